This is an optimization exercise on Yosys and OpenROAD, whose aim is small area, a short achievable clock period and few clock cycles, not a production implementation.
Where RTL was checked, it was by simulation tests only, not by an equivalence proof against the original.
Order is by start time. A run may have started before the one above it ended, and the first run may already hold edits.
Not every run is shown, and edits may drop behaviour that the tests do not exercise.
Function not checked in runs 2 to 12, 17 to 24, 26 to 29, 33 to 35 and 44: the RTL went through the layout flow alone.
In runs 6, 8, 9 and 11 to 53 the design's own scripts or RTL, not TritonCTS, make the clock network.
The clock input has no modelled driver; a real chip could not lean on it and would need a root buffer or a full tree.
Power is estimated from default activity; no workload was simulated.

--- flow/config.mk ---
export PLATFORM = sky130hd
export DESIGN_NAME = conversion
export DESIGN_NICKNAME = conversion
export VERILOG_FILES = /design/flow/design.v
export SDC_FILE = /design/flow/constraint.sdc
export NUM_CORES = 4
export LEC_CHECK = 0
export CAP_MARGIN = 20
export CORE_MARGIN = 2
export CORE_UTILIZATION = 40
export SLEW_MARGIN = 20
--- flow/constraint.sdc ---
create_clock -name core_clock -period 4.5 [get_ports {clk}]
set_input_delay 0.9000 -clock core_clock [delete_from_list [all_inputs] [get_ports {clk}]]
set_output_delay 0.9000 -clock core_clock [all_outputs]
set_load 0.01 [all_outputs]
--- flow/design.v ---
`timescale 1ns / 1ps
module conversion(
	ready,postfix,
	clk,reset,load,infix
);
input clk, reset, load;
input [7:0] infix;
output ready;
output [7:0] postfix;
localparam QN = 29;           
reg       iv, c_dig, c_opn, c_cls, c_hi, c_lo;
reg [3:0] nib;
wire [3:0] in_n = infix[3:0];
always @(posedge clk) begin
	iv    <= load & ~reset;
	c_dig <= load & ~reset & infix[4];
	c_opn <= load & ~reset & ~infix[4] & ~in_n[2] & ~in_n[1] & ~in_n[0];
	c_cls <= load & ~reset & ~infix[4] & ~in_n[2] & ~in_n[1] &  in_n[0];
	c_hi  <= load & ~reset & ~infix[4] &  in_n[1] & ~(in_n[0] ^ in_n[2]);
	c_lo  <= load & ~reset & ~infix[4] &  (in_n[2] ^ in_n[1]) & in_n[0];
	nib   <= in_n;
end
reg        lv, lo, hv, ho;
reg [4:0]  wp;                
reg [2:0]  sp;                
reg        snd, rdy, hd;
reg [3:0]  h;
reg [3:0]  q [1:QN+1];
wire [3:0] hi_n = {1'b1, ho, 1'b1, ho};
wire [3:0] lo_n = {1'b1, lo, ~lo, 1'b1};
wire       pa   = c_cls | c_lo;                      
wire       n1   = c_dig | (hv & (c_hi | pa)) | (lv & pa);
wire       n2   = pa & hv & lv;
wire [3:0] wd0  = c_dig ? nib : (hv ? hi_n : lo_n);
wire [3:0] wd1  = lo_n;
wire [3:0] curv = {lv, lo, hv, ho};
wire [3:0] bus_e = c_opn ? curv : (wp[0] ? wd1 : wd0);
wire [3:0] bus_o = c_opn ? curv : (wp[0] ? wd0 : wd1);
wire [3:0] top  = q[5'd30 - {2'b00, sp}];
wire       more = (wp > 5'd1);
always @(*) q[QN+1] = bus_o;
genvar i;
generate for (i = 1; i <= QN; i = i + 1) begin : g_q
	wire we = (n1 & (wp == i)) | (n2 & (wp == i - 1)) |
	          (c_opn & ({2'b00, sp} == QN - i));
	always @(posedge clk)
		if (snd)      q[i] <= q[i+1];
		else if (we)  q[i] <= (i % 2 == 0) ? bus_e : bus_o;
end endgenerate
always @(posedge clk) begin
	if (reset) begin
		wp  <= 5'd0;
		sp  <= 3'd0;
		lv  <= 1'b0;
		hv  <= 1'b0;
		snd <= 1'b0;
		rdy <= 1'b0;
	end
	else if (snd) begin
		if (more) begin
			h  <= q[1];
			hd <= ~(q[1][3] & (q[1][2] | q[1][1]));
			wp <= wp - 5'd1;
		end
		else if (hv) begin
			h  <= hi_n;
			hd <= 1'b0;
			hv <= 1'b0;
		end
		else if (lv) begin
			h  <= lo_n;
			hd <= 1'b0;
			lv <= 1'b0;
		end
		else begin
			snd <= 1'b0;
			rdy <= 1'b0;
			wp  <= 5'd0;
		end
	end
	else begin
		if (c_dig && wp == 5'd0) begin
			h  <= nib;
			hd <= 1'b1;
		end
		wp <= wp + {3'b000, n2, n1 & ~n2};
		if (c_opn) begin
			sp <= sp + 3'd1;
			lv <= 1'b0;
			hv <= 1'b0;
		end
		else if (c_cls) begin
			sp <= sp - 3'd1;
			{lv, lo, hv, ho} <= top;
		end
		else if (c_hi) begin
			hv <= 1'b1;
			ho <= nib[2];
		end
		else if (c_lo) begin
			lv <= 1'b1;
			lo <= nib[2];
			hv <= 1'b0;
		end
		if (iv && !load) begin
			snd <= 1'b1;
			rdy <= 1'b1;
		end
	end
end
assign ready   = rdy;
assign postfix = {3'b001, hd, h};
endmodule
--- flow/run.sh ---
#!/bin/bash
# synth_recipe.tcl (not shown) runs the flow's synth.tcl, then flattens the netlist and writes it again
# the make line also repeats each setting of config.mk as NAME=value (left out here)
make -C /OpenROAD-flow-scripts/flow DESIGN_CONFIG=/design/flow/config.mk WORK_HOME=/design/flow/orfs CLKGATE_MAP_FILE= SYNTH_SCRIPT=/design/flow/synth_recipe.tcl finish
==> results of run 1 <==
## Yosys cell counts (all sizes together), types with 3 or more instances
| cell | number | area (µm²) |
|---|---|---|
| a222oi | 4 | 40.04 |
| nor3 | 9 | 61.31 |
| nand2b | 8 | 50.05 |
| nor2b | 14 | 87.58 |
| dfxtp | 22 | 440.4 |
| mux2i | 6 | 60.06 |
| nand2 | 92 | 345.3 |
| a22o | 3 | 26.28 |
| a21o | 73 | 548.0 |
| nand3 | 11 | 60.06 |
| a221oi | 5 | 43.79 |
| a31oi | 17 | 106.4 |
| a221o | 9 | 90.09 |
| edfxtp | 123 | 3694 |
| a211oi | 7 | 65.06 |
| and2 | 4 | 25.02 |
| ha | 16 | 200.2 |
| o221ai | 9 | 78.83 |
| o21ai | 33 | 172.7 |
| nor2 | 24 | 95.09 |
| buf | 31 | 195.2 |
| o31ai | 4 | 30.03 |
| or3 | 4 | 30.03 |
| inv | 30 | 112.6 |
| a21boi | 4 | 30.02 |
| nand3b | 3 | 22.52 |
| nor4 | 3 | 18.77 |
| a21oi | 43 | 219.0 |
| clkbuf | 28 | 105.1 |
| and3 | 5 | 31.28 |
| o211ai | 4 | 30.03 |
## final cells by class
class	count	area (µm²)	share of cell area [%]
clock buffers	18	429.2	5.233
clock inverters	14	162.7	1.984
inverters	31	116.4	1.419
multi-input cells	452	2923	35.64
flip-flops and latches	145	4138	50.46
well taps	229	286.5	3.494
repair buffers	15	145.1	1.770
## power groups by stage
stage,clock (mW),sequential [mW],combinational [mW]
after floorplan,0,1.59,0.257
after global placement,0,1.61,0.319
after detailed placement,0,1.62,0.325
after CTS,1.45,1.59,0.329
after global routing,1.51,1.59,0.359
final,1.44,1.59,0.326
## layer usage
layer	up-vias	part of all wire (%)
li1	2493	-
met3	26	6.6
met2	216	46
met1	2655	46
met4	0	2.2
met5	-	0
## worst max-delay path, delay by kind of cell, from the launching register on
family          cells  cell delay, ns
compound gates      3            0.94
buf+inv             1            0.14
fa+ha+maj           1            0.53
flops               1            0.51
simple gates        2            0.65
## registers in the layout (all words and copies together) (netlist names)
register and count:
iv 1, hd 1, c_lo 1, wp 5, c_hi 1, lv 1
h 4, c_cls 1, c_dig 1, hv 1, lo 1, ho 1
q 116, nib 4, c_opn 1, snd 1, rdy 1, sp 3
## cells by family after synthesis
| logic type | Yosys count | share of synthesized area (%) |
|---|---|---|
| compound gates | 236 | 22.48 |
| simple gates | 186 | 12.13 |
| flops | 145 | 55.42 |
| buf+inv | 90 | 5.585 |
| fa+ha+maj | 17 | 2.952 |
| mux | 8 | 1.107 |
| other cells | 2 | 0.1007 |
| xor+xnor | 2 | 0.2349 |
## path summary, 6_finish.rpt
check | startpoint | end | slack (ns)
hold / removal | rdy | rdy | 0.48
setup / recovery | sp[0] | ho | 1.59
hold reg to reg | rdy | rdy | 0.48
setup reg to reg | sp[0] | ho | 1.59
## stage by stage
| stage | std cells | worst slack, ns | util, % |
|---|---|---|---|
| 2_1_floorplan | 687 | 2.403 | - |
| 3_3_place_gp | 872 | 1.570 | 41.93 |
| 3_5_place_dp | 872 | 1.572 | 41.93 |
| 4_1_cts | 904 | 1.579 | 45.19 |
| 5_1_grt | 904 | 1.433 | 45.19 |
| 6_report | 904 | 1.590 | 45.19 |
==> impl_results.md, run 1 <==
- WHS: 0.4788 ns
- Worst Hold Path Cells: 2
- DR DRC count: 0
- Fmax: 0.3437 GHz
- Final Max Slew Viols: 0
- EDFF count, synth: 123
- Setup Buffers After CTS: 0
- Critical Path AT: 3.21 ns
- Final setup fails: 0
- Fin. Hold Viols: 0
- First-pass GRT wire length: 29870 µm
- Cts-stage hold buffer count: 0
- Design area: 8200 µm²
- CTS tree: built
- Reg clk slew, reported paths: 0.06 ns
- Power, Total: 3.352 mW
- Switching share of power: 24.60%
- # resized after CTS: 0
- Setup Crit Path Kind: flip-flop to flip-flop
- Mean area per synthesized cell: 10.87 µm²
- Vias per cell: 5.962
- I/O pins: 20
- NetSw: 0.8246 mW
- Vias in the first global route: 5252
- Post-DP HPWL: 12280 µm
- Drt pass-1 iters: 6
- Crit end category: flip-flop
- Row count: 49
- PD cells: 408.7 nW/µm²
- RSZ-0062 raised after global routing: no
- Final worst path period need: 2.910 ns
- Wirelength, routed: 18870 µm
- Sink Count: 145
- Yosys reg bits: 145
- Final worst path period share: 64.66%
- Avg WL per Cell: 20.87 µm
- Most common cell after layout, fill and taps aside: edfxtp_1
- CTS root buf: clkbuf_16
- Fin nets: 690
- Fraction of layout instances using a drive strength above 1: 7.407%
- Synthesis-to-finish area growth: 9.929%
- Antenna violations before repair: 0
- Max transition margin: 29.79%
- GRT Util Overall: 19.66%
- Crit path launch type: flip-flop
- Initial DRC count: 597
- Number of synthesis warnings: 6
- CP max stage delay: 0.57 ns
- Comb pwr share: 9.7%
- Clock latency on the worst-skew pair: 0.43 ns
- I/O Buffers: 13
- Worst path slowest cell: o32ai_1
- Num CTS Buffers: 17
- Setup TNS: 0 ns
- Setup Skew: 0.009840 ns
- Most frequent cells in the layout: edfxtp_1, nand2_1, a21o_1
- Slew of the pin with the lowest slew margin: 1.042 ns
- Clk pwr share: 42.9%
- Met3 usage: 4.205%
- M2 GR Usage: 30.47%
- Cell Int Power: 2.527 mW
- DIE HEIGHT: 140.6 µm
- Routability cong.: 0.8962
- Worst EP required: 4.80 ns
- Fill cell count: 1695
- Max IR drop VDD: 258.5 µV
- Die Area: 19760 µm²
- Clock Tree Buf Depth: 2
- Remaining antenna violation count: 0
- Cell variety after synth: 77
- Die W: 140.6 µm
- Prevailing post-synth register cell: edfxtp_1
- Syn Inst Count: 686
- Cells along the critical path: inv_1, ha_1, or3_4, nand3_1, a31oi_1, o32ai_1, o221a_1
- Maximum fanout along the worst path: 19
- Synth async-reset ratio: 0%
- LEAKAGE: 3.011 nW
- Post-synthesis sequential area ratio: 55.42%
- Area post-placement: 7609 µm²
- Share of total power in sequential cells: 47.4%
- Cell area after synthesis: 7460 µm²
- Core region area: 18150 µm²
- H-tree levels: 4
- Status: finished clean
- Initial Utilization: 41.11%
- HP Class: flip-flop to flip-flop
- Via count: 5390
- Most used routing layer in global routing: met2
- Grt total ovfl: 0
- Met1 Track Usage GR: 27.56%
- N_diodes: 0
- Largest net degree at the start of global routing: 100
- Max cap viols: 0
- Worst r2r path cells: 7
Testbench counts, summed over its fixed seeds: cycles 5,210.
==> run 2: changes to the inputs <==
--- a/flow/design.v
+++ b/flow/design.v
@@ -37,11 +37,22 @@
 wire [3:0] bus_e = c_opn ? curv : (wp[0] ? wd1 : wd0);
 wire [3:0] bus_o = c_opn ? curv : (wp[0] ? wd0 : wd1);
-wire [3:0] top  = q[5'd30 - {2'b00, sp}];
+reg  [3:0] top;
+always @(*)
+	case (sp)
+	3'd1: top = q[29];
+	3'd2: top = q[28];
+	3'd3: top = q[27];
+	3'd4: top = q[26];
+	3'd5: top = q[25];
+	default: top = q[24];
+	endcase
+wire [31:0] dw = 32'd1 << wp;       
+wire [7:0]  ds = 8'd1 << sp;        
 wire       more = (wp > 5'd1);
 always @(*) q[QN+1] = bus_o;
 genvar i;
 generate for (i = 1; i <= QN; i = i + 1) begin : g_q
-	wire we = (n1 & (wp == i)) | (n2 & (wp == i - 1)) |
-	          (c_opn & ({2'b00, sp} == QN - i));
+	wire we = (n1 & dw[i]) | (n2 & dw[i-1]) |
+	          ((QN - i < 8) ? (c_opn & ds[(QN - i) % 8]) : 1'b0);
 	always @(posedge clk)
 		if (snd)      q[i] <= q[i+1];
--- a/flow/config.mk
+++ b/flow/config.mk
@@ -6,6 +6,8 @@
 export NUM_CORES = 4
 export LEC_CHECK = 0
+export ABC_CLOCK_PERIOD_IN_PS = 1500
 export CAP_MARGIN = 20
 export CORE_MARGIN = 2
 export CORE_UTILIZATION = 40
+export SETUP_SLACK_MARGIN = 3.0
 export SLEW_MARGIN = 20
==> run 2 against run 1 <==
  * Still clean
  * Synthesized area shrank 5.8%
  * Sequential share of layout area shrank 6.9 points
  * Utilization grew 11 points
  * Routed wire length grew 12%
  * Worst hold slack gained 0.044 ns
  * Die area shrank 5.6%
  * Count of clock-buffer cells in the layout is the same
  * Sequential power is essentially flat
  * Largest power group unchanged
  * Highest routed layer unchanged
==> impl_results.md, run 2 <==
- Worst R2R Setup Slack: 2.43 ns
- First-pass GRT wire length: 29900 µm
- Mean area per synthesized cell: 11.11 µm²
- FF-to-FF End: wp[4]
- Worst EP required: 4.81 ns
- Cell area after synthesis: 7030 µm²
- Vias per cell: 5.851
- CTS tree: built
- Post-synthesis sequential area ratio: 58.80%
- PD cells: 354.4 nW/µm²
- H-tree levels: 4
- Crit. path cell count: 10
- Setup ws final: 2.428 ns
- Worst r2r path cells: 10
- Worst path slowest cell: o32a_1
- Fin. Hold Viols: 0
- Number of flip-flops in the largest register: 116
- Wirelength, routed: 21090 µm
- Vias in the first global route: 5454
- Reg clk slew, reported paths: 0.06 ns
- Post-synthesis mux area share: 0.4449%
- HP Class: flip-flop to flip-flop
- Max IR drop VDD: 292.4 µV
- Crit path launch type: flip-flop
- Status: finished clean
- Cell variety after synth: 62
- Synthesis-to-finish area growth: 36.89%
- CTS root buf: clkbuf_16
- Max cap viols: 0
- Clock latency on the worst-skew pair: 0.44 ns
- Clock Tree Buf Depth: 2
- Largest net degree at the start of global routing: 102
- Most used routing layer in global routing: met2
- GRT Util Overall: 21.71%
- Final Core Density: 55.84%
- Syn Inst Count: 633
- I/O pins: 20
- Simple-gate share of the synthesized area: 12.24%
- Most common cell on crit path: nor2_4
- Main combinational cell family by area after synthesis: compound AO/OA/AOI/OAI gates
- Via count: 5623
- Hold wc startpoint: q[20][3]
- LEAKAGE: 3.652 nW
- Die Area: 18650 µm²
- Final setup fails: 0
- M2 GR Usage: 34.72%
- Yosys reg bits: 145
- Reg2reg start: c_cls
- Power, Total: 3.411 mW
- Post-Synth XOR/XNOR Area: 0.4983%
- Largest area contributor in the netlist: edfxtp_1
- Met1 Track Usage GR: 26.95%
- Worst Hold Path Cells: 1
- Sink Count: 145
- Routability cong.: 0.8438
- Grt total ovfl: 0
- Synth Area in Adders: 2.776%
- DIE HEIGHT: 136.6 µm
- Post-DP HPWL: 10380 µm
- Drt pass-1 iters: 5
- Post-synth top area share: 52.54%
- Register area: 4192 µm²
- N_diodes: 0
- Setup Skew: 0.01199 ns
- Die W: 136.6 µm
- Synth top area cells: edfxtp_1, a21o_1, dfxtp_1, nand2_1, a21oi_1
- Slew of the pin with the lowest slew margin: 0.5639 ns
- EDFF count, synth: 123
- Crit end category: flip-flop
- Core region area: 17240 µm²
- Hold path endpoint: q[19][3]
- Final worst path period share: 46.05%
- Avg WL per Cell: 21.94 µm
- Setup Crit Path Kind: flip-flop to flip-flop
- Fin nets: 749
- Met3 usage: 6.296%
- CP max stage delay: 0.40 ns
- Setup TNS: 0 ns
- Final Max Slew Viols: 0
- Remaining antenna violation count: 0
- Largest Register: q
- Fraction of layout instances using a drive strength above 1: 38.99%
- Synth async-reset ratio: 0%
- Fmax: 0.4826 GHz
- Most frequent cells in the layout: edfxtp_1, a21o_1, nand2_1, buf_4, nand2_2
- Final worst path period need: 2.072 ns
- Compound-Gate Fraction of Synth Area: 20.23%
- Number of synthesis warnings: 2
- Max transition margin: 62.41%
- I/O Buffers: 13
- Num CTS Buffers: 17
- Commonest cells post-synth: edfxtp_1, nand2_1, a21o_1, a21oi_1, nor2_1
- Maximum fanout along the worst path: 6
- Most common cell in the netlist: edfxtp_1
- Dpl ws: 1.853 ns
- Antenna violations before repair: 0
- Initial DRC count: 519
- Prevailing post-synth register cell: edfxtp_1
- Fill cell count: 1339
- Most common cell after layout, fill and taps aside: edfxtp_1
- RSZ-0062 raised after global routing: yes
- Largest regs: q x116, wp x5
- Initial Utilization: 40.79%
- Row count: 48
- CP delay by family, top: compound AO/OA/AOI/OAI gates
- Cells along the critical path: o32a_1, nor2_4, nor2_4, ha_4, inv_2, fa_2, nor2_4, a21o_1, a222oi_1, o32ai_1
- CP Buf/Inv Count: 1
- DR DRC count: 0
- Critical Path AT: 2.38 ns
- Multi-input logic area: 3339 µm²
==> run 2: changes by cell type after synthesis, sizes merged, moves of 6 or more <==
cell	delta
a31oi	-6
nor2	+8
o21ai	-13
nand2	+8
nor2b	-7
inv	-6
a21oi	-7
==> run 2: timing repair <==
action	in CTS	in global routing
resized for setup	161	86
setup endpoints to repair	269	253
pin swaps	30	31
buffers inserted	56	41
gates cloned	2	6
hold buffers	0	0
==> run 2: kinds of logic after synthesis <==
| group | Yosys count |
|---|---|
| flops | 145 |
| xor+xnor | 4 |
| buf+inv | 78 |
| compound gates | 199 |
| simple gates | 187 |
| mux | 3 |
| other cells | 2 |
| fa+ha+maj | 15 |
==> run 2: worst max-delay path by stage <==
| stage | slack, ns | endpoint | start |
|---|---|---|---|
| 4_1_cts | 2.48 | wp[4] | c_lo |
| 2_1_floorplan | 2.38 | wp[4] | c_cls |
| 3_5_place_dp | 1.85 | h[2] | reset |
| 6_report | 2.43 | wp[4] | c_cls |
| 5_1_grt | 2.34 | wp[4] | c_cls |
| 3_3_place_gp | 1.87 | h[0] | reset |
==> run 2: power by group <==
group	internal (mW)	switching [mW]	leakage (nW)
sequential	1.53	0.0390	1.29
clock	0.754	0.560	0.256
combinational	0.230	0.293	2.11
==> run 2: worst reg2reg max path: cells and delay by family (launching register included) <==
family | cells | cell delay (ns)
DFF | 1 | 0.37
and+or+nand+nor | 3 | 0.23
AOI/OAI and AO/OA | 4 | 0.90
adders and majority gates | 2 | 0.40
buffers and inverters | 1 | 0.05
==> run 2: final cells by class <==
class,count,share of cell area (%)
flip-flops and latches,145,43.55
well taps,225,2.925
repair buffers,121,12.03
clock buffers,18,4.459
inverters,24,1.118
multi-input cells,414,34.70
clock inverters,14,1.222
==> run 2: per-stage QoR <==
stage | instance area, µm² | instances | hold slack, ns
6_report | 9624 | 961 | 0.5231
5_1_grt | 9624 | 961 | 0.5377
4_1_cts | 8935 | 914 | 0.5176
3_5_place_dp | 7363 | 824 | 0.4858
3_3_place_gp | 7363 | 824 | 0.4700
2_1_floorplan | 7224 | 634 | 0.4736
==> run 2: routing by layer <==
metal / up-vias / share of wire (%)
met2: 252 / 48
met4: 0 / 3.8
met3: 63 / 7.1
li1: 2507 / -
met1: 2801 / 41
met5: - / 0
==> run 3: changes to the inputs <==
--- a/flow/config.mk
+++ b/flow/config.mk
@@ -6,8 +6,6 @@
 export NUM_CORES = 4
 export LEC_CHECK = 0
-export ABC_CLOCK_PERIOD_IN_PS = 1500
 export CAP_MARGIN = 20
 export CORE_MARGIN = 2
 export CORE_UTILIZATION = 40
-export SETUP_SLACK_MARGIN = 3.0
 export SLEW_MARGIN = 20
==> run 3 against run 2 <==
  * Sequential cell count did not move
  * Utilization fell by 10 points
  * Synthesized area did not move
  * Synthesized cell count did not move
  * Die area did not move
  * Sequential power barely moved
  * Worst setup slack got worse by 0.81 ns
  * Design area fell by 18%
  * Register-to-register slack got worse by 0.81 ns
  * Largest power group unchanged
  * First-iteration DRC count fell by 5.4%
  * Worst hold slack got worse by 0.0050 ns
==> impl_results.md, run 3 <==
- Status: finished clean
- Most common cell in the netlist: edfxtp_1
- Synth async-reset ratio: 0%
- Critical Path AT: 2.93 ns
- Yosys reg bits: 145
- Clock latency on the worst-skew pair: 0.43 ns
- Largest net degree at the start of global routing: 95
- DIE HEIGHT: 136.6 µm
- Maximum fanout along the worst path: 11
- Number of synthesis warnings: 2
- Die W: 136.6 µm
- Crit end category: flip-flop
- Fmax: 0.3474 GHz
- Sink Count: 145
- Number of flip-flops in the largest register: 116
- Syn Inst Count: 633
- Grt total ovfl: 0
- Wirelength, routed: 16010 µm
- Fraction of layout instances using a drive strength above 1: 7.006%
- Max IR drop VDD: 252.3 µV
- M1 WL: 7129 µm
- Dpl ws: 1.334 ns
- Worst path slowest cell: a21boi_0
- CTS tree: built
- Final setup fails: 0
- Setup ws final: 1.622 ns
- Most frequent cells in the layout: edfxtp_1, nand2_1, a21o_1
- H-tree levels: 4
- Commonest cells post-synth: edfxtp_1, nand2_1, a21o_1, a21oi_1, nor2_1
- Slew of the pin with the lowest slew margin: 1.087 ns
- N_diodes: 0
- Drt pass-1 iters: 5
- DR DRC count: 0
- Multi-input logic area: 2584 µm²
- Cts-stage hold buffer count: 0
- Vias in the first global route: 4733
- GRT Util Overall: 18.19%
- I/O Buffers: 13
- Setup Skew: 0.005779 ns
- Cell area after synthesis: 7030 µm²
- Setup Buffers After CTS: 0
- Register area: 4138 µm²
- Final worst path period need: 2.878 ns
- Core region area: 17240 µm²
- Avg WL per Cell: 18.76 µm
- Antenna violations before repair: 0
- Vias per cell: 5.698
- Routability cong.: 0.8504
- Max transition margin: 27.54%
- Area post-placement: 7238 µm²
- LEAKAGE: 2.880 nW
- Die Area: 18650 µm²
- Post-synthesis sequential area ratio: 58.80%
- DR top layer: met4
- Initial Utilization: 40.79%
- # resized after CTS: 0
- Fin. Hold Viols: 0
- Routed length on met3: 793 µm
- Fin nets: 641
- Most common cell after layout, fill and taps aside: edfxtp_1
- Largest regs: q x116, wp x5
- Largest area contributor in the netlist: edfxtp_1
- PD cells: 429.2 nW/µm²
- Fill cell count: 1570
- Num CTS Buffers: 17
- Final worst path period share: 63.96%
- Worst EP required: 4.56 ns
- Reg clk slew, reported paths: 0.06 ns
- Remaining antenna violation count: 0
- Mean area per synthesized cell: 11.11 µm²
- Synth top area cells: edfxtp_1, a21o_1, dfxtp_1, nand2_1, a21oi_1
- Clock Tree Buf Depth: 2
- EDFF count, synth: 123
- Largest Register: q
- Crit path launch type: flip-flop
- WL met2: 7759 µm
- Final Max Slew Viols: 0
- Setup TNS: 0 ns
- First-pass GRT wire length: 25450 µm
- Post-DP HPWL: 10230 µm
- Cells along the critical path: inv_1, ha_1, o21a_1, a31oi_1, a21boi_0
- RSZ-0062 raised after global routing: no
- Post-synth top area share: 52.54%
- Row count: 48
- CP max stage delay: 0.73 ns
- Prevailing post-synth register cell: edfxtp_1
- Max cap viols: 0
- Cell variety after synth: 62
- Synthesis-to-finish area growth: 11.89%
- HP Class: flip-flop to flip-flop
- Setup Crit Path Kind: flip-flop to flip-flop
- Via count: 4860
- Initial DRC count: 491
- CTS root buf: clkbuf_16
- I/O pins: 20
- Design area: 7866 µm²
run 3: cells by family after synthesis:
logic type / count (synthesis) / share of synthesized area (%)
muxes: 3 / 0.4449
other: 2 / 0.1068
and+or+nand+nor: 187 / 12.24
buffers and inverters: 78 / 4.894
DFF: 145 / 58.80
xor gates and xnor gates: 4 / 0.4984
adders and majority gates: 15 / 2.776
AOI/OAI and AO/OA: 199 / 20.24
run 3: worst paths after layout:
path	start	end	slack (ns)	depth (start not counted)
worst max register to register	wp[1]	h[0]	1.62	5
worst max-delay path	wp[1]	h[0]	1.62	5
worst min register to register	rdy	rdy	0.52	1
worst min-delay path	rdy	rdy	0.52	1
run 3: final cells by class:
| cell class | count | area share (%) |
|---|---|---|
| Clock buffer | 19 | 5.503 |
| Clock inverter | 13 | 2.386 |
| Inverter | 24 | 1.145 |
| Multi-Input combinational cell | 411 | 32.85 |
| Sequential cell | 145 | 52.60 |
| Tap cell | 225 | 3.579 |
| Timing Repair Buffer | 16 | 1.941 |
run 3: worst max-delay path, delay by kind of cell (launching register included):
kind	cells	cell delay, ns
compound gates	3	1.53
flops	1	0.43
fa+ha+maj	1	0.40
buf+inv	1	0.16
run 3: per-stage QoR:
stage	power, mW	utilization [%]	hold WS (ns)	cells
2_1_floorplan	1.821	-	0.4868	634
3_3_place_gp	1.907	41.92	0.4676	821
3_5_place_dp	1.920	41.99	0.5066	821
4_1_cts	3.397	45.59	0.5239	853
5_1_grt	3.494	45.64	0.5297	853
6_report	3.376	45.64	0.5181	853
run 3: metal layers:
| layer | vias to the layer above | GRT usage [%] |
|---|---|---|
| met1 | 2416 | 23.88 |
| met2 | 141 | 29.36 |
| met3 | 26 | 3.963 |
| li1 | 2277 | - |
| met4 | 0 | 7.350 |
| met5 | - | 0 |
run 3: power breakdown:
part / leakage (nW) / total [mW] / switching (mW) / internal [mW]
logic: 1.31 / 0.307 / 0.196 / 0.111
clock network: 0.293 / 1.48 / 0.554 / 0.927
registers: 1.27 / 1.59 / 0.0486 / 1.54
total: 2.88 / 3.38 / 0.798 / 2.58
==> run 4: changes to the inputs <==
--- a/flow/design.v
+++ b/flow/design.v
@@ -9,5 +9,5 @@
 output [7:0] postfix;
 localparam QN = 29;           
-reg       iv, c_dig, c_opn, c_cls, c_hi, c_lo;
+reg       iv, c_dig, c_opn, c_cls, c_hi, c_lo, c_pa;
 reg [3:0] nib;
 wire [3:0] in_n = infix[3:0];
@@ -19,4 +19,5 @@
 	c_hi  <= load & ~reset & ~infix[4] &  in_n[1] & ~(in_n[0] ^ in_n[2]);
 	c_lo  <= load & ~reset & ~infix[4] &  (in_n[2] ^ in_n[1]) & in_n[0];
+	c_pa  <= load & ~reset & ~infix[4] &  ~(in_n[2] & in_n[1]) & in_n[0];
 	nib   <= in_n;
 end
@@ -29,5 +30,5 @@
 wire [3:0] hi_n = {1'b1, ho, 1'b1, ho};
 wire [3:0] lo_n = {1'b1, lo, ~lo, 1'b1};
-wire       pa   = c_cls | c_lo;                      
+wire       pa   = c_pa;                              
 wire       n1   = c_dig | (hv & (c_hi | pa)) | (lv & pa);
 wire       n2   = pa & hv & lv;
@@ -50,4 +51,15 @@
 wire [7:0]  ds = 8'd1 << sp;        
 wire       more = (wp > 5'd1);
+wire [4:0] wp_p1 = wp + 5'd1;
+wire [4:0] wp_p2 = wp + 5'd2;
+wire [4:0] wp_m1 = wp - 5'd1;
+wire       done  = snd & ~more & ~hv & ~lv;
+always @(posedge clk)
+	if (reset | done)       wp <= 5'd0;
+	else if (snd) begin
+		if (more)           wp <= wp_m1;
+	end
+	else if (n2)            wp <= wp_p2;
+	else if (n1)            wp <= wp_p1;
 always @(*) q[QN+1] = bus_o;
 genvar i;
@@ -61,5 +73,4 @@
 always @(posedge clk) begin
 	if (reset) begin
-		wp  <= 5'd0;
 		sp  <= 3'd0;
 		lv  <= 1'b0;
@@ -72,5 +83,4 @@
 			h  <= q[1];
 			hd <= ~(q[1][3] & (q[1][2] | q[1][1]));
-			wp <= wp - 5'd1;
 		end
 		else if (hv) begin
@@ -87,5 +97,4 @@
 			snd <= 1'b0;
 			rdy <= 1'b0;
-			wp  <= 5'd0;
 		end
 	end
@@ -95,5 +104,4 @@
 			hd <= 1'b1;
 		end
-		wp <= wp + {3'b000, n2, n1 & ~n2};
 		if (c_opn) begin
 			sp <= sp + 3'd1;
--- a/flow/config.mk
+++ b/flow/config.mk
@@ -6,6 +6,8 @@
 export NUM_CORES = 4
 export LEC_CHECK = 0
+export ABC_CLOCK_PERIOD_IN_PS = 1900
 export CAP_MARGIN = 20
 export CORE_MARGIN = 2
 export CORE_UTILIZATION = 40
+export SETUP_SLACK_MARGIN = 2.6
 export SLEW_MARGIN = 20
==> run 4 against run 3 <==
  * Critical path depth rose by 2
  * Final cell count rose by 1.6%
  * Worst setup slack improved by 1.0 ns
  * Count of clock-buffer cells in the layout fell by 2
  * Design area rose by 6.2%
  * Critical path type unchanged
  * Critical endpoint is now wp[2]
==> impl_results.md, run 4 <==
- Status: finished clean
- Remaining antenna violation count: 0
- Synth async-reset ratio: 0%
- Row count: 48
- Most frequent cells in the layout: edfxtp_1, nand2_1, a21o_1
- Max transition margin: 33.56%
- Hold wc startpoint: sp[0]
- Power, Total: 3.431 mW
- Avg WL per Cell: 19.51 µm
- N_diodes: 0
- Number of flip-flops in the largest register: 116
- Syn Inst Count: 616
- PD cells: 410.9 nW/µm²
- LEAKAGE: 3.149 nW
- Final Max Slew Viols: 0
- Vias in the first global route: 4715
- Cell variety after synth: 51
- Drt pass-1 iters: 5
- Routability cong.: 0.8840
- Fmax: 0.5408 GHz
- Crit end category: flip-flop
- Dpl ws: 1.762 ns
- Via count: 4901
- Mean area per synthesized cell: 11.24 µm²
- CTS root buf: clkbuf_16
- Antenna violations before repair: 0
- DIE HEIGHT: 135.6 µm
- Die W: 135.6 µm
- Post-synth top area share: 53.35%
- Core region area: 17120 µm²
- Post-synthesis sequential area ratio: 60.00%
- Commonest cells post-synth: edfxtp_1, nand2_1, a21o_1, a21oi_1, clkbuf_1
- GRT Util Overall: 19.10%
- Fin. Hold Viols: 0
- Crit path launch type: flip-flop
- Worst EP required: 4.81 ns
- Largest regs: q x116, wp x5
- Critical Path AT: 2.16 ns
- Clock Tree Buf Depth: 2
- Worst r2r path cells: 7
- Max IR drop VDD: 242.7 µV
- Fin nets: 657
- Post-DP HPWL: 10180 µm
- Cts-stage hold buffer count: 0
- Clock latency on the worst-skew pair: 0.43 ns
- Vias per cell: 5.653
- Setup crit end: wp[2]
- Sink Count: 146
- Grt total ovfl: 0
- H-tree levels: 4
- Num CTS Buffers: 17
- Setup Crit Path Kind: flip-flop to flip-flop
- Synth top area cells: edfxtp_1, a21o_1, dfxtp_1, nand2_1, ha_1
- Largest net degree at the start of global routing: 112
- Setup TNS: 0 ns
- Cell area after synthesis: 6923 µm²
- Final worst path period share: 41.09%
- Layout Cells excl Fill: 867
- HP Class: flip-flop to flip-flop
- Setup Skew: 0.008259 ns
- Most common cell in the netlist: edfxtp_1
- I/O pins: 20
- Die Area: 18380 µm²
- Final worst path period need: 1.849 ns
- Initial DRC count: 383
- Worst R2R Setup Slack: 2.65 ns
- Crit path from: wp[2]
- Slew of the pin with the lowest slew margin: 0.9934 ns
- Final setup fails: 0
- EDFF count, synth: 123
- Initial Utilization: 40.45%
- Yosys reg bits: 146
- FF-to-FF End: wp[2]
- Largest area contributor in the netlist: edfxtp_1
- Fraction of layout instances using a drive strength above 1: 21.50%
- I/O Buffers: 13
- Wirelength, routed: 16920 µm
- Placed cell count: 805
- Reg clk slew, reported paths: 0.06 ns
- Prevailing post-synth register cell: edfxtp_1
- Maximum fanout along the worst path: 11
- Largest Register: q
- Most common cell after layout, fill and taps aside: edfxtp_1
- WHS: 0.5172 ns
- Setup ws final: 2.651 ns
- Reg2reg start: wp[2]
- Number of synthesis warnings: 2
- DR DRC count: 0
- First-pass GRT wire length: 26220 µm
- Max cap viols: 0
- Synthesis-to-finish area growth: 20.64%
- RSZ-0062 raised after global routing: yes
- CTS tree: built
-- run 4: changes by cell type in the layout (fill, tap and decap cells not counted), sizes merged, moves of 7 or more --
cell           delta
o221ai           -10
buf              +33
clkdlybuf4s50     -7
nand2            -15
-- run 4: per-stage QoR --
| stage | area [µm²] | utilization (%) |
|---|---|---|
| finish | 8352 | 48.79 |
| detailed placement | 7216 | 42.16 |
| floorplan | 6984 | - |
| global placement | 7213 | 42.14 |
| global route | 8352 | 48.79 |
| CTS | 8225 | 48.06 |
-- run 4: logic make-up after synthesis --
group	Yosys count	share of synthesized area, %
compound gates	196	19.97
flops	146	60.00
simple gates	166	10.74
xor+xnor	3	0.3796
other cells	2	0.1085
fa+ha+maj	18	3.217
buf+inv	78	4.537
mux	7	1.048
-- run 4: repair_timing --
action	in CTS	in global routing
cloned	1	0
gates resized for setup	88	22
buffers inserted	21	8
pin swaps	8	6
endpoints found under the hold margin	0	0
setup endpoints to repair	255	160
-- run 4: cell type report --
type                    count  area (µm²)
repair buffers             43       376.6
flip-flops and latches    146        4193
fillers                  1537        8765
well taps                 225       281.5
repair inverters            1       7.507
inverters                  27       108.9
clock inverters            15       214.0
multi-input cells         393        2745
clock buffers              17       425.4
-- run 4: worst min path at each step --
stage	cells past startpoint	endpoint
after detailed placement	1	q[19][3]
after global routing	1	q[22][3]
after CTS	2	q[22][0]
after global placement	2	q[14][0]
final	2	sp[0]
after floorplan	2	sp[1]
-- run 4: metal layers --
| metal | track usage, % | vias up | share of wire, % |
|---|---|---|---|
| met5 | 0 | - | 0 |
| met4 | 6.887 | 0 | 2.1 |
| met3 | 4.078 | 25 | 5.3 |
| met2 | 31.12 | 160 | 49 |
| met1 | 25.24 | 2437 | 44 |
| li1 | - | 2279 | - |
-- run 4: worst max-delay path, stage by stage, from the launching register on --
cell and delay, ns:
dfxtp_4 0.37, clkinvlp_4 0.11, buf_4 0.21, ha_1 0.30
nor3_1 0.22, a31o_2 0.15, o22ai_1 0.09, a2111oi_2 0.30
-- run 4: report_power, final --
part	switching, mW	internal [mW]
clock network	0.547	0.978
registers	0.0304	1.54
logic	0.205	0.136
==> run 5: changes to the inputs <==
--- a/flow/config.mk
+++ b/flow/config.mk
@@ -10,4 +10,6 @@
 export CORE_MARGIN = 2
 export CORE_UTILIZATION = 40
+export CTS_CLUSTER_DIAMETER = 200
+export CTS_CLUSTER_SIZE = 40
 export SETUP_SLACK_MARGIN = 2.6
 export SLEW_MARGIN = 20
==> run 5 against run 4 <==
  * Still clean on timing, DRC and antenna
  * Synthesized area did not move
  * Sequential power hardly changed
  * Via count stayed put
  * Sequential cell count stayed put
  * Die area stayed put
  * Maximum frequency stayed put
  * Sequential share of layout area unchanged
  * Routed wire length unchanged
  * Synthesized cell count unchanged
  * Worst hold slack stayed put
  * Combinational power is essentially flat
  * Largest cell class unchanged
  * Highest routed layer unchanged
==> impl_results.md, run 5 <==
- Status: finished clean
- Most frequent cells in the layout: edfxtp_1, nand2_1, a21o_1
- Grt total ovfl: 0
- Initial DRC count: 383
- Post-synthesis sequential area ratio: 60.00%
- Avg WL per Cell: 19.51 µm
- Drt pass-1 iters: 5
- Die Area: 18380 µm²
- Syn Inst Count: 616
- Vias in the first global route: 4715
- Largest area contributor in the netlist: edfxtp_1
- Die W: 135.6 µm
- Worst EP required: 4.81 ns
- CTS root buf: clkbuf_16
- Via count: 4901
- Cts-stage hold buffer count: 0
- Core region area: 17120 µm²
- Largest regs: q x116, wp x5
- Post-synth top area share: 53.35%
- EDFF count, synth: 123
- HP Class: flip-flop to flip-flop
- Max IR drop VDD: 242.7 µV
- Fraction of layout instances using a drive strength above 1: 21.50%
- Initial Utilization: 40.45%
- Largest Register: q
- Crit path launch type: flip-flop
- Clock latency on the worst-skew pair: 0.43 ns
- Fmax: 0.5408 GHz
- Most common cell after layout, fill and taps aside: edfxtp_1
- Synth async-reset ratio: 0%
- CTS tree: built
- RSZ-0062 raised after global routing: yes
- Max cap viols: 0
- Crit end category: flip-flop
- Number of flip-flops in the largest register: 116
- DR DRC count: 0
- Vias per cell: 5.653
- Final Max Slew Viols: 0
- Fin nets: 657
- I/O pins: 20
- Number of synthesis warnings: 2
- Cell variety after synth: 51
- Mean area per synthesized cell: 11.24 µm²
- LEAKAGE: 3.149 nW
- Max transition margin: 33.56%
- Reg clk slew, reported paths: 0.06 ns
- Maximum fanout along the worst path: 11
- Commonest cells post-synth: edfxtp_1, nand2_1, a21o_1, a21oi_1, clkbuf_1
- Routability cong.: 0.8840
- Most common cell in the netlist: edfxtp_1
- Prevailing post-synth register cell: edfxtp_1
- Num CTS Buffers: 17
- H-tree levels: 4
- Register area: 4193 µm²
- Setup TNS: 0 ns
- Fin. Hold Viols: 0
- DIE HEIGHT: 135.6 µm
- Setup Crit Path Kind: flip-flop to flip-flop
- Synth top area cells: edfxtp_1, a21o_1, dfxtp_1, nand2_1, ha_1
- PD cells: 410.9 nW/µm²
- Multi-input logic area: 2745 µm²
- N_diodes: 0
- Sink Count: 146
- Yosys reg bits: 146
- Worst Hold Path Cells: 2
- Synthesis-to-finish area growth: 20.64%
- First-pass GRT wire length: 26220 µm
- I/O Buffers: 13
- Critical Path AT: 2.16 ns
- Cell area after synthesis: 6923 µm²
- Fill cell count: 1537
- Clock Tree Buf Depth: 2
- Antenna violations before repair: 0
- Largest net degree at the start of global routing: 112
- Worst r2r path cells: 7
- Wirelength, routed: 16920 µm
- Final worst path period share: 41.09%
- Final worst path period need: 1.849 ns
- Post-DP HPWL: 10180 µm
- Final Core Density: 48.79%
- GRT Util Overall: 19.10%
- Final setup fails: 0
- Remaining antenna violation count: 0
- Setup Skew: 0.008259 ns
- Slew of the pin with the lowest slew margin: 0.9934 ns
- Row count: 48
[run 5: cell counts after synthesis]
Identical to the previous run, type by type.
[run 5: path summary, 6_finish.rpt]
check        start  slack [ns]    end
max          wp[2]        2.65  wp[2]
min          sp[0]        0.52  sp[0]
max reg2reg  wp[2]        2.65  wp[2]
min reg2reg  sp[0]        0.52  sp[0]
[run 5: timing repair]
item                                    4_1_cts  5_1_grt
gates resized for setup                      88       22
pin swaps                                     8        6
buffers inserted                             21        8
endpoints found under the setup margin      255      160
gates cloned                                  1        0
[run 5: through the flow]
step	area [µm²]	total power, mW	cells	hold WS, ns	setup WS [ns]
after detailed placement	7216	1.877	805	0.5076	1.762
after CTS	8225	3.450	859	0.5208	2.604
after global placement	7213	1.869	805	0.5000	1.801
final	8352	3.431	867	0.5172	2.651
after global routing	8352	3.547	867	0.5318	2.557
after floorplan	6984	1.787	617	0.4806	2.481
[run 5: final cells by class]
class / count / share of cell area, %
Clock buffer: 17 / 5.094
Inverter: 27 / 1.303
Timing Repair Buffer: 43 / 4.509
Multi-Input combinational cell: 393 / 32.87
Clock inverter: 15 / 2.562
Timing Repair inverter: 1 / 0.08989
Tap cell: 225 / 3.371
Sequential cell: 146 / 50.20
[run 5: power breakdown]
| part | internal (mW) | total (mW) | switching (mW) |
|---|---|---|---|
| clock | 0.978 | 1.53 | 0.547 |
| combinational | 0.136 | 0.341 | 0.205 |
| sequential | 1.54 | 1.57 | 0.0304 |
| total | 2.65 | 3.43 | 0.782 |
[run 5: routing by layer]
metal  GRT usage [%]  wire, µm  vias to the layer above
met1           25.24      7458                     2437
li1                -         -                     2279
met5               0         0                        -
met2           31.12      8218                      160
met4           6.887       350                        0
met3           4.078       890                       25
[run 5: cell families after synthesis]
family	after synthesis	synth area share (%)
xor+xnor	3	0.3796
mux	7	1.048
fa+ha+maj	18	3.217
other cells	2	0.1085
compound gates	196	19.97
simple gates	166	10.74
buf+inv	78	4.537
flops	146	60.00
[run 5: worst max-delay path: stages, from the launching register on]
cell        delay, ns
dfxtp_4          0.37
clkinvlp_4       0.11
buf_4            0.21
ha_1             0.30
nor3_1           0.22
a31o_2           0.15
o22ai_1          0.09
a2111oi_2        0.30
==> run 6: changes to the inputs <==
==> flow/flow/run.sh (new file) <==
#!/bin/bash
# Standard ORFS flow, except that the clock tree is built by flow/cts.tcl.
set -euo pipefail
R=orfs/results/$FLOW_PLATFORM/conversion/base
bash standard.sh place > flow_place.log 2>&1
RES=$R SETUP_MARGIN=2.9 NROOT=4 NLEAF=2 ROOTBUF=sky130_fd_sc_hd__clkbuf_8 LEAFBUF=sky130_fd_sc_hd__clkbuf_16 \
	openroad -exit -no_init -threads $NUM_CORES flow/cts.tcl > flow_cts.log 2>&1
bash standard.sh finish > flow_finish.log 2>&1
==> flow/flow/cts.tcl (new file) <==
# Clock tree step in place of ORFS's TritonCTS: a shallow balanced tree built
# by tree.tcl (NROOT buffers on the clock port, NLEAF leaf buffers under
# each), then the same timing repair and legalisation as ORFS's cts step.
set R $::env(RES)
set margin $::env(SETUP_MARGIN)
read_liberty $::env(FLOW_HOME)/platforms/sky130hd/lib/sky130_fd_sc_hd__tt_025C_1v80.lib
read_db $R/3_place.odb
read_sdc $R/3_place.sdc
source $::env(FLOW_HOME)/platforms/sky130hd/setRC.tcl
set_dont_use [get_lib_cells {sky130_fd_sc_hd__probe_p_8 sky130_fd_sc_hd__probec_p_8 sky130_fd_sc_hd__lpflow_*}]
source [file join [file dirname [info script]] tree.tcl]
build_tree $::env(NROOT) $::env(NLEAF) $::env(ROOTBUF) $::env(LEAFBUF)
detailed_placement
estimate_parasitics -placement
set_propagated_clock [all_clocks]
report_clock_latency
repair_timing -setup_margin $margin -verbose
detailed_placement
check_placement -verbose
estimate_parasitics -placement
report_clock_latency
report_worst_slack -max
report_worst_slack -min
write_db $R/4_1_cts.odb
write_sdc -no_timestamp $R/4_cts.sdc
==> flow/flow/tree.tcl (new file) <==
# One- or two-level clock tree, built by hand: the clock port drives NROOT
# buffers; each drives NLEAF leaf buffers (or, with NLEAF 0, the flip-flops
# directly). Flip-flops are split into equal groups by recursive bisection
# of their locations, alternating x and y, so the leaves see equal loads.
proc bisect { items k axis } {
  if {$k <= 1} { return [list $items] }
  set items [lsort -integer -index $axis $items]
  set n [llength $items]
  set k1 [expr {$k / 2}]
  set n1 [expr {($n * $k1 + $k / 2) / $k}]
  set other [expr {$axis == 1 ? 2 : 1}]
  return [concat [bisect [lrange $items 0 [expr {$n1 - 1}]] $k1 $other] \
                 [bisect [lrange $items $n1 end] [expr {$k - $k1}] $other]]
}

proc centre { items } {
  set sx 0; set sy 0
  foreach s $items { incr sx [lindex $s 1]; incr sy [lindex $s 2] }
  set n [llength $items]
  return [list [expr {$sx / $n}] [expr {$sy / $n}]]
}

proc add_buf { name master innet xy } {
  set block [ord::get_db_block]
  set inst [odb::dbInst_create $block $master $name]
  set net [odb::dbNet_create $block "${name}_net"]
  $net setSigType CLOCK
  [$inst findITerm A] connect $innet
  [$inst findITerm X] connect $net
  $inst setLocation [expr {[lindex $xy 0] - [$master getWidth] / 2}] \
                    [expr {[lindex $xy 1] - [$master getHeight] / 2}]
  $inst setPlacementStatus PLACED
  return $net
}

proc build_tree { nroot nleaf root_master leaf_master } {
  set block [ord::get_db_block]
  set db [ord::get_db]
  set rm [$db findMaster $root_master]
  set lm [$db findMaster $leaf_master]
  set clk [$block findNet clk]
  set sinks {}
  foreach it [$clk getITerms] {
    set box [[$it getInst] getBBox]
    lappend sinks [list $it [expr {([$box xMin] + [$box xMax]) / 2}] [expr {([$box yMin] + [$box yMax]) / 2}]]
  }
  set roots [bisect $sinks $nroot 1]
  set r 0
  foreach rg $roots {
    set rnet [add_buf "clkroot_$r" $rm $clk [centre $rg]]
    if {$nleaf == 0} {
      foreach s $rg { set it [lindex $s 0]; $it disconnect; $it connect $rnet }
      puts "root $r: [llength $rg] sinks"
    } else {
      set l 0
      foreach lg [bisect $rg $nleaf 2] {
        set lnet [add_buf "clkleaf_${r}_$l" $lm $rnet [centre $lg]]
        foreach s $lg { set it [lindex $s 0]; $it disconnect; $it connect $lnet }
        puts "leaf $r $l: [llength $lg] sinks"
        incr l
      }
    }
    incr r
  }
}
==> flow/standard.sh (new file) <==
#!/bin/bash
# synth_recipe.tcl (not shown) runs the flow's synth.tcl, then flattens the netlist and writes it again
# the make line also repeats each setting of config.mk as NAME=value (left out here)
make -C /OpenROAD-flow-scripts/flow DESIGN_CONFIG=/design/flow/config.mk WORK_HOME=/design/flow/orfs CLKGATE_MAP_FILE= SYNTH_SCRIPT=/design/flow/synth_recipe.tcl "${@:-finish}"
==> flow/config.mk (replaced) <==
export PLATFORM = sky130hd
export DESIGN_NAME = conversion
export DESIGN_NICKNAME = conversion
export VERILOG_FILES = /design/flow/design.v
export SDC_FILE = /design/flow/constraint.sdc
export NUM_CORES = 4
export LEC_CHECK = 0
export ABC_CLOCK_PERIOD_IN_PS = 1200
export CAP_MARGIN = 20
export CORE_MARGIN = 2
export CORE_UTILIZATION = 40
export SETUP_SLACK_MARGIN = 2.9
export SLEW_MARGIN = 20
removed: flow/run.sh
==> run 6 against run 5 <==
  * Synthesized cell count is the same
  * Clock skew rose by 0.0030 ns
  * Design area up 9.4%
  * Clock power is 48% lower
  * Via count is 9.5% higher
  * Global-route usage is 0.56 points higher
  * First-iteration DRC count up 36%
  * Die area unchanged
  * Critical endpoint unchanged
==> impl_results.md, run 6 <==
- Die W: 135.6 µm
- I/O Buffers: 13
- Layout Cells excl Fill: 916
- First-pass GRT wire length: 28380 µm
- Post-synth top area share: 53.35%
- Initial Utilization: 40.45%
- Final Core Density: 53.40%
- Max cap viols: 0
- Area post-placement: 7440 µm²
- Maximum fanout along the worst path: 4
- Prevailing post-synth register cell: edfxtp_1
- Final worst path period share: 40.07%
- RSZ-0062 raised after global routing: yes
- Mean area per synthesized cell: 11.24 µm²
- Synth top area cells: edfxtp_1, a21o_1, dfxtp_1, nand2_1, ha_1
- Setup Crit Path Kind: flip-flop to flip-flop
- Most common cell after layout, fill and taps aside: edfxtp_1
- Crit path launch type: flip-flop
- Yosys reg bits: 146
- Avg WL per Cell: 21.31 µm
- GRT Util Overall: 19.66%
- Max transition margin: 66.58%
- Largest net degree at the start of global routing: 70
- Critical Path AT: 1.95 ns
- Wirelength, routed: 19520 µm
- Clock latency on the worst-skew pair: 0.29 ns
- DR DRC count: 0
- Largest area contributor in the netlist: edfxtp_1
- Worst EP required: 4.65 ns
- Design area: 9140 µm²
- Final Max Slew Viols: 0
- Via count: 5367
- DIE HEIGHT: 135.6 µm
- Vias per cell: 5.859
- PD cells: 307.5 nW/µm²
- Reg2reg start: wp[0]
- Final setup fails: 0
- I/O pins: 20
- Crit path from: wp[0]
- FF-to-FF End: wp[2]
- Setup crit end: wp[2]
- Power, Total: 2.811 mW
- Crit end category: flip-flop
- Die Area: 18380 µm²
- Slew of the pin with the lowest slew margin: 0.5012 ns
- Grt total ovfl: 0
- Vias in the first global route: 5075
- LEAKAGE: 3.473 nW
- Setup TNS: 0 ns
- Syn Inst Count: 616
- Drt pass-1 iters: 4
- Max IR drop VDD: 250.4 µV
- Initial DRC count: 520
- Synth async-reset ratio: 0%
- Final worst path period need: 1.803 ns
- EDFF count, synth: 123
- Most frequent cells in the layout: edfxtp_1, nand2_1, a21o_1
- Status: finished clean
- Most common cell in the netlist: edfxtp_1
- Fmax: 0.5546 GHz
- Setup Skew: 0.01128 ns
- Core region area: 17120 µm²
- Post-synthesis sequential area ratio: 60.00%
- Worst r2r path cells: 7
- WHS: 0.5244 ns
- Worst R2R Setup Slack: 2.70 ns
- Cell area after synthesis: 6923 µm²
- Fin. Hold Viols: 0
- Placed cell count: 809
- Fraction of layout instances using a drive strength above 1: 36.47%
- Dpl ws: 1.802 ns
- Routability cong.: 0.8603
- Largest Register: q
- Post-DP HPWL: 10590 µm
- Antenna violations before repair: 0
- Largest regs: q x116, wp x5
- Synthesis-to-finish area growth: 32.03%
- HP Class: flip-flop to flip-flop
- N_diodes: 0
- Number of synthesis warnings: 2
- Fin nets: 721
- Cell variety after synth: 51
- Setup ws final: 2.697 ns
- Row count: 48
- Commonest cells post-synth: edfxtp_1, nand2_1, a21o_1, a21oi_1, clkbuf_1
- Number of flip-flops in the largest register: 116
- Remaining antenna violation count: 0
- Reg clk slew, reported paths: 0.08 ns
==> run 6: cell counts after synthesis <==
No cell type changed its count.
==> run 6: critical path: stages, from the launching register on <==
cell and delay [ns]:
dfxtp_4 0.38, buf_4 0.15, ha_4 0.17, ha_4 0.21
nor3_2 0.12, a31o_2 0.16, o22ai_1 0.09, a2111oi_1 0.38
==> run 6: cell families after synthesis <==
| family | count (synthesis) | synth area share [%] |
|---|---|---|
| other | 2 | 0.1085 |
| and+or+nand+nor | 166 | 10.74 |
| buffers and inverters | 78 | 4.537 |
| DFF | 146 | 60.00 |
| AOI/OAI and AO/OA | 196 | 19.97 |
| muxes | 7 | 1.048 |
| adders and majority gates | 18 | 3.217 |
| xor gates and xnor gates | 3 | 0.3796 |
==> run 6: report_power, final <==
group	total (mW)	switching (mW)	internal (mW)
Sequential	1.56	0.0307	1.53
Combinational	0.452	0.255	0.198
Clock	0.798	0.400	0.399
==> run 6: worst min-delay path by stage <==
stage | from | endpoint | cells past startpoint
floorplan | sp[1] | sp[1] | 2
global placement | q[23][0] | q[22][0] | 2
detailed placement | q[4][0] | q[3][0] | 2
global route | q[10][3] | q[9][3] | 1
finish | q[18][3] | q[17][3] | 1
==> run 6: layer usage <==
metal	global-route usage [%]	part of all wire [%]	vias up
li1	-	-	2405
met2	32.77	48	258
met3	2.132	7.5	45
met1	27.49	42	2659
met5	0	0	-
met4	5.150	2.7	0
==> run 6: layout make-up <==
type,count,area (µm²)
plain buffers,12,255.2
fillers,1407,7976
inverters,27,147.6
multi-input cells,396,3266
flip-flops and latches,146,4212
well taps,225,281.5
repair buffers,109,970.9
repair inverters,1,7.507
==> run 7: changes to the inputs <==
==> flow/design.v (replaced) <==
`timescale 1ns / 1ps
module conversion(
	ready,postfix,
	clk,reset,load,infix
);
input clk, reset, load;
input [7:0] infix;
output ready;
output [7:0] postfix;
localparam QN = 29;           
reg       c_dig, c_opn, c_cls, c_hi, c_pa;
reg [3:0] nib;
wire [3:0] in_n = infix[3:0];
wire       ld   = load & ~reset;
always @(posedge clk) begin
	c_dig <= ld &  infix[4];
	c_opn <= ld & ~infix[4] & ~in_n[2] & ~in_n[1] & ~in_n[0];           
	c_cls <= ld & ~infix[4] & ~in_n[2] & ~in_n[1] &  in_n[0];           
	c_hi  <= ld & ~infix[4] &  in_n[1] & ~(in_n[0] ^ in_n[2]);          
	c_pa  <= ld & ~infix[4] & ~(in_n[2] & in_n[1]) & in_n[0];           
	nib   <= in_n;
end
wire iv   = c_dig | c_opn | c_hi | c_pa;
wire c_lo = c_pa & ~c_cls;
reg        lv, lo, hv, ho;
reg [3:0]  hp;                
reg        p;
reg [2:0]  sp;                
reg        snd, rdy, hd;
reg [3:0]  h;
reg [3:0]  q [1:QN+1];
wire [3:0] hi_n = {1'b1, ho, 1'b1, ho};
wire [3:0] lo_n = {1'b1, lo, ~lo, 1'b1};
wire       n1   = c_dig | (hv & (c_hi | c_pa)) | (lv & c_pa);    
wire       n2   = c_pa & hv & lv;                                
wire       wa   = ~p & n1;                   
wire       wb   =  p & n2;                   
wire       wc   = (p & n1) | (~p & n2);      
wire [3:0] wd0  = c_dig ? nib : (hv ? hi_n : lo_n);
wire [3:0] wd1  = lo_n;
wire [3:0] curv = {lv, lo, hv, ho};
wire [3:0] bus_e = c_opn ? curv : (p ? wd1 : wd0);
wire [3:0] bus_o = c_opn ? curv : (p ? wd0 : wd1);
reg  [3:0] top;
always @(*)
	case (sp)
	3'd1: top = q[29];
	3'd2: top = q[28];
	3'd3: top = q[27];
	3'd4: top = q[26];
	3'd5: top = q[25];
	default: top = q[24];
	endcase
reg [15:0] dh;                
reg [7:0]  ds;                
integer k;
always @(*) begin
	for (k = 0; k < 16; k = k + 1) dh[k] = (hp == k);
	for (k = 0; k < 8; k = k + 1)  ds[k] = (sp == k);
end
wire       more = (hp != 4'd0);             
wire       done = snd & ~more & ~hv & ~lv;
wire       inc  = n2 | (n1 & p);
wire [3:0] hp_p1 = hp + 4'd1;
wire [3:0] hp_m1 = hp - 4'd1;
always @(posedge clk)
	if (reset | done) begin
		hp <= 4'd0;
		p  <= 1'b0;
	end
	else if (snd) begin
		if (more) begin
			p <= ~p;
			if (!p) hp <= hp_m1;
		end
	end
	else begin
		p <= p ^ (n1 & ~n2);
		if (inc) hp <= hp_p1;
	end
always @(*) q[QN+1] = bus_o;
genvar i;
generate for (i = 1; i <= QN; i = i + 1) begin : g_q
	wire we;
	if (i % 2 == 0)
		assign we = (wa & dh[i/2]) | (wb & dh[i/2-1]) |
		            ((QN - i < 8) ? (c_opn & ds[(QN - i) % 8]) : 1'b0);
	else
		assign we = (wc & dh[i/2]) |
		            ((QN - i < 8) ? (c_opn & ds[(QN - i) % 8]) : 1'b0);
	always @(posedge clk)
		if (snd)      q[i] <= q[i+1];
		else if (we)  q[i] <= (i % 2 == 0) ? bus_e : bus_o;
end endgenerate
always @(posedge clk) begin
	if (reset) begin
		sp  <= 3'd0;
		lv  <= 1'b0;
		hv  <= 1'b0;
		snd <= 1'b0;
		rdy <= 1'b0;
	end
	else if (snd) begin
		if (more) begin
			h  <= q[1];
			hd <= ~(q[1][3] & (q[1][2] | q[1][1]));
		end
		else if (hv) begin
			h  <= hi_n;
			hd <= 1'b0;
			hv <= 1'b0;
		end
		else if (lv) begin
			h  <= lo_n;
			hd <= 1'b0;
			lv <= 1'b0;
		end
		else begin
			snd <= 1'b0;
			rdy <= 1'b0;
		end
	end
	else begin
		if (c_dig && hp == 4'd0 && !p) begin
			h  <= nib;
			hd <= 1'b1;
		end
		if (c_opn) begin
			sp <= sp + 3'd1;
			lv <= 1'b0;
			hv <= 1'b0;
		end
		else if (c_cls) begin
			sp <= sp - 3'd1;
			{lv, lo, hv, ho} <= top;
		end
		else if (c_hi) begin
			hv <= 1'b1;
			ho <= nib[2];
		end
		else if (c_lo) begin
			lv <= 1'b1;
			lo <= nib[2];
			hv <= 1'b0;
		end
		if (iv && !load) begin
			snd <= 1'b1;
			rdy <= 1'b1;
		end
	end
end
assign ready   = rdy;
assign postfix = {3'b001, hd, h};
endmodule
==> flow/run.sh (new file) <==
#!/bin/bash
# synth_recipe.tcl (not shown) runs the flow's synth.tcl, then flattens the netlist and writes it again
# the make line also repeats each setting of config.mk as NAME=value (left out here)
make -C /OpenROAD-flow-scripts/flow DESIGN_CONFIG=/design/flow/config.mk WORK_HOME=/design/flow/orfs CLKGATE_MAP_FILE= SYNTH_SCRIPT=/design/flow/synth_recipe.tcl finish
--- a/flow/config.mk
+++ b/flow/config.mk
@@ -6,8 +6,8 @@
 export NUM_CORES = 4
 export LEC_CHECK = 0
-export ABC_CLOCK_PERIOD_IN_PS = 1200
+export ABC_CLOCK_PERIOD_IN_PS = 1900
 export CAP_MARGIN = 20
 export CORE_MARGIN = 2
 export CORE_UTILIZATION = 40
-export SETUP_SLACK_MARGIN = 2.9
+export SETUP_SLACK_MARGIN = 2.6
 export SLEW_MARGIN = 20
removed: flow/flow/run.sh
removed: flow/flow/cts.tcl
removed: flow/flow/tree.tcl
removed: flow/standard.sh
==> run 7 against run 6 <==
  * Worst hold slack got worse by 0.036 ns
  * Sequential share of layout area is 5.1 points higher
  * Synthesized cell count is 4.1% lower
  * First-iteration DRC count decreased by 29%
  * Die area down 0.91%
  * Clock skew is 0.0068 ns lower
  * Critical path type unchanged
  * Largest cell class unchanged
==> impl_results.md, run 7 <==
- Status: finished clean
- Die W: 134.9 µm
- CTS root buf: clkbuf_16
- Multi-input logic area: 2570 µm²
- Final worst path period share: 41.62%
- Largest area contributor in the netlist: edfxtp_1
- Clock Tree Buf Depth: 2
- Vias per cell: 5.683
- Post-synth top area share: 53.86%
- Yosys reg bits: 144
- PD cells: 422.5 nW/µm²
- Prevailing post-synth register cell: edfxtp_1
- Cts-stage hold buffer count: 0
- Design area: 8077 µm²
- Fin. Hold Viols: 0
- First-pass GRT wire length: 24980 µm
- Most common cell after layout, fill and taps aside: edfxtp_1
- Synth async-reset ratio: 0%
- Commonest cells post-synth: edfxtp_1, nand2_1, a21o_1, a21oi_1, o21ai_0
- Core region area: 16640 µm²
- Post-DP HPWL: 9977 µm
- Largest net degree at the start of global routing: 77
- Fmax: 0.5340 GHz
- Number of flip-flops in the largest register: 116
- Mean area per synthesized cell: 11.60 µm²
- Fill cell count: 1436
- Final worst path period need: 1.873 ns
- CTS tree: built
- Setup Skew: 0.004522 ns
- Vias in the first global route: 4494
- Setup TNS: 0 ns
- Grt total ovfl: 0
- Antenna violations before repair: 0
- Final Max Slew Viols: 0
- I/O Buffers: 13
- Initial DRC count: 370
- Max IR drop VDD: 302.6 µV
- CP max stage delay: 0.64 ns
- Synthesis-to-finish area growth: 17.77%
- Initial Utilization: 41.21%
- LEAKAGE: 3.054 nW
- RSZ-0062 raised after global routing: yes
- Sink Count: 144
- DR top layer: met4
- Crit path launch type: flip-flop
- Cells along the critical path: clkinvlp_2, o21ai_2
- M1 WL: 7142 µm
- Row count: 47
- Die Area: 18210 µm²
- H-tree levels: 4
- GRT Util Overall: 18.43%
- Avg WL per Cell: 19.30 µm
- Area post-placement: 7044 µm²
- Final Core Density: 48.53%
- Routed length on met3: 978 µm
- M2 GR Usage: 27.83%
- Register area: 4135 µm²
- Cell variety after synth: 64
- Remaining antenna violation count: 0
- Max transition margin: 54.76%
- Fin nets: 628
- Wirelength, routed: 16170 µm
- Drt pass-1 iters: 5
- Maximum fanout along the worst path: 14
- Clock latency on the worst-skew pair: 0.42 ns
- Crit end category: flip-flop
- Num CTS Buffers: 17
- Met1 Track Usage GR: 25.58%
- Max cap viols: 0
- Most used routing layer in global routing: met2
- Post-synthesis sequential area ratio: 59.99%
- Cell area after synthesis: 6858 µm²
- DR DRC count: 0
- WL met2: 7624 µm
- N_diodes: 0
- I/O pins: 20
- Fraction of layout instances using a drive strength above 1: 20.71%
- EDFF count, synth: 123
- Routability cong.: 0.8509
- Via count: 4762
- Syn Inst Count: 591
- Reg clk slew, reported paths: 0.06 ns
- Most frequent cells in the layout: edfxtp_1, nand2_1, a21o_1
- Slew of the pin with the lowest slew margin: 0.6749 ns
- Final setup fails: 0
- Met3 usage: 4.092%
- Largest Register: q
- Setup Crit Path Kind: flip-flop to flip-flop
- Critical Path AT: 1.97 ns
- Most common cell in the netlist: edfxtp_1
- Worst path slowest cell: clkinvlp_2
- DIE HEIGHT: 134.9 µm
- Number of synthesis warnings: 2
- Worst EP required: 4.60 ns
- Synth top area cells: edfxtp_1, a21o_1, dfxtp_1, nand2_1, a21oi_1
- HP Class: flip-flop to flip-flop
-- run 7: cell types whose count changed in the layout (fill, tap and decap cells not counted), moves of 8 or more --
cell	delta
o21ai_4	-8
nor2b_4	-9
ha_4	-10
a21oi_2	-13
o21ai_2	+8
dfxtp_4	-12
nand3_1	+8
buf_6	-19
buf_4	-55
clkbuf_16	+8
a21oi_1	+13
a221o_1	-8
-- run 7: final timing paths --
path	endpoint	cells after the start	start	slack, ns
worst min register to register	rdy	1	rdy	0.49
worst min-delay path	rdy	1	rdy	0.49
worst max-delay path	q[21][3]	2	snd	2.63
worst max register to register	q[21][3]	2	snd	2.63
-- run 7: through the flow --
| stage | hold slack (ns) | instances | setup slack (ns) | power (mW) |
|---|---|---|---|---|
| after floorplan | 0.4868 | 592 | 2.664 | 1.795 |
| after global placement | 0.4673 | 785 | 1.837 | 1.863 |
| after detailed placement | 0.4735 | 785 | 1.809 | 1.873 |
| after CTS | 0.4919 | 824 | 2.567 | 3.410 |
| after global routing | 0.5105 | 838 | 2.520 | 3.530 |
| final | 0.4888 | 838 | 2.627 | 3.413 |
-- run 7: cell type report --
class / instances / area share (%)
clock buffers: 17 / 5.267
clock inverters: 15 / 2.696
inverters: 30 / 1.487
multi-input cells: 375 / 31.82
flip-flops and latches: 144 / 51.20
well taps: 220 / 3.408
repair buffers: 36 / 4.059
repair inverters: 1 / 0.06197
-- run 7: power breakdown --
part / total [mW] / switching, mW / internal (mW)
clock network: 1.52 / 0.545 / 0.979
registers: 1.57 / 0.0322 / 1.53
logic: 0.322 / 0.196 / 0.127
-- run 7: logic make-up (layout without fill, tap and decap cells) --
| group | Yosys count | after routing | share of synthesized area, % |
|---|---|---|---|
| other cells | 2 | 3 | 0.1095 |
| mux | 3 | 3 | 0.5290 |
| compound gates | 195 | 195 | 20.16 |
| buf+inv | 73 | 99 | 5.364 |
| flops | 144 | 144 | 59.99 |
| simple gates | 158 | 158 | 11.11 |
| fa+ha+maj | 13 | 13 | 2.354 |
| xor+xnor | 3 | 3 | 0.3832 |
-- run 7: repair_timing --
| item | in CTS | in global routing |
|---|---|---|
| setup endpoints to repair | 262 | 186 |
| hold endpoints to repair | 0 | 0 |
| gates resized for setup | 71 | 29 |
| setup buffers | 7 | 13 |
| pin swaps | 2 | 8 |
| gates cloned | 0 | 1 |
-- run 7: critical path: cells and delay by family, from the launching register on --
kind            cells  cell delay, ns
buf+inv             1            0.64
flops               1            0.52
compound gates      1            0.38
==> run 8: changes to the inputs <==
==> flow/flow/run.sh (new file) <==
#!/bin/bash
# Standard ORFS flow, except that the clock tree is built by flow/cts.tcl.
set -euo pipefail
R=orfs/results/$FLOW_PLATFORM/conversion/base
bash standard.sh place > flow_place.log 2>&1
RES=$R SETUP_MARGIN=2.85 NROOT=4 NLEAF=2 ROOTBUF=sky130_fd_sc_hd__clkbuf_8 LEAFBUF=sky130_fd_sc_hd__clkbuf_16 \
	openroad -exit -no_init -threads $NUM_CORES flow/cts.tcl > flow_cts.log 2>&1
bash standard.sh finish > flow_finish.log 2>&1
==> flow/flow/cts.tcl (new file) <==
# Clock tree step in place of ORFS's TritonCTS: a shallow balanced tree built
# by tree.tcl (NROOT buffers on the clock port, NLEAF leaf buffers under
# each), then the same timing repair and legalisation as ORFS's cts step.
set R $::env(RES)
set margin $::env(SETUP_MARGIN)
read_liberty $::env(FLOW_HOME)/platforms/sky130hd/lib/sky130_fd_sc_hd__tt_025C_1v80.lib
read_db $R/3_place.odb
read_sdc $R/3_place.sdc
source $::env(FLOW_HOME)/platforms/sky130hd/setRC.tcl
set_dont_use [get_lib_cells {sky130_fd_sc_hd__probe_p_8 sky130_fd_sc_hd__probec_p_8 sky130_fd_sc_hd__lpflow_*}]
source [file join [file dirname [info script]] tree.tcl]
build_tree $::env(NROOT) $::env(NLEAF) $::env(ROOTBUF) $::env(LEAFBUF)
detailed_placement
estimate_parasitics -placement
set_propagated_clock [all_clocks]
report_clock_latency
repair_timing -setup_margin $margin -verbose
detailed_placement
check_placement -verbose
estimate_parasitics -placement
report_clock_latency
report_worst_slack -max
report_worst_slack -min
write_db $R/4_1_cts.odb
write_sdc -no_timestamp $R/4_cts.sdc
==> flow/flow/tree.tcl (new file) <==
# One- or two-level clock tree, built by hand: the clock port drives NROOT
# buffers; each drives NLEAF leaf buffers (or, with NLEAF 0, the flip-flops
# directly). Flip-flops are split into equal groups by recursive bisection
# of their locations, alternating x and y, so the leaves see equal loads.
proc bisect { items k axis } {
  if {$k <= 1} { return [list $items] }
  set items [lsort -integer -index $axis $items]
  set n [llength $items]
  set k1 [expr {$k / 2}]
  set n1 [expr {($n * $k1 + $k / 2) / $k}]
  set other [expr {$axis == 1 ? 2 : 1}]
  return [concat [bisect [lrange $items 0 [expr {$n1 - 1}]] $k1 $other] \
                 [bisect [lrange $items $n1 end] [expr {$k - $k1}] $other]]
}

proc centre { items } {
  set sx 0; set sy 0
  foreach s $items { incr sx [lindex $s 1]; incr sy [lindex $s 2] }
  set n [llength $items]
  return [list [expr {$sx / $n}] [expr {$sy / $n}]]
}

proc add_buf { name master innet xy } {
  set block [ord::get_db_block]
  set inst [odb::dbInst_create $block $master $name]
  set net [odb::dbNet_create $block "${name}_net"]
  $net setSigType CLOCK
  [$inst findITerm A] connect $innet
  [$inst findITerm X] connect $net
  $inst setLocation [expr {[lindex $xy 0] - [$master getWidth] / 2}] \
                    [expr {[lindex $xy 1] - [$master getHeight] / 2}]
  $inst setPlacementStatus PLACED
  return $net
}

proc build_tree { nroot nleaf root_master leaf_master } {
  set block [ord::get_db_block]
  set db [ord::get_db]
  set rm [$db findMaster $root_master]
  set lm [$db findMaster $leaf_master]
  set clk [$block findNet clk]
  set sinks {}
  foreach it [$clk getITerms] {
    set box [[$it getInst] getBBox]
    lappend sinks [list $it [expr {([$box xMin] + [$box xMax]) / 2}] [expr {([$box yMin] + [$box yMax]) / 2}]]
  }
  set roots [bisect $sinks $nroot 1]
  set r 0
  foreach rg $roots {
    set rnet [add_buf "clkroot_$r" $rm $clk [centre $rg]]
    if {$nleaf == 0} {
      foreach s $rg { set it [lindex $s 0]; $it disconnect; $it connect $rnet }
      puts "root $r: [llength $rg] sinks"
    } else {
      set l 0
      foreach lg [bisect $rg $nleaf 2] {
        set lnet [add_buf "clkleaf_${r}_$l" $lm $rnet [centre $lg]]
        foreach s $lg { set it [lindex $s 0]; $it disconnect; $it connect $lnet }
        puts "leaf $r $l: [llength $lg] sinks"
        incr l
      }
    }
    incr r
  }
}
==> flow/standard.sh (new file) <==
#!/bin/bash
# synth_recipe.tcl (not shown) runs the flow's synth.tcl, then flattens the netlist and writes it again
# the make line also repeats each setting of config.mk as NAME=value (left out here)
make -C /OpenROAD-flow-scripts/flow DESIGN_CONFIG=/design/flow/config.mk WORK_HOME=/design/flow/orfs CLKGATE_MAP_FILE= SYNTH_SCRIPT=/design/flow/synth_recipe.tcl "${@:-finish}"
--- a/flow/config.mk
+++ b/flow/config.mk
@@ -10,4 +10,4 @@
 export CORE_MARGIN = 2
 export CORE_UTILIZATION = 40
-export SETUP_SLACK_MARGIN = 2.6
+export SETUP_SLACK_MARGIN = 2.85
 export SLEW_MARGIN = 20
removed: flow/run.sh
==> run 8 against run 7 <==
  * First-iteration DRC count up 52%
  * Still clean on timing, DRC and antenna
  * Final cell count up 5.1%
  * Critical path type unchanged
  * Critical path depth up 2
  * Routed wire length up 17%
  * Sequential share of layout area down 4.6 points
==> impl_results.md, run 8 <==
- Synth top area cells: edfxtp_1, a21o_1, dfxtp_1, nand2_1, a21oi_1
- Final Max Slew Viols: 0
- Clock latency on the worst-skew pair: 0.29 ns
- Most common cell after layout, fill and taps aside: edfxtp_1
- Core region area: 16640 µm²
- Final Core Density: 53.70%
- Crit end category: flip-flop
- Power, Total: 2.788 mW
- Reg2reg start: p
- Largest net degree at the start of global routing: 71
- Row count: 47
- I/O pins: 20
- Wirelength, routed: 18920 µm
- Post-DP HPWL: 10070 µm
- Post-synthesis sequential area ratio: 59.99%
- Initial DRC count: 564
- DR DRC count: 0
- Area post-placement: 7074 µm²
- WHS: 0.4859 ns
- Number of flip-flops in the largest register: 116
- Worst path slowest cell: dfxtp_4
- HP Class: flip-flop to flip-flop
- Cell area after synthesis: 6858 µm²
- Fin nets: 686
- Setup Skew: 0.01349 ns
- Fin. Hold Viols: 0
- FF-to-FF End: q[22][2]
- Crit path launch type: flip-flop
- CP Buf/Inv Count: 1
- Max cap viols: 0
- GRT Util Overall: 18.93%
- Setup TNS: 0 ns
- Critical Path AT: 1.79 ns
- Post-synth top area share: 53.86%
- LEAKAGE: 3.343 nW
- Largest Register: q
- Crit path from: p
- Max IR drop VDD: 161.7 µV
- Die Area: 18210 µm²
- Setup crit end: q[22][2]
- Commonest cells post-synth: edfxtp_1, nand2_1, a21o_1, a21oi_1, o21ai_0
- Placed cell count: 785
- Maximum fanout along the worst path: 6
- Setup Crit Path Kind: flip-flop to flip-flop
- Largest area contributor in the netlist: edfxtp_1
- Remaining antenna violation count: 0
- Die W: 134.9 µm
- Avg WL per Cell: 21.47 µm
- Vias in the first global route: 4843
- Initial Utilization: 41.21%
- Vias per cell: 5.921
- Synth async-reset ratio: 0%
- Most common cell in the netlist: edfxtp_1
- Syn Inst Count: 591
- First-pass GRT wire length: 27140 µm
- Setup ws final: 2.684 ns
- EDFF count, synth: 123
- Worst R2R Setup Slack: 2.68 ns
- PD cells: 312.0 nW/µm²
- Prevailing post-synth register cell: edfxtp_1
- Synthesis-to-finish area growth: 30.30%
- Grt total ovfl: 0
- Most frequent cells in the layout: edfxtp_1, a21o_1, nand2_1
- Final worst path period share: 40.35%
- Status: finished clean
- CP max stage delay: 0.41 ns
- Dpl ws: 1.937 ns
- Yosys reg bits: 144
- CP delay by family, top: compound AO/OA/AOI/OAI gates
- Via count: 5216
- Cells along the critical path: clkinvlp_4, nor3_4, a32o_2, a221o_1
- RSZ-0062 raised after global routing: yes
- Final setup fails: 0
- Layout Cells excl Fill: 881
- Antenna violations before repair: 0
- Mean area per synthesized cell: 11.60 µm²
- Max transition margin: 63.40%
- N_diodes: 0
- Worst EP required: 4.47 ns
- Crit. path cell count: 4
- Design area: 8936 µm²
- Fmax: 0.5508 GHz
- Worst r2r path cells: 4
- Fill cell count: 1330
- Routability cong.: 0.8553
- I/O Buffers: 13
- Reg clk slew, reported paths: 0.08 ns
- DIE HEIGHT: 134.9 µm
- Number of synthesis warnings: 2
- Fraction of layout instances using a drive strength above 1: 37.97%
- Cell variety after synth: 64
- Slew of the pin with the lowest slew margin: 0.5454 ns
- Drt pass-1 iters: 5
- Final worst path period need: 1.816 ns
==> run 8: cell counts after synthesis <==
No cell type changed its count.
==> run 8: logic make-up after synthesis <==
group / count (synthesis) / synth area share [%]
adder cells (fa/ha/maj): 13 / 2.354
multiplexers: 3 / 0.5290
flip-flops: 144 / 59.99
XOR/XNOR: 3 / 0.3832
buffers and inverters: 73 / 5.364
other: 2 / 0.1095
AND/OR/NAND/NOR: 158 / 11.11
AO/OA/AOI/OAI: 195 / 20.16
==> run 8: how the worst min path moves through the flow <==
stage	from	cells past startpoint	end
after floorplan	sp[1]	2	sp[1]
after global placement	rdy	1	rdy
after detailed placement	rdy	1	rdy
after global routing	rdy	1	rdy
final	rdy	1	rdy
==> run 8: power breakdown <==
| group | internal [mW] | switching, mW |
|---|---|---|
| Sequential | 1.53 | 0.0317 |
| Combinational | 0.187 | 0.251 |
| Clock | 0.398 | 0.393 |
| Total | 2.11 | 0.675 |
==> run 8: layout make-up <==
cell class                 instances  area (µm²)  share of cell area (%)
inverter                          30       127.6                   1.428
sequential                       144        4161                   46.57
multi-input combinational        378        3231                   36.15
timing repair buffer              96       878.3                   9.829
buffer                            12       255.2                   2.856
tap                              220       275.3                   3.080
timing repair inverter             1       7.507                 0.08401
==> run 8: worst reg2reg max path, stage by stage, from the launching register on <==
cell and delay [ns]:
dfxtp_4 0.41, clkinvlp_4 0.20, nor3_4 0.33, a32o_2 0.26, a221o_1 0.30
==> run 8: routing by layer <==
metal	track usage [%]	wire (µm)	vias to the layer above
met5	0	0	-
met4	5.382	800	0
met3	0.9009	1387	64
met2	30.96	8991	255
met1	27.61	7738	2601
li1	-	-	2296
==> run 9: changes to the inputs <==
--- a/flow/design.v
+++ b/flow/design.v
@@ -34,7 +34,4 @@
 wire       n1   = c_dig | (hv & (c_hi | c_pa)) | (lv & c_pa);    
 wire       n2   = c_pa & hv & lv;                                
-wire       wa   = ~p & n1;                   
-wire       wb   =  p & n2;                   
-wire       wc   = (p & n1) | (~p & n2);      
 wire [3:0] wd0  = c_dig ? nib : (hv ? hi_n : lo_n);
 wire [3:0] wd1  = lo_n;
@@ -84,8 +81,8 @@
 	wire we;
 	if (i % 2 == 0)
-		assign we = (wa & dh[i/2]) | (wb & dh[i/2-1]) |
+		assign we = (~p & dh[i/2]) | (p & dh[i/2-1]) |
 		            ((QN - i < 8) ? (c_opn & ds[(QN - i) % 8]) : 1'b0);
 	else
-		assign we = (wc & dh[i/2]) |
+		assign we = dh[i/2] |
 		            ((QN - i < 8) ? (c_opn & ds[(QN - i) % 8]) : 1'b0);
 	always @(posedge clk)
@@ -122,7 +119,7 @@
 	end
 	else begin
-		if (c_dig && hp == 4'd0 && !p) begin
-			h  <= nib;
-			hd <= 1'b1;
+		if (hp == 4'd0 && !p) begin    
+			h  <= bus_e;
+			hd <= c_dig;
 		end
 		if (c_opn) begin
==> run 9 against run 8 <==
  * Maximum frequency rose by 5.5%
  * Largest power group unchanged
  * Clock skew rose by 0.0072 ns
  * First-iteration DRC count fell by 15%
  * Combinational power fell by 28%
  * Global-route usage fell by 0.74 points
  * Clock power rose by 2%
  * Register-to-register slack improved by 0.11 ns
  * Final cell count fell by 4.2%
==> impl_results.md, run 9 <==
- Status: finished clean
- M1 WL: 7241 µm
- Critical Path AT: 0.82 ns
- CP Buf/Inv Count: 1
- Max IR drop VDD: 184.1 µV
- Post-synthesis sequential area ratio: 60.74%
- Clock latency on the worst-skew pair: 0.30 ns
- Fin nets: 649
- Fill cell count: 1488
- CP delay by family, top: flip-flops
- Cells along the critical path: clkbuf_2
- Die Area: 17990 µm²
- FF-to-FF End: h[0]
- Fin. Hold Viols: 0
- Final worst path period share: 38.26%
- Row count: 47
- Final Max Slew Viols: 0
- CP max stage delay: 0.38 ns
- Worst EP required: 3.60 ns
- DIE HEIGHT: 134.1 µm
- Fmax: 0.5809 GHz
- Initial Utilization: 40.84%
- Maximum fanout along the worst path: 1
- Mean area per synthesized cell: 11.40 µm²
- Largest Register: q
- Post-DP HPWL: 9600 µm
- DR DRC count: 0
- EDFF count, synth: 123
- Die W: 134.1 µm
- Number of flip-flops in the largest register: 116
- PD cells: 327.9 nW/µm²
- Via count: 4807
- Power, Total: 2.663 mW
- Most frequent cells in the layout: edfxtp_1, nand2_1, a21o_1
- First-pass GRT wire length: 26100 µm
- Most common cell after layout, fill and taps aside: edfxtp_1
- Syn Inst Count: 594
- Hold path endpoint: rdy
- Worst R2R Setup Slack: 2.79 ns
- Synthesis-to-finish area growth: 19.93%
- Prevailing post-synth register cell: edfxtp_1
- N_diodes: 0
- Cell variety after synth: 60
- I/O Buffers: 13
- LEAKAGE: 3.062 nW
- Worst r2r path cells: 6
- Final setup fails: 0
- Routed length on met3: 906 µm
- Avg WL per Cell: 19.89 µm
- Wirelength, routed: 16790 µm
- Worst Hold Path Cells: 1
- Vias in the first global route: 4690
- Setup TNS: 0 ns
- Most common cell in the netlist: edfxtp_1
- Reg2reg start: hp[1]
- Remaining antenna violation count: 0
- WL met2: 8261 µm
- Grt total ovfl: 0
- Post-synth top area share: 54.54%
- Synth top area cells: edfxtp_1, a21o_1, dfxtp_1, nand2_1, a21oi_1
- GRT Util Overall: 18.19%
- Commonest cells post-synth: edfxtp_1, nand2_1, a21o_1, a21oi_1, inv_1
- Largest net degree at the start of global routing: 40
- Worst path slowest cell: edfxtp_1
- RSZ-0062 raised after global routing: yes
- Setup Skew: 0.02065 ns
- Reg clk slew, reported paths: 0.08 ns
- Yosys reg bits: 144
- Number of synthesis warnings: 2
- Drt pass-1 iters: 6
- Core region area: 16580 µm²
- Setup Crit Path Kind: flip-flop to output pin
- DR top layer: met4
- I/O pins: 20
- Vias per cell: 5.695
- Cell area after synthesis: 6773 µm²
- Crit end category: output pin
- Routability cong.: 0.8647
- HP Class: flip-flop to flip-flop
- Synth async-reset ratio: 0%
- Largest area contributor in the netlist: edfxtp_1
- Max cap viols: 0
- Antenna violations before repair: 0
- Fraction of layout instances using a drive strength above 1: 24.84%
- Crit path launch type: flip-flop
- Initial DRC count: 480
- Final worst path period need: 1.722 ns
- Hold wc startpoint: rdy
[run 9: through the flow]
stage | instance area (µm²) | utilization (%) | setup WS (ns) | instances | hold slack (ns)
detailed placement | 6989 | 42.15 | 1.866 | 785 | 0.4757
floorplan | 6800 | - | 2.766 | 595 | 0.4866
global route | 8123 | 48.98 | 2.734 | 844 | 0.5128
finish | 8123 | 48.98 | 2.778 | 844 | 0.5063
global placement | 6983 | 42.11 | 1.933 | 785 | 0.4664
[run 9: power by group]
part	internal, mW	switching (mW)
Clock	0.399	0.406
Sequential	1.52	0.0246
Combinational	0.127	0.186
Total	2.05	0.617
[run 9: worst max path at each step]
stage / startpoint / endpoint / slack, ns / cells after the start
floorplan: hp[1] / h[0] / 2.77 / 7
global placement: snd / hp[3] / 1.93 / 5
detailed placement: snd / hp[3] / 1.87 / 5
global route: hp[0] / h[0] / 2.73 / 6
finish: h[3] / postfix[3] / 2.78 / 1
[run 9: cell type report]
type / count / area, µm² / area share (%)
Buffer: 12 / 255.2 / 3.142
Inverter: 28 / 113.9 / 1.402
Multi-Input combinational cell: 377 / 2700 / 33.24
Sequential cell: 144 / 4158 / 51.19
Tap cell: 220 / 275.3 / 3.389
Timing Repair Buffer: 63 / 620.6 / 7.640
[run 9: kinds of logic after synthesis]
family,share of synthesized area (%)
AOI/OAI and AO/OA,17.92
DFF,60.74
and+or+nand+nor,12.21
xor gates and xnor gates,0.5174
muxes,0.9606
buffers and inverters,5.321
other,0.1109
adders and majority gates,2.217
[run 9: layer usage]
metal  GRT usage (%)  up-vias
met2           30.46      156
li1                -     2202
met1           25.81     2419
met4           4.094        0
met5               0        -
met3           1.776       30
==> run 10: changes to the inputs <==
==> flow/run.sh (new file) <==
#!/bin/bash
# synth_recipe.tcl (not shown) runs the flow's synth.tcl, then flattens the netlist and writes it again
# the make line also repeats each setting of config.mk as NAME=value (left out here)
make -C /OpenROAD-flow-scripts/flow DESIGN_CONFIG=/design/flow/config.mk WORK_HOME=/design/flow/orfs CLKGATE_MAP_FILE= SYNTH_SCRIPT=/design/flow/synth_recipe.tcl finish
--- a/flow/config.mk
+++ b/flow/config.mk
@@ -10,4 +10,4 @@
 export CORE_MARGIN = 2
 export CORE_UTILIZATION = 40
-export SETUP_SLACK_MARGIN = 2.85
+export SETUP_SLACK_MARGIN = 2.6
 export SLEW_MARGIN = 20
removed: flow/flow/run.sh
removed: flow/flow/cts.tcl
removed: flow/flow/tree.tcl
removed: flow/standard.sh
==> run 10 against run 9 <==
  * Still clean on timing, DRC and antenna
  * Sequential share of layout area up 2.4 points
  * Critical path depth is the same
  * Via count shrank 5.4%
  * Die area did not move
  * Routed wire length down 7.1%
  * First-iteration DRC count shrank 18%
  * Worst hold slack got worse by 0.013 ns
  * Clock power rose by 59%
  * Worst setup slack got worse by 0.12 ns
  * Register-to-register slack lost 0.13 ns
  * Combinational power down 18%
  * Critical path type unchanged
  * Critical endpoint is now postfix[1]
==> impl_results.md, run 10 <==
- Status: finished clean
- Cell variety after synth: 60
- Most common cell in the netlist: edfxtp_1
- Reg2reg start: p
- Final setup fails: 0
- Vias per cell: 5.497
- CP max stage delay: 0.36 ns
- Crit end category: output pin
- Cells along the critical path: buf_2
- PD cells: 401.4 nW/µm²
- Design area: 7717 µm²
- Worst path slowest cell: edfxtp_1
- Wirelength, routed: 15600 µm
- DR DRC count: 0
- DIE HEIGHT: 134.1 µm
- Final worst path period share: 40.93%
- Via count: 4546
- Cell area after synthesis: 6773 µm²
- Prevailing post-synth register cell: edfxtp_1
- Maximum fanout along the worst path: 1
- Post-DP HPWL: 9561 µm
- CP Buf/Inv Count: 1
- Mean area per synthesized cell: 11.40 µm²
- Crit path launch type: flip-flop
- Worst r2r path cells: 5
- Max transition margin: 63.21%
- Yosys reg bits: 144
- Clock latency on the worst-skew pair: 0.43 ns
- Max IR drop VDD: 309.9 µV
- Post-synthesis mux area share: 0.9607%
- Vias in the first global route: 4526
- Simple-gate share of the synthesized area: 12.21%
- Synth Area in Adders: 2.217%
- H-tree levels: 4
- Post-synthesis sequential area ratio: 60.74%
- Commonest cells post-synth: edfxtp_1, nand2_1, a21o_1, a21oi_1, inv_1
- Initial DRC count: 395
- Most common cell after layout, fill and taps aside: edfxtp_1
- CTS root buf: clkbuf_16
- Slew of the pin with the lowest slew margin: 0.5366 ns
- Setup TNS: 0 ns
- Setup Crit Path Kind: flip-flop to output pin
- Syn Inst Count: 594
- Sink Count: 144
- Worst R2R Setup Slack: 2.66 ns
- Synth async-reset ratio: 0%
- CTS tree: built
- Routability cong.: 0.8642
- Drt pass-1 iters: 5
- Placed cell count: 785
- Crit. path cell count: 1
- Fmax: 0.5429 GHz
- Cts-stage hold buffer count: 0
- EDFF count, synth: 123
- Main combinational cell family by area after synthesis: compound AO/OA/AOI/OAI gates
- I/O pins: 20
- Dpl ws: 1.621 ns
- Setup Skew: 0.01459 ns
- Die Area: 17990 µm²
- Fin nets: 618
- Fin. Hold Viols: 0
- Worst Hold Path Cells: 1
- Worst EP required: 3.60 ns
- Compound-Gate Fraction of Synth Area: 17.92%
- CP delay by family, top: flip-flops
- Largest Register: q
- Final worst path period need: 1.842 ns
- Avg WL per Cell: 18.86 µm
- Num CTS Buffers: 17
- Post-Synth XOR/XNOR Area: 0.5173%
- Hold wc startpoint: rdy
- First-pass GRT wire length: 25010 µm
- Initial Utilization: 40.84%
- Number of synthesis warnings: 2
- GRT Util Overall: 18.45%
- Post-synth top area share: 54.54%
- RSZ-0062 raised after global routing: yes
- LEAKAGE: 2.886 nW
- Crit path from: h[1]
- N_diodes: 0
- Die W: 134.1 µm
- Clock Tree Buf Depth: 2
- I/O Buffers: 13
- Largest net degree at the start of global routing: 61
- Setup ws final: 2.658 ns
- Max cap viols: 0
- Fraction of layout instances using a drive strength above 1: 15.32%
- Most frequent cells in the layout: edfxtp_1, nand2_1, a21o_1
- Area post-placement: 6960 µm²
- Antenna violations before repair: 0
- Synthesis-to-finish area growth: 13.95%
- Core region area: 16580 µm²
- HP Class: flip-flop to flip-flop
- Final Max Slew Viols: 0
- Layout Cells excl Fill: 827
- Grt total ovfl: 0
- Remaining antenna violation count: 0
- Critical Path AT: 0.94 ns
- Synth top area cells: edfxtp_1, a21o_1, dfxtp_1, nand2_1, a21oi_1
- Number of flip-flops in the largest register: 116
- Reg clk slew, reported paths: 0.06 ns
- Row count: 47
- Largest area contributor in the netlist: edfxtp_1
-- run 10: layout make-up --
cell class	count	area, µm²
well taps	220	275.3
inverters	28	108.9
clock inverters	11	92.59
repair buffers	27	232.7
clock buffers	20	436.7
flip-flops and latches	144	4138
multi-input cells	376	2426
fillers	1567	8866
repair inverters	1	7.507
-- run 10: logic make-up (layout without fill, tap and decap cells) --
logic type | Yosys count | in the layout
muxes | 6 | 6
DFF | 144 | 144
xor gates and xnor gates | 4 | 4
and+or+nand+nor | 173 | 173
buffers and inverters | 75 | 87
other | 2 | 3
adders and majority gates | 12 | 12
AOI/OAI and AO/OA | 178 | 178
-- run 10: final timing paths --
check               end
max          postfix[1]
max reg2reg    q[16][1]
min                 rdy
min reg2reg         rdy
-- run 10: through the flow --
step | util [%] | hold WS (ns) | power [mW]
after global placement | 41.97 | 0.4691 | 1.819
after CTS | 45.96 | 0.4975 | 3.118
after floorplan | - | 0.4949 | 1.750
after detailed placement | 41.97 | 0.4772 | 1.828
after global routing | 46.54 | 0.5198 | 3.204
final | 46.54 | 0.4931 | 3.098
-- run 10: repair_timing --
action                                  CTS  global route
setup buffers                             5             5
endpoints found under the setup margin  250            95
endpoints found under the hold margin     0             0
gates cloned                              1             0
gates resized for setup                  63            18
pin swaps                                 2             1
-- run 10: layer usage --
layer	routed length (µm)	global-route usage (%)	part of all wire, %
met1	7221	24.80	46
met2	7321	29.12	47
met5	0	0	0
met3	780	4.913	5.0
met4	274	6.257	1.8
-- run 10: power by group --
| part | switching (mW) | internal, mW |
|---|---|---|
| logic | 0.162 | 0.0945 |
| clock network | 0.532 | 0.751 |
| registers | 0.0315 | 1.53 |
| total | 0.725 | 2.37 |
==> run 11: changes to the inputs <==
==> flow/flow/run.sh (new file) <==
#!/bin/bash
# Standard ORFS flow, except that the clock tree is built by flow/cts.tcl.
set -euo pipefail
R=orfs/results/$FLOW_PLATFORM/conversion/base
bash standard.sh place > flow_place.log 2>&1
RES=$R SETUP_MARGIN=2.9 NROOT=4 NLEAF=3 ROOTBUF=sky130_fd_sc_hd__buf_12 LEAFBUF=sky130_fd_sc_hd__buf_6 \
	openroad -exit -no_init -threads $NUM_CORES flow/cts.tcl > flow_cts.log 2>&1
bash standard.sh finish > flow_finish.log 2>&1
==> flow/flow/cts.tcl (new file) <==
# Clock tree step in place of ORFS's TritonCTS: a shallow balanced tree built
# by tree.tcl (NROOT buffers on the clock port, NLEAF leaf buffers under
# each), then the same timing repair and legalisation as ORFS's cts step.
set R $::env(RES)
set margin $::env(SETUP_MARGIN)
read_liberty $::env(FLOW_HOME)/platforms/sky130hd/lib/sky130_fd_sc_hd__tt_025C_1v80.lib
read_db $R/3_place.odb
read_sdc $R/3_place.sdc
source $::env(FLOW_HOME)/platforms/sky130hd/setRC.tcl
set_dont_use [get_lib_cells {sky130_fd_sc_hd__probe_p_8 sky130_fd_sc_hd__probec_p_8 sky130_fd_sc_hd__lpflow_*}]
source [file join [file dirname [info script]] tree.tcl]
build_tree $::env(NROOT) $::env(NLEAF) $::env(ROOTBUF) $::env(LEAFBUF)
detailed_placement
estimate_parasitics -placement
set_propagated_clock [all_clocks]
report_clock_latency
repair_timing -setup_margin $margin -verbose
detailed_placement
check_placement -verbose
estimate_parasitics -placement
report_clock_latency
report_worst_slack -max
report_worst_slack -min
write_db $R/4_1_cts.odb
write_sdc -no_timestamp $R/4_cts.sdc
==> flow/flow/tree.tcl (new file) <==
# One- or two-level clock tree, built by hand: the clock port drives NROOT
# buffers; each drives NLEAF leaf buffers (or, with NLEAF 0, the flip-flops
# directly). Flip-flops are split into equal groups by recursive bisection
# of their locations, alternating x and y, so the leaves see equal loads.
proc bisect { items k axis } {
  if {$k <= 1} { return [list $items] }
  set items [lsort -integer -index $axis $items]
  set n [llength $items]
  set k1 [expr {$k / 2}]
  set n1 [expr {($n * $k1 + $k / 2) / $k}]
  set other [expr {$axis == 1 ? 2 : 1}]
  return [concat [bisect [lrange $items 0 [expr {$n1 - 1}]] $k1 $other] \
                 [bisect [lrange $items $n1 end] [expr {$k - $k1}] $other]]
}

proc centre { items } {
  set sx 0; set sy 0
  foreach s $items { incr sx [lindex $s 1]; incr sy [lindex $s 2] }
  set n [llength $items]
  return [list [expr {$sx / $n}] [expr {$sy / $n}]]
}

proc add_buf { name master innet xy } {
  set block [ord::get_db_block]
  set inst [odb::dbInst_create $block $master $name]
  set net [odb::dbNet_create $block "${name}_net"]
  $net setSigType CLOCK
  [$inst findITerm A] connect $innet
  [$inst findITerm X] connect $net
  $inst setLocation [expr {[lindex $xy 0] - [$master getWidth] / 2}] \
                    [expr {[lindex $xy 1] - [$master getHeight] / 2}]
  $inst setPlacementStatus PLACED
  return $net
}

proc build_tree { nroot nleaf root_master leaf_master } {
  set block [ord::get_db_block]
  set db [ord::get_db]
  set rm [$db findMaster $root_master]
  set lm [$db findMaster $leaf_master]
  set clk [$block findNet clk]
  set sinks {}
  foreach it [$clk getITerms] {
    set box [[$it getInst] getBBox]
    lappend sinks [list $it [expr {([$box xMin] + [$box xMax]) / 2}] [expr {([$box yMin] + [$box yMax]) / 2}]]
  }
  set roots [bisect $sinks $nroot 1]
  set r 0
  foreach rg $roots {
    set rnet [add_buf "clkroot_$r" $rm $clk [centre $rg]]
    if {$nleaf == 0} {
      foreach s $rg { set it [lindex $s 0]; $it disconnect; $it connect $rnet }
      puts "root $r: [llength $rg] sinks"
    } else {
      set l 0
      foreach lg [bisect $rg $nleaf 2] {
        set lnet [add_buf "clkleaf_${r}_$l" $lm $rnet [centre $lg]]
        foreach s $lg { set it [lindex $s 0]; $it disconnect; $it connect $lnet }
        puts "leaf $r $l: [llength $lg] sinks"
        incr l
      }
    }
    incr r
  }
}
==> flow/standard.sh (new file) <==
#!/bin/bash
# synth_recipe.tcl (not shown) runs the flow's synth.tcl, then flattens the netlist and writes it again
# the make line also repeats each setting of config.mk as NAME=value (left out here)
make -C /OpenROAD-flow-scripts/flow DESIGN_CONFIG=/design/flow/config.mk WORK_HOME=/design/flow/orfs CLKGATE_MAP_FILE= SYNTH_SCRIPT=/design/flow/synth_recipe.tcl "${@:-finish}"
--- a/flow/config.mk
+++ b/flow/config.mk
@@ -10,4 +10,4 @@
 export CORE_MARGIN = 2
 export CORE_UTILIZATION = 40
-export SETUP_SLACK_MARGIN = 2.6
+export SETUP_SLACK_MARGIN = 2.9
 export SLEW_MARGIN = 20
removed: flow/run.sh
==> run 11 against run 10 <==
  * Combinational power rose by 31%
  * Still clean on timing, DRC and antenna
  * Critical path type is now flip-flop to flip-flop
  * Design area rose by 8.6%
  * Final cell count rose by 4.5%
==> impl_results.md, run 11 <==
- Status: finished clean
- Crit path launch type: flip-flop
- Mean area per synthesized cell: 11.40 µm²
- Drt pass-1 iters: 5
- Reg clk slew, reported paths: 0.09 ns
- Post-DP HPWL: 9677 µm
- Fin. Hold Viols: 0
- Largest Register: q
- Core region area: 16580 µm²
- Synthesis-to-finish area growth: 23.70%
- Fmax: 0.5879 GHz
- Largest net degree at the start of global routing: 67
- Dpl ws: 2.046 ns
- Crit path from: hp[0]
- Commonest cells post-synth: edfxtp_1, nand2_1, a21o_1, a21oi_1, inv_1
- Area post-placement: 7014 µm²
- Die W: 134.1 µm
- Hold wc startpoint: rdy
- Avg WL per Cell: 20.48 µm
- Number of flip-flops in the largest register: 116
- Setup Crit Path Kind: flip-flop to flip-flop
- Synth top area cells: edfxtp_1, a21o_1, dfxtp_1, nand2_1, a21oi_1
- EDFF count, synth: 123
- Initial DRC count: 458
- Slew of the pin with the lowest slew margin: 0.5208 ns
- PD cells: 313.5 nW/µm²
- DR DRC count: 0
- Most common cell in the netlist: edfxtp_1
- Max cap viols: 0
- Final setup fails: 0
- Final Max Slew Viols: 0
- DIE HEIGHT: 134.1 µm
- Post-synth top area share: 54.54%
- Final worst path period share: 37.80%
- Yosys reg bits: 144
- Reg2reg start: hp[0]
- Clock latency on the worst-skew pair: 0.24 ns
- Cell variety after synth: 60
- HP Class: flip-flop to flip-flop
- Number of synthesis warnings: 2
- Via count: 4954
- N_diodes: 0
- Maximum fanout along the worst path: 4
- Design area: 8378 µm²
- Grt total ovfl: 0
- Most frequent cells in the layout: edfxtp_1, nand2_1, a21o_1
- Die Area: 17990 µm²
- Wirelength, routed: 17690 µm
- Largest area contributor in the netlist: edfxtp_1
- Setup Skew: 0.02733 ns
- Final worst path period need: 1.701 ns
- Setup ws final: 2.799 ns
- Final Core Density: 50.52%
- Synth async-reset ratio: 0%
- RSZ-0062 raised after global routing: yes
- Remaining antenna violation count: 0
- Prevailing post-synth register cell: edfxtp_1
- Worst r2r path cells: 6
- Setup TNS: 0 ns
- Max transition margin: 65.23%
- Routability cong.: 0.8512
- Fraction of layout instances using a drive strength above 1: 31.37%
- I/O pins: 20
- LEAKAGE: 3.158 nW
- Vias per cell: 5.734
- Max IR drop VDD: 149.3 µV
- First-pass GRT wire length: 26160 µm
- Antenna violations before repair: 0
- Fin nets: 669
- Power, Total: 2.626 mW
- Row count: 47
- Vias in the first global route: 4683
- Setup crit end: h[0]
- FF-to-FF End: h[0]
- Crit end category: flip-flop
- Post-synthesis sequential area ratio: 60.74%
- Syn Inst Count: 594
- Worst R2R Setup Slack: 2.80 ns
- Initial Utilization: 40.84%
- Cell area after synthesis: 6773 µm²
- Critical Path AT: 1.68 ns
- I/O Buffers: 13
- GRT Util Overall: 18.42%
- Most common cell after layout, fill and taps aside: edfxtp_1
- Worst EP required: 4.48 ns
-- run 11: cell counts after synthesis --
Identical to the previous run, type by type.
-- run 11: worst min-delay path by stage --
stage               cells past startpoint  slack, ns     to
finish                                  1       0.49    rdy
global route                            1       0.52    rdy
detailed placement                      1       0.47    rdy
global placement                        1       0.47    rdy
floorplan                               2       0.49  hp[0]
-- run 11: logic make-up after synthesis --
family / count (synthesis) / share of synthesized area (%)
compound gates: 178 / 17.92
simple gates: 173 / 12.21
flops: 144 / 60.74
buf+inv: 75 / 5.321
fa+ha+maj: 12 / 2.217
mux: 6 / 0.9606
xor+xnor: 4 / 0.5174
other cells: 2 / 0.1109
-- run 11: final cells by class --
| class | instances | area [µm²] |
|---|---|---|
| Buffer | 16 | 215.2 |
| Sequential cell | 144 | 4160 |
| Inverter | 28 | 117.6 |
| Timing Repair inverter | 1 | 7.507 |
| Timing Repair Buffer | 75 | 695.7 |
| Multi-Input combinational cell | 380 | 2907 |
| Tap cell | 220 | 275.3 |
| Fill cell | 1470 | 8205 |
-- run 11: per-stage QoR --
step / hold slack (ns) / std cells
floorplan: 0.4865 / 595
global placement: 0.4658 / 786
detailed placement: 0.4674 / 786
global route: 0.5234 / 864
finish: 0.4933 / 864
-- run 11: power breakdown --
group          internal (mW)  leakage (nW)  total (mW)  switching, mW
Clock                  0.348         0.110       0.743          0.396
Sequential              1.52          1.26        1.55         0.0254
Combinational          0.135          1.78       0.335          0.199
-- run 11: metal layers --
layer  share of wire, %  wire length (µm)  track usage, %  up-vias
met4                2.3               410           3.743        0
met1                 44              7733           25.80     2522
li1                   -                 -               -     2241
met3                5.9              1052           2.230       31
met5                  0                 0               0        -
met2                 48              8494           31.14      160
-- run 11: worst max-delay path: stages (launching register included) --
cell     delay, ns
dfxtp_4       0.36
inv_4         0.07
ha_4          0.15
or3b_4        0.40
or3_4         0.35
o21ai_2       0.07
o21ai_2       0.05
==> run 12: changes to the inputs <==
==> flow/flow/run.sh (replaced) <==
#!/bin/bash
# Standard ORFS flow, except that the clock tree is built by flow/cts.tcl.
set -euo pipefail
R=orfs/results/$FLOW_PLATFORM/conversion/base
bash standard.sh place > flow_place.log 2>&1
RES=$R SETUP_MARGIN=2.75 NROOT=4 NLEAF=3 ROOTBUF=sky130_fd_sc_hd__buf_12 LEAFBUF=sky130_fd_sc_hd__buf_6 \
	openroad -exit -no_init -threads $NUM_CORES flow/cts.tcl > flow_cts.log 2>&1
bash standard.sh finish > flow_finish.log 2>&1
--- a/flow/config.mk
+++ b/flow/config.mk
@@ -10,4 +10,4 @@
 export CORE_MARGIN = 2
 export CORE_UTILIZATION = 40
-export SETUP_SLACK_MARGIN = 2.9
+export SETUP_SLACK_MARGIN = 2.75
 export SLEW_MARGIN = 20
==> run 12 against run 11 <==
  * Register-to-register slack got worse by 0.05 ns
  * Total power fell by 1.9%
  * Clock skew fell by 0.012 ns
  * Design area fell by 6.7%
  * Sequential power barely moved
  * Synthesized cell count did not move
  * Still clean on timing, DRC and antenna
  * Global-route usage fell by 1.4 points
  * Combinational power fell by 13%
  * Maximum frequency fell by 2.8%
  * Utilization fell by 3.4 points
  * First-iteration DRC count fell by 18%
  * Final cell count fell by 3.9%
==> impl_results.md, run 12 <==
- EDFF count, synth: 123
- Clk pwr share: 28.4%
- Wirelength, routed: 15640 µm
- Worst Hold Path Cells: 1
- Most frequent cells in the layout: edfxtp_1, nand2_1, a21o_1
- Cells along the critical path: inv_4, ha_4, or3b_4, or3_4, o21ai_2, o21ai_2
- Core region area: 16580 µm²
- N_diodes: 0
- I/O pins: 20
- Vias per cell: 5.545
- Antenna violations before repair: 0
- HP Class: flip-flop to flip-flop
- Row count: 47
- Die Area: 17990 µm²
- First-pass GRT wire length: 24590 µm
- Synth top area cells: edfxtp_1, a21o_1, dfxtp_1, nand2_1, a21oi_1
- Final setup fails: 0
- Largest Register: q
- Max transition margin: 65.43%
- CP max stage delay: 0.42 ns
- Reg clk slew, reported paths: 0.09 ns
- Switching share of power: 22.75%
- LEAKAGE: 2.970 nW
- Synthesis-to-finish area growth: 15.46%
- Vias in the first global route: 4483
- Crit path launch type: flip-flop
- Yosys reg bits: 144
- Post-synthesis sequential area ratio: 60.74%
- Final worst path period share: 38.89%
- PD cells: 329.4 nW/µm²
- Setup TNS: 0 ns
- Post-DP HPWL: 9353 µm
- Hold path endpoint: rdy
- Fraction of layout instances using a drive strength above 1: 19.67%
- Design area: 7820 µm²
- Worst r2r path cells: 6
- Fin nets: 635
- Largest area contributor in the netlist: edfxtp_1
- Worst R2R Setup Slack: 2.75 ns
- Initial DRC count: 375
- Mean area per synthesized cell: 11.40 µm²
- Cell Int Power: 1.990 mW
- Grt total ovfl: 0
- Cell area after synthesis: 6773 µm²
- Comb pwr share: 11.4%
- Area post-placement: 6978 µm²
- Remaining antenna violation count: 0
- Reg2reg start: hp[1]
- Clock latency on the worst-skew pair: 0.22 ns
- Most common cell in the netlist: edfxtp_1
- Avg WL per Cell: 18.84 µm
- Maximum fanout along the worst path: 6
- Max cap viols: 0
- Largest net degree at the start of global routing: 64
- Die W: 134.1 µm
- FF-to-FF End: h[0]
- Share of total power in sequential cells: 60.2%
- Post-synth top area share: 54.54%
- Register area: 4149 µm²
- Hold wc startpoint: rdy
- Max IR drop VDD: 205.9 µV
- RSZ-0062 raised after global routing: yes
- Number of flip-flops in the largest register: 116
- Fmax: 0.5714 GHz
- Fin. Hold Viols: 0
- Status: finished clean
- NetSw: 0.5860 mW
- Number of synthesis warnings: 2
- GRT Util Overall: 17.06%
- DR DRC count: 0
- Worst EP required: 4.47 ns
- Via count: 4602
- Most common cell after layout, fill and taps aside: edfxtp_1
- I/O Buffers: 13
- Fill cell count: 1531
- Cell variety after synth: 60
- Syn Inst Count: 594
- Commonest cells post-synth: edfxtp_1, nand2_1, a21o_1, a21oi_1, inv_1
- Crit end category: flip-flop
- Critical Path AT: 1.72 ns
- Final Max Slew Viols: 0
- Routability cong.: 0.8520
- Drt pass-1 iters: 5
- Worst path slowest cell: or3b_4
- Final worst path period need: 1.750 ns
- Setup Crit Path Kind: flip-flop to flip-flop
- DIE HEIGHT: 134.1 µm
- Setup Skew: 0.01514 ns
- Prevailing post-synth register cell: edfxtp_1
- Initial Utilization: 40.84%
- Slew of the pin with the lowest slew margin: 0.5178 ns
- Synth async-reset ratio: 0%
- Most common cell on crit path: o21ai_2
- Multi-input logic area: 2589 µm²
==> run 12: changes by cell type in the layout (fill, tap and decap cells not counted), moves of 5 or more <==
cell	delta
buf_6	-8
a21oi_2	-15
o21ai_0	+7
a21oi_1	+17
clkbuf_2	-5
buf_4	-23
==> run 12: kinds of logic (layout without fill, tap and decap cells) <==
| kind of cell | count (synthesis) | count (layout) | share of synthesized area (%) |
|---|---|---|---|
| other cells | 2 | 3 | 0.1109 |
| fa+ha+maj | 12 | 12 | 2.217 |
| mux | 6 | 6 | 0.9606 |
| xor+xnor | 4 | 4 | 0.5174 |
| simple gates | 173 | 173 | 12.21 |
| flops | 144 | 144 | 60.74 |
| buf+inv | 75 | 90 | 5.321 |
| compound gates | 178 | 178 | 17.92 |
==> run 12: layout make-up <==
class / instances / area share [%]
well taps: 220 / 3.520
flip-flops and latches: 144 / 53.06
inverters: 28 / 1.456
plain buffers: 16 / 2.752
multi-input cells: 376 / 33.10
repair inverters: 1 / 0.09600
repair buffers: 45 / 6.016
==> run 12: worst max path at each step <==
| stage | from | to | cells past startpoint |
|---|---|---|---|
| floorplan | hp[1] | h[0] | 7 |
| global placement | snd | q[1][3] | 3 |
| detailed placement | snd | q[1][3] | 3 |
| global route | hp[1] | h[0] | 6 |
| finish | hp[1] | h[0] | 6 |
==> run 12: stage by stage <==
step	total power, mW	worst slack (ns)	std cells	hold WS (ns)	util (%)
after floorplan	1.751	2.766	595	0.4866	-
after global placement	1.817	1.754	785	0.4651	42.08
after detailed placement	1.827	1.724	785	0.4674	42.08
after global routing	2.675	2.709	830	0.5330	47.16
final	2.576	2.750	830	0.4922	47.16
==> run 12: power by group through the flow <==
stage	Sequential (mW)	Combinational, mW	Clock [mW]
after floorplan	1.57	0.179	0
after global routing	1.55	0.322	0.798
final	1.55	0.293	0.732
after detailed placement	1.59	0.232	0
after global placement	1.59	0.225	0
==> run 12: critical path: cells and delay by family, from the launching register on <==
kind | cells | cell delay [ns]
compound gates | 2 | 0.13
fa+ha+maj | 1 | 0.16
buf+inv | 1 | 0.07
flops | 1 | 0.38
simple gates | 2 | 0.77
==> run 12: layer usage <==
layer	share of wire (%)	vias up	wire length [µm]	GRT usage, %
met2	48	139	7568	28.66
met5	0	-	0	0
met4	1.9	0	300	3.392
met1	45	2276	7069	24.43
li1	-	2163	-	-
met3	4.5	24	700	1.474
==> run 13: changes to the inputs <==
--- a/flow/design.v
+++ b/flow/design.v
@@ -24,7 +24,7 @@
 wire c_lo = c_pa & ~c_cls;
 reg        lv, lo, hv, ho;
-reg [3:0]  hp;                
-reg        p;
-reg [2:0]  sp;                
+reg [3:0]  hl, hh;            
+reg        p;                 
+reg [6:0]  so;                
 reg        snd, rdy, hd;
 reg [3:0]  h;
@@ -39,29 +39,20 @@
 wire [3:0] bus_e = c_opn ? curv : (p ? wd1 : wd0);
 wire [3:0] bus_o = c_opn ? curv : (p ? wd0 : wd1);
-reg  [3:0] top;
+wire [3:0] top = ({4{so[1]}} & q[29]) | ({4{so[2]}} & q[28]) |
+                 ({4{so[3]}} & q[27]) | ({4{so[4]}} & q[26]) |
+                 ({4{so[5]}} & q[25]) | ({4{so[6]}} & q[24]);
+reg [15:0] dh;                
+integer k;
 always @(*)
-	case (sp)
-	3'd1: top = q[29];
-	3'd2: top = q[28];
-	3'd3: top = q[27];
-	3'd4: top = q[26];
-	3'd5: top = q[25];
-	default: top = q[24];
-	endcase
-reg [15:0] dh;                
-reg [7:0]  ds;                
-integer k;
-always @(*) begin
-	for (k = 0; k < 16; k = k + 1) dh[k] = (hp == k);
-	for (k = 0; k < 8; k = k + 1)  ds[k] = (sp == k);
-end
-wire       more = (hp != 4'd0);             
+	for (k = 0; k < 16; k = k + 1) dh[k] = hl[k % 4] & hh[k / 4];
+wire [7:0] ds = {1'b0, so};
+wire       h0   = hl[0] & hh[0];
+wire       more = ~h0;                      
 wire       done = snd & ~more & ~hv & ~lv;
 wire       inc  = n2 | (n1 & p);
-wire [3:0] hp_p1 = hp + 4'd1;
-wire [3:0] hp_m1 = hp - 4'd1;
 always @(posedge clk)
 	if (reset | done) begin
-		hp <= 4'd0;
+		hl <= 4'b0001;
+		hh <= 4'b0001;
 		p  <= 1'b0;
 	end
@@ -69,10 +60,16 @@
 		if (more) begin
 			p <= ~p;
-			if (!p) hp <= hp_m1;
+			if (!p) begin                    
+				hl <= {hl[0], hl[3:1]};
+				if (hl[0]) hh <= {hh[0], hh[3:1]};
+			end
 		end
 	end
 	else begin
 		p <= p ^ (n1 & ~n2);
-		if (inc) hp <= hp_p1;
+		if (inc) begin                       
+			hl <= {hl[2:0], hl[3]};
+			if (hl[3]) hh <= {hh[2:0], hh[3]};
+		end
 	end
 always @(*) q[QN+1] = bus_o;
@@ -92,5 +89,5 @@
 always @(posedge clk) begin
 	if (reset) begin
-		sp  <= 3'd0;
+		so  <= 7'd1;
 		lv  <= 1'b0;
 		hv  <= 1'b0;
@@ -119,15 +116,15 @@
 	end
 	else begin
-		if (hp == 4'd0 && !p) begin    
+		if (h0 && !p) begin            
 			h  <= bus_e;
 			hd <= c_dig;
 		end
 		if (c_opn) begin
-			sp <= sp + 3'd1;
+			so <= {so[5:0], 1'b0};
 			lv <= 1'b0;
 			hv <= 1'b0;
 		end
 		else if (c_cls) begin
-			sp <= sp - 3'd1;
+			so <= {1'b0, so[6:1]};
 			{lv, lo, hv, ho} <= top;
 		end
--- a/flow/config.mk
+++ b/flow/config.mk
@@ -6,5 +6,5 @@
 export NUM_CORES = 4
 export LEC_CHECK = 0
-export ABC_CLOCK_PERIOD_IN_PS = 1900
+export ABC_CLOCK_PERIOD_IN_PS = 1500
 export CAP_MARGIN = 20
 export CORE_MARGIN = 2
==> run 13 against run 12 <==
  * Largest power group unchanged
  * Synthesized cell count is 0.17% lower
  * Register-to-register slack gained 0.02 ns
  * Still clean
  * Sequential cell count rose by 8
  * Via count grew 0.26%
  * Routed wire length is 2.0% higher
  * Critical endpoint is now hh[0]
  * Worst hold slack worse by 0.028 ns
==> impl_results.md, run 13 <==
- Status: finished clean
- Worst EP required: 4.61 ns
- CP delay by family, top: buffers and inverters
- Worst path slowest cell: a211oi_1
- Via count: 4614
- Number of synthesis warnings: 2
- Die Area: 18060 µm²
- PD cells: 349.5 nW/µm²
- Max cap viols: 0
- Largest Register: q
- Synth async-reset ratio: 0%
- Fin. Hold Viols: 0
- Syn Inst Count: 593
- Drt pass-1 iters: 5
- Routability cong.: 0.8074
- Final Max Slew Viols: 0
- HP Class: flip-flop to flip-flop
- GRT Util Overall: 17.69%
- Most frequent cells in the layout: edfxtp_1, nand2_1, a21o_1
- Fin nets: 607
- CP Buf/Inv Count: 3
- Setup Crit Path Kind: input pin to flip-flop
- DR DRC count: 0
- Hold wc startpoint: so[0]
- Max IR drop VDD: 193.5 µV
- Post-synthesis mux area share: 2.152%
- Vias per cell: 5.668
- Clock latency on the worst-skew pair: 0.23 ns
- Number of flip-flops in the largest register: 116
- Cell area after synthesis: 6802 µm²
- Synthesis-to-finish area growth: 12.03%
- Die W: 134.4 µm
- Most common cell after layout, fill and taps aside: edfxtp_1
- Layout Cells excl Fill: 814
- Fmax: 0.5737 GHz
- I/O pins: 20
- Main combinational cell family by area after synthesis: compound AO/OA/AOI/OAI gates
- Final worst path period need: 1.743 ns
- Synth Area in Adders: 0%
- First-pass GRT wire length: 25340 µm
- Met1 Track Usage GR: 24.72%
- Avg WL per Cell: 19.61 µm
- Setup TNS: 0 ns
- Cells along the critical path: clkbuf_2, inv_2, o41ai_4, buf_4, a211oi_1, mux2i_1
- FF-to-FF End: q[23][1]
- Slew of the pin with the lowest slew margin: 0.5851 ns
- Post-Synth XOR/XNOR Area: 0.2575%
- Critical Path AT: 1.85 ns
- Reg clk slew, reported paths: 0.08 ns
- Met3 usage: 3.250%
- Most used routing layer in global routing: met2
- Crit end category: flip-flop
- Post-DP HPWL: 9539 µm
- Maximum fanout along the worst path: 11
- Core region area: 16580 µm²
- Final worst path period share: 38.74%
- Wirelength, routed: 15960 µm
- CP max stage delay: 0.21 ns
- Commonest cells post-synth: edfxtp_1, nand2_1, a21o_1, dfxtp_1, clkbuf_1
- Post-synth top area share: 54.30%
- I/O Buffers: 13
- Grt total ovfl: 0
- Hold path endpoint: so[0]
- Fill cell count: 1531
- Reg2reg start: p
- Mean area per synthesized cell: 11.47 µm²
- Simple-gate share of the synthesized area: 11.96%
- RSZ-0062 raised after global routing: yes
- Initial DRC count: 462
- Yosys reg bits: 152
- Worst Hold Path Cells: 2
- Worst R2R Setup Slack: 2.77 ns
- Max transition margin: 60.58%
- Post-synthesis sequential area ratio: 62.84%
- Row count: 47
- Remaining antenna violation count: 0
- Setup Skew: 0.01840 ns
- Largest net degree at the start of global routing: 88
- Fraction of layout instances using a drive strength above 1: 14.14%
- LEAKAGE: 2.924 nW
- Final setup fails: 0
- Prevailing post-synth register cell: edfxtp_1
- Synth top area cells: edfxtp_1, dfxtp_1, a21o_1, nand2_1, a21oi_1
- Placed cell count: 776
- EDFF count, synth: 123
- Compound-Gate Fraction of Synth Area: 17.66%
- DIE HEIGHT: 134.4 µm
- Most common cell in the netlist: edfxtp_1
- Largest area contributor in the netlist: edfxtp_1
- Largest regs: q x116, so x7
- Initial Utilization: 41.01%
- Cell variety after synth: 57
- Worst r2r path cells: 6
- N_diodes: 0
- Vias in the first global route: 4509
- M2 GR Usage: 28.43%
- Antenna violations before repair: 0
- Crit path launch type: input pin
## run 13: cell count changes in the layout (fill, tap and decap cells not counted), sizes merged, moves of 5 or more
cell	change
a31oi	-6
o21ai	-16
dfxtp	+8
nand2b	-5
a21oi	-11
inv	-6
ha	-12
nand2	+24
nand3	-9
buf	-7
## run 13: layer usage
metal | vias to the layer above | routed length [µm]
li1 | 2134 | -
met1 | 2267 | 7038
met2 | 179 | 7525
met3 | 34 | 1002
met4 | 0 | 394
met5 | - | 0
## run 13: cell type report
| class | instances | area, µm² | area share [%] |
|---|---|---|---|
| Inverter | 21 | 83.83 | 1.100 |
| Timing Repair Buffer | 39 | 436.7 | 5.731 |
| Buffer | 16 | 215.2 | 2.824 |
| Multi-Input combinational cell | 366 | 2316 | 30.39 |
| Sequential cell | 152 | 4293 | 56.34 |
| Tap cell | 220 | 275.3 | 3.612 |
## run 13: cell families (layout without fill, tap and decap cells)
kind of cell              after synthesis  after routing
AOI/OAI and AO/OA                     163            163
xor gates and xnor gates                2              2
buffers and inverters                  76             76
DFF                                   152            152
muxes                                  14             14
other                                   2              3
and+or+nand+nor                       184            184
## run 13: tightest hold or removal path: stages (launching register included)
cell	delay [ns]
dfxtp_1	0.33
nand2_1	0.06
nand2_1	0.04
## run 13: how the worst max path moves through the flow
stage	from	slack, ns	end	cells past startpoint
2_1_floorplan	snd	2.80	h[0]	6
3_3_place_gp	reset	1.85	h[2]	4
3_5_place_dp	reset	1.84	h[2]	4
5_1_grt	reset	2.67	hh[0]	6
6_report	reset	2.76	hh[0]	6
## run 13: through the flow
step | area, µm² | power [mW] | hold WS [ns] | setup WS, ns | util [%]
final | 7620 | 2.663 | 0.4637 | 2.757 | 45.95
after global placement | 7007 | 1.883 | 0.4539 | 1.848 | 42.25
after global routing | 7620 | 2.768 | 0.5059 | 2.669 | 45.95
after floorplan | 6817 | 1.813 | 0.4307 | 2.803 | -
after detailed placement | 7007 | 1.891 | 0.4574 | 1.838 | 42.25
## run 13: report_power, final
part	switching (mW)	total, mW	internal, mW
clock	0.410	0.759	0.348
sequential	0.0298	1.63	1.60
combinational	0.166	0.278	0.113
Testbench counts for the RTL of run 13, summed over its fixed seeds: cycles 5,210.
==> run 14: changes to the inputs <==
--- a/flow/config.mk
+++ b/flow/config.mk
@@ -6,5 +6,5 @@
 export NUM_CORES = 4
 export LEC_CHECK = 0
-export ABC_CLOCK_PERIOD_IN_PS = 1500
+export ABC_CLOCK_PERIOD_IN_PS = 1900
 export CAP_MARGIN = 20
 export CORE_MARGIN = 2
==> run 14 against run 13 <==
  * Maximum frequency stayed put
  * Register-to-register slack barely moved
  * Critical path depth stayed put
  * Sequential cell count unchanged
  * Combinational power about the same
  * Design area unchanged
  * Sequential share of layout area is the same
==> impl_results.md, run 14 <==
- Post-synth top area share: 54.30%
- Row count: 47
- Vias per cell: 5.668
- Via count: 4614
- First-pass GRT wire length: 25340 µm
- Setup Crit Path Kind: input pin to flip-flop
- Synth top area cells: edfxtp_1, dfxtp_1, a21o_1, nand2_1, a21oi_1
- Prevailing post-synth register cell: edfxtp_1
- Largest net degree at the start of global routing: 88
- Wirelength, routed: 15960 µm
- Cell variety after synth: 57
- Avg WL per Cell: 19.61 µm
- Setup TNS: 0 ns
- Dpl ws: 1.838 ns
- Die W: 134.4 µm
- Die Area: 18060 µm²
- Synthesis-to-finish area growth: 12.03%
- Max transition margin: 60.58%
- Critical Path AT: 1.85 ns
- Max cap viols: 0
- Synth async-reset ratio: 0%
- RSZ-0062 raised after global routing: yes
- Crit end category: flip-flop
- Number of synthesis warnings: 2
- Design area: 7620 µm²
- Initial Utilization: 41.01%
- Fmax: 0.5737 GHz
- Fin. Hold Viols: 0
- Worst EP required: 4.61 ns
- Number of flip-flops in the largest register: 116
- Slew of the pin with the lowest slew margin: 0.5851 ns
- Reg clk slew, reported paths: 0.08 ns
- Post-synthesis sequential area ratio: 62.84%
- GRT Util Overall: 17.69%
- Core region area: 16580 µm²
- Post-DP HPWL: 9539 µm
- Yosys reg bits: 152
- Final worst path period need: 1.743 ns
- Most common cell after layout, fill and taps aside: edfxtp_1
- PD cells: 349.5 nW/µm²
- Crit path launch type: input pin
- Final Max Slew Viols: 0
- Power, Total: 2.663 mW
- Most frequent cells in the layout: edfxtp_1, nand2_1, a21o_1
- DIE HEIGHT: 134.4 µm
- Maximum fanout along the worst path: 11
- Largest Register: q
- Largest regs: q x116, so x7
- N_diodes: 0
- Drt pass-1 iters: 5
- Max IR drop VDD: 193.5 µV
- Mean area per synthesized cell: 11.47 µm²
- Largest area contributor in the netlist: edfxtp_1
- Vias in the first global route: 4509
- Cell area after synthesis: 6802 µm²
- Fin nets: 607
- Fraction of layout instances using a drive strength above 1: 14.14%
- DR DRC count: 0
- Most common cell in the netlist: edfxtp_1
- Grt total ovfl: 0
- Area post-placement: 7007 µm²
- Antenna violations before repair: 0
- Final worst path period share: 38.74%
- Final setup fails: 0
- Initial DRC count: 462
- I/O pins: 20
- Commonest cells post-synth: edfxtp_1, nand2_1, a21o_1, dfxtp_1, clkbuf_1
- LEAKAGE: 2.924 nW
- Setup Skew: 0.01840 ns
- I/O Buffers: 13
- Clock latency on the worst-skew pair: 0.23 ns
- Status: finished clean
- Routability cong.: 0.8074
- Syn Inst Count: 593
- Setup ws final: 2.757 ns
- Remaining antenna violation count: 0
- HP Class: flip-flop to flip-flop
- WHS: 0.4637 ns
- EDFF count, synth: 123
## run 14: final timing paths
check                            from  endpoint  slack (ns)  depth (start not counted)
worst min register to register  so[0]     so[0]        0.46                          2
worst max register to register      p  q[23][1]        2.77                          6
worst max-delay path            reset     hh[0]        2.76                          6
worst min-delay path            so[0]     so[0]        0.46                          2
## run 14: power breakdown
group          internal, mW  switching [mW]  leakage (nW)  total, mW
clock network         0.348           0.410         0.110      0.759
registers              1.60          0.0298          1.35       1.63
logic                 0.113           0.166          1.47      0.278
total                  2.06           0.606          2.92       2.66
## run 14: cell type report
class | instances | area, µm²
sequential | 152 | 4293
multi-input combinational | 366 | 2316
tap | 220 | 275.3
buffer | 16 | 215.2
inverter | 21 | 83.83
fill | 1531 | 8964
timing repair buffer | 39 | 436.7
## run 14: kinds of logic after synthesis
logic type,after synthesis,share of synthesized area [%]
AND/OR/NAND/NOR,184,11.96
AO/OA/AOI/OAI,163,17.66
flip-flops,152,62.84
buffers and inverters,76,5.022
multiplexers,14,2.152
XOR/XNOR,2,0.2576
other,2,0.1104
## run 14: critical path: stages
cell and delay [ns]:
clkbuf_2 0.20, inv_2 0.16, o41ai_4 0.11, buf_4 0.18, a211oi_1 0.21, mux2i_1 0.09
## run 14: per-stage QoR
step                util (%)  std cells
floorplan                  -        594
global placement       42.25        776
detailed placement     42.25        776
finish                 45.95        814
global route           45.95        814
## run 14: per-layer routing
layer  global-route usage [%]  routed length [µm]  share of wire (%)
met3                    3.250                1002                6.3
met1                    24.72                7038                 44
met5                        0                   0                  0
met4                    4.912                 394                2.5
met2                    28.43                7525                 47
==> run 15: changes to the inputs <==
--- a/flow/flow/run.sh
+++ b/flow/flow/run.sh
@@ -2,4 +2,6 @@
 # Standard ORFS flow, except that the clock tree is built by flow/cts.tcl.
 set -euo pipefail
+# port buffers: plain buf_2 instead of the delay cell buffer_ports picks
+export BUFFER_PORTS_ARGS="-buffer_cell sky130_fd_sc_hd__buf_2"
 R=orfs/results/$FLOW_PLATFORM/conversion/base
 bash standard.sh place > flow_place.log 2>&1
--- a/flow/config.mk
+++ b/flow/config.mk
@@ -6,5 +6,4 @@
 export NUM_CORES = 4
 export LEC_CHECK = 0
-export ABC_CLOCK_PERIOD_IN_PS = 1900
 export CAP_MARGIN = 20
 export CORE_MARGIN = 2
==> run 15 against run 14 <==
  * Worst hold slack improved by 0.013 ns
  * Critical path depth fell by 1
  * Largest power group unchanged
  * Combinational power fell by 1%
  * Still clean
  * Clock power fell by 1%
  * Die area did not move
  * Critical endpoint is now q[8][2]
  * Final cell count rose by 0.37%
==> impl_results.md, run 15 <==
- Antenna violations before repair: 1
- Row count: 47
- Final worst path period need: 1.769 ns
- Comb pwr share: 10.4%
- Critical Path AT: 1.85 ns
- DR DRC count: 0
- Wirelength, routed: 16020 µm
- Crit path launch type: flip-flop
- Hold path endpoint: so[0]
- Fin. Hold Viols: 0
- I/O pins: 20
- Synthesis-to-finish area growth: 11.41%
- Setup Skew: 0.01567 ns
- Prevailing post-synth register cell: edfxtp_1
- GRT Util Overall: 17.40%
- Crit end category: flip-flop
- Mean area per synthesized cell: 11.47 µm²
- Commonest cells post-synth: edfxtp_1, nand2_1, a21o_1, dfxtp_1, clkbuf_1
- LEAKAGE: 2.893 nW
- I/O Buffers: 13
- Fraction of layout instances using a drive strength above 1: 15.58%
- Most common cell after layout, fill and taps aside: edfxtp_1
- N_diodes: 0
- Die W: 134.4 µm
- Worst R2R Setup Slack: 2.73 ns
- Dpl ws: 1.744 ns
- Routability cong.: 0.8276
- Max cap viols: 0
- Cell variety after synth: 57
- Hold wc startpoint: so[0]
- Maximum fanout along the worst path: 15
- Post-synthesis sequential area ratio: 62.84%
- Max transition margin: 66.81%
- Fin nets: 610
- Via count: 4645
- Synth async-reset ratio: 0%
- Largest regs: q x116, so x7
- Cell Int Power: 2.054 mW
- Cell area after synthesis: 6802 µm²
- Setup ws final: 2.731 ns
- Final Max Slew Viols: 0
- Setup TNS: 0 ns
- First-pass GRT wire length: 25060 µm
- Max IR drop VDD: 178.9 µV
- Share of total power in sequential cells: 61.3%
- HP Class: flip-flop to flip-flop
- Initial DRC count: 441
- Fill cell count: 1542
- PD cells: 349.8 nW/µm²
- Worst EP required: 4.59 ns
- Die Area: 18060 µm²
- Yosys reg bits: 152
- Remaining antenna violation count: 0
- Core region area: 16580 µm²
- RSZ-0062 raised after global routing: yes
- Vias in the first global route: 4568
- Avg WL per Cell: 19.61 µm
- Reg2reg start: lo
- Final setup fails: 0
- Number of synthesis warnings: 2
- Grt total ovfl: 0
- Fmax: 0.5654 GHz
- Largest net degree at the start of global routing: 51
- EDFF count, synth: 123
- Vias per cell: 5.685
- Post-DP HPWL: 9484 µm
- Number of flip-flops in the largest register: 116
- Crit path from: lo
- WHS: 0.4763 ns
- Synth top area cells: edfxtp_1, dfxtp_1, a21o_1, nand2_1, a21oi_1
- Most common cell in the netlist: edfxtp_1
- Largest Register: q
- Reg clk slew, reported paths: 0.09 ns
- Worst Hold Path Cells: 2
- Drt pass-1 iters: 6
- Clock latency on the worst-skew pair: 0.23 ns
- Syn Inst Count: 593
- Clk pwr share: 28.3%
- Setup Crit Path Kind: flip-flop to flip-flop
- Post-synth top area share: 54.30%
- Most frequent cells in the layout: edfxtp_1, nand2_1, a21o_1
- DIE HEIGHT: 134.4 µm
- Slew of the pin with the lowest slew margin: 0.4956 ns
- Switching share of power: 22.49%
- FF-to-FF End: q[8][2]
- Largest area contributor in the netlist: edfxtp_1
- Final Core Density: 45.69%
- Final worst path period share: 39.30%
- Status: finished clean
- NetSw: 0.5961 mW
- Initial Utilization: 41.01%
- Worst r2r path cells: 5
run 15: cell types whose count changed in the layout (fill, tap and decap cells not counted), moves of 2 or more:
cell / delta
buf_6: +2
clkdlybuf4s50_1: -6
buf_2: +12
buf_16: +2
a21oi_1: +2
nor3_4: -2
nor3_2: +2
dlymetal6s2s_1: -6
nor2_2: -2
run 15: cell families after synthesis:
group | synth area share (%)
XOR/XNOR | 0.2576
AO/OA/AOI/OAI | 17.66
other | 0.1104
flip-flops | 62.84
multiplexers | 2.152
AND/OR/NAND/NOR | 11.96
buffers and inverters | 5.022
run 15: metal layers:
layer | wire length [µm] | GRT usage [%] | part of all wire (%)
met5 | 0 | 0 | 0
met1 | 7006 | 24.19 | 44
met3 | 864 | 1.738 | 5.4
met4 | 506 | 5.673 | 3.2
met2 | 7645 | 28.77 | 48
run 15: how the worst max path moves through the flow:
stage	endpoint	depth (start not counted)
after floorplan	h[0]	6
final	q[8][2]	5
after global routing	q[16][2]	5
after detailed placement	h[0]	4
after global placement	h[0]	4
run 15: cell type report:
| class | instances | area, µm² | share of cell area [%] |
|---|---|---|---|
| buffer | 16 | 215.2 | 2.840 |
| inverter | 21 | 87.58 | 1.156 |
| multi-input combinational | 367 | 2281 | 30.10 |
| sequential | 152 | 4293 | 56.65 |
| tap | 220 | 275.3 | 3.633 |
| timing repair buffer | 41 | 425.4 | 5.614 |
run 15: through the flow:
| step | instance area, µm² | power, mW | instances |
|---|---|---|---|
| global placement | 6942 | 1.875 | 775 |
| detailed placement | 6942 | 1.884 | 775 |
| global route | 7577 | 2.760 | 817 |
| floorplan | 6817 | 1.813 | 594 |
| finish | 7577 | 2.650 | 817 |
run 15: worst max-delay path, cell delays in order (launching register included):
cell and delay, ns:
edfxtp_1 0.52, mux2i_2 0.15, a2111o_1 0.48, a21oi_4 0.18
buf_12 0.19, a21o_1 0.11
run 15: power groups by stage:
stage | sequential, mW | clock, mW | combinational (mW)
floorplan | 1.64 | 0 | 0.171
global placement | 1.66 | 0 | 0.213
detailed placement | 1.66 | 0 | 0.221
global route | 1.63 | 0.831 | 0.300
finish | 1.63 | 0.750 | 0.274
==> run 16: changes to the inputs <==
--- a/flow/flow/run.sh
+++ b/flow/flow/run.sh
@@ -6,5 +6,5 @@
 R=orfs/results/$FLOW_PLATFORM/conversion/base
 bash standard.sh place > flow_place.log 2>&1
-RES=$R SETUP_MARGIN=2.75 NROOT=4 NLEAF=3 ROOTBUF=sky130_fd_sc_hd__buf_12 LEAFBUF=sky130_fd_sc_hd__buf_6 \
+RES=$R SETUP_MARGIN=2.85 NROOT=4 NLEAF=3 ROOTBUF=sky130_fd_sc_hd__buf_12 LEAFBUF=sky130_fd_sc_hd__buf_6 \
 	openroad -exit -no_init -threads $NUM_CORES flow/cts.tcl > flow_cts.log 2>&1
 bash standard.sh finish > flow_finish.log 2>&1
--- a/flow/config.mk
+++ b/flow/config.mk
@@ -9,4 +9,4 @@
 export CORE_MARGIN = 2
 export CORE_UTILIZATION = 40
-export SETUP_SLACK_MARGIN = 2.75
+export SETUP_SLACK_MARGIN = 2.85
 export SLEW_MARGIN = 20
==> run 16 against run 15 <==
  * Still clean on timing, DRC and antenna
  * Register-to-register slack improved by 0.10 ns
  * Sequential power about the same
  * Maximum frequency increased by 6.0%
  * Combinational power increased by 9.1%
  * Critical endpoint is now hh[0]
  * Largest cell class unchanged
==> impl_results.md, run 16 <==
- Post-DP HPWL: 9428 µm
- Maximum fanout along the worst path: 6
- RSZ-0062 raised after global routing: yes
- DIE HEIGHT: 134.4 µm
- Final setup fails: 0
- Hold path endpoint: so[0]
- Largest Register: q
- I/O Buffers: 13
- Worst path slowest cell: or4_4
- Final worst path period need: 1.669 ns
- Fraction of layout instances using a drive strength above 1: 19.87%
- Wirelength, routed: 16750 µm
- Initial DRC count: 414
- FF-to-FF End: hh[0]
- Core region area: 16580 µm²
- Final Max Slew Viols: 0
- EDFF count, synth: 123
- Fin nets: 622
- Drt pass-1 iters: 6
- HP Class: flip-flop to flip-flop
- Largest area contributor in the netlist: edfxtp_1
- Antenna violations before repair: 0
- Mean area per synthesized cell: 11.47 µm²
- Most frequent cells in the layout: edfxtp_1, nand2_1, a21o_1
- CP max stage delay: 0.55 ns
- Post-synthesis sequential area ratio: 62.84%
- GRT Util Overall: 18.28%
- Hold wc startpoint: so[0]
- Synthesis-to-finish area growth: 14.68%
- Setup TNS: 0 ns
- LEAKAGE: 2.980 nW
- Number of flip-flops in the largest register: 116
- Synth async-reset ratio: 0%
- Yosys reg bits: 152
- Crit path launch type: flip-flop
- Final worst path period share: 37.08%
- Fmax: 0.5992 GHz
- Grt total ovfl: 0
- Reg2reg start: p
- Worst r2r path cells: 5
- Setup Crit Path Kind: flip-flop to flip-flop
- First-pass GRT wire length: 26100 µm
- Cells along the critical path: buf_12, inv_8, or4_4, a22o_4, mux2i_1
- Vias in the first global route: 4671
- Syn Inst Count: 593
- Synth top area cells: edfxtp_1, dfxtp_1, a21o_1, nand2_1, a21oi_1
- Row count: 47
- Number of synthesis warnings: 2
- Power, Total: 2.685 mW
- Reg clk slew, reported paths: 0.10 ns
- Die Area: 18060 µm²
- Initial Utilization: 41.01%
- Cell variety after synth: 57
- DR DRC count: 0
- Clock latency on the worst-skew pair: 0.23 ns
- Worst EP required: 4.61 ns
- Setup Skew: 0.02095 ns
- I/O pins: 20
- Routability cong.: 0.8233
- Prevailing post-synth register cell: edfxtp_1
- Remaining antenna violation count: 0
- Post-synth top area share: 54.30%
- Fin. Hold Viols: 0
- Commonest cells post-synth: edfxtp_1, nand2_1, a21o_1, dfxtp_1, clkbuf_1
- Vias per cell: 5.729
- Status: finished clean
- Most common cell after layout, fill and taps aside: edfxtp_1
- Most common cell in the netlist: edfxtp_1
- Die W: 134.4 µm
- Worst R2R Setup Slack: 2.83 ns
- PD cells: 344.2 nW/µm²
- Crit end category: flip-flop
- Max cap viols: 0
- Largest net degree at the start of global routing: 54
- Cell area after synthesis: 6802 µm²
- Critical Path AT: 1.78 ns
- Worst Hold Path Cells: 2
- Final Core Density: 47.03%
- N_diodes: 0
- Largest regs: q x116, so x7
- Fill cell count: 1535
- Via count: 4749
- Max IR drop VDD: 193.0 µV
- Avg WL per Cell: 20.21 µm
## run 16: cell types whose count changed in the layout (fill, tap and decap cells not counted), sizes merged
cell,delta
clkbuf,+2
buf,+10
## run 16: worst max-delay path by stage
stage / from / end / slack (ns) / cells after the start
6_report: p / hh[0] / 2.83 / 5
3_3_place_gp: c_opn / q[1][3] / 1.98 / 4
3_5_place_dp: c_opn / q[5][3] / 1.93 / 4
5_1_grt: p / hh[2] / 2.80 / 5
2_1_floorplan: c_dig / h[1] / 2.84 / 6
## run 16: power breakdown
| part | switching, mW | internal, mW | total (mW) |
|---|---|---|---|
| Sequential | 0.0273 | 1.60 | 1.62 |
| Combinational | 0.176 | 0.123 | 0.299 |
| Clock | 0.415 | 0.348 | 0.763 |
## run 16: final cells by class
class                      instances  area, µm²  share of cell area [%]
buffer                            16      215.2                   2.759
inverter                          21      95.09                   1.219
multi-input combinational        367       2369                   30.37
sequential                       152       4305                   55.20
tap                              220      275.3                   3.529
timing repair buffer              53      540.5                   6.930
## run 16: metrics by stage
step | setup WS (ns) | instances | area (µm²) | hold slack [ns]
finish | 2.831 | 829 | 7800 | 0.4755
detailed placement | 1.930 | 775 | 6960 | 0.4604
floorplan | 2.841 | 594 | 6844 | 0.4307
global placement | 1.983 | 775 | 6960 | 0.4534
global route | 2.803 | 829 | 7800 | 0.4918
## run 16: kinds of logic (layout without fill, tap and decap cells)
logic type             Yosys count  in the layout  synth area share, %
flip-flops                     152            152                62.84
AND/OR/NAND/NOR                184            185                11.96
XOR/XNOR                         2              2               0.2576
other                            2              3               0.1104
multiplexers                    14             14                2.152
AO/OA/AOI/OAI                  163            163                17.66
buffers and inverters           76             90                5.022
## run 16: metal layers
layer	vias up	part of all wire [%]	track usage [%]
li1	2170	-	-
met2	182	48	30.53
met1	2365	43	25.55
met4	0	2.9	5.029
met3	32	6.0	1.852
met5	-	0	0
## run 16: worst max-delay path: cells and delay by family (launching register included)
| kind | cells | cell delay, ns |
|---|---|---|
| multiplexers | 1 | 0.12 |
| AO/OA/AOI/OAI | 1 | 0.31 |
| buffers and inverters | 2 | 0.15 |
| flip-flops | 1 | 0.41 |
| AND/OR/NAND/NOR | 1 | 0.55 |
==> run 17: changes to the inputs <==
--- a/flow/design.v
+++ b/flow/design.v
@@ -9,5 +9,5 @@
 output [7:0] postfix;
 localparam QN = 29;           
-reg       c_dig, c_opn, c_cls, c_hi, c_pa;
+reg       c_dig, c_opn, c_cls, c_hi, c_pa, c_hp;
 reg [3:0] nib;
 wire [3:0] in_n = infix[3:0];
@@ -19,4 +19,5 @@
 	c_hi  <= ld & ~infix[4] &  in_n[1] & ~(in_n[0] ^ in_n[2]);          
 	c_pa  <= ld & ~infix[4] & ~(in_n[2] & in_n[1]) & in_n[0];           
+	c_hp  <= ld & ~infix[4] & (in_n[1] | in_n[0]);                      
 	nib   <= in_n;
 end
@@ -32,5 +33,5 @@
 wire [3:0] hi_n = {1'b1, ho, 1'b1, ho};
 wire [3:0] lo_n = {1'b1, lo, ~lo, 1'b1};
-wire       n1   = c_dig | (hv & (c_hi | c_pa)) | (lv & c_pa);    
+wire       n1   = c_dig | (hv & c_hp) | (lv & c_pa);             
 wire       n2   = c_pa & hv & lv;                                
 wire [3:0] wd0  = c_dig ? nib : (hv ? hi_n : lo_n);
@@ -52,5 +53,5 @@
 wire       inc  = n2 | (n1 & p);
 always @(posedge clk)
-	if (reset | done) begin
+	if (reset) begin
 		hl <= 4'b0001;
 		hh <= 4'b0001;
@@ -58,10 +59,9 @@
 	end
 	else if (snd) begin
-		if (more) begin
+		if (more | done)
 			p <= ~p;
-			if (!p) begin                    
-				hl <= {hl[0], hl[3:1]};
-				if (hl[0]) hh <= {hh[0], hh[3:1]};
-			end
+		if (more & ~p) begin                 
+			hl <= {hl[0], hl[3:1]};
+			if (hl[0]) hh <= {hh[0], hh[3:1]};
 		end
 	end
==> run 17 against run 16 <==
  * Maximum frequency rose by 1.3%
  * Largest power group unchanged
  * Critical endpoint is now postfix[4]
  * Critical path type is now flip-flop to output pin
  * Clock skew fell by 0.0053 ns
  * Sequential cell count rose by 1
  * Register-to-register slack improved by 0.02 ns
==> impl_results.md, run 17 <==
- Status: finished clean
- Number of flip-flops in the largest register: 116
- Cell area after synthesis: 6857 µm²
- HP Class: flip-flop to flip-flop
- Setup Skew: 0.01567 ns
- Commonest cells post-synth: edfxtp_1, nand2_1, a21o_1, dfxtp_1
- Antenna violations before repair: 0
- LEAKAGE: 2.860 nW
- Cell variety after synth: 61
- M1 WL: 7173 µm
- Routed length on met3: 1229 µm
- Drt pass-1 iters: 5
- Setup Crit Path Kind: flip-flop to output pin
- I/O pins: 20
- Fin nets: 633
- Setup crit end: postfix[4]
- Worst R2R Setup Slack: 2.85 ns
- Max cap viols: 0
- Reg clk slew, reported paths: 0.09 ns
- Number of synthesis warnings: 2
- Largest Register: q
- CP delay by family, top: flip-flops
- Largest net degree at the start of global routing: 45
- Most common cell after layout, fill and taps aside: edfxtp_1
- Fmax: 0.6070 GHz
- Final setup fails: 0
- Syn Inst Count: 599
- Remaining antenna violation count: 0
- Share of total power in sequential cells: 59.6%
- Largest area contributor in the netlist: edfxtp_1
- Fraction of layout instances using a drive strength above 1: 20.00%
- NetSw: 0.6610 mW
- Core region area: 16640 µm²
- Maximum fanout along the worst path: 1
- Die W: 134.9 µm
- Via count: 4889
- RSZ-0062 raised after global routing: yes
- Mean area per synthesized cell: 11.45 µm²
- Initial Utilization: 41.20%
- Post-synth top area share: 53.87%
- WL met2: 8176 µm
- Synthesis-to-finish area growth: 14.91%
- First-pass GRT wire length: 26930 µm
- Worst r2r path cells: 4
- Most frequent cells in the layout: edfxtp_1, nand2_1, a21o_1
- Grt total ovfl: 0
- GRT Util Overall: 18.47%
- Post-synthesis sequential area ratio: 62.63%
- Clock latency on the worst-skew pair: 0.23 ns
- Avg WL per Cell: 20.24 µm
- Crit path from: hd
- Slew of the pin with the lowest slew margin: 0.6112 ns
- Initial DRC count: 491
- Synth async-reset ratio: 0%
- Final worst path period share: 36.61%
- Crit end category: output pin
- Final worst path period need: 1.647 ns
- Largest regs: q x116, so x7
- Row count: 47
- Final Core Density: 47.34%
- DR DRC count: 0
- Final Max Slew Viols: 0
- Synth top area cells: edfxtp_1, dfxtp_1, a21o_1, nand2_1, a21oi_1
- Setup TNS: 0 ns
- Reg2reg start: ho
- Max transition margin: 58.72%
- Vias in the first global route: 4957
- N_diodes: 0
- Switching share of power: 23.86%
- Post-DP HPWL: 9352 µm
- Clk pwr share: 27.4%
- Wirelength, routed: 17000 µm
- Prevailing post-synth register cell: edfxtp_1
- Die Area: 18200 µm²
- Fill cell count: 1480
- Most common cell in the netlist: edfxtp_1
- Crit path launch type: flip-flop
- Cell Int Power: 2.109 mW
- Crit. path cell count: 1
- Max IR drop VDD: 179.9 µV
- CP Buf/Inv Count: 1
- Critical Path AT: 0.75 ns
- CP max stage delay: 0.38 ns
- Comb pwr share: 13.0%
- I/O Buffers: 13
- Fin. Hold Viols: 0
- Vias per cell: 5.820
- Yosys reg bits: 153
- EDFF count, synth: 123
- Cells along the critical path: buf_2
- FF-to-FF End: q[13][2]
- DIE HEIGHT: 134.9 µm
- Routability cong.: 0.7866
- Worst path slowest cell: edfxtp_1
- PD cells: 351.6 nW/µm²
- Worst EP required: 3.60 ns
- DR top layer: met4
-- run 17: how the worst min path moves through the flow --
stage,endpoint,cells after the start,startpoint
final,rdy,2,rdy
after global routing,rdy,2,rdy
after detailed placement,rdy,2,rdy
after global placement,rdy,2,rdy
after floorplan,so[0],2,so[0]
-- run 17: per-stage QoR --
stage               worst slack (ns)  hold slack, ns  power [mW]  instance area, µm²  std cells
finish                         2.853          0.4715       2.770                7879        840
global route                   2.780          0.4977       2.879                7879        840
detailed placement             1.483          0.4584       1.959                6973        780
global placement               1.585          0.4456       1.949                6973        780
floorplan                      2.845          0.4307       1.882                6905        600
-- run 17: kinds of logic (layout without fill, tap and decap cells) --
kind of cell	Yosys count	count (layout)	synth area share (%)
simple gates	171	171	11.22
mux	9	9	1.332
other cells	2	3	0.1095
flops	153	153	62.63
compound gates	182	183	19.23
buf+inv	81	100	5.347
xor+xnor	1	1	0.1278
-- run 17: layout make-up --
cell class | count | area, µm² | share of cell area [%]
inverters | 25 | 97.59 | 1.239
repair inverters | 1 | 7.507 | 0.09528
repair buffers | 58 | 593.1 | 7.527
flip-flops and latches | 153 | 4318 | 54.80
multi-input cells | 367 | 2372 | 30.11
plain buffers | 16 | 215.2 | 2.731
well taps | 220 | 275.3 | 3.494
-- run 17: per-layer routing --
layer,vias to the layer above,global-route usage (%)
li1,2215,-
met1,2448,24.74
met2,188,30.74
met3,38,3.566
met4,0,5.146
met5,-,0
-- run 17: power groups by stage --
stage | logic, mW | registers [mW] | clock network [mW]
floorplan | 0.222 | 1.66 | 0
global placement | 0.259 | 1.69 | 0
detailed placement | 0.268 | 1.69 | 0
global route | 0.390 | 1.66 | 0.833
finish | 0.361 | 1.65 | 0.758
==> run 18: changes to the inputs <==
--- a/flow/flow/run.sh
+++ b/flow/flow/run.sh
@@ -6,5 +6,5 @@
 R=orfs/results/$FLOW_PLATFORM/conversion/base
 bash standard.sh place > flow_place.log 2>&1
-RES=$R SETUP_MARGIN=2.85 NROOT=4 NLEAF=3 ROOTBUF=sky130_fd_sc_hd__buf_12 LEAFBUF=sky130_fd_sc_hd__buf_6 \
+RES=$R SETUP_MARGIN=2.95 NROOT=4 NLEAF=3 ROOTBUF=sky130_fd_sc_hd__buf_12 LEAFBUF=sky130_fd_sc_hd__buf_6 \
 	openroad -exit -no_init -threads $NUM_CORES flow/cts.tcl > flow_cts.log 2>&1
 bash standard.sh finish > flow_finish.log 2>&1
--- a/flow/config.mk
+++ b/flow/config.mk
@@ -9,4 +9,4 @@
 export CORE_MARGIN = 2
 export CORE_UTILIZATION = 40
-export SETUP_SLACK_MARGIN = 2.85
+export SETUP_SLACK_MARGIN = 2.95
 export SLEW_MARGIN = 20
==> run 18 against run 17 <==
  * Sequential cell count unchanged
  * Maximum frequency fell by 1.8%
  * Die area unchanged
  * Via count up 1.6%
  * Register-to-register slack got worse by 0.03 ns
  * Worst hold slack gained 0.034 ns
  * Final cell count rose by 1.5%
  * Global-route usage is 0.59 points lower
  * Synthesized area unchanged
  * Utilization increased by 2.4 points
  * First-iteration DRC count rose by 10%
  * Critical path type is now flip-flop to flip-flop
==> impl_results.md, run 18 <==
- HP Class: flip-flop to flip-flop
- PD cells: 340.1 nW/µm²
- LEAKAGE: 3.000 nW
- Avg WL per Cell: 20.69 µm
- Largest area contributor in the netlist: edfxtp_1
- Wirelength, routed: 17650 µm
- Status: finished clean
- Post-synthesis mux area share: 1.332%
- RSZ-0062 raised after global routing: yes
- EDFF count, synth: 123
- Most frequent cells in the layout: edfxtp_1, nand2_1, a21o_1
- Fill cell count: 1451
- Routability cong.: 0.7908
- Setup Crit Path Kind: flip-flop to flip-flop
- Setup crit end: q[6][2]
- Worst R2R Setup Slack: 2.82 ns
- Slew of the pin with the lowest slew margin: 0.5446 ns
- Setup Skew: 0.01835 ns
- Critical Path AT: 1.65 ns
- Fin nets: 646
- Most common cell after layout, fill and taps aside: edfxtp_1
- Max transition margin: 62.98%
- Prevailing post-synth register cell: edfxtp_1
- CP delay by family, top: flip-flops
- Maximum fanout along the worst path: 7
- Die Area: 18200 µm²
- Cell variety after synth: 61
- Via count: 4967
- Initial DRC count: 542
- Fin. Hold Viols: 0
- GRT Util Overall: 17.89%
- Crit. path cell count: 5
- Initial Utilization: 41.20%
- DIE HEIGHT: 134.9 µm
- Worst r2r path cells: 5
- Number of flip-flops in the largest register: 116
- Placed cell count: 781
- Final setup fails: 0
- Largest net degree at the start of global routing: 66
- Worst path slowest cell: edfxtp_1
- Main combinational cell family by area after synthesis: compound AO/OA/AOI/OAI gates
- I/O Buffers: 13
- Final worst path period share: 37.28%
- Commonest cells post-synth: edfxtp_1, nand2_1, a21o_1, dfxtp_1
- Cell area after synthesis: 6857 µm²
- Die W: 134.9 µm
- Most common cell in the netlist: edfxtp_1
- DR DRC count: 0
- Post-synth top area share: 53.87%
- CP max stage delay: 0.49 ns
- Power, Total: 2.815 mW
- Mean area per synthesized cell: 11.45 µm²
- Post-DP HPWL: 9240 µm
- Largest Register: q
- I/O pins: 20
- Simple-gate share of the synthesized area: 11.22%
- Synth top area cells: edfxtp_1, dfxtp_1, a21o_1, nand2_1, a21oi_1
- Largest regs: q x116, so x7
- Fraction of layout instances using a drive strength above 1: 27.01%
- Grt total ovfl: 0
- Number of synthesis warnings: 2
- Synth async-reset ratio: 0%
- Clock latency on the worst-skew pair: 0.23 ns
- Crit path from: ho
- Vias in the first global route: 4764
- FF-to-FF End: q[6][2]
- Synthesis-to-finish area growth: 20.71%
- Post-synthesis sequential area ratio: 62.63%
- N_diodes: 0
- Vias per cell: 5.823
- Antenna violations before repair: 0
- Reg clk slew, reported paths: 0.09 ns
- Syn Inst Count: 599
- Core region area: 16640 µm²
- Final Max Slew Viols: 0
- Fmax: 0.5962 GHz
- Setup TNS: 0 ns
- Crit path launch type: flip-flop
- Layout Cells excl Fill: 853
- Max IR drop VDD: 195.2 µV
- Row count: 47
- First-pass GRT wire length: 25880 µm
- CP Buf/Inv Count: 1
- Max cap viols: 0
- Post-Synth XOR/XNOR Area: 0.1277%
- Remaining antenna violation count: 0
- Crit end category: flip-flop
- Cells along the critical path: mux2i_2, a2111o_1, a21oi_4, buf_12, a21o_1
- Synth Area in Adders: 0%
- Final worst path period need: 1.677 ns
- Yosys reg bits: 153
- Drt pass-1 iters: 5
- Compound-Gate Fraction of Synth Area: 19.23%
- Reg2reg start: ho
- Worst EP required: 4.47 ns
run 18: report_power, final:
group / switching (mW) / internal, mW / total [mW]
sequential: 0.0359 / 1.61 / 1.65
combinational: 0.234 / 0.177 / 0.411
clock: 0.408 / 0.348 / 0.756
run 18: logic make-up after synthesis:
logic type,count (synthesis)
buffers and inverters,81
XOR/XNOR,1
AO/OA/AOI/OAI,182
multiplexers,9
flip-flops,153
other,2
AND/OR/NAND/NOR,171
run 18: final cells by class:
type | instances | area, µm² | share of cell area (%)
sequential | 153 | 4324 | 52.24
tap | 220 | 275.3 | 3.326
timing repair inverter | 2 | 15.01 | 0.1814
inverter | 25 | 101.3 | 1.224
timing repair buffer | 70 | 783.3 | 9.463
multi-input combinational | 367 | 2562 | 30.96
buffer | 16 | 215.2 | 2.600
run 18: worst min-delay path by stage:
stage / slack [ns] / end / from / cells past startpoint
after global placement: 0.45 / rdy / rdy / 2
after global routing: 0.54 / so[0] / so[0] / 2
after detailed placement: 0.46 / rdy / rdy / 2
after floorplan: 0.43 / so[0] / so[0] / 2
final: 0.51 / so[0] / so[0] / 2
run 18: metal layers:
layer	wire, µm	global-route usage [%]	vias to the layer above
met1	7299	24.36	2470
li1	-	-	2234
met5	0	0	-
met3	1102	2.365	54
met2	8607	29.92	209
met4	636	5.439	0
run 18: worst register-to-register path, cell delays in order, from the launching register on:
cell      delay [ns]
edfxtp_1        0.49
mux2i_2         0.29
a2111o_1        0.24
a21oi_4         0.09
buf_12          0.15
a21o_1          0.16
run 18: per-stage QoR:
| step | instance area (µm²) | setup WS [ns] | hold slack [ns] | util [%] |
|---|---|---|---|---|
| final | 8277 | 2.823 | 0.5050 | 49.73 |
| after global placement | 6984 | 1.609 | 0.4456 | 41.97 |
| after global routing | 8277 | 2.784 | 0.5377 | 49.73 |
| after floorplan | 6922 | 2.845 | 0.4307 | - |
| after detailed placement | 6984 | 1.555 | 0.4556 | 41.97 |
==> run 19: changes to the inputs <==
--- a/flow/flow/run.sh
+++ b/flow/flow/run.sh
@@ -6,5 +6,5 @@
 R=orfs/results/$FLOW_PLATFORM/conversion/base
 bash standard.sh place > flow_place.log 2>&1
-RES=$R SETUP_MARGIN=2.95 NROOT=4 NLEAF=3 ROOTBUF=sky130_fd_sc_hd__buf_12 LEAFBUF=sky130_fd_sc_hd__buf_6 \
+RES=$R SETUP_MARGIN=2.85 NROOT=4 NLEAF=3 ROOTBUF=sky130_fd_sc_hd__buf_12 LEAFBUF=sky130_fd_sc_hd__buf_6 \
 	openroad -exit -no_init -threads $NUM_CORES flow/cts.tcl > flow_cts.log 2>&1
 bash standard.sh finish > flow_finish.log 2>&1
--- a/flow/config.mk
+++ b/flow/config.mk
@@ -8,5 +8,5 @@
 export CAP_MARGIN = 20
 export CORE_MARGIN = 2
-export CORE_UTILIZATION = 40
-export SETUP_SLACK_MARGIN = 2.95
+export CORE_UTILIZATION = 55
+export SETUP_SLACK_MARGIN = 2.85
 export SLEW_MARGIN = 20
==> run 19 against run 18 <==
  * Synthesized area unchanged
  * Routed wire length decreased by 1.2%
  * Register-to-register slack got worse by 0.03 ns
  * Largest cell class unchanged
  * Largest power group unchanged
==> impl_results.md, run 19 <==
- Largest area contributor in the netlist: edfxtp_1
- Post-synthesis sequential area ratio: 62.63%
- Power, Total: 2.787 mW
- Vias in the first global route: 4594
- Critical Path AT: 1.69 ns
- Slew of the pin with the lowest slew margin: 0.6429 ns
- Antenna violations before repair: 0
- Fraction of layout instances using a drive strength above 1: 19.16%
- Largest net degree at the start of global routing: 75
- Vias per cell: 6.162
- Setup ws final: 2.789 ns
- Area post-placement: 6908 µm²
- I/O pins: 20
- Prevailing post-synth register cell: edfxtp_1
- Design area: 7794 µm²
- Fin. Hold Viols: 0
- Largest Register: q
- Post-synth top area share: 53.87%
- WHS: 0.4674 ns
- Hold wc startpoint: rdy
- Routability cong.: 0.7870
- DIE HEIGHT: 115.7 µm
- Grt total ovfl: 0
- Initial DRC count: 416
- Final worst path period share: 38.02%
- Reg2reg start: p
- Number of synthesis warnings: 2
- First-pass GRT wire length: 26220 µm
- Fin nets: 629
- Crit path launch type: flip-flop
- Row count: 40
- Status: finished clean
- Commonest cells post-synth: edfxtp_1, nand2_1, a21o_1, dfxtp_1
- Die W: 115.7 µm
- Synthesis-to-finish area growth: 13.67%
- RSZ-0062 raised after global routing: yes
- EDFF count, synth: 123
- Die Area: 13380 µm²
- Setup Skew: 0.02274 ns
- Max transition margin: 56.69%
- Core region area: 12110 µm²
- Most frequent cells in the layout: edfxtp_1, nand2_1, a21o_1
- Max cap viols: 0
- Cell variety after synth: 61
- Placed cell count: 729
- Final Max Slew Viols: 0
- Final Core Density: 64.35%
- N_diodes: 0
- Syn Inst Count: 599
- Most common cell after layout, fill and taps aside: edfxtp_1
- Mean area per synthesized cell: 11.45 µm²
- Wirelength, routed: 17430 µm
- Maximum fanout along the worst path: 7
- Via count: 4831
- PD cells: 357.6 nW/µm²
- Clock latency on the worst-skew pair: 0.23 ns
- Largest regs: q x116, so x7
- Remaining antenna violation count: 0
- Worst EP required: 4.48 ns
- Post-DP HPWL: 9238 µm
- Yosys reg bits: 153
- Dpl ws: 1.769 ns
- Drt pass-1 iters: 5
- Max IR drop VDD: 251.2 µV
- Avg WL per Cell: 22.24 µm
- Cell area after synthesis: 6857 µm²
- Crit end category: flip-flop
- Fmax: 0.5845 GHz
- Synth async-reset ratio: 0%
- Number of flip-flops in the largest register: 116
- HP Class: flip-flop to flip-flop
- Layout Cells excl Fill: 784
- Reg clk slew, reported paths: 0.10 ns
- DR DRC count: 0
- Final worst path period need: 1.711 ns
- Crit path from: p
- GRT Util Overall: 25.68%
- Most common cell in the netlist: edfxtp_1
- Synth top area cells: edfxtp_1, dfxtp_1, a21o_1, nand2_1, a21oi_1
- I/O Buffers: 13
- Setup TNS: 0 ns
- Initial Utilization: 56.61%
- LEAKAGE: 2.838 nW
- Setup Crit Path Kind: flip-flop to flip-flop
- Final setup fails: 0
-- run 19: logic make-up (layout without fill, tap and decap cells) --
group                  after synthesis  in the layout  share of synthesized area (%)
AO/OA/AOI/OAI                      182            184                          19.23
AND/OR/NAND/NOR                    171            171                          11.22
flip-flops                         153            153                          62.63
buffers and inverters               81             95                          5.347
multiplexers                         9              9                          1.332
other                                2              3                         0.1095
XOR/XNOR                             1              1                         0.1278
-- run 19: per-layer routing --
layer	vias up	routed length (µm)	track usage, %
met5	-	0	0
met2	202	8400	42.22
li1	2220	-	-
met4	0	536	7.619
met3	41	1121	2.301
met1	2368	7375	36.82
-- run 19: critical path: stages, from the launching register on --
cell and delay, ns:
dfxtp_4 0.40, or3b_4 0.40, a21oi_4 0.16, nor3_4 0.07, buf_12 0.14, buf_12 0.13, a21o_1 0.15
-- run 19: final timing paths --
kind               to  slack, ns  cells after the start
max          q[20][1]       2.79                      6
min               rdy       0.47                      2
max reg2reg  q[20][1]       2.79                      6
min reg2reg       rdy       0.47                      2
-- run 19: layout make-up --
cell class / count / area (µm²)
multi-input cells: 368 / 2421
inverters: 25 / 100.1
fillers: 993 / 4318
plain buffers: 16 / 215.2
flip-flops and latches: 153 / 4318
repair buffers: 53 / 521.8
well taps: 168 / 210.2
repair inverters: 1 / 7.507
-- run 19: report_power, final --
part | switching [mW] | leakage (nW) | internal (mW)
Sequential | 0.0389 | 1.32 | 1.61
Combinational | 0.223 | 1.41 | 0.152
Clock | 0.413 | 0.110 | 0.348
==> run 20: changes to the inputs <==
--- a/flow/config.mk
+++ b/flow/config.mk
@@ -8,5 +8,5 @@
 export CAP_MARGIN = 20
 export CORE_MARGIN = 2
-export CORE_UTILIZATION = 55
+export CORE_UTILIZATION = 65
 export SETUP_SLACK_MARGIN = 2.85
 export SLEW_MARGIN = 20
==> run 20 against run 19 <==
  * Still clean on timing, DRC and antenna
  * Clock skew about the same
  * Maximum frequency decreased by 0.12%
  * Die area decreased by 15%
  * Global-route usage increased by 1.6 points
  * Worst setup slack got worse by 0.0021 ns
  * Critical path depth decreased by 1
  * Register-to-register slack about the same
  * Utilization increased by 11 points
  * Sequential share of layout area increased by 0.66 points
  * Critical endpoint is now q[18][2]
  * Largest power group unchanged
==> impl_results.md, run 20 <==
- Fraction of layout instances using a drive strength above 1: 18.64%
- Cell Int Power: 2.101 mW
- Fin. Hold Viols: 0
- Simple-gate share of the synthesized area: 11.22%
- Setup TNS: 0 ns
- Final setup fails: 0
- RSZ-0062 raised after global routing: yes
- Crit end category: flip-flop
- Maximum fanout along the worst path: 9
- Critical Path AT: 1.80 ns
- Remaining antenna violation count: 0
- Number of synthesis warnings: 2
- Largest net degree at the start of global routing: 77
- Die W: 106.7 µm
- Most frequent cells in the layout: edfxtp_1, nand2_1, a21o_1
- Post-Synth XOR/XNOR Area: 0.1277%
- Final worst path period share: 38.07%
- NetSw: 0.6494 mW
- CP max stage delay: 0.51 ns
- Via count: 4822
- Clk pwr share: 27.2%
- Post-synth top area share: 53.87%
- PD cells: 357.4 nW/µm²
- Max IR drop VDD: 264.9 µV
- Largest Register: q
- Routability cong.: 0.8824
- Yosys reg bits: 153
- Max transition margin: 57.53%
- Reg clk slew, reported paths: 0.10 ns
- Met1 Track Usage GR: 37.51%
- Vias in the first global route: 4511
- Mean area per synthesized cell: 11.45 µm²
- I/O pins: 20
- Post-synthesis mux area share: 1.332%
- Compound-Gate Fraction of Synth Area: 19.23%
- Die Area: 11390 µm²
- First-pass GRT wire length: 24290 µm
- Status: finished clean
- Initial Utilization: 66.72%
- Antenna violations before repair: 0
- Power, Total: 2.751 mW
- Avg WL per Cell: 21.42 µm
- DR DRC count: 0
- Most used routing layer in global routing: met2
- Synth async-reset ratio: 0%
- Setup Crit Path Kind: flip-flop to flip-flop
- Comb pwr share: 12.8%
- Cell area after synthesis: 6857 µm²
- Fin nets: 630
- Share of total power in sequential cells: 60.0%
- Drt pass-1 iters: 8
- Met3 usage: 4.377%
- Largest area contributor in the netlist: edfxtp_1
- Final Max Slew Viols: 0
- Switching share of power: 23.61%
- GRT Util Overall: 27.29%
- Main combinational cell family by area after synthesis: compound AO/OA/AOI/OAI gates
- Fmax: 0.5838 GHz
- Prevailing post-synth register cell: edfxtp_1
- Syn Inst Count: 599
- LEAKAGE: 2.832 nW
- Post-synthesis sequential area ratio: 62.63%
- Most common cell in the netlist: edfxtp_1
- HP Class: flip-flop to flip-flop
- Final Core Density: 74.90%
- Vias per cell: 6.404
- Commonest cells post-synth: edfxtp_1, nand2_1, a21o_1, dfxtp_1
- Wirelength, routed: 16130 µm
- Register area: 4315 µm²
- DIE HEIGHT: 106.7 µm
- Post-DP HPWL: 8965 µm
- Synth top area cells: edfxtp_1, dfxtp_1, a21o_1, nand2_1, a21oi_1
- Initial DRC count: 520
- Worst path slowest cell: edfxtp_1
- Synthesis-to-finish area growth: 12.26%
- Number of flip-flops in the largest register: 116
- Cell variety after synth: 61
- Core region area: 10280 µm²
- Slew of the pin with the lowest slew margin: 0.6304 ns
- EDFF count, synth: 123
- M2 GR Usage: 46.27%
- Grt total ovfl: 0
- Synth Area in Adders: 0%
- Largest regs: q x116, so x7
- Multi-input logic area: 2385 µm²
- Cells along the critical path: mux2i_4, a2111o_1, a21oi_4, buf_12, a21o_1
- Most common cell after layout, fill and taps aside: edfxtp_1
- Fill cell count: 714
- I/O Buffers: 13
- N_diodes: 0
- Final worst path period need: 1.713 ns
- Worst EP required: 4.59 ns
- Setup Skew: 0.02281 ns
- Max cap viols: 0
- Crit path launch type: flip-flop
- Row count: 37
- Clock latency on the worst-skew pair: 0.23 ns
## run 20: cell counts after synthesis
No cell type changed its count.
## run 20: power by group through the flow
stage / clock network, mW / registers (mW) / logic, mW
after floorplan: 0 / 1.66 / 0.222
after global routing: 0.814 / 1.65 / 0.377
after detailed placement: 0 / 1.69 / 0.263
after global placement: 0 / 1.69 / 0.254
final: 0.748 / 1.65 / 0.351
## run 20: layout make-up
| type | instances | area share [%] |
|---|---|---|
| Inverter | 25 | 1.268 |
| Buffer | 16 | 2.796 |
| Timing Repair Buffer | 54 | 6.583 |
| Multi-Input combinational cell | 368 | 30.98 |
| Sequential cell | 153 | 56.06 |
| Timing Repair inverter | 1 | 0.09753 |
| Tap cell | 136 | 2.211 |
## run 20: cells by family after synthesis
group / Yosys count
compound gates: 182
xor+xnor: 1
buf+inv: 81
flops: 153
mux: 9
other cells: 2
simple gates: 171
## run 20: worst max-delay path, delay by kind of cell (launching register included)
kind | cells | cell delay, ns
buf+inv | 1 | 0.17
flops | 1 | 0.51
compound gates | 3 | 0.75
mux | 1 | 0.13
## run 20: stage by stage
step | instance area, µm² | worst slack (ns) | hold slack (ns) | std cells
2_1_floorplan | 6905 | 2.845 | 0.4307 | 600
3_3_place_gp | 6868 | 1.664 | 0.4455 | 697
3_5_place_dp | 6868 | 1.579 | 0.4492 | 697
5_1_grt | 7697 | 2.782 | 0.5032 | 753
6_report | 7697 | 2.787 | 0.4584 | 753
## run 20: final timing paths
kind / from / end / slack [ns] / depth (start not counted)
worst max-delay path: ho / q[18][2] / 2.79 / 5
worst min-delay path: rdy / rdy / 0.46 / 2
worst max register to register: ho / q[18][2] / 2.79 / 5
worst min register to register: rdy / rdy / 0.46 / 2
## run 20: metal layers
layer / wire length, µm / share of wire [%]
met4: 489 / 3.0
met2: 7914 / 49
met1: 6560 / 41
met3: 1165 / 7.2
met5: 0 / 0
==> run 21: changes to the inputs <==
--- a/flow/design.v
+++ b/flow/design.v
@@ -23,4 +23,6 @@
 end
 wire iv   = c_dig | c_opn | c_hi | c_pa;
+reg  rst_r;
+always @(posedge clk) rst_r <= reset;
 wire c_lo = c_pa & ~c_cls;
 reg        lv, lo, hv, ho;
@@ -53,5 +55,5 @@
 wire       inc  = n2 | (n1 & p);
 always @(posedge clk)
-	if (reset) begin
+	if (rst_r) begin
 		hl <= 4'b0001;
 		hh <= 4'b0001;
@@ -88,10 +90,9 @@
 end endgenerate
 always @(posedge clk) begin
-	if (reset) begin
+	if (rst_r) begin
 		so  <= 7'd1;
 		lv  <= 1'b0;
 		hv  <= 1'b0;
 		snd <= 1'b0;
-		rdy <= 1'b0;
 	end
 	else if (snd) begin
@@ -110,8 +111,6 @@
 			lv <= 1'b0;
 		end
-		else begin
+		else
 			snd <= 1'b0;
-			rdy <= 1'b0;
-		end
 	end
 	else begin
@@ -138,10 +137,12 @@
 			hv <= 1'b0;
 		end
-		if (iv && !load) begin
+		if (iv && !load)
 			snd <= 1'b1;
-			rdy <= 1'b1;
-		end
 	end
 end
+always @(posedge clk)
+	if (reset | rst_r)     rdy <= 1'b0;
+	else if (snd)          rdy <= ~done;
+	else if (iv && !load)  rdy <= 1'b1;
 assign ready   = rdy;
 assign postfix = {3'b001, hd, h};
--- a/flow/config.mk
+++ b/flow/config.mk
@@ -8,5 +8,5 @@
 export CAP_MARGIN = 20
 export CORE_MARGIN = 2
-export CORE_UTILIZATION = 65
+export CORE_UTILIZATION = 40
 export SETUP_SLACK_MARGIN = 2.85
 export SLEW_MARGIN = 20
==> run 21 against run 20 <==
  * Highest routed layer unchanged
  * Routed wire length increased by 6.6%
  * Global-route usage decreased by 9.4 points
  * Via count increased by 1.1%
  * Worst setup slack got worse by 0.029 ns
==> impl_results.md, run 21 <==
- I/O pins: 20
- Fill cell count: 1537
- Clock latency on the worst-skew pair: 0.24 ns
- Via count: 4873
- Most frequent cells in the layout: edfxtp_1, nand2_1, a21o_1
- Power, Total: 2.910 mW
- Synthesis-to-finish area growth: 14.70%
- DIE HEIGHT: 135.5 µm
- LEAKAGE: 2.871 nW
- Largest net degree at the start of global routing: 43
- Final worst path period share: 38.71%
- Max IR drop VDD: 207.5 µV
- PD cells: 367.1 nW/µm²
- Drt pass-1 iters: 5
- Slew of the pin with the lowest slew margin: 0.7035 ns
- Setup Skew: 0.02754 ns
- Number of flip-flops in the largest register: 116
- Crit path launch type: flip-flop
- Commonest cells post-synth: edfxtp_1, nand2_1, a21o_1, dfxtp_1, buf_2
- Reg clk slew, reported paths: 0.10 ns
- Final worst path period need: 1.742 ns
- Core region area: 17120 µm²
- Post-synth top area share: 53.44%
- Synth top area cells: edfxtp_1, dfxtp_1, a21o_1, nand2_1, buf_2
- Critical Path AT: 1.84 ns
- Initial DRC count: 445
- Mean area per synthesized cell: 11.62 µm²
- GRT Util Overall: 17.90%
- Fmax: 0.5741 GHz
- Synth async-reset ratio: 0%
- Worst EP required: 4.60 ns
- Final Max Slew Viols: 0
- Cell variety after synth: 63
- Cell area after synthesis: 6912 µm²
- Setup Crit Path Kind: flip-flop to flip-flop
- N_diodes: 0
- I/O Buffers: 13
- Prevailing post-synth register cell: edfxtp_1
- Max transition margin: 52.61%
- Grt total ovfl: 0
- Largest area contributor in the netlist: edfxtp_1
- Remaining antenna violation count: 0
- Die W: 135.5 µm
- Status: finished clean
- Avg WL per Cell: 20.36 µm
- Row count: 48
- Crit end category: flip-flop
- Vias per cell: 5.774
- First-pass GRT wire length: 25880 µm
- Syn Inst Count: 595
- EDFF count, synth: 123
- Post-synthesis sequential area ratio: 62.42%
- Fin. Hold Viols: 0
- Final setup fails: 0
- HP Class: flip-flop to flip-flop
- Largest regs: q x116, so x7
- Vias in the first global route: 4632
- Post-DP HPWL: 9599 µm
- Most common cell after layout, fill and taps aside: edfxtp_1
- DR DRC count: 0
- Fraction of layout instances using a drive strength above 1: 20.03%
- Fin nets: 632
- Die Area: 18350 µm²
- Routability cong.: 0.8094
- Maximum fanout along the worst path: 7
- Setup TNS: 0 ns
- Worst R2R Setup Slack: 2.76 ns
- Number of synthesis warnings: 2
- Initial Utilization: 40.38%
- Antenna violations before repair: 0
- Wirelength, routed: 17190 µm
- Yosys reg bits: 154
- RSZ-0062 raised after global routing: yes
- Most common cell in the netlist: edfxtp_1
- Max cap viols: 0
- Largest Register: q
## run 21: final cells by class
type                       count  area [µm²]  share of cell area, %
tap                          225       281.5                  3.551
timing repair inverter         1       7.507                0.09470
sequential                   154        4340                  54.75
buffer                        16       215.2                  2.715
multi-input combinational    365        2389                  30.13
inverter                      25       97.59                  1.231
timing repair buffer          58       596.8                  7.528
## run 21: final timing paths
kind | from | to | cells past startpoint
min | rdy | rdy | 2
min reg2reg | rdy | rdy | 2
max | ho | q[6][2] | 5
max reg2reg | ho | q[6][2] | 5
## run 21: per-layer routing
layer  vias up  global-route usage (%)  part of all wire [%]  routed length, µm
met1      2408                   24.23                    41               7057
met5         -                       0                     0                  0
li1       2225                       -                     -                  -
met3        38                   2.095                   6.7               1156
met4         0                   4.282                   3.1                527
met2       202                   30.94                    49               8447
## run 21: report_power, final
part	total (mW)	internal, mW	switching [mW]
sequential	1.70	1.65	0.0493
combinational	0.450	0.187	0.263
clock	0.761	0.348	0.413
## run 21: stage by stage
stage          hold slack [ns]  std cells  util (%)  setup WS (ns)  instance area, µm²
5_1_grt                 0.5393        844     46.32          2.732                7928
6_report                0.5058        844     46.32          2.758                7928
2_1_floorplan           0.4638        596         -          2.881                6915
3_5_place_dp            0.4959        785     41.02          1.608                7022
3_3_place_gp            0.4843        785     41.02          1.623                7022
## run 21: worst max-delay path, stage by stage, from the launching register on
cell and delay (ns):
edfxtp_1 0.48, mux2i_2 0.13, a2111o_1 0.42, a21oi_4 0.26
clkbuf_16 0.23, a21o_1 0.09
## run 21: cell families after synthesis
logic type	Yosys count	share of synthesized area [%]
AOI/OAI and AO/OA	184	19.79
xor gates and xnor gates	1	0.1267
other	2	0.1087
muxes	8	1.177
DFF	154	62.42
buffers and inverters	79	5.431
and+or+nand+nor	167	10.95
==> run 22: changes to the inputs <==
--- a/flow/flow/run.sh
+++ b/flow/flow/run.sh
@@ -6,5 +6,5 @@
 R=orfs/results/$FLOW_PLATFORM/conversion/base
 bash standard.sh place > flow_place.log 2>&1
-RES=$R SETUP_MARGIN=2.85 NROOT=4 NLEAF=3 ROOTBUF=sky130_fd_sc_hd__buf_12 LEAFBUF=sky130_fd_sc_hd__buf_6 \
+RES=$R SETUP_MARGIN=2.9 NROOT=4 NLEAF=3 ROOTBUF=sky130_fd_sc_hd__buf_12 LEAFBUF=sky130_fd_sc_hd__buf_6 \
 	openroad -exit -no_init -threads $NUM_CORES flow/cts.tcl > flow_cts.log 2>&1
 bash standard.sh finish > flow_finish.log 2>&1
--- a/flow/config.mk
+++ b/flow/config.mk
@@ -9,4 +9,4 @@
 export CORE_MARGIN = 2
 export CORE_UTILIZATION = 40
-export SETUP_SLACK_MARGIN = 2.85
+export SETUP_SLACK_MARGIN = 2.9
 export SLEW_MARGIN = 20
==> run 22 against run 21 <==
  * Global-route usage down 0.17 points
  * Routed wire length down 6.6%
  * Still clean
  * Largest cell class unchanged
  * Maximum frequency grew 4.0%
  * Sequential power hardly changed
  * Clock power down 0.7%
  * Worst setup slack gained 0.067 ns
  * First-iteration DRC count grew 16%
  * Total power shrank 0.82%
  * Highest routed layer unchanged
  * Utilization grew 0.066 points
==> impl_results.md, run 22 <==
- Area post-placement: 7041 µm²
- Largest net degree at the start of global routing: 62
- Prevailing post-synth register cell: edfxtp_1
- FF-to-FF End: q[12][2]
- Initial DRC count: 517
- Commonest cells post-synth: edfxtp_1, nand2_1, a21o_1, dfxtp_1, buf_2
- I/O Buffers: 13
- HP Class: flip-flop to flip-flop
- Hold wc startpoint: rdy
- Worst Hold Path Cells: 2
- Reg2reg start: ho
- Critical Path AT: 1.76 ns
- Die Area: 18350 µm²
- Placed cell count: 787
- I/O pins: 20
- Most common cell after layout, fill and taps aside: edfxtp_1
- Initial Utilization: 40.38%
- DIE HEIGHT: 135.5 µm
- Clock latency on the worst-skew pair: 0.23 ns
- Drt pass-1 iters: 5
- Synthesis-to-finish area growth: 14.86%
- Crit path from: ho
- Worst R2R Setup Slack: 2.82 ns
- DR DRC count: 0
- Fmax: 0.5969 GHz
- Max IR drop VDD: 203.2 µV
- Routability cong.: 0.8161
- Die W: 135.5 µm
- Antenna violations before repair: 0
- Max transition margin: 59.69%
- Most frequent cells in the layout: edfxtp_1, nand2_1, a21o_1
- Design area: 7939 µm²
- Fin. Hold Viols: 0
- Fin nets: 623
- Final Max Slew Viols: 0
- Largest area contributor in the netlist: edfxtp_1
- Cell variety after synth: 63
- Crit path launch type: flip-flop
- Fraction of layout instances using a drive strength above 1: 20.49%
- Row count: 48
- Status: finished clean
- Worst r2r path cells: 5
- Yosys reg bits: 154
- Via count: 4657
- Setup Crit Path Kind: flip-flop to flip-flop
- Vias per cell: 5.577
- Layout Cells excl Fill: 835
- Reg clk slew, reported paths: 0.09 ns
- Final worst path period need: 1.675 ns
- Mean area per synthesized cell: 11.62 µm²
- N_diodes: 0
- Post-DP HPWL: 9714 µm
- Setup TNS: 0 ns
- Largest Register: q
- Slew of the pin with the lowest slew margin: 0.5983 ns
- Setup Skew: 0.02055 ns
- Most common cell in the netlist: edfxtp_1
- Syn Inst Count: 595
- RSZ-0062 raised after global routing: yes
- LEAKAGE: 2.847 nW
- Core region area: 17120 µm²
- Cell area after synthesis: 6912 µm²
- GRT Util Overall: 17.73%
- Worst EP required: 4.59 ns
- Max cap viols: 0
- Hold path endpoint: rdy
- Post-synthesis sequential area ratio: 62.42%
- Post-synth top area share: 53.44%
- Number of synthesis warnings: 2
- Grt total ovfl: 0
- PD cells: 363.6 nW/µm²
- Synth top area cells: edfxtp_1, dfxtp_1, a21o_1, nand2_1, buf_2
- Avg WL per Cell: 19.22 µm
- Maximum fanout along the worst path: 15
- Crit end category: flip-flop
- EDFF count, synth: 123
- First-pass GRT wire length: 25810 µm
- Final worst path period share: 37.23%
- Wirelength, routed: 16050 µm
- Number of flip-flops in the largest register: 116
- Largest regs: q x116, so x7
- Synth async-reset ratio: 0%
- Remaining antenna violation count: 0
- Power, Total: 2.887 mW
- Vias in the first global route: 4681
- Final setup fails: 0
- Final Core Density: 46.38%
## run 22: critical path, stage by stage, from the launching register on
cell	delay, ns
edfxtp_1	0.48
mux2i_4	0.12
a2111o_1	0.46
a21oi_4	0.18
buf_12	0.18
a21o_1	0.10
## run 22: layout make-up
| class | count | area [µm²] |
|---|---|---|
| sequential | 154 | 4339 |
| timing repair buffer | 52 | 556.8 |
| tap | 225 | 281.5 |
| inverter | 25 | 97.59 |
| multi-input combinational | 363 | 2449 |
| buffer | 16 | 215.2 |
| fill | 1560 | 9178 |
## run 22: cell families (layout without fill, tap and decap cells)
logic type | count (synthesis) | count (layout) | share of synthesized area [%]
other | 2 | 3 | 0.1087
multiplexers | 8 | 8 | 1.177
AND/OR/NAND/NOR | 167 | 167 | 10.95
buffers and inverters | 79 | 93 | 5.431
XOR/XNOR | 1 | 1 | 0.1267
flip-flops | 154 | 154 | 62.42
AO/OA/AOI/OAI | 184 | 184 | 19.79
## run 22: worst max path at each step
stage / depth (start not counted) / slack (ns) / end
2_1_floorplan: 6 / 2.90 / h[1]
3_3_place_gp: 4 / 1.92 / q[11][3]
3_5_place_dp: 4 / 1.89 / q[19][3]
5_1_grt: 7 / 2.80 / hh[0]
6_report: 5 / 2.82 / q[12][2]
## run 22: per-stage QoR
stage / hold WS [ns] / setup WS [ns]
global placement: 0.4853 / 1.924
global route: 0.5390 / 2.797
detailed placement: 0.4901 / 1.888
finish: 0.5046 / 2.825
floorplan: 0.4638 / 2.903
## run 22: report_power, final
| part | internal (mW) | total, mW | switching (mW) | leakage (nW) |
|---|---|---|---|---|
| clock | 0.348 | 0.756 | 0.408 | 0.110 |
| sequential | 1.65 | 1.70 | 0.0477 | 1.32 |
| combinational | 0.179 | 0.432 | 0.254 | 1.41 |
## run 22: per-layer routing
| metal | vias up | GRT usage [%] | wire length, µm | share of wire, % |
|---|---|---|---|---|
| li1 | 2201 | - | - | - |
| met1 | 2266 | 24.35 | 6822 | 43 |
| met2 | 158 | 30.77 | 7931 | 49 |
| met3 | 32 | 1.646 | 872 | 5.4 |
| met4 | 0 | 3.819 | 421 | 2.6 |
| met5 | - | 0 | 0 | 0 |
==> run 23: changes to the inputs <==
--- a/flow/design.v
+++ b/flow/design.v
@@ -37,9 +37,15 @@
 wire       n1   = c_dig | (hv & c_hp) | (lv & c_pa);             
 wire       n2   = c_pa & hv & lv;                                
-wire [3:0] wd0  = c_dig ? nib : (hv ? hi_n : lo_n);
-wire [3:0] wd1  = lo_n;
 wire [3:0] curv = {lv, lo, hv, ho};
-wire [3:0] bus_e = c_opn ? curv : (p ? wd1 : wd0);
-wire [3:0] bus_o = c_opn ? curv : (p ? wd0 : wd1);
+wire       e_nib = ~c_opn & ~p & c_dig;
+wire       e_hi  = ~c_opn & ~p & ~c_dig & hv;
+wire       e_lo  = ~c_opn & (p | (~c_dig & ~hv));
+wire       o_nib = ~c_opn &  p & c_dig;
+wire       o_hi  = ~c_opn &  p & ~c_dig & hv;
+wire       o_lo  = ~c_opn & (~p | (~c_dig & ~hv));
+wire [3:0] bus_e = ({4{c_opn}} & curv) | ({4{e_nib}} & nib) |
+                   ({4{e_hi}} & hi_n) | ({4{e_lo}} & lo_n);
+wire [3:0] bus_o = ({4{c_opn}} & curv) | ({4{o_nib}} & nib) |
+                   ({4{o_hi}} & hi_n) | ({4{o_lo}} & lo_n);
 wire [3:0] top = ({4{so[1]}} & q[29]) | ({4{so[2]}} & q[28]) |
                  ({4{so[3]}} & q[27]) | ({4{so[4]}} & q[26]) |
@@ -92,52 +98,37 @@
 	if (rst_r) begin
 		so  <= 7'd1;
-		lv  <= 1'b0;
-		hv  <= 1'b0;
 		snd <= 1'b0;
 	end
 	else if (snd) begin
-		if (more) begin
-			h  <= q[1];
-			hd <= ~(q[1][3] & (q[1][2] | q[1][1]));
-		end
-		else if (hv) begin
-			h  <= hi_n;
-			hd <= 1'b0;
-			hv <= 1'b0;
-		end
-		else if (lv) begin
-			h  <= lo_n;
-			hd <= 1'b0;
-			lv <= 1'b0;
-		end
-		else
+		if (done)
 			snd <= 1'b0;
 	end
 	else begin
-		if (h0 && !p) begin            
-			h  <= bus_e;
-			hd <= c_dig;
-		end
-		if (c_opn) begin
+		if (c_opn)
 			so <= {so[5:0], 1'b0};
-			lv <= 1'b0;
-			hv <= 1'b0;
-		end
-		else if (c_cls) begin
+		else if (c_cls)
 			so <= {1'b0, so[6:1]};
-			{lv, lo, hv, ho} <= top;
-		end
-		else if (c_hi) begin
-			hv <= 1'b1;
-			ho <= nib[2];
-		end
-		else if (c_lo) begin
-			lv <= 1'b1;
-			lo <= nib[2];
-			hv <= 1'b0;
-		end
 		if (iv && !load)
 			snd <= 1'b1;
 	end
+end
+wire keep = ~c_opn & ~c_pa & ~c_hi;         
+always @(posedge clk) begin
+	lv <= ~rst_r & ((snd & lv & (more | hv)) |
+	                (~snd & ((c_cls & top[3]) | c_lo | (~c_opn & ~c_cls & lv))));
+	lo <= (snd & lo) | (~snd & ((c_cls & top[2]) | (c_lo & nib[2]) | (~c_pa & lo)));
+	hv <= ~rst_r & ((snd & hv & more) |
+	                (~snd & ((c_cls & top[1]) | c_hi | (keep & hv))));
+	ho <= (snd & ho) | (~snd & ((c_cls & top[0]) | (c_hi & nib[2]) | (~c_cls & ~c_hi & ho)));
+end
+wire t_q   = snd & more;
+wire t_hi  = snd & ~more & hv;
+wire t_lo  = snd & ~more & ~hv;
+wire t_nib = ~snd & h0 & ~p & c_dig;        
+wire t_h   = ~snd & ~(h0 & ~p & c_dig);
+always @(posedge clk) begin
+	h  <= ({4{t_q}} & q[1]) | ({4{t_hi}} & hi_n) | ({4{t_lo}} & lo_n) |
+	      ({4{t_nib}} & nib) | ({4{t_h}} & h);
+	hd <= (t_q & ~(q[1][3] & (q[1][2] | q[1][1]))) | t_nib | (t_h & hd);
 end
 always @(posedge clk)
==> run 23 against run 22 <==
  * Still clean on timing, DRC and antenna
  * Via count increased by 4.4%
  * Worst hold slack got worse by 0.0054 ns
  * Clock power increased by 2%
  * Maximum frequency decreased by 2.3%
  * Synthesized area decreased by 0.11%
  * Sequential cell count unchanged
  * First-iteration DRC count decreased by 24%
  * Sequential power increased by 4%
  * Worst setup slack got worse by 0.039 ns
  * Combinational power increased by 46%
  * Largest power group unchanged
==> impl_results.md, run 23 <==
- Status: finished clean
- Max cap viols: 0
- Final setup fails: 0
- Simple-gate share of the synthesized area: 11.22%
- Most frequent cells in the layout: edfxtp_1, nand2_1, a21o_1
- Slew of the pin with the lowest slew margin: 0.5455 ns
- Commonest cells post-synth: edfxtp_1, nand2_1, a21o_1, dfxtp_1, a21oi_1
- Vias per cell: 5.758
- CP max stage delay: 0.36 ns
- Final Max Slew Viols: 0
- Fin nets: 632
- Fin. Hold Viols: 0
- Synth top area cells: edfxtp_1, dfxtp_1, a21o_1, nand2_1, a21oi_1
- Remaining antenna violation count: 0
- Largest regs: q x116, so x7
- First-pass GRT wire length: 25990 µm
- Post-synthesis mux area share: 2.392%
- Cell area after synthesis: 6904 µm²
- Post-DP HPWL: 9670 µm
- Post-Synth XOR/XNOR Area: 0.2537%
- Setup TNS: 0 ns
- Crit end category: flip-flop
- Fill cell count: 1600
- Post-synth top area share: 51.32%
- Number of synthesis warnings: 2
- FF-to-FF End: q[6][0]
- Maximum fanout along the worst path: 7
- Post-synthesis sequential area ratio: 61.76%
- Cell variety after synth: 61
- Final worst path period share: 38.09%
- RSZ-0062 raised after global routing: yes
- Crit path launch type: flip-flop
- Fraction of layout instances using a drive strength above 1: 22.94%
- Antenna violations before repair: 0
- Fmax: 0.5833 GHz
- Setup crit end: q[6][0]
- Row count: 48
- Setup ws final: 2.786 ns
- Register area: 4297 µm²
- Largest area contributor in the netlist: edfxtp_1
- Max transition margin: 63.47%
- Initial Utilization: 40.48%
- Avg WL per Cell: 20.75 µm
- DR DRC count: 0
- Crit. path cell count: 5
- N_diodes: 0
- HP Class: flip-flop to flip-flop
- Critical Path AT: 1.69 ns
- CP Buf/Inv Count: 1
- Setup Skew: 0.02112 ns
- I/O Buffers: 13
- Syn Inst Count: 600
- Largest net degree at the start of global routing: 77
- I/O pins: 20
- Vias in the first global route: 4644
- Dpl ws: 2.105 ns
- Cells along the critical path: buf_12, or2b_4, o22ai_4, a211o_4, nand2_2
- Grt total ovfl: 0
- Drt pass-1 iters: 5
- Synth Area in Adders: 0%
- Routability cong.: 0.8439
- EDFF count, synth: 118
- Worst EP required: 4.47 ns
- Worst path slowest cell: dfxtp_4
- Clock latency on the worst-skew pair: 0.24 ns
- Multi-input logic area: 2476 µm²
- Worst R2R Setup Slack: 2.79 ns
- Initial DRC count: 395
- Die Area: 18330 µm²
- Core region area: 17060 µm²
- Most common cell in the netlist: edfxtp_1
- GRT Util Overall: 17.96%
- LEAKAGE: 3.059 nW
- Die W: 135.4 µm
- Worst r2r path cells: 5
- Compound-Gate Fraction of Synth Area: 18.92%
- Most common cell after layout, fill and taps aside: edfxtp_1
- Largest Register: q
- Reg clk slew, reported paths: 0.10 ns
- Number of flip-flops in the largest register: 116
- Main combinational cell family by area after synthesis: compound AO/OA/AOI/OAI gates
- Wirelength, routed: 17520 µm
- Synth async-reset ratio: 0%
- Mean area per synthesized cell: 11.51 µm²
- Synthesis-to-finish area growth: 15.60%
- CP delay by family, top: compound AO/OA/AOI/OAI gates
- Setup Crit Path Kind: flip-flop to flip-flop
- Crit path from: c_opn
- Prevailing post-synth register cell: edfxtp_1
- Yosys reg bits: 154
- Reg2reg start: c_opn
- Final worst path period need: 1.714 ns
- Max IR drop VDD: 228.4 µV
- DIE HEIGHT: 135.4 µm
- PD cells: 396.8 nW/µm²
- Via count: 4860
==> run 23: changes by cell type in the layout (fill, tap and decap cells not counted), moves of 8 or more <==
cell	before	now
nor3_1	4	12
a21oi_1	11	29
a21oi_2	11	2
a22oi_1	4	12
nand2_1	103	86
buf_4	18	26
nand2_2	2	17
==> run 23: stage by stage <==
step                instance area, µm²  hold WS (ns)  total power [mW]  utilization [%]  instances
finish                            7981        0.4993             3.167            46.79        844
floorplan                         6908        0.4439             2.128                -        601
global placement                  7032        0.4535             2.259            41.23        791
global route                      7981        0.5132             3.283            46.79        844
detailed placement                7032        0.4852             2.280            41.23        791
==> run 23: where the power goes <==
group | switching [mW] | internal [mW] | leakage [nW]
Sequential | 0.0690 | 1.70 | 1.34
Clock | 0.420 | 0.348 | 0.110
Combinational | 0.347 | 0.284 | 1.61
==> run 23: cell families (layout without fill, tap and decap cells) <==
| logic type | count (synthesis) | in the layout |
|---|---|---|
| and+or+nand+nor | 169 | 169 |
| other | 2 | 3 |
| buffers and inverters | 78 | 94 |
| AOI/OAI and AO/OA | 179 | 181 |
| muxes | 16 | 16 |
| xor gates and xnor gates | 2 | 2 |
| DFF | 154 | 154 |
==> run 23: layer usage <==
layer / track usage, % / vias to the layer above / wire, µm
li1: - / 2219 / -
met1: 25.12 / 2449 / 7615
met2: 30.29 / 160 / 8391
met3: 1.347 / 32 / 1060
met4: 5.093 / 0 / 450
met5: 0 / - / 0
==> run 23: worst min path at each step <==
| stage | cells after the start | from | slack (ns) | endpoint |
|---|---|---|---|---|
| 2_1_floorplan | 2 | hd | 0.44 | hd |
| 3_3_place_gp | 2 | hd | 0.45 | hd |
| 3_5_place_dp | 2 | hd | 0.49 | hd |
| 5_1_grt | 2 | hd | 0.51 | hd |
| 6_report | 2 | hd | 0.50 | hd |
==> run 23: layout make-up <==
class                      instances  share of cell area, %
timing repair buffer              56                  7.791
tap                              225                  3.527
sequential                       154                  53.83
inverter                          22                  1.129
buffer                            16                  2.696
multi-input combinational        371                  31.02
==> run 23: worst min-delay path, delay by kind of cell (launching register included) <==
family,cells,cell delay [ns]
buf+inv,1,0.05
compound gates,1,0.08
flops,1,0.34
==> run 24: changes to the inputs <==
--- a/flow/flow/run.sh
+++ b/flow/flow/run.sh
@@ -6,5 +6,5 @@
 R=orfs/results/$FLOW_PLATFORM/conversion/base
 bash standard.sh place > flow_place.log 2>&1
-RES=$R SETUP_MARGIN=2.9 NROOT=4 NLEAF=3 ROOTBUF=sky130_fd_sc_hd__buf_12 LEAFBUF=sky130_fd_sc_hd__buf_6 \
+RES=$R SETUP_MARGIN=2.85 NROOT=4 NLEAF=3 ROOTBUF=sky130_fd_sc_hd__buf_12 LEAFBUF=sky130_fd_sc_hd__buf_6 \
 	openroad -exit -no_init -threads $NUM_CORES flow/cts.tcl > flow_cts.log 2>&1
 bash standard.sh finish > flow_finish.log 2>&1
--- a/flow/config.mk
+++ b/flow/config.mk
@@ -9,4 +9,4 @@
 export CORE_MARGIN = 2
 export CORE_UTILIZATION = 40
-export SETUP_SLACK_MARGIN = 2.9
+export SETUP_SLACK_MARGIN = 2.85
 export SLEW_MARGIN = 20
==> run 24 against run 23 <==
  * Sequential share of layout area grew 1.7 points
  * Sequential cell count is the same
  * Worst hold slack lost 0.0040 ns
  * Total power shrank 2.2%
  * Largest power group unchanged
  * Maximum frequency grew 0.12%
  * Critical endpoint unchanged
  * Die area is the same
==> impl_results.md, run 24 <==
- Routability cong.: 0.8439
- FF-to-FF End: q[6][0]
- Row count: 48
- Reg2reg start: c_opn
- Setup TNS: 0 ns
- Initial DRC count: 402
- Post-DP HPWL: 9670 µm
- First-pass GRT wire length: 25990 µm
- Clock latency on the worst-skew pair: 0.24 ns
- Setup Crit Path Kind: flip-flop to flip-flop
- CP max stage delay: 0.36 ns
- Final Core Density: 45.28%
- Vias per cell: 5.757
- Worst R2R Setup Slack: 2.79 ns
- Synth async-reset ratio: 0%
- Final setup fails: 0
- Post-synth top area share: 51.32%
- I/O Buffers: 13
- Yosys reg bits: 154
- Most common cell after layout, fill and taps aside: edfxtp_1
- Cell variety after synth: 61
- Wirelength, routed: 16710 µm
- N_diodes: 0
- Fin. Hold Viols: 0
- Layout Cells excl Fill: 828
- Met1 Track Usage GR: 25.05%
- Maximum fanout along the worst path: 7
- Final worst path period share: 38.05%
- Met3 usage: 1.347%
- WHS: 0.4953 ns
- Setup Skew: 0.02175 ns
- Largest net degree at the start of global routing: 77
- Final worst path period need: 1.712 ns
- CP Buf/Inv Count: 1
- PD cells: 401.0 nW/µm²
- Most frequent cells in the layout: edfxtp_1, nand2_1, a21o_1
- Number of synthesis warnings: 2
- Remaining antenna violation count: 0
- EDFF count, synth: 118
- Final Max Slew Viols: 0
- Prevailing post-synth register cell: edfxtp_1
- Initial Utilization: 40.48%
- Hold wc startpoint: hd
- Cells along the critical path: buf_12, or2b_4, o22ai_4, a211o_4, nand2_2
- Worst Hold Path Cells: 2
- Fin nets: 616
- CP delay by family, top: compound AO/OA/AOI/OAI gates
- Dpl ws: 2.105 ns
- Most common cell in the netlist: edfxtp_1
- DIE HEIGHT: 135.4 µm
- LEAKAGE: 2.933 nW
- Crit end category: flip-flop
- Core region area: 17060 µm²
- Fill cell count: 1618
- Worst path slowest cell: dfxtp_4
- Area post-placement: 7032 µm²
- Die W: 135.4 µm
- Grt total ovfl: 0
- Post-synthesis sequential area ratio: 61.76%
- Crit path launch type: flip-flop
- DR DRC count: 0
- Worst r2r path cells: 5
- Slew of the pin with the lowest slew margin: 0.5381 ns
- I/O pins: 20
- Largest regs: q x116, so x7
- Worst EP required: 4.47 ns
- Hold path endpoint: hd
- Antenna violations before repair: 0
- RSZ-0062 raised after global routing: yes
- Die Area: 18330 µm²
- Via count: 4767
- GRT Util Overall: 17.98%
- Max transition margin: 63.97%
- Cell area after synthesis: 6904 µm²
- Design area: 7722 µm²
- Reg clk slew, reported paths: 0.10 ns
- Number of flip-flops in the largest register: 116
- Syn Inst Count: 600
- M2 GR Usage: 30.15%
- Most used routing layer in global routing: met2
- Power, Total: 3.097 mW
- Synthesis-to-finish area growth: 11.85%
- Max IR drop VDD: 205.3 µV
- Max cap viols: 0
- HP Class: flip-flop to flip-flop
- Avg WL per Cell: 20.18 µm
- Status: finished clean
- Critical Path AT: 1.69 ns
- Fraction of layout instances using a drive strength above 1: 19.73%
- Largest area contributor in the netlist: edfxtp_1
- Fmax: 0.5840 GHz
- Drt pass-1 iters: 5
- Commonest cells post-synth: edfxtp_1, nand2_1, a21o_1, dfxtp_1, a21oi_1
- Largest Register: q
- Crit. path cell count: 5
- Vias in the first global route: 4640
- Placed cell count: 791
- Mean area per synthesized cell: 11.51 µm²
- Synth top area cells: edfxtp_1, dfxtp_1, a21o_1, nand2_1, a21oi_1
- Setup ws final: 2.788 ns
-- run 24: worst min-delay path: cells and delay by family (launching register included) --
kind / cells / cell delay [ns]
AO/OA/AOI/OAI: 1 / 0.08
buffers and inverters: 1 / 0.05
flip-flops: 1 / 0.33
-- run 24: layer usage --
layer	vias to the layer above	part of all wire, %
met1	2407	45
li1	2190	-
met4	0	3.1
met3	30	4.3
met2	140	48
met5	-	0
-- run 24: how the worst max path moves through the flow --
stage / startpoint / end
after global routing: c_opn / q[6][0]
final: c_opn / q[6][0]
after floorplan: p / q[14][0]
after global placement: p / q[1][2]
after detailed placement: p / q[1][2]
-- run 24: layout make-up --
| class | instances | area (µm²) | area share, % |
|---|---|---|---|
| repair buffers | 40 | 390.4 | 5.055 |
| well taps | 225 | 281.5 | 3.645 |
| multi-input cells | 371 | 2455 | 31.79 |
| inverters | 22 | 90.09 | 1.167 |
| flip-flops and latches | 154 | 4290 | 55.56 |
| plain buffers | 16 | 215.2 | 2.787 |
-- run 24: logic make-up after synthesis --
| family | after synthesis | synth area share, % |
|---|---|---|
| AO/OA/AOI/OAI | 179 | 18.92 |
| other | 2 | 0.1088 |
| flip-flops | 154 | 61.76 |
| XOR/XNOR | 2 | 0.2538 |
| buffers and inverters | 78 | 5.346 |
| multiplexers | 16 | 2.392 |
| AND/OR/NAND/NOR | 169 | 11.22 |
-- run 24: power by group --
| group | leakage (nW) | switching (mW) | internal [mW] |
|---|---|---|---|
| combinational | 1.48 | 0.331 | 0.239 |
| sequential | 1.34 | 0.0653 | 1.70 |
| clock | 0.110 | 0.416 | 0.348 |
==> run 25: changes to the inputs <==
==> flow/design.v: back to that of run 13 <==
--- a/flow/flow/run.sh
+++ b/flow/flow/run.sh
@@ -6,5 +6,5 @@
 R=orfs/results/$FLOW_PLATFORM/conversion/base
 bash standard.sh place > flow_place.log 2>&1
-RES=$R SETUP_MARGIN=2.85 NROOT=4 NLEAF=3 ROOTBUF=sky130_fd_sc_hd__buf_12 LEAFBUF=sky130_fd_sc_hd__buf_6 \
+RES=$R SETUP_MARGIN=2.85 NROOT=4 NLEAF=2 ROOTBUF=sky130_fd_sc_hd__buf_16 LEAFBUF=sky130_fd_sc_hd__buf_16 \
 	openroad -exit -no_init -threads $NUM_CORES flow/cts.tcl > flow_cts.log 2>&1
 bash standard.sh finish > flow_finish.log 2>&1
==> run 25 against run 24 <==
  * Still clean
  * Sequential power shrank 8%
  * Die area down 1.4%
  * Synthesized cell count shrank 1.2%
  * Design area increased by 1.9%
  * Routed wire length is 0.13% lower
  * Clock power rose by 36%
  * Utilization is 2.2 points higher
  * Worst setup slack improved by 0.051 ns
  * First-iteration DRC count shrank 9.7%
  * Combinational power fell by 49%
  * Sequential share of layout area decreased by 0.83 points
  * Total power decreased by 4.6%
  * Critical path type unchanged
  * Highest routed layer unchanged
==> impl_results.md, run 25 <==
- WL met2: 8120 µm
- LEAKAGE: 3.005 nW
- M1 WL: 7211 µm
- Final setup fails: 0
- Worst R2R Setup Slack: 2.84 ns
- Most frequent cells in the layout: edfxtp_1, nand2_1, a21o_1
- RSZ-0062 raised after global routing: yes
- Mean area per synthesized cell: 11.47 µm²
- CP delay by family, top: simple AND/OR/NAND/NOR gates
- Most common cell after layout, fill and taps aside: edfxtp_1
- Switching share of power: 21.91%
- Reg2reg start: c_dig
- Max cap viols: 0
- Cells along the critical path: buf_6, nor3_4, or4_4, a22o_4, mux2i_1
- Number of synthesis warnings: 2
- I/O Buffers: 13
- Fmax: 0.6020 GHz
- Wirelength, routed: 16690 µm
- DIE HEIGHT: 134.4 µm
- Setup TNS: 0 ns
- Crit path launch type: flip-flop
- Status: finished clean
- Maximum fanout along the worst path: 6
- NetSw: 0.6473 mW
- Vias per cell: 5.823
- CP Buf/Inv Count: 1
- Hold path endpoint: so[0]
- Drt pass-1 iters: 5
- Fraction of layout instances using a drive strength above 1: 18.91%
- Commonest cells post-synth: edfxtp_1, nand2_1, a21o_1, dfxtp_1, clkbuf_1
- Die Area: 18060 µm²
- Largest Register: q
- Routability cong.: 0.8233
- Initial DRC count: 363
- Final worst path period share: 36.91%
- Syn Inst Count: 593
- Synth top area cells: edfxtp_1, dfxtp_1, a21o_1, nand2_1, a21oi_1
- Largest regs: q x116, so x7
- Routed length on met3: 862 µm
- Comb pwr share: 10.0%
- Fin nets: 616
- Final worst path period need: 1.661 ns
- Post-synth top area share: 54.30%
- Number of flip-flops in the largest register: 116
- Register area: 4305 µm²
- Fill cell count: 1522
- EDFF count, synth: 123
- DR DRC count: 0
- Worst EP required: 4.62 ns
- Remaining antenna violation count: 0
- Grt total ovfl: 0
- Share of total power in sequential cells: 54.9%
- Largest net degree at the start of global routing: 54
- Setup Crit Path Kind: flip-flop to flip-flop
- Reg clk slew, reported paths: 0.08 ns
- Row count: 47
- Initial Utilization: 41.01%
- Clock latency on the worst-skew pair: 0.24 ns
- Multi-input logic area: 2356 µm²
- Cell Int Power: 2.307 mW
- Critical Path AT: 1.78 ns
- Crit end category: flip-flop
- Post-synthesis sequential area ratio: 62.84%
- Hold wc startpoint: so[0]
- Placed cell count: 775
- Core region area: 16580 µm²
- Synth async-reset ratio: 0%
- Yosys reg bits: 152
- Cell area after synthesis: 6802 µm²
- Cell variety after synth: 57
- Slew of the pin with the lowest slew margin: 0.5072 ns
- Die W: 134.4 µm
- Fin. Hold Viols: 0
- Most common cell in the netlist: edfxtp_1
- Antenna violations before repair: 0
- Worst path slowest cell: or4_4
- CP max stage delay: 0.58 ns
- First-pass GRT wire length: 26320 µm
- Via count: 4792
- Synthesis-to-finish area growth: 15.65%
- FF-to-FF End: hh[0]
- Clk pwr share: 35.1%
- Layout Cells excl Fill: 823
- HP Class: flip-flop to flip-flop
- Largest area contributor in the netlist: edfxtp_1
- Setup Skew: 0.01147 ns
- PD cells: 375.6 nW/µm²
- DR top layer: met4
- I/O pins: 20
- Worst r2r path cells: 5
- Worst Hold Path Cells: 2
- N_diodes: 0
- Prevailing post-synth register cell: edfxtp_1
- Max transition margin: 66.04%
- Post-DP HPWL: 9428 µm
- Final Max Slew Viols: 0
- GRT Util Overall: 18.49%
- Avg WL per Cell: 20.28 µm
- Max IR drop VDD: 272.3 µV
- Vias in the first global route: 4749
run 25: changes by cell type in the layout (fill, tap and decap cells not counted), sizes merged, moves of 4 or more:
cell    change
a211o       -4
edfxtp      +5
a22oi       -8
o21a        -4
a21o        +5
nand2      +16
and3        +4
nor3        -8
a21oi       -8
buf         +5
dfxtp       -7
o211ai      -4
run 25: kinds of logic (layout without fill, tap and decap cells):
logic type | after synthesis | in the layout | synth area share [%]
XOR/XNOR | 2 | 2 | 0.2576
flip-flops | 152 | 152 | 62.84
AO/OA/AOI/OAI | 163 | 163 | 17.66
AND/OR/NAND/NOR | 184 | 185 | 11.96
other | 2 | 3 | 0.1104
multiplexers | 14 | 14 | 2.152
buffers and inverters | 76 | 84 | 5.022
run 25: layer usage:
layer	vias up	global-route usage (%)
met5	-	0
met4	0	5.146
met3	43	1.172
met2	193	31.26
met1	2396	25.93
li1	2160	-
run 25: stage by stage:
step	power [mW]	hold WS (ns)	utilization, %	area (µm²)	setup slack, ns
detailed placement	1.885	0.4604	41.97	6960	1.930
floorplan	1.815	0.4307	-	6844	2.841
global placement	1.877	0.4534	41.97	6960	1.983
global route	3.056	0.5032	47.43	7866	2.809
finish	2.954	0.4691	47.43	7866	2.839
run 25: how the worst max path moves through the flow:
stage	depth (start not counted)	startpoint	slack [ns]	to
floorplan	6	c_dig	2.84	h[1]
global placement	4	c_opn	1.98	q[1][3]
detailed placement	4	c_opn	1.93	q[5][3]
global route	5	ho	2.81	q[2][2]
finish	5	c_dig	2.84	hh[0]
run 25: layout make-up:
class | count | area share (%)
plain buffers | 12 | 4.199
inverters | 21 | 1.113
multi-input cells | 367 | 29.95
flip-flops and latches | 152 | 54.73
well taps | 220 | 3.499
repair buffers | 51 | 6.505
run 25: tightest hold or removal path, cell delays in order, from the launching register on:
cell and delay (ns):
dfxtp_1 0.33, nand2_1 0.06, nand2_1 0.04
run 25: power groups by stage:
| stage | sequential [mW] | combinational (mW) | clock (mW) |
|---|---|---|---|
| 2_1_floorplan | 1.64 | 0.173 | 0 |
| 3_3_place_gp | 1.66 | 0.216 | 0 |
| 3_5_place_dp | 1.66 | 0.224 | 0 |
| 5_1_grt | 1.63 | 0.320 | 1.11 |
| 6_report | 1.62 | 0.294 | 1.04 |
Testbench counts for the RTL of run 25, summed over its fixed seeds: cycles 5,210.
==> run 26: changes to the inputs <==
==> flow/design.v: back to that of run 23 <==
==> run 26 against run 25 <==
  * Still clean on timing, DRC and antenna
  * Highest routed layer unchanged
  * Critical endpoint is now q[6][0]
  * Clock skew increased by 0.00093 ns
  * Sequential cell count increased by 2
  * Synthesized area increased by 1.5%
  * Synthesized cell count increased by 1.2%
==> impl_results.md, run 26 <==
- Fraction of layout instances using a drive strength above 1: 19.93%
- Cell area after synthesis: 6904 µm²
- Max transition margin: 63.30%
- Fmax: 0.6007 GHz
- Final worst path period need: 1.665 ns
- Setup Skew: 0.01240 ns
- Wirelength, routed: 17050 µm
- Critical Path AT: 1.66 ns
- Core region area: 17060 µm²
- Cell variety after synth: 61
- Number of synthesis warnings: 2
- Post-DP HPWL: 9670 µm
- Grt total ovfl: 0
- HP Class: flip-flop to flip-flop
- Crit path launch type: flip-flop
- Row count: 48
- Setup TNS: 0 ns
- Mean area per synthesized cell: 11.51 µm²
- Crit end category: flip-flop
- Worst path slowest cell: dfxtp_4
- Most common cell on crit path: buf_12
- Post-synth top area share: 51.32%
- Most frequent cells in the layout: edfxtp_1, nand2_1, a21o_1
- Setup Crit Path Kind: flip-flop to flip-flop
- Maximum fanout along the worst path: 7
- Initial DRC count: 388
- Remaining antenna violation count: 0
- Die W: 135.4 µm
- Drt pass-1 iters: 5
- Largest net degree at the start of global routing: 77
- EDFF count, synth: 118
- Fin nets: 620
- Fin. Hold Viols: 0
- Initial Utilization: 40.48%
- Slew of the pin with the lowest slew margin: 0.5497 ns
- Avg WL per Cell: 20.49 µm
- I/O pins: 20
- Prevailing post-synth register cell: edfxtp_1
- I/O Buffers: 13
- RSZ-0062 raised after global routing: yes
- Number of flip-flops in the largest register: 116
- Largest Register: q
- Dpl ws: 2.105 ns
- PD cells: 429.7 nW/µm²
- Final setup fails: 0
- Largest regs: q x116, so x7
- Commonest cells post-synth: edfxtp_1, nand2_1, a21o_1, dfxtp_1, a21oi_1
- GRT Util Overall: 18.52%
- N_diodes: 0
- Synth top area cells: edfxtp_1, dfxtp_1, a21o_1, nand2_1, a21oi_1
- Via count: 4811
- Synthesis-to-finish area growth: 14.99%
- Largest area contributor in the netlist: edfxtp_1
- Final worst path period share: 36.99%
- Antenna violations before repair: 0
- Synth async-reset ratio: 0%
- Routability cong.: 0.8439
- Syn Inst Count: 600
- Final Max Slew Viols: 0
- Die Area: 18330 µm²
- Most common cell after layout, fill and taps aside: edfxtp_1
- CP max stage delay: 0.36 ns
- Worst EP required: 4.49 ns
- Yosys reg bits: 154
- Post-synthesis sequential area ratio: 61.76%
- Max IR drop VDD: 203.4 µV
- DIE HEIGHT: 135.4 µm
- Vias per cell: 5.782
- Setup ws final: 2.835 ns
- Most common cell in the netlist: edfxtp_1
- Max cap viols: 0
- DR DRC count: 0
- Clock latency on the worst-skew pair: 0.24 ns
- First-pass GRT wire length: 26510 µm
- Vias in the first global route: 4646
- Cells along the critical path: buf_12, or2b_4, o22ai_4, buf_12, a211o_4, nand2_2
- Fill cell count: 1575
- LEAKAGE: 3.014 nW
- Reg clk slew, reported paths: 0.08 ns
- Status: finished clean
-- run 26: cell type report --
cell class	instances	area, µm²	area share [%]
repair buffers	47	467.9	5.894
plain buffers	12	330.3	4.161
flip-flops and latches	154	4290	54.04
inverters	22	90.09	1.135
well taps	225	281.5	3.546
multi-input cells	372	2479	31.22
-- run 26: where the power goes --
part / internal, mW / switching [mW]
Clock: 0.593 / 0.443
Sequential: 1.70 / 0.0650
Combinational: 0.263 / 0.351
-- run 26: final timing paths --
check	start	end	slack [ns]	cells past startpoint
setup / recovery	c_opn	q[6][0]	2.84	6
hold / removal	hd	hd	0.49	2
hold reg to reg	hd	hd	0.49	2
setup reg to reg	c_opn	q[6][0]	2.84	6
-- run 26: per-stage QoR --
stage	hold slack [ns]	utilization, %	area [µm²]	total power, mW	instances
5_1_grt	0.5094	46.54	7939	3.536	832
3_5_place_dp	0.4852	41.23	7032	2.280	791
2_1_floorplan	0.4439	-	6908	2.128	601
3_3_place_gp	0.4535	41.23	7032	2.259	791
6_report	0.4931	46.54	7939	3.412	832
-- run 26: cell families (layout without fill, tap and decap cells) --
logic type                Yosys count  count (layout)  synth area share (%)
and+or+nand+nor                   169             169                 11.22
AOI/OAI and AO/OA                 179             182                 18.92
muxes                              16              16                 2.392
xor gates and xnor gates            2               2                0.2538
other                               2               3                0.1088
buffers and inverters              78              81                 5.346
DFF                               154             154                 61.76
-- run 26: layer usage --
layer / part of all wire (%) / GRT usage (%)
met2: 48 / 31.42
met4: 2.5 / 4.630
met5: 0 / 0
met1: 45 / 26.11
met3: 4.6 / 1.235
-- run 26: critical path, delay by kind of cell (launching register included) --
family | cells | cell delay (ns)
AOI/OAI and AO/OA | 2 | 0.42
buffers and inverters | 2 | 0.28
DFF | 1 | 0.36
and+or+nand+nor | 2 | 0.35
==> run 27: changes to the inputs <==
--- a/flow/design.v
+++ b/flow/design.v
@@ -48,7 +48,7 @@
 wire [3:0] bus_o = ({4{c_opn}} & curv) | ({4{o_nib}} & nib) |
                    ({4{o_hi}} & hi_n) | ({4{o_lo}} & lo_n);
-wire [3:0] top = ({4{so[1]}} & q[29]) | ({4{so[2]}} & q[28]) |
-                 ({4{so[3]}} & q[27]) | ({4{so[4]}} & q[26]) |
-                 ({4{so[5]}} & q[25]) | ({4{so[6]}} & q[24]);
+wire [3:0] top = ({4{so[1]}} & ~q[29]) | ({4{so[2]}} & q[28]) |
+                 ({4{so[3]}} & ~q[27]) | ({4{so[4]}} & q[26]) |
+                 ({4{so[5]}} & ~q[25]) | ({4{so[6]}} & q[24]);
 reg [15:0] dh;                
 integer k;
@@ -81,5 +81,7 @@
 		end
 	end
-always @(*) q[QN+1] = bus_o;
+always @(*) q[QN+1] = 4'b0000;
+wire [3:0] bn_e = {4{~snd}} & ~bus_e;
+wire [3:0] bn_o = {4{~snd}} &  bus_o;
 genvar i;
 generate for (i = 1; i <= QN; i = i + 1) begin : g_q
@@ -92,6 +94,6 @@
 		            ((QN - i < 8) ? (c_opn & ds[(QN - i) % 8]) : 1'b0);
 	always @(posedge clk)
-		if (snd)      q[i] <= q[i+1];
-		else if (we)  q[i] <= (i % 2 == 0) ? bus_e : bus_o;
+		if (snd | we)
+			q[i] <= ~(({4{snd}} & q[i+1]) | ((i % 2 == 0) ? bn_e : bn_o));
 end endgenerate
 always @(posedge clk) begin
@@ -128,7 +130,7 @@
 wire t_h   = ~snd & ~(h0 & ~p & c_dig);
 always @(posedge clk) begin
-	h  <= ({4{t_q}} & q[1]) | ({4{t_hi}} & hi_n) | ({4{t_lo}} & lo_n) |
+	h  <= ({4{t_q}} & ~q[1]) | ({4{t_hi}} & hi_n) | ({4{t_lo}} & lo_n) |
 	      ({4{t_nib}} & nib) | ({4{t_h}} & h);
-	hd <= (t_q & ~(q[1][3] & (q[1][2] | q[1][1]))) | t_nib | (t_h & hd);
+	hd <= (t_q & ~(~q[1][3] & (~q[1][2] | ~q[1][1]))) | t_nib | (t_h & hd);
 end
 always @(posedge clk)
--- a/flow/flow/run.sh
+++ b/flow/flow/run.sh
@@ -6,5 +6,5 @@
 R=orfs/results/$FLOW_PLATFORM/conversion/base
 bash standard.sh place > flow_place.log 2>&1
-RES=$R SETUP_MARGIN=2.85 NROOT=4 NLEAF=2 ROOTBUF=sky130_fd_sc_hd__buf_16 LEAFBUF=sky130_fd_sc_hd__buf_16 \
+RES=$R SETUP_MARGIN=2.85 NROOT=4 NLEAF=3 ROOTBUF=sky130_fd_sc_hd__buf_12 LEAFBUF=sky130_fd_sc_hd__buf_6 \
 	openroad -exit -no_init -threads $NUM_CORES flow/cts.tcl > flow_cts.log 2>&1
 bash standard.sh finish > flow_finish.log 2>&1
==> run 27 against run 26 <==
  * Sequential power hardly changed
  * Synthesized area decreased by 2.1%
  * Via count is 2.0% lower
  * Clock power is 25% lower
  * Still clean on timing, DRC and antenna
  * Highest routed layer is now met5
  * Maximum frequency down 3.5%
  * Register-to-register slack got worse by 0.06 ns
  * Utilization decreased by 0.43 points
  * Final cell count down 3.6%
  * Largest power group unchanged
==> impl_results.md, run 27 <==
- Crit path launch type: flip-flop
- Synthesis-to-finish area growth: 12.69%
- Synth Area in Adders: 0%
- Maximum fanout along the worst path: 7
- Yosys reg bits: 154
- Final setup fails: 0
- LEAKAGE: 2.620 nW
- Slew of the pin with the lowest slew margin: 0.7224 ns
- Die W: 134.0 µm
- Largest Register: q
- Max cap viols: 0
- Drt pass-1 iters: 5
- Fin. Hold Viols: 0
- Mean area per synthesized cell: 11.93 µm²
- Die Area: 17960 µm²
- Final worst path period need: 1.725 ns
- DR DRC count: 0
- Cells along the critical path: buf_6, buf_6, o211ai_1, a221oi_2, buf_4, buf_12, a21oi_2
- Routability cong.: 0.7910
- NetSw: 0.8467 mW
- First-pass GRT wire length: 26140 µm
- Largest area contributor in the netlist: edfxtp_1
- Prevailing post-synth register cell: edfxtp_1
- Largest net degree at the start of global routing: 52
- Fmax: 0.5798 GHz
- N_diodes: 0
- Synth top area cells: edfxtp_1, dfxtp_1, a21oi_1, o21ai_0, nand2_1
- HP Class: flip-flop to flip-flop
- Synth async-reset ratio: 0%
- Setup TNS: 0 ns
- RSZ-0062 raised after global routing: yes
- Post-synth top area share: 52.41%
- Setup Skew: 0.02054 ns
- GRT Util Overall: 18.41%
- EDFF count, synth: 118
- Cell Int Power: 2.280 mW
- Cell area after synthesis: 6761 µm²
- Max transition margin: 51.77%
- Most common cell in the netlist: edfxtp_1
- Post-Synth XOR/XNOR Area: 0.1295%
- Wirelength, routed: 16970 µm
- Syn Inst Count: 567
- Final Max Slew Viols: 0
- Compound-Gate Fraction of Synth Area: 20.34%
- Final Core Density: 46.11%
- Number of synthesis warnings: 2
- I/O pins: 20
- Post-synthesis sequential area ratio: 63.06%
- Initial DRC count: 444
- Via count: 4714
- Grt total ovfl: 0
- Row count: 47
- Antenna violations before repair: 1
- Simple-gate share of the synthesized area: 8.623%
- Comb pwr share: 18.9%
- Reg clk slew, reported paths: 0.10 ns
- PD cells: 410.3 nW/µm²
- Most frequent cells in the layout: edfxtp_1, a21oi_1, nand2_1
- Initial Utilization: 40.92%
- Post-synthesis mux area share: 1.962%
- Clock latency on the worst-skew pair: 0.23 ns
- Cell variety after synth: 63
- Fin nets: 595
- Max IR drop VDD: 200.7 µV
- Share of total power in sequential cells: 56.2%
- Vias per cell: 5.878
- Largest regs: q x116, so x7
- Switching share of power: 27.08%
- Final worst path period share: 38.33%
- I/O Buffers: 13
- Worst path slowest cell: dfxtp_4
- Status: finished clean
- Fraction of layout instances using a drive strength above 1: 22.16%
- Vias in the first global route: 4702
- Commonest cells post-synth: edfxtp_1, a21oi_1, nand2_1, o21ai_0, dfxtp_1
- CP max stage delay: 0.39 ns
- Critical Path AT: 1.69 ns
- Clk pwr share: 24.9%
- Worst EP required: 4.47 ns
- Most common cell after layout, fill and taps aside: edfxtp_1
- Number of flip-flops in the largest register: 116
- Main combinational cell family by area after synthesis: compound AO/OA/AOI/OAI gates
- Avg WL per Cell: 21.16 µm
- Crit end category: flip-flop
- Core region area: 16520 µm²
- Remaining antenna violation count: 0
- Setup Crit Path Kind: flip-flop to flip-flop
- Post-DP HPWL: 9258 µm
- DIE HEIGHT: 134.0 µm
- Most common cell on crit path: buf_6
## run 27: changes by cell type after synthesis, sizes merged, moves of 7 or more
cell / before / now
a21o: 70 / 3
nand2: 103 / 60
a22oi: 12 / 5
o21ai: 13 / 69
a21oi: 33 / 72
## run 27: worst max-delay path, delay by kind of cell, from the launching register on
kind                   cells  cell delay [ns]
buffers and inverters      4             0.57
AOI/OAI and AO/OA          3             0.50
DFF                        1             0.39
## run 27: worst paths after layout
kind          from       end  slack (ns)  depth (start not counted)
min          so[0]     so[0]        0.52                          2
min reg2reg  so[0]     so[0]        0.52                          2
max reg2reg  c_dig  q[18][2]        2.78                          7
max          c_dig  q[18][2]        2.78                          7
## run 27: cells by family (layout without fill, tap and decap cells)
family,count (synthesis),in the layout
flip-flops,154,154
buffers and inverters,69,81
multiplexers,13,13
other,2,3
XOR/XNOR,1,1
AND/OR/NAND/NOR,120,121
AO/OA/AOI/OAI,208,209
## run 27: routing by layer
| layer | vias to the layer above | GRT usage, % | share of wire (%) |
|---|---|---|---|
| li1 | 2144 | - | - |
| met1 | 2368 | 25.07 | 44 |
| met2 | 155 | 30.03 | 46 |
| met3 | 45 | 3.439 | 6.7 |
| met4 | 2 | 5.789 | 3.2 |
| met5 | - | 0 | 0.053 |
## run 27: power by group through the flow
stage	clock network, mW	logic [mW]	registers [mW]
after floorplan	0	0.334	1.77
after global placement	0	0.390	1.81
after detailed placement	0	0.406	1.81
after global routing	0.843	0.638	1.77
final	0.780	0.589	1.76
## run 27: cell type report
type                       instances  area (µm²)
sequential                       154        4288
buffer                            16       215.2
fill                            1508        8905
timing repair buffer              49       462.9
tap                              220       275.3
inverter                          16       83.83
multi-input combinational        347        2295
## run 27: stage by stage
step	total power [mW]	area, µm²	worst slack (ns)	std cells	hold WS [ns]
floorplan	2.099	6765	3.000	568	0.4760
global placement	2.196	6802	1.707	751	0.5012
detailed placement	2.216	6802	1.670	751	0.5072
global route	3.248	7620	2.769	802	0.5471
finish	3.127	7620	2.775	802	0.5234
==> run 28: changes to the inputs <==
--- a/flow/flow/run.sh
+++ b/flow/flow/run.sh
@@ -6,5 +6,5 @@
 R=orfs/results/$FLOW_PLATFORM/conversion/base
 bash standard.sh place > flow_place.log 2>&1
-RES=$R SETUP_MARGIN=2.85 NROOT=4 NLEAF=3 ROOTBUF=sky130_fd_sc_hd__buf_12 LEAFBUF=sky130_fd_sc_hd__buf_6 \
+RES=$R SETUP_MARGIN=2.85 NROOT=4 NLEAF=2 ROOTBUF=sky130_fd_sc_hd__buf_16 LEAFBUF=sky130_fd_sc_hd__buf_16 \
 	openroad -exit -no_init -threads $NUM_CORES flow/cts.tcl > flow_cts.log 2>&1
 bash standard.sh finish > flow_finish.log 2>&1
==> run 28 against run 27 <==
  * Still clean on timing, DRC and antenna
  * Sequential cell count unchanged
  * Register-to-register slack better by 0.05 ns
  * Worst setup slack better by 0.053 ns
  * First-iteration DRC count down 3.4%
  * Synthesized cell count unchanged
  * Utilization up 0.48 points
==> impl_results.md, run 28 <==
- Fraction of layout instances using a drive strength above 1: 21.38%
- Most common cell in the netlist: edfxtp_1
- Synthesis-to-finish area growth: 13.88%
- Drt pass-1 iters: 4
- RSZ-0062 raised after global routing: yes
- Max cap viols: 0
- Crit end category: flip-flop
- Register area: 4289 µm²
- Setup Crit Path Kind: flip-flop to flip-flop
- Final Max Slew Viols: 0
- M2 GR Usage: 30.34%
- Worst Hold Path Cells: 2
- Status: finished clean
- Number of synthesis warnings: 2
- Fmax: 0.5982 GHz
- Maximum fanout along the worst path: 7
- LEAKAGE: 2.670 nW
- Clock latency on the worst-skew pair: 0.24 ns
- Reg2reg start: c_dig
- Final Core Density: 46.60%
- EDFF count, synth: 118
- Final setup fails: 0
- Hold wc startpoint: so[0]
- First-pass GRT wire length: 25960 µm
- Die Area: 17960 µm²
- Most frequent cells in the layout: edfxtp_1, a21oi_1, nand2_1
- Cell area after synthesis: 6761 µm²
- Synth top area cells: edfxtp_1, dfxtp_1, a21oi_1, o21ai_0, nand2_1
- Avg WL per Cell: 21.29 µm
- Most common cell after layout, fill and taps aside: edfxtp_1
- Vias in the first global route: 4638
- Final worst path period need: 1.672 ns
- Cell variety after synth: 63
- Met1 Track Usage GR: 25.25%
- Syn Inst Count: 567
- Via count: 4681
- Mean area per synthesized cell: 11.93 µm²
- DR DRC count: 0
- Critical Path AT: 1.66 ns
- Setup Skew: 0.009074 ns
- Fill cell count: 1496
- Initial DRC count: 429
- Remaining antenna violation count: 0
- Initial Utilization: 40.92%
- I/O pins: 20
- Die W: 134.0 µm
- Synth async-reset ratio: 0%
- HP Class: flip-flop to flip-flop
- PD cells: 435.0 nW/µm²
- Crit path launch type: flip-flop
- Setup TNS: 0 ns
- Number of flip-flops in the largest register: 116
- N_diodes: 0
- Prevailing post-synth register cell: edfxtp_1
- Largest regs: q x116, so x7
- Yosys reg bits: 154
- Grt total ovfl: 0
- Vias per cell: 5.851
- Final worst path period share: 37.15%
- Commonest cells post-synth: edfxtp_1, a21oi_1, nand2_1, o21ai_0, dfxtp_1
- Worst EP required: 4.49 ns
- Largest Register: q
- Most used routing layer in global routing: met2
- Fin. Hold Viols: 0
- FF-to-FF End: q[19][2]
- Row count: 47
- DIE HEIGHT: 134.0 µm
- Worst r2r path cells: 6
- Post-DP HPWL: 9258 µm
- Fin nets: 593
- Antenna violations before repair: 0
- Slew of the pin with the lowest slew margin: 0.7191 ns
- Routability cong.: 0.7910
- Max IR drop VDD: 213.0 µV
- Post-synth top area share: 52.41%
- Hold path endpoint: so[0]
- Met3 usage: 3.061%
- Largest area contributor in the netlist: edfxtp_1
- Largest net degree at the start of global routing: 52
- Core region area: 16520 µm²
- Worst R2R Setup Slack: 2.83 ns
- GRT Util Overall: 18.23%
- Multi-input logic area: 2277 µm²
- Reg clk slew, reported paths: 0.08 ns
- Post-synthesis sequential area ratio: 63.06%
- Wirelength, routed: 17030 µm
- I/O Buffers: 13
- Max transition margin: 52.00%
run 28: cell counts after synthesis:
Identical to the previous run, type by type.
run 28: kinds of logic (layout without fill, tap and decap cells):
logic type	count (synthesis)	in the layout	synth area share, %
DFF	154	154	63.06
other	2	3	0.1111
muxes	13	13	1.962
and+or+nand+nor	120	121	8.623
buffers and inverters	69	78	5.774
xor gates and xnor gates	1	1	0.1296
AOI/OAI and AO/OA	208	210	20.34
run 28: power by group:
part | switching, mW | total [mW] | internal [mW]
combinational | 0.339 | 0.559 | 0.219
sequential | 0.0589 | 1.75 | 1.70
clock | 0.443 | 1.04 | 0.593
total | 0.841 | 3.35 | 2.51
run 28: cell type report:
class	instances	area share (%)
Sequential cell	154	55.70
Multi-Input combinational cell	348	29.57
Timing Repair Buffer	50	5.899
Buffer	12	4.290
Tap cell	220	3.575
Inverter	16	0.9587
run 28: worst max-delay path by stage:
stage          start  slack (ns)  cells past startpoint       end
2_1_floorplan    snd        3.00                      6  q[24][0]
3_5_place_dp     snd        1.67                      3  q[16][0]
6_report       c_dig        2.83                      6  q[19][2]
3_3_place_gp     snd        1.71                      3  q[16][0]
5_1_grt        c_dig        2.76                      6  q[17][2]
run 28: critical path, cell delays in order (launching register included):
cell and delay [ns]:
dfxtp_4 0.37, buf_4 0.15, nand2_1 0.09, a21oi_2 0.25
a221o_2 0.32, buf_12 0.17, o21ai_2 0.06
run 28: layer usage:
metal  part of all wire, %  wire length [µm]
met5                     0                 0
met4                   2.4               416
met2                    47              8045
met3                   6.0              1026
met1                    44              7542
run 28: stage by stage:
| step | worst slack [ns] | std cells | cell area, µm² | hold WS (ns) | total power [mW] |
|---|---|---|---|---|---|
| 3_3_place_gp | 1.707 | 751 | 6802 | 0.5012 | 2.196 |
| 5_1_grt | 2.760 | 800 | 7700 | 0.5518 | 3.485 |
| 2_1_floorplan | 3.000 | 568 | 6765 | 0.4760 | 2.099 |
| 3_5_place_dp | 1.670 | 751 | 6802 | 0.5072 | 2.216 |
| 6_report | 2.828 | 800 | 7700 | 0.5230 | 3.350 |
==> run 29: changes to the inputs <==
--- a/flow/flow/run.sh
+++ b/flow/flow/run.sh
@@ -6,5 +6,5 @@
 R=orfs/results/$FLOW_PLATFORM/conversion/base
 bash standard.sh place > flow_place.log 2>&1
-RES=$R SETUP_MARGIN=2.85 NROOT=4 NLEAF=2 ROOTBUF=sky130_fd_sc_hd__buf_16 LEAFBUF=sky130_fd_sc_hd__buf_16 \
+RES=$R SETUP_MARGIN=2.92 NROOT=4 NLEAF=2 ROOTBUF=sky130_fd_sc_hd__buf_16 LEAFBUF=sky130_fd_sc_hd__buf_16 \
 	openroad -exit -no_init -threads $NUM_CORES flow/cts.tcl > flow_cts.log 2>&1
 bash standard.sh finish > flow_finish.log 2>&1
--- a/flow/config.mk
+++ b/flow/config.mk
@@ -9,4 +9,4 @@
 export CORE_MARGIN = 2
 export CORE_UTILIZATION = 40
-export SETUP_SLACK_MARGIN = 2.85
+export SETUP_SLACK_MARGIN = 2.92
 export SLEW_MARGIN = 20
==> run 29 against run 28 <==
  * Still clean
  * Clock power hardly changed
  * Utilization grew 2.4 points
  * Via count up 3.3%
  * Largest cell class unchanged
  * Largest power group unchanged
==> impl_results.md, run 29 <==
- Fin nets: 613
- Fraction of layout instances using a drive strength above 1: 27.83%
- Placed cell count: 751
- GRT Util Overall: 18.59%
- Via count: 4836
- Drt pass-1 iters: 5
- Synth async-reset ratio: 0%
- Largest net degree at the start of global routing: 52
- Vias per cell: 5.898
- Post-synthesis sequential area ratio: 63.06%
- First-pass GRT wire length: 26320 µm
- Remaining antenna violation count: 0
- Largest regs: q x116, so x7
- Number of synthesis warnings: 2
- Met1 Track Usage GR: 25.64%
- Slew of the pin with the lowest slew margin: 0.7440 ns
- Reg clk slew, reported paths: 0.09 ns
- Avg WL per Cell: 21.84 µm
- Fill cell count: 1427
- RSZ-0062 raised after global routing: yes
- Post-Synth XOR/XNOR Area: 0.1295%
- Maximum fanout along the worst path: 7
- Worst EP required: 4.48 ns
- I/O pins: 20
- Core region area: 16520 µm²
- Initial Utilization: 40.92%
- CP max stage delay: 0.44 ns
- Final setup fails: 0
- Status: finished clean
- Grt total ovfl: 0
- Cell variety after synth: 63
- WHS: 0.5203 ns
- Commonest cells post-synth: edfxtp_1, a21oi_1, nand2_1, o21ai_0, dfxtp_1
- Cells along the critical path: nand2b_4, o22ai_4, buf_6, a21boi_4, clkbuf_16, a21oi_1
- Compound-Gate Fraction of Synth Area: 20.34%
- Max IR drop VDD: 230.8 µV
- Final worst path period share: 37.08%
- EDFF count, synth: 118
- Final worst path period need: 1.668 ns
- Post-synthesis mux area share: 1.962%
- I/O Buffers: 13
- Synth top area cells: edfxtp_1, dfxtp_1, a21oi_1, o21ai_0, nand2_1
- Synthesis-to-finish area growth: 19.74%
- Antenna violations before repair: 1
- PD cells: 428.7 nW/µm²
- Simple-gate share of the synthesized area: 8.623%
- Vias in the first global route: 4713
- Final Core Density: 49.00%
- Syn Inst Count: 567
- Post-synth top area share: 52.41%
- Most frequent cells in the layout: edfxtp_1, a21oi_1, nand2_1
- Crit path launch type: flip-flop
- Fin. Hold Viols: 0
- Die Area: 17960 µm²
- Largest Register: q
- Cell area after synthesis: 6761 µm²
- Row count: 47
- Most common cell in the netlist: edfxtp_1
- Critical Path AT: 1.65 ns
- Die W: 134.0 µm
- HP Class: flip-flop to flip-flop
- Initial DRC count: 482
- Setup Crit Path Kind: flip-flop to flip-flop
- Yosys reg bits: 154
- Max cap viols: 0
- Clock latency on the worst-skew pair: 0.24 ns
- Wirelength, routed: 17910 µm
- Fmax: 0.5994 GHz
- Most used routing layer in global routing: met2
- Crit end category: flip-flop
- Final Max Slew Viols: 0
- Main combinational cell family by area after synthesis: compound AO/OA/AOI/OAI gates
- Max transition margin: 50.33%
- Register area: 4302 µm²
- Routability cong.: 0.7910
- Multi-input logic area: 2361 µm²
- Most common cell after layout, fill and taps aside: edfxtp_1
- Worst path slowest cell: edfxtp_1
- Largest area contributor in the netlist: edfxtp_1
- M2 GR Usage: 30.80%
- Number of flip-flops in the largest register: 116
- Mean area per synthesized cell: 11.93 µm²
- Post-DP HPWL: 9258 µm
- N_diodes: 0
- Setup TNS: 0 ns
- DR DRC count: 0
- Setup Skew: 0.01424 ns
- Layout Cells excl Fill: 820
- Met3 usage: 2.986%
- DIE HEIGHT: 134.0 µm
- LEAKAGE: 2.823 nW
- Prevailing post-synth register cell: edfxtp_1
- Synth Area in Adders: 0%
run 29: layout make-up:
cell class,count,area share [%]
timing repair inverter,1,0.1391
sequential,154,53.13
buffer,12,4.080
tap,220,3.400
inverter,16,1.144
multi-input combinational,347,29.16
timing repair buffer,70,8.948
run 29: kinds of logic after synthesis:
kind of cell | Yosys count
compound gates | 208
other cells | 2
buf+inv | 69
flops | 154
simple gates | 120
xor+xnor | 1
mux | 13
run 29: worst paths after layout:
check                                from        to  slack (ns)  depth (start not counted)
worst min register to register      so[0]     so[0]        0.52                          2
worst max register to register  flip-flop  q[15][0]        2.83                          6
worst min-delay path                so[0]     so[0]        0.52                          2
worst max-delay path            flip-flop  q[15][0]        2.83                          6
run 29: critical path, delay by kind of cell, from the launching register on:
family                 cells  cell delay [ns]
buffers and inverters      2             0.37
AND/OR/NAND/NOR            1             0.18
flip-flops                 1             0.44
AO/OA/AOI/OAI              3             0.40
run 29: power breakdown:
group / switching [mW] / total, mW / internal (mW)
sequential: 0.0661 / 1.76 / 1.70
combinational: 0.384 / 0.666 / 0.282
clock: 0.447 / 1.04 / 0.593
total: 0.897 / 3.47 / 2.57
run 29: metrics by stage:
stage | setup slack [ns] | total power [mW] | area, µm²
after floorplan | 3.000 | 2.099 | 6765
after global placement | 1.707 | 2.196 | 6802
after detailed placement | 1.670 | 2.216 | 6802
after global routing | 2.821 | 3.597 | 8097
final | 2.832 | 3.471 | 8097
run 29: metal layers:
metal,up-vias,wire [µm]
li1,2192,-
met1,2439,7903
met2,161,8448
met3,42,1015
met4,2,528
met5,-,13
==> run 30: changes to the inputs <==
--- a/flow/design.v
+++ b/flow/design.v
@@ -38,14 +38,14 @@
 wire       n2   = c_pa & hv & lv;                                
 wire [3:0] curv = {lv, lo, hv, ho};
-wire       e_nib = ~c_opn & ~p & c_dig;
-wire       e_hi  = ~c_opn & ~p & ~c_dig & hv;
-wire       e_lo  = ~c_opn & (p | (~c_dig & ~hv));
-wire       o_nib = ~c_opn &  p & c_dig;
-wire       o_hi  = ~c_opn &  p & ~c_dig & hv;
-wire       o_lo  = ~c_opn & (~p | (~c_dig & ~hv));
-wire [3:0] bus_e = ({4{c_opn}} & curv) | ({4{e_nib}} & nib) |
-                   ({4{e_hi}} & hi_n) | ({4{e_lo}} & lo_n);
-wire [3:0] bus_o = ({4{c_opn}} & curv) | ({4{o_nib}} & nib) |
-                   ({4{o_hi}} & hi_n) | ({4{o_lo}} & lo_n);
+wire       e_nib = ~p & c_dig;
+wire       e_hi  = ~p & ~c_dig & hv;
+wire       e_lo  = p | (~c_dig & ~hv);
+wire       o_nib =  p & c_dig;
+wire       o_hi  =  p & ~c_dig & hv;
+wire       o_lo  = ~p | (~c_dig & ~hv);
+wire [3:0] bus_e = ({4{e_nib}} & nib) | ({4{e_hi}} & hi_n) | ({4{e_lo}} & lo_n);
+wire [3:0] bus_o = ({4{o_nib}} & nib) | ({4{o_hi}} & hi_n) | ({4{o_lo}} & lo_n);
+wire [3:0] bus_es = c_opn ? curv : bus_e;
+wire [3:0] bus_os = c_opn ? curv : bus_o;
 wire [3:0] top = ({4{so[1]}} & ~q[29]) | ({4{so[2]}} & q[28]) |
                  ({4{so[3]}} & ~q[27]) | ({4{so[4]}} & q[26]) |
@@ -82,6 +82,8 @@
 	end
 always @(*) q[QN+1] = 4'b0000;
-wire [3:0] bn_e = {4{~snd}} & ~bus_e;
-wire [3:0] bn_o = {4{~snd}} &  bus_o;
+wire [3:0] bn_e  = {4{~snd}} & ~bus_e;
+wire [3:0] bn_o  = {4{~snd}} &  bus_o;
+wire [3:0] bn_es = {4{~snd}} & ~bus_es;
+wire [3:0] bn_os = {4{~snd}} &  bus_os;
 genvar i;
 generate for (i = 1; i <= QN; i = i + 1) begin : g_q
@@ -95,5 +97,6 @@
 	always @(posedge clk)
 		if (snd | we)
-			q[i] <= ~(({4{snd}} & q[i+1]) | ((i % 2 == 0) ? bn_e : bn_o));
+			q[i] <= ~(({4{snd}} & q[i+1]) | ((i % 2 == 0) ? ((i >= QN - 5) ? bn_es : bn_e)
+			                                               : ((i >= QN - 5) ? bn_os : bn_o)));
 end endgenerate
 always @(posedge clk) begin
--- a/flow/flow/run.sh
+++ b/flow/flow/run.sh
@@ -6,5 +6,5 @@
 R=orfs/results/$FLOW_PLATFORM/conversion/base
 bash standard.sh place > flow_place.log 2>&1
-RES=$R SETUP_MARGIN=2.92 NROOT=4 NLEAF=2 ROOTBUF=sky130_fd_sc_hd__buf_16 LEAFBUF=sky130_fd_sc_hd__buf_16 \
+RES=$R SETUP_MARGIN=2.85 NROOT=4 NLEAF=2 ROOTBUF=sky130_fd_sc_hd__buf_16 LEAFBUF=sky130_fd_sc_hd__buf_16 \
 	openroad -exit -no_init -threads $NUM_CORES flow/cts.tcl > flow_cts.log 2>&1
 bash standard.sh finish > flow_finish.log 2>&1
--- a/flow/config.mk
+++ b/flow/config.mk
@@ -9,4 +9,4 @@
 export CORE_MARGIN = 2
 export CORE_UTILIZATION = 40
-export SETUP_SLACK_MARGIN = 2.92
+export SETUP_SLACK_MARGIN = 2.85
 export SLEW_MARGIN = 20
==> run 30 against run 29 <==
  * Largest cell class unchanged
  * Final cell count fell by 3.2%
  * Still clean
  * Worst hold slack got worse by 0.036 ns
  * Via count fell by 2.7%
==> impl_results.md, run 30 <==
- Status: finished clean
- Wirelength, routed: 16240 µm
- Most frequent cells in the layout: edfxtp_1, o21ai_0, a21oi_1
- Setup ws final: 2.784 ns
- Post-synth top area share: 53.74%
- Final Max Slew Viols: 0
- Worst path slowest cell: dfxtp_4
- Mean area per synthesized cell: 11.43 µm²
- Vias per cell: 5.924
- Routability cong.: 0.8665
- Clk pwr share: 30.9%
- Fin nets: 591
- M1 WL: 7189 µm
- Crit end category: flip-flop
- Crit path launch type: flip-flop
- Prevailing post-synth register cell: edfxtp_1
- Max transition margin: 28.18%
- Antenna violations before repair: 0
- Critical Path AT: 1.85 ns
- Reg clk slew, reported paths: 0.08 ns
- Row count: 46
- NetSw: 0.8521 mW
- Grt total ovfl: 0
- Cell Int Power: 2.506 mW
- RSZ-0062 raised after global routing: yes
- Worst EP required: 4.63 ns
- Post-DP HPWL: 9718 µm
- First-pass GRT wire length: 25850 µm
- GRT Util Overall: 18.06%
- Fraction of layout instances using a drive strength above 1: 18.17%
- Number of flip-flops in the largest register: 116
- WL met2: 7600 µm
- Largest Register: q
- Remaining antenna violation count: 0
- Post-synthesis sequential area ratio: 64.67%
- LEAKAGE: 2.544 nW
- Cells along the critical path: buf_16, a21bo_4, o221a_4, or4_1, and3_1
- Most common cell after layout, fill and taps aside: edfxtp_1
- Max cap viols: 0
- Cell area after synthesis: 6594 µm²
- Routed length on met3: 911 µm
- Final worst path period need: 1.716 ns
- Max IR drop VDD: 265.8 µV
- Setup Crit Path Kind: flip-flop to flip-flop
- Share of total power in sequential cells: 53.5%
- N_diodes: 0
- Initial DRC count: 435
- Largest area contributor in the netlist: edfxtp_1
- Number of synthesis warnings: 2
- Dpl ws: 1.848 ns
- Fill cell count: 1449
- Largest regs: q x116, so x7
- Setup TNS: 0 ns
- Via count: 4704
- Cell variety after synth: 54
- Switching share of power: 25.38%
- I/O Buffers: 13
- Maximum fanout along the worst path: 4
- Drt pass-1 iters: 5
- Synthesis-to-finish area growth: 15.10%
- Most common cell in the netlist: edfxtp_1
- Comb pwr share: 15.6%
- Fin. Hold Viols: 0
- Syn Inst Count: 577
- CP Buf/Inv Count: 1
- Final setup fails: 0
- Slew of the pin with the lowest slew margin: 1.076 ns
- Largest net degree at the start of global routing: 53
- Die Area: 17530 µm²
- Avg WL per Cell: 20.45 µm
- Clock latency on the worst-skew pair: 0.24 ns
- Final worst path period share: 38.14%
- Yosys reg bits: 154
- Synth async-reset ratio: 0%
- DR DRC count: 0
- DIE HEIGHT: 132.4 µm
- Initial Utilization: 41.21%
- PD cells: 442.4 nW/µm²
- Setup Skew: 0.007239 ns
- DR top layer: met4
- HP Class: flip-flop to flip-flop
- Vias in the first global route: 4599
- Synth top area cells: edfxtp_1, dfxtp_1, o21ai_0, a21oi_1, nand2_1
- Fmax: 0.5827 GHz
- Die W: 132.4 µm
- I/O pins: 20
- CP max stage delay: 0.41 ns
- Core region area: 16000 µm²
- Commonest cells post-synth: edfxtp_1, o21ai_0, a21oi_1, nand2_1
- CP delay by family, top: simple AND/OR/NAND/NOR gates
- EDFF count, synth: 118
## run 30: cell count changes after synthesis, moves of 6 or more
cell      delta
nor3_1       -6
a211oi_1     +9
buf_6        -6
buf_2        -7
clkbuf_1    +20
o21ai_0     +33
buf_4        -9
a21oi_1     -15
o21ai_2     -11
## run 30: routing by layer
metal | GRT usage, % | up-vias
met1 | 26.73 | 2351
met3 | 1.038 | 31
met5 | 0 | -
met4 | 6.452 | 0
li1 | - | 2148
met2 | 28.27 | 174
## run 30: cell families (layout without fill, tap and decap cells)
group	after synthesis	count (layout)	share of synthesized area (%)
AOI/OAI and AO/OA	216	216	20.04
xor gates and xnor gates	1	1	0.1329
buffers and inverters	73	73	4.573
DFF	154	154	64.67
muxes	15	15	2.391
other	2	3	0.1139
and+or+nand+nor	116	116	8.084
## run 30: worst paths after layout
path               from    end  cells after the start  slack [ns]
setup / recovery    snd  hh[0]                      5        2.78
hold / removal    so[0]  so[0]                      2        0.48
setup reg to reg    snd  hh[0]                      5        2.78
hold reg to reg   so[0]  so[0]                      2        0.48
## run 30: power groups by stage
stage,combinational (mW),clock [mW],sequential (mW)
floorplan,0.321,0,1.79
global placement,0.423,0,1.82
detailed placement,0.439,0,1.82
global route,0.582,1.10,1.81
finish,0.524,1.04,1.79
## run 30: cell type report
cell class	count	area [µm²]	area share, %
repair inverters	1	11.26	0.1484
inverters	19	97.59	1.286
multi-input cells	351	2202	29.01
repair buffers	41	394.1	5.193
well taps	216	270.3	3.561
flip-flops and latches	154	4284	56.45
plain buffers	12	330.3	4.352
## run 30: tightest hold or removal path, cell delays in order (launching register included)
cell	delay, ns
dfxtp_1	0.34
nand2_1	0.06
nand2_1	0.04
## run 30: metrics by stage
| stage | util (%) | power [mW] | hold slack, ns | cell area, µm² | instances |
|---|---|---|---|---|---|
| 5_1_grt | 47.44 | 3.491 | 0.5212 | 7590 | 794 |
| 2_1_floorplan | - | 2.107 | 0.4307 | 6601 | 578 |
| 3_5_place_dp | 42.21 | 2.261 | 0.4745 | 6754 | 759 |
| 3_3_place_gp | 42.18 | 2.243 | 0.4774 | 6749 | 759 |
| 6_report | 47.44 | 3.358 | 0.4846 | 7590 | 794 |
Testbench counts for the RTL of run 30, summed over its fixed seeds: cycles 5,210.
==> run 31: changes to the inputs <==
--- a/flow/flow/run.sh
+++ b/flow/flow/run.sh
@@ -6,5 +6,5 @@
 R=orfs/results/$FLOW_PLATFORM/conversion/base
 bash standard.sh place > flow_place.log 2>&1
-RES=$R SETUP_MARGIN=2.85 NROOT=4 NLEAF=2 ROOTBUF=sky130_fd_sc_hd__buf_16 LEAFBUF=sky130_fd_sc_hd__buf_16 \
+RES=$R SETUP_MARGIN=2.85 NROOT=4 NLEAF=3 ROOTBUF=sky130_fd_sc_hd__buf_12 LEAFBUF=sky130_fd_sc_hd__buf_6 \
 	openroad -exit -no_init -threads $NUM_CORES flow/cts.tcl > flow_cts.log 2>&1
 bash standard.sh finish > flow_finish.log 2>&1
==> run 31 against run 30 <==
  * Synthesized area unchanged
  * Via count decreased by 1.3%
  * Combinational power decreased by 3%
  * Routed wire length decreased by 2.0%
  * Sequential power about the same
==> impl_results.md, run 31 <==
- Status: finished clean
- Met1 Track Usage GR: 27.00%
- Crit end category: flip-flop
- PD cells: 414.6 nW/µm²
- Setup Crit Path Kind: flip-flop to flip-flop
- Clk pwr share: 25.0%
- GRT Util Overall: 18.15%
- First-pass GRT wire length: 25880 µm
- LEAKAGE: 2.469 nW
- Fmax: 0.5771 GHz
- Reg2reg start: snd
- Largest Register: q
- Share of total power in sequential cells: 58.5%
- Register area: 4285 µm²
- Worst r2r path cells: 5
- Grt total ovfl: 0
- Fin. Hold Viols: 0
- Cell Int Power: 2.251 mW
- Worst EP required: 4.63 ns
- Reg clk slew, reported paths: 0.09 ns
- Critical Path AT: 1.86 ns
- Largest net degree at the start of global routing: 53
- Comb pwr share: 16.5%
- Switching share of power: 26.55%
- Post-synth top area share: 53.74%
- Routability cong.: 0.8665
- Vias per cell: 5.842
- Max IR drop VDD: 226.2 µV
- Initial Utilization: 41.21%
- Mean area per synthesized cell: 11.43 µm²
- Antenna violations before repair: 0
- Slew of the pin with the lowest slew margin: 1.021 ns
- Worst R2R Setup Slack: 2.77 ns
- Max transition margin: 31.86%
- Maximum fanout along the worst path: 4
- Wirelength, routed: 15910 µm
- Most common cell after layout, fill and taps aside: edfxtp_1
- I/O pins: 20
- Setup Skew: 0.01653 ns
- Fraction of layout instances using a drive strength above 1: 17.96%
- Crit path launch type: flip-flop
- Cell area after synthesis: 6594 µm²
- Post-DP HPWL: 9718 µm
- Final Max Slew Viols: 0
- Hold wc startpoint: so[0]
- Core region area: 16000 µm²
- Die Area: 17530 µm²
- NetSw: 0.8138 mW
- Max cap viols: 0
- M2 GR Usage: 28.50%
- Setup TNS: 0 ns
- Largest regs: q x116, so x7
- Synth top area cells: edfxtp_1, dfxtp_1, o21ai_0, a21oi_1, nand2_1
- Avg WL per Cell: 20.02 µm
- Met3 usage: 1.307%
- Die W: 132.4 µm
- DR DRC count: 0
- Cell variety after synth: 54
- DIE HEIGHT: 132.4 µm
- Fill cell count: 1481
- Final setup fails: 0
- Via count: 4644
- Final worst path period share: 38.51%
- Vias in the first global route: 4577
- FF-to-FF End: hh[0]
- Power, Total: 3.065 mW
- N_diodes: 0
- Most frequent cells in the layout: edfxtp_1, o21ai_0, a21oi_1
- Row count: 46
- EDFF count, synth: 118
- Drt pass-1 iters: 5
- Fin nets: 592
- Most used routing layer in global routing: met2
- Number of synthesis warnings: 2
- Hold path endpoint: so[0]
- Worst Hold Path Cells: 2
- Prevailing post-synth register cell: edfxtp_1
- Multi-input logic area: 2175 µm²
- Yosys reg bits: 154
- Most common cell in the netlist: edfxtp_1
- RSZ-0062 raised after global routing: yes
- Post-synthesis sequential area ratio: 64.67%
- Synthesis-to-finish area growth: 12.11%
- Initial DRC count: 473
- Remaining antenna violation count: 0
- Clock latency on the worst-skew pair: 0.23 ns
- Commonest cells post-synth: edfxtp_1, o21ai_0, a21oi_1, nand2_1
- Number of flip-flops in the largest register: 116
- Synth async-reset ratio: 0%
- Final worst path period need: 1.733 ns
- I/O Buffers: 13
- HP Class: flip-flop to flip-flop
- Crit path from: snd
- Syn Inst Count: 577
- Largest area contributor in the netlist: edfxtp_1
-- run 31: cell types whose count changed in the layout (fill, tap and decap cells not counted), sizes merged --
cell  delta
buf      +2
inv      -1
-- run 31: worst max path at each step --
stage	cells past startpoint	slack, ns	end
final	5	2.77	hh[0]
after global routing	5	2.73	hh[0]
after detailed placement	5	1.85	hh[0]
after global placement	3	1.85	q[2][3]
after floorplan	7	2.87	q[2][0]
-- run 31: power by group through the flow --
stage / Combinational (mW) / Clock, mW / Sequential, mW
6_report: 0.506 / 0.767 / 1.79
5_1_grt: 0.565 / 0.827 / 1.80
3_5_place_dp: 0.439 / 0 / 1.82
3_3_place_gp: 0.423 / 0 / 1.82
2_1_floorplan: 0.321 / 0 / 1.79
-- run 31: routing by layer --
metal	routed length, µm	vias to the layer above
li1	-	2149
met1	7034	2274
met2	7298	179
met3	1027	42
met4	551	0
met5	0	-
-- run 31: logic make-up after synthesis --
logic type             Yosys count  share of synthesized area (%)
AND/OR/NAND/NOR                116                          8.084
flip-flops                     154                          64.67
other                            2                         0.1139
XOR/XNOR                         1                         0.1329
buffers and inverters           73                          4.573
AO/OA/AOI/OAI                  216                          20.04
multiplexers                    15                          2.391
-- run 31: through the flow --
| stage | hold slack (ns) | instances | cell area, µm² | worst slack (ns) | utilization, % |
|---|---|---|---|---|---|
| finish | 0.4857 | 795 | 7392 | 2.767 | 46.20 |
| global route | 0.5220 | 795 | 7392 | 2.729 | 46.20 |
| detailed placement | 0.4745 | 759 | 6754 | 1.848 | 42.21 |
| global placement | 0.4774 | 759 | 6749 | 1.854 | 42.18 |
| floorplan | 0.4307 | 578 | 6601 | 2.871 | - |
-- run 31: layout make-up --
type	count	share of cell area [%]
Sequential cell	154	57.97
Buffer	16	2.911
Timing Repair Buffer	39	4.909
Multi-Input combinational cell	351	29.42
Tap cell	216	3.656
Inverter	19	1.134
-- run 31: critical path, cell delays in order, from the launching register on --
cell and delay (ns):
dfxtp_4 0.43, buf_16 0.13, a21bo_4 0.22, o221a_4 0.28
or4_1 0.40, and3_1 0.17
==> run 32: changes to the inputs <==
--- a/flow/design.v
+++ b/flow/design.v
@@ -60,25 +60,17 @@
 wire       done = snd & ~more & ~hv & ~lv;
 wire       inc  = n2 | (n1 & p);
-always @(posedge clk)
-	if (rst_r) begin
-		hl <= 4'b0001;
-		hh <= 4'b0001;
-		p  <= 1'b0;
-	end
-	else if (snd) begin
-		if (more | done)
-			p <= ~p;
-		if (more & ~p) begin                 
-			hl <= {hl[0], hl[3:1]};
-			if (hl[0]) hh <= {hh[0], hh[3:1]};
-		end
-	end
-	else begin
-		p <= p ^ (n1 & ~n2);
-		if (inc) begin                       
-			hl <= {hl[2:0], hl[3]};
-			if (hl[3]) hh <= {hh[2:0], hh[3]};
-		end
-	end
+wire rl  = ~snd & inc;
+wire rr  = snd & more & ~p;
+wire rlh = rl & hl[3];
+wire rrh = rr & hl[0];
+always @(posedge clk) begin
+	hl <= rst_r ? 4'b0001 :
+	      ({4{rl}} & {hl[2:0], hl[3]}) | ({4{rr}} & {hl[0], hl[3:1]}) |
+	      ({4{~rl & ~rr}} & hl);
+	hh <= rst_r ? 4'b0001 :
+	      ({4{rlh}} & {hh[2:0], hh[3]}) | ({4{rrh}} & {hh[0], hh[3:1]}) |
+	      ({4{~rlh & ~rrh}} & hh);
+	p  <= ~rst_r & (p ^ (snd ? (more | done) : (n1 & ~n2)));
+end
 always @(*) q[QN+1] = 4'b0000;
 wire [3:0] bn_e  = {4{~snd}} & ~bus_e;
==> run 32 against run 31 <==
  * Still clean
  * Routed wire length is 4.7% higher
  * Synthesized area is 1.9% higher
  * Critical path depth is 1 higher
  * Die area is 1.8% higher
  * Largest cell class unchanged
==> impl_results.md, run 32 <==
- Cell variety after synth: 66
- First-pass GRT wire length: 25810 µm
- Final setup fails: 0
- Largest net degree at the start of global routing: 75
- EDFF count, synth: 118
- Fmax: 0.6024 GHz
- Fraction of layout instances using a drive strength above 1: 19.76%
- Die Area: 17850 µm²
- Critical Path AT: 1.64 ns
- N_diodes: 0
- Initial DRC count: 474
- Vias in the first global route: 4597
- Row count: 47
- DR DRC count: 0
- Cell area after synthesis: 6719 µm²
- Area post-placement: 6792 µm²
- Slew of the pin with the lowest slew margin: 0.7968 ns
- Most common cell after layout, fill and taps aside: edfxtp_1
- Antenna violations before repair: 0
- Number of flip-flops in the largest register: 116
- Largest regs: q x116, so x7
- Post-DP HPWL: 10000 µm
- Routability cong.: 0.8752
- Setup Crit Path Kind: flip-flop to flip-flop
- RSZ-0062 raised after global routing: yes
- GRT Util Overall: 17.88%
- Via count: 4729
- Setup Skew: 0.02167 ns
- Syn Inst Count: 576
- Drt pass-1 iters: 5
- Crit path launch type: flip-flop
- Reg clk slew, reported paths: 0.10 ns
- Worst EP required: 4.48 ns
- Clock latency on the worst-skew pair: 0.24 ns
- Max transition margin: 46.81%
- Final worst path period share: 36.89%
- Number of synthesis warnings: 2
- Maximum fanout along the worst path: 6
- PD cells: 403.9 nW/µm²
- Post-synth top area share: 52.74%
- Grt total ovfl: 0
- Initial Utilization: 40.66%
- I/O Buffers: 13
- Commonest cells post-synth: edfxtp_1, o21ai_0, a21oi_1, nand2_1, dfxtp_1
- Fin. Hold Viols: 0
- I/O pins: 20
- Synthesis-to-finish area growth: 12.31%
- Final Max Slew Viols: 0
- Prevailing post-synth register cell: edfxtp_1
- HP Class: flip-flop to flip-flop
- Most frequent cells in the layout: edfxtp_1, o21ai_0, nand2_1, a21oi_1, dfxtp_1
- Synth async-reset ratio: 0%
- Most common cell in the netlist: edfxtp_1
- Remaining antenna violation count: 0
- Wirelength, routed: 16660 µm
- Largest Register: q
- LEAKAGE: 2.597 nW
- Core region area: 16520 µm²
- Fin nets: 600
- Max cap viols: 0
- Status: finished clean
- Dpl ws: 2.067 ns
- Largest area contributor in the netlist: edfxtp_1
- Final worst path period need: 1.660 ns
- Yosys reg bits: 154
- Max IR drop VDD: 213.0 µV
- DIE HEIGHT: 133.6 µm
- Die W: 133.6 µm
- Vias per cell: 5.860
- Synth top area cells: edfxtp_1, dfxtp_1, o21ai_0, a21oi_1, nand2_1
- Avg WL per Cell: 20.64 µm
- Mean area per synthesized cell: 11.66 µm²
- Setup TNS: 0 ns
- Setup ws final: 2.840 ns
- Post-synthesis sequential area ratio: 63.46%
- Design area: 7546 µm²
- Fill cell count: 1468
- Crit end category: flip-flop
run 32: cell count changes in the layout (fill, tap and decap cells not counted), moves of 4 or more:
cell / before / now
nand3_1: 3 / 15
buf_4: 16 / 25
a211oi_2: 6 / 0
o21ai_0: 80 / 74
o21ai_1: 6 / 0
inv_1: 17 / 12
o211ai_1: 8 / 3
a21oi_2: 1 / 5
nor3_1: 5 / 9
run 32: cell type report:
class	count	area [µm²]	share of cell area, %
inverter	15	65.06	0.8622
sequential	154	4282	56.74
tap	220	275.3	3.648
multi-input combinational	352	2232	29.58
timing repair buffer	50	476.7	6.317
buffer	16	215.2	2.852
run 32: report_power, final:
part | internal [mW] | leakage [nW] | switching, mW
combinational | 0.233 | 1.12 | 0.306
clock | 0.348 | 0.110 | 0.416
sequential | 1.68 | 1.37 | 0.0604
total | 2.26 | 2.60 | 0.783
run 32: path summary, 6_finish.rpt:
path / startpoint / endpoint / slack [ns] / cells past startpoint
max: p / q[7][2] / 2.84 / 6
min: h[2] / h[2] / 0.54 / 2
max reg2reg: p / q[7][2] / 2.84 / 6
min reg2reg: h[2] / h[2] / 0.54 / 2
run 32: through the flow:
stage / utilization (%) / std cells / power (mW) / hold slack (ns)
after floorplan: - / 577 / 2.049 / 0.4569
after global routing: 45.67 / 807 / 3.176 / 0.5600
final: 45.67 / 807 / 3.048 / 0.5382
after global placement: 41.10 / 758 / 2.160 / 0.4952
after detailed placement: 41.10 / 758 / 2.173 / 0.5235
run 32: per-layer routing:
| layer | up-vias | global-route usage [%] | routed length (µm) |
|---|---|---|---|
| li1 | 2161 | - | - |
| met2 | 180 | 28.44 | 7741 |
| met5 | - | 0 | 0 |
| met1 | 2351 | 25.46 | 7336 |
| met4 | 0 | 6.619 | 636 |
| met3 | 37 | 1.903 | 942 |
run 32: cell families after synthesis:
logic type,after synthesis,share of synthesized area [%]
AO/OA/AOI/OAI,206,19.59
XOR/XNOR,1,0.1304
multiplexers,14,2.197
buffers and inverters,72,5.456
other,2,0.1118
flip-flops,154,63.46
AND/OR/NAND/NOR,127,9.050
run 32: worst max-delay path, stage by stage (launching register included):
cell and delay, ns:
dfxtp_4 0.39, buf_6 0.12, clkinvlp_4 0.15, a21o_1 0.23, a21oi_4 0.25, clkbuf_16 0.21
a21oi_1 0.04
Testbench counts for the RTL of run 32, summed over its fixed seeds: cycles 5,210.
==> run 33: changes to the inputs <==
--- a/flow/design.v
+++ b/flow/design.v
@@ -38,14 +38,16 @@
 wire       n2   = c_pa & hv & lv;                                
 wire [3:0] curv = {lv, lo, hv, ho};
-wire       e_nib = ~p & c_dig;
-wire       e_hi  = ~p & ~c_dig & hv;
-wire       e_lo  = p | (~c_dig & ~hv);
-wire       o_nib =  p & c_dig;
-wire       o_hi  =  p & ~c_dig & hv;
-wire       o_lo  = ~p | (~c_dig & ~hv);
-wire [3:0] bus_e = ({4{e_nib}} & nib) | ({4{e_hi}} & hi_n) | ({4{e_lo}} & lo_n);
-wire [3:0] bus_o = ({4{o_nib}} & nib) | ({4{o_hi}} & hi_n) | ({4{o_lo}} & lo_n);
-wire [3:0] bus_es = c_opn ? curv : bus_e;
-wire [3:0] bus_os = c_opn ? curv : bus_o;
+reg        pn;
+wire       e_nib = ~snd &  pn & c_dig;
+wire       e_hi  = ~snd &  pn & ~c_dig & hv;
+wire       e_lo  = ~snd & (~pn | (~c_dig & ~hv));
+wire       o_nib = ~snd & ~pn & c_dig;
+wire       o_hi  = ~snd & ~pn & ~c_dig & hv;
+wire       o_lo  = ~snd & ( pn | (~c_dig & ~hv));
+wire [3:0] bn_e = ({4{e_nib}} & ~nib) | ({4{e_hi}} & ~hi_n) | ({4{e_lo}} & ~lo_n);
+wire [3:0] bn_o = ({4{o_nib}} &  nib) | ({4{o_hi}} &  hi_n) | ({4{o_lo}} &  lo_n);
+wire       s_cur = ~snd & c_opn;
+wire [3:0] bn_es = c_opn ? ({4{s_cur}} & ~curv) : bn_e;
+wire [3:0] bn_os = c_opn ? ({4{s_cur}} &  curv) : bn_o;
 wire [3:0] top = ({4{so[1]}} & ~q[29]) | ({4{so[2]}} & q[28]) |
                  ({4{so[3]}} & ~q[27]) | ({4{so[4]}} & q[26]) |
@@ -72,10 +74,7 @@
 	      ({4{~rlh & ~rrh}} & hh);
 	p  <= ~rst_r & (p ^ (snd ? (more | done) : (n1 & ~n2)));
+	pn <= ~(~rst_r & (p ^ (snd ? (more | done) : (n1 & ~n2))));
 end
 always @(*) q[QN+1] = 4'b0000;
-wire [3:0] bn_e  = {4{~snd}} & ~bus_e;
-wire [3:0] bn_o  = {4{~snd}} &  bus_o;
-wire [3:0] bn_es = {4{~snd}} & ~bus_es;
-wire [3:0] bn_os = {4{~snd}} &  bus_os;
 genvar i;
 generate for (i = 1; i <= QN; i = i + 1) begin : g_q
==> run 33 against run 32 <==
  * First-iteration DRC count increased by 9.1%
  * Critical path depth decreased by 1
  * Design area decreased by 2.2%
  * Utilization increased by 0.46 points
  * Clock skew increased by 0.0042 ns
  * Total power increased by 0.16%
  * Worst setup slack got worse by 0.041 ns
  * Final cell count decreased by 0.87%
  * Highest routed layer unchanged
==> impl_results.md, run 33 <==
- Cell variety after synth: 55
- Max transition margin: 50.72%
- Critical Path AT: 1.66 ns
- Reg clk slew, reported paths: 0.09 ns
- Yosys reg bits: 155
- Crit path launch type: flip-flop
- Max IR drop VDD: 266.1 µV
- I/O Buffers: 13
- Cell area after synthesis: 6589 µm²
- Synth top area cells: edfxtp_1, dfxtp_1, a21oi_1, nand2_1, o21ai_0
- RSZ-0062 raised after global routing: yes
- Post-DP HPWL: 9575 µm
- Vias per cell: 5.810
- Initial Utilization: 41.18%
- Remaining antenna violation count: 0
- Worst path slowest cell: or3b_4
- Setup Skew: 0.02586 ns
- Worst EP required: 4.46 ns
- Via count: 4648
- Design area: 7380 µm²
- Final Max Slew Viols: 0
- HP Class: flip-flop to flip-flop
- Hold path endpoint: h[1]
- Worst r2r path cells: 5
- DIE HEIGHT: 132.3 µm
- Clock latency on the worst-skew pair: 0.24 ns
- Worst R2R Setup Slack: 2.80 ns
- Core region area: 16000 µm²
- Final worst path period share: 37.80%
- Commonest cells post-synth: a21oi_1, edfxtp_1, nand2_1, dfxtp_1, clkbuf_1
- Vias in the first global route: 4557
- Fin. Hold Viols: 0
- Row count: 46
- Most common cell after layout, fill and taps aside: edfxtp_1
- Most frequent cells in the layout: edfxtp_1, a21oi_1, nand2_1
- Avg WL per Cell: 19.50 µm
- Routability cong.: 0.8802
- N_diodes: 0
- Setup Crit Path Kind: flip-flop to flip-flop
- Grt total ovfl: 0
- Worst Hold Path Cells: 2
- Post-synth top area share: 53.78%
- Largest Register: q
- Syn Inst Count: 572
- PD cells: 413.7 nW/µm²
- Fin nets: 597
- CP max stage delay: 0.42 ns
- EDFF count, synth: 118
- Number of flip-flops in the largest register: 116
- Number of synthesis warnings: 2
- LEAKAGE: 2.534 nW
- Die Area: 17520 µm²
- DR DRC count: 0
- FF-to-FF End: q[14][2]
- Die W: 132.3 µm
- Area post-placement: 6738 µm²
- Post-synthesis sequential area ratio: 65.02%
- Fraction of layout instances using a drive strength above 1: 17.29%
- GRT Util Overall: 17.80%
- Maximum fanout along the worst path: 11
- First-pass GRT wire length: 25610 µm
- Cells along the critical path: or3b_4, a21bo_4, a21oi_4, buf_12, a21oi_1
- Max cap viols: 0
- Fmax: 0.5878 GHz
- Wirelength, routed: 15600 µm
- I/O pins: 20
- Hold wc startpoint: h[1]
- Final setup fails: 0
- Synth async-reset ratio: 0%
- Prevailing post-synth register cell: edfxtp_1
- Setup TNS: 0 ns
- Status: finished clean
- Crit end category: flip-flop
- Slew of the pin with the lowest slew margin: 0.7382 ns
- Largest net degree at the start of global routing: 74
- Largest regs: q x116, so x7
- Largest area contributor in the netlist: edfxtp_1
- Mean area per synthesized cell: 11.52 µm²
- Antenna violations before repair: 0
- Final worst path period need: 1.701 ns
- Drt pass-1 iters: 6
- Initial DRC count: 517
- Synthesis-to-finish area growth: 12.00%
==> run 33: cell count changes in the layout (fill, tap and decap cells not counted), sizes merged, moves of 5 or more <==
cell,previous run,this run
nor3,9,3
a21oi,62,119
a221oi,6,1
nand2b,2,8
a22oi,3,9
o21ai,74,21
==> run 33: logic make-up (layout without fill, tap and decap cells) <==
kind of cell	count (synthesis)	after routing	synth area share [%]
other cells	2	3	0.1140
buf+inv	66	76	4.501
mux	12	12	1.918
xor+xnor	2	2	0.2659
flops	155	155	65.02
simple gates	130	131	9.495
compound gates	205	205	18.69
==> run 33: worst max-delay path, delay by kind of cell, from the launching register on <==
| kind | cells | cell delay (ns) |
|---|---|---|
| compound gates | 3 | 0.45 |
| simple gates | 1 | 0.42 |
| flops | 1 | 0.40 |
| buf+inv | 1 | 0.15 |
==> run 33: worst max path at each step <==
stage / slack, ns / start / endpoint
global route: 2.76 / flip-flop / q[14][2]
floorplan: 2.88 / flip-flop / q[10][2]
global placement: 2.16 / hv / q[4][2]
detailed placement: 2.12 / hv / q[22][2]
finish: 2.80 / flip-flop / q[14][2]
==> run 33: metrics by stage <==
| step | worst slack [ns] | hold WS [ns] | total power [mW] | util (%) | cells |
|---|---|---|---|---|---|
| global placement | 2.160 | 0.5018 | 2.187 | 42.11 | 755 |
| detailed placement | 2.117 | 0.5143 | 2.200 | 42.11 | 755 |
| global route | 2.761 | 0.5525 | 3.187 | 46.12 | 800 |
| floorplan | 2.884 | 0.4754 | 2.064 | - | 573 |
| finish | 2.799 | 0.5340 | 3.053 | 46.12 | 800 |
==> run 33: report_power, final <==
part | internal (mW) | switching [mW] | leakage [nW]
combinational | 0.213 | 0.309 | 1.05
sequential | 1.70 | 0.0617 | 1.37
clock | 0.348 | 0.423 | 0.110
total | 2.26 | 0.794 | 2.53
==> run 33: final cells by class <==
cell class                 count  area, µm²
timing repair buffer          47      394.1
inverter                      13      56.30
tap                          216      270.3
fill                        1525       8621
multi-input combinational    353       2137
sequential                   155       4307
buffer                        16      215.2
==> run 33: per-layer routing <==
layer / GRT usage, % / up-vias / share of wire (%)
li1: - / 2145 / -
met1: 26.56 / 2273 / 45
met2: 27.72 / 188 / 45
met3: 1.845 / 42 / 6.2
met4: 4.898 / 0 / 3.3
met5: 0 / - / 0
==> run 34: changes to the inputs <==
--- a/flow/flow/run.sh
+++ b/flow/flow/run.sh
@@ -6,5 +6,5 @@
 R=orfs/results/$FLOW_PLATFORM/conversion/base
 bash standard.sh place > flow_place.log 2>&1
-RES=$R SETUP_MARGIN=2.85 NROOT=4 NLEAF=3 ROOTBUF=sky130_fd_sc_hd__buf_12 LEAFBUF=sky130_fd_sc_hd__buf_6 \
+RES=$R SETUP_MARGIN=2.85 NROOT=4 NLEAF=2 ROOTBUF=sky130_fd_sc_hd__buf_16 LEAFBUF=sky130_fd_sc_hd__buf_16 \
 	openroad -exit -no_init -threads $NUM_CORES flow/cts.tcl > flow_cts.log 2>&1
 bash standard.sh finish > flow_finish.log 2>&1
==> run 34 against run 33 <==
  * Design area increased by 1.4%
  * Still clean
  * Highest routed layer unchanged
  * Combinational power decreased by 2%
  * Sequential share of layout area decreased by 0.78 points
  * Largest power group unchanged
  * Global-route usage decreased by 0.066 points
  * Critical endpoint is now q[22][2]
  * Maximum frequency decreased by 2.1%
==> impl_results.md, run 34 <==
- Status: finished clean
- Commonest cells post-synth: a21oi_1, edfxtp_1, nand2_1, dfxtp_1, clkbuf_1
- Crit end category: flip-flop
- Number of flip-flops in the largest register: 116
- Cell variety after synth: 55
- Initial Utilization: 41.18%
- Synth async-reset ratio: 0%
- Fill cell count: 1497
- Post-DP HPWL: 9575 µm
- Clock latency on the worst-skew pair: 0.24 ns
- Setup Crit Path Kind: flip-flop to flip-flop
- Mean area per synthesized cell: 11.52 µm²
- Yosys reg bits: 155
- GRT Util Overall: 17.74%
- CP Buf/Inv Count: 1
- Number of synthesis warnings: 2
- Max IR drop VDD: 277.1 µV
- Most common cell after layout, fill and taps aside: edfxtp_1
- Power, Total: 3.318 mW
- Post-synthesis sequential area ratio: 65.02%
- Slew of the pin with the lowest slew margin: 0.7428 ns
- Worst Hold Path Cells: 2
- Worst EP required: 4.47 ns
- Hold wc startpoint: h[1]
- Max cap viols: 0
- Antenna violations before repair: 0
- Worst R2R Setup Slack: 2.76 ns
- Max transition margin: 50.41%
- Synthesis-to-finish area growth: 13.52%
- Final worst path period share: 38.61%
- Setup TNS: 0 ns
- Maximum fanout along the worst path: 11
- Routability cong.: 0.8802
- Fmax: 0.5756 GHz
- FF-to-FF End: q[22][2]
- RSZ-0062 raised after global routing: yes
- Worst path slowest cell: or3b_4
- Largest area contributor in the netlist: edfxtp_1
- Cells along the critical path: or3b_4, a21bo_4, a21oi_4, buf_12, a21oi_1
- HP Class: flip-flop to flip-flop
- Cell area after synthesis: 6589 µm²
- Hold path endpoint: h[1]
- LEAKAGE: 2.577 nW
- Via count: 4594
- Largest Register: q
- Vias per cell: 5.786
- Crit path launch type: flip-flop
- Setup Skew: 0.009678 ns
- Drt pass-1 iters: 5
- Final worst path period need: 1.737 ns
- Post-synth top area share: 53.78%
- Fraction of layout instances using a drive strength above 1: 15.92%
- Initial DRC count: 599
- First-pass GRT wire length: 25480 µm
- Remaining antenna violation count: 0
- EDFF count, synth: 118
- N_diodes: 0
- Fin nets: 591
- Fin. Hold Viols: 0
- Synth top area cells: edfxtp_1, dfxtp_1, a21oi_1, nand2_1, o21ai_0
- Wirelength, routed: 15570 µm
- Grt total ovfl: 0
- I/O Buffers: 13
- CP delay by family, top: compound AO/OA/AOI/OAI gates
- PD cells: 443.6 nW/µm²
- DR DRC count: 0
- Most frequent cells in the layout: edfxtp_1, a21oi_1, nand2_1
- Vias in the first global route: 4519
- Syn Inst Count: 572
- CP max stage delay: 0.42 ns
- Avg WL per Cell: 19.60 µm
- Worst r2r path cells: 5
- Row count: 46
- DIE HEIGHT: 132.3 µm
- Prevailing post-synth register cell: edfxtp_1
- Final setup fails: 0
- Die Area: 17520 µm²
- Reg clk slew, reported paths: 0.09 ns
- Largest regs: q x116, so x7
- I/O pins: 20
- Die W: 132.3 µm
- Core region area: 16000 µm²
- Largest net degree at the start of global routing: 74
- Final Max Slew Viols: 0
- Critical Path AT: 1.71 ns
run 34: worst min-delay path, cell delays in order, from the launching register on:
cell and delay (ns):
dfxtp_1 0.33, a211oi_1 0.06, a21oi_1 0.10
run 34: routing by layer:
layer	up-vias	wire [µm]	GRT usage, %
met5	-	0	0
met4	0	378	3.704
met3	27	711	0.7689
met2	162	7232	28.30
met1	2264	7243	27.06
li1	2141	-	-
run 34: how the worst max path moves through the flow:
| stage | from | end | depth (start not counted) |
|---|---|---|---|
| 6_report | flip-flop | q[22][2] | 5 |
| 5_1_grt | flip-flop | q[12][2] | 5 |
| 3_5_place_dp | hv | q[22][2] | 4 |
| 3_3_place_gp | hv | q[4][2] | 4 |
| 2_1_floorplan | flip-flop | q[10][2] | 5 |
run 34: per-stage QoR:
| stage | instances | hold slack, ns | worst slack (ns) | utilization [%] | cell area, µm² |
|---|---|---|---|---|---|
| 3_5_place_dp | 755 | 0.5143 | 2.117 | 42.11 | 6738 |
| 6_report | 794 | 0.5281 | 2.763 | 46.75 | 7480 |
| 5_1_grt | 794 | 0.5464 | 2.719 | 46.75 | 7480 |
| 3_3_place_gp | 755 | 0.5018 | 2.160 | 42.11 | 6738 |
| 2_1_floorplan | 573 | 0.4754 | 2.884 | - | 6593 |
run 34: layout make-up:
class / count / area, µm² / area share (%)
sequential: 155 / 4307 / 57.58
inverter: 13 / 56.30 / 0.7528
buffer: 12 / 330.3 / 4.416
multi-input combinational: 353 / 2133 / 28.52
tap: 216 / 270.3 / 3.613
timing repair buffer: 45 / 382.9 / 5.119
run 34: cells by family (layout without fill, tap and decap cells):
kind of cell,count (synthesis),after routing,share of synthesized area [%]
and+or+nand+nor,130,131,9.495
DFF,155,155,65.02
AOI/OAI and AO/OA,205,205,18.69
xor gates and xnor gates,2,2,0.2659
muxes,12,12,1.918
buffers and inverters,66,70,4.501
other,2,3,0.1140
run 34: power breakdown:
part           internal [mW]  switching (mW)
clock network          0.593           0.449
registers               1.70          0.0659
logic                  0.207           0.306
==> run 35: changes to the inputs <==
--- a/flow/design.v
+++ b/flow/design.v
@@ -12,5 +12,5 @@
 reg [3:0] nib;
 wire [3:0] in_n = infix[3:0];
-wire       ld   = load & ~reset;
+wire       ld   = load;           
 always @(posedge clk) begin
 	c_dig <= ld &  infix[4];
==> run 35 against run 34 <==
  * Critical path depth unchanged
  * Via count increased by 1.9%
  * Clock skew fell by 0.0024 ns
  * Critical path type unchanged
  * Synthesized cell count up 1.9%
  * First-iteration DRC count shrank 23%
  * Still clean on timing, DRC and antenna
  * Synthesized area increased by 0.85%
  * Clock power about the same
  * Sequential power up 3%
  * Register-to-register slack improved by 0.05 ns
==> impl_results.md, run 35 <==
- Setup TNS: 0 ns
- Crit path launch type: flip-flop
- I/O Buffers: 13
- LEAKAGE: 2.611 nW
- Cells along the critical path: or3b_4, a211oi_2, buf_6, a22o_4, a21oi_1
- DIE HEIGHT: 132.9 µm
- Wirelength, routed: 16110 µm
- Routability cong.: 0.8473
- Register area: 4308 µm²
- Final worst path period share: 37.52%
- Comb pwr share: 17.5%
- Setup Skew: 0.007259 ns
- Cell variety after synth: 51
- Slew of the pin with the lowest slew margin: 0.8257 ns
- CP Buf/Inv Count: 1
- Yosys reg bits: 155
- Initial DRC count: 462
- Crit end category: flip-flop
- Fin. Hold Viols: 0
- Commonest cells post-synth: edfxtp_1, a21oi_1, nand2_1, dfxtp_1, o21ai_0
- Core region area: 16410 µm²
- Cell Int Power: 2.566 mW
- N_diodes: 0
- Crit. path cell count: 5
- Via count: 4681
- I/O pins: 20
- Worst r2r path cells: 5
- Post-synthesis sequential area ratio: 64.47%
- Mean area per synthesized cell: 11.40 µm²
- Setup Crit Path Kind: flip-flop to flip-flop
- Vias in the first global route: 4657
- Syn Inst Count: 583
- Row count: 47
- Avg WL per Cell: 19.76 µm
- CP max stage delay: 0.45 ns
- Post-synth top area share: 53.32%
- Die Area: 17660 µm²
- Share of total power in sequential cells: 52.5%
- Synth top area cells: edfxtp_1, dfxtp_1, a21oi_1, nand2_1, o21ai_0
- Critical Path AT: 1.66 ns
- Remaining antenna violation count: 0
- EDFF count, synth: 118
- Status: finished clean
- Most common cell in the netlist: edfxtp_1
- Largest area contributor in the netlist: edfxtp_1
- Largest Register: q
- Clock latency on the worst-skew pair: 0.24 ns
- Reg clk slew, reported paths: 0.08 ns
- Final setup fails: 0
- Max cap viols: 0
- First-pass GRT wire length: 25830 µm
- Most common cell after layout, fill and taps aside: edfxtp_1
- Die W: 132.9 µm
- Largest net degree at the start of global routing: 76
- Clk pwr share: 30.0%
- Worst path slowest cell: edfxtp_1
- Max transition margin: 44.88%
- RSZ-0062 raised after global routing: yes
- CP delay by family, top: flip-flops
- Fraction of layout instances using a drive strength above 1: 18.82%
- Multi-input logic area: 2223 µm²
- Final Max Slew Viols: 0
- Largest regs: q x116, so x7
- Fin nets: 608
- Worst EP required: 4.47 ns
- HP Class: flip-flop to flip-flop
- Synthesis-to-finish area growth: 14.91%
- Grt total ovfl: 0
- WHS: 0.5110 ns
- Drt pass-1 iters: 5
- Initial Utilization: 40.50%
- Maximum fanout along the worst path: 3
- Synth async-reset ratio: 0%
- Prevailing post-synth register cell: edfxtp_1
- Final worst path period need: 1.688 ns
- Most frequent cells in the layout: edfxtp_1, a21oi_1, nand2_1
- Antenna violations before repair: 0
- Number of flip-flops in the largest register: 116
- Switching share of power: 25.64%
- Fmax: 0.5923 GHz
- DR DRC count: 0
- Fill cell count: 1463
- PD cells: 451.8 nW/µm²
- GRT Util Overall: 18.00%
- NetSw: 0.8847 mW
- Cell area after synthesis: 6645 µm²
- Max IR drop VDD: 250.3 µV
- Vias per cell: 5.744
- Number of synthesis warnings: 2
- Post-DP HPWL: 9723 µm
- Worst Hold Path Cells: 1
[run 35: power by group through the flow]
stage                     logic [mW]  clock network (mW)  registers, mW
final                          0.605                1.03           1.81
after global routing           0.663                1.11           1.82
after global placement         0.433                   0           1.85
after detailed placement       0.450                   0           1.86
after floorplan                0.337                   0           1.81
[run 35: stage by stage]
| step | instance area, µm² | std cells | power (mW) | setup slack (ns) | util (%) |
|---|---|---|---|---|---|
| global placement | 6809 | 771 | 2.286 | 1.963 | 41.50 |
| global route | 7636 | 815 | 3.595 | 2.777 | 46.54 |
| detailed placement | 6809 | 771 | 2.306 | 1.894 | 41.50 |
| finish | 7636 | 815 | 3.450 | 2.812 | 46.54 |
| floorplan | 6649 | 584 | 2.142 | 2.934 | - |
[run 35: cells by family (layout without fill, tap and decap cells)]
family	Yosys count	after routing	synth area share (%)
mux	13	13	2.071
xor+xnor	1	1	0.1318
compound gates	209	209	18.87
simple gates	133	133	9.509
other cells	2	3	0.1130
flops	155	155	64.47
buf+inv	70	81	4.839
[run 35: worst paths after layout]
check	from	end	slack, ns
max	flip-flop	q[26][0]	2.81
min	q[1][3]	h[3]	0.51
max reg2reg	flip-flop	q[26][0]	2.81
min reg2reg	q[1][3]	h[3]	0.51
[run 35: cell type report]
type / count / share of cell area [%]
Buffer: 12 / 4.326
Inverter: 17 / 0.8848
Sequential cell: 155 / 56.41
Multi-Input combinational cell: 359 / 29.12
Timing Repair inverter: 2 / 0.1639
Timing Repair Buffer: 50 / 5.489
Tap cell: 220 / 3.605
[run 35: routing by layer]
layer	track usage, %	share of wire [%]
met3	1.226	4.6
met2	29.56	47
met5	0	0
met1	26.03	46
met4	4.839	2.3
[run 35: worst register-to-register path, stage by stage, from the launching register on]
cell and delay [ns]:
edfxtp_1 0.45, or3b_4 0.41, a211oi_2 0.21, buf_6 0.16, a22o_4 0.14, a21oi_1 0.05
==> run 36: changes to the inputs <==
--- a/flow/design.v
+++ b/flow/design.v
@@ -12,5 +12,5 @@
 reg [3:0] nib;
 wire [3:0] in_n = infix[3:0];
-wire       ld   = load;           
+wire       ld   = load & ~reset;
 always @(posedge clk) begin
 	c_dig <= ld &  infix[4];
@@ -38,16 +38,14 @@
 wire       n2   = c_pa & hv & lv;                                
 wire [3:0] curv = {lv, lo, hv, ho};
-reg        pn;
-wire       e_nib = ~snd &  pn & c_dig;
-wire       e_hi  = ~snd &  pn & ~c_dig & hv;
-wire       e_lo  = ~snd & (~pn | (~c_dig & ~hv));
-wire       o_nib = ~snd & ~pn & c_dig;
-wire       o_hi  = ~snd & ~pn & ~c_dig & hv;
-wire       o_lo  = ~snd & ( pn | (~c_dig & ~hv));
-wire [3:0] bn_e = ({4{e_nib}} & ~nib) | ({4{e_hi}} & ~hi_n) | ({4{e_lo}} & ~lo_n);
-wire [3:0] bn_o = ({4{o_nib}} &  nib) | ({4{o_hi}} &  hi_n) | ({4{o_lo}} &  lo_n);
-wire       s_cur = ~snd & c_opn;
-wire [3:0] bn_es = c_opn ? ({4{s_cur}} & ~curv) : bn_e;
-wire [3:0] bn_os = c_opn ? ({4{s_cur}} &  curv) : bn_o;
+wire       e_nib = ~p & c_dig;
+wire       e_hi  = ~p & ~c_dig & hv;
+wire       e_lo  = p | (~c_dig & ~hv);
+wire       o_nib =  p & c_dig;
+wire       o_hi  =  p & ~c_dig & hv;
+wire       o_lo  = ~p | (~c_dig & ~hv);
+wire [3:0] bus_e = ({4{e_nib}} & nib) | ({4{e_hi}} & hi_n) | ({4{e_lo}} & lo_n);
+wire [3:0] bus_o = ({4{o_nib}} & nib) | ({4{o_hi}} & hi_n) | ({4{o_lo}} & lo_n);
+wire [3:0] bus_es = c_opn ? curv : bus_e;
+wire [3:0] bus_os = c_opn ? curv : bus_o;
 wire [3:0] top = ({4{so[1]}} & ~q[29]) | ({4{so[2]}} & q[28]) |
                  ({4{so[3]}} & ~q[27]) | ({4{so[4]}} & q[26]) |
@@ -74,7 +72,10 @@
 	      ({4{~rlh & ~rrh}} & hh);
 	p  <= ~rst_r & (p ^ (snd ? (more | done) : (n1 & ~n2)));
-	pn <= ~(~rst_r & (p ^ (snd ? (more | done) : (n1 & ~n2))));
 end
 always @(*) q[QN+1] = 4'b0000;
+wire [3:0] bn_e  = {4{~snd}} & ~bus_e;
+wire [3:0] bn_o  = {4{~snd}} &  bus_o;
+wire [3:0] bn_es = {4{~snd}} & ~bus_es;
+wire [3:0] bn_os = {4{~snd}} &  bus_os;
 genvar i;
 generate for (i = 1; i <= QN; i = i + 1) begin : g_q
==> run 36 against run 35 <==
  * Worst setup slack improved by 0.066 ns
  * Worst hold slack improved by 0.026 ns
  * Final cell count decreased by 2.3%
  * Via count decreased by 0.15%
  * Register-to-register slack improved by 0.07 ns
  * Synthesized area increased by 1.1%
  * Still clean
  * Routed wire length increased by 1.2%
==> impl_results.md, run 36 <==
- Status: finished clean
- Most common cell after layout, fill and taps aside: edfxtp_1
- Fraction of layout instances using a drive strength above 1: 17.36%
- Max transition margin: 44.75%
- Vias per cell: 5.872
- Core region area: 16520 µm²
- Prevailing post-synth register cell: edfxtp_1
- Fill cell count: 1459
- Initial DRC count: 517
- Crit end category: flip-flop
- Synthesis-to-finish area growth: 12.29%
- Wirelength, routed: 16290 µm
- Row count: 47
- Drt pass-1 iters: 5
- Mean area per synthesized cell: 11.66 µm²
- Remaining antenna violation count: 0
- N_diodes: 0
- Largest area contributor in the netlist: edfxtp_1
- Fmax: 0.6164 GHz
- Most common cell in the netlist: edfxtp_1
- Switching share of power: 24.36%
- DR DRC count: 0
- Number of synthesis warnings: 2
- Slew of the pin with the lowest slew margin: 0.8276 ns
- DIE HEIGHT: 133.6 µm
- First-pass GRT wire length: 25520 µm
- Vias in the first global route: 4568
- HP Class: flip-flop to flip-flop
- Post-synthesis sequential area ratio: 63.46%
- Setup TNS: 0 ns
- Fin. Hold Viols: 0
- Cell variety after synth: 66
- Crit path launch type: flip-flop
- Layout Cells excl Fill: 796
- Commonest cells post-synth: edfxtp_1, o21ai_0, a21oi_1, nand2_1, dfxtp_1
- Reg clk slew, reported paths: 0.08 ns
- Final worst path period need: 1.622 ns
- Syn Inst Count: 576
- Worst EP required: 4.47 ns
- PD cells: 436.7 nW/µm²
- NetSw: 0.8026 mW
- Setup Skew: 0.01748 ns
- Final worst path period share: 36.05%
- Largest net degree at the start of global routing: 75
- Most frequent cells in the layout: edfxtp_1, o21ai_0, a21oi_1
- Cell Int Power: 2.492 mW
- Placed cell count: 758
- Final setup fails: 0
- Post-DP HPWL: 10000 µm
- Final Max Slew Viols: 0
- RSZ-0062 raised after global routing: yes
- Critical Path AT: 1.59 ns
- LEAKAGE: 2.585 nW
- Fin nets: 589
- Die Area: 17850 µm²
- WHS: 0.5375 ns
- Largest regs: q x116, so x7
- Max cap viols: 0
- Clk pwr share: 31.5%
- Antenna violations before repair: 0
- I/O pins: 20
- Synth top area cells: edfxtp_1, dfxtp_1, o21ai_0, a21oi_1, nand2_1
- Routability cong.: 0.8752
- Cell area after synthesis: 6719 µm²
- Clock latency on the worst-skew pair: 0.25 ns
- GRT Util Overall: 17.64%
- Die W: 133.6 µm
- Post-synth top area share: 52.74%
- Share of total power in sequential cells: 52.9%
- Maximum fanout along the worst path: 7
- Initial Utilization: 40.66%
- Final Core Density: 45.66%
- I/O Buffers: 13
- Synth async-reset ratio: 0%
- Avg WL per Cell: 20.47 µm
- EDFF count, synth: 118
- Yosys reg bits: 154
- Largest Register: q
- Setup Crit Path Kind: flip-flop to flip-flop
- Comb pwr share: 15.6%
- Via count: 4674
- Number of flip-flops in the largest register: 116
- Max IR drop VDD: 202.8 µV
- Grt total ovfl: 0
==> run 36: cell types whose count changed in the layout (fill, tap and decap cells not counted), sizes merged, moves of 4 or more <==
cell    change
o211ai      -4
a21o        +5
nor2b       -6
a21oi      -54
a22oi       -5
nand2b      -4
buf         -9
a221oi      +4
o21ai      +45
==> run 36: critical path, cell delays in order (launching register included) <==
cell      delay [ns]
edfxtp_1        0.42
nand2b_4        0.17
mux2i_4         0.34
a21o_4          0.28
o221ai_1        0.14
==> run 36: logic make-up after synthesis <==
| family | count (synthesis) | share of synthesized area, % |
|---|---|---|
| and+or+nand+nor | 127 | 9.050 |
| xor gates and xnor gates | 1 | 0.1304 |
| buffers and inverters | 72 | 5.456 |
| AOI/OAI and AO/OA | 206 | 19.59 |
| DFF | 154 | 63.46 |
| muxes | 14 | 2.197 |
| other | 2 | 0.1118 |
==> run 36: area by class of cell <==
class | instances | area (µm²) | share of cell area [%]
flip-flops and latches | 154 | 4282 | 56.75
multi-input cells | 352 | 2202 | 29.19
repair buffers | 43 | 387.9 | 5.141
plain buffers | 12 | 330.3 | 4.378
well taps | 220 | 275.3 | 3.648
inverters | 15 | 67.56 | 0.8955
==> run 36: through the flow <==
step | setup WS, ns | total power, mW | cell area (µm²)
3_5_place_dp | 2.067 | 2.173 | 6792
3_3_place_gp | 2.124 | 2.160 | 6792
2_1_floorplan | 2.962 | 2.049 | 6723
6_report | 2.878 | 3.295 | 7545
5_1_grt | 2.788 | 3.414 | 7545
==> run 36: power groups by stage <==
| stage | combinational [mW] | clock [mW] | sequential (mW) |
|---|---|---|---|
| 6_report | 0.513 | 1.04 | 1.74 |
| 3_3_place_gp | 0.382 | 0 | 1.78 |
| 5_1_grt | 0.561 | 1.10 | 1.75 |
| 2_1_floorplan | 0.302 | 0 | 1.75 |
| 3_5_place_dp | 0.391 | 0 | 1.78 |
==> run 36: final timing paths <==
check	start	endpoint	slack [ns]	depth (start not counted)
max	flip-flop	q[24][0]	2.88	4
min	so[0]	so[0]	0.54	2
max reg2reg	flip-flop	q[24][0]	2.88	4
min reg2reg	so[0]	so[0]	0.54	2
==> run 36: metal layers <==
layer	global-route usage (%)	share of wire, %
met5	0	0
met4	5.142	3.0
met3	0.8752	4.7
met2	28.61	47
met1	25.87	45
Testbench counts for the RTL of run 36, summed over its fixed seeds: cycles 5,210.
==> run 37: changes to the inputs <==
--- a/flow/flow/run.sh
+++ b/flow/flow/run.sh
@@ -6,5 +6,5 @@
 R=orfs/results/$FLOW_PLATFORM/conversion/base
 bash standard.sh place > flow_place.log 2>&1
-RES=$R SETUP_MARGIN=2.85 NROOT=4 NLEAF=2 ROOTBUF=sky130_fd_sc_hd__buf_16 LEAFBUF=sky130_fd_sc_hd__buf_16 \
+RES=$R SETUP_MARGIN=2.85 NROOT=4 NLEAF=2 ROOTBUF=sky130_fd_sc_hd__buf_16 LEAFBUF=sky130_fd_sc_hd__buf_12 \
 	openroad -exit -no_init -threads $NUM_CORES flow/cts.tcl > flow_cts.log 2>&1
 bash standard.sh finish > flow_finish.log 2>&1
==> run 37 against run 36 <==
  * Still clean on timing, DRC and antenna
  * Synthesized cell count is the same
  * Register-to-register slack lost 0.02 ns
  * Worst hold slack lost 0.0011 ns
  * Sequential share of layout area grew 0.46 points
  * First-iteration DRC count grew 3.5%
  * Combinational power is essentially flat
  * Total power shrank 4.4%
  * Sequential power is essentially flat
  * Critical path type unchanged
  * Highest routed layer unchanged
==> impl_results.md, run 37 <==
- Grt total ovfl: 0
- Cell variety after synth: 66
- Most common cell in the netlist: edfxtp_1
- Wirelength, routed: 16260 µm
- Post-synth top area share: 52.74%
- Switching share of power: 24.51%
- LEAKAGE: 2.559 nW
- Number of flip-flops in the largest register: 116
- Post-DP HPWL: 10000 µm
- Prevailing post-synth register cell: edfxtp_1
- RSZ-0062 raised after global routing: yes
- Comb pwr share: 16.3%
- Most frequent cells in the layout: edfxtp_1, o21ai_0, a21oi_1
- EDFF count, synth: 118
- I/O pins: 20
- Core region area: 16520 µm²
- Cell area after synthesis: 6719 µm²
- GRT Util Overall: 17.70%
- Syn Inst Count: 576
- Final Max Slew Viols: 0
- Largest Register: q
- Share of total power in sequential cells: 55.4%
- Synth async-reset ratio: 0%
- Via count: 4657
- Row count: 47
- Cells along the critical path: nand2_1, o22ai_1
- Initial DRC count: 535
- CP Buf/Inv Count: 0
- Die Area: 17850 µm²
- Max transition margin: 45.71%
- Cell Int Power: 2.379 mW
- Crit path launch type: flip-flop
- Clock latency on the worst-skew pair: 0.23 ns
- Critical Path AT: 1.51 ns
- Worst EP required: 4.36 ns
- Final setup fails: 0
- Commonest cells post-synth: edfxtp_1, o21ai_0, a21oi_1, nand2_1, dfxtp_1
- Design area: 7485 µm²
- Crit end category: flip-flop
- Number of synthesis warnings: 2
- NetSw: 0.7724 mW
- Area post-placement: 6792 µm²
- Vias per cell: 5.851
- HP Class: flip-flop to flip-flop
- Max cap viols: 0
- Final worst path period share: 36.56%
- Fin. Hold Viols: 0
- Setup Skew: 0.01098 ns
- Yosys reg bits: 154
- Maximum fanout along the worst path: 12
- Worst path slowest cell: dfxtp_1
- Reg clk slew, reported paths: 0.08 ns
- CP delay by family, top: flip-flops
- Largest net degree at the start of global routing: 75
- Die W: 133.6 µm
- Synth top area cells: edfxtp_1, dfxtp_1, o21ai_0, a21oi_1, nand2_1
- CP max stage delay: 0.62 ns
- Most common cell after layout, fill and taps aside: edfxtp_1
- Fraction of layout instances using a drive strength above 1: 17.36%
- Clk pwr share: 28.4%
- Initial Utilization: 40.66%
- Fin nets: 589
- Largest regs: q x116, so x7
- Routability cong.: 0.8752
- Fill cell count: 1468
- DR DRC count: 0
- First-pass GRT wire length: 25590 µm
- Fmax: 0.6079 GHz
- Status: finished clean
- I/O Buffers: 13
- Setup TNS: 0 ns
- Avg WL per Cell: 20.43 µm
- DIE HEIGHT: 133.6 µm
- Setup Crit Path Kind: flip-flop to flip-flop
- N_diodes: 0
- Vias in the first global route: 4552
- Largest area contributor in the netlist: edfxtp_1
- Slew of the pin with the lowest slew margin: 0.8133 ns
- Remaining antenna violation count: 0
- Final worst path period need: 1.645 ns
- Post-synthesis sequential area ratio: 63.46%
- Antenna violations before repair: 0
- Max IR drop VDD: 176.6 µV
- Mean area per synthesized cell: 11.66 µm²
- Drt pass-1 iters: 5
- PD cells: 421.0 nW/µm²
- Synthesis-to-finish area growth: 11.40%
[run 37: cell families after synthesis]
family / after synthesis / share of synthesized area [%]
and+or+nand+nor: 127 / 9.050
xor gates and xnor gates: 1 / 0.1304
buffers and inverters: 72 / 5.456
other: 2 / 0.1118
muxes: 14 / 2.197
DFF: 154 / 63.46
AOI/OAI and AO/OA: 206 / 19.59
[run 37: through the flow]
stage / utilization [%] / worst slack (ns) / hold slack (ns) / power [mW] / instances
floorplan: - / 2.962 / 0.4569 / 2.049 / 577
global route: 45.29 / 2.774 / 0.5581 / 3.272 / 796
global placement: 41.10 / 2.124 / 0.4952 / 2.160 / 758
detailed placement: 41.10 / 2.067 / 0.5235 / 2.173 / 758
finish: 45.29 / 2.855 / 0.5364 / 3.151 / 796
[run 37: cell type report]
type / count / area (µm²) / share of cell area, %
sequential: 154 / 4282 / 57.20
multi-input combinational: 352 / 2202 / 29.42
timing repair buffer: 43 / 387.9 / 5.182
tap: 220 / 275.3 / 3.678
buffer: 12 / 270.3 / 3.611
inverter: 15 / 67.56 / 0.9027
[run 37: path summary, 6_finish.rpt]
check | end | slack [ns] | start | depth (start not counted)
setup / recovery | q[16][3] | 2.85 | hl[3] | 2
hold / removal | hd | 0.54 | hd | 2
setup reg to reg | q[16][3] | 2.85 | hl[3] | 2
hold reg to reg | hd | 0.54 | hd | 2
[run 37: power by group through the flow]
stage	logic (mW)	registers [mW]	clock network (mW)
after floorplan	0.302	1.75	0
after global placement	0.382	1.78	0
after detailed placement	0.391	1.78	0
after global routing	0.561	1.75	0.958
final	0.513	1.74	0.894
[run 37: worst register-to-register path, cell delays in order (launching register included)]
cell and delay [ns]:
dfxtp_1 0.62, nand2_1 0.16, o22ai_1 0.50
[run 37: per-layer routing]
metal / wire length [µm] / track usage [%] / vias to the layer above / share of wire, %
met5: 0 / 0 / - / 0
met3: 659 / 0.9132 / 29 / 4.1
met1: 7451 / 25.97 / 2341 / 46
met2: 7665 / 28.55 / 139 / 47
li1: - / - / 2148 / -
met4: 487 / 5.378 / 0 / 3.0
==> run 38: changes to the inputs <==
--- a/flow/flow/run.sh
+++ b/flow/flow/run.sh
@@ -6,5 +6,5 @@
 R=orfs/results/$FLOW_PLATFORM/conversion/base
 bash standard.sh place > flow_place.log 2>&1
-RES=$R SETUP_MARGIN=2.85 NROOT=4 NLEAF=2 ROOTBUF=sky130_fd_sc_hd__buf_16 LEAFBUF=sky130_fd_sc_hd__buf_12 \
+RES=$R SETUP_MARGIN=2.9 NROOT=4 NLEAF=2 ROOTBUF=sky130_fd_sc_hd__buf_16 LEAFBUF=sky130_fd_sc_hd__buf_16 \
 	openroad -exit -no_init -threads $NUM_CORES flow/cts.tcl > flow_cts.log 2>&1
 bash standard.sh finish > flow_finish.log 2>&1
--- a/flow/config.mk
+++ b/flow/config.mk
@@ -9,4 +9,4 @@
 export CORE_MARGIN = 2
 export CORE_UTILIZATION = 40
-export SETUP_SLACK_MARGIN = 2.85
+export SETUP_SLACK_MARGIN = 2.75
 export SLEW_MARGIN = 20
==> run 38 against run 37 <==
  * Clock skew up 0.0050 ns
  * Worst setup slack worse by 0.0058 ns
  * Synthesized area did not move
  * Design area hardly changed
  * Clock power grew 16%
  * Utilization about the same
  * Routed wire length hardly changed
  * Sequential power is essentially flat
  * Register-to-register slack is essentially flat
  * Via count rose by 0.19%
  * Largest power group unchanged
==> impl_results.md, run 38 <==
- Status: finished clean
- Grt total ovfl: 0
- HP Class: flip-flop to flip-flop
- Synthesis-to-finish area growth: 11.47%
- Final Max Slew Viols: 0
- Max cap viols: 0
- I/O Buffers: 13
- Die W: 133.6 µm
- Largest area contributor in the netlist: edfxtp_1
- NetSw: 0.7945 mW
- Fin nets: 583
- Synth async-reset ratio: 0%
- Clock latency on the worst-skew pair: 0.25 ns
- Syn Inst Count: 576
- Max IR drop VDD: 202.2 µV
- Most common cell after layout, fill and taps aside: edfxtp_1
- Layout Cells excl Fill: 790
- Vias per cell: 5.906
- Fraction of layout instances using a drive strength above 1: 16.32%
- Most frequent cells in the layout: edfxtp_1, o21ai_0, a21oi_1
- RSZ-0062 raised after global routing: yes
- Antenna violations before repair: 0
- Setup Crit Path Kind: flip-flop to flip-flop
- Most common cell in the netlist: edfxtp_1
- LEAKAGE: 2.559 nW
- Worst EP required: 4.63 ns
- Crit end category: flip-flop
- Post-DP HPWL: 10000 µm
- I/O pins: 20
- Cell variety after synth: 66
- Reg2reg start: snd
- Register area: 4282 µm²
- Final setup fails: 0
- Largest regs: q x116, so x7
- Number of flip-flops in the largest register: 116
- Crit path launch type: flip-flop
- Number of synthesis warnings: 2
- Die Area: 17850 µm²
- Switching share of power: 24.25%
- Worst Hold Path Cells: 2
- Critical Path AT: 1.78 ns
- Placed cell count: 758
- Setup TNS: 0 ns
- Largest net degree at the start of global routing: 54
- Wirelength, routed: 16270 µm
- Worst R2R Setup Slack: 2.85 ns
- Hold path endpoint: h[2]
- Comb pwr share: 15.2%
- FF-to-FF End: hv
- N_diodes: 0
- Largest Register: q
- Via count: 4666
- Max transition margin: 46.44%
- Core region area: 16520 µm²
- Drt pass-1 iters: 5
- First-pass GRT wire length: 26160 µm
- Initial DRC count: 474
- Slew of the pin with the lowest slew margin: 0.8023 ns
- Clk pwr share: 31.6%
- Commonest cells post-synth: edfxtp_1, o21ai_0, a21oi_1, nand2_1, dfxtp_1
- Mean area per synthesized cell: 11.66 µm²
- Hold wc startpoint: h[2]
- PD cells: 437.4 nW/µm²
- Vias in the first global route: 4642
- Fill cell count: 1475
- Final worst path period need: 1.651 ns
- Prevailing post-synth register cell: edfxtp_1
- Synth top area cells: edfxtp_1, dfxtp_1, o21ai_0, a21oi_1, nand2_1
- Initial Utilization: 40.66%
- GRT Util Overall: 18.21%
- EDFF count, synth: 118
- Maximum fanout along the worst path: 6
- Multi-input logic area: 2208 µm²
- Share of total power in sequential cells: 53.2%
- Routability cong.: 0.8752
- DR DRC count: 0
- Final worst path period share: 36.69%
- Cell Int Power: 2.482 mW
- Avg WL per Cell: 20.60 µm
- DIE HEIGHT: 133.6 µm
- Reg clk slew, reported paths: 0.08 ns
- Post-synthesis sequential area ratio: 63.46%
- Cell area after synthesis: 6719 µm²
- Worst r2r path cells: 5
- Fmax: 0.6057 GHz
- Remaining antenna violation count: 0
- Yosys reg bits: 154
- Setup Skew: 0.01600 ns
- Fin. Hold Viols: 0
- Post-synth top area share: 52.74%
- Row count: 47
==> run 38: cell count changes in the layout (fill, tap and decap cells not counted), sizes merged <==
cell,delta
clkinvlp,-1
clkbuf,-1
buf,-5
inv,+1
==> run 38: logic make-up after synthesis <==
| group | share of synthesized area [%] |
|---|---|
| mux | 2.197 |
| xor+xnor | 0.1304 |
| compound gates | 19.59 |
| buf+inv | 5.456 |
| simple gates | 9.050 |
| other cells | 0.1118 |
| flops | 63.46 |
==> run 38: how the worst max path moves through the flow <==
stage | end | from | depth (start not counted)
global placement | hh[1] | snd | 5
floorplan | q[16][0] | snd | 5
global route | q[25][2] | p | 5
finish | hv | snd | 5
detailed placement | hl[2] | snd | 5
==> run 38: cell type report <==
cell class,instances,area share (%)
sequential,154,57.17
multi-input combinational,352,29.49
timing repair buffer,37,4.444
buffer,12,4.410
tap,220,3.675
inverter,15,0.8186
==> run 38: power by group through the flow <==
stage / logic, mW / clock network, mW / registers, mW
2_1_floorplan: 0.302 / 0 / 1.75
3_3_place_gp: 0.382 / 0 / 1.78
3_5_place_dp: 0.391 / 0 / 1.78
5_1_grt: 0.548 / 1.10 / 1.75
6_report: 0.498 / 1.04 / 1.74
==> run 38: worst max-delay path: stages (launching register included) <==
cell and delay (ns):
dfxtp_4 0.44, buf_4 0.16, a21boi_0 0.34, o21ai_0 0.19
nor2b_1 0.16, a221oi_1 0.26
==> run 38: stage by stage <==
| step | power [mW] | hold slack (ns) | cell area (µm²) | utilization, % | worst slack, ns |
|---|---|---|---|---|---|
| detailed placement | 2.173 | 0.5235 | 6792 | 41.10 | 2.067 |
| global route | 3.402 | 0.5578 | 7490 | 45.32 | 2.745 |
| finish | 3.276 | 0.5372 | 7490 | 45.32 | 2.849 |
| floorplan | 2.049 | 0.4569 | 6723 | - | 2.962 |
| global placement | 2.160 | 0.4952 | 6792 | 41.10 | 2.124 |
==> run 38: layer usage <==
layer  track usage (%)  wire, µm  vias up
met2             29.44      7696      147
li1                  -         -     2135
met1             26.42      7314     2357
met5                 0         0        -
met4             5.851       478        0
met3             1.142       783       27
==> run 39: changes to the inputs <==
--- a/flow/flow/run.sh
+++ b/flow/flow/run.sh
@@ -6,5 +6,5 @@
 R=orfs/results/$FLOW_PLATFORM/conversion/base
 bash standard.sh place > flow_place.log 2>&1
-RES=$R SETUP_MARGIN=2.9 NROOT=4 NLEAF=2 ROOTBUF=sky130_fd_sc_hd__buf_16 LEAFBUF=sky130_fd_sc_hd__buf_16 \
+RES=$R SETUP_MARGIN=2.85 NROOT=4 NLEAF=2 ROOTBUF=sky130_fd_sc_hd__buf_16 LEAFBUF=sky130_fd_sc_hd__buf_16 \
 	openroad -exit -no_init -threads $NUM_CORES flow/cts.tcl > flow_cts.log 2>&1
 bash standard.sh finish > flow_finish.log 2>&1
--- a/flow/config.mk
+++ b/flow/config.mk
@@ -9,4 +9,4 @@
 export CORE_MARGIN = 2
 export CORE_UTILIZATION = 40
-export SETUP_SLACK_MARGIN = 2.75
+export SETUP_SLACK_MARGIN = 2.9
 export SLEW_MARGIN = 20
==> run 39 against run 38 <==
  * Still clean on timing, DRC and antenna
  * Design area up 3.3%
  * Register-to-register slack about the same
  * Routed wire length increased by 1.6%
  * Global-route usage down 0.57 points
  * Final cell count up 1.6%
  * First-iteration DRC count rose by 14%
  * Clock skew fell by 0.0047 ns
  * Sequential share of layout area shrank 1.7 points
  * Maximum frequency is 0.45% lower
  * Clock power about the same
  * Total power grew 2.7%
  * Largest power group unchanged
==> impl_results.md, run 39 <==
- Status: finished clean
- Final setup fails: 0
- I/O pins: 20
- I/O Buffers: 13
- EDFF count, synth: 118
- Vias in the first global route: 4568
- FF-to-FF End: q[21][2]
- Initial Utilization: 40.66%
- Crit end category: flip-flop
- Max transition margin: 46.12%
- Mean area per synthesized cell: 11.66 µm²
- Commonest cells post-synth: edfxtp_1, o21ai_0, a21oi_1, nand2_1, dfxtp_1
- LEAKAGE: 2.651 nW
- DIE HEIGHT: 133.6 µm
- Max cap viols: 0
- Critical Path AT: 1.64 ns
- Worst Hold Path Cells: 1
- RSZ-0062 raised after global routing: yes
- Synth async-reset ratio: 0%
- Fin nets: 596
- Avg WL per Cell: 20.59 µm
- Row count: 47
- Synth top area cells: edfxtp_1, dfxtp_1, o21ai_0, a21oi_1, nand2_1
- Number of synthesis warnings: 2
- Placed cell count: 758
- Fin. Hold Viols: 0
- Number of flip-flops in the largest register: 116
- Max IR drop VDD: 201.3 µV
- Prevailing post-synth register cell: edfxtp_1
- Post-DP HPWL: 10000 µm
- Reg clk slew, reported paths: 0.08 ns
- Multi-input logic area: 2271 µm²
- Setup TNS: 0 ns
- Slew of the pin with the lowest slew margin: 0.8072 ns
- Largest net degree at the start of global routing: 75
- Wirelength, routed: 16540 µm
- Via count: 4709
- Antenna violations before repair: 0
- Yosys reg bits: 154
- Hold wc startpoint: q[21][3]
- Setup Skew: 0.01128 ns
- PD cells: 434.7 nW/µm²
- Fmax: 0.6030 GHz
- Remaining antenna violation count: 0
- Die Area: 17850 µm²
- Reg2reg start: p
- Largest area contributor in the netlist: edfxtp_1
- Clock latency on the worst-skew pair: 0.24 ns
- Hold path endpoint: q[20][3]
- HP Class: flip-flop to flip-flop
- Cell area after synthesis: 6719 µm²
- Met3 usage: 0.8752%
- Most frequent cells in the layout: edfxtp_1, o21ai_0, nand2_1
- Fill cell count: 1447
- Routability cong.: 0.8752
- Crit path launch type: flip-flop
- M2 GR Usage: 28.61%
- Cell variety after synth: 66
- Synthesis-to-finish area growth: 15.16%
- Worst EP required: 4.48 ns
- Post-synth top area share: 52.74%
- Final worst path period share: 36.85%
- Core region area: 16520 µm²
- GRT Util Overall: 17.64%
- Fraction of layout instances using a drive strength above 1: 21.27%
- Largest Register: q
- First-pass GRT wire length: 25520 µm
- Worst R2R Setup Slack: 2.84 ns
- Most used routing layer in global routing: met2
- DR DRC count: 0
- Met1 Track Usage GR: 25.87%
- Register area: 4289 µm²
- N_diodes: 0
- Setup Crit Path Kind: flip-flop to flip-flop
- Syn Inst Count: 576
- Drt pass-1 iters: 6
- Maximum fanout along the worst path: 6
- Vias per cell: 5.864
- Final Max Slew Viols: 0
- Die W: 133.6 µm
- Most common cell in the netlist: edfxtp_1
- Initial DRC count: 542
- Grt total ovfl: 0
- Layout Cells excl Fill: 803
- Post-synthesis sequential area ratio: 63.46%
- Worst r2r path cells: 6
- Final worst path period need: 1.658 ns
- Most common cell after layout, fill and taps aside: edfxtp_1
- Largest regs: q x116, so x7
run 39: cell count changes in the layout (fill, tap and decap cells not counted), sizes merged:
cell / previous run / this run
inv: 15 / 14
clkbuf: 1 / 3
buf: 48 / 59
clkinvlp: 0 / 1
run 39: logic make-up after synthesis:
family          share of synthesized area, %
xor+xnor                              0.1304
flops                                  63.46
simple gates                           9.050
other cells                           0.1118
mux                                    2.197
compound gates                         19.59
buf+inv                                5.456
run 39: worst max-delay path: stages, from the launching register on:
cell and delay, ns:
dfxtp_4 0.39, buf_6 0.12, clkinvlp_4 0.15, a21o_1 0.23, a21oi_4 0.26, clkbuf_16 0.21
a21oi_1 0.04
run 39: worst max path at each step:
stage	slack, ns	startpoint	cells after the start	end
after floorplan	2.96	snd	5	q[16][0]
after global placement	2.12	snd	5	hh[1]
after detailed placement	2.07	snd	5	hl[2]
after global routing	2.76	snd	5	p
final	2.84	p	6	q[21][2]
run 39: per-layer routing:
layer | wire length [µm] | share of wire [%] | vias to the layer above
li1 | - | - | 2159
met1 | 7283 | 44 | 2357
met2 | 7990 | 48 | 168
met3 | 880 | 5.3 | 25
met4 | 383 | 2.3 | 0
met5 | 0 | 0 | -
run 39: metrics by stage:
stage	util (%)	area (µm²)	total power [mW]	hold slack, ns	setup slack (ns)
final	46.82	7737	3.364	0.5433	2.842
after global routing	46.82	7737	3.485	0.5555	2.762
after detailed placement	41.10	6792	2.173	0.5235	2.067
after global placement	41.10	6792	2.160	0.4952	2.124
after floorplan	-	6723	2.049	0.4569	2.962
run 39: area by class of cell:
cell class | instances | area share [%]
Tap cell | 220 | 3.558
Multi-Input combinational cell | 352 | 29.35
Buffer | 12 | 4.269
Inverter | 15 | 0.8732
Sequential cell | 154 | 55.43
Timing Repair Buffer | 50 | 6.517
run 39: power breakdown:
| part | switching (mW) | internal [mW] |
|---|---|---|
| Clock | 0.443 | 0.593 |
| Combinational | 0.313 | 0.261 |
| Sequential | 0.0668 | 1.69 |
==> run 40: changes to the inputs <==
--- a/flow/flow/run.sh
+++ b/flow/flow/run.sh
@@ -6,5 +6,5 @@
 R=orfs/results/$FLOW_PLATFORM/conversion/base
 bash standard.sh place > flow_place.log 2>&1
-RES=$R SETUP_MARGIN=2.85 NROOT=4 NLEAF=2 ROOTBUF=sky130_fd_sc_hd__buf_16 LEAFBUF=sky130_fd_sc_hd__buf_16 \
+RES=$R SETUP_MARGIN=2.85 NROOT=4 NLEAF=3 ROOTBUF=sky130_fd_sc_hd__buf_16 LEAFBUF=sky130_fd_sc_hd__buf_8 \
 	openroad -exit -no_init -threads $NUM_CORES flow/cts.tcl > flow_cts.log 2>&1
 bash standard.sh finish > flow_finish.log 2>&1
--- a/flow/config.mk
+++ b/flow/config.mk
@@ -9,4 +9,4 @@
 export CORE_MARGIN = 2
 export CORE_UTILIZATION = 40
-export SETUP_SLACK_MARGIN = 2.9
+export SETUP_SLACK_MARGIN = 2.85
 export SLEW_MARGIN = 20
==> run 40 against run 39 <==
  * Utilization down 0.94 points
  * Combinational power down 9.6%
  * Synthesized area unchanged
  * Routed wire length up 0.21%
  * Register-to-register slack better by 0.02 ns
  * Sequential power about the same
  * Synthesized cell count unchanged
  * Sequential share of layout area up 1.0 points
  * Largest cell class unchanged
  * Critical endpoint is now q[26][1]
  * Highest routed layer unchanged
  * Worst setup slack better by 0.020 ns
  * Clock skew up 0.0088 ns
==> impl_results.md, run 40 <==
- Post-synthesis sequential area ratio: 63.46%
- Most common cell in the netlist: edfxtp_1
- CP delay by family, top: compound AO/OA/AOI/OAI gates
- Setup ws final: 2.861 ns
- Mean area per synthesized cell: 11.66 µm²
- Via count: 4741
- Post-synth top area share: 52.74%
- Crit path launch type: flip-flop
- DIE HEIGHT: 133.6 µm
- Largest area contributor in the netlist: edfxtp_1
- Drt pass-1 iters: 5
- Synthesis-to-finish area growth: 12.85%
- Commonest cells post-synth: edfxtp_1, o21ai_0, a21oi_1, nand2_1, dfxtp_1
- Met1 Track Usage GR: 25.72%
- EDFF count, synth: 118
- Synth top area cells: edfxtp_1, dfxtp_1, o21ai_0, a21oi_1, nand2_1
- Comb pwr share: 16.2%
- Clock latency on the worst-skew pair: 0.24 ns
- Met3 usage: 1.903%
- Status: finished clean
- Fill cell count: 1469
- Die W: 133.6 µm
- Fin. Hold Viols: 0
- Setup Crit Path Kind: flip-flop to flip-flop
- Fmax: 0.6103 GHz
- RSZ-0062 raised after global routing: yes
- Largest Register: q
- Final Max Slew Viols: 0
- Cells along the critical path: buf_8, mux2_2, a221o_2
- CP max stage delay: 0.43 ns
- Max transition margin: 46.20%
- I/O Buffers: 13
- Die Area: 17850 µm²
- Syn Inst Count: 576
- Number of synthesis warnings: 2
- Most frequent cells in the layout: edfxtp_1, o21ai_0, a21oi_1
- Final setup fails: 0
- Largest net degree at the start of global routing: 75
- CP Buf/Inv Count: 1
- Core region area: 16520 µm²
- Fin nets: 597
- Share of total power in sequential cells: 54.7%
- Setup TNS: 0 ns
- Most used routing layer in global routing: met2
- I/O pins: 20
- PD cells: 421.1 nW/µm²
- Cell area after synthesis: 6719 µm²
- Routability cong.: 0.8752
- Most common cell after layout, fill and taps aside: edfxtp_1
- Number of flip-flops in the largest register: 116
- Cell Int Power: 2.395 mW
- Vias per cell: 5.897
- Cell variety after synth: 66
- Worst EP required: 4.46 ns
- M2 GR Usage: 28.44%
- Grt total ovfl: 0
- Antenna violations before repair: 0
- Worst path slowest cell: a221o_2
- Clk pwr share: 29.1%
- Worst r2r path cells: 3
- Multi-input logic area: 2222 µm²
- DR DRC count: 0
- Final worst path period share: 36.41%
- Maximum fanout along the worst path: 11
- Crit. path cell count: 3
- Avg WL per Cell: 20.61 µm
- Max IR drop VDD: 256.6 µV
- Vias in the first global route: 4622
- Slew of the pin with the lowest slew margin: 0.8059 ns
- Initial DRC count: 500
- Max cap viols: 0
- Prevailing post-synth register cell: edfxtp_1
- N_diodes: 0
- Switching share of power: 25.01%
- Remaining antenna violation count: 0
- Post-DP HPWL: 10000 µm
- Initial Utilization: 40.66%
- Crit end category: flip-flop
- HP Class: flip-flop to flip-flop
- Worst Hold Path Cells: 1
- Dpl ws: 2.067 ns
- GRT Util Overall: 17.98%
- Row count: 47
- Synth async-reset ratio: 0%
- Register area: 4282 µm²
- Setup Skew: 0.02008 ns
- Reg clk slew, reported paths: 0.09 ns
- First-pass GRT wire length: 25920 µm
- Fraction of layout instances using a drive strength above 1: 19.01%
- Yosys reg bits: 154
- Final worst path period need: 1.639 ns
- LEAKAGE: 2.608 nW
- Largest regs: q x116, so x7
- Critical Path AT: 1.60 ns
- NetSw: 0.7987 mW
- Wirelength, routed: 16570 µm
-- run 40: changes by cell type in the layout (fill, tap and decap cells not counted), moves of 4 or more --
cell / previous run / this run
a21oi_1: 52 / 59
a21oi_2: 8 / 2
buf_16: 14 / 6
buf_2: 7 / 14
buf_6: 9 / 2
buf_8: 0 / 13
dfxtp_1: 24 / 30
dfxtp_2: 8 / 2
o21ai_0: 70 / 74
o21ai_1: 4 / 0
-- run 40: through the flow --
step           power, mW  utilization [%]  hold WS, ns  instances  cell area [µm²]
3_5_place_dp       2.173            41.10       0.5235        758             6792
5_1_grt            3.325            45.88       0.5560        804             7582
2_1_floorplan      2.049                -       0.4569        577             6723
3_3_place_gp       2.160            41.10       0.4952        758             6792
6_report           3.193            45.88       0.5368        804             7582
-- run 40: cell type report --
class / instances / share of cell area (%)
Buffer: 16 / 3.828
Inverter: 15 / 0.8911
Multi-Input combinational cell: 352 / 29.31
Sequential cell: 154 / 56.47
Tap cell: 220 / 3.630
Timing Repair Buffer: 47 / 5.875
-- run 40: metal layers --
layer	share of wire, %	up-vias	wire, µm
li1	-	2165	-
met1	44	2351	7359
met2	46	193	7659
met3	6.0	32	1000
met4	3.3	0	553
met5	0	-	0
-- run 40: path summary, 6_finish.rpt --
kind | from | endpoint | slack, ns
max | p | q[26][1] | 2.86
min | q[21][3] | q[20][3] | 0.54
max reg2reg | p | q[26][1] | 2.86
min reg2reg | q[21][3] | q[20][3] | 0.54
-- run 40: logic make-up after synthesis --
group                  count (synthesis)  share of synthesized area, %
AO/OA/AOI/OAI                        206                         19.59
XOR/XNOR                               1                        0.1304
buffers and inverters                 72                         5.456
flip-flops                           154                         63.46
multiplexers                          14                         2.197
other                                  2                        0.1118
AND/OR/NAND/NOR                      127                         9.050
-- run 40: power groups by stage --
| stage | Sequential, mW | Clock (mW) | Combinational (mW) |
|---|---|---|---|
| floorplan | 1.75 | 0 | 0.302 |
| global placement | 1.78 | 0 | 0.382 |
| detailed placement | 1.78 | 0 | 0.391 |
| global route | 1.75 | 1.01 | 0.566 |
| finish | 1.75 | 0.929 | 0.519 |
==> run 41: changes to the inputs <==
--- a/flow/flow/run.sh
+++ b/flow/flow/run.sh
@@ -6,5 +6,5 @@
 R=orfs/results/$FLOW_PLATFORM/conversion/base
 bash standard.sh place > flow_place.log 2>&1
-RES=$R SETUP_MARGIN=2.85 NROOT=4 NLEAF=3 ROOTBUF=sky130_fd_sc_hd__buf_16 LEAFBUF=sky130_fd_sc_hd__buf_8 \
+RES=$R SETUP_MARGIN=2.85 NROOT=4 NLEAF=2 ROOTBUF=sky130_fd_sc_hd__buf_16 LEAFBUF=sky130_fd_sc_hd__buf_16 \
 	openroad -exit -no_init -threads $NUM_CORES flow/cts.tcl > flow_cts.log 2>&1
 bash standard.sh finish > flow_finish.log 2>&1
--- a/flow/config.mk
+++ b/flow/config.mk
@@ -8,5 +8,5 @@
 export CAP_MARGIN = 20
 export CORE_MARGIN = 2
-export CORE_UTILIZATION = 40
+export CORE_UTILIZATION = 33
 export SETUP_SLACK_MARGIN = 2.85
 export SLEW_MARGIN = 20
==> run 41 against run 40 <==
  * Sequential share of layout area is essentially flat
  * Clock skew shrank 0.010 ns
  * Die area grew 21%
==> impl_results.md, run 41 <==
- Cell Int Power: 2.473 mW
- Max cap viols: 0
- Layout Cells excl Fill: 839
- Clk pwr share: 31.9%
- RSZ-0062 raised after global routing: yes
- Post-synth top area share: 52.74%
- Remaining antenna violation count: 0
- Vias in the first global route: 4485
- Clock latency on the worst-skew pair: 0.24 ns
- Share of total power in sequential cells: 53.3%
- Number of synthesis warnings: 2
- Synth Area in Adders: 0%
- Yosys reg bits: 154
- Largest Register: q
- Largest area contributor in the netlist: edfxtp_1
- LEAKAGE: 2.548 nW
- DIE HEIGHT: 146.7 µm
- Fin. Hold Viols: 0
- Commonest cells post-synth: edfxtp_1, o21ai_0, a21oi_1, nand2_1, dfxtp_1
- Synth top area cells: edfxtp_1, dfxtp_1, o21ai_0, a21oi_1, nand2_1
- Largest regs: q x116, so x7
- Mean area per synthesized cell: 11.66 µm²
- Vias per cell: 5.634
- Crit path launch type: flip-flop
- Max transition margin: 45.70%
- Wirelength, routed: 16150 µm
- Initial Utilization: 33.42%
- Antenna violations before repair: 0
- Routability cong.: 0.9019
- Worst EP required: 4.47 ns
- Cell variety after synth: 66
- Synthesis-to-finish area growth: 12.76%
- HP Class: flip-flop to flip-flop
- Maximum fanout along the worst path: 7
- Drt pass-1 iters: 6
- Grt total ovfl: 0
- Main combinational cell family by area after synthesis: compound AO/OA/AOI/OAI gates
- Max IR drop VDD: 244.0 µV
- Reg clk slew, reported paths: 0.09 ns
- Critical Path AT: 1.61 ns
- Most common cell after layout, fill and taps aside: edfxtp_1
- Largest net degree at the start of global routing: 49
- Crit end category: flip-flop
- Post-Synth XOR/XNOR Area: 0.1304%
- Fin nets: 582
- Most common cell in the netlist: edfxtp_1
- Post-synthesis sequential area ratio: 63.46%
- Simple-gate share of the synthesized area: 9.050%
- I/O Buffers: 13
- Setup Skew: 0.01010 ns
- Area post-placement: 6847 µm²
- I/O pins: 20
- Fmax: 0.6120 GHz
- EDFF count, synth: 118
- N_diodes: 0
- GRT Util Overall: 14.76%
- DR DRC count: 0
- Status: finished clean
- Initial DRC count: 584
- Final worst path period share: 36.31%
- Row count: 52
- Cell area after synthesis: 6719 µm²
- Compound-Gate Fraction of Synth Area: 19.59%
- Final Max Slew Viols: 0
- Number of flip-flops in the largest register: 116
- Core region area: 20100 µm²
- Placed cell count: 807
- Final setup fails: 0
- Prevailing post-synth register cell: edfxtp_1
- Design area: 7576 µm²
- Slew of the pin with the lowest slew margin: 0.8134 ns
- Most frequent cells in the layout: edfxtp_1, o21ai_0, a21oi_1
- NetSw: 0.7989 mW
- Setup TNS: 0 ns
- Comb pwr share: 14.8%
- Synth async-reset ratio: 0%
- Switching share of power: 24.42%
- Setup Crit Path Kind: flip-flop to flip-flop
- Post-synthesis mux area share: 2.197%
- Final worst path period need: 1.634 ns
- Post-DP HPWL: 9943 µm
- Fraction of layout instances using a drive strength above 1: 16.52%
- Syn Inst Count: 576
- Die W: 146.7 µm
- Via count: 4727
- Die Area: 21520 µm²
- Avg WL per Cell: 19.24 µm
- First-pass GRT wire length: 25820 µm
- PD cells: 431.8 nW/µm²
run 41: area by class of cell:
cell class	count	area [µm²]
Buffer	12	330.3
Fill cell	1913	12530
Inverter	15	65.06
Multi-Input combinational cell	352	2222
Sequential cell	154	4282
Tap cell	270	337.8
Timing Repair Buffer	36	339.1
run 41: logic make-up (layout without fill, tap and decap cells):
| family | count (synthesis) | count (layout) |
|---|---|---|
| compound gates | 206 | 207 |
| flops | 154 | 154 |
| xor+xnor | 1 | 1 |
| buf+inv | 72 | 63 |
| mux | 14 | 14 |
| simple gates | 127 | 127 |
| other cells | 2 | 3 |
run 41: path summary, 6_finish.rpt:
check	start	endpoint	slack, ns	depth (start not counted)
worst max-delay path	c_dig	q[12][0]	2.87	4
worst min-delay path	hd	hd	0.53	2
worst min register to register	hd	hd	0.53	2
worst max register to register	c_dig	q[12][0]	2.87	4
run 41: critical path: stages, from the launching register on:
cell and delay (ns):
dfxtp_4 0.42, clkinvlp_4 0.16, mux2i_4 0.37, a21o_4 0.28, o21ai_0 0.13
run 41: power groups by stage:
stage          registers [mW]  logic [mW]  clock network (mW)
2_1_floorplan            1.75       0.302                   0
3_3_place_gp             1.78       0.378                   0
3_5_place_dp             1.78       0.388                   0
5_1_grt                  1.75       0.529                1.12
6_report                 1.74       0.484                1.04
run 41: metal layers:
layer / up-vias / wire, µm / share of wire [%] / track usage, %
met4: 0 / 397 / 2.5 / 3.495
met5: - / 0 / 0 / 0
met1: 2347 / 7048 / 44 / 21.94
li1: 2137 / - / - / -
met2: 213 / 7523 / 47 / 23.24
met3: 30 / 1174 / 7.3 / 1.677
run 41: stage by stage:
step | setup slack, ns | hold slack [ns] | utilization [%] | total power [mW]
3_3_place_gp | 2.132 | 0.5049 | 34.06 | 2.154
6_report | 2.866 | 0.5295 | 37.68 | 3.271
3_5_place_dp | 2.088 | 0.5254 | 34.06 | 2.165
5_1_grt | 2.814 | 0.5522 | 37.68 | 3.402
2_1_floorplan | 2.962 | 0.4569 | - | 2.049
==> run 42: changes to the inputs <==
--- a/flow/config.mk
+++ b/flow/config.mk
@@ -8,5 +8,6 @@
 export CAP_MARGIN = 20
 export CORE_MARGIN = 2
-export CORE_UTILIZATION = 33
+export CORE_UTILIZATION = 40
+export GPL_TIMING_DRIVEN = 0
 export SETUP_SLACK_MARGIN = 2.85
 export SLEW_MARGIN = 20
==> run 42 against run 41 <==
  * Synthesized area unchanged
  * Clock skew grew 0.0055 ns
  * Utilization increased by 8.7 points
  * Global-route usage rose by 4.1 points
  * Synthesized cell count stayed put
  * Critical path depth down 2
  * Register-to-register slack worse by 0.03 ns
  * Final cell count decreased by 1.2%
  * Clock power is essentially flat
  * Sequential cell count is the same
  * Routed wire length increased by 3.9%
  * Highest routed layer unchanged
==> impl_results.md, run 42 <==
- Status: finished clean
- Largest net degree at the start of global routing: 21
- Row count: 47
- Number of flip-flops in the largest register: 116
- Synth Area in Adders: 0%
- Max transition margin: 58.48%
- WHS: 0.5161 ns
- Initial DRC count: 430
- Most common cell in the netlist: edfxtp_1
- Worst EP required: 3.60 ns
- Initial Utilization: 40.66%
- Critical Path AT: 0.78 ns
- Routability cong.: 0.8975
- I/O pins: 20
- Yosys reg bits: 154
- Area post-placement: 7063 µm²
- Vias per cell: 5.806
- EDFF count, synth: 118
- Largest area contributor in the netlist: edfxtp_1
- Commonest cells post-synth: edfxtp_1, o21ai_0, a21oi_1, nand2_1, dfxtp_1
- Setup Crit Path Kind: flip-flop to output pin
- Worst r2r path cells: 4
- FF-to-FF End: hv
- Main combinational cell family by area after synthesis: compound AO/OA/AOI/OAI gates
- Hold path endpoint: so[0]
- Prevailing post-synth register cell: edfxtp_1
- Simple-gate share of the synthesized area: 9.050%
- Post-synthesis mux area share: 2.197%
- Core region area: 16520 µm²
- Cell variety after synth: 66
- DR top layer: met4
- Setup Skew: 0.01564 ns
- Clock latency on the worst-skew pair: 0.25 ns
- Slew of the pin with the lowest slew margin: 0.6176 ns
- Number of synthesis warnings: 2
- Most frequent cells in the layout: edfxtp_1, o21ai_0, a21oi_1
- Crit path launch type: flip-flop
- Max IR drop VDD: 205.2 µV
- Final Core Density: 46.34%
- RSZ-0062 raised after global routing: yes
- Cell area after synthesis: 6719 µm²
- LEAKAGE: 2.674 nW
- Synth top area cells: edfxtp_1, dfxtp_1, o21ai_0, a21oi_1, nand2_1
- Worst Hold Path Cells: 2
- Vias in the first global route: 4716
- Post-synthesis sequential area ratio: 63.46%
- Fin. Hold Viols: 0
- Die W: 133.6 µm
- Post-synth top area share: 52.74%
- Final worst path period share: 37.26%
- M1 WL: 7444 µm
- Maximum fanout along the worst path: 2
- Remaining antenna violation count: 0
- Antenna violations before repair: 0
- Design area: 7657 µm²
- WL met2: 7792 µm
- GRT Util Overall: 18.81%
- Largest Register: q
- DIE HEIGHT: 133.6 µm
- HP Class: flip-flop to flip-flop
- Max cap viols: 0
- DR DRC count: 0
- Final Max Slew Viols: 0
- Synthesis-to-finish area growth: 13.97%
- Final setup fails: 0
- Reg2reg start: so[2]
- Drt pass-1 iters: 5
- PD cells: 429.5 nW/µm²
- Hold wc startpoint: so[0]
- Most common cell after layout, fill and taps aside: edfxtp_1
- Synth async-reset ratio: 0%
- Worst R2R Setup Slack: 2.84 ns
- Compound-Gate Fraction of Synth Area: 19.59%
- I/O Buffers: 13
- Mean area per synthesized cell: 11.66 µm²
- Post-DP HPWL: 11760 µm
- Routed length on met3: 925 µm
- Reg clk slew, reported paths: 0.08 ns
- First-pass GRT wire length: 26690 µm
- Setup TNS: 0 ns
- Largest regs: q x116, so x7
- Fraction of layout instances using a drive strength above 1: 19.38%
- Final worst path period need: 1.677 ns
- Crit end category: output pin
- Syn Inst Count: 576
- Fmax: 0.5964 GHz
- N_diodes: 0
- Fin nets: 622
- Wirelength, routed: 16780 µm
- Via count: 4813
- Die Area: 17850 µm²
- Grt total ovfl: 0
- Avg WL per Cell: 20.24 µm
- Post-Synth XOR/XNOR Area: 0.1304%
-- run 42: cell types whose count changed in the layout (fill, tap and decap cells not counted), moves of 3 or more --
| cell | change |
|---|---|
| dfxtp_2 | +3 |
| buf_6 | +11 |
| o221ai_1 | +3 |
| clkbuf_2 | +3 |
| buf_2 | +13 |
| clkbuf_4 | +5 |
| dfxtp_4 | -4 |
| clkbuf_1 | +14 |
| o221ai_2 | -3 |
-- run 42: cells by family (layout without fill, tap and decap cells) --
family          count (synthesis)  after routing
mux                            14             14
other cells                     2              3
compound gates                206            206
xor+xnor                        1              1
buf+inv                        72            104
simple gates                  127            127
flops                         154            154
-- run 42: how the worst max path moves through the flow --
stage | from | end | slack (ns)
after floorplan | snd | q[16][0] | 2.96
final | hd | postfix[4] | 2.82
after detailed placement | snd | q[8][0] | 2.43
after global routing | hd | postfix[4] | 2.80
after global placement | flip-flop | q[6][0] | 2.42
-- run 42: area by class of cell --
type | instances | area [µm²]
inverters | 15 | 62.56
well taps | 220 | 275.3
flip-flops and latches | 154 | 4270
multi-input cells | 351 | 2205
repair buffers | 20 | 123.9
plain buffers | 69 | 720.7
fillers | 1504 | 8867
-- run 42: routing by layer --
layer / vias up / track usage (%)
met1: 2387 / 27.18
li1: 2207 / -
met4: 0 / 5.910
met5: - / 0
met3: 40 / 1.560
met2: 179 / 30.30
-- run 42: worst max-delay path: stages (launching register included) --
cell and delay, ns:
dfxtp_2 0.33, buf_6 0.10, buf_6 0.11
-- run 42: through the flow --
stage / setup slack, ns / power, mW / instances
3_5_place_dp: 2.435 / 2.204 / 810
2_1_floorplan: 2.962 / 2.049 / 577
3_3_place_gp: 2.416 / 2.191 / 810
6_report: 2.823 / 3.289 / 829
5_1_grt: 2.802 / 3.413 / 829
-- run 42: report_power, final --
group	switching [mW]	internal, mW
Clock	0.455	0.593
Combinational	0.307	0.205
Sequential	0.0424	1.69
Total	0.805	2.48
==> run 43: changes to the inputs <==
--- a/flow/config.mk
+++ b/flow/config.mk
@@ -9,5 +9,5 @@
 export CORE_MARGIN = 2
 export CORE_UTILIZATION = 40
-export GPL_TIMING_DRIVEN = 0
+export GPL_ROUTABILITY_DRIVEN = 0
 export SETUP_SLACK_MARGIN = 2.85
 export SLEW_MARGIN = 20
==> run 43 against run 42 <==
  * Still clean on timing, DRC and antenna
  * Global-route usage decreased by 1.2 points
  * Sequential share of layout area up 0.98 points
  * Routed wire length shrank 2.9%
  * Register-to-register slack gained 0.04 ns
  * Worst setup slack better by 0.054 ns
  * Synthesized cell count unchanged
  * Via count is 2.9% lower
  * Sequential power is essentially flat
  * First-iteration DRC count up 20%
  * Sequential cell count unchanged
  * Critical endpoint is now q[24][0]
  * Largest power group unchanged
  * Highest routed layer unchanged
==> impl_results.md, run 43 <==
- Status: finished clean
- Largest regs: q x116, so x7
- Fmax: 0.6164 GHz
- M2 GR Usage: 28.61%
- Drt pass-1 iters: 5
- Final Core Density: 45.66%
- Remaining antenna violation count: 0
- DR DRC count: 0
- Fraction of layout instances using a drive strength above 1: 17.36%
- PD cells: 436.7 nW/µm²
- First-pass GRT wire length: 25520 µm
- Commonest cells post-synth: edfxtp_1, o21ai_0, a21oi_1, nand2_1, dfxtp_1
- NetSw: 0.8026 mW
- Yosys reg bits: 154
- Largest area contributor in the netlist: edfxtp_1
- Final worst path period share: 36.05%
- Cell area after synthesis: 6719 µm²
- Setup Skew: 0.01748 ns
- GRT Util Overall: 17.64%
- Slew of the pin with the lowest slew margin: 0.8276 ns
- Setup Crit Path Kind: flip-flop to flip-flop
- Most used routing layer in global routing: met2
- Most frequent cells in the layout: edfxtp_1, o21ai_0, a21oi_1
- Fill cell count: 1459
- Number of flip-flops in the largest register: 116
- Fin nets: 589
- RSZ-0062 raised after global routing: yes
- Post-synthesis sequential area ratio: 63.46%
- CP delay by family, top: compound AO/OA/AOI/OAI gates
- Cell Int Power: 2.492 mW
- I/O pins: 20
- Max transition margin: 44.75%
- Post-DP HPWL: 10000 µm
- Largest Register: q
- Max cap viols: 0
- Prevailing post-synth register cell: edfxtp_1
- Number of synthesis warnings: 2
- Area post-placement: 6792 µm²
- Largest net degree at the start of global routing: 75
- Initial Utilization: 40.66%
- Comb pwr share: 15.6%
- Initial DRC count: 517
- Critical Path AT: 1.59 ns
- Final Max Slew Viols: 0
- Design area: 7545 µm²
- CP Buf/Inv Count: 0
- DIE HEIGHT: 133.6 µm
- Crit path launch type: flip-flop
- Die Area: 17850 µm²
- Antenna violations before repair: 0
- Switching share of power: 24.36%
- Cells along the critical path: nand2b_4, mux2i_4, a21o_4, o221ai_1
- Cell variety after synth: 66
- Wirelength, routed: 16290 µm
- Via count: 4674
- Final worst path period need: 1.622 ns
- Syn Inst Count: 576
- Met3 usage: 0.8752%
- Reg clk slew, reported paths: 0.08 ns
- Clk pwr share: 31.5%
- CP max stage delay: 0.42 ns
- Met1 Track Usage GR: 25.87%
- Worst Hold Path Cells: 2
- Clock latency on the worst-skew pair: 0.25 ns
- Grt total ovfl: 0
- Worst EP required: 4.47 ns
- N_diodes: 0
- Post-synth top area share: 52.74%
- Worst r2r path cells: 4
- Synth top area cells: edfxtp_1, dfxtp_1, o21ai_0, a21oi_1, nand2_1
- Synth async-reset ratio: 0%
- Setup TNS: 0 ns
- Core region area: 16520 µm²
- HP Class: flip-flop to flip-flop
- Crit. path cell count: 4
- Synthesis-to-finish area growth: 12.29%
- LEAKAGE: 2.585 nW
- Most common cell after layout, fill and taps aside: edfxtp_1
- Fin. Hold Viols: 0
- Most common cell in the netlist: edfxtp_1
- Share of total power in sequential cells: 52.9%
- I/O Buffers: 13
- Final setup fails: 0
- Die W: 133.6 µm
- Vias in the first global route: 4568
- Row count: 47
- Mean area per synthesized cell: 11.66 µm²
- Power, Total: 3.295 mW
- Crit end category: flip-flop
- Maximum fanout along the worst path: 7
- Worst path slowest cell: edfxtp_1
- Avg WL per Cell: 20.47 µm
- EDFF count, synth: 118
- Vias per cell: 5.872
- Max IR drop VDD: 202.8 µV
[run 43: cell counts after synthesis]
No cell type changed its count.
[run 43: layer usage]
metal / part of all wire [%] / up-vias
met2: 47 / 158
met1: 45 / 2343
li1: - / 2143
met5: 0 / -
met3: 4.7 / 30
met4: 3.0 / 0
[run 43: final timing paths]
| check | from | endpoint | slack (ns) |
|---|---|---|---|
| setup / recovery | flip-flop | q[24][0] | 2.88 |
| hold / removal | so[0] | so[0] | 0.54 |
| setup reg to reg | flip-flop | q[24][0] | 2.88 |
| hold reg to reg | so[0] | so[0] | 0.54 |
[run 43: area by class of cell]
cell class	count	area, µm²	share of cell area, %
Buffer	12	330.3	4.378
Inverter	15	67.56	0.8955
Multi-Input combinational cell	352	2202	29.19
Sequential cell	154	4282	56.75
Tap cell	220	275.3	3.648
Timing Repair Buffer	43	387.9	5.141
[run 43: worst reg2reg max path, delay by kind of cell, from the launching register on]
family	cells	cell delay [ns]
flip-flops	1	0.42
multiplexers	1	0.34
AND/OR/NAND/NOR	1	0.17
AO/OA/AOI/OAI	2	0.42
[run 43: kinds of logic after synthesis]
| group | after synthesis | synth area share, % |
|---|---|---|
| and+or+nand+nor | 127 | 9.050 |
| other | 2 | 0.1118 |
| buffers and inverters | 72 | 5.456 |
| muxes | 14 | 2.197 |
| AOI/OAI and AO/OA | 206 | 19.59 |
| xor gates and xnor gates | 1 | 0.1304 |
| DFF | 154 | 63.46 |
[run 43: power groups by stage]
stage                     clock, mW  combinational (mW)  sequential, mW
final                          1.04               0.513            1.74
after global routing           1.10               0.561            1.75
after detailed placement          0               0.391            1.78
after global placement            0               0.382            1.78
after floorplan                   0               0.302            1.75
[run 43: stage by stage]
| stage | setup WS, ns | std cells | hold slack [ns] |
|---|---|---|---|
| floorplan | 2.962 | 577 | 0.4569 |
| global placement | 2.124 | 758 | 0.4952 |
| detailed placement | 2.067 | 758 | 0.5235 |
| global route | 2.788 | 796 | 0.5578 |
| finish | 2.878 | 796 | 0.5375 |
==> run 44: changes to the inputs <==
--- a/flow/design.v
+++ b/flow/design.v
@@ -12,5 +12,5 @@
 reg [3:0] nib;
 wire [3:0] in_n = infix[3:0];
-wire       ld   = load & ~reset;
+wire       ld   = load;           
 always @(posedge clk) begin
 	c_dig <= ld &  infix[4];
--- a/flow/config.mk
+++ b/flow/config.mk
@@ -9,5 +9,4 @@
 export CORE_MARGIN = 2
 export CORE_UTILIZATION = 40
-export GPL_ROUTABILITY_DRIVEN = 0
 export SETUP_SLACK_MARGIN = 2.85
 export SLEW_MARGIN = 20
==> run 44 against run 43 <==
  * Maximum frequency decreased by 6.2%
  * Sequential share of layout area increased by 0.70 points
  * Combinational power increased by 5.1%
  * Critical endpoint unchanged
==> impl_results.md, run 44 <==
- Remaining antenna violation count: 0
- Most common cell after layout, fill and taps aside: edfxtp_1
- Die W: 133.3 µm
- Die Area: 17780 µm²
- WHS: 0.5305 ns
- Cell area after synthesis: 6691 µm²
- Setup Skew: 0.01025 ns
- Design area: 7453 µm²
- Fraction of layout instances using a drive strength above 1: 16.22%
- Synth async-reset ratio: 0%
- Post-synthesis mux area share: 2.206%
- Via count: 4638
- Fin. Hold Viols: 0
- Final worst path period need: 1.729 ns
- Register area: 4282 µm²
- Commonest cells post-synth: edfxtp_1, o21ai_0, a21oi_1, nand2_1, dfxtp_1
- Crit end category: flip-flop
- N_diodes: 0
- DIE HEIGHT: 133.3 µm
- Clk pwr share: 30.5%
- Initial Utilization: 40.64%
- GRT Util Overall: 18.05%
- Slew of the pin with the lowest slew margin: 0.8573 ns
- Max IR drop VDD: 258.9 µV
- Synth Area in Adders: 0%
- Synthesis-to-finish area growth: 11.39%
- Largest Register: q
- Largest regs: q x116, so x7
- I/O Buffers: 13
- Final worst path period share: 38.42%
- I/O pins: 20
- Row count: 47
- Final Core Density: 45.27%
- Simple-gate share of the synthesized area: 8.639%
- Fill cell count: 1554
- Main combinational cell family by area after synthesis: compound AO/OA/AOI/OAI gates
- Hold wc startpoint: hd
- Number of flip-flops in the largest register: 116
- Switching share of power: 25.24%
- Cells along the critical path: nand2b_4, mux2i_4, a21o_4, o221ai_1
- Power, Total: 3.376 mW
- Setup Crit Path Kind: flip-flop to flip-flop
- Critical Path AT: 1.70 ns
- Largest area contributor in the netlist: edfxtp_1
- Initial DRC count: 580
- Antenna violations before repair: 0
- Fin nets: 574
- Reg clk slew, reported paths: 0.08 ns
- Core region area: 16470 µm²
- Most common cell in the netlist: edfxtp_1
- Avg WL per Cell: 20.65 µm
- Vias per cell: 5.939
- Comb pwr share: 16.0%
- Final Max Slew Viols: 0
- Worst path slowest cell: edfxtp_1
- Max transition margin: 42.77%
- DR DRC count: 0
- Setup TNS: 0 ns
- Multi-input logic area: 2213 µm²
- PD cells: 452.9 nW/µm²
- Synth top area cells: edfxtp_1, dfxtp_1, o21ai_0, a21oi_1, nand2_1
- Drt pass-1 iters: 6
- Status: finished clean
- NetSw: 0.8521 mW
- RSZ-0062 raised after global routing: yes
- Clock latency on the worst-skew pair: 0.24 ns
- Share of total power in sequential cells: 53.5%
- Vias in the first global route: 4596
- Post-synth top area share: 52.95%
- Prevailing post-synth register cell: edfxtp_1
- Area post-placement: 6748 µm²
- Maximum fanout along the worst path: 7
- Post-synthesis sequential area ratio: 63.72%
- Number of synthesis warnings: 2
- Cell variety after synth: 64
- Compound-Gate Fraction of Synth Area: 19.58%
- LEAKAGE: 2.495 nW
- Worst EP required: 4.47 ns
- Largest net degree at the start of global routing: 60
- Final setup fails: 0
- HP Class: flip-flop to flip-flop
- Routability cong.: 0.8947
- Max cap viols: 0
- Most frequent cells in the layout: edfxtp_1, o21ai_0, a21oi_1
- First-pass GRT wire length: 25590 µm
- CP max stage delay: 0.45 ns
- Fmax: 0.5784 GHz
- CP delay by family, top: flip-flops
- CP Buf/Inv Count: 0
- Grt total ovfl: 0
- Syn Inst Count: 575
- Mean area per synthesized cell: 11.64 µm²
- EDFF count, synth: 118
- Post-DP HPWL: 9908 µm
- Wirelength, routed: 16130 µm
- Yosys reg bits: 154
- Post-Synth XOR/XNOR Area: 0.1309%
- Cell Int Power: 2.524 mW
- Crit path launch type: flip-flop
[run 44: cell count changes after synthesis, sizes merged, moves of 2 or more]
cell     change
and3         -2
o211ai       +3
nor2         -2
a22oi        +4
a2bb2oi      -2
a22o         -2
[run 44: kinds of logic (layout without fill, tap and decap cells)]
group	Yosys count	in the layout
multiplexers	14	14
XOR/XNOR	1	1
AO/OA/AOI/OAI	207	208
buffers and inverters	72	56
flip-flops	154	154
other	2	3
AND/OR/NAND/NOR	125	125
[run 44: final cells by class]
| type | count | area share [%] |
|---|---|---|
| Inverter | 15 | 0.9065 |
| Sequential cell | 154 | 57.45 |
| Buffer | 12 | 4.432 |
| Timing Repair Buffer | 29 | 3.827 |
| Multi-Input combinational cell | 351 | 29.70 |
| Tap cell | 220 | 3.693 |
[run 44: routing by layer]
layer | vias to the layer above | GRT usage, % | wire length [µm]
met5 | - | 0 | 0
met4 | 0 | 4.965 | 482
met3 | 37 | 1.104 | 767
met2 | 159 | 30.33 | 7718
met1 | 2319 | 25.61 | 7159
li1 | 2123 | - | -
[run 44: worst reg2reg max path, stage by stage, from the launching register on]
cell and delay, ns:
edfxtp_1 0.45, nand2b_4 0.18, mux2i_4 0.38, a21o_4 0.30, o221ai_1 0.15
[run 44: power groups by stage]
stage                     logic, mW  registers [mW]  clock network [mW]
after floorplan               0.345            1.79                   0
after global placement        0.418            1.84                   0
after detailed placement      0.432            1.84                   0
after global routing          0.589            1.82                1.10
final                         0.539            1.81                1.03
[run 44: path summary, 6_finish.rpt]
path / end / slack [ns] / depth (start not counted)
setup / recovery: q[24][0] / 2.77 / 4
hold / removal: hd / 0.53 / 2
setup reg to reg: q[24][0] / 2.77 / 4
hold reg to reg: hd / 0.53 / 2
[run 44: through the flow]
stage,cells,setup slack [ns]
after global routing,781,2.761
final,781,2.771
after detailed placement,756,2.034
after global placement,756,2.111
after floorplan,576,2.974
==> run 45: changes to the inputs <==
--- a/flow/design.v
+++ b/flow/design.v
@@ -12,5 +12,5 @@
 reg [3:0] nib;
 wire [3:0] in_n = infix[3:0];
-wire       ld   = load;           
+wire       ld   = load & ~reset;
 always @(posedge clk) begin
 	c_dig <= ld &  infix[4];
--- a/flow/flow/run.sh
+++ b/flow/flow/run.sh
@@ -6,5 +6,5 @@
 R=orfs/results/$FLOW_PLATFORM/conversion/base
 bash standard.sh place > flow_place.log 2>&1
-RES=$R SETUP_MARGIN=2.85 NROOT=4 NLEAF=2 ROOTBUF=sky130_fd_sc_hd__buf_16 LEAFBUF=sky130_fd_sc_hd__buf_16 \
+RES=$R SETUP_MARGIN=2.8 NROOT=4 NLEAF=2 ROOTBUF=sky130_fd_sc_hd__buf_16 LEAFBUF=sky130_fd_sc_hd__buf_16 \
 	openroad -exit -no_init -threads $NUM_CORES flow/cts.tcl > flow_cts.log 2>&1
 bash standard.sh finish > flow_finish.log 2>&1
--- a/flow/config.mk
+++ b/flow/config.mk
@@ -9,4 +9,4 @@
 export CORE_MARGIN = 2
 export CORE_UTILIZATION = 40
-export SETUP_SLACK_MARGIN = 2.85
+export SETUP_SLACK_MARGIN = 2.8
 export SLEW_MARGIN = 20
==> run 45 against run 44 <==
  * Critical path depth decreased by 1
  * Clock skew increased by 0.0029 ns
  * First-iteration DRC count decreased by 7.6%
  * Largest cell class unchanged
  * Utilization about the same
  * Synthesized cell count increased by 0.17%
  * Worst setup slack improved by 0.055 ns
  * Design area increased by 0.35%
  * Clock power about the same
  * Sequential cell count unchanged
  * Sequential power decreased by 3%
==> impl_results.md, run 45 <==
- Post-synth top area share: 52.74%
- NetSw: 0.7975 mW
- Drt pass-1 iters: 5
- Crit end category: flip-flop
- Largest Register: q
- Prevailing post-synth register cell: edfxtp_1
- Synthesis-to-finish area growth: 11.32%
- Max cap viols: 0
- Antenna violations before repair: 0
- Fmax: 0.5974 GHz
- Reg2reg start: p
- Setup TNS: 0 ns
- Commonest cells post-synth: edfxtp_1, o21ai_0, a21oi_1, nand2_1, dfxtp_1
- Core region area: 16520 µm²
- Post-DP HPWL: 10000 µm
- Number of synthesis warnings: 2
- Hold wc startpoint: h[2]
- Post-Synth XOR/XNOR Area: 0.1304%
- Die W: 133.6 µm
- Final worst path period share: 37.20%
- Largest net degree at the start of global routing: 75
- Final setup fails: 0
- I/O Buffers: 13
- Most common cell after layout, fill and taps aside: edfxtp_1
- Post-synthesis mux area share: 2.197%
- First-pass GRT wire length: 25420 µm
- Worst EP required: 4.48 ns
- Clock latency on the worst-skew pair: 0.24 ns
- Setup Crit Path Kind: flip-flop to flip-flop
- Vias in the first global route: 4533
- Share of total power in sequential cells: 53.3%
- Clk pwr share: 31.7%
- Initial Utilization: 40.66%
- Switching share of power: 24.33%
- Worst r2r path cells: 3
- RSZ-0062 raised after global routing: yes
- EDFF count, synth: 118
- Syn Inst Count: 576
- Max IR drop VDD: 199.4 µV
- N_diodes: 0
- Mean area per synthesized cell: 11.66 µm²
- Synth top area cells: edfxtp_1, dfxtp_1, o21ai_0, a21oi_1, nand2_1
- PD cells: 438.3 nW/µm²
- Synth Area in Adders: 0%
- Compound-Gate Fraction of Synth Area: 19.59%
- Hold path endpoint: h[2]
- Grt total ovfl: 0
- Design area: 7480 µm²
- Fill cell count: 1471
- Row count: 47
- Worst Hold Path Cells: 2
- WHS: 0.5369 ns
- Number of flip-flops in the largest register: 116
- Simple-gate share of the synthesized area: 9.050%
- Avg WL per Cell: 20.57 µm
- Fraction of layout instances using a drive strength above 1: 15.82%
- Remaining antenna violation count: 0
- I/O pins: 20
- Main combinational cell family by area after synthesis: compound AO/OA/AOI/OAI gates
- CP max stage delay: 0.43 ns
- Reg clk slew, reported paths: 0.08 ns
- Post-synthesis sequential area ratio: 63.46%
- Final worst path period need: 1.674 ns
- Critical Path AT: 1.65 ns
- GRT Util Overall: 17.64%
- Maximum fanout along the worst path: 11
- Dpl ws: 2.067 ns
- Initial DRC count: 536
- DIE HEIGHT: 133.6 µm
- LEAKAGE: 2.549 nW
- Status: finished clean
- FF-to-FF End: q[26][1]
- Fin. Hold Viols: 0
- Vias per cell: 5.845
- Routability cong.: 0.8752
- Yosys reg bits: 154
- Power, Total: 3.278 mW
- Cell area after synthesis: 6719 µm²
- Max transition margin: 44.95%
- Most common cell in the netlist: edfxtp_1
- Comb pwr share: 15.1%
- Via count: 4612
- Cell Int Power: 2.481 mW
- Worst R2R Setup Slack: 2.83 ns
- Setup ws final: 2.826 ns
- Largest regs: q x116, so x7
- Slew of the pin with the lowest slew margin: 0.8246 ns
- Wirelength, routed: 16230 µm
- DR DRC count: 0
- Final Max Slew Viols: 0
- Setup Skew: 0.01316 ns
- Crit path launch type: flip-flop
- Layout Cells excl Fill: 789
- HP Class: flip-flop to flip-flop
- Die Area: 17850 µm²
- Synth async-reset ratio: 0%
- Area post-placement: 6792 µm²
- Largest area contributor in the netlist: edfxtp_1
- Fin nets: 582
- Final Core Density: 45.26%
- Cells along the critical path: buf_8, mux2_2, a221o_2
- Worst path slowest cell: a221o_2
- Cell variety after synth: 66
- Most frequent cells in the layout: edfxtp_1, o21ai_0, a21oi_1
- Placed cell count: 758
==> run 45: layout make-up <==
type                       count  area [µm²]  share of cell area (%)
buffer                        12       330.3                   4.416
sequential                   154        4279                   57.21
inverter                      15       58.81                  0.7862
timing repair buffer          36       347.8                   4.650
tap                          220       275.3                   3.680
multi-input combinational    352        2188                   29.26
==> run 45: power groups by stage <==
stage | clock network (mW) | logic (mW) | registers, mW
after floorplan | 0 | 0.302 | 1.75
after global placement | 0 | 0.382 | 1.78
after detailed placement | 0 | 0.391 | 1.78
after global routing | 1.10 | 0.543 | 1.75
final | 1.04 | 0.494 | 1.75
==> run 45: metal layers <==
metal | part of all wire [%] | GRT usage (%) | up-vias
met5 | 0 | 0 | -
met2 | 46 | 27.69 | 140
li1 | - | - | 2133
met4 | 3.5 | 6.738 | 0
met3 | 4.2 | 1.027 | 34
met1 | 46 | 25.90 | 2305
==> run 45: cells by family after synthesis <==
| group | after synthesis |
|---|---|
| compound gates | 206 |
| xor+xnor | 1 |
| buf+inv | 72 |
| flops | 154 |
| mux | 14 |
| other cells | 2 |
| simple gates | 127 |
==> run 45: worst max path at each step <==
stage          from  endpoint  slack (ns)  depth (start not counted)
3_3_place_gp    snd     hh[1]        2.12                          5
6_report          p  q[26][1]        2.83                          3
2_1_floorplan   snd  q[16][0]        2.96                          5
5_1_grt         snd         p        2.78                          5
3_5_place_dp    snd     hl[2]        2.07                          5
==> run 45: worst max-delay path, delay by kind of cell, from the launching register on <==
family	cells	cell delay (ns)
compound gates	1	0.43
flops	1	0.42
mux	1	0.39
buf+inv	1	0.18
Testbench counts for the RTL of run 45, summed over its fixed seeds: cycles 5,210.
==> run 46: changes to the inputs <==
--- a/flow/flow/run.sh
+++ b/flow/flow/run.sh
@@ -6,5 +6,5 @@
 R=orfs/results/$FLOW_PLATFORM/conversion/base
 bash standard.sh place > flow_place.log 2>&1
-RES=$R SETUP_MARGIN=2.8 NROOT=4 NLEAF=2 ROOTBUF=sky130_fd_sc_hd__buf_16 LEAFBUF=sky130_fd_sc_hd__buf_16 \
+RES=$R SETUP_MARGIN=2.85 NROOT=4 NLEAF=2 ROOTBUF=sky130_fd_sc_hd__buf_16 LEAFBUF=sky130_fd_sc_hd__buf_16 \
 	openroad -exit -no_init -threads $NUM_CORES flow/cts.tcl > flow_cts.log 2>&1
 bash standard.sh finish > flow_finish.log 2>&1
--- a/flow/config.mk
+++ b/flow/config.mk
@@ -6,7 +6,7 @@
 export NUM_CORES = 4
 export LEC_CHECK = 0
-export CAP_MARGIN = 20
+export CAP_MARGIN = 10
 export CORE_MARGIN = 2
 export CORE_UTILIZATION = 40
-export SETUP_SLACK_MARGIN = 2.8
-export SLEW_MARGIN = 20
+export SETUP_SLACK_MARGIN = 2.85
+export SLEW_MARGIN = 10
==> run 46 against run 45 <==
  * Design area increased by 0.87%
  * Final cell count increased by 0.89%
  * Sequential cell count unchanged
  * Register-to-register slack improved by 0.05 ns
  * Worst setup slack improved by 0.051 ns
  * Synthesized cell count unchanged
  * Synthesized area unchanged
  * Clock skew increased by 0.0043 ns
  * Critical path type unchanged
  * Maximum frequency increased by 3.2%
  * Via count increased by 1.3%
  * Utilization increased by 0.39 points
  * First-iteration DRC count decreased by 3.5%
==> impl_results.md, run 46 <==
- Post-Synth XOR/XNOR Area: 0.1304%
- Synth async-reset ratio: 0%
- Drt pass-1 iters: 5
- Remaining antenna violation count: 0
- Simple-gate share of the synthesized area: 9.050%
- CP Buf/Inv Count: 0
- First-pass GRT wire length: 25520 µm
- DR DRC count: 0
- Vias per cell: 5.872
- Main combinational cell family by area after synthesis: compound AO/OA/AOI/OAI gates
- Fmax: 0.6164 GHz
- Final worst path period share: 36.05%
- Prevailing post-synth register cell: edfxtp_1
- Die W: 133.6 µm
- Cell area after synthesis: 6719 µm²
- Synth top area cells: edfxtp_1, dfxtp_1, o21ai_0, a21oi_1, nand2_1
- Max IR drop VDD: 202.8 µV
- I/O Buffers: 13
- Max transition margin: 44.75%
- Worst path slowest cell: edfxtp_1
- Slew of the pin with the lowest slew margin: 0.8276 ns
- Number of flip-flops in the largest register: 116
- Final setup fails: 0
- Number of synthesis warnings: 2
- RSZ-0062 raised after global routing: yes
- Commonest cells post-synth: edfxtp_1, o21ai_0, a21oi_1, nand2_1, dfxtp_1
- N_diodes: 0
- LEAKAGE: 2.585 nW
- Multi-input logic area: 2202 µm²
- DIE HEIGHT: 133.6 µm
- EDFF count, synth: 118
- Yosys reg bits: 154
- Mean area per synthesized cell: 11.66 µm²
- Largest Register: q
- Setup TNS: 0 ns
- Worst EP required: 4.47 ns
- Clk pwr share: 31.5%
- Most common cell after layout, fill and taps aside: edfxtp_1
- Row count: 47
- Wirelength, routed: 16290 µm
- Initial DRC count: 517
- Power, Total: 3.295 mW
- Final Core Density: 45.66%
- Comb pwr share: 15.6%
- Maximum fanout along the worst path: 7
- Fill cell count: 1459
- Crit end category: flip-flop
- Area post-placement: 6792 µm²
- Core region area: 16520 µm²
- Post-synth top area share: 52.74%
- Setup Skew: 0.01748 ns
- NetSw: 0.8026 mW
- Synthesis-to-finish area growth: 12.29%
- GRT Util Overall: 17.64%
- HP Class: flip-flop to flip-flop
- Largest regs: q x116, so x7
- Avg WL per Cell: 20.47 µm
- Fraction of layout instances using a drive strength above 1: 17.36%
- Clock latency on the worst-skew pair: 0.25 ns
- Cells along the critical path: nand2b_4, mux2i_4, a21o_4, o221ai_1
- Largest net degree at the start of global routing: 75
- Compound-Gate Fraction of Synth Area: 19.59%
- Initial Utilization: 40.66%
- Syn Inst Count: 576
- Status: finished clean
- Largest area contributor in the netlist: edfxtp_1
- Vias in the first global route: 4568
- Most frequent cells in the layout: edfxtp_1, o21ai_0, a21oi_1
- I/O pins: 20
- Setup Crit Path Kind: flip-flop to flip-flop
- Final Max Slew Viols: 0
- Crit path launch type: flip-flop
- Cell variety after synth: 66
- Design area: 7545 µm²
- Post-synthesis sequential area ratio: 63.46%
- Post-synthesis mux area share: 2.197%
- PD cells: 436.7 nW/µm²
- Cell Int Power: 2.492 mW
- Critical Path AT: 1.59 ns
- Grt total ovfl: 0
- Die Area: 17850 µm²
- CP delay by family, top: compound AO/OA/AOI/OAI gates
- Reg clk slew, reported paths: 0.08 ns
- Final worst path period need: 1.622 ns
- Routability cong.: 0.8752
- Post-DP HPWL: 10000 µm
- Fin nets: 589
- Via count: 4674
- Switching share of power: 24.36%
- Register area: 4282 µm²
- Antenna violations before repair: 0
- Fin. Hold Viols: 0
- Synth Area in Adders: 0%
- Share of total power in sequential cells: 52.9%
- Max cap viols: 0
- CP max stage delay: 0.42 ns
- WHS: 0.5375 ns
- Most common cell in the netlist: edfxtp_1
[run 46: cell counts after synthesis]
Identical to the previous run, type by type.
[run 46: layout make-up]
class                           count  area share, %
Multi-Input combinational cell    352          29.19
Tap cell                          220          3.648
Sequential cell                   154          56.75
Timing Repair Buffer               43          5.141
Inverter                           15         0.8955
Buffer                             12          4.378
[run 46: power groups by stage]
stage / clock network (mW) / registers (mW) / logic [mW]
detailed placement: 0 / 1.78 / 0.391
finish: 1.04 / 1.74 / 0.513
global route: 1.10 / 1.75 / 0.561
global placement: 0 / 1.78 / 0.382
floorplan: 0 / 1.75 / 0.302
[run 46: tightest hold or removal path: cells and delay by family (launching register included)]
kind            cells  cell delay [ns]
compound gates      1             0.08
flops               1             0.35
buf+inv             1             0.06
[run 46: per-layer routing]
| metal | vias up | wire length (µm) | track usage, % |
|---|---|---|---|
| met5 | - | 0 | 0 |
| met4 | 0 | 487 | 5.142 |
| met3 | 30 | 771 | 0.8752 |
| met2 | 158 | 7668 | 28.61 |
| met1 | 2343 | 7364 | 25.87 |
| li1 | 2143 | - | - |
[run 46: cell families after synthesis]
group,after synthesis
AO/OA/AOI/OAI,206
XOR/XNOR,1
buffers and inverters,72
flip-flops,154
multiplexers,14
other,2
AND/OR/NAND/NOR,127
[run 46: path summary, 6_finish.rpt]
check | slack, ns | startpoint | cells past startpoint | end
setup / recovery | 2.88 | flip-flop | 4 | q[24][0]
hold / removal | 0.54 | so[0] | 2 | so[0]
setup reg to reg | 2.88 | flip-flop | 4 | q[24][0]
hold reg to reg | 0.54 | so[0] | 2 | so[0]
[run 46: stage by stage]
stage          std cells  worst slack [ns]
2_1_floorplan        577             2.962
3_3_place_gp         758             2.124
3_5_place_dp         758             2.067
5_1_grt              796             2.788
6_report             796             2.878
==> run 47: changes to the inputs <==
--- a/flow/config.mk
+++ b/flow/config.mk
@@ -6,7 +6,7 @@
 export NUM_CORES = 4
 export LEC_CHECK = 0
-export CAP_MARGIN = 10
+export CAP_MARGIN = 0
 export CORE_MARGIN = 2
 export CORE_UTILIZATION = 40
 export SETUP_SLACK_MARGIN = 2.85
-export SLEW_MARGIN = 10
+export SLEW_MARGIN = 0
==> run 47 against run 46 <==
  * Critical path type unchanged
  * Sequential cell count is the same
  * First-iteration DRC count is the same
  * Largest cell class unchanged
  * Clock skew is the same
  * Still clean
  * Global-route usage is the same
  * Sequential power is essentially flat
  * Combinational power is essentially flat
==> impl_results.md, run 47 <==
- Register area: 4282 µm²
- Setup Skew: 0.01748 ns
- Routability cong.: 0.8752
- Fin. Hold Viols: 0
- Worst r2r path cells: 4
- Number of flip-flops in the largest register: 116
- Clk pwr share: 31.5%
- Max IR drop VDD: 202.8 µV
- Max transition margin: 44.75%
- Setup TNS: 0 ns
- Grt total ovfl: 0
- Crit path launch type: flip-flop
- Setup Crit Path Kind: flip-flop to flip-flop
- RSZ-0062 raised after global routing: yes
- Final Core Density: 45.66%
- Remaining antenna violation count: 0
- N_diodes: 0
- Drt pass-1 iters: 5
- Largest regs: q x116, so x7
- Cells along the critical path: nand2b_4, mux2i_4, a21o_4, o221ai_1
- Critical Path AT: 1.59 ns
- Die Area: 17850 µm²
- Final worst path period share: 36.05%
- Prevailing post-synth register cell: edfxtp_1
- Share of total power in sequential cells: 52.9%
- Switching share of power: 24.36%
- Via count: 4674
- Most common cell in the netlist: edfxtp_1
- Largest Register: q
- Fill cell count: 1459
- Fin nets: 589
- Hold wc startpoint: so[0]
- Cell Int Power: 2.492 mW
- Commonest cells post-synth: edfxtp_1, o21ai_0, a21oi_1, nand2_1, dfxtp_1
- Placed cell count: 758
- Largest net degree at the start of global routing: 75
- Vias per cell: 5.872
- Initial DRC count: 517
- Synthesis-to-finish area growth: 12.29%
- Fmax: 0.6164 GHz
- Crit end category: flip-flop
- Post-DP HPWL: 10000 µm
- Row count: 47
- Number of synthesis warnings: 2
- Wirelength, routed: 16290 µm
- EDFF count, synth: 118
- Maximum fanout along the worst path: 7
- Max cap viols: 0
- GRT Util Overall: 17.64%
- Fraction of layout instances using a drive strength above 1: 17.36%
- Antenna violations before repair: 0
- Status: finished clean
- WHS: 0.5375 ns
- Slew of the pin with the lowest slew margin: 0.8276 ns
- Most common cell after layout, fill and taps aside: edfxtp_1
- Worst Hold Path Cells: 2
- DIE HEIGHT: 133.6 µm
- Vias in the first global route: 4568
- Yosys reg bits: 154
- Synth top area cells: edfxtp_1, dfxtp_1, o21ai_0, a21oi_1, nand2_1
- Clock latency on the worst-skew pair: 0.25 ns
- Final setup fails: 0
- Layout Cells excl Fill: 796
- I/O pins: 20
- PD cells: 436.7 nW/µm²
- Comb pwr share: 15.6%
- Final Max Slew Viols: 0
- I/O Buffers: 13
- Initial Utilization: 40.66%
- Largest area contributor in the netlist: edfxtp_1
- Cell area after synthesis: 6719 µm²
- CP max stage delay: 0.42 ns
- Cell variety after synth: 66
- Post-synthesis sequential area ratio: 63.46%
- Final worst path period need: 1.622 ns
- DR DRC count: 0
- Reg clk slew, reported paths: 0.08 ns
- HP Class: flip-flop to flip-flop
- Most frequent cells in the layout: edfxtp_1, o21ai_0, a21oi_1
- Die W: 133.6 µm
- Mean area per synthesized cell: 11.66 µm²
- First-pass GRT wire length: 25520 µm
- LEAKAGE: 2.585 nW
- Syn Inst Count: 576
- Post-synth top area share: 52.74%
- Core region area: 16520 µm²
- Synth async-reset ratio: 0%
- Multi-input logic area: 2202 µm²
- Worst path slowest cell: edfxtp_1
- NetSw: 0.8026 mW
- Worst EP required: 4.47 ns
- Avg WL per Cell: 20.47 µm
-- run 47: cell counts in the layout (fill, tap and decap cells not counted) --
No cell type changed its count.
-- run 47: worst max-delay path: cells and delay by family (launching register included) --
| family | cells | cell delay, ns |
|---|---|---|
| AOI/OAI and AO/OA | 2 | 0.42 |
| muxes | 1 | 0.34 |
| and+or+nand+nor | 1 | 0.17 |
| DFF | 1 | 0.42 |
-- run 47: area by class of cell --
cell class	count	share of cell area [%]
Sequential cell	154	56.75
Multi-Input combinational cell	352	29.19
Timing Repair Buffer	43	5.141
Buffer	12	4.378
Tap cell	220	3.648
Inverter	15	0.8955
-- run 47: final timing paths --
path / end / slack, ns
setup / recovery: q[24][0] / 2.88
hold / removal: so[0] / 0.54
setup reg to reg: q[24][0] / 2.88
hold reg to reg: so[0] / 0.54
-- run 47: per-stage QoR --
step / total power, mW / setup slack [ns] / instance area, µm²
after floorplan: 2.049 / 2.962 / 6723
after global placement: 2.160 / 2.124 / 6792
after detailed placement: 2.173 / 2.067 / 6792
after global routing: 3.414 / 2.788 / 7545
final: 3.295 / 2.878 / 7545
-- run 47: metal layers --
layer  vias up  part of all wire, %  GRT usage, %
met2       158                   47         28.61
met3        30                  4.7        0.8752
met4         0                  3.0         5.142
met1      2343                   45         25.87
li1       2143                    -             -
met5         -                    0             0
-- run 47: cell families after synthesis --
logic type | after synthesis | share of synthesized area (%)
buffers and inverters | 72 | 5.456
flip-flops | 154 | 63.46
AND/OR/NAND/NOR | 127 | 9.050
AO/OA/AOI/OAI | 206 | 19.59
XOR/XNOR | 1 | 0.1304
multiplexers | 14 | 2.197
other | 2 | 0.1118
-- run 47: power by group through the flow --
| stage | clock network [mW] | registers [mW] | logic (mW) |
|---|---|---|---|
| floorplan | 0 | 1.75 | 0.302 |
| global placement | 0 | 1.78 | 0.382 |
| detailed placement | 0 | 1.78 | 0.391 |
| global route | 1.10 | 1.75 | 0.561 |
| finish | 1.04 | 1.74 | 0.513 |
==> run 48: changes to the inputs <==
--- a/flow/flow/run.sh
+++ b/flow/flow/run.sh
@@ -6,5 +6,5 @@
 R=orfs/results/$FLOW_PLATFORM/conversion/base
 bash standard.sh place > flow_place.log 2>&1
-RES=$R SETUP_MARGIN=2.85 NROOT=4 NLEAF=2 ROOTBUF=sky130_fd_sc_hd__buf_16 LEAFBUF=sky130_fd_sc_hd__buf_16 \
+RES=$R TNS=0 SETUP_MARGIN=2.85 NROOT=4 NLEAF=2 ROOTBUF=sky130_fd_sc_hd__buf_16 LEAFBUF=sky130_fd_sc_hd__buf_16 \
 	openroad -exit -no_init -threads $NUM_CORES flow/cts.tcl > flow_cts.log 2>&1
 bash standard.sh finish > flow_finish.log 2>&1
--- a/flow/flow/cts.tcl
+++ b/flow/flow/cts.tcl
@@ -15,5 +15,5 @@
 set_propagated_clock [all_clocks]
 report_clock_latency
-repair_timing -setup_margin $margin -verbose
+repair_timing -setup_margin $margin -repair_tns $::env(TNS) -verbose
 detailed_placement
 check_placement -verbose
--- a/flow/config.mk
+++ b/flow/config.mk
@@ -6,7 +6,8 @@
 export NUM_CORES = 4
 export LEC_CHECK = 0
-export CAP_MARGIN = 0
+export CAP_MARGIN = 20
 export CORE_MARGIN = 2
 export CORE_UTILIZATION = 40
 export SETUP_SLACK_MARGIN = 2.85
-export SLEW_MARGIN = 0
+export SLEW_MARGIN = 20
+export TNS_END_PERCENT = 0
==> run 48 against run 47 <==
  * First-iteration DRC count decreased by 3.5%
  * Utilization decreased by 1.7 points
  * Still clean on timing, DRC and antenna
  * Synthesized cell count unchanged
  * Maximum frequency decreased by 9.2%
  * Routed wire length decreased by 5.3%
  * Critical endpoint is now q[16][3]
  * Register-to-register slack got worse by 0.16 ns
  * Clock power about the same
  * Worst setup slack got worse by 0.16 ns
  * Via count decreased by 3.3%
  * Sequential share of layout area increased by 2.1 points
  * Clock skew decreased by 0.0072 ns
==> impl_results.md, run 48 <==
- Most common cell after layout, fill and taps aside: edfxtp_1
- Worst EP required: 4.47 ns
- Dpl ws: 2.067 ns
- Worst path slowest cell: o31ai_4
- DR DRC count: 0
- Hold wc startpoint: h[2]
- Cell Int Power: 2.434 mW
- Post-DP HPWL: 10000 µm
- I/O Buffers: 13
- Setup TNS: 0 ns
- Vias per cell: 5.846
- Clk pwr share: 32.1%
- Slew of the pin with the lowest slew margin: 0.8114 ns
- Post-synthesis sequential area ratio: 63.46%
- Fmax: 0.5595 GHz
- Core region area: 16520 µm²
- Setup Skew: 0.01025 ns
- Final worst path period share: 39.72%
- Most common cell in the netlist: edfxtp_1
- Yosys reg bits: 154
- Largest regs: q x116, so x7
- Reg2reg start: c_dig
- Wirelength, routed: 15420 µm
- Final Max Slew Viols: 0
- Largest Register: q
- Comb pwr share: 13.2%
- Status: finished clean
- Number of flip-flops in the largest register: 116
- NetSw: 0.7701 mW
- Antenna violations before repair: 0
- Row count: 47
- Fin nets: 566
- Setup ws final: 2.713 ns
- Grt total ovfl: 0
- CP delay by family, top: compound AO/OA/AOI/OAI gates
- Cell variety after synth: 66
- Largest area contributor in the netlist: edfxtp_1
- Maximum fanout along the worst path: 11
- Initial DRC count: 499
- Largest net degree at the start of global routing: 75
- Via count: 4519
- Synthesis-to-finish area growth: 8.231%
- CP Buf/Inv Count: 2
- I/O pins: 20
- Share of total power in sequential cells: 54.6%
- Setup Crit Path Kind: flip-flop to flip-flop
- Cells along the critical path: inv_1, o31ai_4, buf_4, o21ai_0
- DIE HEIGHT: 133.6 µm
- Remaining antenna violation count: 0
- Crit end category: flip-flop
- RSZ-0062 raised after global routing: yes
- Syn Inst Count: 576
- Clock latency on the worst-skew pair: 0.24 ns
- Post-synth top area share: 52.74%
- Most frequent cells in the layout: edfxtp_1, o21ai_0, a21oi_1
- Reg clk slew, reported paths: 0.08 ns
- First-pass GRT wire length: 25020 µm
- Vias in the first global route: 4510
- Avg WL per Cell: 19.95 µm
- GRT Util Overall: 17.28%
- Die W: 133.6 µm
- Synth top area cells: edfxtp_1, dfxtp_1, o21ai_0, a21oi_1, nand2_1
- Commonest cells post-synth: edfxtp_1, o21ai_0, a21oi_1, nand2_1, dfxtp_1
- EDFF count, synth: 118
- Critical Path AT: 1.76 ns
- Fin. Hold Viols: 0
- Final setup fails: 0
- Max transition margin: 45.83%
- Fraction of layout instances using a drive strength above 1: 12.66%
- Placed cell count: 758
- Routability cong.: 0.8752
- Layout Cells excl Fill: 773
- Max IR drop VDD: 194.5 µV
- Initial Utilization: 40.66%
- Final worst path period need: 1.787 ns
- Fill cell count: 1497
- Drt pass-1 iters: 5
- Mean area per synthesized cell: 11.66 µm²
- N_diodes: 0
- Number of synthesis warnings: 2
- Die Area: 17850 µm²
- Synth async-reset ratio: 0%
- Switching share of power: 24.03%
- PD cells: 440.7 nW/µm²
- Cell area after synthesis: 6719 µm²
- Crit path from: c_dig
- Prevailing post-synth register cell: edfxtp_1
- CP max stage delay: 0.48 ns
- HP Class: flip-flop to flip-flop
- Crit path launch type: flip-flop
- Max cap viols: 0
- WHS: 0.5365 ns
- LEAKAGE: 2.439 nW
==> run 48: cell counts after synthesis <==
Identical to the previous run, type by type.
==> run 48: power by group through the flow <==
| stage | registers, mW | clock network [mW] | logic, mW |
|---|---|---|---|
| after floorplan | 1.75 | 0 | 0.302 |
| final | 1.75 | 1.03 | 0.424 |
| after detailed placement | 1.78 | 0 | 0.391 |
| after global routing | 1.76 | 1.10 | 0.473 |
| after global placement | 1.78 | 0 | 0.382 |
==> run 48: logic make-up after synthesis <==
group                  synth area share (%)
XOR/XNOR                             0.1304
buffers and inverters                 5.456
flip-flops                            63.46
multiplexers                          2.197
AO/OA/AOI/OAI                         19.59
other                                0.1118
AND/OR/NAND/NOR                       9.050
==> run 48: tightest hold or removal path: cells and delay by family (launching register included) <==
family / cells / cell delay (ns)
DFF: 1 / 0.33
muxes: 1 / 0.06
AOI/OAI and AO/OA: 1 / 0.12
==> run 48: routing by layer <==
layer  vias to the layer above  global-route usage (%)  wire, µm
met2                       135                   27.18      7192
li1                       2094                       -         -
met4                         0                   6.619       541
met5                         -                       0         0
met1                      2261                   25.33      7002
met3                        29                  0.9893       685
==> run 48: final cells by class <==
type / instances / area, µm² / area share, %
Buffer: 12 / 330.3 / 4.542
Sequential cell: 154 / 4278 / 58.83
Timing Repair Buffer: 21 / 168.9 / 2.323
Multi-Input combinational cell: 351 / 2161 / 29.71
Inverter: 15 / 58.81 / 0.8087
Tap cell: 220 / 275.3 / 3.785
==> run 48: stage by stage <==
stage | utilization, % | total power [mW] | instance area [µm²]
2_1_floorplan | - | 2.049 | 6723
3_3_place_gp | 41.10 | 2.160 | 6792
3_5_place_dp | 41.10 | 2.173 | 6792
5_1_grt | 44.01 | 3.334 | 7272
6_report | 44.01 | 3.204 | 7272
==> run 48: worst paths after layout <==
path | endpoint | slack, ns | cells after the start
setup reg to reg | q[16][3] | 2.71 | 4
setup / recovery | q[16][3] | 2.71 | 4
hold / removal | h[2] | 0.54 | 2
hold reg to reg | h[2] | 0.54 | 2
==> run 49: changes to the inputs <==
--- a/flow/flow/run.sh
+++ b/flow/flow/run.sh
@@ -6,5 +6,5 @@
 R=orfs/results/$FLOW_PLATFORM/conversion/base
 bash standard.sh place > flow_place.log 2>&1
-RES=$R TNS=0 SETUP_MARGIN=2.85 NROOT=4 NLEAF=2 ROOTBUF=sky130_fd_sc_hd__buf_16 LEAFBUF=sky130_fd_sc_hd__buf_16 \
+RES=$R TNS=20 SETUP_MARGIN=2.85 NROOT=4 NLEAF=2 ROOTBUF=sky130_fd_sc_hd__buf_16 LEAFBUF=sky130_fd_sc_hd__buf_16 \
 	openroad -exit -no_init -threads $NUM_CORES flow/cts.tcl > flow_cts.log 2>&1
 bash standard.sh finish > flow_finish.log 2>&1
--- a/flow/config.mk
+++ b/flow/config.mk
@@ -11,3 +11,3 @@
 export SETUP_SLACK_MARGIN = 2.85
 export SLEW_MARGIN = 20
-export TNS_END_PERCENT = 0
+export TNS_END_PERCENT = 20
==> run 49 against run 48 <==
  * Still clean on timing, DRC and antenna
  * Critical path depth fell by 1
  * Total power up 2.2%
  * Sequential cell count is the same
  * Die area stayed put
  * Register-to-register slack better by 0.07 ns
  * Via count grew 3.3%
  * Sequential share of layout area decreased by 1.7 points
  * Final cell count is 2.5% higher
  * First-iteration DRC count down 11%
  * Maximum frequency rose by 3.8%
  * Clock power about the same
  * Critical path type unchanged
==> impl_results.md, run 49 <==
- Most common cell in the netlist: edfxtp_1
- RSZ-0062 raised after global routing: yes
- DR DRC count: 0
- Crit end category: flip-flop
- Largest net degree at the start of global routing: 75
- Slew of the pin with the lowest slew margin: 0.8015 ns
- Worst r2r path cells: 3
- GRT Util Overall: 17.63%
- Post-DP HPWL: 10000 µm
- Avg WL per Cell: 20.70 µm
- M2 GR Usage: 28.09%
- Cell variety after synth: 66
- Fmax: 0.5810 GHz
- Fin. Hold Viols: 0
- Initial DRC count: 442
- Crit path launch type: flip-flop
- LEAKAGE: 2.567 nW
- Routability cong.: 0.8752
- Vias per cell: 5.896
- Wirelength, routed: 16400 µm
- Final Max Slew Viols: 0
- Reg2reg start: p
- Final worst path period need: 1.721 ns
- Most used routing layer in global routing: met2
- Mean area per synthesized cell: 11.66 µm²
- Worst EP required: 4.48 ns
- Core region area: 16520 µm²
- Setup TNS: 0 ns
- Clock latency on the worst-skew pair: 0.25 ns
- Via count: 4670
- HP Class: flip-flop to flip-flop
- Max transition margin: 46.50%
- Initial Utilization: 40.66%
- N_diodes: 0
- Placed cell count: 758
- Commonest cells post-synth: edfxtp_1, o21ai_0, a21oi_1, nand2_1, dfxtp_1
- Setup Skew: 0.01651 ns
- CP max stage delay: 0.45 ns
- Vias in the first global route: 4556
- Fin nets: 585
- Drt pass-1 iters: 7
- Status: finished clean
- Largest area contributor in the netlist: edfxtp_1
- Yosys reg bits: 154
- Synth async-reset ratio: 0%
- Most common cell after layout, fill and taps aside: edfxtp_1
- Post-synthesis sequential area ratio: 63.46%
- Final setup fails: 0
- Worst path slowest cell: a221o_2
- FF-to-FF End: q[26][1]
- Critical Path AT: 1.70 ns
- PD cells: 437.1 nW/µm²
- Most frequent cells in the layout: edfxtp_1, o21ai_0, a21oi_1
- Antenna violations before repair: 0
- Synth top area cells: edfxtp_1, dfxtp_1, o21ai_0, a21oi_1, nand2_1
- Met1 Track Usage GR: 25.70%
- Row count: 47
- First-pass GRT wire length: 25430 µm
- Fill cell count: 1471
- Met3 usage: 1.065%
- I/O pins: 20
- Layout Cells excl Fill: 792
- Remaining antenna violation count: 0
- Reg clk slew, reported paths: 0.08 ns
- Final worst path period share: 38.25%
- Grt total ovfl: 0
- EDFF count, synth: 118
- Prevailing post-synth register cell: edfxtp_1
- Largest regs: q x116, so x7
- Syn Inst Count: 576
- Max IR drop VDD: 202.6 µV
- Die W: 133.6 µm
- Number of synthesis warnings: 2
- Worst R2R Setup Slack: 2.78 ns
- Maximum fanout along the worst path: 11
- Die Area: 17850 µm²
- Cells along the critical path: buf_6, mux2_2, a221o_2
- Synthesis-to-finish area growth: 11.51%
- Number of flip-flops in the largest register: 116
- I/O Buffers: 13
- Fraction of layout instances using a drive strength above 1: 15.91%
- Setup crit end: q[26][1]
- Largest Register: q
- Cell area after synthesis: 6719 µm²
- Setup Crit Path Kind: flip-flop to flip-flop
- DIE HEIGHT: 133.6 µm
- Post-synth top area share: 52.74%
- Max cap viols: 0
- Crit path from: p
## run 49: area by class of cell
cell class              count  area, µm²  area share [%]
flip-flops and latches    154       4279           57.11
multi-input cells         352       2175           29.02
repair buffers             39      371.6           4.960
plain buffers              12      330.3           4.409
well taps                 220      275.3           3.674
inverters                  15      61.31          0.8183
## run 49: power by group
group	switching [mW]	internal, mW
Sequential	0.0617	1.68
Combinational	0.291	0.201
Clock	0.444	0.593
## run 49: cells by family after synthesis
kind of cell / Yosys count / synth area share (%)
other: 2 / 0.1118
multiplexers: 14 / 2.197
flip-flops: 154 / 63.46
XOR/XNOR: 1 / 0.1304
buffers and inverters: 72 / 5.456
AO/OA/AOI/OAI: 206 / 19.59
AND/OR/NAND/NOR: 127 / 9.050
## run 49: worst min-delay path by stage
stage / cells past startpoint / slack [ns] / end / start
2_1_floorplan: 2 / 0.46 / so[0] / so[0]
3_3_place_gp: 2 / 0.50 / hd / hd
3_5_place_dp: 2 / 0.52 / hd / hd
5_1_grt: 2 / 0.56 / hd / hd
6_report: 2 / 0.54 / h[2] / h[2]
## run 49: per-layer routing
layer  share of wire [%]  up-vias
met4                 3.8        0
met3                 5.3       41
li1                    -     2137
met5                   0        -
met2                  46      172
met1                  45     2320
## run 49: metrics by stage
step           total power, mW  hold slack (ns)  setup WS [ns]  area (µm²)  utilization, %
3_3_place_gp             2.160           0.4952          2.124        6792           41.10
6_report                 3.275           0.5367          2.779        7492           45.34
5_1_grt                  3.397           0.5578          2.748        7492           45.34
2_1_floorplan            2.049           0.4569          2.962        6723               -
3_5_place_dp             2.173           0.5235          2.067        6792           41.10
## run 49: worst max-delay path: cells and delay by family, from the launching register on
family          cells  cell delay, ns
buf+inv             1            0.19
mux                 1            0.40
compound gates      1            0.45
flops               1            0.42
==> run 50: changes to the inputs <==
--- a/flow/flow/run.sh
+++ b/flow/flow/run.sh
@@ -6,5 +6,5 @@
 R=orfs/results/$FLOW_PLATFORM/conversion/base
 bash standard.sh place > flow_place.log 2>&1
-RES=$R TNS=20 SETUP_MARGIN=2.85 NROOT=4 NLEAF=2 ROOTBUF=sky130_fd_sc_hd__buf_16 LEAFBUF=sky130_fd_sc_hd__buf_16 \
+RES=$R TNS=0 SETUP_MARGIN=2.95 NROOT=4 NLEAF=2 ROOTBUF=sky130_fd_sc_hd__buf_16 LEAFBUF=sky130_fd_sc_hd__buf_16 \
 	openroad -exit -no_init -threads $NUM_CORES flow/cts.tcl > flow_cts.log 2>&1
 bash standard.sh finish > flow_finish.log 2>&1
--- a/flow/config.mk
+++ b/flow/config.mk
@@ -9,5 +9,5 @@
 export CORE_MARGIN = 2
 export CORE_UTILIZATION = 40
-export SETUP_SLACK_MARGIN = 2.85
+export SETUP_SLACK_MARGIN = 2.95
 export SLEW_MARGIN = 20
-export TNS_END_PERCENT = 20
+export TNS_END_PERCENT = 0
==> run 50 against run 49 <==
  * Clock power barely moved
  * Utilization rose by 0.42 points
  * Synthesized area did not move
  * Total power rose by 0.48%
  * Routed wire length fell by 0.21%
  * Sequential share of layout area fell by 0.49 points
  * Sequential power barely moved
  * Sequential cell count did not move
  * Design area rose by 0.92%
  * Register-to-register slack improved by 0.04 ns
  * Still clean
  * Critical path type unchanged
  * Die area did not move
==> impl_results.md, run 50 <==
- Yosys reg bits: 154
- Register area: 4282 µm²
- Most frequent cells in the layout: edfxtp_1, o21ai_0, a21oi_1
- Largest regs: q x116, so x7
- Maximum fanout along the worst path: 11
- DR DRC count: 0
- Syn Inst Count: 576
- HP Class: flip-flop to flip-flop
- Largest net degree at the start of global routing: 75
- Synth Area in Adders: 0%
- Cells along the critical path: buf_8, mux2_2, a221o_2
- Reg clk slew, reported paths: 0.08 ns
- Post-synthesis mux area share: 2.197%
- Multi-input logic area: 2222 µm²
- Initial Utilization: 40.66%
- Clock latency on the worst-skew pair: 0.25 ns
- Critical Path AT: 1.65 ns
- Post-synthesis sequential area ratio: 63.46%
- Vias in the first global route: 4511
- Remaining antenna violation count: 0
- I/O Buffers: 13
- Fin. Hold Viols: 0
- Largest area contributor in the netlist: edfxtp_1
- Slew of the pin with the lowest slew margin: 0.8285 ns
- Core region area: 16520 µm²
- Vias per cell: 5.899
- Final worst path period share: 37.31%
- DIE HEIGHT: 133.6 µm
- Final worst path period need: 1.679 ns
- Synth top area cells: edfxtp_1, dfxtp_1, o21ai_0, a21oi_1, nand2_1
- Post-synth top area share: 52.74%
- Avg WL per Cell: 20.63 µm
- Max IR drop VDD: 203.7 µV
- Cell variety after synth: 66
- Initial DRC count: 539
- Most common cell in the netlist: edfxtp_1
- Mean area per synthesized cell: 11.66 µm²
- CP max stage delay: 0.43 ns
- Main combinational cell family by area after synthesis: compound AO/OA/AOI/OAI gates
- N_diodes: 0
- Setup Skew: 0.01715 ns
- Fmax: 0.5956 GHz
- Cell area after synthesis: 6719 µm²
- Crit path launch type: flip-flop
- Max cap viols: 0
- RSZ-0062 raised after global routing: yes
- Die Area: 17850 µm²
- Antenna violations before repair: 0
- Post-Synth XOR/XNOR Area: 0.1304%
- Drt pass-1 iters: 5
- Number of flip-flops in the largest register: 116
- PD cells: 435.2 nW/µm²
- Worst path slowest cell: a221o_2
- Setup ws final: 2.821 ns
- EDFF count, synth: 118
- Worst EP required: 4.48 ns
- Compound-Gate Fraction of Synth Area: 19.59%
- Fill cell count: 1469
- Commonest cells post-synth: edfxtp_1, o21ai_0, a21oi_1, nand2_1, dfxtp_1
- Setup Crit Path Kind: flip-flop to flip-flop
- Crit end category: flip-flop
- Number of synthesis warnings: 2
- First-pass GRT wire length: 25010 µm
- Synth async-reset ratio: 0%
- Final setup fails: 0
- Fraction of layout instances using a drive strength above 1: 16.75%
- Fin nets: 586
- Status: finished clean
- Largest Register: q
- Post-DP HPWL: 10000 µm
- Prevailing post-synth register cell: edfxtp_1
- Simple-gate share of the synthesized area: 9.050%
- Via count: 4678
- LEAKAGE: 2.587 nW
- GRT Util Overall: 17.27%
- Power, Total: 3.290 mW
- Most common cell after layout, fill and taps aside: edfxtp_1
- Final Max Slew Viols: 0
- I/O pins: 20
- Setup TNS: 0 ns
- Routability cong.: 0.8752
- Wirelength, routed: 16360 µm
- Grt total ovfl: 0
- Dpl ws: 2.067 ns
- Row count: 47
- Die W: 133.6 µm
- Synthesis-to-finish area growth: 12.53%
- Max transition margin: 44.69%
## run 50: cell counts after synthesis
No cell type changed its count.
## run 50: final timing paths
kind	from	end	slack, ns	cells after the start
worst max-delay path	p	q[26][1]	2.82	3
worst min-delay path	h[2]	h[2]	0.54	2
worst max register to register	p	q[26][1]	2.82	3
worst min register to register	h[2]	h[2]	0.54	2
## run 50: critical path: cells and delay by family, from the launching register on
family | cells | cell delay (ns)
compound gates | 1 | 0.43
buf+inv | 1 | 0.18
flops | 1 | 0.42
mux | 1 | 0.40
## run 50: where the power goes
group | leakage, nW | internal (mW) | switching, mW
Sequential | 1.37 | 1.68 | 0.0632
Clock | 0.152 | 0.593 | 0.444
Combinational | 1.07 | 0.212 | 0.294
## run 50: cell type report
type / instances / area share [%]
Sequential cell: 154 / 56.63
Inverter: 15 / 0.7778
Tap cell: 220 / 3.641
Multi-Input combinational cell: 352 / 29.39
Buffer: 12 / 4.369
Timing Repair Buffer: 40 / 5.196
## run 50: cells by family (layout without fill, tap and decap cells)
logic type      Yosys count  count (layout)
compound gates          206             207
flops                   154             154
simple gates            127             127
buf+inv                  72              67
mux                      14              14
other cells               2               3
xor+xnor                  1               1
## run 50: stage by stage
step                      cell area [µm²]  std cells  util (%)  hold slack [ns]
after floorplan                      6723        577         -           0.4569
after global placement               6792        758     41.10           0.4952
after detailed placement             6792        758     41.10           0.5235
after global routing                 7561        793     45.76           0.5578
final                                7561        793     45.76           0.5363
## run 50: metal layers
| metal | up-vias | wire (µm) | part of all wire [%] | global-route usage, % |
|---|---|---|---|---|
| li1 | 2139 | - | - | - |
| met2 | 190 | 7648 | 47 | 27.21 |
| met3 | 31 | 886 | 5.4 | 1.027 |
| met5 | - | 0 | 0 | 0 |
| met1 | 2318 | 7308 | 45 | 25.25 |
| met4 | 0 | 517 | 3.2 | 6.619 |
==> run 51: changes to the inputs <==
--- a/flow/flow/run.sh
+++ b/flow/flow/run.sh
@@ -6,5 +6,5 @@
 R=orfs/results/$FLOW_PLATFORM/conversion/base
 bash standard.sh place > flow_place.log 2>&1
-RES=$R TNS=0 SETUP_MARGIN=2.95 NROOT=4 NLEAF=2 ROOTBUF=sky130_fd_sc_hd__buf_16 LEAFBUF=sky130_fd_sc_hd__buf_16 \
+RES=$R TNS=0 SETUP_MARGIN=3.15 NROOT=4 NLEAF=2 ROOTBUF=sky130_fd_sc_hd__buf_16 LEAFBUF=sky130_fd_sc_hd__buf_16 \
 	openroad -exit -no_init -threads $NUM_CORES flow/cts.tcl > flow_cts.log 2>&1
 bash standard.sh finish > flow_finish.log 2>&1
--- a/flow/config.mk
+++ b/flow/config.mk
@@ -9,5 +9,5 @@
 export CORE_MARGIN = 2
 export CORE_UTILIZATION = 40
-export SETUP_SLACK_MARGIN = 2.95
+export SETUP_SLACK_MARGIN = 3.15
 export SLEW_MARGIN = 20
 export TNS_END_PERCENT = 0
==> run 51 against run 50 <==
  * Utilization rose by 0.97 points
  * Synthesized cell count unchanged
  * Global-route usage is 0.71 points higher
  * Synthesized area is the same
  * Sequential cell count did not move
  * Maximum frequency rose by 5.9%
  * Worst setup slack better by 0.094 ns
  * First-iteration DRC count fell by 21%
  * Register-to-register slack better by 0.09 ns
  * Combinational power rose by 8.9%
  * Critical endpoint is now q[28][1]
  * Critical path type unchanged
==> impl_results.md, run 51 <==
- Via count: 4715
- Most frequent cells in the layout: edfxtp_1, o21ai_0, a21oi_1
- FF-to-FF End: q[28][1]
- Register area: 4290 µm²
- Antenna violations before repair: 0
- Worst Hold Path Cells: 2
- CP Buf/Inv Count: 1
- Final Max Slew Viols: 0
- Synth top area cells: edfxtp_1, dfxtp_1, o21ai_0, a21oi_1, nand2_1
- Largest regs: q x116, so x7
- Crit path launch type: flip-flop
- Prevailing post-synth register cell: edfxtp_1
- LEAKAGE: 2.635 nW
- Status: finished clean
- Fin nets: 594
- Number of flip-flops in the largest register: 116
- Design area: 7721 µm²
- Largest net degree at the start of global routing: 63
- First-pass GRT wire length: 25870 µm
- Synth async-reset ratio: 0%
- Setup Crit Path Kind: flip-flop to flip-flop
- Routability cong.: 0.8789
- Worst path slowest cell: a221o_1
- Setup TNS: 0 ns
- Largest Register: q
- Crit end category: flip-flop
- Slew of the pin with the lowest slew margin: 0.8211 ns
- GRT Util Overall: 17.98%
- Remaining antenna violation count: 0
- Post-synth top area share: 52.74%
- Final worst path period need: 1.585 ns
- PD cells: 430.9 nW/µm²
- Clock latency on the worst-skew pair: 0.24 ns
- Largest area contributor in the netlist: edfxtp_1
- Row count: 47
- Initial Utilization: 40.66%
- Core region area: 16520 µm²
- Die Area: 17850 µm²
- Setup Skew: 0.01191 ns
- Multi-input logic area: 2248 µm²
- DIE HEIGHT: 133.6 µm
- Commonest cells post-synth: edfxtp_1, o21ai_0, a21oi_1, nand2_1, dfxtp_1
- Final setup fails: 0
- Yosys reg bits: 154
- Fill cell count: 1462
- Grt total ovfl: 0
- Vias in the first global route: 4681
- I/O Buffers: 13
- Worst R2R Setup Slack: 2.92 ns
- Mean area per synthesized cell: 11.66 µm²
- Initial DRC count: 428
- Number of synthesis warnings: 2
- Avg WL per Cell: 20.33 µm
- Wirelength, routed: 16290 µm
- Hold wc startpoint: so[0]
- Synthesis-to-finish area growth: 14.92%
- EDFF count, synth: 118
- Final worst path period share: 35.21%
- Cell variety after synth: 66
- Fin. Hold Viols: 0
- Max transition margin: 45.18%
- Worst r2r path cells: 3
- RSZ-0062 raised after global routing: yes
- Critical Path AT: 1.54 ns
- Vias per cell: 5.886
- CP delay by family, top: compound AO/OA/AOI/OAI gates
- Max IR drop VDD: 228.2 µV
- Drt pass-1 iters: 5
- Post-DP HPWL: 9871 µm
- Fraction of layout instances using a drive strength above 1: 19.97%
- Cell area after synthesis: 6719 µm²
- Cells along the critical path: buf_12, mux2_4, a221o_1
- Max cap viols: 0
- CP max stage delay: 0.43 ns
- Area post-placement: 6822 µm²
- HP Class: flip-flop to flip-flop
- Post-synthesis sequential area ratio: 63.46%
- Syn Inst Count: 576
- Fmax: 0.6310 GHz
- Hold path endpoint: so[0]
- Reg clk slew, reported paths: 0.08 ns
- Die W: 133.6 µm
- I/O pins: 20
- N_diodes: 0
- Reg2reg start: p
- Most common cell in the netlist: edfxtp_1
- Worst EP required: 4.46 ns
- DR DRC count: 0
- WHS: 0.5287 ns
- Most common cell after layout, fill and taps aside: edfxtp_1
- Maximum fanout along the worst path: 7
[run 51: cell count changes in the layout (fill, tap and decap cells not counted), sizes merged]
cell | previous run | this run
clkinvlp | 0 | 1
inv | 15 | 14
clkbuf | 2 | 3
buf | 50 | 57
[run 51: worst max-delay path by stage]
stage               startpoint         end  slack, ns  cells after the start
finish                       p    q[28][1]       2.92                      3
global route              h[3]  postfix[3]       2.89                      1
floorplan                c_dig    q[21][2]       3.10                      6
global placement         c_dig     q[2][3]       2.27                      4
detailed placement          hv     q[3][2]       2.23                      4
[run 51: power breakdown]
part | switching [mW] | leakage (nW) | internal, mW
Clock | 0.432 | 0.152 | 0.593
Sequential | 0.0642 | 1.37 | 1.69
Combinational | 0.300 | 1.11 | 0.250
[run 51: final cells by class]
| type | count | area share, % |
|---|---|---|
| inverters | 15 | 0.8751 |
| flip-flops and latches | 154 | 55.57 |
| plain buffers | 12 | 4.278 |
| multi-input cells | 352 | 29.12 |
| repair buffers | 48 | 6.595 |
| well taps | 220 | 3.565 |
[run 51: worst min-delay path: cells and delay by family, from the launching register on]
family	cells	cell delay (ns)
flops	1	0.35
buf+inv	1	0.06
compound gates	1	0.07
[run 51: per-layer routing]
metal	routed length (µm)	vias to the layer above	global-route usage, %
met4	497	0	4.610
met1	7069	2325	26.42
met3	1056	36	0.8371
met5	0	-	0
li1	-	2162	-
met2	7663	192	29.44
[run 51: kinds of logic after synthesis]
logic type	Yosys count	share of synthesized area, %
AO/OA/AOI/OAI	206	19.59
flip-flops	154	63.46
AND/OR/NAND/NOR	127	9.050
buffers and inverters	72	5.456
multiplexers	14	2.197
other	2	0.1118
XOR/XNOR	1	0.1304
[run 51: per-stage QoR]
step | std cells | utilization, % | total power, mW | setup slack [ns]
floorplan | 577 | - | 2.061 | 3.101
global placement | 757 | 41.28 | 2.158 | 2.271
detailed placement | 757 | 41.28 | 2.173 | 2.235
global route | 801 | 46.73 | 3.461 | 2.895
finish | 801 | 46.73 | 3.327 | 2.915
==> run 52: changes to the inputs <==
--- a/flow/flow/run.sh
+++ b/flow/flow/run.sh
@@ -6,5 +6,5 @@
 R=orfs/results/$FLOW_PLATFORM/conversion/base
 bash standard.sh place > flow_place.log 2>&1
-RES=$R TNS=0 SETUP_MARGIN=3.15 NROOT=4 NLEAF=2 ROOTBUF=sky130_fd_sc_hd__buf_16 LEAFBUF=sky130_fd_sc_hd__buf_16 \
+RES=$R TNS=0 SETUP_MARGIN=3.3 NROOT=4 NLEAF=2 ROOTBUF=sky130_fd_sc_hd__buf_16 LEAFBUF=sky130_fd_sc_hd__buf_16 \
 	openroad -exit -no_init -threads $NUM_CORES flow/cts.tcl > flow_cts.log 2>&1
 bash standard.sh finish > flow_finish.log 2>&1
--- a/flow/config.mk
+++ b/flow/config.mk
@@ -9,5 +9,5 @@
 export CORE_MARGIN = 2
 export CORE_UTILIZATION = 40
-export SETUP_SLACK_MARGIN = 3.15
+export SETUP_SLACK_MARGIN = 3.3
 export SLEW_MARGIN = 20
 export TNS_END_PERCENT = 0
==> run 52 against run 51 <==
  * Still clean on timing, DRC and antenna
  * First-iteration DRC count unchanged
  * Final cell count unchanged
  * Die area unchanged
  * Largest cell class unchanged
==> impl_results.md, run 52 <==
- Fmax: 0.6310 GHz
- Synth top area cells: edfxtp_1, dfxtp_1, o21ai_0, a21oi_1, nand2_1
- Setup Crit Path Kind: flip-flop to flip-flop
- Area post-placement: 6822 µm²
- Cell variety after synth: 66
- Largest area contributor in the netlist: edfxtp_1
- WHS: 0.5287 ns
- Initial DRC count: 428
- Grt total ovfl: 0
- Setup Skew: 0.01191 ns
- Vias per cell: 5.886
- Design area: 7721 µm²
- Largest regs: q x116, so x7
- Final worst path period share: 35.21%
- Placed cell count: 757
- Most frequent cells in the layout: edfxtp_1, o21ai_0, a21oi_1
- DIE HEIGHT: 133.6 µm
- I/O Buffers: 13
- Clock latency on the worst-skew pair: 0.24 ns
- Crit end category: flip-flop
- Wirelength, routed: 16290 µm
- Die W: 133.6 µm
- Prevailing post-synth register cell: edfxtp_1
- LEAKAGE: 2.635 nW
- Post-synth top area share: 52.74%
- Core region area: 16520 µm²
- Largest net degree at the start of global routing: 63
- Most common cell after layout, fill and taps aside: edfxtp_1
- Row count: 47
- Multi-input logic area: 2248 µm²
- Final worst path period need: 1.585 ns
- Max transition margin: 45.18%
- Via count: 4715
- Crit path from: p
- Cell area after synthesis: 6719 µm²
- Die Area: 17850 µm²
- N_diodes: 0
- Remaining antenna violation count: 0
- Worst EP required: 4.46 ns
- Post-synthesis sequential area ratio: 63.46%
- Fin nets: 594
- Avg WL per Cell: 20.33 µm
- First-pass GRT wire length: 25870 µm
- Number of synthesis warnings: 2
- EDFF count, synth: 118
- Layout Cells excl Fill: 801
- Routability cong.: 0.8789
- Slew of the pin with the lowest slew margin: 0.8211 ns
- Antenna violations before repair: 0
- Drt pass-1 iters: 5
- Reg clk slew, reported paths: 0.08 ns
- Fill cell count: 1462
- Worst r2r path cells: 3
- Largest Register: q
- Status: finished clean
- Fin. Hold Viols: 0
- Max cap viols: 0
- Mean area per synthesized cell: 11.66 µm²
- Final Max Slew Viols: 0
- RSZ-0062 raised after global routing: yes
- Crit path launch type: flip-flop
- Most common cell in the netlist: edfxtp_1
- Setup crit end: q[28][1]
- Post-DP HPWL: 9871 µm
- Setup TNS: 0 ns
- PD cells: 430.9 nW/µm²
- I/O pins: 20
- Initial Utilization: 40.66%
- Syn Inst Count: 576
- Commonest cells post-synth: edfxtp_1, o21ai_0, a21oi_1, nand2_1, dfxtp_1
- GRT Util Overall: 17.98%
- Worst R2R Setup Slack: 2.92 ns
- Fraction of layout instances using a drive strength above 1: 19.97%
- Max IR drop VDD: 228.2 µV
- Final setup fails: 0
- Number of flip-flops in the largest register: 116
- Synthesis-to-finish area growth: 14.92%
- Vias in the first global route: 4681
- Maximum fanout along the worst path: 7
- Register area: 4290 µm²
- Yosys reg bits: 154
- Synth async-reset ratio: 0%
- Reg2reg start: p
- DR DRC count: 0
- Critical Path AT: 1.54 ns
- FF-to-FF End: q[28][1]
- HP Class: flip-flop to flip-flop
==> run 52: critical path, stage by stage (launching register included) <==
cell and delay (ns):
dfxtp_4 0.42, buf_12 0.12, mux2_4 0.33, a221o_1 0.43
==> run 52: final cells by class <==
cell class | instances | area share [%]
inverter | 15 | 0.8751
tap | 220 | 3.565
sequential | 154 | 55.57
timing repair buffer | 48 | 6.595
multi-input combinational | 352 | 29.12
buffer | 12 | 4.278
==> run 52: cells by family (layout without fill, tap and decap cells) <==
family	Yosys count	after routing	share of synthesized area [%]
AOI/OAI and AO/OA	206	207	19.59
xor gates and xnor gates	1	1	0.1304
buffers and inverters	72	75	5.456
DFF	154	154	63.46
muxes	14	14	2.197
other	2	3	0.1118
and+or+nand+nor	127	127	9.050
==> run 52: worst min path at each step <==
stage | to | slack (ns) | cells after the start | start
after floorplan | so[0] | 0.46 | 2 | so[0]
after global placement | hd | 0.50 | 2 | hd
after detailed placement | so[0] | 0.52 | 2 | so[0]
after global routing | q[17][1] | 0.56 | 1 | q[18][1]
final | so[0] | 0.53 | 2 | so[0]
==> run 52: power by group <==
part	switching [mW]	internal [mW]
Sequential	0.0642	1.69
Clock	0.432	0.593
Combinational	0.300	0.250
Total	0.797	2.53
==> run 52: metrics by stage <==
step	power [mW]	util, %	worst slack [ns]
after floorplan	2.061	-	3.101
after detailed placement	2.173	41.28	2.235
final	3.327	46.73	2.915
after global routing	3.461	46.73	2.895
after global placement	2.158	41.28	2.271
==> run 52: per-layer routing <==
layer / GRT usage [%] / vias up / part of all wire, %
li1: - / 2162 / -
met3: 0.8371 / 36 / 6.5
met5: 0 / - / 0
met2: 29.44 / 192 / 47
met1: 26.42 / 2325 / 43
met4: 4.610 / 0 / 3.1
==> run 53: changes to the inputs <==
--- a/flow/flow/run.sh
+++ b/flow/flow/run.sh
@@ -6,5 +6,5 @@
 R=orfs/results/$FLOW_PLATFORM/conversion/base
 bash standard.sh place > flow_place.log 2>&1
-RES=$R TNS=0 SETUP_MARGIN=3.3 NROOT=4 NLEAF=2 ROOTBUF=sky130_fd_sc_hd__buf_16 LEAFBUF=sky130_fd_sc_hd__buf_16 \
+RES=$R TNS=0 SETUP_MARGIN=3.05 NROOT=4 NLEAF=2 ROOTBUF=sky130_fd_sc_hd__buf_16 LEAFBUF=sky130_fd_sc_hd__buf_16 \
 	openroad -exit -no_init -threads $NUM_CORES flow/cts.tcl > flow_cts.log 2>&1
 bash standard.sh finish > flow_finish.log 2>&1
--- a/flow/config.mk
+++ b/flow/config.mk
@@ -9,5 +9,5 @@
 export CORE_MARGIN = 2
 export CORE_UTILIZATION = 40
-export SETUP_SLACK_MARGIN = 3.3
+export SETUP_SLACK_MARGIN = 3.05
 export SLEW_MARGIN = 20
 export TNS_END_PERCENT = 0
==> run 53 against run 52 <==
  * Still clean
  * Critical path depth is 2 lower
  * Worst setup slack worse by 0.036 ns
  * Via count is 1.9% lower
  * Worst hold slack worse by 0.011 ns
  * Utilization is 0.80 points lower
  * Clock power hardly changed
  * Register-to-register slack hardly changed
  * Synthesized cell count stayed put
  * Total power is 1.2% lower
  * Synthesized area stayed put
  * Largest power group unchanged
==> impl_results.md, run 53 <==
- Crit path launch type: flip-flop
- EDFF count, synth: 118
- Avg WL per Cell: 20.46 µm
- Mean area per synthesized cell: 11.66 µm²
- Number of synthesis warnings: 2
- Final worst path period need: 1.621 ns
- Max cap viols: 0
- Status: finished clean
- Maximum fanout along the worst path: 2
- Most common cell after layout, fill and taps aside: edfxtp_1
- Max transition margin: 46.93%
- Post-DP HPWL: 9911 µm
- DIE HEIGHT: 133.6 µm
- RSZ-0062 raised after global routing: yes
- First-pass GRT wire length: 26320 µm
- Setup Crit Path Kind: flip-flop to output pin
- Setup TNS: 0 ns
- Prevailing post-synth register cell: edfxtp_1
- GRT Util Overall: 18.51%
- Register area: 4285 µm²
- LEAKAGE: 2.581 nW
- Vias per cell: 5.847
- Slew of the pin with the lowest slew margin: 0.7950 ns
- CP delay by family, top: flip-flops
- Worst path slowest cell: dfxtp_1
- Setup ws final: 2.879 ns
- Syn Inst Count: 576
- Fill cell count: 1484
- Number of flip-flops in the largest register: 116
- CP max stage delay: 0.34 ns
- Final worst path period share: 36.01%
- Post-synth top area share: 52.74%
- Via count: 4625
- Row count: 47
- Remaining antenna violation count: 0
- Synthesis-to-finish area growth: 12.94%
- Largest net degree at the start of global routing: 62
- Post-synthesis sequential area ratio: 63.46%
- Multi-input logic area: 2246 µm²
- Setup Skew: 0.01155 ns
- Synth top area cells: edfxtp_1, dfxtp_1, o21ai_0, a21oi_1, nand2_1
- N_diodes: 0
- Die W: 133.6 µm
- DR DRC count: 0
- Core region area: 16520 µm²
- Critical Path AT: 0.72 ns
- Largest area contributor in the netlist: edfxtp_1
- Yosys reg bits: 154
- Clock latency on the worst-skew pair: 0.24 ns
- Routability cong.: 0.9266
- Cell area after synthesis: 6719 µm²
- Final Core Density: 45.92%
- Final Max Slew Viols: 0
- I/O pins: 20
- Grt total ovfl: 0
- CP Buf/Inv Count: 1
- Largest Register: q
- Fmax: 0.6171 GHz
- Largest regs: q x116, so x7
- Synth async-reset ratio: 0%
- I/O Buffers: 13
- Fraction of layout instances using a drive strength above 1: 17.51%
- Fin nets: 584
- Vias in the first global route: 4595
- HP Class: flip-flop to flip-flop
- Initial DRC count: 495
- Most frequent cells in the layout: edfxtp_1, o21ai_0, a21oi_1
- Initial Utilization: 40.66%
- Cell variety after synth: 66
- Max IR drop VDD: 219.4 µV
- Drt pass-1 iters: 5
- Commonest cells post-synth: edfxtp_1, o21ai_0, a21oi_1, nand2_1, dfxtp_1
- Crit end category: output pin
- Cells along the critical path: buf_2
- Die Area: 17850 µm²
- Antenna violations before repair: 0
- Fin. Hold Viols: 0
- Most common cell in the netlist: edfxtp_1
- PD cells: 433.0 nW/µm²
- Reg clk slew, reported paths: 0.08 ns
- Dpl ws: 2.143 ns
- Final setup fails: 0
- Worst EP required: 3.60 ns
- Wirelength, routed: 16190 µm
-- run 53: per-stage QoR --
step	cell area (µm²)	instances	power [mW]	hold slack, ns
after floorplan	6729	577	2.049	0.4569
after global placement	6798	758	2.157	0.4989
after detailed placement	6798	758	2.171	0.5049
after global routing	7589	791	3.415	0.5518
final	7589	791	3.286	0.5178
-- run 53: metal layers --
| layer | part of all wire, % | track usage [%] |
|---|---|---|
| met5 | 0 | 0 |
| met4 | 2.9 | 4.196 |
| met1 | 44 | 26.63 |
| met2 | 47 | 30.90 |
| met3 | 5.9 | 1.332 |
-- run 53: power breakdown --
part,switching [mW],total (mW),internal (mW)
Sequential,0.0622,1.74,1.68
Combinational,0.292,0.503,0.211
Clock,0.445,1.04,0.593
-- run 53: worst paths after layout --
| path | startpoint | endpoint | slack [ns] | cells past startpoint |
|---|---|---|---|---|
| worst min register to register | so[0] | so[0] | 0.52 | 2 |
| worst max-delay path | h[2] | postfix[2] | 2.88 | 1 |
| worst max register to register | p | q[17][2] | 2.91 | 5 |
| worst min-delay path | so[0] | so[0] | 0.52 | 2 |
-- run 53: layout make-up --
class | instances | area share [%]
Buffer | 12 | 4.353
Inverter | 15 | 0.8079
Multi-Input combinational cell | 352 | 29.60
Sequential cell | 154 | 56.47
Tap cell | 220 | 3.627
Timing Repair Buffer | 38 | 5.144
-- run 53: tightest hold or removal path, stage by stage, from the launching register on --
cell     delay, ns
dfxtp_1       0.35
inv_1         0.05
o21ai_0       0.07
-- run 53: cell families after synthesis --
| logic type | count (synthesis) | synth area share (%) |
|---|---|---|
| DFF | 154 | 63.46 |
| other | 2 | 0.1118 |
| and+or+nand+nor | 127 | 9.050 |
| xor gates and xnor gates | 1 | 0.1304 |
| AOI/OAI and AO/OA | 206 | 19.59 |
| buffers and inverters | 72 | 5.456 |
| muxes | 14 | 2.197 |

[what the ideal ports hide]
Ports are ideal in the flow. The routed layouts listed here were re-timed in OpenROAD.
Step 1, drivers: a clkbuf_16 drives clk and a buf_2 each remaining input, both assumed.
Step 2 adds t to the input delays and takes it off the output delays; t is the mean of the earliest and latest rising clock arrival at the registers after step 1. Input paths then give back, and output paths get back, about the clock's delay inside the block.
Slacks: ideal ports / drivers / drivers and shift; pairs: ideal ports / drivers.
run	shift t [ns]	setup WS [ns]	clock arrival spread, ns	cell pins on the clock port's net
run 1	0.469	1.590 / 1.590 / 1.569	0.010 / 0.010	1
run 2	0.475	2.428 / 2.428 / 2.428	0.011 / 0.012	1
run 3	0.465	1.622 / 1.622 / 1.292	0.008 / 0.008	1
run 4	0.463	2.651 / 2.618 / 2.347	0.009 / 0.008	1
run 5	0.463	2.651 / 2.618 / 2.347	0.009 / 0.008	1
run 6	0.358	2.697 / 2.697 / 2.493	0.012 / 0.011	4
run 7	0.462	2.627 / 2.617 / 2.224	0.005 / 0.005	1
run 8	0.359	2.684 / 2.685 / 2.544	0.015 / 0.015	4
run 9	0.367	2.778 / 2.698 / 2.559	0.021 / 0.021	4
run 10	0.461	2.658 / 2.620 / 2.277	0.015 / 0.015	1
run 11	0.314	2.799 / 2.765 / 2.676	0.029 / 0.029	4
run 12	0.308	2.750 / 2.747 / 2.571	0.015 / 0.016	4
run 13	0.318	2.757 / 2.696 / 2.508	0.018 / 0.019	4
run 14	0.318	2.757 / 2.696 / 2.508	0.018 / 0.019	4
run 15	0.314	2.731 / 2.728 / 2.547	0.016 / 0.015	4
run 16	0.316	2.831 / 2.760 / 2.615	0.021 / 0.021	4
run 17	0.316	2.853 / 2.757 / 2.620	0.016 / 0.016	4
run 18	0.314	2.823 / 2.758 / 2.727	0.018 / 0.018	4
run 19	0.314	2.789 / 2.782 / 2.703	0.023 / 0.023	4
run 20	0.316	2.787 / 2.746 / 2.648	0.024 / 0.023	4
run 21	0.325	2.758 / 2.742 / 2.741	0.028 / 0.027	4
run 22	0.318	2.825 / 2.758 / 2.825	0.020 / 0.021	4
run 23	0.326	2.786 / 2.786 / 2.786	0.021 / 0.021	4
run 24	0.324	2.788 / 2.784 / 2.780	0.022 / 0.023	4
run 25	0.348	2.839 / 2.740 / 2.617	0.012 / 0.011	4
run 26	0.351	2.835 / 2.763 / 2.785	0.012 / 0.012	4
run 27	0.322	2.775 / 2.775 / 2.752	0.021 / 0.022	4
run 28	0.348	2.828 / 2.773 / 2.752	0.009 / 0.009	4
run 29	0.351	2.832 / 2.795 / 2.832	0.015 / 0.015	4
run 30	0.347	2.784 / 2.765 / 2.747	0.008 / 0.007	4
run 31	0.315	2.767 / 2.767 / 2.745	0.017 / 0.018	4
run 32	0.323	2.840 / 2.800 / 2.729	0.022 / 0.022	4
run 33	0.317	2.799 / 2.799 / 2.799	0.026 / 0.025	4
run 34	0.348	2.763 / 2.763 / 2.763	0.009 / 0.010	4
run 35	0.346	2.812 / 2.779 / 2.812	0.008 / 0.009	4
run 36	0.349	2.878 / 2.783 / 2.726	0.019 / 0.019	4
run 37	0.335	2.855 / 2.793 / 2.731	0.013 / 0.013	4
run 38	0.350	2.849 / 2.781 / 2.727	0.019 / 0.019	4
run 39	0.346	2.842 / 2.798 / 2.842	0.012 / 0.012	4
run 40	0.338	2.861 / 2.790 / 2.725	0.020 / 0.020	4
run 41	0.349	2.866 / 2.777 / 2.734	0.010 / 0.010	4
run 42	0.352	2.823 / 2.710 / 2.739	0.016 / 0.017	4
run 43	0.349	2.878 / 2.783 / 2.726	0.019 / 0.019	4
run 44	0.349	2.771 / 2.771 / 2.771	0.010 / 0.011	4
run 45	0.348	2.826 / 2.774 / 2.728	0.017 / 0.017	4
run 46	0.349	2.878 / 2.783 / 2.726	0.019 / 0.019	4
run 47	0.349	2.878 / 2.783 / 2.726	0.019 / 0.019	4
run 48	0.347	2.713 / 2.713 / 2.713	0.012 / 0.011	4
run 49	0.349	2.779 / 2.779 / 2.727	0.020 / 0.020	4
run 50	0.350	2.821 / 2.778 / 2.726	0.019 / 0.020	4
run 51	0.338	2.915 / 2.812 / 2.915	0.012 / 0.012	4
run 52	0.338	2.915 / 2.812 / 2.915	0.012 / 0.012	4
run 53	0.349	2.879 / 2.765 / 2.900	0.012 / 0.012	4
After both steps setup and hold are still met in every run listed. The setup slack of run 7, which loses most, moves by -0.010 ns with the drivers and by -0.403 ns with both steps.
